Context: an optimization exercise on an open-source flow, tuned for small area, a short achievable clock period and few clock cycles. The choices shown serve that exercise and are no tape-out recipe. RTL that was checked went through simulation tests only; none was proved equivalent to the original. The runs stand in the order in which they began. Some may have run side by side, so a run need not build on the results above it, and the first need not be the original design. Some runs may be left out. An edit can pass the tests and still lose a function that they never use. The RTL of runs 2 to 19 was laid out without a check of its function. Power figures rest on the tool's default switching activity, not on a simulated workload.

<file path="design/flow/run.sh">
#!/bin/bash
# synth_recipe.tcl (not shown) runs the flow's synth.tcl, then flattens the netlist and writes it again
# the make line also repeats each setting of config.mk as NAME=value (left out here)
make -C /OpenROAD-flow-scripts/flow DESIGN_CONFIG=/design/flow/config.mk WORK_HOME=/design/flow/orfs CLKGATE_MAP_FILE= SYNTH_SCRIPT=/design/flow/synth_recipe.tcl finish
</file>
<file path="design/flow/config.mk">
export PLATFORM = sky130hd
export DESIGN_NAME = systolic_array
export DESIGN_NICKNAME = systolic_array
export VERILOG_FILES = /design/flow/design.v
export SDC_FILE = /design/flow/constraint.sdc
export NUM_CORES = 8
export LEC_CHECK = 0
export CAP_MARGIN = 40
export CORE_MARGIN = 2
export CORE_UTILIZATION = 35
export SLEW_MARGIN = 40
</file>
<file path="design/flow/constraint.sdc">
create_clock -name core_clock -period 9.0 [get_ports {clk}]
set_input_delay 1.8000 -clock core_clock [delete_from_list [all_inputs] [get_ports {clk}]]
set_output_delay 1.8000 -clock core_clock [all_outputs]
set_load 0.01 [all_outputs]
</file>
<file path="design/flow/design.v">
module systolic_array #(
    parameter DATAWIDTH = 16,
    parameter N_SIZE = 5            
) (
    input  wire                     clk,
    input  wire                     rst_n,
    input  wire                     valid_in,
    input  wire signed [N_SIZE*DATAWIDTH-1:0] matrix_a_in,
    input  wire signed [N_SIZE*DATAWIDTH-1:0] matrix_b_in,
    output wire valid_out,
    output reg signed [N_SIZE*2*DATAWIDTH-1:0] matrix_c_out                  
);
    wire signed [DATAWIDTH-1:0] a_internal_flow [0:N_SIZE-1][0:N_SIZE];
    wire signed [DATAWIDTH-1:0] b_internal_flow [0:N_SIZE][0:N_SIZE-1];
    wire signed [2*DATAWIDTH-1:0] c_pe_out [0:N_SIZE-1][0:N_SIZE-1];
    wire valid_pe_input [0:N_SIZE-1][0:N_SIZE-1];
    reg [0:2*N_SIZE-1] valid_shift;
    wire valid_out_start = valid_shift[2*N_SIZE-1];
    reg [N_SIZE-1:0] valid_out_shift;
    localparam ROW_CNT_WIDTH = ($clog2(N_SIZE) > 0) ? $clog2(N_SIZE) : 1;
    reg [ROW_CNT_WIDTH-1:0] row_counter;
    genvar i, j;
    generate
        for (i = 0; i < N_SIZE; i = i + 1) begin : a_input_delay_gen
            reg signed [DATAWIDTH-1:0] a_delay_chain [0:i];
            always @(posedge clk or negedge rst_n) begin
                if (!rst_n) begin
                    for (integer k = 0; k <= i; k = k + 1) begin
                        a_delay_chain[k] <= 0;
                    end
                end else begin
                    a_delay_chain[0] <= matrix_a_in[i*DATAWIDTH +: DATAWIDTH];
                    for (integer k = 0; k < i; k = k + 1) begin
                        a_delay_chain[k+1] <= a_delay_chain[k];
                    end
                end
            end
            assign a_internal_flow[i][0] = a_delay_chain[i];
        end
    endgenerate
    generate
        for (j = 0; j < N_SIZE; j = j + 1) begin : b_input_delay_gen
            reg signed [DATAWIDTH-1:0] b_delay_chain [0:j];
            always @(posedge clk or negedge rst_n) begin
                if (!rst_n) begin
                    for (integer k = 0; k <= j; k = k + 1) begin
                        b_delay_chain[k] <= 0;
                    end
                end else begin
                    b_delay_chain[0] <= matrix_b_in[j*DATAWIDTH +: DATAWIDTH];
                    for (integer k = 0; k < j; k = k + 1) begin
                        b_delay_chain[k+1] <= b_delay_chain[k];
                    end
                end
            end
            assign b_internal_flow[0][j] = b_delay_chain[j];
        end
    endgenerate
    generate
        for (i = 0; i < N_SIZE; i = i + 1) begin : valid_row_gen
            for (j = 0; j < N_SIZE; j = j + 1) begin : valid_col_gen
                reg valid_delay_chain [0:i+j];
                always @(posedge clk or negedge rst_n) begin
                    if (!rst_n) begin
                        for (integer k = 0; k <= (i+j); k = k + 1) begin
                            valid_delay_chain[k] <= 1'b0;
                        end
                    end else begin
                        valid_delay_chain[0] <= valid_in;
                        for (integer k = 0; k < (i+j); k = k + 1) begin
                            valid_delay_chain[k+1] <= valid_delay_chain[k];
                        end
                    end
                end
                assign valid_pe_input[i][j] = valid_delay_chain[i+j];
            end
        end
    endgenerate
    generate
        for (i = 0; i < N_SIZE; i = i + 1) begin : row_gen
            for (j = 0; j < N_SIZE; j = j + 1) begin : col_gen
                processing_element #(
                    .DATAWIDTH(DATAWIDTH)
                ) pe_inst (
                    .clk(clk),
                    .rst_n(rst_n),
                    .valid_in(valid_pe_input[i][j]),  
                    .a_in_pe(a_internal_flow[i][j]),  
                    .b_in_pe(b_internal_flow[i][j]),  
                    .a_out_pe(a_internal_flow[i][j+1]),  
                    .b_out_pe(b_internal_flow[i+1][j]),  
                    .c_out_pe(c_pe_out[i][j]),        
                    .valid_out_pe()                   
                );
            end
        end
    endgenerate
    always @(posedge clk or negedge rst_n) begin
        if (!rst_n) begin
            valid_shift <= 0;  
        end else begin
            valid_shift[0] <= valid_in;  
            for (integer k = 0; k < 2*N_SIZE-1; k = k + 1) begin
                valid_shift[k+1] <= valid_shift[k];
            end
        end
    end
    always @(posedge clk or negedge rst_n) begin
        if (!rst_n) begin
            valid_out_shift <= 0;  
        end else begin
            if (valid_out_start) begin
                valid_out_shift <= {N_SIZE{1'b1}};
            end else begin
                valid_out_shift <= valid_out_shift >> 1;
            end
        end
    end
    always @(posedge clk or negedge rst_n) begin
        if (!rst_n) begin
            row_counter <= 0;  
        end else if (|valid_out_shift) begin  
            if (row_counter < N_SIZE-1) begin
                row_counter <= row_counter + 1;  
            end else begin
                row_counter <= 0;  
            end
        end else begin
            row_counter <= 0;  
        end
    end
    assign valid_out = |valid_out_shift;
    always @(*) begin
        for (integer j = 0; j < N_SIZE; j = j + 1) begin
            matrix_c_out[j*2*DATAWIDTH +: 2*DATAWIDTH] = c_pe_out[row_counter][j];
        end
    end
endmodule
module processing_element #(
    parameter DATAWIDTH = 16
) (
    input  wire clk,
    input  wire rst_n,
    input  wire valid_in,
    input  wire signed [DATAWIDTH-1:0] a_in_pe,
    input  wire signed [DATAWIDTH-1:0] b_in_pe,
    output wire valid_out_pe,
    output wire signed [DATAWIDTH-1:0] a_out_pe,
    output wire signed [DATAWIDTH-1:0] b_out_pe,
    output wire signed [2*DATAWIDTH-1:0] c_out_pe
);
    reg signed [DATAWIDTH-1:0] a_reg, b_reg;
    reg signed [2*DATAWIDTH-1:0] c_accum_reg;
    reg valid_reg;
    always @(posedge clk or negedge rst_n) begin
        if (!rst_n) begin
            a_reg       <= 0;
            b_reg       <= 0;
            c_accum_reg <= 0;
            valid_reg   <= 1'b0;
        end else begin
            a_reg <= a_in_pe;
            b_reg <= b_in_pe;
            valid_reg <= valid_in;
            if (valid_in) begin
                c_accum_reg <= c_accum_reg + (a_in_pe * b_in_pe);
            end
        end
    end
    assign a_out_pe     = a_reg;
    assign b_out_pe     = b_reg;
    assign c_out_pe     = c_accum_reg;
    assign valid_out_pe = valid_reg;
endmodule
</file>
==> results.toml, run 1 <==
[clocking]
htreeDepth = 5
clkSlewWorstSetupHoldPaths_ns = 0.06
cts_inserted_buffers = 280
cts_tree = "built"
clockBufferDepth = 5
cts_sinks = 1938
root_buffer = "clkbuf_16"
clk_latency_ns = 1.08
cts_resized = 0
post-cts-setup-buffers = 0
hold_buffers = 0

[yosys]
ys_seq_area_share_pct = 13.9
synth_common_cells = "inv_1 (8411), fa_1 (7300), nand2_1 (3603)"
synth-edff-count = 0
synth_flop_cell = "dfrtp_1"
synth.distinct_cells = 90
yosys.area.top_type = "fa_1"
synth_most_common_cell = "inv_1"
synth-seq-cells = 1938
synth_warnings = 72
syn-cell-area_sq_um = 350000
synth_top_area_share_pct = 41.8
postSynthAreaPerCell_sq_um = 9.76
ys_top_cells_by_area = "fa_1 (42%), dfrtp_1 (14%), inv_1 (9.0%)"
synth-async-reset-ratio_pct = 100
syn_nets = 45800
synth_cells = 35800

[status]
outcome = "finished clean"

[sta]
fin_crit_sh_pct = 98.7
hold_ws_ns = 0.322
slew-limit-headroom_pct = 29.2
slew_violations = 0
fin_skew_ns = 0.0881
tightest_slew_ns = 1.06
hold_viol_final = 0
rsz0062_at_grt = "no"
setup_tns_ns = 0
finalSetupViolCount = 0
max_freq_mhz = 113
fin_crit_ns = 8.89

[die]
core_region_area_sq_um = 997000
placementRows = 367
initial_core_util_pct = 35.1
io_pins = 324
die-area_sq_um = 1010000
fp.dieW_mm = 1.00
die_h_mm = 1.00

[detailed_routing]
drtIter0Drc = 29100
ant_nets = 0
firstDrtPassIters = 13
dr_total_vias = 274000
post_drt_wl_per_cell_um = 32.1
wirelength_mm = 1600
drc = 0
vias_per_cell = 5.48

[job]
cap_violations = 0

[worst_setup_path]
end_kind = "output pin"
worstPathMaxFanout = 50
cp.arrival_ns = 7.09
startpoint_type = "flip-flop"
critical_path_class = "flip-flop to output pin"
cp_data_required_time_ns = 7.20

[placed_design]
gp_congestion = 1.08
place_hpwl_mm = 1300
io_buffers = 323

[global_routing]
grt_overflow = 0
grt_max_degree = 158
grt_pass1_vias = 291000
grt_pass1_wl_mm = 2250
track_usage_pct = 31.8
antenna_found_initial = 273

[cells_and_area]
drive_gt1_share_pct = 7.52
nets = 46000
largest_register_ffs = 800
synthToLayoutAreaGrowth_pct = 10.3
num-fill-cells = 98100

[worst_hold_path]
min_path_type = "flip-flop to flip-flop"
metrics by stage:
stage	cell area [sq um]	std cells	utilization [%]	setup WS [ns]
global route	385000	49700	38.6	0.0937
detailed placement	375000	49100	37.6	1.36
floorplan	350000	35800	-	2.19
finish	386000	49900	38.7	0.115
CTS	384000	49600	38.6	0.245
global placement	374000	49100	37.5	0.818
cell families after synthesis:
kind of cell	count (synthesis)	synth area share, %
mux	610	1.95
flops	1938	13.9
compound gates	3888	8.04
fa+ha+maj	9763	50.6
buf+inv	9828	10.6
simple gates	8835	12.5
xor+xnor	963	2.42
critical path, cell delays in order (launching register included):
cell and delay, ns:
dfrtp_1 0.47, ha_1 0.24, ha_1 0.76, and2_4 0.33
nor2b_4 0.20, xnor2_4 0.17, or2_1 0.30, nor2_2 0.08
nor4_1 0.41, nand4_1 0.12, or4_2 0.72, buf_12 0.27
buf_4 0.35, a21oi_2 0.74, clkdlybuf4s50_1 0.74
per-layer routing:
metal	vias up	global-route usage (%)	part of all wire [%]
li1	111000	-	-
met2	13800	46.9	42
met1	145000	39.6	39
met3	3741	10.6	10
met4	60	21.8	8.6
met5	-	0	0.026
layout make-up:
class                   instances  area [sq um]  area share [%]
diodes                        291           728           0.189
clock buffers                 345          7530            1.95
clock inverters               156          2130           0.553
inverters                    8415         31600            8.19
multi-input cells           24100        265000            68.7
flip-flops and latches       1938         49000            12.7
well taps                   13300         16600            4.31
repair buffers               1420         13100            3.40
placed cells by master (no fill, tap or decap), types with 279 or more instances in the layout:
cell type	instances
inv_1	8406
a221oi_1	295
fa_1	7283
a21o_1	296
and2_1	3094
xnor2_1	748
dfrtp_1	1577
clkbuf_16	281
mux2_2	576
a222oi_1	364
nand2_1	3601
buf_4	958
clkdlybuf4s50_1	313
o21ai_0	359
nor2_1	804
nand3_1	279
diode_2	291
ha_1	2461
a21oi_1	778
a22oi_1	671
dfrtp_2	351
path summary, 6_finish.rpt:
check / from / to / slack [ns] / cells past startpoint
setup / recovery: row_counter[0] / matrix_c_out[102] / 0.11 / 14
setup reg to reg: a_input_delay_gen[0].a_delay_chain[0][15] / row_gen[0].col_gen[0].pe_inst.c_accum_reg[31] / 1.43 / 23
hold / removal: a_input_delay_gen[4].a_delay_chain[2][15] / a_input_delay_gen[4].a_delay_chain[3][15] / 0.32 / 0
max in group asynchronous: rst_n / row_gen[3].col_gen[4].pe_inst.c_accum_reg[13] / 6.30 / 4
hold reg to reg: a_input_delay_gen[4].a_delay_chain[2][15] / a_input_delay_gen[4].a_delay_chain[3][15] / 0.32 / 0
min in group asynchronous: rst_n / row_gen[0].col_gen[4].pe_inst.c_accum_reg[31] / 0.76 / 1
Testbench counts, summed over its fixed seeds: cycles 38,400.
Power of run 1 is not shown: default switching activity piles up to over one toggle a cycle in this logic, so the estimate is an artifact.
==> run 2: too many edits to list; what changed since run 1 <==
design/flow/design.v: 174 -> 579 lines; modules unchanged: 0
  systolic_array: edited, 138 -> 77 lines, not shown
  mac_lane: new, 502 lines, shown in part
  removed: processing_element
==> module mac_lane as of run 2, first 15 of 502 lines <==
module mac_lane (
    input  wire        clk,
    input  wire        first,
    input  wire [7:0]  neg,
    input  wire [7:0]  one,
    input  wire [7:0]  two,
    input  wire [15:0] b,
    output reg  [31:0] acc
);
    wire pp0_0 = ((one[0] & b[0]) ^ neg[0]);
    wire pp0_1 = (((one[0] & b[1]) | (two[0] & b[0])) ^ neg[0]);
    wire pp0_2 = (((one[0] & b[2]) | (two[0] & b[1])) ^ neg[0]);
    wire pp0_3 = (((one[0] & b[3]) | (two[0] & b[2])) ^ neg[0]);
    wire pp0_4 = (((one[0] & b[4]) | (two[0] & b[3])) ^ neg[0]);
    wire pp0_5 = (((one[0] & b[5]) | (two[0] & b[4])) ^ neg[0]);
--- a/design/flow/config.mk
+++ b/design/flow/config.mk
@@ -7,5 +7,6 @@
 export LEC_CHECK = 0
 export CAP_MARGIN = 40
 export CORE_MARGIN = 2
-export CORE_UTILIZATION = 35
+export CORE_UTILIZATION = 45
+export SETUP_SLACK_MARGIN = 5
 export SLEW_MARGIN = 40
==> results.toml, run 2 <==
[status]
outcome = "finished clean"

[clocking]
root_buffer = "clkbuf_16"
cts_tree = "built"
cts_sinks = 1213
cts_inserted_buffers = 133
clk_latency_ns = 0.79
clockBufferDepth = 3
htreeDepth = 4
hold_buffers = 0
clkSlewWorstSetupHoldPaths_ns = 0.06

[sta]
hold_ws_ns = 0.292
setup_tns_ns = 0
slew-limit-headroom_pct = 39.6
max_freq_mhz = 255
finalSetupViolCount = 0
fin_crit_ns = 3.92
slew_violations = 0
rsz0062_at_grt = "yes"
tightest_slew_ns = 0.905
fin_skew_ns = 0.0615
hold_viol_final = 0
fin_crit_sh_pct = 43.6

[worst_setup_path]
reg2reg_slack_ns = 5.08
path_cells = "buf_4, buf_12, buf_12, nand2b_1, fa_1, inv_1, ha_1, a21o_1, a21oi_2, o21a_1, a2bb2oi_1, o311a_1, nor2_1, a221oi_2, xnor2_1"
path_delay_family = "compound AO/OA/AOI/OAI gates"
cp_data_required_time_ns = 9.67
crit_top_cell = "buf_12"
startpoint = "first"
worst-path-buf-inv = 4
startpoint_type = "flip-flop"
cpPeakStageDelay_ns = 0.56
slowest_stage = "dfrtp_4"
critical_path_class = "flip-flop to flip-flop"
end_kind = "flip-flop"
cp.arrival_ns = 4.59
worstPathMaxFanout = 43
reg2reg_from = "first"

[yosys]
synth-edff-count = 0
synth-async-reset-ratio_pct = 0.660
synth.distinct_cells = 68
synth_most_common_cell = "dfxtp_1"
ys_seq_area_share_pct = 38.0
syn_nets = 7111
synth_top_area_share_pct = 37.7
synth_cells = 6075
synth_flop_cell = "dfxtp_1"
synth_common_cells = "dfxtp_1 (1205), inv_1 (963), a22oi_1 (601)"
syn-cell-area_sq_um = 64100
synth_warnings = 14
yosys.area.top_type = "dfxtp_1"
synth-seq-cells = 1213
ys_top_cells_by_area = "dfxtp_1 (38%), fa_1 (18%), xnor2_1 (7.5%)"
postSynthAreaPerCell_sq_um = 10.5

[die]
initial_core_util_pct = 45.3
core_region_area_sq_um = 141000
die_h_um = 381
die-area_sq_um = 145000
io_pins = 324
placementRows = 138
fp.dieW_um = 381

[cells_and_area]
num-fill-cells = 12500
fin_util_pct = 53.0
seq_area_sq_um = 24400
mostFrequentLayoutCells = "dfxtp_1 (1149), inv_1 (962), a22oi_1 (600)"
drive_gt1_share_pct = 9.71
synthToLayoutAreaGrowth_pct = 17.1
largest_register_ffs = 400
fin_area_sq_um = 75000
nets = 7262
multiInputGateArea_sq_um = 35000
final_common_cell = "dfxtp_1"

[global_routing]
grt_pass1_vias = 45300
antenna_found_initial = 21
grt_pass1_wl_mm = 264
grt_max_degree = 77
grt_overflow = 0
track_usage_pct = 23.5

[detailed_routing]
dr_total_vias = 43500
drc = 0
vias_per_cell = 5.29
post_drt_wl_per_cell_um = 21.4
wirelength_mm = 176
ant_nets = 0
firstDrtPassIters = 5
drtIter0Drc = 3179

[worst_hold_path]
min_from = "col[1].b_st[1][2]"
min_path_type = "flip-flop to flip-flop"

[pwr]
switching_share_pct = 40.5
p_leak_uw = 0.0318
power_uw = 28000
seqPwrFrac_pct = 25.7
p_sw_uw = 11300
clkPwrFrac_pct = 20.4
ir_worst_vdd_mv = 0.243
p_comb_share_pct = 54.0
p_int_uw = 16700
power.density_nw_per_um2 = 373

[placed_design]
place_hpwl_mm = 116
post_dp_cell_area_sq_um = 68700
gp_congestion = 0.869
io_buffers = 323

[job]
cap_violations = 0
-- run 2: cell types whose count changed in the layout (fill, tap and decap cells not counted), sizes merged, moves of 364 or more --
cell / delta
inv: -7479
fa: -6730
nand2: -3476
and2: -3097
ha: -2160
dfrtp: -1931
dfxtp: +1205
buf: -982
nor2: -786
a21oi: -659
mux2: -445
a222oi: -364
-- run 2: metal layers --
layer | track usage, % | vias to the layer above | part of all wire (%)
li1 | - | 19800 | -
met2 | 36.6 | 1795 | 44
met4 | 9.93 | 30 | 4.3
met1 | 30.3 | 21500 | 42
met5 | 0 | - | 0.18
met3 | 6.78 | 407 | 9.5
-- run 2: power groups by stage --
stage / Clock (uW) / Combinational, uW / Sequential, uW
floorplan: 0 / 10500 / 7140
finish: 5700 / 15100 / 7180
detailed placement: 0 / 14100 / 7320
global placement: 0 / 14000 / 7340
global route: 6060 / 17000 / 7270
CTS: 5850 / 14500 / 7220
-- run 2: cells by family (layout without fill, tap and decap cells) --
kind of cell | after synthesis | after routing | synth area share [%]
buffers and inverters | 1400 | 1656 | 8.21
AOI/OAI and AO/OA | 1084 | 1084 | 11.9
and+or+nand+nor | 520 | 520 | 4.17
adders and majority gates | 873 | 873 | 23.7
DFF | 1213 | 1213 | 38.0
muxes | 146 | 146 | 2.54
other | 0 | 5 | 0
xor gates and xnor gates | 839 | 839 | 11.5
-- run 2: final cells by class --
class	count	share of cell area, %
tap	1890	3.15
inverter	964	4.88
multi-input combinational	3462	46.6
antenna	5	0.0167
timing repair buffer	452	6.36
clock buffer	182	5.03
clock inverter	58	1.33
sequential	1213	32.6
-- run 2: stage by stage --
step                setup WS [ns]  cells
floorplan                    5.01   6075
global placement             3.99   7922
detailed placement           3.99   7923
CTS                          4.93   8172
global route                 4.92   8222
finish                       5.08   8226
-- run 2: timing repair --
| action | in CTS | in global routing |
|---|---|---|
| setup buffers | 9 | 45 |
| cloned | 0 | 4 |
| pin swaps | 8 | 26 |
| hold endpoints to repair | 0 | 0 |
| setup endpoints to repair | 199 | 73 |
| gates resized for setup | 75 | 100 |
-- run 2: final timing paths --
check                                      endpoint  cells past startpoint
min in group asynchronous                    cnt[0]                      1
max in group asynchronous                     first                      1
worst max register to register  col[1].lane.acc[28]                     15
worst max-delay path            col[1].lane.acc[28]                     15
worst min register to register    col[1].b_st[2][2]                      0
worst min-delay path              col[1].b_st[2][2]                      0
-- run 2: worst reg2reg max path, cell delays in order, from the launching register on --
cell       delay [ns]
dfrtp_4          0.56
buf_4            0.18
buf_12           0.15
buf_12           0.18
nand2b_1         0.28
fa_1             0.48
inv_1            0.04
ha_1             0.35
a21o_1           0.20
a21oi_2          0.19
o21a_1           0.19
a2bb2oi_1        0.22
o311a_1          0.27
nor2_1           0.12
a221oi_2         0.29
xnor2_1          0.15
==> run 3: too many edits to list; what changed since run 2 <==
design/flow/design.v: 579 -> 586 lines; modules unchanged: 1
  mac_lane: edited, 502 -> 509 lines, shown in part
==> module mac_lane as of run 3, first 19 of 509 lines <==
module mac_lane (
    input  wire        clk,
    input  wire        first,
    input  wire [7:0]  neg,
    input  wire [7:0]  one,
    input  wire [7:0]  two,
    input  wire [15:0] b,
    output reg  [31:0] acc
);
    wire pp0_0 = ((one[0] & b[0]) ^ neg[0]);
    wire pp0_1 = (((one[0] & b[1]) | (two[0] & b[0])) ^ neg[0]);
    wire pp0_2 = (((one[0] & b[2]) | (two[0] & b[1])) ^ neg[0]);
    wire pp0_3 = (((one[0] & b[3]) | (two[0] & b[2])) ^ neg[0]);
    wire pp0_4 = (((one[0] & b[4]) | (two[0] & b[3])) ^ neg[0]);
    wire pp0_5 = (((one[0] & b[5]) | (two[0] & b[4])) ^ neg[0]);
    wire pp0_6 = (((one[0] & b[6]) | (two[0] & b[5])) ^ neg[0]);
    wire pp0_7 = (((one[0] & b[7]) | (two[0] & b[6])) ^ neg[0]);
    wire pp0_8 = (((one[0] & b[8]) | (two[0] & b[7])) ^ neg[0]);
    wire pp0_9 = (((one[0] & b[9]) | (two[0] & b[8])) ^ neg[0]);
==> results.toml, run 3 <==
[status]
outcome = "finished clean"

[yosys]
synth-seq-cells = 1324
synth_most_common_cell = "dfxtp_1"
synth.distinct_cells = 77
synth_warnings = 14
syn_nets = 6605
synth_top_area_share_pct = 41.3
synth-edff-count = 0
ys_seq_area_share_pct = 41.6
synth_cells = 5599
postSynthAreaPerCell_sq_um = 11.4
synth_flop_cell = "dfxtp_1"
ys_top_cells_by_area = "dfxtp_1 (41%), fa_1 (18%), xnor2_1 (9.0%)"
syn-cell-area_sq_um = 63900
synth-async-reset-ratio_pct = 0.604
synth_common_cells = "dfxtp_1 (1316), xnor2_1 (657), a22oi_1 (603)"
yosys.area.top_type = "dfxtp_1"

[clocking]
hold_buffers = 0
clk_latency_ns = 0.81
cts_tree = "built"
cts_sinks = 1324
htreeDepth = 4
clkSlewWorstSetupHoldPaths_ns = 0.06
root_buffer = "clkbuf_16"
cts_inserted_buffers = 143
clockBufferDepth = 3

[worst_setup_path]
reg2reg_from = "first"
rr_worst_depth = 14
reg2reg_slack_ns = 5.04
startpoint_type = "flip-flop"
timing.rr.end = "col[3].lane.acc[30]"
end_kind = "flip-flop"
critical_path_class = "flip-flop to flip-flop"
cp_data_required_time_ns = 9.73
cp.arrival_ns = 4.69
worstPathMaxFanout = 64

[die]
io_pins = 324
die_h_um = 381
placementRows = 138
die-area_sq_um = 145000
core_region_area_sq_um = 141000
initial_core_util_pct = 45.2
fp.dieW_um = 381

[detailed_routing]
ant_nets = 0
top_layer = "met5"
dr_total_vias = 41500
firstDrtPassIters = 6
drt-met1-wl_mm = 74.4
drc = 0
drtIter0Drc = 3110
route.met3.wl_mm = 12.8
vias_per_cell = 5.38
wl_met2_mm = 75.2
wirelength_mm = 167
post_drt_wl_per_cell_um = 21.6

[placed_design]
io_buffers = 323
gp_congestion = 0.883
dp_slack_ns = 4.38
place_hpwl_mm = 112

[worst_hold_path]
min_from = "col[4].b_st[2][2]"
whs_path_depth = 0
whs_endpoint = "col[4].b_st[3][2]"
min_path_type = "flip-flop to flip-flop"

[sta]
finalSetupViolCount = 0
fin_crit_sh_pct = 44.0
slew_violations = 0
tightest_slew_ns = 0.884
hold_viol_final = 0
slew-limit-headroom_pct = 41.0
rsz0062_at_grt = "yes"
fin_crit_ns = 3.96
max_freq_mhz = 252
setup_tns_ns = 0
layout_setup_ws_ns = 5.04
fin_skew_ns = 0.0737

[global_routing]
grt_max_degree = 72
grt_pass1_wl_mm = 259
grt_overflow = 0
antenna_found_initial = 7
grt_pass1_vias = 43700
track_usage_pct = 22.9

[job]
cap_violations = 0

[cells_and_area]
nets = 6722
mostFrequentLayoutCells = "dfxtp_1 (1266), xnor2_1 (657), a22oi_1 (602)"
final_common_cell = "dfxtp_1"
synthToLayoutAreaGrowth_pct = 16.2
largest_register_ffs = 412
drive_gt1_share_pct = 10.6
num-fill-cells = 12500

[pwr]
power.density_nw_per_um2 = 409
p_leak_uw = 0.0295
ir_worst_vdd_mv = 0.322
-- run 3: changes by cell type in the layout (fill, tap and decap cells not counted), sizes merged, moves of 51 or more --
cell,previous run,this run
dfxtp,1205,1316
inv,965,375
nand2b,134,31
nor2b,59,110
xnor2,545,657
xor2,294,178
-- run 3: report_power, final --
part	total (uW)	internal [uW]	leakage (uW)	switching, uW
logic	16400	7360	0.0159	9000
clock network	6260	3700	0.00249	2570
registers	7700	7000	0.0111	699
total	30300	18100	0.0295	12300
-- run 3: kinds of logic after synthesis --
family	count (synthesis)	synth area share [%]
flops	1324	41.6
compound gates	1105	12.2
fa+ha+maj	843	23.2
xor+xnor	835	11.5
buf+inv	810	4.80
simple gates	536	4.27
mux	146	2.55
-- run 3: what timing repair did --
| action | CTS | global route |
|---|---|---|
| pin swaps | 3 | 14 |
| endpoints found under the setup margin | 61 | 38 |
| gates cloned | 0 | 1 |
| resized for setup | 13 | 50 |
| buffers inserted | 4 | 6 |
-- run 3: cell type report --
cell class / instances / area, sq um / area share (%)
Timing Repair Buffer: 410 / 4020 / 5.42
Antenna cell: 5 / 12.5 / 0.0169
Inverter: 372 / 1400 / 1.88
Clock inverter: 74 / 1250 / 1.69
Tap cell: 1890 / 2360 / 3.19
Clock buffer: 185 / 3960 / 5.33
Sequential cell: 1324 / 26700 / 35.9
Multi-Input combinational cell: 3465 / 34500 / 46.5
-- run 3: metal layers --
layer,vias up,GRT usage [%]
li1,18900,-
met4,6,7.12
met2,1519,35.9
met3,278,5.38
met1,20900,31.5
met5,-,0
-- run 3: worst max path at each step --
stage / from / slack (ns) / endpoint
after CTS: first / 5.00 / col[3].lane.acc[30]
after floorplan: first / 5.38 / col[3].lane.acc[30]
after global placement: first / 4.44 / col[2].lane.acc[31]
after global routing: first / 4.86 / col[2].lane.acc[28]
final: first / 5.04 / col[3].lane.acc[30]
after detailed placement: first / 4.38 / col[2].lane.acc[31]
-- run 3: stage by stage --
step	cells	utilization [%]	area [sq um]	hold WS (ns)	total power, uW
final	7725	52.5	74200	0.277	30300
after global routing	7720	52.5	74200	0.277	32700
after CTS	7712	52.3	73800	0.275	29900
after detailed placement	7449	48.5	68500	0.312	23400
after global placement	7446	48.4	68400	0.310	23300
after floorplan	5599	-	63900	0.310	19400
-- run 3: worst max-delay path: stages, from the launching register on --
cell and delay [ns]:
dfrtp_4 0.59, buf_12 0.22, nand2b_1 0.22, fa_1 0.50, inv_1 0.04, ha_1 0.33, a21o_1 0.22, a21oi_2 0.21
o211ai_1 0.19, a21oi_2 0.28, o31ai_2 0.16, a211o_1 0.29, a21o_1 0.21, a221oi_2 0.26, xnor2_1 0.14
==> run 4, diff against run 3 <==
==> design/flow/flow/run.sh (new file) <==
#!/bin/bash
set -euo pipefail
MARGIN=6.0
bash standard.sh synth > log_synth.txt 2>&1
bash standard.sh SETUP_SLACK_MARGIN=$MARGIN finish > log_layout.txt 2>&1
test -f out/final.def
==> design/flow/standard.sh (new file) <==
#!/bin/bash
# synth_recipe.tcl (not shown) runs the flow's synth.tcl, then flattens the netlist and writes it again
# the make line also repeats each setting of config.mk as NAME=value (left out here)
make -C /OpenROAD-flow-scripts/flow DESIGN_CONFIG=/design/flow/config.mk WORK_HOME=/design/flow/orfs CLKGATE_MAP_FILE= SYNTH_SCRIPT=/design/flow/synth_recipe.tcl "${@:-finish}"
--- a/design/flow/config.mk
+++ b/design/flow/config.mk
@@ -8,5 +8,4 @@
 export CAP_MARGIN = 40
 export CORE_MARGIN = 2
 export CORE_UTILIZATION = 45
-export SETUP_SLACK_MARGIN = 5
 export SLEW_MARGIN = 40
removed: design/flow/run.sh
==> results.toml, run 4 <==
[sta]
rsz0062_at_grt = "yes"
layout_setup_ws_ns = 5.25
tightest_slew_ns = 0.884
fin_crit_ns = 3.75
max_freq_mhz = 266
slew_violations = 0
fin_skew_ns = 0.0693
slew-limit-headroom_pct = 41.0
finalSetupViolCount = 0
setup_tns_ns = 0
hold_viol_final = 0
fin_crit_sh_pct = 41.7

[worst_setup_path]
cp_data_required_time_ns = 9.70
path_cells = "buf_4, buf_12, clkbuf_16, or2_2, fa_1, ha_2, nand2_1, nor2_1, a211oi_2, o31a_1, o21ai_2, a41o_1, a311o_1, xnor2_1"
cp.arrival_ns = 4.45
rr_worst_depth = 14
critical_path_class = "flip-flop to flip-flop"
end_kind = "flip-flop"
startpoint_type = "flip-flop"
slowest_stage = "dfrtp_4"
worstPathMaxFanout = 7
cpPeakStageDelay_ns = 0.54

[clocking]
clkSlewWorstSetupHoldPaths_ns = 0.06
cts_inserted_buffers = 145
cts_tree = "built"
clockBufferDepth = 3
htreeDepth = 4
clk_latency_ns = 0.81
hold_buffers = 0
cts_sinks = 1324
root_buffer = "clkbuf_16"

[cells_and_area]
drive_gt1_share_pct = 25.6
final_common_cell = "dfxtp_1"
mostFrequentLayoutCells = "dfxtp_1 (1106), xnor2_1 (649), a22oi_1 (602)"
synthToLayoutAreaGrowth_pct = 26.1
nets = 7004
largest_register_ffs = 412

[worst_hold_path]
whs_path_depth = 0
min_path_type = "flip-flop to flip-flop"

[yosys]
synth_common_cells = "dfxtp_1 (1316), xnor2_1 (657), a22oi_1 (603)"
syn_nets = 6605
synth-async-reset-ratio_pct = 0.604
syn-cell-area_sq_um = 63900
synth_top_area_share_pct = 41.3
synth.distinct_cells = 77
ys_seq_area_share_pct = 41.6
synth_warnings = 14
ys_top_cells_by_area = "dfxtp_1 (41%), fa_1 (18%), xnor2_1 (9.0%)"
synth_most_common_cell = "dfxtp_1"
synth-seq-cells = 1324
synth_flop_cell = "dfxtp_1"
postSynthAreaPerCell_sq_um = 11.4
synth-edff-count = 0
synth_cells = 5599
yosys.area.top_type = "dfxtp_1"

[detailed_routing]
drtIter0Drc = 3716
firstDrtPassIters = 6
dr_total_vias = 43800
wirelength_mm = 190
ant_nets = 0
post_drt_wl_per_cell_um = 23.7
vias_per_cell = 5.46
drc = 0

[die]
io_pins = 324
fp.dieW_um = 381
die-area_sq_um = 145000
core_region_area_sq_um = 141000
die_h_um = 381
placementRows = 138
initial_core_util_pct = 45.2

[status]
outcome = "finished clean"

[global_routing]
track_usage_pct = 24.9
grt_pass1_wl_mm = 277
antenna_found_initial = 18
grt_pass1_vias = 44800
grt_max_degree = 57
grt_overflow = 0

[placed_design]
place_hpwl_mm = 115
dp_slack_ns = 4.73
io_buffers = 323
gp_congestion = 0.865

[job]
cap_violations = 0
run 4: layout make-up:
type	count	area [sq um]
clock inverters	82	1240
inverters	372	1400
diodes	8	20.0
flip-flops and latches	1324	27000
well taps	1890	2360
clock buffers	181	4060
fillers	11800	60700
multi-input cells	3465	36900
repair buffers	690	7500
run 4: timing repair:
| action | 4_1_cts | 5_1_grt |
|---|---|---|
| buffers inserted | 136 | 127 |
| gates cloned | 3 | 14 |
| pin swaps | 60 | 228 |
| setup endpoints to repair | 455 | 316 |
| gates resized for setup | 1267 | 380 |
run 4: final timing paths:
path,startpoint,endpoint,slack (ns)
hold / removal,col[1].b_st[3][13],col[1].b_st[4][13],0.30
setup / recovery,first,col[4].lane.acc[31],5.25
min in group asynchronous,rst_n,first,1.29
hold reg to reg,col[1].b_st[3][13],col[1].b_st[4][13],0.30
max in group asynchronous,rst_n,load,7.38
setup reg to reg,first,col[4].lane.acc[31],5.25
run 4: per-stage QoR:
stage	cells	util [%]	hold WS [ns]	cell area, sq um
2_1_floorplan	5599	-	0.310	64400
3_3_place_gp	7457	48.8	0.310	68900
3_5_place_dp	7460	48.9	0.312	69000
4_1_cts	7862	54.7	0.304	77300
5_1_grt	8004	57.0	0.313	80500
6_report	8012	57.0	0.301	80500
run 4: cell families after synthesis:
family                   synth area share (%)
flip-flops                               41.6
AO/OA/AOI/OAI                            12.2
adder cells (fa/ha/maj)                  23.2
XOR/XNOR                                 11.5
buffers and inverters                    4.80
AND/OR/NAND/NOR                          4.27
multiplexers                             2.55
run 4: critical path, delay by kind of cell (launching register included):
| family | cells | cell delay [ns] |
|---|---|---|
| fa+ha+maj | 2 | 0.82 |
| buf+inv | 3 | 0.50 |
| simple gates | 3 | 0.45 |
| compound gates | 5 | 1.19 |
| flops | 1 | 0.54 |
| xor+xnor | 1 | 0.12 |
run 4: layer usage:
metal / wire (um) / track usage (%) / vias to the layer above
met1: 78500 / 32.8 / 22000
met3: 16400 / 5.87 / 424
li1: - / - / 19500
met2: 87200 / 39.6 / 1882
met5: 161 / 0 / -
met4: 7840 / 9.62 / 22
Power of run 4 is not shown: the default activity estimate is doubtful for this run.
==> run 5: too many edits to list; what changed since run 4 <==
design/flow/design.v: 586 -> 2850 lines; modules unchanged: 0
  systolic_array: edited, 77 -> 125 lines, not shown
  mac_lane0: new, 545 lines, not shown
  mac_lane1: new, 545 lines, not shown
  mac_lane2: new, 545 lines, not shown
  mac_lane3: new, 545 lines, not shown
  mac_lane4: new, 545 lines, not shown
  removed: mac_lane
==> design/flow/flow/run.sh (replaced) <==
#!/bin/bash
set -euo pipefail
MARGIN=5.9
bash standard.sh synth > log_synth.txt 2>&1
bash standard.sh SETUP_SLACK_MARGIN=$MARGIN finish > log_layout.txt 2>&1
test -f out/final.def
==> results.toml, run 5 <==
[status]
outcome = "finished clean"

[detailed_routing]
ant_nets = 0
drtIter0Drc = 2875
drc = 0
dr_total_vias = 45300
vias_per_cell = 5.16
firstDrtPassIters = 5
post_drt_wl_per_cell_um = 20.1
wirelength_mm = 177

[yosys]
synth.distinct_cells = 74
ys_top_cells_by_area = "dfxtp_1 (40%), fa_1 (17%), xnor2_1 (8.7%)"
syn-cell-area_sq_um = 67600
synth_flop_cell = "dfxtp_1"
synth-edff-count = 0
synth_warnings = 18
yosys.area.top_type = "dfxtp_1"
synth_common_cells = "dfxtp_1 (1334), inv_1 (853), xnor2_1 (671)"
synth-async-reset-ratio_pct = 0.373
synth_cells = 6312
ys_seq_area_share_pct = 39.7
synth_most_common_cell = "dfxtp_1"
syn_nets = 7410
synth-seq-cells = 1339
postSynthAreaPerCell_sq_um = 10.7
synth_top_area_share_pct = 39.5

[clocking]
root_buffer = "clkbuf_16"
clk_latency_ns = 0.79
clockBufferDepth = 3
cts_inserted_buffers = 141
clkSlewWorstSetupHoldPaths_ns = 0.06
htreeDepth = 4
cts_tree = "built"
cts_sinks = 1339
hold_buffers = 0

[cells_and_area]
drive_gt1_share_pct = 23.2
final_common_cell = "dfxtp_1"
nets = 7757
largest_register_ffs = 400
synthToLayoutAreaGrowth_pct = 22.1
mostFrequentLayoutCells = "dfxtp_1 (1099), inv_1 (816), xnor2_1 (663)"

[sta]
slew-limit-headroom_pct = 39.0
rsz0062_at_grt = "yes"
hold_viol_final = 0
setup_tns_ns = 0
fin_crit_ns = 3.61
fin_crit_sh_pct = 40.1
fin_skew_ns = 0.0466
tightest_slew_ns = 0.914
max_freq_mhz = 277
layout_setup_ws_ns = 5.39
slew_violations = 0
finalSetupViolCount = 0

[global_routing]
antenna_found_initial = 7
grt_max_degree = 49
grt_pass1_vias = 47900
grt_overflow = 0
track_usage_pct = 22.9
grt_pass1_wl_mm = 273

[worst_hold_path]
min_path_type = "flip-flop to flip-flop"
whs_endpoint = "col[0].b_st[2][4]"
min_from = "col[0].b_st[1][4]"
whs_path_depth = 0

[die]
initial_core_util_pct = 45.2
placementRows = 142
fp.dieW_um = 392
core_region_area_sq_um = 149000
die_h_um = 392
die-area_sq_um = 153000
io_pins = 324

[placed_design]
dp_slack_ns = 5.11
io_buffers = 323
gp_congestion = 0.862
place_hpwl_mm = 119

[worst_setup_path]
critical_path_class = "flip-flop to flip-flop"
reg2reg_from = "lane1.s1[27]"
cpPeakStageDelay_ns = 0.51
cp.arrival_ns = 4.28
rr_worst_depth = 13
path_cells = "ha_4, inv_2, fa_1, inv_2, fa_1, ha_4, nand4_1, nor4b_4, o31a_1, o2bb2ai_4, a221oi_4, o41a_1, xnor2_1"
slowest_stage = "fa_1"
cp_data_required_time_ns = 9.67
timing.rr.end = "lane1.acc[30]"
worstPathMaxFanout = 6
end_kind = "flip-flop"
startpoint_type = "flip-flop"
reg2reg_slack_ns = 5.39

[job]
cap_violations = 0
-- run 5: critical path: cells and delay by family (launching register included) --
kind	cells	cell delay (ns)
buffers and inverters	2	0.08
AOI/OAI and AO/OA	4	0.92
and+or+nand+nor	2	0.49
adders and majority gates	4	1.58
xor gates and xnor gates	1	0.13
DFF	1	0.33
-- run 5: how the worst max path moves through the flow --
stage	from	endpoint	slack (ns)
floorplan	lane1.s1[54]	lane1.acc[31]	5.56
global placement	first_4	lane4.acc[28]	5.08
detailed placement	first_3	lane3.acc[30]	5.11
CTS	lane0.s1[21]	lane0.acc[30]	5.37
global route	lane4.s1[27]	lane4.acc[28]	5.28
finish	lane1.s1[27]	lane1.acc[30]	5.39
-- run 5: per-layer routing --
layer / wire length, um / vias up / track usage, %
met5: 13 / - / 0
met4: 5210 / 2 / 8.63
met3: 9920 / 323 / 4.05
met2: 87600 / 1366 / 39.0
met1: 74100 / 22600 / 28.9
li1: - / 21100 / -
-- run 5: final cells by class --
cell class | count | area, sq um
sequential | 1339 | 27200
fill | 12800 | 66900
timing repair buffer | 595 | 5750
clock buffer | 183 | 3970
inverter | 863 | 3240
clock inverter | 73 | 1110
tap | 2016 | 2520
antenna | 5 | 12.5
multi-input combinational | 3719 | 38700
-- run 5: repair_timing --
item	4_1_cts	5_1_grt
endpoints found under the setup margin	257	181
pin swaps	162	172
gates cloned	3	1
gates resized for setup	1303	236
setup buffers	129	70
-- run 5: kinds of logic (layout without fill, tap and decap cells) --
family,Yosys count,in the layout,synth area share [%]
adders and majority gates,935,935,23.5
DFF,1339,1339,39.7
muxes,270,270,4.46
other,0,5,0
buffers and inverters,1254,1714,6.98
xor gates and xnor gates,831,831,10.8
and+or+nand+nor,705,705,4.98
AOI/OAI and AO/OA,978,978,9.59
-- run 5: per-stage QoR --
step | area, sq um | cells | util [%] | hold WS [ns]
after floorplan | 68200 | 6312 | - | 0.310
after global placement | 72900 | 8327 | 48.8 | 0.310
after detailed placement | 73000 | 8329 | 48.9 | 0.312
after global routing | 82500 | 8792 | 55.2 | 0.319
after CTS | 80900 | 8717 | 54.1 | 0.315
final | 82500 | 8793 | 55.2 | 0.309
Power of run 5 is not shown: the default activity estimate is doubtful for this run.
## Run 6: large edit since run 5, in outline
design/flow/design.v: 2850 -> 2705 lines; modules unchanged: 0
  systolic_array: edited, 125 -> 125 lines, not shown
  mac_lane0: edited, 545 -> 516 lines, not shown
  mac_lane1: edited, 545 -> 516 lines, not shown
  mac_lane2: edited, 545 -> 516 lines, not shown
  mac_lane3: edited, 545 -> 516 lines, not shown
  mac_lane4: edited, 545 -> 516 lines, not shown
==> results.toml, run 6 <==
[status]
outcome = "finished clean"

[clocking]
clkSlewWorstSetupHoldPaths_ns = 0.06
htreeDepth = 4
hold_buffers = 0
cts_inserted_buffers = 146
root_buffer = "clkbuf_16"
clk_latency_ns = 0.80
clockBufferDepth = 3
cts_sinks = 1366
cts_tree = "built"

[yosys]
synth.distinct_cells = 75
ys_top_cells_by_area = "dfxtp_1 (43%), fa_1 (18%), xnor2_1 (9.2%)"
synth-edff-count = 0
synth_common_cells = "dfxtp_1 (1361), xnor2_1 (672), fa_1 (560)"
synth_top_area_share_pct = 42.6
synth_cells = 5590
synth-async-reset-ratio_pct = 0.366
synth-seq-cells = 1366
syn_nets = 6598
yosys.area.top_type = "dfxtp_1"
syn-cell-area_sq_um = 64000
synth_most_common_cell = "dfxtp_1"
synth_flop_cell = "dfxtp_1"
ys_seq_area_share_pct = 42.8
postSynthAreaPerCell_sq_um = 11.4
synth_warnings = 18

[detailed_routing]
ant_nets = 0
dr_total_vias = 41900
drc = 0
post_drt_wl_per_cell_um = 21.4
firstDrtPassIters = 5
drtIter0Drc = 3223
wirelength_mm = 169
vias_per_cell = 5.32

[global_routing]
grt_overflow = 0
grt_pass1_wl_mm = 260
grt_pass1_vias = 43800
grt_max_degree = 64
track_usage_pct = 23.1
antenna_found_initial = 21

[sta]
rsz0062_at_grt = "yes"
tightest_slew_ns = 0.914
slew-limit-headroom_pct = 39.0
slew_violations = 0
hold_viol_final = 0
fin_crit_ns = 3.58
fin_crit_sh_pct = 39.8
fin_skew_ns = 0.0513
max_freq_mhz = 279
setup_tns_ns = 0
finalSetupViolCount = 0
layout_setup_ws_ns = 5.42

[worst_setup_path]
worstPathMaxFanout = 4
startpoint_type = "flip-flop"
cp_data_required_time_ns = 9.71
end_kind = "flip-flop"
critical_path_class = "flip-flop to flip-flop"
cp.arrival_ns = 4.29

[cells_and_area]
fin_area_sq_um = 77000
nets = 6879
synthToLayoutAreaGrowth_pct = 20.3
drive_gt1_share_pct = 20.7
final_common_cell = "dfxtp_1"
mostFrequentLayoutCells = "dfxtp_1 (1143), xnor2_1 (665), fa_1 (553)"
largest_register_ffs = 400
fin_util_pct = 54.4

[die]
die_h_um = 381
fp.dieW_um = 381
initial_core_util_pct = 45.2
core_region_area_sq_um = 141000
io_pins = 324
placementRows = 138
die-area_sq_um = 145000

[worst_hold_path]
min_path_type = "flip-flop to flip-flop"

[placed_design]
io_buffers = 323
gp_congestion = 0.864
place_hpwl_mm = 110
dp_slack_ns = 4.83
post_dp_cell_area_sq_um = 69100

[job]
cap_violations = 0
[run 6: cell type report]
type | count | area [sq um]
multi-input cells | 3386 | 35100
clock inverters | 79 | 1190
repair buffers | 522 | 4910
diodes | 3 | 7.51
inverters | 449 | 1690
well taps | 1890 | 2360
flip-flops and latches | 1366 | 27700
clock buffers | 186 | 4020
fillers | 12200 | 64500
[run 6: what timing repair did]
item / in CTS / in global routing
cloned: 1 / 0
gates resized for setup: 1102 / 171
setup endpoints to repair: 251 / 187
pin swaps: 120 / 130
setup buffers: 74 / 51
[run 6: per-stage QoR]
stage,hold WS [ns],cells
4_1_cts,0.294,7827
3_5_place_dp,0.312,7487
2_1_floorplan,0.310,5590
5_1_grt,0.298,7878
3_3_place_gp,0.310,7487
6_report,0.299,7881
[run 6: cell families (layout without fill, tap and decap cells)]
group                    after synthesis  in the layout  synth area share, %
flip-flops                          1366           1366                 42.8
AO/OA/AOI/OAI                       1061           1061                 11.2
adder cells (fa/ha/maj)              845            845                 23.1
buffers and inverters                838           1236                 4.92
XOR/XNOR                             827            827                 11.3
AND/OR/NAND/NOR                      501            501                 4.03
multiplexers                         152            152                 2.63
other                                  0              3                    0
[run 6: final timing paths]
path	start	endpoint	cells past startpoint	slack (ns)
max	lane3.s1[7]	lane3.acc[27]	14	5.42
min	col[0].b_st[2][12]	col[0].b_st[3][12]	0	0.30
max reg2reg	lane3.s1[7]	lane3.acc[27]	14	5.42
min reg2reg	col[0].b_st[2][12]	col[0].b_st[3][12]	0	0.30
max in group asynchronous	rst_n	cnt[1]	1	7.55
min in group asynchronous	rst_n	cnt[0]	1	1.24
[run 6: layer usage]
| metal | up-vias | global-route usage [%] | wire [um] |
|---|---|---|---|
| li1 | 19100 | - | - |
| met1 | 20800 | 31.9 | 75100 |
| met2 | 1607 | 35.2 | 74200 |
| met3 | 341 | 6.39 | 14600 |
| met4 | 36 | 7.15 | 4550 |
| met5 | - | 0 | 219 |
[run 6: worst max-delay path, cell delays in order, from the launching register on]
cell	delay, ns
dfxtp_2	0.32
fa_1	0.53
inv_1	0.05
fa_1	0.49
inv_2	0.05
ha_4	0.28
nand2_2	0.06
o2111a_2	0.28
o31a_1	0.28
nor2_4	0.19
a311o_1	0.29
a31oi_4	0.12
o21ai_2	0.20
a21boi_2	0.20
xor2_1	0.18
Power of run 6 is not shown: the default activity estimate is doubtful for this run.
--- run 7: outline of the changes from run 6 ---
design/flow/design.v: 2705 -> 2590 lines; modules unchanged: 1
  mac_lane0: edited, 516 -> 493 lines, not shown
  mac_lane1: edited, 516 -> 493 lines, not shown
  mac_lane2: edited, 516 -> 493 lines, not shown
  mac_lane3: edited, 516 -> 493 lines, not shown
  mac_lane4: edited, 516 -> 493 lines, not shown
==> results.toml, run 7 <==
[status]
outcome = "finished clean"

[cells_and_area]
mostFrequentLayoutCells = "dfxtp_1 (1000), inv_1 (923), xnor2_1 (655)"
num-fill-cells = 11600
largest_register_ffs = 400
synthToLayoutAreaGrowth_pct = 28.8
drive_gt1_share_pct = 27.4
nets = 7666
final_common_cell = "dfxtp_1"

[worst_setup_path]
critical_path_class = "flip-flop to flip-flop"
worstPathMaxFanout = 5
cp.arrival_ns = 4.09
reg2reg_from = "first_0"
startpoint = "first_0"
cp_data_required_time_ns = 9.66
end_kind = "flip-flop"
startpoint_type = "flip-flop"

[placed_design]
gp_congestion = 0.872
place_hpwl_mm = 113
io_buffers = 323

[yosys]
yosys.area_share.simple_pct = 4.00
ys_seq_area_share_pct = 39.1
synth_flop_cell = "dfxtp_1"
synth_cells = 6103
synth-compound-area-share_pct = 11.5
synth_common_cells = "dfxtp_1 (1246), inv_1 (1008), xnor2_1 (677)"
synth_most_common_cell = "dfxtp_1"
synthMuxAreaShare_pct = 2.53
ys_top_cells_by_area = "dfxtp_1 (39%), fa_1 (18%), xnor2_1 (9.3%)"
synth_top_family_by_area = "adder cells"
synth_adder_area_share_pct = 23.2
syn-cell-area_sq_um = 64100
synth_warnings = 18
synth-edff-count = 0
synth-seq-cells = 1251
postSynthAreaPerCell_sq_um = 10.5
synthXorXnorAreaFrac_pct = 11.3
synth_top_area_share_pct = 38.9
syn_nets = 7116
synth-async-reset-ratio_pct = 0.400
yosys.area.top_type = "dfxtp_1"
synth.distinct_cells = 79

[detailed_routing]
drc = 0
drtIter0Drc = 3712
vias_per_cell = 5.31
wirelength_mm = 189
ant_nets = 0
post_drt_wl_per_cell_um = 21.9
dr_total_vias = 46000
firstDrtPassIters = 7

[clocking]
root_buffer = "clkbuf_16"
cts_tree = "built"
clk_latency_ns = 0.80
cts_sinks = 1251
hold_buffers = 0
clockBufferDepth = 3
cts_inserted_buffers = 134
clkSlewWorstSetupHoldPaths_ns = 0.06
htreeDepth = 4

[worst_hold_path]
min_from = "col[2].b_st[1][15]"
min_path_type = "flip-flop to flip-flop"

[die]
die-area_sq_um = 145000
io_pins = 324
fp.dieW_um = 381
die_h_um = 381
initial_core_util_pct = 45.3
placementRows = 138
core_region_area_sq_um = 141000

[global_routing]
grt_pass1_vias = 47000
grt_overflow = 0
antenna_found_initial = 32
grt_pass1_wl_mm = 282
track_usage_pct = 25.1
grt_max_degree = 52

[sta]
fin_crit_sh_pct = 38.1
slew-limit-headroom_pct = 45.0
tightest_slew_ns = 0.802
hold_viol_final = 0
setup_tns_ns = 0
max_freq_mhz = 292
fin_skew_ns = 0.0662
finalSetupViolCount = 0
fin_crit_ns = 3.43
rsz0062_at_grt = "yes"
slew_violations = 0

[job]
cap_violations = 0
-- run 7: cell count changes after synthesis, moves of 9 or more --
cell,previous run,this run
nand2_1,133,179
dfxtp_1,1361,1246
nor2b_1,71,46
nand3_1,23,34
nor2_1,88,101
or2_2,26,10
inv_1,440,1008
buf_1,51,41
o21bai_1,19,29
and2_1,49,13
o21ai_1,11,25
inv_2,7,17
clkbuf_1,334,343
nand2b_1,54,82
-- run 7: what timing repair did --
action | CTS | global route
endpoints found under the setup margin | 383 | 181
gates cloned | 36 | 13
setup buffers | 235 | 123
gates resized for setup | 1432 | 466
pin swaps | 203 | 275
-- run 7: kinds of logic after synthesis --
logic type / after synthesis
mux: 146
fa+ha+maj: 850
xor+xnor: 827
flops: 1251
buf+inv: 1411
compound gates: 1089
simple gates: 529
-- run 7: final timing paths --
path / endpoint / slack [ns] / cells past startpoint
setup / recovery: lane0.acc[30] / 5.57 / 14
hold reg to reg: col[2].b_st[2][15] / 0.29 / 0
max in group asynchronous: cnt[0] / 7.55 / 1
setup reg to reg: lane0.acc[30] / 5.57 / 14
hold / removal: col[2].b_st[2][15] / 0.29 / 0
min in group asynchronous: cnt[1] / 1.25 / 1
-- run 7: stage by stage --
step           area, sq um  worst slack (ns)  util, %  hold WS [ns]  std cells
6_report             82500              5.57     58.4         0.293       8657
5_1_grt              82500              5.48     58.3         0.306       8653
4_1_cts              79400              5.59     56.1         0.296       8516
3_5_place_dp         69200              5.00     48.9         0.312       8000
3_3_place_gp         69200              4.97     48.9         0.309       8000
2_1_floorplan        64600              5.85        -         0.310       6103
-- run 7: cell type report --
type                       instances  area (sq um)  share of cell area [%]
multi-input combinational       3441         37100                    45.0
sequential                      1251         25600                    31.0
timing repair buffer             793          8510                    10.3
inverter                        1025          4010                    4.86
clock buffer                     167          3750                    4.54
tap                             1890          2360                    2.87
clock inverter                    78          1110                    1.34
timing repair inverter             7          50.0                  0.0607
antenna                            5          12.5                  0.0152
-- run 7: metal layers --
layer | share of wire [%] | vias to the layer above | GRT usage, % | wire [um]
li1 | - | 20700 | - | -
met1 | 43 | 22600 | 34.6 | 81300
met2 | 43 | 2179 | 37.9 | 82300
met3 | 9.7 | 543 | 6.77 | 18300
met4 | 3.7 | 50 | 9.13 | 7070
met5 | 0.18 | - | 0 | 336
-- run 7: worst max-delay path, cell delays in order (launching register included) --
cell and delay, ns:
dfxtp_4 0.37, buf_12 0.14, nand2b_4 0.13, fa_1 0.49
inv_2 0.05, ha_4 0.25, a21o_1 0.16, a21oi_2 0.18
nor2b_2 0.07, o311a_1 0.40, o221a_4 0.27, a21oi_4 0.25
nor4_4 0.09, o41ai_2 0.32, xnor2_1 0.12
Power of run 7 is left out: the tool's default activity adds up to more than one toggle a clock period on the data nets, which glitch-free logic cannot reach.
==> run 8, diff against run 7 <==
==> design/flow/design.v: back to that of run 6 <==
--- a/design/flow/config.mk
+++ b/design/flow/config.mk
@@ -9,3 +9,4 @@
 export CORE_MARGIN = 2
 export CORE_UTILIZATION = 45
 export SLEW_MARGIN = 40
+export TNS_END_PERCENT = 10
==> results.toml, run 8 <==
[yosys]
synth-seq-cells = 1366
yosys.area_share.simple_pct = 4.03
synth_adder_area_share_pct = 23.1
synth_top_area_share_pct = 42.6
synth-async-reset-ratio_pct = 0.366
synth_most_common_cell = "dfxtp_1"
synth_cells = 5590
synthMuxAreaShare_pct = 2.63
postSynthAreaPerCell_sq_um = 11.4
syn-cell-area_sq_um = 64000
ys_seq_area_share_pct = 42.8
synth_flop_cell = "dfxtp_1"
yosys.area.top_type = "dfxtp_1"
synth.distinct_cells = 75
synth_warnings = 18
synth_top_family_by_area = "adder cells"
synth_common_cells = "dfxtp_1 (1361), xnor2_1 (672), fa_1 (560)"
synthXorXnorAreaFrac_pct = 11.3
ys_top_cells_by_area = "dfxtp_1 (43%), fa_1 (18%), xnor2_1 (9.2%)"
synth-edff-count = 0
synth-compound-area-share_pct = 11.2
syn_nets = 6598

[global_routing]
grt_pass1_wl_mm = 255
track_usage_pct = 22.6
grt_overflow = 0
grt_pass1_vias = 43400
antenna_found_initial = 30
grt_max_degree = 60

[pwr]
power.density_nw_per_um2 = 421
ir_worst_vdd_mv = 0.387
p_leak_uw = 0.0301

[worst_setup_path]
cp_data_required_time_ns = 9.64
worstPathMaxFanout = 3
timing.rr.end = "lane1.acc[30]"
endpoint = "lane1.acc[30]"
cp.arrival_ns = 4.21
critical_path_class = "flip-flop to flip-flop"
startpoint_type = "flip-flop"
rr_worst_depth = 15
end_kind = "flip-flop"
reg2reg_slack_ns = 5.43
reg2reg_from = "lane1.s1[7]"
startpoint = "lane1.s1[7]"

[cells_and_area]
synthToLayoutAreaGrowth_pct = 17.9
fin_area_sq_um = 75400
final_common_cell = "dfxtp_1"
nets = 6805
fin_util_pct = 53.3
mostFrequentLayoutCells = "dfxtp_1 (1288), xnor2_1 (671), fa_1 (552)"
drive_gt1_share_pct = 13.4
largest_register_ffs = 400
num-fill-cells = 12200

[placed_design]
gp_congestion = 0.846
post_dp_cell_area_sq_um = 68800
place_hpwl_mm = 110
io_buffers = 323

[clocking]
htreeDepth = 4
clkSlewWorstSetupHoldPaths_ns = 0.06
root_buffer = "clkbuf_16"
clk_latency_ns = 0.79
cts_sinks = 1366
cts_inserted_buffers = 143
cts_tree = "built"
clockBufferDepth = 3
hold_buffers = 0

[die]
core_region_area_sq_um = 141000
placementRows = 138
fp.dieW_um = 381
io_pins = 324
die_h_um = 381
initial_core_util_pct = 45.2
die-area_sq_um = 145000

[detailed_routing]
ant_nets = 0
dr_total_vias = 41700
drc = 0
firstDrtPassIters = 6
post_drt_wl_per_cell_um = 21.1
vias_per_cell = 5.33
wirelength_mm = 165
drtIter0Drc = 2926

[sta]
tightest_slew_ns = 0.916
setup_tns_ns = 0
slew_violations = 0
fin_skew_ns = 0.0413
fin_crit_sh_pct = 39.6
hold_viol_final = 0
fin_crit_ns = 3.57
rsz0062_at_grt = "yes"
max_freq_mhz = 280
slew-limit-headroom_pct = 39.0
finalSetupViolCount = 0

[job]
cap_violations = 0

[worst_hold_path]
min_path_type = "flip-flop to flip-flop"
min_from = "a_st[8][2]"

[status]
outcome = "finished clean"
## run 8: cell count changes after synthesis, sizes merged, moves of 12 or more
cell,change
and2,+37
buf,+12
dfxtp,+115
inv,-578
nand2,-46
nand2b,-28
nor2,-13
nor2b,+25
or2,+14
## run 8: cells by family after synthesis
group	after synthesis
AOI/OAI and AO/OA	1061
xor gates and xnor gates	827
adders and majority gates	845
buffers and inverters	838
DFF	1366
muxes	152
and+or+nand+nor	501
## run 8: metal layers
metal | GRT usage, % | up-vias | part of all wire (%)
met5 | 0 | - | 0.17
met4 | 7.85 | 42 | 2.9
met3 | 6.16 | 329 | 8.7
met2 | 34.8 | 1612 | 45
met1 | 30.5 | 20800 | 44
li1 | - | 18900 | -
## run 8: how the worst min path moves through the flow
| stage | cells after the start | slack (ns) | endpoint |
|---|---|---|---|
| CTS | 0 | 0.31 | a_st[2][10] |
| global placement | 0 | 0.31 | col[2].b_st[2][3] |
| detailed placement | 0 | 0.31 | col[2].b_st[4][7] |
| finish | 0 | 0.31 | a_st[7][2] |
| global route | 0 | 0.31 | a_st[3][9] |
| floorplan | 0 | 0.31 | a_st[11][0] |
## run 8: repair_timing
action | CTS | global route
buffers inserted | 33 | 21
pin swaps | 88 | 53
resized for setup | 172 | 127
endpoints found under the setup margin | 266 | 292
cloned | 0 | 0
## run 8: cell type report
class	instances	area, sq um	share of cell area, %
antenna	10	25.0	0.0332
clock buffer	196	4060	5.38
tap	1890	2360	3.14
sequential	1366	27500	36.5
timing repair buffer	451	4250	5.64
multi-input combinational	3386	34500	45.8
clock inverter	67	996	1.32
inverter	449	1690	2.24
## run 8: worst max-delay path, stage by stage, from the launching register on
cell and delay [ns]:
dfxtp_2 0.32, fa_1 0.55, inv_2 0.06, fa_1 0.50, inv_2 0.05, ha_4 0.22
o21ai_4 0.07, nor2_4 0.06, o31ai_4 0.29, a21oi_2 0.11, or4b_4 0.58, a31oi_4 0.18
o21ai_2 0.07, a21oi_2 0.17, o21ai_1 0.10, xnor2_1 0.12
## run 8: through the flow
step / power, uW / worst slack (ns) / hold slack, ns / instances
detailed placement: 23100 / 4.86 / 0.312 / 7488
global placement: 23000 / 4.75 / 0.310 / 7488
CTS: 31100 / 5.36 / 0.311 / 7784
finish: 31800 / 5.43 / 0.308 / 7815
global route: 34200 / 5.31 / 0.311 / 7805
floorplan: 19300 / 5.60 / 0.310 / 5590
## run 8: report_power, final
part / leakage [uW] / internal [uW] / total (uW) / switching (uW)
clock: 0.00244 / 3670 / 6200 / 2530
sequential: 0.0114 / 7250 / 7830 / 586
combinational: 0.0163 / 8580 / 17700 / 9130
total: 0.0301 / 19500 / 31800 / 12300
==> run 9, diff against run 8 <==
--- a/design/flow/config.mk
+++ b/design/flow/config.mk
@@ -8,5 +8,7 @@
 export CAP_MARGIN = 40
 export CORE_MARGIN = 2
 export CORE_UTILIZATION = 45
+export CTS_CLUSTER_DIAMETER = 150
+export CTS_CLUSTER_SIZE = 28
 export SLEW_MARGIN = 40
 export TNS_END_PERCENT = 10
==> results.toml, run 9 <==
[detailed_routing]
drtIter0Drc = 2949
dr_total_vias = 40800
post_drt_wl_per_cell_um = 21.3
firstDrtPassIters = 6
wirelength_mm = 162
vias_per_cell = 5.37
drc = 0
ant_nets = 0

[yosys]
ys_top_cells_by_area = "dfxtp_1 (43%), fa_1 (18%), xnor2_1 (9.2%)"
synth-async-reset-ratio_pct = 0.366
synth_common_cells = "dfxtp_1 (1361), xnor2_1 (672), fa_1 (560)"
synth_top_area_share_pct = 42.6
syn_nets = 6598
postSynthAreaPerCell_sq_um = 11.4
synth_flop_cell = "dfxtp_1"
synth_warnings = 18
synth_cells = 5590
synth-seq-cells = 1366
syn-cell-area_sq_um = 64000
ys_seq_area_share_pct = 42.8
yosys.area.top_type = "dfxtp_1"
synth_most_common_cell = "dfxtp_1"
synth-edff-count = 0
synth.distinct_cells = 75

[sta]
fin_skew_ns = 0.0543
slew-limit-headroom_pct = 40.6
finalSetupViolCount = 0
tightest_slew_ns = 0.891
setup_tns_ns = 0
fin_crit_ns = 3.56
max_freq_mhz = 281
fin_crit_sh_pct = 39.6
hold_viol_final = 0
slew_violations = 0
rsz0062_at_grt = "yes"

[global_routing]
grt_pass1_vias = 42200
grt_overflow = 0
antenna_found_initial = 31
track_usage_pct = 22.1
grt_max_degree = 60
grt_pass1_wl_mm = 251

[placed_design]
place_hpwl_mm = 110
post_dp_cell_area_sq_um = 68800
placed_cells = 7488
io_buffers = 323
gp_congestion = 0.846

[worst_setup_path]
worstPathMaxFanout = 5
cp.arrival_ns = 4.17
end_kind = "flip-flop"
slowest_stage = "fa_1"
cp_data_required_time_ns = 9.61
critical_path_class = "flip-flop to flip-flop"
startpoint_type = "flip-flop"
reg2reg_slack_ns = 5.44
cpPeakStageDelay_ns = 0.56
path_cells = "fa_1, fa_1, ha_4, inv_1, or3_1, o211ai_1, and3_4, nor3_4, a21oi_2, a211o_1, a21oi_2, xnor2_1"

[cells_and_area]
mostFrequentLayoutCells = "dfxtp_1 (1288), xnor2_1 (671), fa_1 (553)"
fin_cells = 7610
nets = 6718
fin_area_sq_um = 71900
drive_gt1_share_pct = 10.8
final_common_cell = "dfxtp_1"
largest_register_ffs = 400
synthToLayoutAreaGrowth_pct = 12.4

[clocking]
hold_buffers = 0
cts_inserted_buffers = 55
clkSlewWorstSetupHoldPaths_ns = 0.12
cts_sinks = 1366
htreeDepth = 2
root_buffer = "clkbuf_16"
clk_latency_ns = 0.74
cts_tree = "built"
clockBufferDepth = 3

[die]
fp.dieW_um = 381
die_h_um = 381
die-area_sq_um = 145000
io_pins = 324
core_region_area_sq_um = 141000
placementRows = 138
initial_core_util_pct = 45.2

[pwr]
p_leak_uw = 0.0284
power.density_nw_per_um2 = 399
ir_worst_vdd_mv = 0.381

[worst_hold_path]
min_path_type = "flip-flop to flip-flop"

[status]
outcome = "finished clean"

[job]
cap_violations = 0
run 9: worst paths after layout:
| path | startpoint | depth (start not counted) | to |
|---|---|---|---|
| setup / recovery | lane2.s1[28] | 12 | lane2.acc[30] |
| hold / removal | col[0].b_st[3][6] | 0 | col[0].b_st[4][6] |
| setup reg to reg | lane2.s1[28] | 12 | lane2.acc[30] |
| hold reg to reg | col[0].b_st[3][6] | 0 | col[0].b_st[4][6] |
| max in group asynchronous | rst_n | 1 | cnt[3] |
| min in group asynchronous | rst_n | 1 | cnt[4] |
run 9: kinds of logic after synthesis:
family | synth area share (%)
flops | 42.8
simple gates | 4.03
xor+xnor | 11.3
buf+inv | 4.92
mux | 2.63
compound gates | 11.2
fa+ha+maj | 23.1
run 9: critical path, delay by kind of cell (launching register included):
family                     cells  cell delay (ns)
buffers and inverters          1             0.06
and+or+nand+nor                3             0.77
xor gates and xnor gates       1             0.13
AOI/OAI and AO/OA              4             0.82
DFF                            1             0.34
adders and majority gates      3             1.34
run 9: routing by layer:
metal | wire length, um | track usage (%) | vias up
met2 | 72300 | 34.5 | 1464
li1 | - | - | 18600
met3 | 13000 | 4.89 | 263
met1 | 72700 | 30.8 | 20500
met4 | 4040 | 5.99 | 46
met5 | 302 | 0 | -
run 9: final cells by class:
cell class / count / area [sq um]
multi-input cells: 3386 / 34600
inverters: 449 / 1690
flip-flops and latches: 1366 / 27500
clock inverters: 5 / 126
fillers: 12500 / 69500
repair buffers: 452 / 4240
well taps: 1890 / 2360
clock buffers: 57 / 1380
diodes: 5 / 12.5
run 9: where the power goes:
part           internal, uW  switching (uW)  total (uW)
registers              7230             580        7810
clock network          1130            1880        3010
logic                  8630            9210       17800
run 9: timing repair:
action,in CTS,in global routing
buffers inserted,43,12
setup endpoints to repair,267,292
gates cloned,0,0
pin swaps,98,49
endpoints found under the hold margin,0,0
resized for setup,183,97
run 9: metrics by stage:
step	util [%]	hold WS [ns]	setup slack [ns]	total power [uW]
final	50.8	0.304	5.44	28700
after global routing	50.8	0.295	5.31	31000
after CTS	50.6	0.309	5.40	28100
after detailed placement	48.7	0.312	4.86	23100
after global placement	48.7	0.310	4.75	23000
after floorplan	-	0.310	5.60	19300
## Run 10: large edit since run 9, in outline
design/flow/design.v: 2705 -> 2414 lines; modules unchanged: 0
  systolic_array: edited, 125 -> 124 lines, not shown
  mac_lane0: edited, 516 -> 458 lines, not shown
  mac_lane1: edited, 516 -> 458 lines, not shown
  mac_lane2: edited, 516 -> 458 lines, not shown
  mac_lane3: edited, 516 -> 458 lines, not shown
  mac_lane4: edited, 516 -> 458 lines, not shown
==> results.toml, run 10 <==
[yosys]
synth-edff-count = 0
yosys.area_share.simple_pct = 5.71
synth_top_area_share_pct = 43.1
synth-compound-area-share_pct = 13.4
synth_warnings = 18
ys_seq_area_share_pct = 43.2
synth_most_common_cell = "dfxtp_1"
synth_cells = 6459
synth_common_cells = "dfxtp_1 (1521), xnor2_1 (791), fa_1 (425)"
synth.distinct_cells = 85
synth-async-reset-ratio_pct = 0.328
syn-cell-area_sq_um = 70700
synth_adder_area_share_pct = 19.3
synthMuxAreaShare_pct = 2.35
synth_top_family_by_area = "adder cells"
synth-seq-cells = 1526
synth_flop_cell = "dfxtp_1"
ys_top_cells_by_area = "dfxtp_1 (43%), fa_1 (12%), xnor2_1 (9.8%)"
postSynthAreaPerCell_sq_um = 10.9
synthXorXnorAreaFrac_pct = 11.9
yosys.area.top_type = "dfxtp_1"
syn_nets = 7457

[cells_and_area]
mostFrequentLayoutCells = "dfxtp_1 (1443), xnor2_1 (791), fa_1 (419)"
synthToLayoutAreaGrowth_pct = 12.1
fin_area_sq_um = 79300
largest_register_ffs = 400
final_common_cell = "dfxtp_1"
drive_gt1_share_pct = 10.4
nets = 7606
fin_util_pct = 50.7

[die]
die-area_sq_um = 160000
initial_core_util_pct = 45.3
io_pins = 324
die_h_um = 400
core_region_area_sq_um = 156000
placementRows = 145
fp.dieW_um = 400

[global_routing]
grt_pass1_vias = 48300
antenna_found_initial = 1
grt_max_degree = 52
grt_pass1_wl_mm = 275
grt_overflow = 0
track_usage_pct = 21.4

[detailed_routing]
vias_per_cell = 5.47
drc = 0
firstDrtPassIters = 7
drtIter0Drc = 3205
dr_total_vias = 47400
ant_nets = 0
post_drt_wl_per_cell_um = 20.5
wirelength_mm = 178

[clocking]
clk_latency_ns = 0.78
cts_sinks = 1526
cts_tree = "built"
root_buffer = "clkbuf_16"
cts_inserted_buffers = 60
clkSlewWorstSetupHoldPaths_ns = 0.12
clockBufferDepth = 3
htreeDepth = 2

[sta]
slew_violations = 0
slew-limit-headroom_pct = 40.5
fin_skew_ns = 0.0577
finalSetupViolCount = 0
max_freq_mhz = 294
tightest_slew_ns = 0.892
fin_crit_ns = 3.41
rsz0062_at_grt = "yes"
hold_viol_final = 0
fin_crit_sh_pct = 37.8
hold_ws_ns = 0.305
setup_tns_ns = 0

[worst_hold_path]
min_path_type = "flip-flop to flip-flop"
whs_path_depth = 0

[placed_design]
post_dp_cell_area_sq_um = 75700
gp_congestion = 0.857
io_buffers = 323
place_hpwl_mm = 120

[worst_setup_path]
cp.arrival_ns = 1.61
cpPeakStageDelay_ns = 0.54
critical_path_class = "flip-flop to output pin"
rr_worst_depth = 14
end_kind = "output pin"
worstPathMaxFanout = 2
slowest_stage = "clkdlybuf4s50_1"
cp_data_required_time_ns = 7.20
path_cells = "clkdlybuf4s50_1"
startpoint_type = "flip-flop"
worst-path-buf-inv = 1
path_delay_family = "buffers and inverters"
cp_num_cells = 1

[status]
outcome = "finished clean"

[job]
cap_violations = 0
==> run 10: worst paths after layout <==
path	end	slack, ns	start
setup / recovery	matrix_c_out[96]	5.59	lane3.acc[0]
hold / removal	col[0].b_st[2][3]	0.31	col[0].b_st[1][3]
setup reg to reg	lane1.prod[30]	5.60	lane1.s1[7]
hold reg to reg	col[0].b_st[2][3]	0.31	col[0].b_st[1][3]
max in group asynchronous	cnt[3]	7.53	rst_n
min in group asynchronous	cnt[0]	1.25	rst_n
==> run 10: final cells by class <==
cell class / count / area, sq um
diodes: 1 / 2.50
clock buffers: 64 / 1520
clock inverters: 5 / 96.3
fillers: 14000 / 76900
inverters: 358 / 1340
multi-input cells: 4170 / 38500
flip-flops and latches: 1526 / 30700
well taps: 2058 / 2570
repair buffers: 492 / 4490
==> run 10: repair_timing <==
item,CTS,global route
setup endpoints to repair,289,299
pin swaps,49,101
endpoints found under the hold margin,0,0
setup buffers,42,46
hold buffers,0,0
resized for setup,346,163
gates cloned,2,1
==> run 10: cell families after synthesis <==
group,count (synthesis)
simple gates,795
compound gates,1426
mux,150
buf+inv,763
flops,1526
xor+xnor,964
fa+ha+maj,835
==> run 10: worst register-to-register path, delay by kind of cell (launching register included) <==
family          cells  cell delay [ns]
buf+inv             2             0.08
xor+xnor            1             0.13
flops               1             0.34
simple gates        2             0.64
compound gates      7             1.29
fa+ha+maj           2             0.82
==> run 10: routing by layer <==
| metal | global-route usage, % | routed length [um] | share of wire, % |
|---|---|---|---|
| met4 | 6.41 | 5280 | 3.0 |
| met1 | 28.2 | 76700 | 43 |
| met3 | 2.86 | 10300 | 5.8 |
| met5 | 0 | 0 | 0 |
| met2 | 36.7 | 85300 | 48 |
==> run 10: metrics by stage <==
step	instances	setup WS (ns)
after CTS	8626	5.54
after global routing	8674	5.48
final	8674	5.59
after floorplan	6459	5.84
after detailed placement	8513	5.19
after global placement	8512	4.88
Power of run 10 is not shown: default switching activity piles up to over one toggle a cycle in this logic, so the estimate is an artifact.
==> run 11, diff against run 10 <==
==> design/flow/design.v: back to that of run 6 <==
==> design/flow/flow/run.sh (replaced) <==
#!/bin/bash
set -euo pipefail
MARGIN=5.9
R=orfs/results/sky130hd/systolic_array/base
bash standard.sh synth > log_synth.txt 2>&1
python3 flow/polarity.py $R/1_2_yosys.v > log_polarity.txt 2>&1
bash standard.sh SETUP_SLACK_MARGIN=$MARGIN \
  "BUFFER_PORTS_ARGS=-buffer_cell sky130_fd_sc_hd__buf_4" finish > log_layout.txt 2>&1
test -f out/final.def
==> design/flow/flow/polarity.py (new file) <==
#!/usr/bin/env python3
"""Remove inverters around full adders in a Yosys sky130hd netlist.

A full adder is self-dual: complementing its three inputs complements both
outputs.  XOR/XNOR gates take either input polarity (swapping XOR for XNOR).
This pass gives every full adder and XOR gate a phase (output stored true or
complemented) so that as few inverters as possible are needed, removes the
netlist's inverters and re-inserts one where a pin still needs the other
polarity of a net.  Registers and every other cell are left as they are.

usage: polarity.py NETLIST.v  (rewritten in place)
"""
import re
import sys
from collections import defaultdict

path = sys.argv[1]
text = open(path).read()

m = re.search(r"^module\s+(\S+)\s*\(", text, re.M)
body_start = text.index(";", m.end()) + 1
end = text.rindex("endmodule")
header, body, tail = text[:body_start], text[body_start:end], text[end:]

# split body into statements
stmts = [s.strip() for s in body.split(";") if s.strip()]
decls, cells, others = [], [], []
cell_re = re.compile(r"^(\S+)\s+(\S+)\s*\((.*)\)$", re.S)
pin_re = re.compile(r"\.(\w+)\(\s*(.*?)\s*\)\s*(?:,|$)", re.S)
for s in stmts:
    if s.startswith(("wire", "input", "output", "reg")):
        decls.append(s)
        continue
    if s.startswith("assign"):
        others.append(s)
        continue
    mm = cell_re.match(s)
    if not mm or not mm.group(1).startswith("sky130_fd_sc_hd__"):
        others.append(s)
        continue
    typ, name, conns = mm.groups()
    pins = {}
    for p, n in pin_re.findall(conns):
        pins[p] = n.strip()
    cells.append({"type": typ, "name": name, "pins": pins})

OUTP = {"X", "Y", "Q", "Q_N", "SUM", "COUT", "HI", "LO"}
def base(t):
    return re.sub(r"^sky130_fd_sc_hd__", "", t)

def kind(c):
    b = base(c["type"])
    if re.match(r"inv_\d+$", b):
        return "inv"
    if re.match(r"fa_\d+$", b):
        return "fa"
    if re.match(r"xn?or2_\d+$", b):
        return "xor"
    return "other"

driver = {}
loads = defaultdict(list)
for i, c in enumerate(cells):
    for p, n in c["pins"].items():
        if p in OUTP:
            driver[n] = (i, p)
        else:
            loads[n].append((i, p))
ports_out = set()
for d in decls:
    if d.startswith("output"):
        mm = re.match(r"output\s+(?:\[(\d+):(\d+)\]\s+)?(\S+)", d)
        hi, lo, nm = mm.groups()
        if hi is None:
            ports_out.add(nm)
        else:
            for k in range(int(lo), int(hi) + 1):
                ports_out.add(f"{nm}[{k}]")

def root(n):
    """Follow inverters back: (root net, parity)."""
    k = 0
    seen = 0
    while n in driver and kind(cells[driver[n][0]]) == "inv" and seen < 64:
        n = cells[driver[n][0]]["pins"]["A"]
        k ^= 1
        seen += 1
    return n, k

# sinks: every non-inverter cell input pin, and every output port
sinks = []  # (cell index or None, pin, port name, root net, parity)
for i, c in enumerate(cells):
    if kind(c) == "inv":
        continue
    for p, n in c["pins"].items():
        if p in OUTP:
            continue
        r, k = root(n)
        sinks.append((i, p, None, r, k))
# output ports driven through inverters
port_sinks = []
for n in ports_out:
    if n in driver and kind(cells[driver[n][0]]) == "inv":
        r, k = root(n)
        port_sinks.append((n, r, k))

phase = [0] * len(cells)   # for fa and xor cells
def src_phase(r):
    if r in driver:
        i = driver[r][0]
        if kind(cells[i]) in ("fa", "xor"):
            return phase[i]
    return 0

def need(s):
    i, p, _, r, k = s
    kd = kind(cells[i])
    if kd == "xor":
        return 0
    want = k ^ (phase[i] if kd == "fa" else 0)
    return want ^ src_phase(r)

sinks_by_root = defaultdict(list)
sinks_by_cell = defaultdict(list)
for s in sinks:
    sinks_by_root[s[3]].append(s)
    sinks_by_cell[s[0]].append(s)
port_by_root = defaultdict(list)
for ps in port_sinks:
    port_by_root[ps[1]].append(ps)

def root_cost(r):
    nd = any(need(s) for s in sinks_by_root[r])
    nd = nd or any(k ^ src_phase(r) for _, _, k in port_by_root[r])
    return 1 if nd else 0

def cell_cost(i):
    roots = set(s[3] for s in sinks_by_cell[i])
    c = cells[i]
    for p, n in c["pins"].items():
        if p in OUTP:
            roots.add(n)
    return sum(root_cost(r) for r in roots)

flippable = [i for i, c in enumerate(cells) if kind(c) in ("fa", "xor")]
total0 = sum(root_cost(r) for r in set(list(sinks_by_root) + list(port_by_root)))
for it in range(20):
    changed = 0
    for i in flippable:
        before = cell_cost(i)
        phase[i] ^= 1
        after = cell_cost(i)
        if after < before:
            changed += 1
        else:
            phase[i] ^= 1
    if not changed:
        break
total1 = sum(root_cost(r) for r in set(list(sinks_by_root) + list(port_by_root)))
ninv = sum(1 for c in cells if kind(c) == "inv")

# rewrite
new_cells = []
comp = {}
newwires = []
inv_type = "sky130_fd_sc_hd__inv_1"
def complement(r):
    if r not in comp:
        w = f"_pol{len(comp)}_"
        comp[r] = w
        newwires.append(w)
        new_cells.append({"type": inv_type, "name": f"_polinv{len(comp)}_",
                          "pins": {"A": r, "Y": w}})
    return comp[r]

def physical(r, want_comp):
    return complement(r) if want_comp else r

for s in sinks:
    i, p, _, r, k = s
    c = cells[i]
    kd = kind(c)
    if kd == "xor":
        # take the root net as it is, fold the polarity into the gate type
        pol = k ^ src_phase(r)
        c["pins"][p] = r
        c.setdefault("tog", 0)
        c["tog"] ^= pol
    else:
        c["pins"][p] = physical(r, need(s) == 1)
# xor cells: output polarity = original type ^ input toggles ^ phase
for i, c in enumerate(cells):
    if kind(c) != "xor":
        continue
    b = base(c["type"])
    is_xnor = b.startswith("xnor")
    drive = b.split("_")[1]
    outp = "Y" if is_xnor else "X"
    out = c["pins"].pop(outp)
    inv_now = is_xnor ^ c.get("tog", 0) ^ phase[i]
    if inv_now:
        c["type"] = f"sky130_fd_sc_hd__xnor2_{drive}"
        c["pins"]["Y"] = out
    else:
        c["type"] = f"sky130_fd_sc_hd__xor2_{drive}"
        c["pins"]["X"] = out
# output ports fed by inverters: drive the port from an inverter of the root
# (or a buffer-free connection is not possible: keep an inverter cell)
port_cells = []
for n, r, k in port_sinks:
    want = k ^ src_phase(r)
    if want:
        port_cells.append({"type": inv_type, "name": f"_polport{len(port_cells)}_",
                           "pins": {"A": r, "Y": n}})
    else:
        port_cells.append({"type": "sky130_fd_sc_hd__buf_1", "name": f"_polport{len(port_cells)}_",
                           "pins": {"A": r, "X": n}})

kept = [c for c in cells if kind(c) != "inv"]
out_cells = kept + new_cells + port_cells

def esc(n):
    return n + " " if n.startswith("\\") else n

def fmt(c):
    pins = ",\n".join(f"    .{p}({esc(n)})" for p, n in c["pins"].items())
    return f"  {c['type']} {c['name']} (\n{pins}\n  );"

# wires: keep declarations of nets still used, add new ones
used = set()
for c in out_cells:
    used.update(c["pins"].values())
lines = [header]
for d in decls:
    mm = re.match(r"wire\s+(?:\[\d+:\d+\]\s+)?(\S+)$", d)
    if mm and not d.startswith(("input", "output")):
        nm = mm.group(1)
        if nm not in used and not any(u.startswith(nm + "[") or u == nm for u in used) and not re.search(r"\[", d):
            continue
    lines.append(f"  {d} ;")
for w in newwires:
    lines.append(f"  wire {w};")
for o in others:
    lines.append(f"  {o} ;")
for c in out_cells:
    lines.append(fmt(c))
open(path, "w").write("\n".join(lines) + "\n" + tail)
print(f"polarity: {ninv} inverters before, {len(newwires)} after "
      f"(+{sum(1 for c in port_cells if 'inv' in c['type'])} at ports); "
      f"root cost {total0} -> {total1}")
==> results.toml, run 11 <==
[yosys]
postSynthAreaPerCell_sq_um = 11.8
syn_nets = 6352
synth_cells = 5344
syn-cell-area_sq_um = 63100
synth_warnings = 18

[sta]
fin_skew_ns = 0.0453
slew-limit-headroom_pct = 38.6
fin_crit_sh_pct = 39.6
rsz0062_at_grt = "yes"
layout_setup_ws_ns = 5.44
slew_violations = 0
max_freq_mhz = 281
finalSetupViolCount = 0
hold_viol_final = 0
setup_tns_ns = 0
fin_crit_ns = 3.56
tightest_slew_ns = 0.919

[clocking]
htreeDepth = 2
clkSlewWorstSetupHoldPaths_ns = 0.11
root_buffer = "clkbuf_16"
clockBufferDepth = 3
cts_sinks = 1366
hold_buffers = 0
cts_inserted_buffers = 55
cts_tree = "built"
clk_latency_ns = 0.74

[detailed_routing]
post_drt_wl_per_cell_um = 22.0
firstDrtPassIters = 6
drc = 0
ant_nets = 0
wirelength_mm = 162
drtIter0Drc = 3081
dr_total_vias = 39700
vias_per_cell = 5.38

[worst_setup_path]
critical_path_class = "flip-flop to flip-flop"
rr_worst_depth = 13
endpoint = "lane2.acc[30]"
reg2reg_from = "lane2.s1[17]"
slowest_stage = "fa_1"
cpPeakStageDelay_ns = 0.60
startpoint_type = "flip-flop"
cp_num_cells = 13
timing.rr.end = "lane2.acc[30]"
end_kind = "flip-flop"
path_cells = "fa_1, fa_1, ha_4, a21oi_2, o21ai_1, a31oi_1, o211ai_1, and3_4, nor3_2, a21oi_1, a211o_1, a21oi_1, xnor2_1"
cp_data_required_time_ns = 9.64
startpoint = "lane2.s1[17]"
worstPathMaxFanout = 4
reg2reg_slack_ns = 5.44
worst-path-buf-inv = 0
cp.arrival_ns = 4.20
path_delay_family = "adder cells"

[die]
placementRows = 137
die-area_sq_um = 143000
fp.dieW_um = 378
die_h_um = 378
initial_core_util_pct = 45.2
io_pins = 324
core_region_area_sq_um = 139000

[cells_and_area]
largest_register_ffs = 400
mostFrequentLayoutCells = "dfxtp_1 (1301), xnor2_1 (628), fa_1 (558)"
synthToLayoutAreaGrowth_pct = 11.4
nets = 6500
final_common_cell = "dfxtp_1"
drive_gt1_share_pct = 16.5
num-fill-cells = 12400

[worst_hold_path]
min_path_type = "flip-flop to flip-flop"
whs_path_depth = 0

[placed_design]
place_hpwl_mm = 110
io_buffers = 323
gp_congestion = 0.845
dp_slack_ns = 4.75

[status]
outcome = "finished clean"

[pwr]
p_leak_uw = 0.0277
power.density_nw_per_um2 = 401
power_uw = 28100
ir_worst_vdd_mv = 0.304

[global_routing]
grt_max_degree = 52
antenna_found_initial = 28
grt_overflow = 0
grt_pass1_vias = 41300
grt_pass1_wl_mm = 250
track_usage_pct = 22.6

[job]
cap_violations = 0
run 11: cell types whose count changed in the layout (fill, tap and decap cells not counted), moves of 51 or more:
cell             before   now
nor2_1              136    84
dlygate4sd2_1       140     0
o21ai_0             140    66
clkdlybuf4s50_1     170     0
a21o_1              135    84
buf_4               156   471
fa_1                419   558
nand2_1             201   132
ha_1                380   248
inv_1               346   196
xnor2_1             791   628
a21oi_1             229   120
dfxtp_1            1443  1301
run 11: per-stage QoR:
stage | hold slack (ns) | utilization, % | instances | cell area, sq um
floorplan | 0.310 | - | 5344 | 63100
global placement | 0.310 | 48.1 | 7234 | 67100
detailed placement | 0.312 | 48.1 | 7234 | 67100
CTS | 0.287 | 49.9 | 7329 | 69500
global route | 0.301 | 50.4 | 7374 | 70200
finish | 0.306 | 50.4 | 7377 | 70200
run 11: layout make-up:
| type | count | area, sq um | share of cell area [%] |
|---|---|---|---|
| multi-input cells | 3386 | 34400 | 49.0 |
| flip-flops and latches | 1366 | 27500 | 39.1 |
| repair buffers | 480 | 3680 | 5.24 |
| well taps | 1876 | 2350 | 3.34 |
| clock buffers | 56 | 1380 | 1.97 |
| inverters | 203 | 777 | 1.11 |
| clock inverters | 7 | 159 | 0.226 |
| diodes | 3 | 7.51 | 0.0107 |
run 11: worst min path at each step:
stage | startpoint | slack, ns | endpoint
2_1_floorplan | a_st[12][0] | 0.31 | a_st[11][0]
3_3_place_gp | col[4].b_st[1][14] | 0.31 | col[4].b_st[2][14]
3_5_place_dp | col[3].b_st[3][12] | 0.31 | col[3].b_st[4][12]
4_1_cts | a_st[10][13] | 0.29 | a_st[9][13]
5_1_grt | a_st[10][13] | 0.30 | a_st[9][13]
6_report | a_st[10][13] | 0.31 | a_st[9][13]
run 11: metal layers:
| layer | wire, um | part of all wire [%] | global-route usage, % |
|---|---|---|---|
| met1 | 73000 | 45 | 31.9 |
| met2 | 71500 | 44 | 34.6 |
| met3 | 13600 | 8.4 | 5.29 |
| met4 | 3850 | 2.4 | 5.72 |
| met5 | 241 | 0.15 | 0 |
run 11: report_power, final:
group,total (uW),internal (uW),switching (uW)
Clock,3030,1160,1870
Sequential,7740,7220,520
Combinational,17400,8380,8980
run 11: what timing repair did:
| action | CTS | global route |
|---|---|---|
| resized for setup | 116 | 76 |
| buffers inserted | 31 | 45 |
| cloned | 1 | 0 |
| setup endpoints to repair | 148 | 197 |
| pin swaps | 86 | 61 |
--- run 12: outline of the changes from run 11 ---
design/flow/design.v: 2705 -> 2414 lines; modules unchanged: 0
  systolic_array: edited, 125 -> 124 lines, not shown
  mac_lane0: edited, 516 -> 458 lines, not shown
  mac_lane1: edited, 516 -> 458 lines, not shown
  mac_lane2: edited, 516 -> 458 lines, not shown
  mac_lane3: edited, 516 -> 458 lines, not shown
  mac_lane4: edited, 516 -> 458 lines, not shown
==> results.toml, run 12 <==
[status]
outcome = "finished clean"

[detailed_routing]
vias_per_cell = 5.46
firstDrtPassIters = 6
post_drt_wl_per_cell_um = 20.9
dr_total_vias = 46300
drtIter0Drc = 3035
ant_nets = 0
drc = 0
wirelength_mm = 177

[sta]
fin_crit_sh_pct = 36.1
slew-limit-headroom_pct = 39.1
layout_setup_ws_ns = 5.75
fin_crit_ns = 3.25
setup_tns_ns = 0
fin_skew_ns = 0.0905
max_freq_mhz = 308
hold_viol_final = 0
slew_violations = 0
rsz0062_at_grt = "yes"
finalSetupViolCount = 0
tightest_slew_ns = 0.913

[clocking]
clockBufferDepth = 3
root_buffer = "clkbuf_16"
hold_buffers = 0
cts_tree = "built"
clkSlewWorstSetupHoldPaths_ns = 0.12
clk_latency_ns = 0.77
cts_sinks = 1535
htreeDepth = 2
cts_inserted_buffers = 60

[placed_design]
dp_slack_ns = 5.35
io_buffers = 323
place_hpwl_mm = 123
gp_congestion = 0.868

[cells_and_area]
largest_register_ffs = 400
mostFrequentLayoutCells = "dfxtp_1 (1449), xnor2_1 (768), a22oi_1 (482)"
final_common_cell = "dfxtp_1"
nets = 7417
synthToLayoutAreaGrowth_pct = 11.5
drive_gt1_share_pct = 15.8

[worst_setup_path]
worstPathMaxFanout = 3
reg2reg_slack_ns = 5.75
startpoint_type = "flip-flop"
critical_path_class = "flip-flop to flip-flop"
cp.arrival_ns = 3.86
end_kind = "flip-flop"
cp_data_required_time_ns = 9.62

[yosys]
postSynthAreaPerCell_sq_um = 11.2
syn-cell-area_sq_um = 70400
synth_cells = 6291
syn_nets = 7296
synth_warnings = 18

[global_routing]
grt_overflow = 0
track_usage_pct = 21.7
grt_pass1_vias = 48000
antenna_found_initial = 18
grt_pass1_wl_mm = 272
grt_max_degree = 53

[die]
die-area_sq_um = 160000
fp.dieW_um = 400
die_h_um = 400
io_pins = 324
core_region_area_sq_um = 156000
placementRows = 145
initial_core_util_pct = 45.2

[job]
cap_violations = 0

[pwr]
ir_worst_vdd_mv = 0.198
p_leak_uw = 0.0310
power.density_nw_per_um2 = 343

[worst_hold_path]
min_path_type = "flip-flop to flip-flop"
## run 12: per-layer routing
layer  vias up  routed length [um]  global-route usage, %
li1      21700                   -                      -
met1     22900               76200                   28.0
met2      1352               83500                   36.8
met3       309               11900                   4.37
met4        26                5190                   6.55
met5         -                 179                      0
## run 12: through the flow
stage	hold slack [ns]	util [%]	instance area (sq um)	instances	total power [uW]
floorplan	0.310	-	70500	6291	18700
global placement	0.309	47.8	74500	8318	22000
detailed placement	0.312	47.8	74500	8319	22200
CTS	0.312	49.6	77400	8436	26300
global route	0.323	50.4	78500	8477	29000
finish	0.305	50.4	78500	8480	26900
## run 12: worst max-delay path: stages (launching register included)
cell and delay (ns):
dfxtp_2 0.34, fa_1 0.52, ha_4 0.29, a21o_1 0.12
a21oi_2 0.05, and2_1 0.15, o41a_1 0.48, o31ai_4 0.32
a221o_1 0.24, and4_4 0.25, o31ai_4 0.07, nor2b_4 0.14
xnor2_1 0.12
## run 12: timing repair
| action | in CTS | in global routing |
|---|---|---|
| buffers inserted | 49 | 36 |
| endpoints found under the hold margin | 0 | 0 |
| gates resized for setup | 147 | 142 |
| setup endpoints to repair | 184 | 186 |
| gates cloned | 1 | 3 |
| pin swaps | 98 | 75 |
## run 12: area by class of cell
cell class	count	area (sq um)
Tap cell	2058	2570
Clock inverter	4	97.6
Fill cell	13800	77400
Multi-Input combinational cell	4128	38800
Timing Repair Buffer	489	3850
Sequential cell	1535	30900
Inverter	198	743
Antenna cell	5	12.5
Clock buffer	63	1510
## run 12: final timing paths
kind                              startpoint           endpoint  depth (start not counted)
min in group asynchronous              rst_n             cnt[0]                          1
min reg2reg                col[4].b_st[3][2]  col[4].b_st[4][2]                          0
max                             lane2.s1[27]     lane2.prod[29]                         12
max reg2reg                     lane2.s1[27]     lane2.prod[29]                         12
min                        col[4].b_st[3][2]  col[4].b_st[4][2]                          0
max in group asynchronous              rst_n             cnt[2]                          1
## run 12: report_power, final
group	switching [uW]	total, uW	internal [uW]
registers	793	9080	8290
clock network	2070	3290	1220
logic	7600	14500	6940
total	10500	26900	16400
## Run 13: large edit since run 12, in outline
design/flow/design.v: 2414 -> 2704 lines; modules unchanged: 0
  systolic_array: edited, 124 -> 124 lines, not shown
  mac_lane0: edited, 458 -> 516 lines, shown in part
  mac_lane1: edited, 458 -> 516 lines, not shown
  mac_lane2: edited, 458 -> 516 lines, not shown
  mac_lane3: edited, 458 -> 516 lines, not shown
  mac_lane4: edited, 458 -> 516 lines, not shown
==> module mac_lane0, changes in run 13, first 11 of 77 lines <==
@@ -448,11 +448,69 @@
     wire u50 = (s1[76] & s1[77]) | (s1[76] & s1[78]) | (s1[77] & s1[78]);
     wire u51 = s1[79] ^ s1[80];
     wire u52 = s1[79] & s1[80];
-    wire [31:0] x = {1'b0, s1[82], u52, u50, u48, u46, u44, u42, u40, u38, u36, u34, u32, u30, u28, u26, u24, u22, u20, u18, u16, u14, u12, u10, u8, u6, u4, u2, u1, s1[3], s1[2], s1[0]};
-    wire [31:0] y = {1'b0, 1'b0, s1[81], u51, u49, u47, u45, u43, u41, u39, u37, u35, u33, u31, u29, u27, u25, u23, u21, u19, u17, u15, u13, u11, u9, u7, u5, u3, s1[6], 1'b0, 1'b0, s1[1]};
-    reg  [31:0] prod;
-    always @(posedge clk) begin
-        prod <= x + y;
-        acc  <= acc_in + prod;
-    end
==> results.toml, run 13 <==
[worst_setup_path]
path_cells = "fa_1, fa_1, ha_4, o211ai_1, o211ai_1, a41o_1, a2111o_1, a31oi_4, o31a_4, o21bai_1, a21oi_1, xnor2_1"
cp_data_required_time_ns = 9.61
critical_path_class = "flip-flop to flip-flop"
reg2reg_slack_ns = 5.51
slowest_stage = "fa_1"
worst-path-buf-inv = 0
end_kind = "flip-flop"
cpPeakStageDelay_ns = 0.55
reg2reg_from = "lane3.s1[9]"
startpoint_type = "flip-flop"
cp.arrival_ns = 4.11
worstPathMaxFanout = 4
rr_worst_depth = 12
path_delay_family = "compound AO/OA/AOI/OAI gates"
timing.rr.end = "lane3.acc[25]"
startpoint = "lane3.s1[9]"

[worst_hold_path]
min_from = "col[3].b_st[3][10]"
min_path_type = "flip-flop to flip-flop"
whs_endpoint = "col[3].b_st[4][10]"
whs_path_depth = 0

[die]
io_pins = 324
placementRows = 138
die_h_um = 380
fp.dieW_um = 380
core_region_area_sq_um = 141000
die-area_sq_um = 145000
initial_core_util_pct = 45.1

[cells_and_area]
final_common_cell = "dfxtp_1"
mostFrequentLayoutCells = "dfxtp_1 (1307), xnor2_1 (659), fa_1 (555)"
nets = 6519
drive_gt1_share_pct = 16.2
synthToLayoutAreaGrowth_pct = 11.0
largest_register_ffs = 400

[clocking]
cts_tree = "built"
root_buffer = "clkbuf_16"
cts_inserted_buffers = 55
hold_buffers = 0
clkSlewWorstSetupHoldPaths_ns = 0.12
clockBufferDepth = 3
htreeDepth = 2
cts_sinks = 1375
clk_latency_ns = 0.74

[yosys]
syn-cell-area_sq_um = 63700
postSynthAreaPerCell_sq_um = 11.8
syn_nets = 6412
synth_warnings = 18
synth_cells = 5397

[job]
cap_violations = 0

[status]
outcome = "finished clean"

[sta]
setup_tns_ns = 0
rsz0062_at_grt = "yes"
fin_crit_sh_pct = 38.8
tightest_slew_ns = 0.904
slew_violations = 0
fin_crit_ns = 3.49
fin_skew_ns = 0.0427
hold_viol_final = 0
slew-limit-headroom_pct = 39.6
finalSetupViolCount = 0
max_freq_mhz = 286

[detailed_routing]
wirelength_mm = 164
vias_per_cell = 5.42
dr_total_vias = 40100
firstDrtPassIters = 6
drc = 0
post_drt_wl_per_cell_um = 22.2
ant_nets = 0
drtIter0Drc = 2849

[placed_design]
io_buffers = 323
place_hpwl_mm = 113
gp_congestion = 0.857

[global_routing]
track_usage_pct = 22.3
grt_pass1_vias = 41600
antenna_found_initial = 5
grt_pass1_wl_mm = 252
grt_overflow = 0
grt_max_degree = 69
-- run 13: timing repair --
item | CTS | global route
setup endpoints to repair | 215 | 255
cloned | 0 | 1
buffers inserted | 47 | 16
pin swaps | 90 | 65
gates resized for setup | 140 | 73
-- run 13: through the flow --
step | setup slack, ns | area, sq um | instances | utilization (%) | hold WS [ns]
after global placement | 5.25 | 67600 | 7271 | 47.9 | 0.310
after floorplan | 5.68 | 63700 | 5397 | - | 0.310
final | 5.51 | 70700 | 7400 | 50.1 | 0.313
after global routing | 5.38 | 70700 | 7399 | 50.1 | 0.318
after detailed placement | 5.14 | 67600 | 7271 | 47.9 | 0.312
after CTS | 5.43 | 70200 | 7380 | 49.7 | 0.300
-- run 13: worst max-delay path by stage --
stage               slack [ns]  depth (start not counted)            end
finish                    5.51                         12  lane3.acc[25]
global route              5.38                         12  lane3.acc[25]
CTS                       5.43                         12  lane3.acc[25]
detailed placement        5.14                         13  lane4.acc[30]
global placement          5.25                         13  lane4.acc[30]
floorplan                 5.68                         12  lane3.acc[25]
-- run 13: per-layer routing --
layer | up-vias | GRT usage (%) | wire length, um
li1 | 18300 | - | -
met1 | 20200 | 31.5 | 74600
met2 | 1403 | 35.2 | 74400
met3 | 225 | 3.50 | 10100
met4 | 2 | 6.82 | 4790
met5 | - | 0 | 9
-- run 13: cell type report --
type / instances / area [sq um]
timing repair buffer: 463 / 3660
clock inverter: 5 / 97.6
tap: 1890 / 2360
antenna: 1 / 2.50
inverter: 171 / 642
sequential: 1375 / 27600
multi-input combinational: 3438 / 34900
fill: 12500 / 70400
clock buffer: 57 / 1390
Power of run 13 is not shown: the default activity estimate is doubtful for this run.
==> run 14: too many edits to list; what changed since run 13 <==
design/flow/design.v: 2704 -> 4229 lines; modules unchanged: 1
  mac_lane0: edited, 516 -> 821 lines, not shown
  mac_lane1: edited, 516 -> 821 lines, not shown
  mac_lane2: edited, 516 -> 821 lines, not shown
  mac_lane3: edited, 516 -> 821 lines, not shown
  mac_lane4: edited, 516 -> 821 lines, not shown
==> results.toml, run 14 <==
[sta]
fin_crit_sh_pct = 40.0
max_freq_mhz = 278
fin_crit_ns = 3.60
rsz0062_at_grt = "yes"
hold_ws_ns = 0.309
tightest_slew_ns = 0.839
setup_tns_ns = 0
slew_violations = 0
fin_skew_ns = 0.0527
slew-limit-headroom_pct = 44.0
hold_viol_final = 0
finalSetupViolCount = 0
layout_setup_ws_ns = 5.40

[worst_setup_path]
endpoint = "lane3.acc[23]"
startpoint_type = "flip-flop"
reg2reg_from = "first_3"
rr_worst_depth = 13
startpoint = "first_3"
timing.rr.end = "lane3.acc[23]"
reg2reg_slack_ns = 5.40
critical_path_class = "flip-flop to flip-flop"
worstPathMaxFanout = 5
cp_data_required_time_ns = 9.66
end_kind = "flip-flop"
cp.arrival_ns = 4.26

[cells_and_area]
num-fill-cells = 12100
fin_area_sq_um = 70800
final_common_cell = "dfxtp_1"
nets = 6706
largest_register_ffs = 400
synthToLayoutAreaGrowth_pct = 14.0
drive_gt1_share_pct = 18.6
mostFrequentLayoutCells = "dfxtp_1 (1148), fa_1 (558), xnor2_1 (526)"

[die]
die_h_um = 376
io_pins = 324
core_region_area_sq_um = 137000
placementRows = 136
die-area_sq_um = 141000
fp.dieW_um = 376
initial_core_util_pct = 45.2

[job]
cap_violations = 0

[global_routing]
antenna_found_initial = 5
grt_pass1_wl_mm = 256
track_usage_pct = 23.4
grt_max_degree = 69
grt_pass1_vias = 42200
grt_overflow = 0

[placed_design]
place_hpwl_mm = 111
io_buffers = 323
dp_slack_ns = 4.95
post_dp_cell_area_sq_um = 66000
gp_congestion = 0.854

[detailed_routing]
dr_total_vias = 40800
ant_nets = 0
wirelength_mm = 168
drc = 0
post_drt_wl_per_cell_um = 22.4
vias_per_cell = 5.45
firstDrtPassIters = 6
drtIter0Drc = 3353

[yosys]
synth_warnings = 18
synth_cells = 5492
syn-cell-area_sq_um = 62100
syn_nets = 6511
postSynthAreaPerCell_sq_um = 11.3

[clocking]
hold_buffers = 0
cts_tree = "built"
clk_latency_ns = 0.73
cts_inserted_buffers = 50
clkSlewWorstSetupHoldPaths_ns = 0.12
cts_sinks = 1260
htreeDepth = 2
root_buffer = "clkbuf_16"
clockBufferDepth = 3

[worst_hold_path]
min_path_type = "flip-flop to flip-flop"
min_from = "col[3].b_st[1][14]"

[status]
outcome = "finished clean"
-- run 14: worst min-delay path by stage --
stage | slack (ns) | endpoint | depth (start not counted)
after CTS | 0.31 | col[2].b_st[3][15] | 0
after global routing | 0.31 | col[2].b_st[3][15] | 0
after floorplan | 0.31 | a_st[11][0] | 0
after global placement | 0.31 | a_st[6][3] | 0
final | 0.31 | col[3].b_st[2][14] | 0
after detailed placement | 0.31 | col[2].b_st[2][6] | 0
-- run 14: final cells by class --
class | instances | area (sq um) | share of cell area [%]
Antenna cell | 5 | 12.5 | 0.0177
Clock buffer | 54 | 1270 | 1.79
Clock inverter | 3 | 80.1 | 0.113
Inverter | 381 | 1490 | 2.10
Multi-Input combinational cell | 3446 | 35300 | 49.8
Sequential cell | 1260 | 25500 | 36.0
Tap cell | 1794 | 2240 | 3.17
Timing Repair Buffer | 547 | 4980 | 7.03
Timing Repair inverter | 1 | 5.00 | 0.00707
-- run 14: timing repair --
item | CTS | global route
endpoints found under the setup margin | 291 | 220
gates cloned | 12 | 2
resized for setup | 282 | 127
pin swaps | 91 | 35
buffers inserted | 89 | 50
-- run 14: stage by stage --
step | util [%] | instances
after floorplan | - | 5492
after global placement | 48.0 | 7276
after detailed placement | 48.1 | 7276
after CTS | 50.8 | 7434
after global routing | 51.6 | 7487
final | 51.6 | 7491
-- run 14: per-layer routing --
layer	track usage, %	part of all wire, %
met2	38.4	47
met3	3.94	6.8
met5	0	0.0042
met4	8.10	3.6
met1	31.4	42
-- run 14: worst max-delay path: stages, from the launching register on --
cell,delay [ns]
dfxtp_4,0.38
buf_12,0.13
and2_4,0.13
fa_1,0.50
ha_4,0.29
o211ai_1,0.11
o211ai_2,0.26
a311oi_4,0.17
o211ai_1,0.38
a2111oi_4,0.16
o41ai_4,0.47
nor2_2,0.11
o31ai_2,0.29
xor2_1,0.16
Power of run 14 is not shown: the default activity estimate is doubtful for this run.
--- run 15: outline of the changes from run 14 ---
design/flow/design.v: 4229 -> 4344 lines; modules unchanged: 1
  mac_lane0: edited, 821 -> 844 lines, not shown
  mac_lane1: edited, 821 -> 844 lines, not shown
  mac_lane2: edited, 821 -> 844 lines, not shown
  mac_lane3: edited, 821 -> 844 lines, not shown
  mac_lane4: edited, 821 -> 844 lines, not shown
==> results.toml, run 15 <==
[status]
outcome = "finished clean"

[job]
cap_violations = 0

[yosys]
synth_cells = 5489
syn-cell-area_sq_um = 64200
syn_nets = 6503
synth_warnings = 18
postSynthAreaPerCell_sq_um = 11.7

[sta]
rsz0062_at_grt = "yes"
slew_violations = 0
fin_crit_sh_pct = 39.2
layout_setup_ws_ns = 5.47
fin_crit_ns = 3.53
hold_viol_final = 0
tightest_slew_ns = 0.904
fin_skew_ns = 0.0377
slew-limit-headroom_pct = 39.7
finalSetupViolCount = 0
max_freq_mhz = 283
setup_tns_ns = 0

[cells_and_area]
largest_register_ffs = 400
final_common_cell = "dfxtp_1"
synthToLayoutAreaGrowth_pct = 11.0
nets = 6575
mostFrequentLayoutCells = "dfxtp_1 (1294), xnor2_1 (649), fa_1 (557)"
num-fill-cells = 12700
drive_gt1_share_pct = 16.5

[global_routing]
grt_pass1_vias = 42300
track_usage_pct = 22.6
grt_overflow = 0
antenna_found_initial = 6
grt_max_degree = 69
grt_pass1_wl_mm = 258

[placed_design]
io_buffers = 323
gp_congestion = 0.866
dp_slack_ns = 5.15
place_hpwl_mm = 115

[clocking]
clockBufferDepth = 3
root_buffer = "clkbuf_16"
clkSlewWorstSetupHoldPaths_ns = 0.11
clk_latency_ns = 0.72
htreeDepth = 2
cts_sinks = 1375
cts_inserted_buffers = 55
cts_tree = "built"

[detailed_routing]
drc = 0
dr_total_vias = 40800
post_drt_wl_per_cell_um = 22.6
wirelength_mm = 168
drtIter0Drc = 3258
vias_per_cell = 5.47
firstDrtPassIters = 6
ant_nets = 0

[worst_hold_path]
whs_path_depth = 0
min_path_type = "flip-flop to flip-flop"

[die]
die_h_um = 382
core_region_area_sq_um = 142000
initial_core_util_pct = 45.3
placementRows = 138
die-area_sq_um = 146000
io_pins = 324
fp.dieW_um = 382

[worst_setup_path]
worstPathMaxFanout = 7
end_kind = "flip-flop"
rr_worst_depth = 11
cp.arrival_ns = 4.17
cp_data_required_time_ns = 9.64
critical_path_class = "flip-flop to flip-flop"
startpoint_type = "flip-flop"
[run 15: path summary, 6_finish.rpt]
check                                  start            end  slack [ns]
worst max-delay path            lane2.s1[26]  lane2.acc[30]        5.47
worst min-delay path              a_st[3][7]     a_st[2][7]        0.32
worst max register to register  lane2.s1[26]  lane2.acc[30]        5.47
worst min register to register    a_st[3][7]     a_st[2][7]        0.32
max in group asynchronous              rst_n         cnt[4]        8.03
min in group asynchronous              rst_n         cnt[0]        0.85
[run 15: per-layer routing]
layer | vias up | global-route usage (%) | routed length, um
li1 | 18600 | - | -
met1 | 20500 | 32.4 | 76300
met2 | 1406 | 35.6 | 76500
met3 | 229 | 3.60 | 11300
met4 | 2 | 5.50 | 4140
met5 | - | 0 | 8
[run 15: cell type report]
type	instances	area (sq um)	share of cell area, %
multi-input cells	3516	35500	49.8
flip-flops and latches	1375	27700	38.9
repair buffers	459	3660	5.14
well taps	1890	2360	3.32
clock buffers	58	1390	1.95
inverters	154	578	0.811
clock inverters	5	82.6	0.116
diodes	1	2.50	0.00351
[run 15: per-stage QoR]
step           cell area, sq um  utilization (%)  hold WS, ns  instances
5_1_grt                   71200             50.3        0.324       7457
6_report                  71200             50.3        0.316       7458
2_1_floorplan             64300                -        0.310       5489
4_1_cts                   70200             49.6        0.323       7423
3_5_place_dp              68000             48.0        0.312       7329
3_3_place_gp              67900             48.0        0.310       7329
[run 15: critical path, stage by stage (launching register included)]
cell      delay (ns)
dfxtp_2         0.34
fa_2            0.61
fa_1            0.47
ha_4            0.32
nand3_1         0.08
o211ai_1        0.23
a21oi_2         0.10
a311o_1         0.42
o21ai_4         0.29
a31oi_4         0.16
o211ai_1        0.25
xor2_1          0.18
[run 15: repair_timing]
item / in CTS / in global routing
resized for setup: 115 / 135
hold buffers: 0 / 0
setup endpoints to repair: 237 / 243
setup buffers: 31 / 33
gates cloned: 0 / 1
pin swaps: 59 / 61
Power of run 15 is not shown: default switching activity piles up to over one toggle a cycle in this logic, so the estimate is an artifact.
--- run 16: outline of the changes from run 15 ---
design/flow/design.v: 4344 -> 2939 lines; modules unchanged: 0
  systolic_array: edited, 124 -> 124 lines, not shown
  mac_lane0: edited, 844 -> 563 lines, not shown
  mac_lane1: edited, 844 -> 563 lines, not shown
  mac_lane2: edited, 844 -> 563 lines, not shown
  mac_lane3: edited, 844 -> 563 lines, not shown
  mac_lane4: edited, 844 -> 563 lines, not shown
==> results.toml, run 16 <==
[pwr]
power.density_nw_per_um2 = 321
p_leak_uw = 0.0319
ir_worst_vdd_mv = 0.188

[sta]
fin_skew_ns = 0.0454
slew_violations = 0
hold_ws_ns = 0.306
fin_crit_ns = 3.17
max_freq_mhz = 315
hold_viol_final = 0
rsz0062_at_grt = "yes"
fin_crit_sh_pct = 35.2
setup_tns_ns = 0
tightest_slew_ns = 0.724
finalSetupViolCount = 0
slew-limit-headroom_pct = 50.4

[detailed_routing]
wirelength_mm = 177
vias_per_cell = 5.31
post_drt_wl_per_cell_um = 21.4
firstDrtPassIters = 6
drtIter0Drc = 3262
drc = 0
dr_total_vias = 43800
ant_nets = 0

[die]
die_h_um = 404
initial_core_util_pct = 45.4
die-area_sq_um = 163000
core_region_area_sq_um = 159000
io_pins = 324
fp.dieW_um = 404
placementRows = 146

[cells_and_area]
nets = 7339
final_common_cell = "dfxtp_1"
synthToLayoutAreaGrowth_pct = 10.3
mostFrequentLayoutCells = "dfxtp_1 (1465), fa_1 (712), xnor2_1 (538)"
drive_gt1_share_pct = 13.8
largest_register_ffs = 400

[clocking]
cts_tree = "built"
hold_buffers = 0
htreeDepth = 3
clk_latency_ns = 0.73
clkSlewWorstSetupHoldPaths_ns = 0.12
cts_inserted_buffers = 66
clockBufferDepth = 3
root_buffer = "clkbuf_16"
cts_sinks = 1575

[worst_setup_path]
path_cells = "a22oi_1, xnor2_1, fa_1, fa_1, fa_1, fa_1"
rr_worst_depth = 6
cp_data_required_time_ns = 9.61
critical_path_class = "flip-flop to flip-flop"
crit_top_cell = "fa_1"
startpoint_type = "flip-flop"
worst-path-buf-inv = 0
cp.arrival_ns = 3.79
slowest_stage = "dfxtp_2"
reg2reg_from = "col[4].b_st[0][6]"
worstPathMaxFanout = 17
cpPeakStageDelay_ns = 0.74
path_delay_family = "adder cells"
end_kind = "flip-flop"
reg2reg_slack_ns = 5.83
timing.rr.end = "lane4.s1[32]"

[worst_hold_path]
whs_path_depth = 0
min_from = "col[4].b_st[2][4]"
whs_endpoint = "col[4].b_st[3][4]"
min_path_type = "flip-flop to flip-flop"

[global_routing]
grt_pass1_wl_mm = 274
antenna_found_initial = 4
grt_max_degree = 69
grt_pass1_vias = 46300
track_usage_pct = 21.6
grt_overflow = 0

[yosys]
syn-cell-area_sq_um = 72100
synth_cells = 6047
postSynthAreaPerCell_sq_um = 11.9
synth_warnings = 18
syn_nets = 7217

[job]
cap_violations = 0

[status]
outcome = "finished clean"

[placed_design]
io_buffers = 323
place_hpwl_mm = 120
gp_congestion = 0.855
[run 16: cell count changes in the layout (fill, tap and decap cells not counted), sizes merged, moves of 20 or more]
| cell | previous run | this run |
|---|---|---|
| xnor2 | 649 | 538 |
| inv | 154 | 285 |
| clkinvlp | 0 | 22 |
| xor2 | 183 | 290 |
| a21oi | 166 | 132 |
| and2 | 46 | 109 |
| nor2b | 76 | 182 |
| fa | 560 | 715 |
| dfxtp | 1370 | 1570 |
| a21o | 100 | 72 |
| or2 | 27 | 6 |
| o21ai | 117 | 97 |
| nor2 | 85 | 131 |
[run 16: report_power, final]
part           internal, uW  switching [uW]  leakage [uW]
sequential             9180            1070        0.0133
clock                  1410            2140      0.000892
combinational          5390            6300        0.0177
[run 16: worst max path at each step]
stage | slack [ns] | cells after the start | endpoint | startpoint
final | 5.83 | 6 | lane4.s1[32] | col[4].b_st[0][6]
after global placement | 5.14 | 8 | lane4.s1[32] | e1_4[1]
after detailed placement | 5.12 | 8 | lane4.s1[32] | e1_4[1]
after global routing | 5.77 | 10 | lane1.acc[28] | lane1.acc_s[2]
after floorplan | 5.84 | 7 | lane1.s1[40] | e0_1[2]
after CTS | 5.79 | 7 | lane1.s1[32] | col[1].b_st[0][9]
[run 16: worst register-to-register path: stages, from the launching register on]
cell and delay, ns:
dfxtp_2 0.74, a22oi_1 0.24, xnor2_1 0.26, fa_1 0.48, fa_1 0.40, fa_1 0.55, fa_1 0.42
[run 16: metrics by stage]
stage	cell area (sq um)	setup WS, ns	cells	utilization [%]	total power (uW)
6_report	79500	5.83	8252	50.1	25500
5_1_grt	79500	5.77	8250	50.1	27900
4_1_cts	79000	5.79	8209	49.8	25900
3_5_place_dp	76200	5.12	8086	48.0	22100
3_3_place_gp	76000	5.14	8082	47.9	21700
2_1_floorplan	72100	5.84	6047	-	18400
[run 16: metal layers]
layer / track usage [%] / routed length [um] / vias up
met4: 8.06 / 6200 / 0
met3: 4.14 / 13200 / 308
li1: - / - / 20200
met2: 34.4 / 81600 / 1531
met5: 0 / 0 / -
met1: 29.3 / 75700 / 21800
[run 16: area by class of cell]
class	count	area [sq um]
Clock inverter	6	86.3
Fill cell	14000	79200
Inverter	298	1180
Timing Repair Buffer	482	4220
Antenna cell	2	5.00
Tap cell	2072	2590
Timing Repair inverter	6	37.5
Clock buffer	71	1730
Multi-Input combinational cell	3740	37900
Sequential cell	1575	31700
[run 16: timing repair]
action,CTS,global route
resized for setup,104,62
setup endpoints to repair,156,97
cloned,10,6
pin swaps,2,7
setup buffers,36,35
--- run 17: outline of the changes from run 16 ---
design/flow/design.v: 2939 -> 3054 lines; modules unchanged: 1
  mac_lane0: edited, 563 -> 586 lines, not shown
  mac_lane1: edited, 563 -> 586 lines, not shown
  mac_lane2: edited, 563 -> 586 lines, not shown
  mac_lane3: edited, 563 -> 586 lines, not shown
  mac_lane4: edited, 563 -> 586 lines, not shown
==> results.toml, run 17 <==
[worst_setup_path]
cp.arrival_ns = 3.74
critical_path_class = "flip-flop to flip-flop"
startpoint_type = "flip-flop"
worstPathMaxFanout = 37
cp_data_required_time_ns = 9.62
end_kind = "flip-flop"
reg2reg_slack_ns = 5.88

[sta]
fin_crit_ns = 3.12
fin_crit_sh_pct = 34.7
max_freq_mhz = 320
slew-limit-headroom_pct = 37.1
tightest_slew_ns = 0.944
rsz0062_at_grt = "yes"
setup_tns_ns = 0
hold_viol_final = 0
slew_violations = 0
fin_skew_ns = 0.0464
finalSetupViolCount = 0

[pwr]
ir_worst_vdd_mv = 0.168
power.density_nw_per_um2 = 325
clkPwrFrac_pct = 14.6
p_int_uw = 16400
p_sw_uw = 9920
p_comb_share_pct = 45.6
switching_share_pct = 37.7
p_leak_uw = 0.0328
seqPwrFrac_pct = 39.8

[cells_and_area]
synthToLayoutAreaGrowth_pct = 8.72
drive_gt1_share_pct = 12.1
num-fill-cells = 14700
largest_register_ffs = 400
mostFrequentLayoutCells = "dfxtp_1 (1623), fa_1 (708), xnor2_1 (610)"
multiInputGateArea_sq_um = 37600
fin_area_sq_um = 80800
fin_util_pct = 49.1
final_common_cell = "dfxtp_1"
nets = 7408
seq_area_sq_um = 34000

[detailed_routing]
dr_total_vias = 44000
drc = 0
wirelength_mm = 180
drt-met1-wl_mm = 82.1
drtIter0Drc = 3608
wl_met2_mm = 82.9
vias_per_cell = 5.22
top_layer = "met4"
firstDrtPassIters = 6
post_drt_wl_per_cell_um = 21.3
route.met3.wl_mm = 10.7
ant_nets = 0

[die]
die_h_um = 410
io_pins = 324
placementRows = 149
die-area_sq_um = 168000
fp.dieW_um = 410
initial_core_util_pct = 45.2
core_region_area_sq_um = 164000

[clocking]
root_buffer = "clkbuf_16"
cts_inserted_buffers = 70
clkSlewWorstSetupHoldPaths_ns = 0.12
cts_sinks = 1690
cts_tree = "built"
hold_buffers = 0
clk_latency_ns = 0.74
htreeDepth = 3
clockBufferDepth = 3

[global_routing]
grt_overflow = 0
track_usage_pct = 21.3
antenna_found_initial = 3
grt_max_degree = 69
grt_pass1_vias = 46200
grt_pass1_wl_mm = 279

[placed_design]
gp_congestion = 0.843
io_buffers = 323
place_hpwl_mm = 124
post_dp_cell_area_sq_um = 78500

[job]
cap_violations = 0

[yosys]
syn-cell-area_sq_um = 74300
synth_warnings = 18
syn_nets = 7351
synth_cells = 6186
postSynthAreaPerCell_sq_um = 12.0

[status]
outcome = "finished clean"

[worst_hold_path]
min_path_type = "flip-flop to flip-flop"
==> run 17: area by class of cell <==
cell class | instances | share of cell area, %
Clock buffer | 73 | 2.18
Antenna cell | 2 | 0.00620
Multi-Input combinational cell | 3704 | 46.6
Tap cell | 2189 | 3.39
Clock inverter | 9 | 0.195
Sequential cell | 1690 | 42.0
Inverter | 371 | 1.72
Timing Repair Buffer | 406 | 3.88
==> run 17: worst max-delay path: stages, from the launching register on <==
cell	delay [ns]
dfxtp_2	0.33
buf_4	0.40
buf_4	0.58
a22oi_1	0.21
xnor2_1	0.17
ha_1	0.31
fa_1	0.54
fa_1	0.42
==> run 17: final timing paths <==
kind,start,end,cells after the start
worst max-delay path,e1_4[7],lane0.s1[41],7
worst min-delay path,col[3].b_st[3][0],col[3].b_st[4][0],0
worst max register to register,e1_4[7],lane0.s1[41],7
worst min register to register,col[3].b_st[3][0],col[3].b_st[4][0],0
max in group asynchronous,rst_n,cnt[1],1
min in group asynchronous,rst_n,cnt[2],1
==> run 17: per-stage QoR <==
step | total power [uW] | hold slack [ns] | worst slack (ns) | std cells
3_3_place_gp | 22200 | 0.310 | 5.56 | 8346
5_1_grt | 28600 | 0.318 | 5.80 | 8442
2_1_floorplan | 18600 | 0.310 | 6.04 | 6186
4_1_cts | 26500 | 0.310 | 5.78 | 8429
3_5_place_dp | 22500 | 0.312 | 5.57 | 8347
6_report | 26300 | 0.315 | 5.88 | 8444
==> run 17: power by group through the flow <==
stage          logic [uW]  registers, uW  clock network [uW]
2_1_floorplan        8120          10500                   0
3_3_place_gp        11500          10600                   0
3_5_place_dp        11800          10600                   0
4_1_cts             12000          10500                4000
5_1_grt             13700          10700                4230
6_report            12000          10500                3840
==> run 17: timing repair <==
action | in CTS | in global routing
pin swaps | 0 | 27
gates resized for setup | 20 | 31
hold endpoints to repair | 0 | 0
setup buffers | 0 | 13
setup endpoints to repair | 95 | 69
==> run 17: routing by layer <==
metal	vias up	track usage (%)
li1	20300	-
met1	22000	30.3
met2	1424	33.9
met3	250	3.04
met4	0	6.12
met5	-	0
==> run 18: too many edits to list; what changed since run 17 <==
design/flow/design.v: 3054 -> 2594 lines; modules unchanged: 0
  systolic_array: edited, 124 -> 124 lines, not shown
  mac_lane0: edited, 586 -> 494 lines, not shown
  mac_lane1: edited, 586 -> 494 lines, not shown
  mac_lane2: edited, 586 -> 494 lines, not shown
  mac_lane3: edited, 586 -> 494 lines, not shown
  mac_lane4: edited, 586 -> 494 lines, not shown
==> results.toml, run 18 <==
[worst_setup_path]
rr_worst_depth = 13
reg2reg_from = "first_1"
reg2reg_slack_ns = 5.60
timing.rr.end = "lane1.acc[29]"
cp.arrival_ns = 4.02
startpoint_type = "flip-flop"
worstPathMaxFanout = 6
critical_path_class = "flip-flop to flip-flop"
end_kind = "flip-flop"
cp_data_required_time_ns = 9.62

[yosys]
syn_nets = 6553
syn-cell-area_sq_um = 62400
synth_warnings = 18
postSynthAreaPerCell_sq_um = 11.3
synth_cells = 5533

[placed_design]
gp_congestion = 0.869
dp_slack_ns = 5.01
place_hpwl_mm = 110
io_buffers = 323

[die]
die_h_um = 376
die-area_sq_um = 142000
placementRows = 136
fp.dieW_um = 376
core_region_area_sq_um = 137000
initial_core_util_pct = 45.4
io_pins = 324

[detailed_routing]
drc = 0
top_layer = "met5"
wirelength_mm = 174
firstDrtPassIters = 6
drtIter0Drc = 3410
vias_per_cell = 5.50
route.met3.wl_mm = 13.1
ant_nets = 0
post_drt_wl_per_cell_um = 23.1
drt-met1-wl_mm = 73.8
dr_total_vias = 41400
wl_met2_mm = 80.2

[sta]
layout_setup_ws_ns = 5.60
slew_violations = 0
finalSetupViolCount = 0
fin_skew_ns = 0.0492
setup_tns_ns = 0
hold_viol_final = 0
rsz0062_at_grt = "yes"
slew-limit-headroom_pct = 41.4
fin_crit_sh_pct = 37.7
max_freq_mhz = 294
tightest_slew_ns = 0.877
fin_crit_ns = 3.40

[global_routing]
antenna_found_initial = 7
grt_max_degree = 69
grt_pass1_vias = 42400
track_usage_pct = 23.2
grt_overflow = 0
grt_pass1_wl_mm = 255

[pwr]
p_comb_share_pct = 63.1
power.density_nw_per_um2 = 389
p_leak_uw = 0.0289
p_int_uw = 16400
switching_share_pct = 41.6
p_sw_uw = 11600
clkPwrFrac_pct = 10.0
ir_worst_vdd_mv = 0.285
seqPwrFrac_pct = 26.9

[clocking]
cts_inserted_buffers = 51
clkSlewWorstSetupHoldPaths_ns = 0.11
root_buffer = "clkbuf_16"
htreeDepth = 2
clk_latency_ns = 0.72
clockBufferDepth = 3
cts_sinks = 1260
cts_tree = "built"
hold_buffers = 0

[worst_hold_path]
whs_path_depth = 0
whs_endpoint = "col[0].b_st[4][12]"
min_from = "col[0].b_st[3][12]"
min_path_type = "flip-flop to flip-flop"

[cells_and_area]
mostFrequentLayoutCells = "dfxtp_1 (1161), fa_1 (548), xnor2_1 (533)"
largest_register_ffs = 400
num_antenna_cells = 0
synthToLayoutAreaGrowth_pct = 15.3
drive_gt1_share_pct = 19.7
nets = 6749
num-fill-cells = 12100
multiInputGateArea_sq_um = 35900
seq_area_sq_um = 25400
final_common_cell = "dfxtp_1"

[job]
cap_violations = 0

[status]
outcome = "finished clean"
## run 18: changes by cell type in the layout (fill, tap and decap cells not counted), sizes merged, moves of 28 or more
cell,change
nor2,+28
fa,-145
nand2b,-61
xnor2,-74
dfxtp,-430
nand2,-38
xor2,+72
and2,-31
buf,+134
## run 18: worst max path at each step
stage | startpoint | slack, ns | endpoint
6_report | first_1 | 5.60 | lane1.acc[29]
5_1_grt | first_1 | 5.50 | lane1.acc[29]
4_1_cts | first_2 | 5.60 | lane2.acc[30]
3_5_place_dp | first_3 | 5.01 | lane3.acc[28]
3_3_place_gp | first_1 | 4.85 | lane1.acc[25]
2_1_floorplan | first_1 | 5.84 | lane1.acc[25]
## run 18: final cells by class
| type | count | area share (%) |
|---|---|---|
| Timing Repair inverter | 3 | 0.0209 |
| Multi-Input combinational cell | 3481 | 50.0 |
| Tap cell | 1794 | 3.12 |
| Sequential cell | 1260 | 35.4 |
| Clock buffer | 52 | 1.78 |
| Inverter | 366 | 1.99 |
| Clock inverter | 5 | 0.165 |
| Timing Repair Buffer | 566 | 7.51 |
## run 18: timing repair
| action | 4_1_cts | 5_1_grt |
|---|---|---|
| setup endpoints to repair | 269 | 239 |
| buffers inserted | 64 | 86 |
| cloned | 13 | 16 |
| pin swaps | 69 | 119 |
| gates resized for setup | 230 | 260 |
## run 18: stage by stage
stage                     cells  util (%)  total power (uW)  cell area (sq um)  hold slack (ns)
after detailed placement   7291      48.2             21800              66300            0.312
after global placement     7290      48.1             21700              66200            0.310
after global routing       7527      52.3             30200              71900            0.311
after floorplan            5533         -             18200              62700            0.310
final                      7527      52.3             28000              71900            0.312
after CTS                  7425      50.6             26300              69600            0.310
## run 18: per-layer routing
layer	up-vias	track usage, %
met1	20700	31.5
met4	6	6.94
met2	1646	37.8
met3	320	4.06
li1	18800	-
met5	-	0
## run 18: worst max-delay path, cell delays in order, from the launching register on
cell and delay [ns]:
dfxtp_4 0.42, buf_6 0.14, nand2_1 0.06, inv_1 0.06
fa_1 0.45, ha_4 0.31, nand2_1 0.09, o211ai_1 0.30
nand4_1 0.22, a2111o_1 0.57, and3_4 0.23, o31ai_4 0.21
a21oi_1 0.11, xnor2_1 0.13
## run 18: power by group through the flow
stage	Sequential (uW)	Clock, uW	Combinational, uW
3_3_place_gp	7680	0	14000
2_1_floorplan	7500	0	10700
6_report	7540	2800	17700
5_1_grt	7640	3120	19400
4_1_cts	7550	2920	15900
3_5_place_dp	7660	0	14200
==> run 19, diff against run 18 <==
==> design/flow/design.v: back to that of run 13 <==
--- a/design/flow/config.mk
+++ b/design/flow/config.mk
@@ -7,8 +7,9 @@
 export LEC_CHECK = 0
 export CAP_MARGIN = 40
 export CORE_MARGIN = 2
-export CORE_UTILIZATION = 45
-export CTS_CLUSTER_DIAMETER = 150
+export CORE_UTILIZATION = 60
+export CTS_CLUSTER_DIAMETER = 100
 export CTS_CLUSTER_SIZE = 28
+export PLACE_DENSITY = 0.7
 export SLEW_MARGIN = 40
 export TNS_END_PERCENT = 10
==> results.toml, run 19 <==
[global_routing]
grt_overflow = 0
grt_pass1_vias = 41500
track_usage_pct = 28.2
grt_max_degree = 69
grt_pass1_wl_mm = 239
antenna_found_initial = 4

[sta]
hold_viol_final = 0
max_freq_mhz = 279
slew-limit-headroom_pct = 38.9
hold_ws_ns = 0.323
fin_crit_sh_pct = 39.8
tightest_slew_ns = 0.916
fin_crit_ns = 3.58
rsz0062_at_grt = "yes"
fin_skew_ns = 0.0398
finalSetupViolCount = 0
slew_violations = 0
setup_tns_ns = 0

[die]
placementRows = 119
core_region_area_sq_um = 105000
initial_core_util_pct = 60.5
die_h_um = 330
io_pins = 324
die-area_sq_um = 109000
fp.dieW_um = 330

[worst_setup_path]
startpoint_type = "flip-flop"
cp.arrival_ns = 4.21
critical_path_class = "flip-flop to flip-flop"
crit_top_cell = "fa_1"
timing.rr.end = "lane3.acc[25]"
cpPeakStageDelay_ns = 0.55
worstPathMaxFanout = 4
reg2reg_slack_ns = 5.42
slowest_stage = "fa_1"
rr_worst_depth = 12
path_cells = "fa_1, fa_1, ha_4, o21a_1, o21a_2, a41o_1, a2111o_1, a31oi_4, o31a_4, o21bai_4, a21oi_2, xnor2_1"
end_kind = "flip-flop"
cp_data_required_time_ns = 9.63
reg2reg_from = "lane3.s1[12]"

[placed_design]
place_hpwl_mm = 104
gp_congestion = 0.887
io_buffers = 323
post_dp_cell_area_sq_um = 66900

[cells_and_area]
fin_area_sq_um = 70000
multiInputGateArea_sq_um = 34900
drive_gt1_share_pct = 16.0
num_antenna_cells = 0
nets = 6501
fin_util_pct = 66.5
largest_register_ffs = 400
num-fill-cells = 8029
final_common_cell = "dfxtp_1"
synthToLayoutAreaGrowth_pct = 9.95
seq_area_sq_um = 27600
mostFrequentLayoutCells = "dfxtp_1 (1309), xnor2_1 (659), fa_1 (557)"

[yosys]
synth_warnings = 18
postSynthAreaPerCell_sq_um = 11.8
syn_nets = 6412
synth_cells = 5397
syn-cell-area_sq_um = 63700

[detailed_routing]
drc = 0
ant_nets = 0
dr_total_vias = 40400
firstDrtPassIters = 6
drtIter0Drc = 3298
wirelength_mm = 154
vias_per_cell = 5.86
post_drt_wl_per_cell_um = 22.4

[job]
cap_violations = 0

[worst_hold_path]
min_path_type = "flip-flop to flip-flop"
min_from = "col[4].b_st[1][4]"
whs_endpoint = "col[4].b_st[2][4]"
whs_path_depth = 0

[clocking]
cts_sinks = 1375
htreeDepth = 2
cts_inserted_buffers = 57
clk_latency_ns = 0.73
cts_tree = "built"
root_buffer = "clkbuf_16"
hold_buffers = 0
clkSlewWorstSetupHoldPaths_ns = 0.11
clockBufferDepth = 3

[status]
outcome = "finished clean"
## run 19: cell types whose count changed in the layout (fill, tap and decap cells not counted), sizes merged, moves of 11 or more
cell      previous run  this run
inv                352       172
xnor2              536       659
nand2              176       134
xor2               293       166
nor2b               48        80
clkinvlp            18         1
buf                540       443
and2                 9        50
or2                  5        30
nand2b              90        49
nor2               106        95
bufbuf              13         0
dfxtp             1255      1370
a21o                92        69
## run 19: worst max path at each step
stage | startpoint | endpoint | slack (ns)
after detailed placement | first_4 | lane4.acc[30] | 5.09
final | lane3.s1[12] | lane3.acc[25] | 5.42
after CTS | lane1.s1[9] | lane1.acc[30] | 5.43
after global routing | lane3.s1[7] | lane3.acc[31] | 5.27
after floorplan | lane3.s1[12] | lane3.acc[25] | 5.68
after global placement | first_4 | lane4.acc[30] | 4.86
## run 19: layout make-up
class | instances | area share, %
well taps | 1391 | 2.49
clock buffers | 63 | 2.10
repair buffers | 443 | 4.90
inverters | 171 | 0.917
flip-flops and latches | 1375 | 39.5
clock inverters | 11 | 0.298
multi-input cells | 3438 | 49.8
## run 19: per-layer routing
metal  vias up  track usage, %  part of all wire [%]  routed length, um
met5         -           0.130                     0                  0
met4         0            8.37                   2.8               4280
met3       291            5.31                   8.1              12500
met2      1803            45.1                    47              71800
met1     20000            39.1                    43              65700
li1      18300               -                     -                  -
## run 19: per-stage QoR
| step | setup slack, ns | cells |
|---|---|---|
| floorplan | 5.68 | 5397 |
| global placement | 4.86 | 6764 |
| detailed placement | 5.09 | 6766 |
| CTS | 5.43 | 6872 |
| global route | 5.27 | 6892 |
| finish | 5.42 | 6892 |
## run 19: what timing repair did
| item | 4_1_cts | 5_1_grt |
|---|---|---|
| setup endpoints to repair | 174 | 196 |
| setup buffers | 32 | 19 |
| pin swaps | 85 | 77 |
| cloned | 0 | 0 |
| gates resized for setup | 115 | 86 |
## run 19: worst max-delay path, delay by kind of cell (launching register included)
kind	cells	cell delay (ns)
DFF	1	0.33
xor gates and xnor gates	1	0.13
AOI/OAI and AO/OA	8	1.80
adders and majority gates	3	1.24
Power of run 19 is not shown: the default activity estimate is doubtful for this run.
==> run 20, diff against run 19 <==
--- a/design/flow/design.v
+++ b/design/flow/design.v
@@ -15,11 +15,11 @@
     localparam CW = 2*DATAWIDTH;
     reg [4:0] cnt;
     reg       load;      
-    reg       first_0;   
-    reg       first_1;   
-    reg       first_2;   
-    reg       first_3;   
-    reg       first_4;   
+    reg [3:0] first_0;   
+    reg [3:0] first_1;   
+    reg [3:0] first_2;   
+    reg [3:0] first_3;   
+    reg [3:0] first_4;   
     wire      run = (cnt != 5'd0) | valid_in;
     wire [4:0] cnt_nx = (cnt == 5'd31) ? cnt : cnt + 5'd1;
     always @(posedge clk or negedge rst_n) begin
@@ -31,11 +31,26 @@
     always @(posedge clk) begin
         load      <= ~run | (cnt_nx <= 5'd4);
         valid_out <= run & ((cnt_nx == 5'd7) | (cnt_nx == 5'd12) | (cnt_nx == 5'd17) | (cnt_nx == 5'd22) | (cnt_nx == 5'd27));
-        first_0 <= run & ((cnt_nx == 5'd2) | (cnt_nx == 5'd7) | (cnt_nx == 5'd12) | (cnt_nx == 5'd17) | (cnt_nx == 5'd22));
-        first_1 <= ~(run & ((cnt_nx == 5'd2) | (cnt_nx == 5'd7) | (cnt_nx == 5'd12) | (cnt_nx == 5'd17) | (cnt_nx == 5'd22)));
-        first_2 <= run & ((cnt_nx == 5'd1) | (cnt_nx == 5'd2) | (cnt_nx == 5'd7) | (cnt_nx == 5'd12) | (cnt_nx == 5'd17) | (cnt_nx == 5'd22));
-        first_3 <= ~(run & ((cnt_nx == 5'd1) | (cnt_nx == 5'd2) | (cnt_nx == 5'd7) | (cnt_nx == 5'd12) | (cnt_nx == 5'd17) | (cnt_nx == 5'd22)));
-        first_4 <= run & ((cnt_nx == 5'd2) | (cnt_nx == 5'd7) | (cnt_nx == 5'd12) | (cnt_nx == 5'd17) | (cnt_nx == 5'd22) | (cnt_nx == 5'd27));
+        first_0[0] <= run & ((cnt_nx == 5'd2) | (cnt_nx == 5'd7) | (cnt_nx == 5'd12) | (cnt_nx == 5'd17) | (cnt_nx == 5'd22));
+        first_0[1] <= ~(run & ((cnt_nx == 5'd2) | (cnt_nx == 5'd7) | (cnt_nx == 5'd12) | (cnt_nx == 5'd17) | (cnt_nx == 5'd22)));
+        first_0[2] <= run & ((cnt_nx == 5'd1) | (cnt_nx == 5'd2) | (cnt_nx == 5'd7) | (cnt_nx == 5'd12) | (cnt_nx == 5'd17) | (cnt_nx == 5'd22));
+        first_0[3] <= ~(run & ((cnt_nx == 5'd1) | (cnt_nx == 5'd2) | (cnt_nx == 5'd7) | (cnt_nx == 5'd12) | (cnt_nx == 5'd17) | (cnt_nx == 5'd22)));
+        first_1[0] <= run & ((cnt_nx == 5'd2) | (cnt_nx == 5'd7) | (cnt_nx == 5'd12) | (cnt_nx == 5'd17) | (cnt_nx == 5'd22) | (cnt_nx == 5'd27));
+        first_1[1] <= ~(run & ((cnt_nx == 5'd2) | (cnt_nx == 5'd7) | (cnt_nx == 5'd12) | (cnt_nx == 5'd17) | (cnt_nx == 5'd22) | (cnt_nx == 5'd27)));
+        first_1[2] <= run & ((cnt_nx == 5'd1) | (cnt_nx == 5'd2) | (cnt_nx == 5'd7) | (cnt_nx == 5'd12) | (cnt_nx == 5'd17) | (cnt_nx == 5'd22) | (cnt_nx == 5'd27));
+        first_1[3] <= ~(run & ((cnt_nx == 5'd1) | (cnt_nx == 5'd2) | (cnt_nx == 5'd7) | (cnt_nx == 5'd12) | (cnt_nx == 5'd17) | (cnt_nx == 5'd22) | (cnt_nx == 5'd27)));
+        first_2[0] <= run & ((cnt_nx == 5'd2) | (cnt_nx == 5'd7) | (cnt_nx == 5'd12) | (cnt_nx == 5'd17) | (cnt_nx == 5'd22) | (cnt_nx == 5'd28));
+        first_2[1] <= ~(run & ((cnt_nx == 5'd2) | (cnt_nx == 5'd7) | (cnt_nx == 5'd12) | (cnt_nx == 5'd17) | (cnt_nx == 5'd22) | (cnt_nx == 5'd28)));
+        first_2[2] <= run & ((cnt_nx == 5'd1) | (cnt_nx == 5'd2) | (cnt_nx == 5'd7) | (cnt_nx == 5'd12) | (cnt_nx == 5'd17) | (cnt_nx == 5'd22) | (cnt_nx == 5'd28));
+        first_2[3] <= ~(run & ((cnt_nx == 5'd1) | (cnt_nx == 5'd2) | (cnt_nx == 5'd7) | (cnt_nx == 5'd12) | (cnt_nx == 5'd17) | (cnt_nx == 5'd22) | (cnt_nx == 5'd28)));
+        first_3[0] <= run & ((cnt_nx == 5'd2) | (cnt_nx == 5'd7) | (cnt_nx == 5'd12) | (cnt_nx == 5'd17) | (cnt_nx == 5'd22) | (cnt_nx == 5'd27) | (cnt_nx == 5'd28));
+        first_3[1] <= ~(run & ((cnt_nx == 5'd2) | (cnt_nx == 5'd7) | (cnt_nx == 5'd12) | (cnt_nx == 5'd17) | (cnt_nx == 5'd22) | (cnt_nx == 5'd27) | (cnt_nx == 5'd28)));
+        first_3[2] <= run & ((cnt_nx == 5'd1) | (cnt_nx == 5'd2) | (cnt_nx == 5'd7) | (cnt_nx == 5'd12) | (cnt_nx == 5'd17) | (cnt_nx == 5'd22) | (cnt_nx == 5'd27) | (cnt_nx == 5'd28));
+        first_3[3] <= ~(run & ((cnt_nx == 5'd1) | (cnt_nx == 5'd2) | (cnt_nx == 5'd7) | (cnt_nx == 5'd12) | (cnt_nx == 5'd17) | (cnt_nx == 5'd22) | (cnt_nx == 5'd27) | (cnt_nx == 5'd28)));
+        first_4[0] <= run & ((cnt_nx == 5'd2) | (cnt_nx == 5'd7) | (cnt_nx == 5'd12) | (cnt_nx == 5'd17) | (cnt_nx == 5'd22) | (cnt_nx == 5'd29));
+        first_4[1] <= ~(run & ((cnt_nx == 5'd2) | (cnt_nx == 5'd7) | (cnt_nx == 5'd12) | (cnt_nx == 5'd17) | (cnt_nx == 5'd22) | (cnt_nx == 5'd29)));
+        first_4[2] <= run & ((cnt_nx == 5'd1) | (cnt_nx == 5'd2) | (cnt_nx == 5'd7) | (cnt_nx == 5'd12) | (cnt_nx == 5'd17) | (cnt_nx == 5'd22) | (cnt_nx == 5'd29));
+        first_4[3] <= ~(run & ((cnt_nx == 5'd1) | (cnt_nx == 5'd2) | (cnt_nx == 5'd7) | (cnt_nx == 5'd12) | (cnt_nx == 5'd17) | (cnt_nx == 5'd22) | (cnt_nx == 5'd29)));
     end
     reg signed [DW-1:0] a_st [1:20];
     integer q;
@@ -124,7 +139,7 @@
 endmodule
 module mac_lane0 (
     input  wire        clk,
-    input  wire        first,
+    input  wire [3:0]  first,
     input  wire [7:0]  e0,
     input  wire [7:0]  e1,
     input  wire [7:0]  e2,
@@ -519,7 +534,7 @@
         s1[81] <= pp7_15;
         s1[82] <= pp7_16;
     end
-    wire [31:0] acc_in = first ? 32'h55570000 : acc;
+    wire [31:0] acc_in = {(!first[3] ? 8'h55 : acc[31:24]), (first[2] ? 8'h57 : acc[23:16]), (!first[1] ? 8'h0 : acc[15:8]), (first[0] ? 8'h0 : acc[7:0])};
     wire u1 = s1[4] ^ s1[5];
     wire u2 = s1[4] & s1[5];
     wire u3 = s1[7] ^ s1[8] ^ s1[9];
@@ -636,11 +651,12 @@
     wire u114 = s1[82] & acc_in[30];
     wire [31:0] x = {u114, u112, u110, u108, u106, u104, u102, u100, u98, u96, u94, u92, u90, u88, u86, u84, u82, u80, u78, u76, u74, u72, u70, u68, u66, u64, u62, u60, u58, u56, u54, u53};
     wire [31:0] y = {acc_in[31], u113, u111, u109, u107, u105, u103, u101, u99, u97, u95, u93, u91, u89, u87, u85, u83, u81, u79, u77, u75, u73, u71, u69, u67, u65, u63, u61, u59, u57, u55, acc_in[0]};
-    always @(posedge clk) acc <= x + y;
+    wire [31:0] sum = x + y;
+    always @(posedge clk) acc <= sum;
 endmodule
 module mac_lane1 (
     input  wire        clk,
-    input  wire        first,
+    input  wire [3:0]  first,
     input  wire [7:0]  e0,
     input  wire [7:0]  e1,
     input  wire [7:0]  e2,
@@ -1035,7 +1051,7 @@
         s1[81] <= pp7_15;
         s1[82] <= pp7_16;
     end
-    wire [31:0] acc_in = !first ? 32'h55570000 : acc;
+    wire [31:0] acc_in = {(!first[3] ? 8'h55 : acc[31:24]), (first[2] ? 8'h57 : acc[23:16]), (!first[1] ? 8'h0 : acc[15:8]), (first[0] ? 8'h0 : acc[7:0])};
     wire u1 = s1[4] ^ s1[5];
     wire u2 = s1[4] & s1[5];
     wire u3 = s1[7] ^ s1[8] ^ s1[9];
@@ -1152,11 +1168,12 @@
     wire u114 = s1[82] & acc_in[30];
     wire [31:0] x = {u114, u112, u110, u108, u106, u104, u102, u100, u98, u96, u94, u92, u90, u88, u86, u84, u82, u80, u78, u76, u74, u72, u70, u68, u66, u64, u62, u60, u58, u56, u54, u53};
     wire [31:0] y = {acc_in[31], u113, u111, u109, u107, u105, u103, u101, u99, u97, u95, u93, u91, u89, u87, u85, u83, u81, u79, u77, u75, u73, u71, u69, u67, u65, u63, u61, u59, u57, u55, acc_in[0]};
-    always @(posedge clk) acc <= x + y;
+    wire [31:0] sum = x + y;
+    always @(posedge clk) acc <= sum;
 endmodule
 module mac_lane2 (
     input  wire        clk,
-    input  wire        first,
+    input  wire [3:0]  first,
     input  wire [7:0]  e0,
     input  wire [7:0]  e1,
     input  wire [7:0]  e2,
@@ -1551,7 +1568,7 @@
         s1[81] <= pp7_15;
         s1[82] <= pp7_16;
     end
-    wire [31:0] acc_in = first ? 32'h55570000 : acc;
+    wire [31:0] acc_in = {(!first[3] ? 8'h55 : acc[31:24]), (first[2] ? 8'h57 : acc[23:16]), (!first[1] ? 8'h0 : acc[15:8]), (first[0] ? 8'h0 : acc[7:0])};
     wire u1 = s1[4] ^ s1[5];
     wire u2 = s1[4] & s1[5];
     wire u3 = s1[7] ^ s1[8] ^ s1[9];
@@ -1668,11 +1685,12 @@
     wire u114 = s1[82] & acc_in[30];
     wire [31:0] x = {u114, u112, u110, u108, u106, u104, u102, u100, u98, u96, u94, u92, u90, u88, u86, u84, u82, u80, u78, u76, u74, u72, u70, u68, u66, u64, u62, u60, u58, u56, u54, u53};
     wire [31:0] y = {acc_in[31], u113, u111, u109, u107, u105, u103, u101, u99, u97, u95, u93, u91, u89, u87, u85, u83, u81, u79, u77, u75, u73, u71, u69, u67, u65, u63, u61, u59, u57, u55, acc_in[0]};
-    always @(posedge clk) acc <= x + y;
+    wire [31:0] sum = x + y;
+    always @(posedge clk) acc <= sum;
 endmodule
 module mac_lane3 (
     input  wire        clk,
-    input  wire        first,
+    input  wire [3:0]  first,
     input  wire [7:0]  e0,
     input  wire [7:0]  e1,
     input  wire [7:0]  e2,
@@ -2067,7 +2085,7 @@
         s1[81] <= pp7_15;
         s1[82] <= pp7_16;
     end
-    wire [31:0] acc_in = !first ? 32'h55570000 : acc;
+    wire [31:0] acc_in = {(!first[3] ? 8'h55 : acc[31:24]), (first[2] ? 8'h57 : acc[23:16]), (!first[1] ? 8'h0 : acc[15:8]), (first[0] ? 8'h0 : acc[7:0])};
     wire u1 = s1[4] ^ s1[5];
     wire u2 = s1[4] & s1[5];
     wire u3 = s1[7] ^ s1[8] ^ s1[9];
@@ -2184,11 +2202,12 @@
     wire u114 = s1[82] & acc_in[30];
     wire [31:0] x = {u114, u112, u110, u108, u106, u104, u102, u100, u98, u96, u94, u92, u90, u88, u86, u84, u82, u80, u78, u76, u74, u72, u70, u68, u66, u64, u62, u60, u58, u56, u54, u53};
     wire [31:0] y = {acc_in[31], u113, u111, u109, u107, u105, u103, u101, u99, u97, u95, u93, u91, u89, u87, u85, u83, u81, u79, u77, u75, u73, u71, u69, u67, u65, u63, u61, u59, u57, u55, acc_in[0]};
-    always @(posedge clk) acc <= x + y;
+    wire [31:0] sum = x + y;
+    always @(posedge clk) acc <= sum;
 endmodule
 module mac_lane4 (
     input  wire        clk,
-    input  wire        first,
+    input  wire [3:0]  first,
     input  wire [7:0]  e0,
     input  wire [7:0]  e1,
     input  wire [7:0]  e2,
@@ -2583,7 +2602,7 @@
         s1[81] <= pp7_15;
         s1[82] <= pp7_16;
     end
-    wire [31:0] acc_in = first ? 32'h55570000 : acc;
+    wire [31:0] acc_in = {(!first[3] ? 8'h55 : acc[31:24]), (first[2] ? 8'h57 : acc[23:16]), (!first[1] ? 8'h0 : acc[15:8]), (first[0] ? 8'h0 : acc[7:0])};
     wire u1 = s1[4] ^ s1[5];
     wire u2 = s1[4] & s1[5];
     wire u3 = s1[7] ^ s1[8] ^ s1[9];
@@ -2700,5 +2719,6 @@
     wire u114 = s1[82] & acc_in[30];
     wire [31:0] x = {u114, u112, u110, u108, u106, u104, u102, u100, u98, u96, u94, u92, u90, u88, u86, u84, u82, u80, u78, u76, u74, u72, u70, u68, u66, u64, u62, u60, u58, u56, u54, u53};
     wire [31:0] y = {acc_in[31], u113, u111, u109, u107, u105, u103, u101, u99, u97, u95, u93, u91, u89, u87, u85, u83, u81, u79, u77, u75, u73, u71, u69, u67, u65, u63, u61, u59, u57, u55, acc_in[0]};
-    always @(posedge clk) acc <= x + y;
+    wire [31:0] sum = x + y;
+    always @(posedge clk) acc <= sum;
 endmodule
--- a/design/flow/flow/polarity.py
+++ b/design/flow/flow/polarity.py
@@ -8,6 +8,9 @@
 netlist's inverters and re-inserts one where a pin still needs the other
 polarity of a net.  Registers and every other cell are left as they are.
 
+It also gives the high-fanout operand registers (B operands, Booth digit
+registers) a stronger drive: same cell type, larger size.
+
 usage: polarity.py NETLIST.v  (rewritten in place)
 """
 import re
@@ -16,6 +19,7 @@
 
 path = sys.argv[1]
 text = open(path).read()
+text = re.sub(r"\(\*.*?\*\)", "", text, flags=re.S)
 
 m = re.search(r"^module\s+(\S+)\s*\(", text, re.M)
 body_start = text.index(";", m.end()) + 1
@@ -217,6 +221,17 @@
                            "pins": {"A": r, "X": n}})
 
 kept = [c for c in cells if kind(c) != "inv"]
+UPSIZE = [(re.compile(r"^\\col\[\d\]\.b_st\[0\]\[\d+\]\$_DFF_P_$"), "sky130_fd_sc_hd__dfxtp_4"),
+          (re.compile(r"^\\e[012]_\d\[\d\]\$_DFF_P_$"), "sky130_fd_sc_hd__dfxtp_2")]
+nup = 0
+for c in kept:
+    if c["type"] != "sky130_fd_sc_hd__dfxtp_1":
+        continue
+    for rx, cell in UPSIZE:
+        if rx.match(c["name"]):
+            c["type"] = cell
+            nup += 1
+            break
 out_cells = kept + new_cells + port_cells
 
 def esc(n):
@@ -247,4 +262,4 @@
 open(path, "w").write("\n".join(lines) + "\n" + tail)
 print(f"polarity: {ninv} inverters before, {len(newwires)} after "
       f"(+{sum(1 for c in port_cells if 'inv' in c['type'])} at ports); "
-      f"root cost {total0} -> {total1}")
+      f"root cost {total0} -> {total1}; {nup} registers upsized")
--- a/design/flow/config.mk
+++ b/design/flow/config.mk
@@ -7,9 +7,8 @@
 export LEC_CHECK = 0
 export CAP_MARGIN = 40
 export CORE_MARGIN = 2
-export CORE_UTILIZATION = 60
-export CTS_CLUSTER_DIAMETER = 100
+export CORE_UTILIZATION = 45
+export CTS_CLUSTER_DIAMETER = 150
 export CTS_CLUSTER_SIZE = 28
-export PLACE_DENSITY = 0.7
 export SLEW_MARGIN = 40
 export TNS_END_PERCENT = 10
==> results.toml, run 20 <==
[status]
outcome = "finished clean"

[cells_and_area]
seq_area_sq_um = 28300
largest_register_ffs = 400
drive_gt1_share_pct = 17.0
synthToLayoutAreaGrowth_pct = 10.5
nets = 6674
multiInputGateArea_sq_um = 35600
final_common_cell = "dfxtp_1"
mostFrequentLayoutCells = "dfxtp_1 (1213), xnor2_1 (657), fa_1 (559)"
num-fill-cells = 12800

[detailed_routing]
wirelength_mm = 166
ant_nets = 0
drtIter0Drc = 3157
drc = 0
dr_total_vias = 40800
post_drt_wl_per_cell_um = 21.9
firstDrtPassIters = 6
vias_per_cell = 5.37

[global_routing]
track_usage_pct = 22.2
antenna_found_initial = 4
grt_pass1_wl_mm = 256
grt_pass1_vias = 42400
grt_max_degree = 69
grt_overflow = 0

[sta]
hold_viol_final = 0
max_freq_mhz = 289
slew-limit-headroom_pct = 40.3
rsz0062_at_grt = "yes"
tightest_slew_ns = 0.895
slew_violations = 0
fin_crit_sh_pct = 38.4
finalSetupViolCount = 0
fin_skew_ns = 0.0709
fin_crit_ns = 3.46
setup_tns_ns = 0

[worst_setup_path]
rr_worst_depth = 11
critical_path_class = "flip-flop to flip-flop"
cp_data_required_time_ns = 9.59
timing.rr.end = "lane3.acc[30]"
end_kind = "flip-flop"
worstPathMaxFanout = 3
reg2reg_slack_ns = 5.54
cp.arrival_ns = 4.04
reg2reg_from = "lane3.s1[22]"
startpoint_type = "flip-flop"

[yosys]
syn_nets = 6629
synth_cells = 5614
syn-cell-area_sq_um = 65300
postSynthAreaPerCell_sq_um = 11.6
synth_warnings = 18

[clocking]
cts_tree = "built"
clockBufferDepth = 3
cts_inserted_buffers = 55
clkSlewWorstSetupHoldPaths_ns = 0.12
htreeDepth = 2
root_buffer = "clkbuf_16"
clk_latency_ns = 0.75
cts_sinks = 1390
hold_buffers = 0

[die]
die-area_sq_um = 148000
placementRows = 139
die_h_um = 385
io_pins = 324
initial_core_util_pct = 45.4
core_region_area_sq_um = 144000
fp.dieW_um = 385

[worst_hold_path]
whs_path_depth = 0
whs_endpoint = "col[4].b_st[2][9]"
min_from = "col[4].b_st[1][9]"
min_path_type = "flip-flop to flip-flop"

[placed_design]
io_buffers = 323
place_hpwl_mm = 115
gp_congestion = 0.861

[job]
cap_violations = 0
-- run 20: worst max-delay path, stage by stage, from the launching register on --
cell and delay [ns]:
dfxtp_2 0.34, fa_1 0.55, fa_1 0.45, ha_4 0.27, a2111o_1 0.45, a211oi_4 0.19
buf_6 0.15, o41ai_4 0.08, o31a_1 0.30, a221oi_4 0.33, o31ai_2 0.10, xor2_1 0.14
-- run 20: per-stage QoR --
| stage | util [%] | cell area (sq um) | hold WS (ns) | std cells | setup WS, ns |
|---|---|---|---|---|---|
| 3_5_place_dp | 48.0 | 69000 | 0.312 | 7446 | 5.36 |
| 3_3_place_gp | 47.9 | 68800 | 0.309 | 7440 | 4.26 |
| 5_1_grt | 50.2 | 72100 | 0.290 | 7592 | 5.42 |
| 4_1_cts | 49.6 | 71300 | 0.286 | 7564 | 5.49 |
| 2_1_floorplan | - | 65500 | 0.310 | 5614 | 5.76 |
| 6_report | 50.2 | 72100 | 0.293 | 7595 | 5.54 |
-- run 20: layout make-up --
cell class,count,share of cell area (%)
Multi-Input combinational cell,3529,49.4
Sequential cell,1390,39.2
Timing Repair Buffer,411,4.48
Tap cell,1903,3.30
Clock buffer,83,2.05
Inverter,272,1.42
Clock inverter,4,0.127
Antenna cell,3,0.0104
-- run 20: repair_timing --
| action | CTS | global route |
|---|---|---|
| endpoints found under the setup margin | 206 | 257 |
| setup buffers | 31 | 28 |
| pin swaps | 77 | 62 |
| gates resized for setup | 104 | 124 |
-- run 20: worst max-delay path by stage --
stage	cells after the start	endpoint	slack (ns)	start
final	11	lane3.acc[30]	5.54	lane3.s1[22]
after global routing	11	lane3.acc[30]	5.42	lane3.s1[16]
after CTS	12	lane1.acc[29]	5.49	lane1.s1[9]
after detailed placement	11	lane2.acc[28]	5.36	lane2.s1[7]
after global placement	7	first_0[3]	4.26	cnt[0]
after floorplan	12	lane1.acc[30]	5.76	lane1.s1[18]
-- run 20: metal layers --
metal  track usage [%]  wire, um  vias up
met5                 0         0        -
met4              6.43      4360        0
met3              3.64     10700      224
met2              36.0     78200     1402
met1              30.7     72800    20300
li1                  -         -    18900
Testbench counts for the RTL of run 20, summed over its fixed seeds: cycles 67,200.
Power of run 20 is not shown: the default activity estimate is doubtful for this run.
==> run 21: too many edits to list; what changed since run 20 <==
design/flow/design.v: 2724 -> 2609 lines; modules unchanged: 1
  mac_lane0: edited, 517 -> 494 lines, not shown
  mac_lane1: edited, 517 -> 494 lines, not shown
  mac_lane2: edited, 517 -> 494 lines, not shown
  mac_lane3: edited, 517 -> 494 lines, not shown
  mac_lane4: edited, 517 -> 494 lines, not shown
--- a/design/flow/config.mk
+++ b/design/flow/config.mk
@@ -8,7 +8,6 @@
 export CAP_MARGIN = 40
 export CORE_MARGIN = 2
 export CORE_UTILIZATION = 45
-export CTS_CLUSTER_DIAMETER = 150
-export CTS_CLUSTER_SIZE = 28
+export CTS_CLUSTER_SIZE = 16
 export SLEW_MARGIN = 40
 export TNS_END_PERCENT = 10
==> results.toml, run 21 <==
[sta]
fin_crit_sh_pct = 37.0
finalSetupViolCount = 0
slew_violations = 0
hold_viol_final = 0
fin_crit_ns = 3.33
rsz0062_at_grt = "yes"
setup_tns_ns = 0
slew-limit-headroom_pct = 39.6
tightest_slew_ns = 0.900
fin_skew_ns = 0.0693
max_freq_mhz = 301

[yosys]
postSynthAreaPerCell_sq_um = 11.4
synth_warnings = 18
synth_cells = 5533
syn_nets = 6553
syn-cell-area_sq_um = 62900

[detailed_routing]
wirelength_mm = 172
vias_per_cell = 5.39
drc = 0
dr_total_vias = 42100
post_drt_wl_per_cell_um = 22.0
ant_nets = 0
firstDrtPassIters = 7
drtIter0Drc = 3438

[clocking]
cts_sinks = 1275
root_buffer = "clkbuf_16"
cts_inserted_buffers = 137
clk_latency_ns = 0.80
clockBufferDepth = 3
cts_tree = "built"
hold_buffers = 0
clkSlewWorstSetupHoldPaths_ns = 0.06
htreeDepth = 4

[placed_design]
place_hpwl_mm = 113
io_buffers = 323
gp_congestion = 0.860
post_dp_cell_area_sq_um = 66500
placed_cells = 7358

[cells_and_area]
final_common_cell = "dfxtp_1"
mostFrequentLayoutCells = "dfxtp_1 (1093), fa_1 (552), xnor2_1 (532)"
nets = 6837
fin_area_sq_um = 75300
fin_cells = 7811
num-fill-cells = 12100
drive_gt1_share_pct = 22.5
synthToLayoutAreaGrowth_pct = 19.7
largest_register_ffs = 400
multiInputGateArea_sq_um = 35800
seq_area_sq_um = 26100

[die]
die-area_sq_um = 143000
fp.dieW_um = 378
core_region_area_sq_um = 139000
placementRows = 137
io_pins = 324
initial_core_util_pct = 45.2
die_h_um = 378

[pwr]
power.density_nw_per_um2 = 407
ir_worst_vdd_mv = 0.295
clkPwrFrac_pct = 19.1
switching_share_pct = 40.0
p_sw_uw = 12300
p_comb_share_pct = 56.0
p_int_uw = 18400
seqPwrFrac_pct = 24.9
p_leak_uw = 0.0304

[global_routing]
grt_pass1_wl_mm = 259
grt_overflow = 0
grt_pass1_vias = 43100
grt_max_degree = 65
track_usage_pct = 23.7
antenna_found_initial = 1

[job]
cap_violations = 0

[status]
outcome = "finished clean"

[worst_setup_path]
timing.rr.end = "lane3.acc[28]"
endpoint = "lane3.acc[28]"
worstPathMaxFanout = 7
reg2reg_from = "first_3[0]"
startpoint = "first_3[0]"
crit_top_cell = "o21ai_4"
cp.arrival_ns = 4.04
cp_data_required_time_ns = 9.72
path_cells = "nand2b_4, inv_2, fa_1, ha_4, or4_4, o21ai_4, a2111oi_4, buf_4, o21ai_4, a31oi_4, buf_6, a221oi_4, o21ai_2, a21oi_2, xnor2_1"
reg2reg_slack_ns = 5.67
critical_path_class = "flip-flop to flip-flop"
end_kind = "flip-flop"
startpoint_type = "flip-flop"
rr_worst_depth = 15
slowest_stage = "fa_1"
cpPeakStageDelay_ns = 0.55

[worst_hold_path]
min_path_type = "flip-flop to flip-flop"
-- run 21: per-layer routing --
metal	wire length [um]	part of all wire, %	track usage (%)	up-vias
met1	71300	42	31.5	20900
li1	-	-	-	19100
met4	7560	4.4	10.4	2
met3	14200	8.3	5.58	411
met5	13	0.0076	0	-
met2	78500	46	36.9	1730
-- run 21: timing repair --
action                                  in CTS  in global routing
pin swaps                                   93                 92
setup buffers                               85                 95
gates cloned                                 9                  6
endpoints found under the hold margin        0                  0
resized for setup                          248                172
endpoints found under the setup margin     328                266
-- run 21: worst min path at each step --
stage,slack [ns],endpoint,cells past startpoint,start
floorplan,0.31,a_st[11][0],0,a_st[12][0]
global placement,0.31,a_st[1][3],0,a_st[2][3]
detailed placement,0.31,col[2].b_st[3][9],0,col[2].b_st[2][9]
CTS,0.28,col[4].b_st[2][10],0,col[4].b_st[1][10]
global route,0.29,col[4].b_st[2][10],0,col[4].b_st[1][10]
finish,0.28,col[4].b_st[2][10],0,col[4].b_st[1][10]
-- run 21: power groups by stage --
stage | clock, uW | sequential, uW | combinational, uW
after floorplan | 0 | 7540 | 10300
after global placement | 0 | 7790 | 13500
after detailed placement | 0 | 7780 | 13700
after CTS | 5990 | 7650 | 15400
after global routing | 6240 | 7740 | 19000
final | 5840 | 7640 | 17200
-- run 21: critical path, delay by kind of cell, from the launching register on --
family                   cells  cell delay (ns)
adder cells (fa/ha/maj)      2             0.77
AO/OA/AOI/OAI                7             1.03
AND/OR/NAND/NOR              2             0.62
XOR/XNOR                     1             0.13
buffers and inverters        3             0.37
flip-flops                   1             0.38
-- run 21: layout make-up --
class / instances / share of cell area (%)
sequential: 1275 / 34.6
antenna: 2 / 0.00664
clock inverter: 62 / 1.21
clock buffer: 193 / 5.27
timing repair buffer: 539 / 6.29
multi-input combinational: 3483 / 47.5
tap: 1876 / 3.12
timing repair inverter: 6 / 0.0399
inverter: 375 / 1.95
-- run 21: stage by stage --
| step | util (%) | setup WS, ns | power (uW) | hold WS [ns] |
|---|---|---|---|---|
| after global placement | 47.7 | 4.50 | 21300 | 0.310 |
| after detailed placement | 47.7 | 5.04 | 21500 | 0.312 |
| after global routing | 54.1 | 5.51 | 33000 | 0.288 |
| after floorplan | - | 5.84 | 17900 | 0.310 |
| final | 54.1 | 5.67 | 30700 | 0.283 |
| after CTS | 53.0 | 5.65 | 29100 | 0.283 |
Testbench counts for the RTL of run 21, summed over its fixed seeds: cycles 67,200.
==> run 22, diff against run 21 <==
--- a/design/flow/config.mk
+++ b/design/flow/config.mk
@@ -8,6 +8,7 @@
 export CAP_MARGIN = 40
 export CORE_MARGIN = 2
 export CORE_UTILIZATION = 45
-export CTS_CLUSTER_SIZE = 16
+export CTS_CLUSTER_DIAMETER = 100
+export CTS_CLUSTER_SIZE = 22
 export SLEW_MARGIN = 40
 export TNS_END_PERCENT = 10
==> results.toml, run 22 <==
[yosys]
syn_nets = 6553
synth_cells = 5533
synth_warnings = 18
syn-cell-area_sq_um = 62900
postSynthAreaPerCell_sq_um = 11.4

[global_routing]
grt_overflow = 0
grt_pass1_vias = 42100
grt_pass1_wl_mm = 255
antenna_found_initial = 3
grt_max_degree = 65
track_usage_pct = 23.3

[sta]
fin_crit_ns = 3.36
tightest_slew_ns = 0.838
slew_violations = 0
fin_skew_ns = 0.0448
setup_tns_ns = 0
hold_viol_final = 0
rsz0062_at_grt = "yes"
hold_ws_ns = 0.317
fin_crit_sh_pct = 37.3
slew-limit-headroom_pct = 42.5
max_freq_mhz = 298
finalSetupViolCount = 0

[clocking]
htreeDepth = 3
cts_tree = "built"
hold_buffers = 0
cts_sinks = 1275
clockBufferDepth = 3
clk_latency_ns = 0.71
cts_inserted_buffers = 71
root_buffer = "clkbuf_16"
clkSlewWorstSetupHoldPaths_ns = 0.09

[pwr]
ir_worst_vdd_mv = 0.269
p_sw_uw = 11500
p_leak_uw = 0.0288
power_uw = 27700
p_comb_share_pct = 60.0
power.density_nw_per_um2 = 385
p_int_uw = 16200
seqPwrFrac_pct = 27.5
switching_share_pct = 41.6
clkPwrFrac_pct = 12.5

[cells_and_area]
num-fill-cells = 12400
mostFrequentLayoutCells = "dfxtp_1 (1095), fa_1 (554), xnor2_1 (531)"
synthToLayoutAreaGrowth_pct = 14.3
final_common_cell = "dfxtp_1"
drive_gt1_share_pct = 19.4
fin_util_pct = 51.7
largest_register_ffs = 400
nets = 6723
fin_area_sq_um = 71900

[detailed_routing]
wirelength_mm = 168
ant_nets = 0
post_drt_wl_per_cell_um = 22.1
vias_per_cell = 5.42
drc = 0
drtIter0Drc = 3369
dr_total_vias = 41300
firstDrtPassIters = 7

[worst_hold_path]
min_path_type = "flip-flop to flip-flop"

[placed_design]
io_buffers = 323
gp_congestion = 0.860
post_dp_cell_area_sq_um = 66500
place_hpwl_mm = 113

[die]
placementRows = 137
die-area_sq_um = 143000
io_pins = 324
initial_core_util_pct = 45.2
core_region_area_sq_um = 139000
fp.dieW_um = 378
die_h_um = 378

[worst_setup_path]
worstPathMaxFanout = 8
startpoint_type = "flip-flop"
end_kind = "flip-flop"
cp_data_required_time_ns = 9.58
cp.arrival_ns = 3.94
critical_path_class = "flip-flop to flip-flop"

[job]
cap_violations = 0

[status]
outcome = "finished clean"
run 22: stage by stage:
step	setup WS [ns]	instances
final	5.64	7623
after global routing	5.51	7622
after CTS	5.63	7547
after detailed placement	5.04	7358
after global placement	4.50	7358
after floorplan	5.84	5533
run 22: path summary, 6_finish.rpt:
check	startpoint	endpoint	slack [ns]	depth (start not counted)
worst max-delay path	first_3[1]	lane3.acc[30]	5.64	14
worst min-delay path	col[4].b_st[3][15]	col[4].b_st[4][15]	0.32	0
worst max register to register	first_3[1]	lane3.acc[30]	5.64	14
worst min register to register	col[4].b_st[3][15]	col[4].b_st[4][15]	0.32	0
max in group asynchronous	rst_n	cnt[0]	7.97	1
min in group asynchronous	rst_n	cnt[3]	0.92	1
run 22: power by group through the flow:
stage	combinational [uW]	clock, uW	sequential, uW
floorplan	10300	0	7540
global placement	13500	0	7790
detailed placement	13700	0	7780
CTS	15200	3610	7630
global route	18400	3800	7730
finish	16600	3480	7620
run 22: layer usage:
metal | part of all wire, % | up-vias | GRT usage (%)
met3 | 7.7 | 360 | 4.81
met4 | 4.3 | 2 | 9.22
met5 | 0.0077 | - | 0
met2 | 46 | 1673 | 36.4
met1 | 42 | 20500 | 31.5
li1 | - | 18800 | -
run 22: area by class of cell:
type	instances	area, sq um	share of cell area (%)
timing repair inverter	5	27.5	0.0383
timing repair buffer	492	4310	5.99
multi-input combinational	3483	35600	49.5
antenna	1	2.50	0.00348
sequential	1275	26100	36.2
clock inverter	16	221	0.308
inverter	375	1460	2.03
tap	1876	2350	3.26
clock buffer	100	1930	2.68
run 22: critical path, cell delays in order (launching register included):
cell and delay (ns):
dfxtp_4 0.39, nand2_1 0.07, inv_1 0.05, fa_1 0.52, ha_4 0.33, and4_4 0.24
nand2_2 0.09, a2111oi_4 0.32, buf_4 0.20, o21ai_4 0.07, a31oi_4 0.24, a21oi_4 0.12
o31ai_4 0.29, a41oi_2 0.16, xnor2_1 0.15
run 22: repair_timing:
action	CTS	global route
pin swaps	75	78
gates cloned	7	5
setup buffers	66	69
resized for setup	208	163
endpoints found under the setup margin	236	171
==> run 23, diff against run 22 <==
--- a/design/flow/flow/run.sh
+++ b/design/flow/flow/run.sh
@@ -1,6 +1,6 @@
 #!/bin/bash
 set -euo pipefail
-MARGIN=5.9
+MARGIN=6.1
 R=orfs/results/sky130hd/systolic_array/base
 bash standard.sh synth > log_synth.txt 2>&1
 python3 flow/polarity.py $R/1_2_yosys.v > log_polarity.txt 2>&1
--- a/design/flow/config.mk
+++ b/design/flow/config.mk
@@ -11,4 +11,4 @@
 export CTS_CLUSTER_DIAMETER = 100
 export CTS_CLUSTER_SIZE = 22
 export SLEW_MARGIN = 40
-export TNS_END_PERCENT = 10
+export TNS_END_PERCENT = 30
==> results.toml, run 23 <==
[clocking]
cts_sinks = 1275
root_buffer = "clkbuf_16"
clkSlewWorstSetupHoldPaths_ns = 0.09
cts_inserted_buffers = 71
clk_latency_ns = 0.72
hold_buffers = 0
htreeDepth = 3
clockBufferDepth = 3
cts_tree = "built"

[detailed_routing]
ant_nets = 0
vias_per_cell = 5.48
dr_total_vias = 42700
drtIter0Drc = 3423
wirelength_mm = 183
drc = 0
post_drt_wl_per_cell_um = 23.6
firstDrtPassIters = 6

[sta]
fin_crit_sh_pct = 37.4
max_freq_mhz = 297
finalSetupViolCount = 0
slew_violations = 0
slew-limit-headroom_pct = 44.2
rsz0062_at_grt = "yes"
fin_skew_ns = 0.0386
hold_viol_final = 0
setup_tns_ns = 0
tightest_slew_ns = 0.830
fin_crit_ns = 3.36

[worst_setup_path]
reg2reg_slack_ns = 5.64
critical_path_class = "flip-flop to flip-flop"
rr_worst_depth = 14
path_cells = "buf_6, nand2b_4, inv_2, fa_1, ha_4, a21oi_4, o21ai_4, a41o_1, o31ai_4, buf_6, o22ai_4, a221o_2, o41a_1, xnor2_1"
endpoint = "lane4.acc[31]"
cp_data_required_time_ns = 9.61
crit_top_cell = "buf_6"
cp.arrival_ns = 3.97
slowest_stage = "fa_1"
cpPeakStageDelay_ns = 0.51
reg2reg_from = "first_4[0]"
end_kind = "flip-flop"
timing.rr.end = "lane4.acc[31]"
worstPathMaxFanout = 7
worst-path-buf-inv = 3
path_delay_family = "compound AO/OA/AOI/OAI gates"
cp_num_cells = 14
startpoint = "first_4[0]"
startpoint_type = "flip-flop"

[cells_and_area]
fin_cells = 7782
largest_register_ffs = 400
final_common_cell = "dfxtp_1"
drive_gt1_share_pct = 28.1
nets = 6880
synthToLayoutAreaGrowth_pct = 20.7
mostFrequentLayoutCells = "dfxtp_1 (1069), xnor2_1 (500), buf_4 (490)"

[placed_design]
placed_cells = 7360
place_hpwl_mm = 114
io_buffers = 323
gp_congestion = 0.873

[die]
placementRows = 137
die-area_sq_um = 143000
fp.dieW_um = 378
core_region_area_sq_um = 139000
io_pins = 324
initial_core_util_pct = 45.2
die_h_um = 378

[global_routing]
antenna_found_initial = 9
grt_overflow = 0
grt_pass1_wl_mm = 269
track_usage_pct = 24.9
grt_max_degree = 62
grt_pass1_vias = 43200

[pwr]
ir_worst_vdd_mv = 0.287
power.density_nw_per_um2 = 383
p_leak_uw = 0.0302

[yosys]
synth_cells = 5533
synth_warnings = 18
syn-cell-area_sq_um = 62900
postSynthAreaPerCell_sq_um = 11.4
syn_nets = 6553

[job]
cap_violations = 0

[status]
outcome = "finished clean"

[worst_hold_path]
min_path_type = "flip-flop to flip-flop"
==> run 23: final cells by class <==
| type | count | area (sq um) |
|---|---|---|
| repair buffers | 649 | 6660 |
| clock buffers | 97 | 1880 |
| clock inverters | 17 | 205 |
| flip-flops and latches | 1275 | 26200 |
| inverters | 375 | 1470 |
| fillers | 12000 | 63200 |
| well taps | 1876 | 2350 |
| diodes | 5 | 12.5 |
| multi-input cells | 3483 | 37200 |
| repair inverters | 5 | 35.0 |
==> run 23: what timing repair did <==
item | CTS | global route
pin swaps | 233 | 201
buffers inserted | 135 | 122
setup endpoints to repair | 450 | 367
resized for setup | 494 | 358
gates cloned | 36 | 10
==> run 23: power by group <==
group / internal (uW) / switching [uW]
clock: 1510 / 1950
sequential: 6880 / 794
combinational: 8700 / 9300
==> run 23: through the flow <==
step | cell area, sq um | worst slack [ns] | utilization (%) | power, uW | hold slack (ns)
finish | 76000 | 5.64 | 54.6 | 29100 | 0.313
global route | 76000 | 5.54 | 54.6 | 31300 | 0.327
CTS | 73300 | 5.66 | 52.7 | 27500 | 0.307
detailed placement | 67000 | 5.07 | 48.2 | 21900 | 0.312
global placement | 67000 | 4.25 | 48.1 | 21800 | 0.310
floorplan | 64100 | 5.96 | - | 18400 | 0.310
==> run 23: worst min path at each step <==
stage,start,to,slack (ns),cells after the start
after detailed placement,col[0].b_st[3][3],col[0].b_st[4][3],0.31,0
after floorplan,a_st[12][0],a_st[11][0],0.31,0
after global placement,a_st[14][0],a_st[13][0],0.31,0
after global routing,col[2].b_st[3][8],col[2].b_st[4][8],0.33,0
after CTS,a_st[19][7],a_st[18][7],0.31,0
final,a_st[19][7],a_st[18][7],0.31,0
==> run 23: metal layers <==
metal / wire, um / track usage, % / part of all wire, %
met3: 16700 / 5.38 / 9.1
met1: 74000 / 33.0 / 40
met2: 84200 / 39.3 / 46
met4: 8530 / 10.7 / 4.7
met5: 10 / 0 / 0.0055
==> run 24, diff against run 23 <==
==> design/flow/flow/run.sh (replaced) <==
#!/bin/bash
set -euo pipefail
MARGIN=5.9
R=orfs/results/sky130hd/systolic_array/base
bash standard.sh synth > log_synth.txt 2>&1
python3 flow/polarity.py $R/1_2_yosys.v > log_polarity.txt 2>&1
python3 flow/s2build.py $R/1_2_yosys.v flow/s2map.json > log_s2build.txt 2>&1
bash standard.sh SETUP_SLACK_MARGIN=$MARGIN \
  "BUFFER_PORTS_ARGS=-buffer_cell sky130_fd_sc_hd__buf_4" finish > log_layout.txt 2>&1
test -f out/final.def
==> design/flow/flow/s2build.py (new file) <==
#!/usr/bin/env python3
"""Rebuild the accumulator stage of each multiply-accumulate lane with
hand-mapped sky130hd cells.

The accumulator stage of lane v is all the logic between its registers
lane<v>.s1[*], lane<v>.acc[*], first_<v>[*] and the D pins of lane<v>.acc[*]:
    acc <= gated(acc) + (sum of the s1 bits at their column weights)
where gated() replaces a segment of acc with the row-start constant while its
first_<v> register is active.  S2MAP.json (written by gen/gen2.py) gives the
column of every s1 bit, the segments and the constant.  The rebuilt logic is a
3:2 row split with the late accumulator input last, a Kogge-Stone adder with
alternating inverting prefix cells, and XOR outputs.  Registers are not
touched.  A lane whose registers are not all found is left as it is.

usage: s2build.py NETLIST.v S2MAP.json   (netlist rewritten in place)
"""
import json
import re
import sys
from collections import defaultdict

path, mpath = sys.argv[1], sys.argv[2]
M = json.load(open(mpath))
W = M["W"]
K5 = M["K5"]
text = open(path).read()
text = re.sub(r"\(\*.*?\*\)", "", text, flags=re.S)
m = re.search(r"^module\s+(\S+)\s*\(", text, re.M)
body_start = text.index(";", m.end()) + 1
end = text.rindex("endmodule")
header, body, tail = text[:body_start], text[body_start:end], text[end:]
stmts = [s.strip() for s in body.split(";") if s.strip()]
decls, cells, others = [], [], []
cell_re = re.compile(r"^(\S+)\s+(\S+)\s*\((.*)\)$", re.S)
pin_re = re.compile(r"\.(\w+)\(\s*(.*?)\s*\)\s*(?:,|$)", re.S)
for s in stmts:
    if s.startswith(("wire", "input", "output", "reg")):
        decls.append(s)
        continue
    mm = cell_re.match(s)
    if s.startswith("assign") or not mm or not mm.group(1).startswith("sky130_fd_sc_hd__"):
        others.append(s)
        continue
    typ, name, conns = mm.groups()
    cells.append({"type": typ, "name": name,
                  "pins": {p: n.strip() for p, n in pin_re.findall(conns)}})

OUTP = {"X", "Y", "Q", "Q_N", "SUM", "COUT", "HI", "LO"}
def is_ff(c):
    return re.match(r"sky130_fd_sc_hd__(df|sdf|edf|dl)", c["type"]) is not None

def index():
    drv, lds = {}, defaultdict(list)
    for i, c in enumerate(cells):
        if c is None:
            continue
        for p, n in c["pins"].items():
            if p in OUTP:
                drv[n] = i
            else:
                lds[n].append(i)
    return drv, lds

inst = {c["name"]: i for i, c in enumerate(cells)}
newwires = []
nnew = [0]
def wire():
    nnew[0] += 1
    w = f"_s2n{nnew[0]}_"
    newwires.append(w)
    return w
def add(typ, **pins):
    nnew[0] += 1
    cells.append({"type": "sky130_fd_sc_hd__" + typ, "name": f"_s2c{nnew[0]}_", "pins": pins})

# arrival-time model (ns after the clock edge)
T_Q, T_GATE = 0.35, 0.55
report = []

def build_lane(L):
    v = L["lane"]
    drv0, _ = index()
    def reg(nm):
        """the register by instance name, or the register driving the net of
        that name (synthesis may have merged equal registers)"""
        i = inst.get(nm)
        if i is not None and cells[i] is not None:
            return cells[i]
        net = nm[:-len("$_DFF_P_")]
        j = drv0.get(net)
        if j is not None and is_ff(cells[j]):
            return cells[j]
        return None
    s1 = {}
    missing = {}
    for k, col in L["s1"]:
        c = reg(f"\\lane{v}.s1[{k}]$_DFF_P_")
        if c is None:
            # merged with the same bit of another lane: found in the cone below
            missing[k] = col
            continue
        s1[k] = (c["pins"]["Q"], col)
    accq, accd = {}, {}
    for i in range(W):
        c = reg(f"\\lane{v}.acc[{i}]$_DFF_P_")
        if c is None:
            return f"lane {v}: acc[{i}] not found"
        accq[i], accd[i] = c["pins"]["Q"], c["pins"]["D"]
    firstq = {}
    for q, lo, hi, inv in L["first"]:
        c = reg(f"\\first_{v}[{q}]$_DFF_P_")
        if c is None:
            return f"lane {v}: first_{v}[{q}] not found"
        firstq[q] = c["pins"]["Q"]
    drv, lds = index()
    leaves = set(n for n, _ in s1.values()) | set(accq.values()) | set(firstq.values())
    cone, seen = set(), set()
    stack = list(accd.values())
    while stack:
        n = stack.pop()
        if n in seen or n in leaves or n in ("1'b0", "1'b1", "1'h0", "1'h1"):
            continue
        seen.add(n)
        i = drv.get(n)
        if i is None:
            return f"lane {v}: net {n} has no driver in the cone"
        c = cells[i]
        if is_ff(c):
            mm = re.match(r"^\\lane\d+\.s1\[(\d+)\]\$_DFF_P_$", c["name"])
            if mm and int(mm.group(1)) in missing:
                k = int(mm.group(1))
                s1[k] = (n, missing.pop(k))
                leaves.add(n)
                continue
            return f"lane {v}: cone reaches register {c['name']}"
        cone.add(i)
        for p, nn in c["pins"].items():
            if p not in OUTP:
                stack.append(nn)
    if missing:
        return f"lane {v}: s1 bits {sorted(missing)} not found"
    # remove the cone cells used only inside the cone
    dsts = set(accd.values())
    removable = set()
    changed = True
    cand = set(cone)
    while changed:
        changed = False
        for i in list(cand):
            outs = [n for p, n in cells[i]["pins"].items() if p in OUTP]
            ok = all(all(j in removable or (j in cand and j != i) for j in lds[n]) or n in dsts
                     and all(j in cand or is_ff(cells[j]) and cells[j]["pins"].get("D") == n for j in lds[n])
                     for n in outs)
            if ok and i not in removable:
                removable.add(i)
                changed = True
    # (a conservative pass: only cells whose every load is a removable cell or an acc D pin)
    removable = set()
    order = list(cone)
    changed = True
    while changed:
        changed = False
        for i in order:
            if i in removable:
                continue
            outs = [n for p, n in cells[i]["pins"].items() if p in OUTP]
            good = True
            for n in outs:
                for j in lds[n]:
                    if j in removable:
                        continue
                    if is_ff(cells[j]) and n in dsts:
                        continue
                    good = False
            if good:
                removable.add(i)
                changed = True
    kept = len(cone) - len(removable)
    for i in removable:
        cells[i] = None

    # gating
    acc_in = {}
    for q, lo, hi, inv in L["first"]:
        f = firstq[q]
        for i in range(lo, hi + 1):
            kb = (K5 >> i) & 1
            o = wire()
            if kb == 0 and not inv:
                add("nor2b_1", A=f, B_N=accq[i], Y=o)        # acc & ~f
            elif kb == 0 and inv:
                add("and2_1", A=accq[i], B=f, X=o)            # acc & f'
            elif kb == 1 and not inv:
                add("or2_1", A=accq[i], B=f, X=o)             # acc | f
            else:
                add("nand2b_1", A_N=accq[i], B=f, Y=o)       # acc | ~f'
            acc_in[i] = o
    # 3:2 reduction to two rows
    cols = [[] for _ in range(W)]
    for k, (n, col) in s1.items():
        cols[col].append((n, T_Q))
    for i in range(W):
        cols[i].append((acc_in[i], T_GATE))
    rows = [[] for _ in range(W)]
    carry = []
    for c in range(W):
        pool = sorted(cols[c] + carry, key=lambda x: x[1])
        carry = []
        while len(pool) > 2:
            a, b, d = pool[0], pool[1], pool[2]
            pool = pool[3:]
            x = wire()
            if d[1] - max(a[1], b[1]) > 0.08:
                # split 3:2: the late input d goes through one gate
                h, g = wire(), wire()
                add("xor2_1", A=a[0], B=b[0], X=h)
                add("xor2_1", A=h, B=d[0], X=x)
                te = max(a[1], b[1]) + 0.22
                pool.append((x, max(te, d[1]) + 0.2))
                if c + 1 < W:
                    add("and2_1", A=a[0], B=b[0], X=g)
                    y = wire()
                    add("a21o_1", A1=h, A2=d[0], B1=g, X=y)
                    carry.append((y, max(te, d[1]) + 0.25))
            else:
                if c + 1 < W:
                    y = wire()
                    add("fa_1", A=a[0], B=b[0], CIN=d[0], SUM=x, COUT=y)
                    carry.append((y, max(a[1], b[1], d[1]) + 0.42))
                else:
                    add("xor3_1", A=a[0], B=b[0], C=d[0], X=x)
                pool.append((x, max(a[1], b[1], d[1]) + 0.5))
            pool.sort(key=lambda x: x[1])
        rows[c] = pool
    # generate / propagate; signals are (net, inverted) or ("0"/"1", None)
    G, P, p0 = [], [], []
    for c in range(W):
        r = rows[c]
        if len(r) == 2:
            p, g = wire(), wire()
            add("ha_1", A=r[0][0], B=r[1][0], SUM=p, COUT=g)
            G.append((g, 0)); P.append((p, 0)); p0.append((p, 0))
        elif len(r) == 1:
            G.append(("0", None)); P.append((r[0][0], 0)); p0.append((r[0][0], 0))
        else:
            G.append(("0", None)); P.append(("0", None)); p0.append(("0", None))
    def const(s):
        return s[1] is None
    def inv(s):
        if const(s):
            return ("1" if s[0] == "0" else "0", None)
        o = wire()
        add("inv_1", A=s[0], Y=o)
        return (o, 1 - s[1])
    def same_pol(sigs, pol):
        return [s if const(s) or s[1] == pol else inv(s) for s in sigs]
    def val(s, pol):
        """net carrying the signal with polarity pol (constants by tie cells)"""
        if const(s):
            bit = s[0] if pol == 0 else ("1" if s[0] == "0" else "0")
            o = wire()
            add("conb_1", HI=o if bit == "1" else wire(), LO=o if bit == "0" else wire())
            return o
        return s[0] if s[1] == pol else inv(s)[0]
    def gop(gi, pi, gj):
        """gi | pi & gj"""
        if const(gj) and gj[0] == "0" or const(pi) and pi[0] == "0":
            return gi
        if const(gi) and gi[0] == "0":
            return aop(pi, gj)
        if const(gi) and gi[0] == "1":
            return gi
        # choose polarity from the majority of the inputs
        pols = [s[1] for s in (gi, pi, gj) if not const(s)]
        pol = 1 if sum(pols) * 2 > len(pols) else 0
        gi, pi, gj = [s if not const(s) else s for s in (gi, pi, gj)]
        o = wire()
        if pol == 0:
            add("a21oi_1", A1=val(pi, 0), A2=val(gj, 0), B1=val(gi, 0), Y=o)
            return (o, 1)
        add("o21ai_0", A1=val(pi, 1), A2=val(gj, 1), B1=val(gi, 1), Y=o)
        return (o, 0)
    def aop(a, b):
        """a & b"""
        if const(a):
            return b if a[0] == "1" else ("0", None)
        if const(b):
            return a if b[0] == "1" else ("0", None)
        pol = 1 if a[1] + b[1] >= 1 else 0
        o = wire()
        if pol == 0:
            add("nand2_1", A=val(a, 0), B=val(b, 0), Y=o)
            return (o, 1)
        add("nor2_1", A=val(a, 1), B=val(b, 1), Y=o)
        return (o, 0)
    d = 1
    while d < W:
        nG, nP = list(G), list(P)
        for i in range(d, W):
            nG[i] = gop(G[i], P[i], G[i - d])
            if i >= 2 * d:
                nP[i] = aop(P[i], P[i - d])
            else:
                nP[i] = None
        G = nG
        P = [p if p is not None else ("0", None) for p in nP]
        d *= 2
    # sums
    for i in range(W):
        out = accd[i]
        p = p0[i]
        if i == 0:
            cin = ("0", None)
        else:
            cin = G[i - 1]
        if const(cin) and cin[0] == "0":
            if const(p):
                add("conb_1", HI=wire(), LO=out) if p[0] == "0" else add("conb_1", HI=out, LO=wire())
            elif p[1] == 0:
                add("buf_1", A=p[0], X=out)
            else:
                add("inv_1", A=p[0], Y=out)
            continue
        a = val(p, 0)
        if cin[1] == 0:
            add("xor2_1", A=a, B=cin[0], X=out)
        else:
            add("xnor2_1", A=a, B=cin[0], Y=out)
    return f"lane {v}: rebuilt; {len(removable)} cells removed, {kept} kept (shared)"

for L in M["lanes"]:
    report.append(build_lane(L))

# drop cells left without loads (combinational only), repeatedly
while True:
    drv, lds = index()
    ports = set()
    for dcl in decls:
        if dcl.startswith("output"):
            mm = re.match(r"output\s+(?:\[(\d+):(\d+)\]\s+)?(\S+)", dcl)
            hi, lo, nm = mm.groups()
            ports |= {nm} if hi is None else {f"{nm}[{k}]" for k in range(int(lo), int(hi) + 1)}
    dead = 0
    for i, c in enumerate(cells):
        if c is None or is_ff(c) or "conb" in c["type"] and False:
            continue
        outs = [n for p, n in c["pins"].items() if p in OUTP]
        if outs and all(not lds.get(n) and n not in ports for n in outs):
            cells[i] = None
            dead += 1
    if not dead:
        break

def esc(n):
    return n + " " if n.startswith("\\") else n
used = set()
for c in cells:
    if c is not None:
        used.update(c["pins"].values())
lines = [header]
for dcl in decls:
    mm = re.match(r"wire\s+(?:\[\d+:\d+\]\s+)?(\S+)$", dcl)
    if mm and "[" not in dcl and mm.group(1) not in used:
        continue
    lines.append(f"  {dcl} ;")
for w in newwires:
    if w in used:
        lines.append(f"  wire {w};")
for o in others:
    lines.append(f"  {o} ;")
for c in cells:
    if c is None:
        continue
    pins = ",\n".join(f"    .{p}({esc(n)})" for p, n in c["pins"].items())
    lines.append(f"  {c['type']} {c['name']} (\n{pins}\n  );")
open(path, "w").write("\n".join(lines) + "\n" + tail)
print("s2build: " + "; ".join(report))
==> design/flow/flow/s2map.json (new file) <==
{"W": 32, "K5": 1431764992, "acc": "bin", "stages": 2, "lanes": [{"lane": 0, "s1": [[0, 0], [1, 0], [2, 1], [3, 2], [4, 2], [5, 3], [6, 3], [7, 4], [8, 4], [9, 5], [10, 5], [11, 6], [12, 6], [13, 7], [14, 7], [15, 8], [16, 8], [17, 9], [18, 9], [19, 10], [20, 10], [21, 11], [22, 11], [23, 12], [24, 12], [25, 13], [26, 13], [27, 14], [28, 14], [29, 15], [30, 15], [31, 16], [32, 16], [33, 17], [34, 17], [35, 18], [36, 18], [37, 19], [38, 19], [39, 20], [40, 20], [41, 21], [42, 21], [43, 22], [44, 22], [45, 23], [46, 23], [47, 24], [48, 24], [49, 25], [50, 25], [51, 26], [52, 26], [53, 27], [54, 27], [55, 28], [56, 28], [57, 29], [58, 29], [59, 30]], "first": [[0, 0, 7, 0], [1, 8, 15, 1], [2, 16, 23, 0], [3, 24, 31, 1]]}, {"lane": 1, "s1": [[0, 0], [1, 0], [2, 1], [3, 2], [4, 2], [5, 3], [6, 3], [7, 4], [8, 4], [9, 5], [10, 5], [11, 6], [12, 6], [13, 7], [14, 7], [15, 8], [16, 8], [17, 9], [18, 9], [19, 10], [20, 10], [21, 11], [22, 11], [23, 12], [24, 12], [25, 13], [26, 13], [27, 14], [28, 14], [29, 15], [30, 15], [31, 16], [32, 16], [33, 17], [34, 17], [35, 18], [36, 18], [37, 19], [38, 19], [39, 20], [40, 20], [41, 21], [42, 21], [43, 22], [44, 22], [45, 23], [46, 23], [47, 24], [48, 24], [49, 25], [50, 25], [51, 26], [52, 26], [53, 27], [54, 27], [55, 28], [56, 28], [57, 29], [58, 29], [59, 30]], "first": [[0, 0, 7, 0], [1, 8, 15, 1], [2, 16, 23, 0], [3, 24, 31, 1]]}, {"lane": 2, "s1": [[0, 0], [1, 0], [2, 1], [3, 2], [4, 2], [5, 3], [6, 3], [7, 4], [8, 4], [9, 5], [10, 5], [11, 6], [12, 6], [13, 7], [14, 7], [15, 8], [16, 8], [17, 9], [18, 9], [19, 10], [20, 10], [21, 11], [22, 11], [23, 12], [24, 12], [25, 13], [26, 13], [27, 14], [28, 14], [29, 15], [30, 15], [31, 16], [32, 16], [33, 17], [34, 17], [35, 18], [36, 18], [37, 19], [38, 19], [39, 20], [40, 20], [41, 21], [42, 21], [43, 22], [44, 22], [45, 23], [46, 23], [47, 24], [48, 24], [49, 25], [50, 25], [51, 26], [52, 26], [53, 27], [54, 27], [55, 28], [56, 28], [57, 29], [58, 29], [59, 30]], "first": [[0, 0, 7, 0], [1, 8, 15, 1], [2, 16, 23, 0], [3, 24, 31, 1]]}, {"lane": 3, "s1": [[0, 0], [1, 0], [2, 1], [3, 2], [4, 2], [5, 3], [6, 3], [7, 4], [8, 4], [9, 5], [10, 5], [11, 6], [12, 6], [13, 7], [14, 7], [15, 8], [16, 8], [17, 9], [18, 9], [19, 10], [20, 10], [21, 11], [22, 11], [23, 12], [24, 12], [25, 13], [26, 13], [27, 14], [28, 14], [29, 15], [30, 15], [31, 16], [32, 16], [33, 17], [34, 17], [35, 18], [36, 18], [37, 19], [38, 19], [39, 20], [40, 20], [41, 21], [42, 21], [43, 22], [44, 22], [45, 23], [46, 23], [47, 24], [48, 24], [49, 25], [50, 25], [51, 26], [52, 26], [53, 27], [54, 27], [55, 28], [56, 28], [57, 29], [58, 29], [59, 30]], "first": [[0, 0, 7, 0], [1, 8, 15, 1], [2, 16, 23, 0], [3, 24, 31, 1]]}, {"lane": 4, "s1": [[0, 0], [1, 0], [2, 1], [3, 2], [4, 2], [5, 3], [6, 3], [7, 4], [8, 4], [9, 5], [10, 5], [11, 6], [12, 6], [13, 7], [14, 7], [15, 8], [16, 8], [17, 9], [18, 9], [19, 10], [20, 10], [21, 11], [22, 11], [23, 12], [24, 12], [25, 13], [26, 13], [27, 14], [28, 14], [29, 15], [30, 15], [31, 16], [32, 16], [33, 17], [34, 17], [35, 18], [36, 18], [37, 19], [38, 19], [39, 20], [40, 20], [41, 21], [42, 21], [43, 22], [44, 22], [45, 23], [46, 23], [47, 24], [48, 24], [49, 25], [50, 25], [51, 26], [52, 26], [53, 27], [54, 27], [55, 28], [56, 28], [57, 29], [58, 29], [59, 30]], "first": [[0, 0, 7, 0], [1, 8, 15, 1], [2, 16, 23, 0], [3, 24, 31, 1]]}]}
--- a/design/flow/config.mk
+++ b/design/flow/config.mk
@@ -11,4 +11,4 @@
 export CTS_CLUSTER_DIAMETER = 100
 export CTS_CLUSTER_SIZE = 22
 export SLEW_MARGIN = 40
-export TNS_END_PERCENT = 30
+export TNS_END_PERCENT = 10
==> results.toml, run 24 <==
[cells_and_area]
drive_gt1_share_pct = 13.4
num-fill-cells = 13000
seq_area_sq_um = 26000
nets = 7132
synthToLayoutAreaGrowth_pct = 11.1
fin_util_pct = 50.2
fin_area_sq_um = 71800
fin_cells = 8235
mostFrequentLayoutCells = "dfxtp_1 (1117), xor2_1 (601), xnor2_1 (535)"
largest_register_ffs = 400
multiInputGateArea_sq_um = 36300
final_common_cell = "dfxtp_1"

[clocking]
clk_latency_ns = 0.73
root_buffer = "clkbuf_16"
clockBufferDepth = 3
cts_sinks = 1275
cts_tree = "built"
cts_inserted_buffers = 72
clkSlewWorstSetupHoldPaths_ns = 0.10
htreeDepth = 3

[placed_design]
placed_cells = 8028
place_hpwl_mm = 127
post_dp_cell_area_sq_um = 68200
gp_congestion = 0.911
io_buffers = 323

[detailed_routing]
ant_nets = 0
drtIter0Drc = 3786
drt-met1-wl_mm = 81.3
wirelength_mm = 183
vias_per_cell = 5.43
wl_met2_mm = 82.9
dr_total_vias = 44700
post_drt_wl_per_cell_um = 22.2
route.met3.wl_mm = 13.2
top_layer = "met5"
drc = 0
firstDrtPassIters = 6

[die]
io_pins = 324
fp.dieW_um = 383
initial_core_util_pct = 45.2
placementRows = 139
die-area_sq_um = 147000
core_region_area_sq_um = 143000
die_h_um = 383

[sta]
finalSetupViolCount = 0
hold_viol_final = 0
slew_violations = 0
slew-limit-headroom_pct = 44.9
fin_crit_sh_pct = 35.4
fin_crit_ns = 3.19
rsz0062_at_grt = "yes"
fin_skew_ns = 0.0427
max_freq_mhz = 314
tightest_slew_ns = 0.827
setup_tns_ns = 0

[worst_setup_path]
rr_worst_depth = 8
cp_data_required_time_ns = 7.20
slowest_stage = "dfxtp_1"
cp_num_cells = 1
worstPathMaxFanout = 2
cp.arrival_ns = 1.39
worst-path-buf-inv = 1
cpPeakStageDelay_ns = 0.47
critical_path_class = "flip-flop to output pin"
startpoint_type = "flip-flop"
end_kind = "output pin"
path_delay_family = "flip-flops"
path_cells = "buf_4"

[yosys]
syn_nets = 7025
synth_warnings = 18
syn-cell-area_sq_um = 64700
synth_cells = 6175
postSynthAreaPerCell_sq_um = 10.5

[pwr]
power.density_nw_per_um2 = 380
ir_worst_vdd_mv = 0.193
p_leak_uw = 0.0290

[global_routing]
antenna_found_initial = 4
grt_overflow = 0
track_usage_pct = 24.4
grt_pass1_wl_mm = 276
grt_max_degree = 109
grt_pass1_vias = 45200

[worst_hold_path]
min_path_type = "flip-flop to flip-flop"
whs_path_depth = 0

[status]
outcome = "finished clean"

[job]
cap_violations = 0
-- run 24: timing repair --
| action | in CTS | in global routing |
|---|---|---|
| resized for setup | 57 | 48 |
| setup buffers | 25 | 48 |
| endpoints found under the setup margin | 215 | 148 |
| endpoints found under the hold margin | 0 | 0 |
| pin swaps | 0 | 10 |
| cloned | 7 | 3 |
| hold buffers | 0 | 0 |
-- run 24: worst register-to-register path, stage by stage (launching register included) --
cell and delay, ns:
dfxtp_4 0.39, clkinvlp_4 0.20, buf_4 0.21, o22ai_1 0.16
xnor2_1 0.17, fa_1 0.46, fa_1 0.42, fa_2 0.55
fa_1 0.46
-- run 24: stage by stage --
stage | setup WS (ns) | power [uW] | hold slack (ns)
global placement | 5.18 | 23500 | 0.310
global route | 5.74 | 29600 | 0.325
detailed placement | 5.16 | 23500 | 0.312
CTS | 5.72 | 27400 | 0.321
floorplan | 5.84 | 18800 | 0.310
finish | 5.81 | 27300 | 0.317
-- run 24: power by group --
| group | switching, uW | internal, uW |
|---|---|---|
| clock network | 2020 | 1630 |
| registers | 824 | 6870 |
| logic | 9680 | 6290 |
| total | 12500 | 14800 |
-- run 24: final timing paths --
path	start	endpoint	slack, ns
max	lane2.acc[14]	matrix_c_out[78]	5.81
min	a_st[5][15]	a_st[4][15]	0.32
max reg2reg	col[1].b_st[0][13]	lane1.s1[38]	5.83
min reg2reg	a_st[5][15]	a_st[4][15]	0.32
max in group asynchronous	rst_n	cnt[0]	8.02
min in group asynchronous	rst_n	cnt[0]	0.86
-- run 24: area by class of cell --
| class | count | area share, % |
|---|---|---|
| inverters | 271 | 1.50 |
| flip-flops and latches | 1275 | 36.2 |
| clock inverters | 21 | 0.531 |
| diodes | 6 | 0.0209 |
| repair inverters | 3 | 0.0314 |
| repair buffers | 425 | 5.14 |
| multi-input cells | 4234 | 50.6 |
| clock buffers | 97 | 2.68 |
| well taps | 1903 | 3.31 |
-- run 24: per-layer routing --
layer / track usage (%) / vias up
li1: - / 20700
met1: 33.8 / 21900
met2: 38.6 / 1757
met3: 4.09 / 308
met4: 8.17 / 4
met5: 0 / -
==> run 25, diff against run 24 <==
==> design/flow/design.v: back to that of run 20 <==
==> design/flow/flow/s2map.json (replaced) <==
{"W": 32, "K5": 1431764992, "acc": "bin", "stages": 2, "lanes": [{"lane": 0, "s1": [[0, 0], [1, 0], [2, 1], [3, 2], [4, 3], [5, 3], [6, 3], [7, 4], [8, 4], [9, 4], [10, 5], [11, 5], [12, 5], [13, 6], [14, 6], [15, 6], [16, 7], [17, 7], [18, 7], [19, 8], [20, 8], [21, 8], [22, 9], [23, 9], [24, 9], [25, 10], [26, 10], [27, 10], [28, 11], [29, 11], [30, 11], [31, 12], [32, 12], [33, 12], [34, 13], [35, 13], [36, 13], [37, 14], [38, 14], [39, 14], [40, 15], [41, 15], [42, 15], [43, 16], [44, 16], [45, 16], [46, 17], [47, 17], [48, 17], [49, 18], [50, 18], [51, 18], [52, 19], [53, 19], [54, 19], [55, 20], [56, 20], [57, 20], [58, 21], [59, 21], [60, 21], [61, 22], [62, 22], [63, 22], [64, 23], [65, 23], [66, 23], [67, 24], [68, 24], [69, 24], [70, 25], [71, 25], [72, 25], [73, 26], [74, 26], [75, 26], [76, 27], [77, 27], [78, 27], [79, 28], [80, 28], [81, 29], [82, 30]], "first": [[0, 0, 7, 0], [1, 8, 15, 1], [2, 16, 23, 0], [3, 24, 31, 1]]}, {"lane": 1, "s1": [[0, 0], [1, 0], [2, 1], [3, 2], [4, 3], [5, 3], [6, 3], [7, 4], [8, 4], [9, 4], [10, 5], [11, 5], [12, 5], [13, 6], [14, 6], [15, 6], [16, 7], [17, 7], [18, 7], [19, 8], [20, 8], [21, 8], [22, 9], [23, 9], [24, 9], [25, 10], [26, 10], [27, 10], [28, 11], [29, 11], [30, 11], [31, 12], [32, 12], [33, 12], [34, 13], [35, 13], [36, 13], [37, 14], [38, 14], [39, 14], [40, 15], [41, 15], [42, 15], [43, 16], [44, 16], [45, 16], [46, 17], [47, 17], [48, 17], [49, 18], [50, 18], [51, 18], [52, 19], [53, 19], [54, 19], [55, 20], [56, 20], [57, 20], [58, 21], [59, 21], [60, 21], [61, 22], [62, 22], [63, 22], [64, 23], [65, 23], [66, 23], [67, 24], [68, 24], [69, 24], [70, 25], [71, 25], [72, 25], [73, 26], [74, 26], [75, 26], [76, 27], [77, 27], [78, 27], [79, 28], [80, 28], [81, 29], [82, 30]], "first": [[0, 0, 7, 0], [1, 8, 15, 1], [2, 16, 23, 0], [3, 24, 31, 1]]}, {"lane": 2, "s1": [[0, 0], [1, 0], [2, 1], [3, 2], [4, 3], [5, 3], [6, 3], [7, 4], [8, 4], [9, 4], [10, 5], [11, 5], [12, 5], [13, 6], [14, 6], [15, 6], [16, 7], [17, 7], [18, 7], [19, 8], [20, 8], [21, 8], [22, 9], [23, 9], [24, 9], [25, 10], [26, 10], [27, 10], [28, 11], [29, 11], [30, 11], [31, 12], [32, 12], [33, 12], [34, 13], [35, 13], [36, 13], [37, 14], [38, 14], [39, 14], [40, 15], [41, 15], [42, 15], [43, 16], [44, 16], [45, 16], [46, 17], [47, 17], [48, 17], [49, 18], [50, 18], [51, 18], [52, 19], [53, 19], [54, 19], [55, 20], [56, 20], [57, 20], [58, 21], [59, 21], [60, 21], [61, 22], [62, 22], [63, 22], [64, 23], [65, 23], [66, 23], [67, 24], [68, 24], [69, 24], [70, 25], [71, 25], [72, 25], [73, 26], [74, 26], [75, 26], [76, 27], [77, 27], [78, 27], [79, 28], [80, 28], [81, 29], [82, 30]], "first": [[0, 0, 7, 0], [1, 8, 15, 1], [2, 16, 23, 0], [3, 24, 31, 1]]}, {"lane": 3, "s1": [[0, 0], [1, 0], [2, 1], [3, 2], [4, 3], [5, 3], [6, 3], [7, 4], [8, 4], [9, 4], [10, 5], [11, 5], [12, 5], [13, 6], [14, 6], [15, 6], [16, 7], [17, 7], [18, 7], [19, 8], [20, 8], [21, 8], [22, 9], [23, 9], [24, 9], [25, 10], [26, 10], [27, 10], [28, 11], [29, 11], [30, 11], [31, 12], [32, 12], [33, 12], [34, 13], [35, 13], [36, 13], [37, 14], [38, 14], [39, 14], [40, 15], [41, 15], [42, 15], [43, 16], [44, 16], [45, 16], [46, 17], [47, 17], [48, 17], [49, 18], [50, 18], [51, 18], [52, 19], [53, 19], [54, 19], [55, 20], [56, 20], [57, 20], [58, 21], [59, 21], [60, 21], [61, 22], [62, 22], [63, 22], [64, 23], [65, 23], [66, 23], [67, 24], [68, 24], [69, 24], [70, 25], [71, 25], [72, 25], [73, 26], [74, 26], [75, 26], [76, 27], [77, 27], [78, 27], [79, 28], [80, 28], [81, 29], [82, 30]], "first": [[0, 0, 7, 0], [1, 8, 15, 1], [2, 16, 23, 0], [3, 24, 31, 1]]}, {"lane": 4, "s1": [[0, 0], [1, 0], [2, 1], [3, 2], [4, 3], [5, 3], [6, 3], [7, 4], [8, 4], [9, 4], [10, 5], [11, 5], [12, 5], [13, 6], [14, 6], [15, 6], [16, 7], [17, 7], [18, 7], [19, 8], [20, 8], [21, 8], [22, 9], [23, 9], [24, 9], [25, 10], [26, 10], [27, 10], [28, 11], [29, 11], [30, 11], [31, 12], [32, 12], [33, 12], [34, 13], [35, 13], [36, 13], [37, 14], [38, 14], [39, 14], [40, 15], [41, 15], [42, 15], [43, 16], [44, 16], [45, 16], [46, 17], [47, 17], [48, 17], [49, 18], [50, 18], [51, 18], [52, 19], [53, 19], [54, 19], [55, 20], [56, 20], [57, 20], [58, 21], [59, 21], [60, 21], [61, 22], [62, 22], [63, 22], [64, 23], [65, 23], [66, 23], [67, 24], [68, 24], [69, 24], [70, 25], [71, 25], [72, 25], [73, 26], [74, 26], [75, 26], [76, 27], [77, 27], [78, 27], [79, 28], [80, 28], [81, 29], [82, 30]], "first": [[0, 0, 7, 0], [1, 8, 15, 1], [2, 16, 23, 0], [3, 24, 31, 1]]}]}
==> results.toml, run 25 <==
[worst_setup_path]
cp_data_required_time_ns = 7.20
worstPathMaxFanout = 2
cpPeakStageDelay_ns = 0.46
end_kind = "output pin"
cp.arrival_ns = 1.38
worst-path-buf-inv = 1
startpoint_type = "flip-flop"
critical_path_class = "flip-flop to output pin"
path_delay_family = "flip-flops"
slowest_stage = "dfxtp_1"
path_cells = "buf_4"

[sta]
max_freq_mhz = 314
fin_skew_ns = 0.0677
tightest_slew_ns = 0.876
fin_crit_sh_pct = 35.4
hold_viol_final = 0
fin_crit_ns = 3.18
rsz0062_at_grt = "yes"
slew_violations = 0
hold_ws_ns = 0.287
slew-limit-headroom_pct = 41.6
setup_tns_ns = 0
finalSetupViolCount = 0

[clocking]
clkSlewWorstSetupHoldPaths_ns = 0.09
cts_sinks = 1390
hold_buffers = 0
htreeDepth = 3
clockBufferDepth = 3
cts_inserted_buffers = 76
cts_tree = "built"
clk_latency_ns = 0.74
root_buffer = "clkbuf_16"

[detailed_routing]
ant_nets = 0
drc = 0
post_drt_wl_per_cell_um = 22.8
dr_total_vias = 41400
vias_per_cell = 5.38
wirelength_mm = 175
drtIter0Drc = 3417
firstDrtPassIters = 8

[worst_hold_path]
min_path_type = "flip-flop to flip-flop"

[die]
io_pins = 324
die_h_um = 383
initial_core_util_pct = 45.2
core_region_area_sq_um = 143000
placementRows = 139
fp.dieW_um = 383
die-area_sq_um = 147000

[global_routing]
grt_pass1_wl_mm = 268
grt_max_degree = 69
grt_overflow = 0
antenna_found_initial = 7
grt_pass1_vias = 43000
track_usage_pct = 23.7

[job]
cap_violations = 0

[cells_and_area]
multiInputGateArea_sq_um = 34400
seq_area_sq_um = 28300
fin_cells = 7706
nets = 6703
num-fill-cells = 13000
largest_register_ffs = 400
final_common_cell = "dfxtp_1"
synthToLayoutAreaGrowth_pct = 9.20
drive_gt1_share_pct = 13.1
mostFrequentLayoutCells = "dfxtp_1 (1227), xnor2_1 (646), fa_1 (545)"

[placed_design]
placed_cells = 7581
place_hpwl_mm = 124
gp_congestion = 0.902
io_buffers = 323

[yosys]
syn_nets = 6696
synth_cells = 5751
postSynthAreaPerCell_sq_um = 11.3
synth_warnings = 18
syn-cell-area_sq_um = 64800

[status]
outcome = "finished clean"
run 25: repair_timing:
| action | CTS | global route |
|---|---|---|
| endpoints found under the setup margin | 144 | 168 |
| buffers inserted | 0 | 1 |
| gates resized for setup | 20 | 33 |
run 25: path summary, 6_finish.rpt:
kind                                    start                 end  slack (ns)  cells past startpoint
max in group asynchronous               rst_n              cnt[0]        8.02                      1
min                        col[2].b_st[1][12]  col[2].b_st[2][12]        0.29                      0
max reg2reg                           e1_4[3]        lane4.s1[47]        5.93                      7
min in group asynchronous               rst_n              cnt[4]        0.87                      1
min reg2reg                col[2].b_st[1][12]  col[2].b_st[2][12]        0.29                      0
max                             lane2.acc[10]    matrix_c_out[74]        5.82                      1
run 25: routing by layer:
metal | track usage [%] | part of all wire (%) | up-vias | routed length [um]
met4 | 7.23 | 2.6 | 0 | 4580
met2 | 36.6 | 45 | 1548 | 78600
met1 | 34.1 | 46 | 20600 | 80300
met5 | 0 | 0 | - | 0
li1 | - | - | 19100 | -
met3 | 3.95 | 6.8 | 234 | 12000
run 25: final cells by class:
class                   instances  share of cell area, %
repair buffers                346                   3.84
multi-input cells            3768                   48.6
diodes                          1                0.00354
inverters                     176                  0.934
well taps                    1903                   3.37
clock buffers                 105                   2.88
clock inverters                17                  0.380
flip-flops and latches       1390                   40.0
run 25: per-stage QoR:
step / worst slack (ns) / util [%] / area [sq um]
detailed placement: 5.48 / 47.6 / 68200
global placement: 4.99 / 47.6 / 68200
finish: 5.82 / 49.4 / 70700
floorplan: 6.16 / - / 64800
CTS: 5.73 / 49.3 / 70600
global route: 5.77 / 49.4 / 70700
Testbench counts for the RTL of run 25, summed over its fixed seeds: cycles 67,200.
Power of run 25 is not shown: the default activity estimate is doubtful for this run.
==> run 26, diff against run 25 <==
--- a/design/flow/flow/run.sh
+++ b/design/flow/flow/run.sh
@@ -1,6 +1,6 @@
 #!/bin/bash
 set -euo pipefail
-MARGIN=5.9
+MARGIN=6.1
 R=orfs/results/sky130hd/systolic_array/base
 bash standard.sh synth > log_synth.txt 2>&1
 python3 flow/polarity.py $R/1_2_yosys.v > log_polarity.txt 2>&1
--- a/design/flow/flow/polarity.py
+++ b/design/flow/flow/polarity.py
@@ -222,7 +222,8 @@
 
 kept = [c for c in cells if kind(c) != "inv"]
 UPSIZE = [(re.compile(r"^\\col\[\d\]\.b_st\[0\]\[\d+\]\$_DFF_P_$"), "sky130_fd_sc_hd__dfxtp_4"),
-          (re.compile(r"^\\e[012]_\d\[\d\]\$_DFF_P_$"), "sky130_fd_sc_hd__dfxtp_2")]
+          (re.compile(r"^\\e[012]_\d\[\d\]\$_DFF_P_$"), "sky130_fd_sc_hd__dfxtp_2"),
+          (re.compile(r"^\\lane\d\.acc\[\d+\]\$_DFF_P_$"), "sky130_fd_sc_hd__dfxtp_2")]
 nup = 0
 for c in kept:
     if c["type"] != "sky130_fd_sc_hd__dfxtp_1":
==> results.toml, run 26 <==
[status]
outcome = "finished clean"

[detailed_routing]
ant_nets = 0
post_drt_wl_per_cell_um = 22.8
vias_per_cell = 5.40
dr_total_vias = 41600
wirelength_mm = 176
firstDrtPassIters = 6
drc = 0
drtIter0Drc = 3640

[placed_design]
gp_congestion = 0.914
place_hpwl_mm = 124
dp_slack_ns = 5.45
io_buffers = 323
post_dp_cell_area_sq_um = 68400

[clocking]
htreeDepth = 3
clockBufferDepth = 3
clkSlewWorstSetupHoldPaths_ns = 0.10
clk_latency_ns = 0.75
cts_tree = "built"
cts_inserted_buffers = 75
cts_sinks = 1390
hold_buffers = 0
root_buffer = "clkbuf_16"

[cells_and_area]
mostFrequentLayoutCells = "dfxtp_1 (1065), xnor2_1 (646), fa_1 (544)"
fin_util_pct = 50.1
nets = 6711
final_common_cell = "dfxtp_1"
largest_register_ffs = 400
drive_gt1_share_pct = 19.1
synthToLayoutAreaGrowth_pct = 10.6
fin_area_sq_um = 71800

[global_routing]
grt_overflow = 0
track_usage_pct = 23.6
grt_pass1_vias = 42600
grt_max_degree = 70
antenna_found_initial = 12
grt_pass1_wl_mm = 267

[die]
die_h_um = 384
placementRows = 139
die-area_sq_um = 147000
fp.dieW_um = 384
io_pins = 324
core_region_area_sq_um = 143000
initial_core_util_pct = 45.3

[worst_setup_path]
cpPeakStageDelay_ns = 0.40
timing.rr.end = "lane2.acc[20]"
reg2reg_slack_ns = 6.02
worstPathMaxFanout = 2
cp_num_cells = 1
startpoint_type = "flip-flop"
path_cells = "buf_4"
path_delay_family = "flip-flops"
worst-path-buf-inv = 1
endpoint = "matrix_c_out[120]"
slowest_stage = "dfxtp_2"
end_kind = "output pin"
startpoint = "lane3.acc[24]"
critical_path_class = "flip-flop to output pin"
cp_data_required_time_ns = 7.20
rr_worst_depth = 8
reg2reg_from = "lane2.s1[4]"
cp.arrival_ns = 1.27

[yosys]
syn_nets = 6696
postSynthAreaPerCell_sq_um = 11.3
synth_warnings = 18
synth_cells = 5751
syn-cell-area_sq_um = 65000

[sta]
finalSetupViolCount = 0
slew_violations = 0
hold_viol_final = 0
fin_crit_ns = 3.07
fin_skew_ns = 0.0648
rsz0062_at_grt = "yes"
setup_tns_ns = 0
tightest_slew_ns = 0.877
fin_crit_sh_pct = 34.1
max_freq_mhz = 326
layout_setup_ws_ns = 5.93
slew-limit-headroom_pct = 41.5

[job]
cap_violations = 0

[worst_hold_path]
min_path_type = "flip-flop to flip-flop"
## run 26: cell type report
cell class | instances | area, sq um
multi-input combinational | 3768 | 35100
clock buffer | 103 | 1990
clock inverter | 15 | 339
inverter | 176 | 698
sequential | 1390 | 28500
timing repair buffer | 355 | 2830
fill | 13000 | 71600
antenna | 1 | 2.50
tap | 1903 | 2380
## run 26: what timing repair did
action / 4_1_cts / 5_1_grt
buffers inserted: 9 / 2
pin swaps: 3 / 24
setup endpoints to repair: 361 / 316
cloned: 0 / 0
resized for setup: 89 / 247
## run 26: worst min-delay path by stage
stage,start,to,slack (ns),cells after the start
5_1_grt,col[2].b_st[3][7],col[2].b_st[4][7],0.31,0
6_report,col[2].b_st[3][7],col[2].b_st[4][7],0.30,0
4_1_cts,col[2].b_st[3][7],col[2].b_st[4][7],0.30,0
3_3_place_gp,col[1].b_st[3][11],col[1].b_st[4][11],0.31,0
3_5_place_dp,col[2].b_st[1][8],col[2].b_st[2][8],0.31,0
2_1_floorplan,a_st[12][0],a_st[11][0],0.31,0
## run 26: layer usage
| layer | global-route usage [%] | part of all wire (%) |
|---|---|---|
| met3 | 4.13 | 7.0 |
| met4 | 6.75 | 2.5 |
| met2 | 36.1 | 44 |
| met5 | 0.162 | 0.031 |
| met1 | 34.1 | 46 |
## run 26: stage by stage
step / instances / hold WS, ns
floorplan: 5751 / 0.310
global placement: 7581 / 0.310
detailed placement: 7581 / 0.312
CTS: 7708 / 0.296
global route: 7710 / 0.306
finish: 7711 / 0.296
Power of run 26 is not shown: the default activity estimate is doubtful for this run.
==> run 27, diff against run 26 <==
==> design/flow/flow/run.sh (replaced) <==
#!/bin/bash
set -euo pipefail
MARGIN=6.1
R=orfs/results/sky130hd/systolic_array/base
bash standard.sh synth > log_synth.txt 2>&1
python3 flow/polarity.py $R/1_2_yosys.v > log_polarity.txt 2>&1
python3 flow/s2build.py $R/1_2_yosys.v flow/s2map.json > log_s2build.txt 2>&1
bash standard.sh SETUP_SLACK_MARGIN=$MARGIN \
  "BUFFER_PORTS_ARGS=-buffer_cell sky130_fd_sc_hd__buf_2" finish > log_layout.txt 2>&1
test -f out/final.def
==> results.toml, run 27 <==
[status]
outcome = "finished clean"

[clocking]
clkSlewWorstSetupHoldPaths_ns = 0.10
cts_sinks = 1390
root_buffer = "clkbuf_16"
htreeDepth = 3
clk_latency_ns = 0.74
clockBufferDepth = 3
cts_inserted_buffers = 75
cts_tree = "built"

[sta]
rsz0062_at_grt = "yes"
slew-limit-headroom_pct = 43.8
fin_crit_sh_pct = 34.0
tightest_slew_ns = 0.843
slew_violations = 0
max_freq_mhz = 327
setup_tns_ns = 0
hold_viol_final = 0
fin_skew_ns = 0.0682
fin_crit_ns = 3.06
finalSetupViolCount = 0

[die]
io_pins = 324
die-area_sq_um = 147000
placementRows = 139
initial_core_util_pct = 45.3
core_region_area_sq_um = 143000
die_h_um = 384
fp.dieW_um = 384

[global_routing]
grt_pass1_vias = 42700
grt_overflow = 0
grt_max_degree = 69
grt_pass1_wl_mm = 266
track_usage_pct = 23.5
antenna_found_initial = 15

[yosys]
synth_cells = 5751
postSynthAreaPerCell_sq_um = 11.3
syn_nets = 6696
syn-cell-area_sq_um = 65000
synth_warnings = 18

[detailed_routing]
dr_total_vias = 42100
drtIter0Drc = 3638
wirelength_mm = 176
drc = 0
firstDrtPassIters = 6
vias_per_cell = 5.45
post_drt_wl_per_cell_um = 22.8
ant_nets = 0

[worst_setup_path]
worst-path-buf-inv = 1
cpPeakStageDelay_ns = 0.40
rr_worst_depth = 6
reg2reg_from = "e0_1[3]"
slowest_stage = "dfxtp_2"
cp_data_required_time_ns = 7.20
cp.arrival_ns = 1.26
startpoint_type = "flip-flop"
path_delay_family = "flip-flops"
end_kind = "output pin"
worstPathMaxFanout = 2
timing.rr.end = "lane1.s1[47]"
reg2reg_slack_ns = 5.99
path_cells = "buf_2"
critical_path_class = "flip-flop to output pin"

[worst_hold_path]
whs_path_depth = 0
whs_endpoint = "col[2].b_st[4][6]"
min_path_type = "flip-flop to flip-flop"
min_from = "col[2].b_st[3][6]"

[cells_and_area]
fin_cells = 7717
fin_util_pct = 49.5
synthToLayoutAreaGrowth_pct = 9.32
nets = 6714
mostFrequentLayoutCells = "dfxtp_1 (1065), xnor2_1 (646), fa_1 (544)"
final_common_cell = "dfxtp_1"
drive_gt1_share_pct = 18.8
largest_register_ffs = 400

[placed_design]
place_hpwl_mm = 125
placed_cells = 7582
io_buffers = 323
gp_congestion = 0.915

[job]
cap_violations = 0
[run 27: how the worst max path moves through the flow]
stage	startpoint	to	slack, ns	depth (start not counted)
2_1_floorplan	matrix_a_in[7]	e0_4[4]	6.16	5
4_1_cts	lane2.acc[19]	matrix_c_out[83]	5.86	1
6_report	lane3.acc[20]	matrix_c_out[116]	5.94	1
3_5_place_dp	first_0[0]	lane0.acc[28]	5.31	12
5_1_grt	lane0.s1[25]	lane0.acc[31]	5.90	9
3_3_place_gp	cnt[0]	first_4[3]	4.52	7
[run 27: through the flow]
stage / cell area, sq um / hold slack [ns] / worst slack [ns]
after CTS: 70200 / 0.297 / 5.86
final: 71000 / 0.297 / 5.94
after global routing: 71000 / 0.304 / 5.90
after global placement: 67600 / 0.310 / 4.52
after floorplan: 65000 / 0.310 / 6.16
after detailed placement: 67600 / 0.312 / 5.31
[run 27: what timing repair did]
item | 4_1_cts | 5_1_grt
gates cloned | 1 | 0
endpoints found under the setup margin | 375 | 325
hold buffers | 0 | 0
resized for setup | 79 | 238
pin swaps | 3 | 18
setup buffers | 3 | 9
[run 27: final cells by class]
class,instances,area (sq um)
Antenna cell,2,5.00
Clock buffer,102,2000
Clock inverter,18,329
Fill cell,13000,72500
Inverter,176,661
Multi-Input combinational cell,3768,35000
Sequential cell,1390,28500
Tap cell,1903,2380
Timing Repair Buffer,358,2110
[run 27: layer usage]
layer	vias up	wire length [um]	part of all wire [%]	track usage (%)
met5	-	31	0.018	0
li1	19100	-	-	-
met1	21000	80800	46	34.2
met2	1662	78000	44	35.9
met4	6	4840	2.7	7.23
met3	269	12600	7.1	3.72
Power of run 27 is not shown: the default activity estimate is doubtful for this run.
==> run 28, diff against run 27 <==
--- a/design/flow/flow/run.sh
+++ b/design/flow/flow/run.sh
@@ -1,6 +1,6 @@
 #!/bin/bash
 set -euo pipefail
-MARGIN=6.1
+MARGIN=6.3
 R=orfs/results/sky130hd/systolic_array/base
 bash standard.sh synth > log_synth.txt 2>&1
 python3 flow/polarity.py $R/1_2_yosys.v > log_polarity.txt 2>&1
==> results.toml, run 28 <==
[status]
outcome = "finished clean"

[cells_and_area]
largest_register_ffs = 400
synthToLayoutAreaGrowth_pct = 14.1
drive_gt1_share_pct = 25.2
num-fill-cells = 12700
multiInputGateArea_sq_um = 37500
final_common_cell = "dfxtp_1"
seq_area_sq_um = 28600
nets = 6757
mostFrequentLayoutCells = "dfxtp_1 (1050), xnor2_1 (646), fa_1 (530)"

[placed_design]
place_hpwl_mm = 125
gp_congestion = 0.916
io_buffers = 323

[worst_setup_path]
reg2reg_slack_ns = 6.06
worst-path-buf-inv = 1
rr_worst_depth = 6
path_delay_family = "flip-flops"
startpoint_type = "flip-flop"
reg2reg_from = "e0_1[3]"
endpoint = "matrix_c_out[88]"
cp_num_cells = 1
cpPeakStageDelay_ns = 0.38
end_kind = "output pin"
startpoint = "lane2.acc[24]"
slowest_stage = "dfxtp_2"
timing.rr.end = "lane1.s1[47]"
cp_data_required_time_ns = 7.20
path_cells = "buf_2"
critical_path_class = "flip-flop to output pin"
cp.arrival_ns = 1.28
worstPathMaxFanout = 2

[global_routing]
grt_pass1_wl_mm = 269
track_usage_pct = 24.0
grt_max_degree = 70
grt_overflow = 0
grt_pass1_vias = 43000
antenna_found_initial = 12

[yosys]
synth_cells = 5751
synth_warnings = 18
syn-cell-area_sq_um = 65000
syn_nets = 6696
postSynthAreaPerCell_sq_um = 11.3

[clocking]
cts_inserted_buffers = 76
htreeDepth = 3
cts_tree = "built"
root_buffer = "clkbuf_16"
clockBufferDepth = 3
clkSlewWorstSetupHoldPaths_ns = 0.09
cts_sinks = 1390
clk_latency_ns = 0.77
hold_buffers = 0

[die]
placementRows = 139
die-area_sq_um = 147000
initial_core_util_pct = 45.3
fp.dieW_um = 384
io_pins = 324
die_h_um = 384
core_region_area_sq_um = 143000

[sta]
fin_skew_ns = 0.0624
setup_tns_ns = 0
fin_crit_ns = 3.08
finalSetupViolCount = 0
max_freq_mhz = 324
slew-limit-headroom_pct = 43.7
tightest_slew_ns = 0.844
slew_violations = 0
hold_viol_final = 0
rsz0062_at_grt = "yes"
fin_crit_sh_pct = 34.2

[detailed_routing]
ant_nets = 0
drc = 0
drtIter0Drc = 3553
vias_per_cell = 5.44
wirelength_mm = 180
firstDrtPassIters = 6
dr_total_vias = 42200
post_drt_wl_per_cell_um = 23.2

[worst_hold_path]
min_path_type = "flip-flop to flip-flop"

[job]
cap_violations = 0
[run 28: final cells by class]
type	count	share of cell area (%)
Antenna cell	5	0.0169
Sequential cell	1390	38.5
Multi-Input combinational cell	3768	50.5
Tap cell	1903	3.21
Inverter	176	0.891
Timing Repair Buffer	400	3.73
Clock buffer	106	2.74
Clock inverter	17	0.388
[run 28: worst min path at each step]
stage / slack (ns) / end / depth (start not counted) / startpoint
after global routing: 0.30 / col[3].b_st[2][13] / 0 / col[3].b_st[1][13]
after CTS: 0.30 / col[3].b_st[4][4] / 0 / col[3].b_st[3][4]
after detailed placement: 0.31 / a_st[11][11] / 0 / a_st[12][11]
final: 0.30 / col[3].b_st[4][4] / 0 / col[3].b_st[3][4]
after floorplan: 0.31 / a_st[11][0] / 0 / a_st[12][0]
after global placement: 0.31 / a_st[1][5] / 0 / a_st[2][5]
[run 28: per-stage QoR]
step                area, sq um  instances  utilization, %  hold slack (ns)  worst slack, ns
floorplan                 65000       5751               -            0.310             6.22
global placement          67600       7581            47.1            0.310             4.64
detailed placement        67700       7583            47.2            0.312             5.44
CTS                       71700       7735            50.0            0.300             5.87
global route              74200       7761            51.7            0.296             5.88
finish                    74200       7765            51.7            0.296             5.92
[run 28: what timing repair did]
item                                    CTS  global route
buffers inserted                         21            25
resized for setup                       336           557
pin swaps                                33           111
gates cloned                              8             0
endpoints found under the setup margin  419           346
hold endpoints to repair                  0             0
[run 28: metal layers]
layer	part of all wire, %	wire, um	up-vias	track usage, %
met5	0.043	77	-	0
met4	2.9	5230	12	7.85
met3	6.7	12000	293	4.00
met2	45	81000	1611	36.9
met1	45	81700	21100	34.3
li1	-	-	19200	-
Power of run 28 is not shown: the default activity estimate is doubtful for this run.
==> run 29, diff against run 28 <==
--- a/design/flow/flow/run.sh
+++ b/design/flow/flow/run.sh
@@ -1,6 +1,6 @@
 #!/bin/bash
 set -euo pipefail
-MARGIN=6.3
+MARGIN=6.1
 R=orfs/results/sky130hd/systolic_array/base
 bash standard.sh synth > log_synth.txt 2>&1
 python3 flow/polarity.py $R/1_2_yosys.v > log_polarity.txt 2>&1
--- a/design/flow/config.mk
+++ b/design/flow/config.mk
@@ -7,7 +7,7 @@
 export LEC_CHECK = 0
 export CAP_MARGIN = 40
 export CORE_MARGIN = 2
-export CORE_UTILIZATION = 45
+export CORE_UTILIZATION = 58
 export CTS_CLUSTER_DIAMETER = 100
 export CTS_CLUSTER_SIZE = 22
 export SLEW_MARGIN = 40
==> results.toml, run 29 <==
[worst_setup_path]
path_delay_family = "flip-flops"
end_kind = "output pin"
worstPathMaxFanout = 2
worst-path-buf-inv = 1
cp_data_required_time_ns = 7.20
cp_num_cells = 1
slowest_stage = "dfxtp_2"
path_cells = "buf_2"
startpoint_type = "flip-flop"
rr_worst_depth = 6
critical_path_class = "flip-flop to output pin"
cp.arrival_ns = 1.22
cpPeakStageDelay_ns = 0.38

[yosys]
postSynthAreaPerCell_sq_um = 11.3
synth_cells = 5751
synth_warnings = 18
syn_nets = 6696
syn-cell-area_sq_um = 65000

[cells_and_area]
nets = 6716
drive_gt1_share_pct = 18.5
fin_util_pct = 63.5
synthToLayoutAreaGrowth_pct = 8.35
fin_cells = 7304
final_common_cell = "dfxtp_1"
mostFrequentLayoutCells = "dfxtp_1 (1067), xnor2_1 (646), fa_1 (545)"
num-fill-cells = 9029
largest_register_ffs = 400

[sta]
fin_skew_ns = 0.0395
setup_tns_ns = 0
slew-limit-headroom_pct = 41.2
tightest_slew_ns = 0.882
slew_violations = 0
max_freq_mhz = 331
finalSetupViolCount = 0
hold_viol_final = 0
fin_crit_sh_pct = 33.6
rsz0062_at_grt = "yes"
fin_crit_ns = 3.02

[worst_hold_path]
whs_path_depth = 0
min_path_type = "flip-flop to flip-flop"

[detailed_routing]
drtIter0Drc = 3455
drc = 0
post_drt_wl_per_cell_um = 22.9
firstDrtPassIters = 6
wirelength_mm = 167
dr_total_vias = 42000
vias_per_cell = 5.75
ant_nets = 0

[global_routing]
grt_max_degree = 70
grt_pass1_wl_mm = 256
grt_pass1_vias = 42600
track_usage_pct = 28.8
antenna_found_initial = 12
grt_overflow = 0

[clocking]
cts_sinks = 1390
clockBufferDepth = 3
cts_tree = "built"
root_buffer = "clkbuf_16"
cts_inserted_buffers = 75
hold_buffers = 0
clkSlewWorstSetupHoldPaths_ns = 0.09
clk_latency_ns = 0.70
htreeDepth = 3

[die]
fp.dieW_um = 339
core_region_area_sq_um = 111000
placementRows = 122
die-area_sq_um = 115000
die_h_um = 339
initial_core_util_pct = 58.6
io_pins = 324

[placed_design]
placed_cells = 7169
gp_congestion = 0.956
io_buffers = 323
place_hpwl_mm = 118

[job]
cap_violations = 0

[status]
outcome = "finished clean"
run 29: path summary, 6_finish.rpt:
check / end / start / slack (ns)
min reg2reg: col[2].b_st[3][6] / col[2].b_st[2][6] / 0.31
min in group asynchronous: cnt[2] / rst_n / 0.89
max reg2reg: lane1.s1[47] / e0_1[3] / 6.02
max: matrix_c_out[28] / lane0.acc[28] / 5.98
max in group asynchronous: cnt[0] / rst_n / 7.96
min: col[2].b_st[3][6] / col[2].b_st[2][6] / 0.31
run 29: final cells by class:
| type | count | area (sq um) | area share [%] |
|---|---|---|---|
| flip-flops and latches | 1390 | 28500 | 40.5 |
| inverters | 176 | 661 | 0.938 |
| clock inverters | 14 | 236 | 0.336 |
| diodes | 5 | 12.5 | 0.0178 |
| clock buffers | 103 | 2000 | 2.85 |
| multi-input cells | 3768 | 35100 | 49.8 |
| repair buffers | 360 | 2080 | 2.96 |
| well taps | 1488 | 1860 | 2.64 |
run 29: through the flow:
step | setup WS (ns) | hold slack, ns | area, sq um
detailed placement | 5.62 | 0.312 | 67100
global placement | 5.10 | 0.310 | 67100
finish | 5.98 | 0.314 | 70400
global route | 5.94 | 0.315 | 70400
CTS | 5.90 | 0.307 | 69500
floorplan | 6.16 | 0.310 | 65000
run 29: layer usage:
layer / part of all wire [%] / GRT usage [%]
met4: 2.8 / 8.69
met1: 45 / 41.5
met5: 0.026 / 0
met2: 44 / 43.9
met3: 7.8 / 5.92
run 29: what timing repair did:
action | in CTS | in global routing
pin swaps | 1 | 34
setup endpoints to repair | 310 | 325
gates resized for setup | 42 | 255
setup buffers | 2 | 11
Power of run 29 is not shown: the default activity estimate is doubtful for this run.
==> run 30, diff against run 29 <==
--- a/design/flow/flow/s2build.py
+++ b/design/flow/flow/s2build.py
@@ -12,7 +12,8 @@
 alternating inverting prefix cells, and XOR outputs.  Registers are not
 touched.  A lane whose registers are not all found is left as it is.
 
-usage: s2build.py NETLIST.v S2MAP.json   (netlist rewritten in place)
+usage: s2build.py NETLIST.v S2MAP.json [ks|hc|sk]   (netlist rewritten in place;
+       the adder's prefix network: Kogge-Stone, Han-Carlson or Sklansky)
 """
 import json
 import re
@@ -20,6 +21,7 @@
 from collections import defaultdict
 
 path, mpath = sys.argv[1], sys.argv[2]
+PREFIX = sys.argv[3] if len(sys.argv) > 3 else "ks"
 M = json.load(open(mpath))
 W = M["W"]
 K5 = M["K5"]
@@ -293,18 +295,47 @@
             return (o, 1)
         add("nor2_1", A=val(a, 1), B=val(b, 1), Y=o)
         return (o, 0)
-    d = 1
-    while d < W:
-        nG, nP = list(G), list(P)
-        for i in range(d, W):
-            nG[i] = gop(G[i], P[i], G[i - d])
-            if i >= 2 * d:
-                nP[i] = aop(P[i], P[i - d])
-            else:
-                nP[i] = None
+    if PREFIX == "ks":
+        d = 1
+        while d < W:
+            nG, nP = list(G), list(P)
+            for i in range(d, W):
+                nG[i] = gop(G[i], P[i], G[i - d])
+                if i >= 2 * d:
+                    nP[i] = aop(P[i], P[i - d])
+                else:
+                    nP[i] = None
+            G = nG
+            P = [p if p is not None else ("0", None) for p in nP]
+            d *= 2
+    elif PREFIX == "hc":
+        # Han-Carlson: Kogge-Stone on the odd bits, then one level for the even bits
+        d = 1
+        while d < W:
+            nG, nP = list(G), list(P)
+            for i in range(1, W, 2):
+                if i - d >= 0 and (d == 1 or i - d >= 1):
+                    j = i - d
+                    nG[i] = gop(G[i], P[i], G[j])
+                    nP[i] = aop(P[i], P[j]) if j - d >= 0 else ("0", None)
+            G, P = nG, nP
+            d *= 2
+        nG = list(G)
+        for i in range(2, W, 2):
+            nG[i] = gop(G[i], P[i], G[i - 1])
         G = nG
-        P = [p if p is not None else ("0", None) for p in nP]
-        d *= 2
+    else:
+        # Sklansky
+        d = 1
+        while d < W:
+            nG, nP = list(G), list(P)
+            for i in range(W):
+                if (i // d) % 2 == 1:
+                    j = (i // d) * d - 1
+                    nG[i] = gop(G[i], P[i], G[j])
+                    nP[i] = aop(P[i], P[j])
+            G, P = nG, nP
+            d *= 2
     # sums
     for i in range(W):
         out = accd[i]
--- a/design/flow/config.mk
+++ b/design/flow/config.mk
@@ -8,7 +8,7 @@
 export CAP_MARGIN = 40
 export CORE_MARGIN = 2
 export CORE_UTILIZATION = 58
-export CTS_CLUSTER_DIAMETER = 100
-export CTS_CLUSTER_SIZE = 22
+export CTS_CLUSTER_DIAMETER = 60
+export CTS_CLUSTER_SIZE = 30
 export SLEW_MARGIN = 40
 export TNS_END_PERCENT = 10
==> results.toml, run 30 <==
[sta]
tightest_slew_ns = 0.863
hold_viol_final = 0
setup_tns_ns = 0
fin_crit_ns = 3.05
fin_crit_sh_pct = 33.9
finalSetupViolCount = 0
fin_skew_ns = 0.0456
layout_setup_ws_ns = 5.95
rsz0062_at_grt = "yes"
max_freq_mhz = 328
slew-limit-headroom_pct = 42.4
slew_violations = 0

[detailed_routing]
drtIter0Drc = 3295
drc = 0
vias_per_cell = 5.72
wirelength_mm = 169
dr_total_vias = 42200
post_drt_wl_per_cell_um = 22.9
firstDrtPassIters = 7
ant_nets = 0

[yosys]
synth_cells = 5751
syn-cell-area_sq_um = 65000
syn_nets = 6696
synth_warnings = 18
postSynthAreaPerCell_sq_um = 11.3

[global_routing]
track_usage_pct = 29.1
grt_pass1_wl_mm = 259
antenna_found_initial = 12
grt_pass1_vias = 43200
grt_max_degree = 70
grt_overflow = 0

[clocking]
root_buffer = "clkbuf_16"
cts_inserted_buffers = 105
hold_buffers = 0
clockBufferDepth = 3
cts_sinks = 1390
clkSlewWorstSetupHoldPaths_ns = 0.10
htreeDepth = 3
cts_tree = "built"
clk_latency_ns = 0.74

[cells_and_area]
drive_gt1_share_pct = 20.0
largest_register_ffs = 400
mostFrequentLayoutCells = "dfxtp_1 (1066), xnor2_1 (646), fa_1 (545)"
fin_cells = 7384
final_common_cell = "dfxtp_1"
multiInputGateArea_sq_um = 35100
synthToLayoutAreaGrowth_pct = 11.6
seq_area_sq_um = 28500
nets = 6748
num-fill-cells = 8819
fin_util_pct = 65.4

[worst_setup_path]
cp.arrival_ns = 1.25
timing.rr.end = "lane1.s1[47]"
rr_worst_depth = 6
path_delay_family = "flip-flops"
worstPathMaxFanout = 2
end_kind = "output pin"
endpoint = "matrix_c_out[76]"
worst-path-buf-inv = 1
slowest_stage = "dfxtp_4"
reg2reg_from = "e0_1[3]"
startpoint_type = "flip-flop"
cp_num_cells = 1
critical_path_class = "flip-flop to output pin"
reg2reg_slack_ns = 5.98
cpPeakStageDelay_ns = 0.41
cp_data_required_time_ns = 7.20
startpoint = "lane2.acc[12]"
path_cells = "buf_6"

[die]
die-area_sq_um = 115000
io_pins = 324
fp.dieW_um = 339
die_h_um = 339
placementRows = 122
core_region_area_sq_um = 111000
initial_core_util_pct = 58.6

[placed_design]
gp_congestion = 0.956
io_buffers = 323
dp_slack_ns = 5.62
place_hpwl_mm = 118
placed_cells = 7169

[job]
cap_violations = 0

[status]
outcome = "finished clean"

[worst_hold_path]
min_path_type = "flip-flop to flip-flop"
-- run 30: repair_timing --
action / CTS / global route
setup endpoints to repair: 313 / 330
endpoints found under the hold margin: 0 / 0
pin swaps: 1 / 38
buffers inserted: 2 / 13
gates resized for setup: 40 / 260
-- run 30: worst min-delay path by stage --
stage / from / cells past startpoint / to / slack, ns
finish: col[4].b_st[2][14] / 0 / col[4].b_st[3][14] / 0.31
global route: col[4].b_st[2][14] / 0 / col[4].b_st[3][14] / 0.30
CTS: col[2].b_st[2][4] / 0 / col[2].b_st[3][4] / 0.31
detailed placement: col[1].b_st[3][5] / 0 / col[1].b_st[4][5] / 0.31
global placement: col[2].b_st[2][0] / 0 / col[2].b_st[3][0] / 0.31
floorplan: a_st[12][0] / 0 / a_st[11][0] / 0.31
-- run 30: metal layers --
metal  part of all wire (%)  track usage (%)  up-vias
met4                    2.8             8.74        4
li1                       -                -    19200
met2                     45             44.7     1763
met3                    7.9             6.12      311
met1                     45             41.5    20900
met5                  0.018                0        -
-- run 30: final cells by class --
type,instances,share of cell area [%]
Sequential cell,1390,39.3
Multi-Input combinational cell,3768,48.4
Timing Repair Buffer,362,2.91
Inverter,176,0.911
Clock buffer,114,3.82
Tap cell,1488,2.57
Clock inverter,82,2.11
Antenna cell,4,0.0138
-- run 30: metrics by stage --
step           area (sq um)  hold slack [ns]
6_report              72500            0.312
2_1_floorplan         65000            0.310
5_1_grt               72500            0.304
3_3_place_gp          67100            0.310
4_1_cts               71600            0.313
3_5_place_dp          67100            0.312
Power of run 30 is not shown: the default activity estimate is doubtful for this run.
==> run 31, diff against run 30 <==
==> design/flow/flow/s2build.py: back to that of run 24 <==
==> design/flow/config.mk (replaced) <==
export PLATFORM = sky130hd
export DESIGN_NAME = systolic_array
export DESIGN_NICKNAME = systolic_array
export VERILOG_FILES = /design/flow/design.v
export SDC_FILE = /design/flow/constraint.sdc
export NUM_CORES = 8
export LEC_CHECK = 0
export CAP_MARGIN = 20
export CORE_MARGIN = 2
export CORE_UTILIZATION = 58
export CTS_CLUSTER_DIAMETER = 100
export CTS_CLUSTER_SIZE = 22
export SLEW_MARGIN = 20
export TNS_END_PERCENT = 10
==> results.toml, run 31 <==
[cells_and_area]
drive_gt1_share_pct = 18.2
largest_register_ffs = 400
nets = 6710
final_common_cell = "dfxtp_1"
synthToLayoutAreaGrowth_pct = 8.10
mostFrequentLayoutCells = "dfxtp_1 (1068), xnor2_1 (646), fa_1 (545)"

[global_routing]
antenna_found_initial = 12
grt_overflow = 0
grt_max_degree = 70
grt_pass1_wl_mm = 256
grt_pass1_vias = 42700
track_usage_pct = 28.8

[sta]
slew_violations = 0
fin_crit_ns = 3.03
rsz0062_at_grt = "yes"
hold_viol_final = 0
tightest_slew_ns = 1.03
max_freq_mhz = 330
fin_crit_sh_pct = 33.6
setup_tns_ns = 0
finalSetupViolCount = 0
fin_skew_ns = 0.0586
slew-limit-headroom_pct = 29.3

[worst_setup_path]
critical_path_class = "flip-flop to output pin"
cp_data_required_time_ns = 7.20
slowest_stage = "dfxtp_2"
cpPeakStageDelay_ns = 0.37
cp.arrival_ns = 1.23
path_cells = "buf_2"
startpoint_type = "flip-flop"
worst-path-buf-inv = 1
end_kind = "output pin"
startpoint = "lane0.acc[24]"
path_delay_family = "flip-flops"
worstPathMaxFanout = 2
reg2reg_from = "e0_1[3]"

[clocking]
htreeDepth = 3
cts_tree = "built"
root_buffer = "clkbuf_16"
cts_sinks = 1390
clockBufferDepth = 3
hold_buffers = 0
cts_inserted_buffers = 74
clk_latency_ns = 0.72
clkSlewWorstSetupHoldPaths_ns = 0.10

[yosys]
synth_warnings = 18
postSynthAreaPerCell_sq_um = 11.3
syn_nets = 6696
synth_cells = 5751
syn-cell-area_sq_um = 65000

[die]
die-area_sq_um = 115000
core_region_area_sq_um = 111000
placementRows = 122
fp.dieW_um = 339
initial_core_util_pct = 58.6
die_h_um = 339
io_pins = 324

[detailed_routing]
drtIter0Drc = 3182
firstDrtPassIters = 6
dr_total_vias = 41800
post_drt_wl_per_cell_um = 22.9
drc = 0
ant_nets = 0
vias_per_cell = 5.72
wirelength_mm = 167

[status]
outcome = "finished clean"

[placed_design]
io_buffers = 323
gp_congestion = 0.956
place_hpwl_mm = 118

[job]
cap_violations = 0

[worst_hold_path]
min_path_type = "flip-flop to flip-flop"
min_from = "a_st[12][0]"
==> run 31: layer usage <==
metal | routed length [um] | up-vias | track usage, % | share of wire, %
li1 | - | 19100 | - | -
met1 | 75900 | 20700 | 41.7 | 45
met2 | 73500 | 1657 | 43.8 | 44
met3 | 12700 | 303 | 5.69 | 7.6
met4 | 5040 | 6 | 8.77 | 3.0
met5 | 43 | - | 0 | 0.026
==> run 31: per-stage QoR <==
step | hold WS (ns) | utilization, % | setup WS (ns) | std cells | cell area [sq um]
after floorplan | 0.310 | - | 6.16 | 5751 | 65000
after global placement | 0.310 | 60.5 | 5.10 | 7168 | 67100
after detailed placement | 0.312 | 60.5 | 5.48 | 7169 | 67100
after CTS | 0.322 | 62.7 | 5.88 | 7289 | 69500
after global routing | 0.326 | 63.4 | 5.85 | 7297 | 70200
final | 0.321 | 63.4 | 5.97 | 7298 | 70200
==> run 31: final timing paths <==
| path | end | slack [ns] | depth (start not counted) |
|---|---|---|---|
| min reg2reg | a_st[11][0] | 0.32 | 0 |
| max reg2reg | lane1.s1[47] | 6.01 | 6 |
| min in group asynchronous | cnt[1] | 0.92 | 1 |
| max | matrix_c_out[24] | 5.97 | 1 |
| max in group asynchronous | cnt[0] | 7.94 | 1 |
| min | a_st[11][0] | 0.32 | 0 |
==> run 31: layout make-up <==
cell class                      count  area [sq um]
Timing Repair Buffer              355          2030
Inverter                          176           661
Tap cell                         1488          1860
Sequential cell                  1390         28500
Multi-Input combinational cell   3768         35000
Clock buffer                      105          2000
Clock inverter                     12           228
Fill cell                        9073         40600
Antenna cell                        4          10.0
==> run 31: what timing repair did <==
item | 4_1_cts | 5_1_grt
setup endpoints to repair | 320 | 324
buffers inserted | 3 | 5
pin swaps | 1 | 35
gates resized for setup | 51 | 235
cloned | 0 | 0
Power of run 31 is not shown: the default activity estimate is doubtful for this run.
==> run 32, diff against run 31 <==
==> design/flow/config.mk (replaced) <==
export PLATFORM = sky130hd
export DESIGN_NAME = systolic_array
export DESIGN_NICKNAME = systolic_array
export VERILOG_FILES = /design/flow/design.v
export SDC_FILE = /design/flow/constraint.sdc
export NUM_CORES = 8
export LEC_CHECK = 0
export CAP_MARGIN = 40
export CORE_MARGIN = 2
export CORE_UTILIZATION = 58
export CTS_CLUSTER_DIAMETER = 100
export CTS_CLUSTER_SIZE = 22
export SLEW_MARGIN = 40
export TNS_END_PERCENT = 3
==> results.toml, run 32 <==
[status]
outcome = "finished clean"

[clocking]
clk_latency_ns = 0.70
cts_sinks = 1390
root_buffer = "clkbuf_16"
cts_tree = "built"
clkSlewWorstSetupHoldPaths_ns = 0.10
clockBufferDepth = 3
hold_buffers = 0
cts_inserted_buffers = 75
htreeDepth = 3

[cells_and_area]
drive_gt1_share_pct = 17.3
largest_register_ffs = 400
nets = 6714
synthToLayoutAreaGrowth_pct = 7.83
final_common_cell = "dfxtp_1"
mostFrequentLayoutCells = "dfxtp_1 (1067), xnor2_1 (646), fa_1 (545)"

[sta]
fin_skew_ns = 0.0362
setup_tns_ns = 0
fin_crit_ns = 3.02
hold_ws_ns = 0.315
tightest_slew_ns = 0.882
finalSetupViolCount = 0
fin_crit_sh_pct = 33.5
rsz0062_at_grt = "yes"
hold_viol_final = 0
max_freq_mhz = 331
slew-limit-headroom_pct = 41.2
slew_violations = 0

[global_routing]
grt_pass1_vias = 42600
grt_overflow = 0
grt_max_degree = 70
track_usage_pct = 28.8
grt_pass1_wl_mm = 256
antenna_found_initial = 12

[detailed_routing]
dr_total_vias = 41900
drtIter0Drc = 3306
firstDrtPassIters = 8
wirelength_mm = 167
ant_nets = 0
vias_per_cell = 5.74
post_drt_wl_per_cell_um = 22.8
drc = 0

[yosys]
synth_warnings = 18
syn_nets = 6696
syn-cell-area_sq_um = 65000
postSynthAreaPerCell_sq_um = 11.3
synth_cells = 5751

[job]
cap_violations = 0

[die]
core_region_area_sq_um = 111000
die_h_um = 339
placementRows = 122
io_pins = 324
die-area_sq_um = 115000
fp.dieW_um = 339
initial_core_util_pct = 58.6

[worst_setup_path]
slowest_stage = "dfxtp_4"
path_delay_family = "flip-flops"
worstPathMaxFanout = 2
rr_worst_depth = 6
cp.arrival_ns = 1.22
cp_data_required_time_ns = 7.20
cp_num_cells = 1
path_cells = "buf_6"
startpoint_type = "flip-flop"
critical_path_class = "flip-flop to output pin"
worst-path-buf-inv = 1
cpPeakStageDelay_ns = 0.41
end_kind = "output pin"

[placed_design]
gp_congestion = 0.956
io_buffers = 323
place_hpwl_mm = 118

[worst_hold_path]
min_path_type = "flip-flop to flip-flop"
whs_path_depth = 0
## run 32: path summary, 6_finish.rpt
path | endpoint | slack [ns] | startpoint
worst max register to register | lane1.s1[47] | 6.01 | e0_1[3]
worst max-delay path | matrix_c_out[76] | 5.98 | lane2.acc[12]
worst min-delay path | col[2].b_st[3][6] | 0.31 | col[2].b_st[2][6]
min in group asynchronous | cnt[2] | 0.90 | rst_n
worst min register to register | col[2].b_st[3][6] | 0.31 | col[2].b_st[2][6]
max in group asynchronous | cnt[0] | 7.96 | rst_n
## run 32: layout make-up
| class | instances | area (sq um) |
|---|---|---|
| clock buffers | 103 | 2000 |
| repair buffers | 358 | 2060 |
| well taps | 1488 | 1860 |
| inverters | 176 | 661 |
| fillers | 9060 | 40800 |
| diodes | 5 | 12.5 |
| clock inverters | 14 | 236 |
| multi-input cells | 3768 | 34700 |
| flip-flops and latches | 1390 | 28500 |
## run 32: per-stage QoR
| step | setup WS (ns) | cell area [sq um] | utilization, % | cells |
|---|---|---|---|---|
| 2_1_floorplan | 6.16 | 65000 | - | 5751 |
| 3_5_place_dp | 5.62 | 67100 | 60.6 | 7169 |
| 3_3_place_gp | 5.10 | 67100 | 60.5 | 7168 |
| 4_1_cts | 5.84 | 69500 | 62.7 | 7288 |
| 5_1_grt | 5.94 | 70100 | 63.2 | 7300 |
| 6_report | 5.98 | 70100 | 63.2 | 7302 |
## run 32: timing repair
action                                  4_1_cts  5_1_grt
endpoints found under the setup margin      310      331
setup buffers                                 2        9
pin swaps                                     1       15
resized for setup                            30      160
## run 32: per-layer routing
layer | global-route usage, % | vias up | share of wire, %
met1 | 41.5 | 20800 | 45
li1 | - | 19100 | -
met5 | 0 | - | 0.026
met2 | 43.9 | 1745 | 44
met4 | 8.69 | 6 | 2.8
met3 | 5.92 | 267 | 7.9
Power of run 32 is not shown: the default activity estimate is doubtful for this run.
==> run 33, diff against run 32 <==
--- a/design/flow/flow/s2build.py
+++ b/design/flow/flow/s2build.py
@@ -237,23 +237,26 @@
     for c in range(W):
         r = rows[c]
         if len(r) == 2:
+            # inverted propagate and generate: faster than a half adder
             p, g = wire(), wire()
-            add("ha_1", A=r[0][0], B=r[1][0], SUM=p, COUT=g)
-            G.append((g, 0)); P.append((p, 0)); p0.append((p, 0))
+            add("xnor2_1", A=r[0][0], B=r[1][0], Y=p)
+            add("nand2_1", A=r[0][0], B=r[1][0], Y=g)
+            G.append((g, 1)); P.append((p, 1)); p0.append((p, 1))
         elif len(r) == 1:
             G.append(("0", None)); P.append((r[0][0], 0)); p0.append((r[0][0], 0))
         else:
             G.append(("0", None)); P.append(("0", None)); p0.append(("0", None))
     def const(s):
         return s[1] is None
+    invcache = {}
     def inv(s):
         if const(s):
             return ("1" if s[0] == "0" else "0", None)
-        o = wire()
-        add("inv_1", A=s[0], Y=o)
-        return (o, 1 - s[1])
-    def same_pol(sigs, pol):
-        return [s if const(s) or s[1] == pol else inv(s) for s in sigs]
+        if s[0] not in invcache:
+            o = wire()
+            add("inv_1", A=s[0], Y=o)
+            invcache[s[0]] = (o, 1 - s[1])
+        return invcache[s[0]]
     def val(s, pol):
         """net carrying the signal with polarity pol (constants by tie cells)"""
         if const(s):
@@ -262,48 +265,54 @@
             add("conb_1", HI=o if bit == "1" else wire(), LO=o if bit == "0" else wire())
             return o
         return s[0] if s[1] == pol else inv(s)[0]
-    def gop(gi, pi, gj):
-        """gi | pi & gj"""
+    def gop(gi, pi, gj, pol):
+        """gi | pi & gj from inputs of polarity pol; result has polarity 1 - pol"""
         if const(gj) and gj[0] == "0" or const(pi) and pi[0] == "0":
             return gi
-        if const(gi) and gi[0] == "0":
-            return aop(pi, gj)
         if const(gi) and gi[0] == "1":
             return gi
-        # choose polarity from the majority of the inputs
-        pols = [s[1] for s in (gi, pi, gj) if not const(s)]
-        pol = 1 if sum(pols) * 2 > len(pols) else 0
-        gi, pi, gj = [s if not const(s) else s for s in (gi, pi, gj)]
+        if const(gi) and gi[0] == "0":
+            return aop(pi, gj, pol)
         o = wire()
         if pol == 0:
             add("a21oi_1", A1=val(pi, 0), A2=val(gj, 0), B1=val(gi, 0), Y=o)
             return (o, 1)
-        add("o21ai_0", A1=val(pi, 1), A2=val(gj, 1), B1=val(gi, 1), Y=o)
+        add("o21ai_1", A1=val(pi, 1), A2=val(gj, 1), B1=val(gi, 1), Y=o)
         return (o, 0)
-    def aop(a, b):
-        """a & b"""
+    def aop(a, b, pol):
+        """a & b from inputs of polarity pol; result has polarity 1 - pol"""
         if const(a):
             return b if a[0] == "1" else ("0", None)
         if const(b):
             return a if b[0] == "1" else ("0", None)
-        pol = 1 if a[1] + b[1] >= 1 else 0
         o = wire()
         if pol == 0:
             add("nand2_1", A=val(a, 0), B=val(b, 0), Y=o)
             return (o, 1)
         add("nor2_1", A=val(a, 1), B=val(b, 1), Y=o)
         return (o, 0)
+    # bring every node to one polarity before the prefix network
+    pol = 1 if sum(1 for g in G if not const(g) and g[1] == 1) * 2 > len(G) else 0
+    G = [g if const(g) or g[1] == pol else inv(g) for g in G]
+    P = [p if const(p) or p[1] == pol else inv(p) for p in P]
     d = 1
     while d < W:
         nG, nP = list(G), list(P)
-        for i in range(d, W):
-            nG[i] = gop(G[i], P[i], G[i - d])
-            if i >= 2 * d:
-                nP[i] = aop(P[i], P[i - d])
+        for i in range(W):
+            if i >= d:
+                nG[i] = gop(G[i], P[i], G[i - d], pol)
+                nP[i] = aop(P[i], P[i - d], pol) if i >= 2 * d else ("0", None)
             else:
-                nP[i] = None
-        G = nG
-        P = [p if p is not None else ("0", None) for p in nP]
+                # finished node: an inverted copy keeps the levels uniform
+                # (not needed after the last level: the sum gate takes either)
+                nG[i] = G[i] if const(G[i]) or 2 * d >= W else inv(G[i])
+                nP[i] = ("0", None)
+        # results of gop/aop already have polarity 1 - pol; folded results may not
+        if 2 * d < W:
+            nG = [g if const(g) or g[1] == 1 - pol else inv(g) for g in nG]
+        nP = [p if const(p) or p[1] == 1 - pol else inv(p) for p in nP]
+        G, P = nG, nP
+        pol = 1 - pol
         d *= 2
     # sums
     for i in range(W):
@@ -321,8 +330,11 @@
             else:
                 add("inv_1", A=p[0], Y=out)
             continue
-        a = val(p, 0)
-        if cin[1] == 0:
+        if const(p):
+            a, pp = val(p, 0), 0
+        else:
+            a, pp = p[0], p[1]
+        if pp ^ cin[1] == 0:
             add("xor2_1", A=a, B=cin[0], X=out)
         else:
             add("xnor2_1", A=a, B=cin[0], Y=out)
--- a/design/flow/config.mk
+++ b/design/flow/config.mk
@@ -11,4 +11,4 @@
 export CTS_CLUSTER_DIAMETER = 100
 export CTS_CLUSTER_SIZE = 22
 export SLEW_MARGIN = 40
-export TNS_END_PERCENT = 3
+export TNS_END_PERCENT = 10
==> results.toml, run 33 <==
[status]
outcome = "finished clean"

[clocking]
cts_inserted_buffers = 75
htreeDepth = 3
cts_sinks = 1390
clockBufferDepth = 3
clkSlewWorstSetupHoldPaths_ns = 0.10
cts_tree = "built"
root_buffer = "clkbuf_16"
hold_buffers = 0
clk_latency_ns = 0.72

[detailed_routing]
drc = 0
ant_nets = 0
firstDrtPassIters = 6
dr_total_vias = 42400
wirelength_mm = 170
post_drt_wl_per_cell_um = 22.8
drtIter0Drc = 3585
vias_per_cell = 5.67

[sta]
setup_tns_ns = 0
fin_crit_sh_pct = 33.7
slew-limit-headroom_pct = 39.7
max_freq_mhz = 330
rsz0062_at_grt = "yes"
finalSetupViolCount = 0
fin_skew_ns = 0.0481
tightest_slew_ns = 0.905
slew_violations = 0
fin_crit_ns = 3.03
hold_viol_final = 0

[global_routing]
grt_pass1_wl_mm = 260
grt_overflow = 0
grt_max_degree = 69
grt_pass1_vias = 42800
track_usage_pct = 29.3
antenna_found_initial = 11

[die]
initial_core_util_pct = 58.7
io_pins = 324
placementRows = 122
fp.dieW_um = 339
die_h_um = 339
core_region_area_sq_um = 111000
die-area_sq_um = 115000

[worst_setup_path]
startpoint_type = "flip-flop"
worstPathMaxFanout = 2
reg2reg_from = "e0_1[3]"
worst-path-buf-inv = 1
cp.arrival_ns = 1.23
critical_path_class = "flip-flop to output pin"
cpPeakStageDelay_ns = 0.38
slowest_stage = "dfxtp_2"
cp_data_required_time_ns = 7.20
path_delay_family = "flip-flops"
end_kind = "output pin"
startpoint = "lane2.acc[19]"
path_cells = "buf_2"

[cells_and_area]
drive_gt1_share_pct = 17.6
mostFrequentLayoutCells = "dfxtp_1 (1066), xnor2_1 (663), fa_1 (543)"
nets = 6756
synthToLayoutAreaGrowth_pct = 8.63
largest_register_ffs = 400
num-fill-cells = 9158
num_antenna_cells = 0
final_common_cell = "dfxtp_1"

[placed_design]
gp_congestion = 0.929
place_hpwl_mm = 120
io_buffers = 323

[yosys]
synth_cells = 5911
postSynthAreaPerCell_sq_um = 11.0
synth_warnings = 18
syn_nets = 6726
syn-cell-area_sq_um = 65100

[job]
cap_violations = 0

[worst_hold_path]
min_path_type = "flip-flop to flip-flop"
min_from = "col[0].b_st[1][9]"
-- run 33: changes by cell type in the layout (fill, tap and decap cells not counted), moves of 39 or more --
cell,previous run,this run
a21oi_2,73,23
ha_1,232,106
inv_1,173,212
nand2_1,296,360
nor2_1,191,242
o21ai_0,221,36
o21ai_1,25,270
xnor2_2,0,74
-- run 33: final timing paths --
check	to	slack (ns)	depth (start not counted)
setup reg to reg	lane1.s1[47]	5.98	6
hold / removal	col[0].b_st[2][9]	0.29	0
hold reg to reg	col[0].b_st[2][9]	0.29	0
max in group asynchronous	cnt[0]	7.98	1
min in group asynchronous	cnt[4]	0.88	1
setup / recovery	matrix_c_out[83]	5.97	1
-- run 33: layout make-up --
type	count	area, sq um	area share (%)
clock buffer	109	2030	2.88
clock inverter	12	243	0.343
inverter	216	822	1.16
multi-input combinational	3893	35200	49.7
sequential	1390	28500	40.3
tap	1488	1860	2.63
timing repair buffer	365	2090	2.96
-- run 33: per-layer routing --
metal	wire length [um]	vias up	GRT usage (%)
met2	75700	1676	44.7
met1	77400	21000	43.4
li1	-	19500	-
met5	11	-	0
met3	13400	249	4.99
met4	3560	2	7.07
-- run 33: metrics by stage --
stage | std cells | setup slack [ns] | hold WS [ns] | area [sq um] | util [%]
2_1_floorplan | 5911 | 6.16 | 0.310 | 65100 | -
3_3_place_gp | 7331 | 4.73 | 0.309 | 67200 | 60.5
3_5_place_dp | 7331 | 5.41 | 0.312 | 67200 | 60.6
4_1_cts | 7457 | 5.92 | 0.287 | 69700 | 62.8
5_1_grt | 7473 | 5.95 | 0.299 | 70700 | 63.7
6_report | 7473 | 5.97 | 0.288 | 70700 | 63.7
-- run 33: what timing repair did --
action                     4_1_cts  5_1_grt
setup endpoints to repair      287      307
resized for setup               28      163
buffers inserted                 5       15
hold endpoints to repair         0        0
pin swaps                        1       13
Power of run 33 is not shown: the default activity estimate is doubtful for this run.
==> run 34, diff against run 33 <==
==> design/flow/flow/run.sh (replaced) <==
#!/bin/bash
set -euo pipefail
MARGIN=6.1
R=orfs/results/sky130hd/systolic_array/base
bash standard.sh synth > log_synth.txt 2>&1
python3 flow/polarity.py $R/1_2_yosys.v > log_polarity.txt 2>&1
python3 flow/s2build.py $R/1_2_yosys.v flow/s2map.json > log_s2build.txt 2>&1
bash standard.sh SETUP_SLACK_MARGIN=$MARGIN "PRE_RESIZE_TCL=$PWD/flow/fanout.tcl" \
  "BUFFER_PORTS_ARGS=-buffer_cell sky130_fd_sc_hd__buf_2" finish > log_layout.txt 2>&1
test -f out/final.def
==> design/flow/flow/fanout.tcl (new file) <==
# Hook sourced before the post-placement repair_design step: limit the fanout
# of every net so that the high-fanout operand and control registers get a
# buffer tree (one buffer per group of loads) instead of one long net.
set_max_fanout 16 [current_design]
==> results.toml, run 34 <==
[global_routing]
grt_overflow = 0
track_usage_pct = 31.7
grt_pass1_wl_mm = 277
grt_pass1_vias = 44000
antenna_found_initial = 11
grt_max_degree = 24

[clocking]
cts_inserted_buffers = 73
clockBufferDepth = 3
cts_tree = "built"
clkSlewWorstSetupHoldPaths_ns = 0.09
clk_latency_ns = 0.71
htreeDepth = 3
cts_sinks = 1390
root_buffer = "clkbuf_16"
hold_buffers = 0

[detailed_routing]
drtIter0Drc = 4256
dr_total_vias = 43900
vias_per_cell = 5.72
drc = 0
firstDrtPassIters = 6
ant_nets = 0
wirelength_mm = 184
post_drt_wl_per_cell_um = 24.0

[cells_and_area]
drive_gt1_share_pct = 20.0
nets = 6948
synthToLayoutAreaGrowth_pct = 11.0
largest_register_ffs = 400
num-fill-cells = 9012
final_common_cell = "dfxtp_1"
mostFrequentLayoutCells = "dfxtp_1 (1067), xnor2_1 (668), fa_1 (539)"
fin_cells = 7662

[worst_hold_path]
min_path_type = "flip-flop to flip-flop"
min_from = "a_st[10][13]"

[sta]
hold_viol_final = 0
slew_violations = 0
finalSetupViolCount = 0
rsz0062_at_grt = "yes"
fin_crit_ns = 3.02
slew-limit-headroom_pct = 41.8
fin_skew_ns = 0.0360
tightest_slew_ns = 0.873
setup_tns_ns = 0
max_freq_mhz = 331
fin_crit_sh_pct = 33.6

[worst_setup_path]
cp.arrival_ns = 1.22
slowest_stage = "dfxtp_2"
reg2reg_from = "e1_4[7]"
worst-path-buf-inv = 1
startpoint = "lane2.acc[20]"
end_kind = "output pin"
cpPeakStageDelay_ns = 0.39
worstPathMaxFanout = 2
path_delay_family = "flip-flops"
critical_path_class = "flip-flop to output pin"
startpoint_type = "flip-flop"
path_cells = "buf_6"
cp_data_required_time_ns = 7.20

[yosys]
syn_nets = 6726
synth_warnings = 18
postSynthAreaPerCell_sq_um = 11.0
synth_cells = 5911
syn-cell-area_sq_um = 65100

[die]
fp.dieW_um = 339
io_pins = 324
die_h_um = 339
initial_core_util_pct = 58.7
die-area_sq_um = 115000
core_region_area_sq_um = 111000
placementRows = 122

[placed_design]
gp_congestion = 0.929
io_buffers = 323
place_hpwl_mm = 139
placed_cells = 7524

[job]
cap_violations = 0

[status]
outcome = "finished clean"
-- run 34: worst paths after layout --
path,slack (ns),endpoint,depth (start not counted)
setup / recovery,5.98,matrix_c_out[84],1
hold / removal,0.31,a_st[9][13],0
hold reg to reg,0.31,a_st[9][13],0
setup reg to reg,6.04,lane4.s1[44],6
min in group asynchronous,0.88,cnt[4],1
max in group asynchronous,7.98,cnt[0],1
-- run 34: what timing repair did --
action	4_1_cts	5_1_grt
setup buffers	5	17
gates resized for setup	532	309
pin swaps	2	24
setup endpoints to repair	599	381
-- run 34: final cells by class --
class / count / area [sq um] / area share [%]
antenna: 1 / 2.50 / 0.00346
sequential: 1390 / 28500 / 39.4
clock inverter: 11 / 239 / 0.331
clock buffer: 104 / 1940 / 2.69
multi-input combinational: 3893 / 35100 / 48.6
inverter: 216 / 860 / 1.19
timing repair buffer: 559 / 3720 / 5.15
tap: 1488 / 1860 / 2.58
-- run 34: per-layer routing --
metal	vias up	wire (um)	global-route usage (%)
li1	19900	-	-
met1	21500	80500	46.3
met2	2156	78900	46.6
met3	355	19000	8.05
met4	10	5670	8.80
met5	-	66	0
-- run 34: stage by stage --
| step | hold slack (ns) | setup slack (ns) | cell area, sq um | util (%) |
|---|---|---|---|---|
| floorplan | 0.310 | 6.16 | 65100 | - |
| finish | 0.307 | 5.98 | 72300 | 65.1 |
| global placement | 0.309 | 4.73 | 67200 | 60.5 |
| detailed placement | 0.312 | 3.21 | 68800 | 62.0 |
| global route | 0.329 | 5.94 | 72300 | 65.1 |
| CTS | 0.321 | 5.85 | 71200 | 64.2 |
Power of run 34 is not shown: the default activity estimate is doubtful for this run.
==> run 35, diff against run 34 <==
--- a/design/flow/flow/polarity.py
+++ b/design/flow/flow/polarity.py
@@ -8,6 +8,7 @@
 netlist's inverters and re-inserts one where a pin still needs the other
 polarity of a net.  Registers and every other cell are left as they are.
 
+Buffers are removed as well (the layout's repair re-buffers by placement).
 It also gives the high-fanout operand registers (B operands, Booth digit
 registers) a stronger drive: same cell type, larger size.
 
@@ -56,6 +57,8 @@
     b = base(c["type"])
     if re.match(r"inv_\d+$", b):
         return "inv"
+    if re.match(r"(clk)?buf_\d+$", b):
+        return "buf"
     if re.match(r"fa_\d+$", b):
         return "fa"
     if re.match(r"xn?or2_\d+$", b):
@@ -82,19 +85,20 @@
                 ports_out.add(f"{nm}[{k}]")
 
 def root(n):
-    """Follow inverters back: (root net, parity)."""
+    """Follow inverters and buffers back: (root net, parity)."""
     k = 0
     seen = 0
-    while n in driver and kind(cells[driver[n][0]]) == "inv" and seen < 64:
+    while n in driver and kind(cells[driver[n][0]]) in ("inv", "buf") and seen < 64:
+        if kind(cells[driver[n][0]]) == "inv":
+            k ^= 1
         n = cells[driver[n][0]]["pins"]["A"]
-        k ^= 1
         seen += 1
     return n, k
 
 # sinks: every non-inverter cell input pin, and every output port
 sinks = []  # (cell index or None, pin, port name, root net, parity)
 for i, c in enumerate(cells):
-    if kind(c) == "inv":
+    if kind(c) in ("inv", "buf"):
         continue
     for p, n in c["pins"].items():
         if p in OUTP:
@@ -104,7 +108,7 @@
 # output ports driven through inverters
 port_sinks = []
 for n in ports_out:
-    if n in driver and kind(cells[driver[n][0]]) == "inv":
+    if n in driver and kind(cells[driver[n][0]]) in ("inv", "buf"):
         r, k = root(n)
         port_sinks.append((n, r, k))
 
@@ -220,7 +224,7 @@
         port_cells.append({"type": "sky130_fd_sc_hd__buf_1", "name": f"_polport{len(port_cells)}_",
                            "pins": {"A": r, "X": n}})
 
-kept = [c for c in cells if kind(c) != "inv"]
+kept = [c for c in cells if kind(c) not in ("inv", "buf")]
 UPSIZE = [(re.compile(r"^\\col\[\d\]\.b_st\[0\]\[\d+\]\$_DFF_P_$"), "sky130_fd_sc_hd__dfxtp_4"),
           (re.compile(r"^\\e[012]_\d\[\d\]\$_DFF_P_$"), "sky130_fd_sc_hd__dfxtp_2"),
           (re.compile(r"^\\lane\d\.acc\[\d+\]\$_DFF_P_$"), "sky130_fd_sc_hd__dfxtp_2")]
==> results.toml, run 35 <==
[worst_setup_path]
startpoint_type = "flip-flop"
end_kind = "output pin"
worstPathMaxFanout = 2
timing.rr.end = "lane4.s1[44]"
path_delay_family = "flip-flops"
reg2reg_from = "col[4].b_st[0][2]"
slowest_stage = "dfxtp_4"
cp_data_required_time_ns = 7.20
reg2reg_slack_ns = 6.01
cpPeakStageDelay_ns = 0.41
path_cells = "buf_6"
critical_path_class = "flip-flop to output pin"
rr_worst_depth = 6
cp.arrival_ns = 1.24
worst-path-buf-inv = 1

[yosys]
syn_nets = 6334
synth_cells = 5519
syn-cell-area_sq_um = 63600
postSynthAreaPerCell_sq_um = 11.5
synth_warnings = 18

[global_routing]
use_met3_pct = 7.65
track_usage_pct = 32.4
grt_overflow = 0
grt_use_met1_pct = 45.9
grt_pass1_vias = 44800
top_usage_layer = "met2"
grt_max_degree = 24
antenna_found_initial = 20
met2_usage_pct = 48.6
grt_pass1_wl_mm = 276

[worst_hold_path]
min_path_type = "flip-flop to flip-flop"
whs_endpoint = "a_st[2][11]"
min_from = "a_st[3][11]"
whs_path_depth = 0

[job]
cap_violations = 0

[detailed_routing]
firstDrtPassIters = 6
drc = 0
drtIter0Drc = 4236
vias_per_cell = 5.80
dr_total_vias = 44000
wirelength_mm = 182
ant_nets = 0
post_drt_wl_per_cell_um = 24.0

[cells_and_area]
largest_register_ffs = 400
nets = 6938
synthToLayoutAreaGrowth_pct = 13.1
drive_gt1_share_pct = 19.1
final_common_cell = "dfxtp_1"
mostFrequentLayoutCells = "dfxtp_1 (1071), xnor2_1 (686), fa_1 (542)"

[clocking]
cts_inserted_buffers = 74
root_buffer = "clkbuf_16"
clkSlewWorstSetupHoldPaths_ns = 0.10
cts_tree = "built"
clockBufferDepth = 3
cts_sinks = 1390
clk_latency_ns = 0.72
htreeDepth = 3

[placed_design]
io_buffers = 323
gp_congestion = 0.938
place_hpwl_mm = 138

[sta]
fin_crit_ns = 3.04
tightest_slew_ns = 0.907
finalSetupViolCount = 0
max_freq_mhz = 329
fin_skew_ns = 0.0423
rsz0062_at_grt = "yes"
setup_tns_ns = 0
fin_crit_sh_pct = 33.8
slew_violations = 0
slew-limit-headroom_pct = 39.6
hold_viol_final = 0

[die]
core_region_area_sq_um = 109000
die-area_sq_um = 112000
fp.dieW_um = 335
initial_core_util_pct = 58.4
io_pins = 324
placementRows = 121
die_h_um = 335

[status]
outcome = "finished clean"
## run 35: worst max-delay path by stage
stage / startpoint / end / slack, ns / cells after the start
after floorplan: matrix_a_in[7] / e0_4[4] / 6.15 / 5
after global placement: matrix_a_in[9] / e0_4[5] / 5.62 / 6
after detailed placement: e2_3[7] / lane4.s1[41] / 3.29 / 9
after CTS: lane4.acc[20] / matrix_c_out[148] / 5.92 / 1
after global routing: lane4.acc[9] / matrix_c_out[137] / 5.93 / 1
final: lane4.acc[5] / matrix_c_out[133] / 5.96 / 1
## run 35: layout make-up
class / instances / area [sq um]
multi-input combinational: 3893 / 34900
fill: 8726 / 36900
sequential: 1390 / 28500
timing repair buffer: 548 / 3690
antenna: 3 / 7.51
clock buffer: 115 / 2060
clock inverter: 11 / 159
inverter: 216 / 845
tap: 1414 / 1770
## run 35: stage by stage
stage	std cells	worst slack [ns]	util, %	hold slack (ns)	cell area [sq um]
2_1_floorplan	5519	6.15	-	0.310	63600
3_3_place_gp	7257	5.62	61.6	0.310	67100
3_5_place_dp	7451	3.29	63.2	0.312	68800
4_1_cts	7579	5.92	65.4	0.316	71100
5_1_grt	7590	5.93	66.1	0.312	71900
6_report	7590	5.96	66.1	0.308	71900
## run 35: worst register-to-register path: stages (launching register included)
cell           delay, ns
dfxtp_4             0.37
dlygate4sd2_1       0.81
a22oi_1             0.25
xnor2_1             0.19
ha_1                0.31
fa_1                0.54
fa_1                0.41
## run 35: routing by layer
layer / routed length (um) / vias up
li1: - / 19900
met1: 78200 / 21600
met5: 178 / -
met3: 17500 / 448
met4: 7050 / 28
met2: 78900 / 2109
## run 35: repair_timing
action                     CTS  global route
setup endpoints to repair  645           337
buffers inserted             2             8
hold buffers                 0             0
gates resized for setup    650           157
pin swaps                    2             8
Power of run 35 is not shown: the default activity estimate is doubtful for this run.
--- run 36: outline of the changes from run 35 ---
design/flow/design.v: 2724 -> 2694 lines; modules unchanged: 1
  mac_lane0: edited, 517 -> 511 lines, not shown
  mac_lane1: edited, 517 -> 511 lines, not shown
  mac_lane2: edited, 517 -> 511 lines, not shown
  mac_lane3: edited, 517 -> 511 lines, not shown
  mac_lane4: edited, 517 -> 511 lines, not shown
changed, not shown: design/flow/flow/s2map.json
removed: design/flow/flow/fanout.tcl
==> design/flow/flow/run.sh (replaced) <==
#!/bin/bash
set -euo pipefail
MARGIN=6.1
R=orfs/results/sky130hd/systolic_array/base
bash standard.sh synth > log_synth.txt 2>&1
python3 flow/polarity.py $R/1_2_yosys.v > log_polarity.txt 2>&1
python3 flow/s2build.py $R/1_2_yosys.v flow/s2map.json > log_s2build.txt 2>&1
bash standard.sh SETUP_SLACK_MARGIN=$MARGIN \
  "BUFFER_PORTS_ARGS=-buffer_cell sky130_fd_sc_hd__buf_2" finish > log_layout.txt 2>&1
test -f out/final.def
--- a/design/flow/flow/polarity.py
+++ b/design/flow/flow/polarity.py
@@ -12,13 +12,15 @@
 It also gives the high-fanout operand registers (B operands, Booth digit
 registers) a stronger drive: same cell type, larger size.
 
-usage: polarity.py NETLIST.v  (rewritten in place)
+usage: polarity.py NETLIST.v [keepbuf]  (rewritten in place; keepbuf: leave
+       the synthesis buffers in place)
 """
 import re
 import sys
 from collections import defaultdict
 
 path = sys.argv[1]
+KEEPBUF = 1 if len(sys.argv) > 2 and sys.argv[2] == "keepbuf" else 0
 text = open(path).read()
 text = re.sub(r"\(\*.*?\*\)", "", text, flags=re.S)
 
@@ -57,7 +59,7 @@
     b = base(c["type"])
     if re.match(r"inv_\d+$", b):
         return "inv"
-    if re.match(r"(clk)?buf_\d+$", b):
+    if KEEPBUF == 0 and re.match(r"(clk)?buf_\d+$", b):
         return "buf"
     if re.match(r"fa_\d+$", b):
         return "fa"
==> results.toml, run 36 <==
[cells_and_area]
mostFrequentLayoutCells = "dfxtp_1 (1037), xnor2_1 (651), fa_1 (525)"
fin_cells = 7429
drive_gt1_share_pct = 16.9
largest_register_ffs = 400
final_common_cell = "dfxtp_1"
nets = 6763
synthToLayoutAreaGrowth_pct = 10.8

[yosys]
synth_cells = 5555
syn_nets = 6350
synth_warnings = 18
syn-cell-area_sq_um = 63200
postSynthAreaPerCell_sq_um = 11.4

[sta]
max_freq_mhz = 329
layout_setup_ws_ns = 5.96
finalSetupViolCount = 0
fin_skew_ns = 0.0376
fin_crit_sh_pct = 33.7
setup_tns_ns = 0
slew_violations = 0
fin_crit_ns = 3.04
tightest_slew_ns = 0.854
rsz0062_at_grt = "yes"
slew-limit-headroom_pct = 43.0
hold_viol_final = 0

[global_routing]
grt_pass1_wl_mm = 258
track_usage_pct = 30.0
grt_max_degree = 69
grt_pass1_vias = 43500
grt_overflow = 0
antenna_found_initial = 13

[worst_setup_path]
end_kind = "output pin"
startpoint = "lane3.acc[16]"
cpPeakStageDelay_ns = 0.38
reg2reg_from = "e0_1[3]"
startpoint_type = "flip-flop"
worst-path-buf-inv = 1
rr_worst_depth = 6
critical_path_class = "flip-flop to output pin"
path_delay_family = "flip-flops"
cp.arrival_ns = 1.24
endpoint = "matrix_c_out[112]"
worstPathMaxFanout = 2
reg2reg_slack_ns = 6.01
cp_num_cells = 1
timing.rr.end = "lane1.s1[50]"
slowest_stage = "dfxtp_2"
cp_data_required_time_ns = 7.20
path_cells = "buf_2"

[detailed_routing]
dr_total_vias = 42200
ant_nets = 0
wirelength_mm = 167
post_drt_wl_per_cell_um = 22.5
drc = 0
firstDrtPassIters = 6
vias_per_cell = 5.68
drtIter0Drc = 3146

[placed_design]
place_hpwl_mm = 118
dp_slack_ns = 5.54
io_buffers = 323
placed_cells = 7293
gp_congestion = 0.938

[die]
fp.dieW_um = 334
core_region_area_sq_um = 109000
die_h_um = 334
initial_core_util_pct = 58.3
io_pins = 324
die-area_sq_um = 112000
placementRows = 121

[clocking]
clockBufferDepth = 3
cts_inserted_buffers = 73
root_buffer = "clkbuf_16"
clk_latency_ns = 0.72
htreeDepth = 3
cts_sinks = 1360
clkSlewWorstSetupHoldPaths_ns = 0.09
hold_buffers = 0
cts_tree = "built"

[worst_hold_path]
whs_path_depth = 0
min_path_type = "flip-flop to flip-flop"

[job]
cap_violations = 0

[status]
outcome = "finished clean"
==> run 36: cell type report <==
type,instances,area (sq um)
sequential,1360,27900
multi-input combinational,3948,35200
fill,8813,38500
timing repair buffer,358,2030
clock inverter,13,283
tap,1414,1770
clock buffer,107,1980
inverter,227,878
antenna,2,5.00
==> run 36: repair_timing <==
action                     CTS  global route
gates resized for setup     22           136
pin swaps                    0             8
setup endpoints to repair  338           324
setup buffers                3            11
==> run 36: stage by stage <==
step / utilization, % / hold WS (ns) / instance area, sq um
2_1_floorplan: - / 0.310 / 63200
3_3_place_gp: 61.5 / 0.310 / 66700
3_5_place_dp: 61.5 / 0.312 / 66800
4_1_cts: 63.7 / 0.304 / 69200
5_1_grt: 64.5 / 0.312 / 70100
6_report: 64.5 / 0.298 / 70100
==> run 36: worst min path at each step <==
stage	slack (ns)	endpoint	startpoint
after floorplan	0.31	a_st[11][0]	a_st[12][0]
after global placement	0.31	col[2].b_st[3][0]	col[2].b_st[2][0]
after detailed placement	0.31	a_st[11][12]	a_st[12][12]
after CTS	0.30	col[2].b_st[4][5]	col[2].b_st[3][5]
after global routing	0.31	col[2].b_st[4][5]	col[2].b_st[3][5]
final	0.30	col[2].b_st[4][5]	col[2].b_st[3][5]
==> run 36: worst register-to-register path: cells and delay by family, from the launching register on <==
kind / cells / cell delay [ns]
XOR/XNOR: 1 / 0.30
buffers and inverters: 2 / 0.58
flip-flops: 1 / 0.68
adder cells (fa/ha/maj): 3 / 1.30
==> run 36: routing by layer <==
layer	GRT usage (%)	routed length (um)	up-vias
met1	41.6	72800	20700
met2	47.0	75500	1608
met4	10.3	5570	20
met3	6.02	13400	300
met5	0	118	-
li1	-	-	19600
Testbench counts for the RTL of run 36, summed over its fixed seeds: cycles 67,200.
Power of run 36 is not shown: default switching activity piles up to over one toggle a cycle in this logic, so the estimate is an artifact.
==> run 37, diff against run 36 <==
==> design/flow/flow/run.sh (replaced) <==
#!/bin/bash
set -euo pipefail
MARGIN=6.1
R=orfs/results/sky130hd/systolic_array/base
bash standard.sh synth > log_synth.txt 2>&1
python3 flow/polarity.py $R/1_2_yosys.v keepbuf > log_polarity.txt 2>&1
python3 flow/s2build.py $R/1_2_yosys.v flow/s2map.json > log_s2build.txt 2>&1
bash standard.sh SETUP_SLACK_MARGIN=$MARGIN \
  "BUFFER_PORTS_ARGS=-buffer_cell sky130_fd_sc_hd__buf_2" finish > log_layout.txt 2>&1
test -f out/final.def
==> results.toml, run 37 <==
[status]
outcome = "finished clean"

[sta]
rsz0062_at_grt = "yes"
slew_violations = 0
slew-limit-headroom_pct = 45.4
tightest_slew_ns = 0.819
hold_viol_final = 0
fin_crit_ns = 3.03
finalSetupViolCount = 0
max_freq_mhz = 330
setup_tns_ns = 0
fin_skew_ns = 0.0372
fin_crit_sh_pct = 33.7

[worst_hold_path]
min_from = "col[2].b_st[1][3]"
min_path_type = "flip-flop to flip-flop"
whs_path_depth = 0

[worst_setup_path]
path_cells = "buf_2"
reg2reg_from = "e1_4[7]"
startpoint = "lane3.acc[18]"
worst-path-buf-inv = 1
cp_data_required_time_ns = 7.20
rr_worst_depth = 6
cp.arrival_ns = 1.23
cp_num_cells = 1
cpPeakStageDelay_ns = 0.39
critical_path_class = "flip-flop to output pin"
path_delay_family = "flip-flops"
slowest_stage = "dfxtp_2"
end_kind = "output pin"
startpoint_type = "flip-flop"
worstPathMaxFanout = 2

[yosys]
syn-cell-area_sq_um = 64700
syn_nets = 6739
synth_warnings = 18
synth_cells = 5944
postSynthAreaPerCell_sq_um = 10.9

[detailed_routing]
wirelength_mm = 168
vias_per_cell = 5.63
drtIter0Drc = 3558
dr_total_vias = 42300
firstDrtPassIters = 6
post_drt_wl_per_cell_um = 22.4
drc = 0
ant_nets = 0

[clocking]
cts_tree = "built"
cts_inserted_buffers = 74
clkSlewWorstSetupHoldPaths_ns = 0.10
cts_sinks = 1360
htreeDepth = 3
clockBufferDepth = 3
root_buffer = "clkbuf_16"
clk_latency_ns = 0.72
hold_buffers = 0

[placed_design]
place_hpwl_mm = 120
io_buffers = 323
gp_congestion = 0.916

[global_routing]
track_usage_pct = 29.4
grt_pass1_wl_mm = 255
antenna_found_initial = 3
grt_pass1_vias = 42300
grt_overflow = 0
grt_max_degree = 69

[cells_and_area]
largest_register_ffs = 400
num_antenna_cells = 0
mostFrequentLayoutCells = "dfxtp_1 (1036), xnor2_1 (652), fa_1 (525)"
drive_gt1_share_pct = 17.2
final_common_cell = "dfxtp_1"
nets = 6771
synthToLayoutAreaGrowth_pct = 8.62

[die]
die-area_sq_um = 114000
die_h_um = 338
core_region_area_sq_um = 111000
placementRows = 122
fp.dieW_um = 338
io_pins = 324
initial_core_util_pct = 58.5

[job]
cap_violations = 0
run 37: timing repair:
action | 4_1_cts | 5_1_grt
pin swaps | 0 | 13
resized for setup | 45 | 135
setup endpoints to repair | 314 | 322
setup buffers | 5 | 17
run 37: through the flow:
stage | util [%] | instance area [sq um] | worst slack, ns | std cells | hold slack, ns
2_1_floorplan | - | 64700 | 6.12 | 5944 | 0.310
3_3_place_gp | 60.4 | 66800 | 5.00 | 7366 | 0.310
3_5_place_dp | 60.4 | 66800 | 5.60 | 7366 | 0.312
4_1_cts | 62.7 | 69400 | 5.95 | 7491 | 0.310
5_1_grt | 63.5 | 70300 | 5.94 | 7508 | 0.310
6_report | 63.5 | 70300 | 5.97 | 7508 | 0.304
run 37: per-layer routing:
metal	routed length [um]	global-route usage, %
met1	74700	41.9
met2	75900	45.4
met3	13000	5.73
met4	4570	9.00
met5	0	0
run 37: worst reg2reg max path: cells and delay by family (launching register included):
family	cells	cell delay, ns
buffers and inverters	1	0.55
AO/OA/AOI/OAI	1	0.20
adder cells (fa/ha/maj)	3	1.30
XOR/XNOR	1	0.17
flip-flops	1	0.64
run 37: path summary, 6_finish.rpt:
kind	end	slack (ns)
max	matrix_c_out[114]	5.97
min reg2reg	col[2].b_st[2][3]	0.30
min	col[2].b_st[2][3]	0.30
max reg2reg	lane3.s1[44]	6.03
max in group asynchronous	cnt[0]	7.98
min in group asynchronous	cnt[1]	0.88
run 37: area by class of cell:
class	count	area, sq um
well taps	1488	1860
clock inverters	17	329
inverters	227	860
fillers	9075	40400
flip-flops and latches	1360	27900
clock buffers	103	1980
multi-input cells	3948	35200
repair buffers	365	2130
Power of run 37 is left out for the same reason.
==> run 38, diff against run 37 <==
==> design/flow/flow/run.sh (replaced) <==
#!/bin/bash
set -euo pipefail
MARGIN=6.1
R=orfs/results/sky130hd/systolic_array/base
bash standard.sh synth > log_synth.txt 2>&1
python3 flow/polarity.py $R/1_2_yosys.v > log_polarity.txt 2>&1
python3 flow/s2build.py $R/1_2_yosys.v flow/s2map.json > log_s2build.txt 2>&1
bash standard.sh SETUP_SLACK_MARGIN=$MARGIN \
  "BUFFER_PORTS_ARGS=-buffer_cell sky130_fd_sc_hd__buf_2" finish > log_layout.txt 2>&1
test -f out/final.def
--- a/design/flow/flow/polarity.py
+++ b/design/flow/flow/polarity.py
@@ -229,7 +229,7 @@
 kept = [c for c in cells if kind(c) not in ("inv", "buf")]
 UPSIZE = [(re.compile(r"^\\col\[\d\]\.b_st\[0\]\[\d+\]\$_DFF_P_$"), "sky130_fd_sc_hd__dfxtp_4"),
           (re.compile(r"^\\e[012]_\d\[\d\]\$_DFF_P_$"), "sky130_fd_sc_hd__dfxtp_2"),
-          (re.compile(r"^\\lane\d\.acc\[\d+\]\$_DFF_P_$"), "sky130_fd_sc_hd__dfxtp_2")]
+          (re.compile(r"^\\lane\d\.acc\[\d+\]\$_DFF_P_$"), "sky130_fd_sc_hd__dfxtp_4")]
 nup = 0
 for c in kept:
     if c["type"] != "sky130_fd_sc_hd__dfxtp_1":
==> results.toml, run 38 <==
[cells_and_area]
final_common_cell = "dfxtp_1"
fin_area_sq_um = 70500
mostFrequentLayoutCells = "dfxtp_1 (1039), xnor2_1 (653), fa_1 (525)"
largest_register_ffs = 400
fin_util_pct = 64.8
drive_gt1_share_pct = 17.2
nets = 6780
synthToLayoutAreaGrowth_pct = 10.8
num-fill-cells = 8778

[sta]
slew-limit-headroom_pct = 41.9
fin_crit_sh_pct = 33.6
hold_viol_final = 0
finalSetupViolCount = 0
fin_skew_ns = 0.0463
slew_violations = 0
rsz0062_at_grt = "yes"
tightest_slew_ns = 0.871
max_freq_mhz = 330
setup_tns_ns = 0
layout_setup_ws_ns = 5.97
fin_crit_ns = 3.03

[global_routing]
antenna_found_initial = 13
grt_pass1_vias = 43400
track_usage_pct = 29.6
grt_pass1_wl_mm = 257
grt_max_degree = 69
grt_overflow = 0

[worst_setup_path]
startpoint = "lane3.acc[19]"
worstPathMaxFanout = 2
cpPeakStageDelay_ns = 0.38
startpoint_type = "flip-flop"
critical_path_class = "flip-flop to output pin"
end_kind = "output pin"
path_delay_family = "flip-flops"
cp.arrival_ns = 1.23
slowest_stage = "dfxtp_4"
path_cells = "buf_2"
worst-path-buf-inv = 1
reg2reg_from = "e0_1[4]"
cp_data_required_time_ns = 7.20

[yosys]
synth_warnings = 18
postSynthAreaPerCell_sq_um = 11.5
synth_cells = 5555
syn_nets = 6350
syn-cell-area_sq_um = 63600

[die]
fp.dieW_um = 335
core_region_area_sq_um = 109000
io_pins = 324
die-area_sq_um = 112000
placementRows = 121
initial_core_util_pct = 58.5
die_h_um = 335

[detailed_routing]
vias_per_cell = 5.72
dr_total_vias = 42700
ant_nets = 0
drtIter0Drc = 3401
post_drt_wl_per_cell_um = 22.4
wirelength_mm = 167
drc = 0
firstDrtPassIters = 6

[clocking]
cts_inserted_buffers = 73
cts_sinks = 1360
root_buffer = "clkbuf_16"
clk_latency_ns = 0.72
cts_tree = "built"
hold_buffers = 0
clkSlewWorstSetupHoldPaths_ns = 0.10
htreeDepth = 3
clockBufferDepth = 3

[worst_hold_path]
min_from = "a_st[14][4]"
min_path_type = "flip-flop to flip-flop"

[placed_design]
post_dp_cell_area_sq_um = 67200
dp_slack_ns = 5.53
gp_congestion = 0.934
place_hpwl_mm = 119
io_buffers = 323

[status]
outcome = "finished clean"

[job]
cap_violations = 0
==> run 38: cell count changes in the layout (fill, tap and decap cells not counted), moves of 6 or more <==
cell      delta
dfxtp_2    -152
dfxtp_4    +149
clkbuf_1    +10
buf_6        +7
buf_4        +6
==> run 38: repair_timing <==
item / 4_1_cts / 5_1_grt
pin swaps: 0 / 13
setup endpoints to repair: 314 / 321
buffers inserted: 11 / 19
resized for setup: 48 / 124
==> run 38: per-stage QoR <==
step	std cells	hold WS (ns)
after floorplan	5555	0.310
after global placement	7293	0.309
after detailed placement	7294	0.312
after CTS	7431	0.298
after global routing	7452	0.306
final	7452	0.292
==> run 38: layout make-up <==
cell class | count | area (sq um) | share of cell area [%]
flip-flops and latches | 1360 | 28300 | 40.1
clock buffers | 112 | 1980 | 2.81
well taps | 1414 | 1770 | 2.51
clock inverters | 14 | 224 | 0.318
repair buffers | 375 | 2220 | 3.14
multi-input cells | 3948 | 35200 | 49.9
diodes | 2 | 5.00 | 0.00710
inverters | 227 | 878 | 1.25
==> run 38: final timing paths <==
path | cells after the start | slack (ns) | end
max reg2reg | 6 | 6.01 | lane1.s1[47]
max in group asynchronous | 1 | 7.92 | cnt[0]
min reg2reg | 0 | 0.29 | a_st[13][4]
max | 1 | 5.97 | matrix_c_out[115]
min | 0 | 0.29 | a_st[13][4]
min in group asynchronous | 1 | 0.92 | cnt[3]
==> run 38: routing by layer <==
layer  GRT usage (%)  wire length (um)  vias to the layer above  share of wire (%)
li1                -                 -                    19600                  -
met1            41.1             72900                    21000                 44
met2            46.7             76400                     1729                 46
met3            5.60             12800                      329                7.7
met4            9.57              4850                       16                2.9
met5               0               101                        -              0.060
Power of run 38 is left out for the same reason.
==> run 39, diff against run 38 <==
==> design/flow/flow/run.sh (replaced) <==
#!/bin/bash
set -euo pipefail
MARGIN=6.1
R=orfs/results/sky130hd/systolic_array/base
bash standard.sh synth > log_synth.txt 2>&1
python3 flow/polarity.py $R/1_2_yosys.v > log_polarity.txt 2>&1
python3 flow/s2build.py $R/1_2_yosys.v flow/s2map.json > log_s2build.txt 2>&1
bash standard.sh SETUP_SLACK_MARGIN=$MARGIN "POST_GLOBAL_PLACE_TCL=$PWD/flow/inbuf.tcl" \
  "CTS_ARGS=-sink_clustering_enable -repair_clock_nets -sink_clustering_size 22 -sink_clustering_max_diameter 100 -dont_use_dummy_load" \
  "BUFFER_PORTS_ARGS=-buffer_cell sky130_fd_sc_hd__buf_2" finish > log_layout.txt 2>&1
test -f out/final.def
==> design/flow/flow/inbuf.tcl (new file) <==
# Hook sourced after global placement: the input port buffers drive short
# nets into registers with plenty of slack, so the smallest buffer will do.
foreach inst [[ord::get_db_block] getInsts] {
  set name [$inst getName]
  if {[regexp {^input[0-9]+$} $name] && [[$inst getMaster] getName] ne "sky130_fd_sc_hd__buf_1"} {
    replace_cell $inst sky130_fd_sc_hd__buf_1
  }
}
--- a/design/flow/flow/polarity.py
+++ b/design/flow/flow/polarity.py
@@ -229,7 +229,7 @@
 kept = [c for c in cells if kind(c) not in ("inv", "buf")]
 UPSIZE = [(re.compile(r"^\\col\[\d\]\.b_st\[0\]\[\d+\]\$_DFF_P_$"), "sky130_fd_sc_hd__dfxtp_4"),
           (re.compile(r"^\\e[012]_\d\[\d\]\$_DFF_P_$"), "sky130_fd_sc_hd__dfxtp_2"),
-          (re.compile(r"^\\lane\d\.acc\[\d+\]\$_DFF_P_$"), "sky130_fd_sc_hd__dfxtp_4")]
+          (re.compile(r"^\\lane\d\.acc\[\d+\]\$_DFF_P_$"), "sky130_fd_sc_hd__dfxtp_2")]
 nup = 0
 for c in kept:
     if c["type"] != "sky130_fd_sc_hd__dfxtp_1":
==> results.toml, run 39 <==
[yosys]
synth_cells = 5555
syn-cell-area_sq_um = 63200
postSynthAreaPerCell_sq_um = 11.4
synth_warnings = 18
syn_nets = 6350

[die]
die_h_um = 334
placementRows = 121
io_pins = 324
initial_core_util_pct = 58.3
fp.dieW_um = 334

[status]
stop_stage = "global placement"
error = "[ERROR STA-0124] instance type 'odb__dbInst' is not an instance."
outcome = "aborted with a tool error"

[placed_design]
io_buffers = 323
==> run 40, diff against run 39 <==
==> design/flow/flow/inbuf.tcl (replaced) <==
# Hook sourced after global placement: the input port buffers drive short
# nets into registers with plenty of slack, so the smallest buffer will do.
foreach cell [get_cells -quiet input*] {
  if {[regexp {^input[0-9]+$} [get_full_name $cell]] && [get_property $cell ref_name] ne "sky130_fd_sc_hd__buf_1"} {
    replace_cell $cell sky130_fd_sc_hd__buf_1
  }
}
==> results.toml, run 40 <==
[die]
fp.dieW_um = 334
placementRows = 121
initial_core_util_pct = 58.3
core_region_area_sq_um = 109000
die_h_um = 334
io_pins = 324
die-area_sq_um = 112000

[sta]
hold_viol_final = 0
rsz0062_at_grt = "yes"
max_freq_mhz = 333
setup_tns_ns = 0
fin_skew_ns = 0.0730
fin_crit_sh_pct = 33.3
tightest_slew_ns = 0.867
fin_crit_ns = 3.00
hold_ws_ns = 0.282
finalSetupViolCount = 0
slew_violations = 0
slew-limit-headroom_pct = 42.2

[detailed_routing]
drtIter0Drc = 3228
wirelength_mm = 167
ant_nets = 0
dr_total_vias = 42300
drc = 0
vias_per_cell = 5.73
firstDrtPassIters = 5
post_drt_wl_per_cell_um = 22.6

[worst_setup_path]
worstPathMaxFanout = 2
end_kind = "output pin"
startpoint_type = "flip-flop"
cp.arrival_ns = 1.20
path_cells = "buf_2"
cpPeakStageDelay_ns = 0.33
critical_path_class = "flip-flop to output pin"
reg2reg_from = "e1_4[7]"
cp_data_required_time_ns = 7.20
slowest_stage = "dfxtp_2"
startpoint = "lane0.acc[2]"
worst-path-buf-inv = 1
path_delay_family = "flip-flops"

[clocking]
cts_tree = "built"
htreeDepth = 3
hold_buffers = 0
root_buffer = "clkbuf_16"
clkSlewWorstSetupHoldPaths_ns = 0.08
cts_inserted_buffers = 73
clk_latency_ns = 0.69
cts_sinks = 1360
clockBufferDepth = 3

[global_routing]
grt_overflow = 0
track_usage_pct = 29.9
grt_max_degree = 69
antenna_found_initial = 11
grt_pass1_wl_mm = 256
grt_pass1_vias = 43100

[yosys]
postSynthAreaPerCell_sq_um = 11.4
synth_warnings = 18
synth_cells = 5555
syn_nets = 6350
syn-cell-area_sq_um = 63200

[cells_and_area]
final_common_cell = "dfxtp_1"
mostFrequentLayoutCells = "dfxtp_1 (1037), xnor2_1 (644), fa_1 (525)"
nets = 6764
num-fill-cells = 8889
drive_gt1_share_pct = 14.1
largest_register_ffs = 400
synthToLayoutAreaGrowth_pct = 9.90

[job]
cap_violations = 0

[placed_design]
io_buffers = 323
place_hpwl_mm = 118

[worst_hold_path]
min_path_type = "flip-flop to flip-flop"
min_from = "a_st[2][3]"

[status]
outcome = "finished clean"
-- run 40: path summary, 6_finish.rpt --
kind	to	cells past startpoint	slack [ns]
setup / recovery	matrix_c_out[2]	1	6.00
setup reg to reg	lane4.s1[41]	6	6.04
hold / removal	a_st[1][3]	0	0.28
hold reg to reg	a_st[1][3]	0	0.28
max in group asynchronous	cnt[0]	1	7.75
min in group asynchronous	cnt[0]	1	0.98
-- run 40: per-stage QoR --
step | util (%) | instances | area, sq um | setup slack, ns
6_report | 64.0 | 7384 | 69500 | 6.00
5_1_grt | 64.0 | 7382 | 69500 | 5.97
4_1_cts | 63.1 | 7369 | 68500 | 5.93
3_5_place_dp | 61.3 | 7293 | 66600 | 5.54
3_3_place_gp | 61.5 | 7293 | 66700 | 5.58
2_1_floorplan | - | 5555 | 63200 | 5.97
-- run 40: area by class of cell --
class	instances	area [sq um]	area share, %
diodes	3	7.51	0.0108
clock buffers	73	1830	2.63
inverters	227	860	1.24
multi-input cells	3948	35300	50.8
flip-flops and latches	1360	27900	40.1
well taps	1414	1770	2.55
repair buffers	359	1880	2.70
-- run 40: layer usage --
metal | routed length, um | GRT usage [%]
met2 | 75700 | 47.1
met5 | 74 | 0
met4 | 4970 | 9.52
met3 | 13400 | 5.94
met1 | 72600 | 41.5
-- run 40: repair_timing --
action,4_1_cts,5_1_grt
buffers inserted,3,12
resized for setup,19,150
pin swaps,0,8
endpoints found under the hold margin,0,0
endpoints found under the setup margin,346,327
gates cloned,0,0
Power of run 40 is left out for the same reason.
==> run 41, diff against run 40 <==
--- a/design/flow/flow/run.sh
+++ b/design/flow/flow/run.sh
@@ -1,4 +1,13 @@
 #!/bin/bash
+# Own layout flow:
+#  1. the standard synthesis (standard.sh synth), unchanged;
+#  2. flow/polarity.py: removes the inverters and buffers around the full
+#     adders and XOR gates (full adders are self-dual, XOR/XNOR absorb input
+#     inversions) and gives the high-fanout operand registers and the
+#     accumulators a larger drive strength (same cell type);
+#  3. flow/s2build.py: rebuilds each lane's accumulator stage (row-start
+#     gating, 3:2 rows, Kogge-Stone adder) with hand-mapped cells, using
+#     flow/s2map.json written by gen/gen2.py;
 set -euo pipefail
 MARGIN=6.1
 R=orfs/results/sky130hd/systolic_array/base
==> results.toml, run 41 <==
[sta]
slew_violations = 0
tightest_slew_ns = 0.867
hold_viol_final = 0
finalSetupViolCount = 0
slew-limit-headroom_pct = 42.2
setup_tns_ns = 0
rsz0062_at_grt = "yes"
fin_skew_ns = 0.0730
max_freq_mhz = 333
fin_crit_ns = 3.00
fin_crit_sh_pct = 33.3

[placed_design]
post_dp_cell_area_sq_um = 66600
place_hpwl_mm = 118
io_buffers = 323

[cells_and_area]
mostFrequentLayoutCells = "dfxtp_1 (1037), xnor2_1 (644), fa_1 (525)"
largest_register_ffs = 400
fin_area_sq_um = 69500
synthToLayoutAreaGrowth_pct = 9.90
drive_gt1_share_pct = 14.1
final_common_cell = "dfxtp_1"
nets = 6764

[worst_setup_path]
reg2reg_slack_ns = 6.04
cp_num_cells = 1
path_delay_family = "flip-flops"
startpoint_type = "flip-flop"
cp_data_required_time_ns = 7.20
path_cells = "buf_2"
cp.arrival_ns = 1.20
end_kind = "output pin"
slowest_stage = "dfxtp_2"
critical_path_class = "flip-flop to output pin"
startpoint = "lane0.acc[2]"
reg2reg_from = "e1_4[7]"
endpoint = "matrix_c_out[2]"
worst-path-buf-inv = 1
timing.rr.end = "lane4.s1[41]"
worstPathMaxFanout = 2
rr_worst_depth = 6
cpPeakStageDelay_ns = 0.33

[clocking]
htreeDepth = 3
cts_inserted_buffers = 73
clk_latency_ns = 0.69
hold_buffers = 0
clockBufferDepth = 3
cts_tree = "built"
cts_sinks = 1360
clkSlewWorstSetupHoldPaths_ns = 0.08
root_buffer = "clkbuf_16"

[die]
die_h_um = 334
die-area_sq_um = 112000
placementRows = 121
initial_core_util_pct = 58.3
core_region_area_sq_um = 109000
io_pins = 324
fp.dieW_um = 334

[worst_hold_path]
whs_path_depth = 0
min_path_type = "flip-flop to flip-flop"

[detailed_routing]
ant_nets = 0
wirelength_mm = 167
drtIter0Drc = 3228
drc = 0
dr_total_vias = 42300
firstDrtPassIters = 5
vias_per_cell = 5.73
post_drt_wl_per_cell_um = 22.6

[global_routing]
grt_pass1_wl_mm = 256
grt_pass1_vias = 43100
grt_max_degree = 69
track_usage_pct = 29.9
antenna_found_initial = 11
grt_overflow = 0

[job]
cap_violations = 0

[yosys]
syn-cell-area_sq_um = 63200
postSynthAreaPerCell_sq_um = 11.4
synth_warnings = 18
syn_nets = 6350
synth_cells = 5555

[status]
outcome = "finished clean"
-- run 41: worst min path at each step --
stage | start | end
floorplan | a_st[12][0] | a_st[11][0]
finish | a_st[2][3] | a_st[1][3]
global route | a_st[2][3] | a_st[1][3]
CTS | a_st[2][3] | a_st[1][3]
detailed placement | a_st[12][12] | a_st[11][12]
global placement | col[2].b_st[2][0] | col[2].b_st[3][0]
-- run 41: layout make-up --
cell class | instances | area, sq um
timing repair buffer | 359 | 1880
fill | 8889 | 39100
tap | 1414 | 1770
multi-input combinational | 3948 | 35300
inverter | 227 | 860
sequential | 1360 | 27900
antenna | 3 | 7.51
clock buffer | 73 | 1830
-- run 41: per-layer routing --
metal  track usage, %  vias to the layer above  wire (um)
li1                 -                    19500          -
met1             41.5                    20800      72600
met2             47.1                     1651      75700
met3             5.94                      307      13400
met4             9.52                       12       4970
met5                0                        -         74
-- run 41: stage by stage --
stage	cells	setup WS (ns)	hold WS [ns]	utilization, %
6_report	7384	6.00	0.282	64.0
5_1_grt	7382	5.97	0.293	64.0
4_1_cts	7369	5.93	0.288	63.1
3_5_place_dp	7293	5.54	0.312	61.3
3_3_place_gp	7293	5.58	0.310	61.5
2_1_floorplan	5555	5.97	0.310	-
-- run 41: what timing repair did --
action / in CTS / in global routing
endpoints found under the setup margin: 346 / 327
resized for setup: 19 / 150
buffers inserted: 3 / 12
pin swaps: 0 / 8
cloned: 0 / 0
Power of run 41 is left out for the same reason.
==> run 42, diff against run 41 <==
--- a/design/flow/flow/run.sh
+++ b/design/flow/flow/run.sh
@@ -12,7 +12,7 @@
 MARGIN=6.1
 R=orfs/results/sky130hd/systolic_array/base
 bash standard.sh synth > log_synth.txt 2>&1
-python3 flow/polarity.py $R/1_2_yosys.v > log_polarity.txt 2>&1
+python3 flow/polarity.py $R/1_2_yosys.v noupsize > log_polarity.txt 2>&1
 python3 flow/s2build.py $R/1_2_yosys.v flow/s2map.json > log_s2build.txt 2>&1
 bash standard.sh SETUP_SLACK_MARGIN=$MARGIN "POST_GLOBAL_PLACE_TCL=$PWD/flow/inbuf.tcl" \
   "CTS_ARGS=-sink_clustering_enable -repair_clock_nets -sink_clustering_size 22 -sink_clustering_max_diameter 100 -dont_use_dummy_load" \
--- a/design/flow/flow/polarity.py
+++ b/design/flow/flow/polarity.py
@@ -12,15 +12,17 @@
 It also gives the high-fanout operand registers (B operands, Booth digit
 registers) a stronger drive: same cell type, larger size.
 
-usage: polarity.py NETLIST.v [keepbuf]  (rewritten in place; keepbuf: leave
-       the synthesis buffers in place)
+usage: polarity.py NETLIST.v [keepbuf] [noupsize]  (rewritten in place;
+       keepbuf: leave the synthesis buffers in place; noupsize: no register
+       upsizing)
 """
 import re
 import sys
 from collections import defaultdict
 
 path = sys.argv[1]
-KEEPBUF = 1 if len(sys.argv) > 2 and sys.argv[2] == "keepbuf" else 0
+KEEPBUF = 1 if "keepbuf" in sys.argv[2:] else 0
+NOUPSIZE = 1 if "noupsize" in sys.argv[2:] else 0
 text = open(path).read()
 text = re.sub(r"\(\*.*?\*\)", "", text, flags=re.S)
 
@@ -229,10 +231,10 @@
 kept = [c for c in cells if kind(c) not in ("inv", "buf")]
 UPSIZE = [(re.compile(r"^\\col\[\d\]\.b_st\[0\]\[\d+\]\$_DFF_P_$"), "sky130_fd_sc_hd__dfxtp_4"),
           (re.compile(r"^\\e[012]_\d\[\d\]\$_DFF_P_$"), "sky130_fd_sc_hd__dfxtp_2"),
-          (re.compile(r"^\\lane\d\.acc\[\d+\]\$_DFF_P_$"), "sky130_fd_sc_hd__dfxtp_2")]
+          (re.compile(r"^\\lane\d\.acc\[\d+\]\$_DFF_P_$"), "sky130_fd_sc_hd__dfxtp_4")]
 nup = 0
 for c in kept:
-    if c["type"] != "sky130_fd_sc_hd__dfxtp_1":
+    if NOUPSIZE or c["type"] != "sky130_fd_sc_hd__dfxtp_1":
         continue
     for rx, cell in UPSIZE:
         if rx.match(c["name"]):
==> results.toml, run 42 <==
[clocking]
cts_inserted_buffers = 73
clockBufferDepth = 3
cts_sinks = 1360
clkSlewWorstSetupHoldPaths_ns = 0.09
root_buffer = "clkbuf_16"
clk_latency_ns = 0.68
htreeDepth = 3
cts_tree = "built"
hold_buffers = 0

[worst_setup_path]
worst-path-buf-inv = 1
critical_path_class = "flip-flop to output pin"
cp.arrival_ns = 1.21
path_delay_family = "flip-flops"
path_cells = "buf_2"
cpPeakStageDelay_ns = 0.42
worstPathMaxFanout = 2
reg2reg_slack_ns = 6.01
slowest_stage = "dfxtp_1"
startpoint_type = "flip-flop"
cp_data_required_time_ns = 7.20
end_kind = "output pin"

[detailed_routing]
drtIter0Drc = 3344
dr_total_vias = 42600
vias_per_cell = 5.74
post_drt_wl_per_cell_um = 22.5
wirelength_mm = 167
firstDrtPassIters = 6
ant_nets = 0
drc = 0

[sta]
finalSetupViolCount = 0
fin_crit_ns = 3.01
setup_tns_ns = 0
slew_violations = 0
fin_crit_sh_pct = 33.4
hold_viol_final = 0
tightest_slew_ns = 0.893
layout_setup_ws_ns = 5.99
slew-limit-headroom_pct = 40.4
fin_skew_ns = 0.0617
rsz0062_at_grt = "yes"
max_freq_mhz = 333

[job]
cap_violations = 0

[global_routing]
grt_overflow = 0
antenna_found_initial = 8
grt_pass1_wl_mm = 259
grt_max_degree = 69
grt_pass1_vias = 44200
track_usage_pct = 30.2

[placed_design]
dp_slack_ns = 5.54
io_buffers = 323
place_hpwl_mm = 117

[die]
core_region_area_sq_um = 107000
die-area_sq_um = 111000
placementRows = 120
fp.dieW_um = 333
die_h_um = 333
initial_core_util_pct = 58.5
io_pins = 324

[yosys]
postSynthAreaPerCell_sq_um = 11.3
synth_warnings = 18
synth_cells = 5555
syn_nets = 6350
syn-cell-area_sq_um = 62600

[cells_and_area]
largest_register_ffs = 400
mostFrequentLayoutCells = "dfxtp_1 (1259), xnor2_1 (650), fa_1 (525)"
final_common_cell = "dfxtp_1"
nets = 6817
fin_util_pct = 64.8
synthToLayoutAreaGrowth_pct = 10.7
drive_gt1_share_pct = 11.2

[status]
outcome = "finished clean"

[worst_hold_path]
min_path_type = "flip-flop to flip-flop"
## run 42: worst paths after layout
path	start	to	cells past startpoint
setup reg to reg	e2_3[6]	lane3.s1[50]	7
max in group asynchronous	rst_n	cnt[0]	1
min in group asynchronous	rst_n	cnt[4]	1
hold / removal	col[1].b_st[2][4]	col[1].b_st[3][4]	0
setup / recovery	lane3.acc[20]	matrix_c_out[116]	1
hold reg to reg	col[1].b_st[2][4]	col[1].b_st[3][4]	0
## run 42: what timing repair did
| item | 4_1_cts | 5_1_grt |
|---|---|---|
| buffers inserted | 9 | 14 |
| pin swaps | 0 | 12 |
| endpoints found under the setup margin | 304 | 333 |
| resized for setup | 95 | 121 |
## run 42: layout make-up
cell class	count	area, sq um
Tap cell	1403	1760
Fill cell	8716	37700
Timing Repair Buffer	412	2260
Inverter	227	852
Sequential cell	1360	27400
Antenna cell	5	12.5
Clock buffer	73	1830
Multi-Input combinational cell	3948	35200
## run 42: stage by stage
step / cell area [sq um] / hold WS (ns) / cells
after floorplan: 62700 / 0.310 / 5555
after global placement: 66500 / 0.310 / 7327
after detailed placement: 66300 / 0.312 / 7327
after CTS: 68500 / 0.308 / 7409
after global routing: 69300 / 0.308 / 7424
final: 69300 / 0.302 / 7428
## run 42: worst reg2reg max path: stages (launching register included)
cell	delay, ns
dfxtp_2	0.43
buf_6	0.59
a22oi_1	0.27
xor2_1	0.23
fa_1	0.47
fa_1	0.39
inv_1	0.08
fa_1	0.40
## run 42: layer usage
| metal | global-route usage (%) | vias up | share of wire (%) |
|---|---|---|---|
| li1 | - | 19600 | - |
| met1 | 40.7 | 21000 | 43 |
| met2 | 49.3 | 1648 | 47 |
| met3 | 6.01 | 330 | 7.3 |
| met4 | 8.88 | 8 | 3.0 |
| met5 | 0 | - | 0.029 |
Power of run 42 is left out for the same reason.
==> run 43, diff against run 42 <==
--- a/design/flow/flow/run.sh
+++ b/design/flow/flow/run.sh
@@ -9,10 +9,10 @@
 #     gating, 3:2 rows, Kogge-Stone adder) with hand-mapped cells, using
 #     flow/s2map.json written by gen/gen2.py;
 set -euo pipefail
-MARGIN=6.1
+MARGIN=6.0
 R=orfs/results/sky130hd/systolic_array/base
 bash standard.sh synth > log_synth.txt 2>&1
-python3 flow/polarity.py $R/1_2_yosys.v noupsize > log_polarity.txt 2>&1
+python3 flow/polarity.py $R/1_2_yosys.v > log_polarity.txt 2>&1
 python3 flow/s2build.py $R/1_2_yosys.v flow/s2map.json > log_s2build.txt 2>&1
 bash standard.sh SETUP_SLACK_MARGIN=$MARGIN "POST_GLOBAL_PLACE_TCL=$PWD/flow/inbuf.tcl" \
   "CTS_ARGS=-sink_clustering_enable -repair_clock_nets -sink_clustering_size 22 -sink_clustering_max_diameter 100 -dont_use_dummy_load" \
--- a/design/flow/flow/polarity.py
+++ b/design/flow/flow/polarity.py
@@ -12,17 +12,15 @@
 It also gives the high-fanout operand registers (B operands, Booth digit
 registers) a stronger drive: same cell type, larger size.
 
-usage: polarity.py NETLIST.v [keepbuf] [noupsize]  (rewritten in place;
-       keepbuf: leave the synthesis buffers in place; noupsize: no register
-       upsizing)
+usage: polarity.py NETLIST.v [keepbuf]  (rewritten in place; keepbuf: leave
+       the synthesis buffers in place)
 """
 import re
 import sys
 from collections import defaultdict
 
 path = sys.argv[1]
-KEEPBUF = 1 if "keepbuf" in sys.argv[2:] else 0
-NOUPSIZE = 1 if "noupsize" in sys.argv[2:] else 0
+KEEPBUF = 1 if len(sys.argv) > 2 and sys.argv[2] == "keepbuf" else 0
 text = open(path).read()
 text = re.sub(r"\(\*.*?\*\)", "", text, flags=re.S)
 
@@ -231,10 +229,10 @@
 kept = [c for c in cells if kind(c) not in ("inv", "buf")]
 UPSIZE = [(re.compile(r"^\\col\[\d\]\.b_st\[0\]\[\d+\]\$_DFF_P_$"), "sky130_fd_sc_hd__dfxtp_4"),
           (re.compile(r"^\\e[012]_\d\[\d\]\$_DFF_P_$"), "sky130_fd_sc_hd__dfxtp_2"),
-          (re.compile(r"^\\lane\d\.acc\[\d+\]\$_DFF_P_$"), "sky130_fd_sc_hd__dfxtp_4")]
+          (re.compile(r"^\\lane\d\.acc\[\d+\]\$_DFF_P_$"), "sky130_fd_sc_hd__dfxtp_2")]
 nup = 0
 for c in kept:
-    if NOUPSIZE or c["type"] != "sky130_fd_sc_hd__dfxtp_1":
+    if c["type"] != "sky130_fd_sc_hd__dfxtp_1":
         continue
     for rx, cell in UPSIZE:
         if rx.match(c["name"]):
==> results.toml, run 43 <==
[worst_setup_path]
slowest_stage = "dfxtp_2"
end_kind = "output pin"
path_delay_family = "flip-flops"
cp_data_required_time_ns = 7.20
reg2reg_from = "e0_1[3]"
cpPeakStageDelay_ns = 0.36
startpoint_type = "flip-flop"
worstPathMaxFanout = 2
startpoint = "lane0.acc[13]"
path_cells = "buf_2"
worst-path-buf-inv = 1
critical_path_class = "flip-flop to output pin"
cp.arrival_ns = 1.22

[sta]
fin_crit_ns = 3.02
slew_violations = 0
fin_crit_sh_pct = 33.5
layout_setup_ws_ns = 5.98
hold_viol_final = 0
tightest_slew_ns = 0.863
setup_tns_ns = 0
max_freq_mhz = 331
rsz0062_at_grt = "yes"
finalSetupViolCount = 0
slew-limit-headroom_pct = 42.5
fin_skew_ns = 0.0722

[detailed_routing]
vias_per_cell = 5.73
post_drt_wl_per_cell_um = 22.6
drc = 0
firstDrtPassIters = 5
drtIter0Drc = 3188
ant_nets = 0
dr_total_vias = 42200
wirelength_mm = 166

[placed_design]
place_hpwl_mm = 118
io_buffers = 323
dp_slack_ns = 5.54

[worst_hold_path]
min_from = "a_st[2][3]"
min_path_type = "flip-flop to flip-flop"

[clocking]
clkSlewWorstSetupHoldPaths_ns = 0.08
clockBufferDepth = 3
cts_sinks = 1360
root_buffer = "clkbuf_16"
cts_tree = "built"
clk_latency_ns = 0.69
htreeDepth = 3
cts_inserted_buffers = 73
hold_buffers = 0

[die]
io_pins = 324
die_h_um = 334
die-area_sq_um = 112000
initial_core_util_pct = 58.3
fp.dieW_um = 334
placementRows = 121
core_region_area_sq_um = 109000

[cells_and_area]
num-fill-cells = 8953
drive_gt1_share_pct = 12.8
seq_area_sq_um = 27900
largest_register_ffs = 400
final_common_cell = "dfxtp_1"
multiInputGateArea_sq_um = 34800
nets = 6752
synthToLayoutAreaGrowth_pct = 8.85
mostFrequentLayoutCells = "dfxtp_1 (1038), xnor2_1 (690), fa_1 (525)"

[yosys]
syn-cell-area_sq_um = 63200
syn_nets = 6350
postSynthAreaPerCell_sq_um = 11.4
synth_cells = 5555
synth_warnings = 18

[global_routing]
antenna_found_initial = 11
grt_max_degree = 69
track_usage_pct = 29.8
grt_pass1_vias = 43200
grt_pass1_wl_mm = 256
grt_overflow = 0

[job]
cap_violations = 0

[status]
outcome = "finished clean"
run 43: changes by cell type in the layout (fill, tap and decap cells not counted), moves of 13 or more:
cell	delta
dfxtp_2	+145
a21oi_2	-13
xnor2_2	-38
a21oi_1	+13
buf_4	-82
buf_2	+22
dfxtp_4	+76
dfxtp_1	-221
xnor2_1	+40
run 43: metrics by stage:
stage	utilization, %	hold slack (ns)	instance area (sq um)	instances
floorplan	-	0.310	63200	5555
global placement	61.5	0.310	66700	7293
detailed placement	61.3	0.312	66600	7293
CTS	63.1	0.288	68500	7368
global route	63.4	0.293	68800	7370
finish	63.4	0.284	68800	7372
run 43: path summary, 6_finish.rpt:
check | endpoint | slack (ns) | depth (start not counted)
worst max-delay path | matrix_c_out[13] | 5.98 | 1
worst min-delay path | a_st[1][3] | 0.28 | 0
worst max register to register | lane1.s1[50] | 5.98 | 6
worst min register to register | a_st[1][3] | 0.28 | 0
max in group asynchronous | cnt[0] | 7.78 | 1
min in group asynchronous | cnt[1] | 0.97 | 1
run 43: cell type report:
| type | count | share of cell area, % |
|---|---|---|
| Antenna cell | 3 | 0.0109 |
| Tap cell | 1414 | 2.57 |
| Timing Repair Buffer | 347 | 2.48 |
| Inverter | 227 | 1.24 |
| Clock buffer | 73 | 2.65 |
| Sequential cell | 1360 | 40.5 |
| Multi-Input combinational cell | 3948 | 50.6 |
run 43: routing by layer:
| metal | track usage (%) | routed length [um] | up-vias |
|---|---|---|---|
| met2 | 46.9 | 75300 | 1652 |
| li1 | - | - | 19500 |
| met1 | 41.5 | 72700 | 20800 |
| met3 | 5.93 | 13400 | 313 |
| met4 | 9.58 | 4930 | 12 |
| met5 | 0 | 74 | - |
run 43: timing repair:
item | 4_1_cts | 5_1_grt
hold endpoints to repair | 0 | 0
gates resized for setup | 12 | 59
setup buffers | 2 | 1
endpoints found under the setup margin | 149 | 172
Power of run 43 is left out for the same reason.
==> run 44, diff against run 43 <==
--- a/design/flow/flow/run.sh
+++ b/design/flow/flow/run.sh
@@ -9,7 +9,7 @@
 #     gating, 3:2 rows, Kogge-Stone adder) with hand-mapped cells, using
 #     flow/s2map.json written by gen/gen2.py;
 set -euo pipefail
-MARGIN=6.0
+MARGIN=5.95
 R=orfs/results/sky130hd/systolic_array/base
 bash standard.sh synth > log_synth.txt 2>&1
 python3 flow/polarity.py $R/1_2_yosys.v > log_polarity.txt 2>&1
==> results.toml, run 44 <==
[status]
outcome = "finished clean"

[yosys]
syn_nets = 6350
synth_cells = 5555
syn-cell-area_sq_um = 63200
postSynthAreaPerCell_sq_um = 11.4
synth_warnings = 18

[clocking]
htreeDepth = 3
cts_inserted_buffers = 73
root_buffer = "clkbuf_16"
clockBufferDepth = 3
cts_tree = "built"
clk_latency_ns = 0.69
cts_sinks = 1360
clkSlewWorstSetupHoldPaths_ns = 0.08

[cells_and_area]
drive_gt1_share_pct = 12.1
nets = 6749
seq_area_sq_um = 27900
fin_cells = 7369
final_common_cell = "dfxtp_1"
num-fill-cells = 8985
fin_area_sq_um = 68500
synthToLayoutAreaGrowth_pct = 8.33
mostFrequentLayoutCells = "dfxtp_1 (1042), xnor2_1 (718), fa_1 (525)"
largest_register_ffs = 400
multiInputGateArea_sq_um = 34600

[sta]
tightest_slew_ns = 0.903
hold_viol_final = 0
setup_tns_ns = 0
rsz0062_at_grt = "yes"
fin_crit_ns = 3.12
slew-limit-headroom_pct = 39.8
fin_skew_ns = 0.0722
max_freq_mhz = 321
slew_violations = 0
finalSetupViolCount = 0
fin_crit_sh_pct = 34.7
hold_ws_ns = 0.284

[detailed_routing]
drtIter0Drc = 3048
ant_nets = 0
firstDrtPassIters = 7
vias_per_cell = 5.72
drc = 0
wirelength_mm = 166
post_drt_wl_per_cell_um = 22.5
dr_total_vias = 42100

[global_routing]
grt_pass1_wl_mm = 255
grt_pass1_vias = 43100
track_usage_pct = 29.7
antenna_found_initial = 11
grt_max_degree = 69
grt_overflow = 0

[worst_setup_path]
rr_worst_depth = 7
startpoint_type = "flip-flop"
cp_data_required_time_ns = 9.54
end_kind = "flip-flop"
worstPathMaxFanout = 64
cp.arrival_ns = 3.66
critical_path_class = "flip-flop to flip-flop"

[die]
placementRows = 121
die_h_um = 334
io_pins = 324
initial_core_util_pct = 58.3
core_region_area_sq_um = 109000
fp.dieW_um = 334
die-area_sq_um = 112000

[placed_design]
post_dp_cell_area_sq_um = 66600
io_buffers = 323
placed_cells = 7293
place_hpwl_mm = 118

[job]
cap_violations = 0

[worst_hold_path]
min_path_type = "flip-flop to flip-flop"
whs_path_depth = 0
run 44: changes by cell type in the layout (fill, tap and decap cells not counted), sizes merged:
cell / delta
buf: -3
clkinv: +1
clkinvlp: -1
run 44: what timing repair did:
item                                    4_1_cts  5_1_grt
endpoints found under the setup margin       88      108
resized for setup                             9       14
buffers inserted                              0        0
cloned                                        0        0
hold buffers                                  0        0
run 44: through the flow:
| stage | setup WS (ns) | util, % |
|---|---|---|
| after floorplan | 5.97 | - |
| after global placement | 5.58 | 61.5 |
| after detailed placement | 5.54 | 61.3 |
| after CTS | 5.75 | 63.0 |
| after global routing | 5.78 | 63.1 |
| final | 5.88 | 63.1 |
run 44: worst paths after layout:
| check | start | end | slack [ns] |
|---|---|---|---|
| max | e2_3[0] | lane0.s1[44] | 5.88 |
| min | a_st[2][3] | a_st[1][3] | 0.28 |
| max reg2reg | e2_3[0] | lane0.s1[44] | 5.88 |
| min reg2reg | a_st[2][3] | a_st[1][3] | 0.28 |
| max in group asynchronous | rst_n | cnt[0] | 7.78 |
| min in group asynchronous | rst_n | cnt[0] | 0.98 |
run 44: layout make-up:
class / instances / share of cell area (%)
inverter: 227 / 1.24
timing repair buffer: 344 / 2.38
sequential: 1360 / 40.7
tap: 1414 / 2.58
multi-input combinational: 3948 / 50.5
antenna: 3 / 0.0110
clock buffer: 73 / 2.67
run 44: layer usage:
layer | vias up | wire length, um | track usage (%)
met3 | 305 | 13200 | 6.03
li1 | 19500 | - | -
met2 | 1648 | 75000 | 46.9
met4 | 12 | 4830 | 9.57
met1 | 20700 | 72500 | 41.3
met5 | - | 74 | 0
run 44: worst max-delay path, stage by stage, from the launching register on:
cell	delay [ns]
dfxtp_2	0.33
buf_4	0.69
a22oi_1	0.22
xor2_1	0.23
fa_1	0.59
inv_1	0.06
fa_1	0.41
fa_1	0.47
Power of run 44 is left out for the same reason.
==> run 45, diff against run 44 <==
--- a/design/flow/flow/run.sh
+++ b/design/flow/flow/run.sh
@@ -9,7 +9,7 @@
 #     gating, 3:2 rows, Kogge-Stone adder) with hand-mapped cells, using
 #     flow/s2map.json written by gen/gen2.py;
 set -euo pipefail
-MARGIN=5.95
+MARGIN=6.1
 R=orfs/results/sky130hd/systolic_array/base
 bash standard.sh synth > log_synth.txt 2>&1
 python3 flow/polarity.py $R/1_2_yosys.v > log_polarity.txt 2>&1
--- a/design/flow/flow/polarity.py
+++ b/design/flow/flow/polarity.py
@@ -12,15 +12,17 @@
 It also gives the high-fanout operand registers (B operands, Booth digit
 registers) a stronger drive: same cell type, larger size.
 
-usage: polarity.py NETLIST.v [keepbuf]  (rewritten in place; keepbuf: leave
-       the synthesis buffers in place)
+usage: polarity.py NETLIST.v [keepbuf] [noupsize]  (rewritten in place;
+       keepbuf: leave the synthesis buffers in place; noupsize: no register
+       upsizing)
 """
 import re
 import sys
 from collections import defaultdict
 
 path = sys.argv[1]
-KEEPBUF = 1 if len(sys.argv) > 2 and sys.argv[2] == "keepbuf" else 0
+KEEPBUF = 1 if "keepbuf" in sys.argv[2:] else 0
+NOUPSIZE = 1 if "noupsize" in sys.argv[2:] else 0
 text = open(path).read()
 text = re.sub(r"\(\*.*?\*\)", "", text, flags=re.S)
 
@@ -57,7 +59,7 @@
 
 def kind(c):
     b = base(c["type"])
-    if re.match(r"inv_\d+$", b):
+    if re.match(r"(clk)?inv(lp)?_\d+$", b):
         return "inv"
     if KEEPBUF == 0 and re.match(r"(clk)?buf_\d+$", b):
         return "buf"
@@ -232,7 +234,7 @@
           (re.compile(r"^\\lane\d\.acc\[\d+\]\$_DFF_P_$"), "sky130_fd_sc_hd__dfxtp_2")]
 nup = 0
 for c in kept:
-    if c["type"] != "sky130_fd_sc_hd__dfxtp_1":
+    if NOUPSIZE or c["type"] != "sky130_fd_sc_hd__dfxtp_1":
         continue
     for rx, cell in UPSIZE:
         if rx.match(c["name"]):
==> results.toml, run 45 <==
[worst_setup_path]
cpPeakStageDelay_ns = 0.41
critical_path_class = "flip-flop to output pin"
path_delay_family = "flip-flops"
startpoint_type = "flip-flop"
path_cells = "buf_6"
worstPathMaxFanout = 2
end_kind = "output pin"
cp_data_required_time_ns = 7.20
worst-path-buf-inv = 1
reg2reg_slack_ns = 6.02
slowest_stage = "dfxtp_4"
cp.arrival_ns = 1.20

[sta]
rsz0062_at_grt = "yes"
fin_crit_ns = 3.00
max_freq_mhz = 333
setup_tns_ns = 0
fin_skew_ns = 0.0639
hold_viol_final = 0
hold_ws_ns = 0.316
slew_violations = 0
tightest_slew_ns = 0.855
slew-limit-headroom_pct = 43.0
fin_crit_sh_pct = 33.3
finalSetupViolCount = 0

[yosys]
postSynthAreaPerCell_sq_um = 11.4
syn-cell-area_sq_um = 63200
syn_nets = 6350
synth_warnings = 18
synth_cells = 5555

[die]
initial_core_util_pct = 58.3
core_region_area_sq_um = 109000
die_h_um = 334
fp.dieW_um = 334
die-area_sq_um = 112000
placementRows = 121
io_pins = 324

[cells_and_area]
nets = 6772
synthToLayoutAreaGrowth_pct = 10.0
fin_cells = 7392
final_common_cell = "dfxtp_1"
mostFrequentLayoutCells = "dfxtp_1 (1040), xnor2_1 (634), fa_1 (525)"
largest_register_ffs = 400
fin_util_pct = 64.1
drive_gt1_share_pct = 14.5

[global_routing]
track_usage_pct = 30.1
grt_pass1_vias = 43900
grt_overflow = 0
grt_pass1_wl_mm = 259
grt_max_degree = 69
antenna_found_initial = 11

[placed_design]
place_hpwl_mm = 119
io_buffers = 323
placed_cells = 7294

[detailed_routing]
wirelength_mm = 169
dr_total_vias = 42600
drtIter0Drc = 3387
drc = 0
ant_nets = 0
post_drt_wl_per_cell_um = 22.9
vias_per_cell = 5.76
firstDrtPassIters = 6

[clocking]
clkSlewWorstSetupHoldPaths_ns = 0.09
cts_sinks = 1360
hold_buffers = 0
cts_tree = "built"
cts_inserted_buffers = 74
clockBufferDepth = 3
htreeDepth = 3
clk_latency_ns = 0.70
root_buffer = "clkbuf_16"

[worst_hold_path]
min_path_type = "flip-flop to flip-flop"

[status]
outcome = "finished clean"

[job]
cap_violations = 0
-- run 45: cell count changes in the layout (fill, tap and decap cells not counted), sizes merged --
cell / delta
buf: +22
xnor2: -12
xor2: +12
clkinv: -3
inv: +2
clkbuf: +1
clkinvlp: +1
-- run 45: worst register-to-register path, delay by kind of cell, from the launching register on --
kind / cells / cell delay, ns
buffers and inverters: 2 / 0.64
XOR/XNOR: 1 / 0.20
adder cells (fa/ha/maj): 3 / 1.39
AO/OA/AOI/OAI: 1 / 0.29
flip-flops: 1 / 0.33
-- run 45: cell type report --
type	instances	area, sq um
antenna	3	7.51
clock buffer	74	1850
fill	8905	39000
inverter	227	856
multi-input combinational	3948	35300
sequential	1360	27900
tap	1414	1770
timing repair buffer	366	1910
-- run 45: per-layer routing --
metal  GRT usage [%]  share of wire [%]
met5               0              0.063
met4            8.65                2.7
met3            6.32                8.1
met2            47.8                 46
met1            41.8                 43
-- run 45: final timing paths --
path,cells after the start,from,to
worst min-delay path,0,col[3].b_st[1][5],col[3].b_st[2][5]
worst min register to register,0,col[3].b_st[1][5],col[3].b_st[2][5]
worst max-delay path,1,lane0.acc[3],matrix_c_out[3]
max in group asynchronous,1,rst_n,cnt[0]
min in group asynchronous,1,rst_n,cnt[2]
worst max register to register,7,e2_3[5],lane4.s1[47]
-- run 45: repair_timing --
item                       in CTS  in global routing
gates cloned                    0                  0
setup buffers                   4                 17
pin swaps                       0                 16
setup endpoints to repair     320                310
resized for setup              35                139
-- run 45: metrics by stage --
stage | instance area, sq um | setup WS (ns)
2_1_floorplan | 63200 | 5.97
3_3_place_gp | 66700 | 5.59
3_5_place_dp | 66600 | 5.57
4_1_cts | 68600 | 5.96
5_1_grt | 69600 | 5.95
6_report | 69600 | 6.00
Power of run 45 is left out for the same reason.
==> run 46, diff against run 45 <==
--- a/design/flow/flow/run.sh
+++ b/design/flow/flow/run.sh
@@ -9,7 +9,7 @@
 #     gating, 3:2 rows, Kogge-Stone adder) with hand-mapped cells, using
 #     flow/s2map.json written by gen/gen2.py;
 set -euo pipefail
-MARGIN=6.1
+MARGIN=6.2
 R=orfs/results/sky130hd/systolic_array/base
 bash standard.sh synth > log_synth.txt 2>&1
 python3 flow/polarity.py $R/1_2_yosys.v > log_polarity.txt 2>&1
==> results.toml, run 46 <==
[worst_setup_path]
startpoint_type = "flip-flop"
worst-path-buf-inv = 1
cpPeakStageDelay_ns = 0.38
end_kind = "output pin"
cp.arrival_ns = 1.21
slowest_stage = "dfxtp_4"
cp_num_cells = 1
rr_worst_depth = 6
worstPathMaxFanout = 2
path_delay_family = "flip-flops"
critical_path_class = "flip-flop to output pin"
cp_data_required_time_ns = 7.20
path_cells = "buf_6"

[sta]
setup_tns_ns = 0
fin_crit_ns = 3.01
slew_violations = 0
fin_skew_ns = 0.0923
hold_viol_final = 0
fin_crit_sh_pct = 33.4
slew-limit-headroom_pct = 43.1
hold_ws_ns = 0.320
max_freq_mhz = 332
tightest_slew_ns = 0.853
rsz0062_at_grt = "yes"
finalSetupViolCount = 0

[global_routing]
grt_overflow = 0
antenna_found_initial = 15
track_usage_pct = 30.2
grt_pass1_vias = 43500
grt_pass1_wl_mm = 260
grt_max_degree = 69

[yosys]
synth_warnings = 18
postSynthAreaPerCell_sq_um = 11.4
syn-cell-area_sq_um = 63200
synth_cells = 5555
syn_nets = 6350

[clocking]
cts_sinks = 1360
root_buffer = "clkbuf_16"
htreeDepth = 3
hold_buffers = 0
clkSlewWorstSetupHoldPaths_ns = 0.09
clk_latency_ns = 0.71
cts_tree = "built"
clockBufferDepth = 3
cts_inserted_buffers = 73

[cells_and_area]
final_common_cell = "dfxtp_1"
mostFrequentLayoutCells = "dfxtp_1 (1034), xnor2_1 (627), fa_1 (520)"
synthToLayoutAreaGrowth_pct = 11.2
nets = 6806
largest_register_ffs = 400
drive_gt1_share_pct = 16.7

[die]
initial_core_util_pct = 58.3
fp.dieW_um = 334
io_pins = 324
die-area_sq_um = 112000
core_region_area_sq_um = 109000
die_h_um = 334
placementRows = 121

[detailed_routing]
dr_total_vias = 42900
vias_per_cell = 5.78
drc = 0
ant_nets = 0
firstDrtPassIters = 7
wirelength_mm = 170
drtIter0Drc = 3559
post_drt_wl_per_cell_um = 22.9

[status]
outcome = "finished clean"

[worst_hold_path]
whs_path_depth = 0
min_path_type = "flip-flop to flip-flop"

[placed_design]
io_buffers = 323
place_hpwl_mm = 118

[job]
cap_violations = 0
[run 46: per-stage QoR]
| stage | setup slack (ns) | instance area (sq um) | cells | util, % |
|---|---|---|---|---|
| floorplan | 6.15 | 63300 | 5555 | - |
| global placement | 5.61 | 66700 | 7295 | 61.5 |
| detailed placement | 5.54 | 66600 | 7296 | 61.3 |
| CTS | 5.95 | 68700 | 7375 | 63.3 |
| global route | 5.96 | 70300 | 7423 | 64.8 |
| finish | 5.99 | 70300 | 7425 | 64.8 |
[run 46: cell type report]
class                      instances  area [sq um]
clock buffer                      73          1830
fill                            8803         38200
inverter                         227           852
multi-input combinational       3948         35700
timing repair buffer             401          2270
antenna                            2          5.00
tap                             1414          1770
sequential                      1360         27900
[run 46: routing by layer]
metal	up-vias	track usage (%)	share of wire (%)
met3	380	5.61	8.0
met2	1802	47.0	45
li1	19600	-	-
met4	22	10.2	3.5
met5	-	0	0.087
met1	21100	42.5	43
[run 46: final timing paths]
| check | start | end | slack (ns) |
|---|---|---|---|
| setup reg to reg | e1_4[3] | lane4.s1[64] | 6.07 |
| hold reg to reg | col[4].b_st[3][10] | col[4].b_st[4][10] | 0.32 |
| max in group asynchronous | rst_n | cnt[0] | 7.69 |
| min in group asynchronous | rst_n | cnt[2] | 1.02 |
| setup / recovery | lane0.acc[18] | matrix_c_out[18] | 5.99 |
| hold / removal | col[4].b_st[3][10] | col[4].b_st[4][10] | 0.32 |
[run 46: repair_timing]
item	4_1_cts	5_1_grt
hold endpoints to repair	0	0
pin swaps	0	60
setup buffers	6	48
resized for setup	39	261
endpoints found under the setup margin	391	386
Power of run 46 is left out for the same reason.

-- port drivers added, routing unchanged --
How much do the figures lean on ideal ports? The routed layouts below were timed once more, with nothing changed but the port constraints.
Step 1, drivers: a clkbuf_16 drives clk and a buf_2 each remaining input, both assumed.
Step 2 moves the port delays by t, midway between the first and last clock arrival at a register: inputs arrive t later, outputs are due t later. That takes back most of the time a late clock gives input paths.
Slacks: no drivers / after step 1 / after step 2; pairs: no drivers / after step 1.
| run | t (ns) | setup slack, ns | hold WS [ns] | latest minus earliest clock arrival (ns) |
|---|---|---|---|---|
| run 1 | 1.196 | 0.115 / -0.046 / 1.151 | 0.322 / 0.322 / 0.322 | 0.095 / 0.095 |
| run 2 | 0.854 | 5.076 / 5.076 / 5.076 | 0.292 / 0.292 / 0.292 | 0.072 / 0.072 |
| run 3 | 0.856 | 5.038 / 5.038 / 5.038 | 0.277 / 0.277 / 0.277 | 0.088 / 0.088 |
| run 4 | 0.865 | 5.246 / 5.246 / 5.246 | 0.301 / 0.301 / 0.301 | 0.074 / 0.074 |
| run 5 | 0.853 | 5.388 / 5.388 / 5.349 | 0.309 / 0.309 / 0.309 | 0.055 / 0.055 |
| run 6 | 0.857 | 5.422 / 5.422 / 5.163 | 0.299 / 0.299 / 0.299 | 0.053 / 0.053 |
| run 7 | 0.842 | 5.572 / 5.572 / 5.459 | 0.293 / 0.293 / 0.293 | 0.067 / 0.067 |
| run 8 | 0.841 | 5.434 / 5.367 / 4.823 | 0.308 / 0.308 / 0.308 | 0.041 / 0.042 |
| run 9 | 0.792 | 5.438 / 5.395 / 4.865 | 0.304 / 0.304 / 0.304 | 0.057 / 0.056 |
| run 10 | 0.821 | 5.595 / 5.516 / 5.404 | 0.305 / 0.305 / 0.305 | 0.069 / 0.069 |
| run 11 | 0.790 | 5.439 / 5.439 / 4.729 | 0.306 / 0.306 / 0.306 | 0.046 / 0.047 |
| run 12 | 0.809 | 5.753 / 5.753 / 5.658 | 0.305 / 0.305 / 0.305 | 0.095 / 0.095 |
| run 13 | 0.789 | 5.507 / 5.507 / 5.425 | 0.313 / 0.313 / 0.313 | 0.047 / 0.047 |
| run 14 | 0.776 | 5.399 / 5.399 / 5.201 | 0.309 / 0.309 / 0.309 | 0.053 / 0.053 |
| run 15 | 0.779 | 5.470 / 5.470 / 5.262 | 0.316 / 0.316 / 0.316 | 0.043 / 0.042 |
| run 16 | 0.784 | 5.828 / 5.828 / 5.754 | 0.306 / 0.306 / 0.306 | 0.051 / 0.051 |
| run 17 | 0.807 | 5.877 / 5.803 / 5.667 | 0.315 / 0.315 / 0.315 | 0.048 / 0.049 |
| run 18 | 0.778 | 5.604 / 5.604 / 5.232 | 0.312 / 0.312 / 0.312 | 0.058 / 0.058 |
| run 19 | 0.781 | 5.420 / 5.420 / 5.420 | 0.323 / 0.323 / 0.323 | 0.044 / 0.044 |
| run 20 | 0.790 | 5.545 / 5.545 / 5.545 | 0.293 / 0.293 / 0.293 | 0.077 / 0.077 |
| run 21 | 0.838 | 5.674 / 5.674 / 5.473 | 0.283 / 0.283 / 0.283 | 0.070 / 0.070 |
| run 22 | 0.755 | 5.640 / 5.640 / 5.470 | 0.317 / 0.317 / 0.317 | 0.056 / 0.056 |
| run 23 | 0.774 | 5.637 / 5.637 / 5.327 | 0.313 / 0.313 / 0.313 | 0.040 / 0.041 |
| run 24 | 0.800 | 5.812 / 5.727 / 5.571 | 0.317 / 0.317 / 0.317 | 0.048 / 0.048 |
| run 25 | 0.786 | 5.816 / 5.741 / 5.594 | 0.287 / 0.287 / 0.287 | 0.074 / 0.074 |
| run 26 | 0.790 | 5.931 / 5.855 / 5.632 | 0.296 / 0.296 / 0.296 | 0.065 / 0.065 |
| run 27 | 0.781 | 5.944 / 5.869 / 5.724 | 0.297 / 0.297 / 0.297 | 0.069 / 0.069 |
| run 28 | 0.805 | 5.918 / 5.846 / 5.686 | 0.296 / 0.296 / 0.296 | 0.065 / 0.065 |
| run 29 | 0.758 | 5.980 / 5.907 / 5.657 | 0.314 / 0.314 / 0.314 | 0.045 / 0.045 |
| run 30 | 0.799 | 5.947 / 5.866 / 5.672 | 0.312 / 0.312 / 0.312 | 0.054 / 0.054 |
| run 31 | 0.762 | 5.972 / 5.901 / 5.420 | 0.321 / 0.321 / 0.321 | 0.068 / 0.068 |
| run 32 | 0.758 | 5.982 / 5.909 / 5.673 | 0.315 / 0.315 / 0.315 | 0.047 / 0.047 |
| run 33 | 0.764 | 5.969 / 5.896 / 5.664 | 0.288 / 0.288 / 0.288 | 0.048 / 0.048 |
| run 34 | 0.772 | 5.978 / 5.902 / 5.648 | 0.307 / 0.307 / 0.307 | 0.040 / 0.039 |
| run 35 | 0.774 | 5.957 / 5.879 / 5.663 | 0.308 / 0.308 / 0.308 | 0.044 / 0.045 |
| run 36 | 0.776 | 5.965 / 5.886 / 5.637 | 0.298 / 0.298 / 0.298 | 0.040 / 0.041 |
| run 37 | 0.777 | 5.971 / 5.891 / 5.692 | 0.304 / 0.304 / 0.304 | 0.040 / 0.040 |
| run 38 | 0.775 | 5.973 / 5.893 / 5.675 | 0.292 / 0.292 / 0.292 | 0.050 / 0.050 |
| run 40 | 0.738 | 6.001 / 5.922 / 5.569 | 0.282 / 0.282 / 0.282 | 0.076 / 0.075 |
| run 41 | 0.738 | 6.001 / 5.922 / 5.569 | 0.282 / 0.282 / 0.282 | 0.076 / 0.075 |
| run 42 | 0.734 | 5.994 / 5.916 / 5.651 | 0.302 / 0.302 / 0.302 | 0.071 / 0.070 |
| run 43 | 0.738 | 5.982 / 5.903 / 5.572 | 0.284 / 0.284 / 0.284 | 0.077 / 0.076 |
| run 44 | 0.734 | 5.880 / 5.875 / 5.579 | 0.284 / 0.284 / 0.284 | 0.076 / 0.075 |
| run 45 | 0.741 | 6.000 / 5.923 / 5.488 | 0.316 / 0.316 / 0.316 | 0.078 / 0.078 |
| run 46 | 0.741 | 5.990 / 5.912 / 5.646 | 0.320 / 0.320 / 0.320 | 0.094 / 0.094 |
After both steps every run listed still meets setup and hold. The setup slack of run 11, which loses most, moves by 0.000 ns with the drivers and by -0.710 ns with both steps.
